Source: an optimization exercise on an open RTL-to-GDS flow (aim: small area and a short achievable clock period). Production flows keep margins and buffers that such runs may drop.
At most, simulation tests tie the RTL to the original design; equivalence was not proved.
Runs are listed by start time; runs that overlapped did not see each other's results, and the first one shown may already differ from the original design.
Some runs may be left out. An edit can pass the tests and still lose a function that they never use.
No functional check of the RTL was part of runs 3 to 6, 11, 12, 17 to 19, 23 to 26 and 36.
Power and IR drop assume default switching activity.

==> flow/design.v <==
`timescale 1ns / 1ps
module wallace_tree #(
    parameter W  = 32,
    parameter g = 4
)(
    input  wire [(8*W)-1:0] pp_flat,
    input  wire signed [W-1:0] acc_in,
    output wire [(W)+g-1:0] row0,
    output wire [(W)+g-1:0] row1
);
    localparam WT = (W) + g;   
    wire [WT-1:0] pp [0:7];
    genvar j;
    generate
        for (j = 0; j < 8; j = j + 1) begin
            wire [W-1:0] pp_w;
            assign pp_w = pp_flat[(j+1)*W-1 -: W];
            assign pp[j] = {{(WT-W){pp_w[W-1]}}, pp_w};
        end
    endgenerate
    wire [WT-1:0] product_ext;
    assign product_ext = {{(WT-W){acc_in[W-1]}}, acc_in};
    wire [WT-1:0] s1_0, c1_0;
    wire [WT-1:0] s1_1, c1_1;
    wire [WT-1:0] s1_2, c1_2;
    genvar i;
    generate
        for (i = 0; i < WT; i = i + 1) begin
            fa fa1 (pp[0][i], pp[1][i], pp[2][i], s1_0[i], c1_0[i]);
            fa fa2 (pp[3][i], pp[4][i], pp[5][i], s1_1[i], c1_1[i]);
            fa fa3 (pp[6][i], pp[7][i], product_ext[i], s1_2[i], c1_2[i]);
        end
    endgenerate
    wire [WT-1:0] c1_0s = {c1_0[WT-2:0], 1'b0};
    wire [WT-1:0] c1_1s = {c1_1[WT-2:0], 1'b0};
    wire [WT-1:0] c1_2s = {c1_2[WT-2:0], 1'b0};
    wire [WT-1:0] c2_0, c2_1,s2_0,s2_1;
    wire [WT-1:0] c2_0s, c2_1s;
    generate
        for (i = 0; i < WT; i = i + 1) begin
            fa fa4 (s1_0[i], c1_0s[i], s1_2[i], s2_0[i], c2_0[i]);
            fa fa5 (s1_1[i], c1_1s[i], c1_2s[i], s2_1[i], c2_1[i]);
        end
    endgenerate
    assign c2_0s = {c2_0[WT-2:0], 1'b0};
    assign c2_1s = {c2_1[WT-2:0], 1'b0};
    wire [WT-1:0] c3_0,s3_0;
    wire [WT-1:0] c3_0s;
    generate
        for (i = 0; i < WT; i = i + 1) begin
            fa fa6 (s2_0[i], c2_0s[i], s2_1[i], s3_0[i], c3_0[i]);
        end
    endgenerate
    assign c3_0s = {c3_0[WT-2:0], 1'b0};
    wire [WT-1:0] c4_0;
    generate
        for (i = 0; i < WT; i = i + 1) begin
            fa fa7 (s3_0[i], c3_0s[i], c2_1s[i], row0[i], c4_0[i]);
        end
    endgenerate
    assign row1 = {c4_0[WT-2:0], 1'b0};
endmodule
module multiplier_16bit #(
parameter W=16,
parameter g=4
) (
    input  wire clk,
    input  wire rst,
    input  wire signed [W-1:0] a,
    input  wire signed [W-1:0] b,
    output reg  signed [2*W-1:0] product,
    output reg  signed [W-1:0]   a_out,
    output reg  signed [W-1:0]   b_out
);
    localparam WT = (2*W)+g;
    reg signed [2*W-1:0] acc_reg;
    wire signed [(8*2*W)-1:0] pp_flat;
    booth_radix4 booth (
        .a(a),
        .b(b),
        .pp_flat(pp_flat)
    );
    wire signed [WT-1:0] row0, row1;
    wallace_tree wt (
        .pp_flat(pp_flat),
        .acc_in (acc_reg),
        .row0   (row0),
        .row1   (row1)
    );
    wire signed [WT-1:0] final_sum_wide;
    carry_skip_adder cpa (
        .a   (row0),
        .b   (row1),
        .cin (1'b0),
        .sum (final_sum_wide),
        .cout()
    );
    always @(posedge clk) begin
        if (rst) begin
            product <= 0;
            acc_reg <= 0;
            a_out   <= 0;
            b_out   <= 0;
        end else begin
            product <= final_sum_wide[2*W-1:0];
            acc_reg <= final_sum_wide[2*W-1:0];
            a_out <= a;
            b_out <= b;
        end
    end
endmodule
module cla_4bit (
    input  wire [3:0] a, b,
    input  wire       cin,
    output wire [3:0] sum,
    output wire       cout,
    output wire       prop
);
    wire [3:0] g, p;
    wire [4:0] c;
    assign p = a ^ b;
    assign g = a & b;
    assign c[0] = cin;
    assign c[1] = g[0] | (p[0] & c[0]);
    assign c[2] = g[1] | (p[1] & c[1]);
    assign c[3] = g[2] | (p[2] & c[2]);
    assign c[4] = g[3] | (p[3] & c[3]);
    assign sum  = p ^ c[3:0];
    assign cout = c[4];
    assign prop = &p;
endmodule
module carry_skip_adder #(
    parameter W = 16,
    parameter g = 4
)(
    input  wire [(W*2)+g-1:0] a, b,
    input  wire         cin,
    output wire [(W*2)+g-1:0] sum,
    output wire         cout
);
    localparam WT = (2*W)+g;
    localparam BLOCKS = WT / 4;
    wire [BLOCKS:0] c;
    wire [BLOCKS-1:0] block_prop;
    assign c[0] = cin;
    genvar i;
    generate
        for (i = 0; i < BLOCKS; i = i + 1) begin : CSA
            wire cout_i;
            cla_4bit cla (
                .a   (a[i*4 +: 4]),
                .b   (b[i*4 +: 4]),
                .cin (c[i]),
                .sum (sum[i*4 +: 4]),
                .cout(cout_i),
                .prop(block_prop[i])
            );
            assign c[i+1] = block_prop[i] ? c[i] : cout_i;
        end
    endgenerate
    assign cout = c[BLOCKS];
endmodule
module booth_radix4 #(
    parameter W = 16
)(
    input  wire signed [W-1:0] a,
    input  wire signed [W-1:0] b,
    output wire signed [(8*2*W)-1:0] pp_flat
);
    wire signed [W:0]   a_ext = {a[W-1], a};
    wire        [W+1:0] b_ext = {b[W-1], b, 1'b0};
    genvar i;
    generate
        for (i = 0; i < 8; i = i + 1) begin : BOOTH
            wire [2:0] booth_bits = b_ext[2*i +: 3];
            reg  signed [W+1:0] mult;
            wire signed [2*W-1:0] pp_i;
            always @(*) begin
                case (booth_bits)
                    3'b000,
                    3'b111: mult = 0;
                    3'b001,
                    3'b010: mult = {{a_ext[W]}, a_ext};
                    3'b011: mult = {a_ext, 1'b0};
                    3'b100: mult = -{a_ext, 1'b0};
                    3'b101,
                    3'b110: mult = -{{a_ext[W]}, a_ext};
                    default: mult = 0;
                endcase
            end
            assign pp_i = $signed(mult) <<< (2*i);
            assign pp_flat[(i+1)*2*W-1 -: 2*W] = pp_i;
        end
    endgenerate
endmodule
module fa (
    input  wire a,
    input  wire b,
    input  wire c,
    output wire sum,
    output wire carry
);
    assign sum   = a ^ b ^ c;
    assign carry = (a & b) | (b & c) | (a & c);
endmodule
==> flow/run.sh <==
#!/bin/bash
# synth_recipe.tcl (not shown) runs the flow's synth.tcl, then flattens the netlist and writes it again
# the make line also repeats each setting of config.mk as NAME=value (left out here)
make -C /OpenROAD-flow-scripts/flow DESIGN_CONFIG=/design/flow/config.mk WORK_HOME=/design/flow/orfs CLKGATE_MAP_FILE= SYNTH_SCRIPT=/design/flow/synth_recipe.tcl finish
==> flow/config.mk <==
export PLATFORM = sky130hd
export DESIGN_NAME = multiplier_16bit
export DESIGN_NICKNAME = multiplier_16bit
export VERILOG_FILES = /design/flow/design.v
export SDC_FILE = /design/flow/constraint.sdc
export NUM_CORES = 4
export LEC_CHECK = 0
export CAP_MARGIN = 20
export CORE_MARGIN = 2
export CORE_UTILIZATION = 40
export SLEW_MARGIN = 20
==> flow/constraint.sdc <==
create_clock -name core_clock -period 20.0 [get_ports {clk}]
set_input_delay 4.0000 -clock core_clock [delete_from_list [all_inputs] [get_ports {clk}]]
set_output_delay 4.0000 -clock core_clock [all_outputs]
set_load 0.01 [all_outputs]
==> out/results.ini, run 1 <==
[cells_and_area]
fillers=3048
largest_register_ffs=32
area_delta_synth_final_pct=13.0
multi_input_area_sq_um=9800
seqCellArea_sq_um=1280
drive_above_1_share=0.0976
fin_nets=1823
final-instance-count-excl-fill=1970

[sta]
fin_hold_ws_ns=0.627
grt_setup_unrepaired=false
finalSetupTns_ns=0
setup_viol=0
min_period_ns=19.22
skew_ns=0.0134
tightest_slew_ns=1.11
drv_slew=0
slew_headroom=0.250
max_freq_mhz=52.0
hold_violations=0
finalCritPeriodShare=0.961

[power_and_ir_drop]
power_leakage_nw=6.25
pwr-share-clk=0.070
p_sw_frac=0.494
p_int_mw=1.33
powerDensity_nw_per_um2=184
share_comb_of_total_power=0.852
p_sw_mw=1.30
sequentialPowerShare=0.078
peakVddDrop_uv=241

[setup_path]
rr_worst_depth=51
crit_type=primary input to flip-flop
end_kind=flip-flop
rr_endpoint=acc_reg[31]$_SDFF_PP0_
cp_common_cell=fa_1
cpMaxStageDelayCell=clkdlybuf4s50_1
path_max_fanout=13
critical-path-max-stage-delay_ns=0.58
startpoint_type=primary input
r2r_setup_slack_ns=5.92
crit_family=adder cells
timing.rr.start=acc_reg[3]$_SDFF_PP0_
cp_data_arrival_time_ns=19.53
cp_num_buf_inv=7
required_ns=20.31

[cts]
cts_made_buffers=9
clk_latency_ns=0.37
cts_sinks=64
clockBufferDepth=2
ctsResizeCount=0
cts_max_level=3
postCtsHoldBufs=0
cts_root_buf=clkbuf_16
clkTransAtPathRegs_ns=0.06
post_cts_buffers=0
cts_tree=yes

[floorplan]
die_h_microns=182
io-pin-count=98
start_util=0.403
dieArea_sq_um=33000
rows=65
die_w_microns=182
core_area_sq_um=31300

[logic_synthesis]
yosys_warnings=3
synth_area_per_cell_sq_um=8.18
synthArstFlopShare=0
synth_top_area_share=0.273
ys_top_cells_by_area=fa_1 27%, dfxtp_1 10%, inv_1 5.9%, ha_1 5.4%, a221oi_1 4.6%
yosysTopAreaCell=fa_1
ys.flop_type=dfxtp_1
syn_area_sq_um=12600
synth-edff-count=0
seq_area_frac_synth=0.101
syn-instance-count=1543
ys_ff_latch=64
synth.distinct_cells=76

[global_route]
grt_overflow_total=0
grt_pass1_vias=11900
grt_pass1_wl_microns=72500
grt_antenna_before_repair=2
globalRouteTotalUtil=0.293
grt_max_degree=66

[detailed_routing]
wl_microns=47100
drtIter0Drc=1463
vias_per_cell=6.05
ant_nets=0
wire_per_inst_microns=23.9
vias=11900
firstDrtPassIters=6
drc=0

[placed_design]
portBuffers=97
numPlacedInstances=1954
finalWeightedCongestion=1.01
dpl.hpwl_microns=35700

[run_status]
status=finished clean

[min_path]
hold_depth=2
hold_end=acc_reg[0]$_SDFF_PP0_
hold_class=flip-flop to flip-flop
worstHoldStart=acc_reg[0]$_SDFF_PP0_

[flow_run]
drv_cap=0

-- final cells by class --
cell class / count / share of cell area
Multi-Input combinational cell: 1103 / 0.687
Timing Repair Buffer: 180 / 0.110
Sequential cell: 64 / 0.0898
Inverter: 205 / 0.0539
Tap cell: 402 / 0.0353
Clock buffer: 13 / 0.0196
Clock inverter: 2 / 0.00421
Antenna cell: 1 / 0.000175
-- metrics by stage --
step / total power [mW] / util / worst slack (ns) / instance area (sq um)
CTS: 2.69 / 0.455 / 0.602 / 14200
finish: 2.63 / 0.456 / 0.781 / 14300
global route: 3.04 / 0.456 / 0.0477 / 14300
detailed placement: 2.45 / 0.444 / 0.206 / 13900
floorplan: 1.81 / - / 1.26 / 12600
global placement: 2.43 / 0.444 / 0.444 / 13900
-- metal layers --
layer  share of wire  global-route usage  vias to the layer above
met4           0.087               0.219                        0
met5               0                   0                        -
met1            0.38               0.370                     5751
li1                -                   -                     5211
met3           0.092              0.0568                      196
met2            0.44               0.448                      769
-- synthesized netlist by cell type (all sizes together) (4+ instances only) --
master   instances
a2111oi          4
a211o            4
a211oi           6
a21o            10
a21oi           74
a221o           10
a221oi          72
a22o             8
a22oi           21
a2bb2oi          5
a31o             7
a31oi           16
a32oi            4
and2            13
buf             73
clkbuf          98
dfxtp           64
fa             172
ha              54
inv            202
mux2             4
mux2i           41
nand2          119
nand2b           7
nand3            6
nand4            9
nor2           105
nor2b           49
nor3            35
nor4             4
o211ai          14
o21a             4
o21ai           87
o22a             6
o22ai           18
o31ai            5
or2              5
xnor2           52
xor2            23
-- tightest hold or removal path, stage by stage, from the launching register on --
cell and delay [ns]:
dfxtp_1 0.33, ha_1 0.14, nor2b_1 0.12
-- power groups by stage --
stage	clock [mW]	sequential [mW]	combinational, mW
6_report	0.184	0.204	2.24
5_1_grt	0.195	0.208	2.63
4_1_cts	0.191	0.206	2.29
3_5_place_dp	0	0.208	2.24
3_3_place_gp	0	0.209	2.22
2_1_floorplan	0	0.199	1.62
-- logic make-up (layout without fill, tap and decap cells) --
logic type,Yosys count,count (layout),synth area share
other cells,0,1,0
compound gates,395,395,0.220
simple gates,362,362,0.138
xor+xnor,75,75,0.0550
mux,45,45,0.0361
buf+inv,376,400,0.124
flops,64,64,0.101
fa+ha+maj,226,226,0.326
-- worst max-delay path by stage --
| stage | from | end | slack, ns | cells after the start |
|---|---|---|---|---|
| after global placement | a[1] | acc_reg[31]$_SDFF_PP0_ | 0.44 | 59 |
| after CTS | a[0] | acc_reg[31]$_SDFF_PP0_ | 0.60 | 59 |
| after floorplan | a[0] | acc_reg[31]$_SDFF_PP0_ | 1.26 | 59 |
| after detailed placement | a[0] | acc_reg[31]$_SDFF_PP0_ | 0.21 | 59 |
| final | a[2] | acc_reg[31]$_SDFF_PP0_ | 0.78 | 57 |
| after global routing | a[0] | acc_reg[31]$_SDFF_PP0_ | 0.05 | 59 |
-- cells in the final DEF (no fill, tap or decap), drive strengths merged, types with 5 or more instances in the layout --
master	n
nor3	35
and2	13
o21ai	87
ha	54
clkbuf	13
buf	87
a221oi	72
o31ai	5
a31o	7
o211ai	14
dfxtp	64
a221o	10
nand4	9
o22ai	18
a211oi	6
o22a	6
xnor2	52
nor2b	49
nor2	105
or2	5
inv	202
mux2i	41
a2bb2oi	5
fa	172
nand2b	7
nand2	119
a31oi	16
xor2	23
a21oi	74
nand3	6
clkdlybuf4s50	93
a21o	10
a22o	8
a22oi	21
==> run 2, diff against run 1 <==
==> flow/design.v (replaced) <==
`timescale 1ns / 1ps
module multiplier_16bit (
    input  wire clk,
    input  wire rst,
    input  wire signed [15:0] a,
    input  wire signed [15:0] b,
    output reg  signed [31:0] product,
    output reg  signed [15:0] a_out,
    output reg  signed [15:0] b_out
);
    wire [15:0] ag = a & {16{~rst}};
    wire [31:0] accg = product & {32{~rst}};
    wire one0 = b[0] ^ 1'b0;
    wire two0 = (b[1] & ~b[0] & ~1'b0) | (~b[1] & b[0] & 1'b0);
    wire neg0 = b[1];
    wire [16:0] x0;
    assign x0[0] = ((one0 & ag[0]) | (two0 & 1'b0)) ^ neg0;
    assign x0[1] = ((one0 & ag[1]) | (two0 & ag[0])) ^ neg0;
    assign x0[2] = ((one0 & ag[2]) | (two0 & ag[1])) ^ neg0;
    assign x0[3] = ((one0 & ag[3]) | (two0 & ag[2])) ^ neg0;
    assign x0[4] = ((one0 & ag[4]) | (two0 & ag[3])) ^ neg0;
    assign x0[5] = ((one0 & ag[5]) | (two0 & ag[4])) ^ neg0;
    assign x0[6] = ((one0 & ag[6]) | (two0 & ag[5])) ^ neg0;
    assign x0[7] = ((one0 & ag[7]) | (two0 & ag[6])) ^ neg0;
    assign x0[8] = ((one0 & ag[8]) | (two0 & ag[7])) ^ neg0;
    assign x0[9] = ((one0 & ag[9]) | (two0 & ag[8])) ^ neg0;
    assign x0[10] = ((one0 & ag[10]) | (two0 & ag[9])) ^ neg0;
    assign x0[11] = ((one0 & ag[11]) | (two0 & ag[10])) ^ neg0;
    assign x0[12] = ((one0 & ag[12]) | (two0 & ag[11])) ^ neg0;
    assign x0[13] = ((one0 & ag[13]) | (two0 & ag[12])) ^ neg0;
    assign x0[14] = ((one0 & ag[14]) | (two0 & ag[13])) ^ neg0;
    assign x0[15] = ((one0 & ag[15]) | (two0 & ag[14])) ^ neg0;
    assign x0[16] = ((one0 & ag[15]) | (two0 & ag[15])) ^ neg0;
    wire one1 = b[2] ^ b[1];
    wire two1 = (b[3] & ~b[2] & ~b[1]) | (~b[3] & b[2] & b[1]);
    wire neg1 = b[3];
    wire [16:0] x1;
    assign x1[0] = ((one1 & ag[0]) | (two1 & 1'b0)) ^ neg1;
    assign x1[1] = ((one1 & ag[1]) | (two1 & ag[0])) ^ neg1;
    assign x1[2] = ((one1 & ag[2]) | (two1 & ag[1])) ^ neg1;
    assign x1[3] = ((one1 & ag[3]) | (two1 & ag[2])) ^ neg1;
    assign x1[4] = ((one1 & ag[4]) | (two1 & ag[3])) ^ neg1;
    assign x1[5] = ((one1 & ag[5]) | (two1 & ag[4])) ^ neg1;
    assign x1[6] = ((one1 & ag[6]) | (two1 & ag[5])) ^ neg1;
    assign x1[7] = ((one1 & ag[7]) | (two1 & ag[6])) ^ neg1;
    assign x1[8] = ((one1 & ag[8]) | (two1 & ag[7])) ^ neg1;
    assign x1[9] = ((one1 & ag[9]) | (two1 & ag[8])) ^ neg1;
    assign x1[10] = ((one1 & ag[10]) | (two1 & ag[9])) ^ neg1;
    assign x1[11] = ((one1 & ag[11]) | (two1 & ag[10])) ^ neg1;
    assign x1[12] = ((one1 & ag[12]) | (two1 & ag[11])) ^ neg1;
    assign x1[13] = ((one1 & ag[13]) | (two1 & ag[12])) ^ neg1;
    assign x1[14] = ((one1 & ag[14]) | (two1 & ag[13])) ^ neg1;
    assign x1[15] = ((one1 & ag[15]) | (two1 & ag[14])) ^ neg1;
    assign x1[16] = ((one1 & ag[15]) | (two1 & ag[15])) ^ neg1;
    wire one2 = b[4] ^ b[3];
    wire two2 = (b[5] & ~b[4] & ~b[3]) | (~b[5] & b[4] & b[3]);
    wire neg2 = b[5];
    wire [16:0] x2;
    assign x2[0] = ((one2 & ag[0]) | (two2 & 1'b0)) ^ neg2;
    assign x2[1] = ((one2 & ag[1]) | (two2 & ag[0])) ^ neg2;
    assign x2[2] = ((one2 & ag[2]) | (two2 & ag[1])) ^ neg2;
    assign x2[3] = ((one2 & ag[3]) | (two2 & ag[2])) ^ neg2;
    assign x2[4] = ((one2 & ag[4]) | (two2 & ag[3])) ^ neg2;
    assign x2[5] = ((one2 & ag[5]) | (two2 & ag[4])) ^ neg2;
    assign x2[6] = ((one2 & ag[6]) | (two2 & ag[5])) ^ neg2;
    assign x2[7] = ((one2 & ag[7]) | (two2 & ag[6])) ^ neg2;
    assign x2[8] = ((one2 & ag[8]) | (two2 & ag[7])) ^ neg2;
    assign x2[9] = ((one2 & ag[9]) | (two2 & ag[8])) ^ neg2;
    assign x2[10] = ((one2 & ag[10]) | (two2 & ag[9])) ^ neg2;
    assign x2[11] = ((one2 & ag[11]) | (two2 & ag[10])) ^ neg2;
    assign x2[12] = ((one2 & ag[12]) | (two2 & ag[11])) ^ neg2;
    assign x2[13] = ((one2 & ag[13]) | (two2 & ag[12])) ^ neg2;
    assign x2[14] = ((one2 & ag[14]) | (two2 & ag[13])) ^ neg2;
    assign x2[15] = ((one2 & ag[15]) | (two2 & ag[14])) ^ neg2;
    assign x2[16] = ((one2 & ag[15]) | (two2 & ag[15])) ^ neg2;
    wire one3 = b[6] ^ b[5];
    wire two3 = (b[7] & ~b[6] & ~b[5]) | (~b[7] & b[6] & b[5]);
    wire neg3 = b[7];
    wire [16:0] x3;
    assign x3[0] = ((one3 & ag[0]) | (two3 & 1'b0)) ^ neg3;
    assign x3[1] = ((one3 & ag[1]) | (two3 & ag[0])) ^ neg3;
    assign x3[2] = ((one3 & ag[2]) | (two3 & ag[1])) ^ neg3;
    assign x3[3] = ((one3 & ag[3]) | (two3 & ag[2])) ^ neg3;
    assign x3[4] = ((one3 & ag[4]) | (two3 & ag[3])) ^ neg3;
    assign x3[5] = ((one3 & ag[5]) | (two3 & ag[4])) ^ neg3;
    assign x3[6] = ((one3 & ag[6]) | (two3 & ag[5])) ^ neg3;
    assign x3[7] = ((one3 & ag[7]) | (two3 & ag[6])) ^ neg3;
    assign x3[8] = ((one3 & ag[8]) | (two3 & ag[7])) ^ neg3;
    assign x3[9] = ((one3 & ag[9]) | (two3 & ag[8])) ^ neg3;
    assign x3[10] = ((one3 & ag[10]) | (two3 & ag[9])) ^ neg3;
    assign x3[11] = ((one3 & ag[11]) | (two3 & ag[10])) ^ neg3;
    assign x3[12] = ((one3 & ag[12]) | (two3 & ag[11])) ^ neg3;
    assign x3[13] = ((one3 & ag[13]) | (two3 & ag[12])) ^ neg3;
    assign x3[14] = ((one3 & ag[14]) | (two3 & ag[13])) ^ neg3;
    assign x3[15] = ((one3 & ag[15]) | (two3 & ag[14])) ^ neg3;
    assign x3[16] = ((one3 & ag[15]) | (two3 & ag[15])) ^ neg3;
    wire one4 = b[8] ^ b[7];
    wire two4 = (b[9] & ~b[8] & ~b[7]) | (~b[9] & b[8] & b[7]);
    wire neg4 = b[9];
    wire [16:0] x4;
    assign x4[0] = ((one4 & ag[0]) | (two4 & 1'b0)) ^ neg4;
    assign x4[1] = ((one4 & ag[1]) | (two4 & ag[0])) ^ neg4;
    assign x4[2] = ((one4 & ag[2]) | (two4 & ag[1])) ^ neg4;
    assign x4[3] = ((one4 & ag[3]) | (two4 & ag[2])) ^ neg4;
    assign x4[4] = ((one4 & ag[4]) | (two4 & ag[3])) ^ neg4;
    assign x4[5] = ((one4 & ag[5]) | (two4 & ag[4])) ^ neg4;
    assign x4[6] = ((one4 & ag[6]) | (two4 & ag[5])) ^ neg4;
    assign x4[7] = ((one4 & ag[7]) | (two4 & ag[6])) ^ neg4;
    assign x4[8] = ((one4 & ag[8]) | (two4 & ag[7])) ^ neg4;
    assign x4[9] = ((one4 & ag[9]) | (two4 & ag[8])) ^ neg4;
    assign x4[10] = ((one4 & ag[10]) | (two4 & ag[9])) ^ neg4;
    assign x4[11] = ((one4 & ag[11]) | (two4 & ag[10])) ^ neg4;
    assign x4[12] = ((one4 & ag[12]) | (two4 & ag[11])) ^ neg4;
    assign x4[13] = ((one4 & ag[13]) | (two4 & ag[12])) ^ neg4;
    assign x4[14] = ((one4 & ag[14]) | (two4 & ag[13])) ^ neg4;
    assign x4[15] = ((one4 & ag[15]) | (two4 & ag[14])) ^ neg4;
    assign x4[16] = ((one4 & ag[15]) | (two4 & ag[15])) ^ neg4;
    wire one5 = b[10] ^ b[9];
    wire two5 = (b[11] & ~b[10] & ~b[9]) | (~b[11] & b[10] & b[9]);
    wire neg5 = b[11];
    wire [16:0] x5;
    assign x5[0] = ((one5 & ag[0]) | (two5 & 1'b0)) ^ neg5;
    assign x5[1] = ((one5 & ag[1]) | (two5 & ag[0])) ^ neg5;
    assign x5[2] = ((one5 & ag[2]) | (two5 & ag[1])) ^ neg5;
    assign x5[3] = ((one5 & ag[3]) | (two5 & ag[2])) ^ neg5;
    assign x5[4] = ((one5 & ag[4]) | (two5 & ag[3])) ^ neg5;
    assign x5[5] = ((one5 & ag[5]) | (two5 & ag[4])) ^ neg5;
    assign x5[6] = ((one5 & ag[6]) | (two5 & ag[5])) ^ neg5;
    assign x5[7] = ((one5 & ag[7]) | (two5 & ag[6])) ^ neg5;
    assign x5[8] = ((one5 & ag[8]) | (two5 & ag[7])) ^ neg5;
    assign x5[9] = ((one5 & ag[9]) | (two5 & ag[8])) ^ neg5;
    assign x5[10] = ((one5 & ag[10]) | (two5 & ag[9])) ^ neg5;
    assign x5[11] = ((one5 & ag[11]) | (two5 & ag[10])) ^ neg5;
    assign x5[12] = ((one5 & ag[12]) | (two5 & ag[11])) ^ neg5;
    assign x5[13] = ((one5 & ag[13]) | (two5 & ag[12])) ^ neg5;
    assign x5[14] = ((one5 & ag[14]) | (two5 & ag[13])) ^ neg5;
    assign x5[15] = ((one5 & ag[15]) | (two5 & ag[14])) ^ neg5;
    assign x5[16] = ((one5 & ag[15]) | (two5 & ag[15])) ^ neg5;
    wire one6 = b[12] ^ b[11];
    wire two6 = (b[13] & ~b[12] & ~b[11]) | (~b[13] & b[12] & b[11]);
    wire neg6 = b[13];
    wire [16:0] x6;
    assign x6[0] = ((one6 & ag[0]) | (two6 & 1'b0)) ^ neg6;
    assign x6[1] = ((one6 & ag[1]) | (two6 & ag[0])) ^ neg6;
    assign x6[2] = ((one6 & ag[2]) | (two6 & ag[1])) ^ neg6;
    assign x6[3] = ((one6 & ag[3]) | (two6 & ag[2])) ^ neg6;
    assign x6[4] = ((one6 & ag[4]) | (two6 & ag[3])) ^ neg6;
    assign x6[5] = ((one6 & ag[5]) | (two6 & ag[4])) ^ neg6;
    assign x6[6] = ((one6 & ag[6]) | (two6 & ag[5])) ^ neg6;
    assign x6[7] = ((one6 & ag[7]) | (two6 & ag[6])) ^ neg6;
    assign x6[8] = ((one6 & ag[8]) | (two6 & ag[7])) ^ neg6;
    assign x6[9] = ((one6 & ag[9]) | (two6 & ag[8])) ^ neg6;
    assign x6[10] = ((one6 & ag[10]) | (two6 & ag[9])) ^ neg6;
    assign x6[11] = ((one6 & ag[11]) | (two6 & ag[10])) ^ neg6;
    assign x6[12] = ((one6 & ag[12]) | (two6 & ag[11])) ^ neg6;
    assign x6[13] = ((one6 & ag[13]) | (two6 & ag[12])) ^ neg6;
    assign x6[14] = ((one6 & ag[14]) | (two6 & ag[13])) ^ neg6;
    assign x6[15] = ((one6 & ag[15]) | (two6 & ag[14])) ^ neg6;
    assign x6[16] = ((one6 & ag[15]) | (two6 & ag[15])) ^ neg6;
    wire one7 = b[14] ^ b[13];
    wire two7 = (b[15] & ~b[14] & ~b[13]) | (~b[15] & b[14] & b[13]);
    wire neg7 = b[15];
    wire [16:0] x7;
    assign x7[0] = ((one7 & ag[0]) | (two7 & 1'b0)) ^ neg7;
    assign x7[1] = ((one7 & ag[1]) | (two7 & ag[0])) ^ neg7;
    assign x7[2] = ((one7 & ag[2]) | (two7 & ag[1])) ^ neg7;
    assign x7[3] = ((one7 & ag[3]) | (two7 & ag[2])) ^ neg7;
    assign x7[4] = ((one7 & ag[4]) | (two7 & ag[3])) ^ neg7;
    assign x7[5] = ((one7 & ag[5]) | (two7 & ag[4])) ^ neg7;
    assign x7[6] = ((one7 & ag[6]) | (two7 & ag[5])) ^ neg7;
    assign x7[7] = ((one7 & ag[7]) | (two7 & ag[6])) ^ neg7;
    assign x7[8] = ((one7 & ag[8]) | (two7 & ag[7])) ^ neg7;
    assign x7[9] = ((one7 & ag[9]) | (two7 & ag[8])) ^ neg7;
    assign x7[10] = ((one7 & ag[10]) | (two7 & ag[9])) ^ neg7;
    assign x7[11] = ((one7 & ag[11]) | (two7 & ag[10])) ^ neg7;
    assign x7[12] = ((one7 & ag[12]) | (two7 & ag[11])) ^ neg7;
    assign x7[13] = ((one7 & ag[13]) | (two7 & ag[12])) ^ neg7;
    assign x7[14] = ((one7 & ag[14]) | (two7 & ag[13])) ^ neg7;
    assign x7[15] = ((one7 & ag[15]) | (two7 & ag[14])) ^ neg7;
    assign x7[16] = ((one7 & ag[15]) | (two7 & ag[15])) ^ neg7;
    wire s0 = accg[0] ^ neg0 ^ x0[0];
    wire c1 = (accg[0] & neg0) | (accg[0] & x0[0]) | (neg0 & x0[0]);
    wire s2 = accg[1] ^ x0[1] ^ c1;
    wire c3 = (accg[1] & x0[1]) | (accg[1] & c1) | (x0[1] & c1);
    wire s4 = accg[2] ^ neg1 ^ x0[2];
    wire c5 = (accg[2] & neg1) | (accg[2] & x0[2]) | (neg1 & x0[2]);
    wire s6 = x1[0] ^ s4 ^ c3;
    wire c7 = (x1[0] & s4) | (x1[0] & c3) | (s4 & c3);
    wire s8 = accg[3] ^ x0[3] ^ x1[1];
    wire c9 = (accg[3] & x0[3]) | (accg[3] & x1[1]) | (x0[3] & x1[1]);
    wire s10 = c5 ^ s8 ^ c7;
    wire c11 = (c5 & s8) | (c5 & c7) | (s8 & c7);
    wire s12 = accg[4] ^ neg2 ^ x0[4];
    wire c13 = (accg[4] & neg2) | (accg[4] & x0[4]) | (neg2 & x0[4]);
    wire s14 = x1[2] ^ x2[0] ^ c9;
    wire c15 = (x1[2] & x2[0]) | (x1[2] & c9) | (x2[0] & c9);
    wire s16 = s12 ^ s14 ^ c11;
    wire c17 = (s12 & s14) | (s12 & c11) | (s14 & c11);
    wire s18 = accg[5] ^ x0[5] ^ x1[3];
    wire c19 = (accg[5] & x0[5]) | (accg[5] & x1[3]) | (x0[5] & x1[3]);
    wire s20 = x2[1] ^ c13 ^ s18;
    wire c21 = (x2[1] & c13) | (x2[1] & s18) | (c13 & s18);
    wire s22 = c15 ^ s20;
    wire c23 = c15 & s20;
    wire s24 = accg[6] ^ neg3 ^ x0[6];
    wire c25 = (accg[6] & neg3) | (accg[6] & x0[6]) | (neg3 & x0[6]);
    wire s26 = x1[4] ^ x2[2] ^ x3[0];
    wire c27 = (x1[4] & x2[2]) | (x1[4] & x3[0]) | (x2[2] & x3[0]);
    wire s28 = c19 ^ s24 ^ s26;
    wire c29 = (c19 & s24) | (c19 & s26) | (s24 & s26);
    wire s30 = c21 ^ s28 ^ c23;
    wire c31 = (c21 & s28) | (c21 & c23) | (s28 & c23);
    wire s32 = accg[7] ^ x0[7] ^ x1[5];
    wire c33 = (accg[7] & x0[7]) | (accg[7] & x1[5]) | (x0[7] & x1[5]);
    wire s34 = x2[3] ^ x3[1] ^ c25;
    wire c35 = (x2[3] & x3[1]) | (x2[3] & c25) | (x3[1] & c25);
    wire s36 = c27 ^ s32 ^ s34;
    wire c37 = (c27 & s32) | (c27 & s34) | (s32 & s34);
    wire s38 = c29 ^ s36 ^ c31;
    wire c39 = (c29 & s36) | (c29 & c31) | (s36 & c31);
    wire s40 = accg[8] ^ neg4 ^ x0[8];
    wire c41 = (accg[8] & neg4) | (accg[8] & x0[8]) | (neg4 & x0[8]);
    wire s42 = x1[6] ^ x2[4] ^ x3[2];
    wire c43 = (x1[6] & x2[4]) | (x1[6] & x3[2]) | (x2[4] & x3[2]);
    wire s44 = x4[0] ^ c33 ^ s40;
    wire c45 = (x4[0] & c33) | (x4[0] & s40) | (c33 & s40);
    wire s46 = s42 ^ c35 ^ s44;
    wire c47 = (s42 & c35) | (s42 & s44) | (c35 & s44);
    wire s48 = c37 ^ s46;
    wire c49 = c37 & s46;
    wire s50 = accg[9] ^ x0[9] ^ x1[7];
    wire c51 = (accg[9] & x0[9]) | (accg[9] & x1[7]) | (x0[9] & x1[7]);
    wire s52 = x2[5] ^ x3[3] ^ x4[1];
    wire c53 = (x2[5] & x3[3]) | (x2[5] & x4[1]) | (x3[3] & x4[1]);
    wire s54 = c41 ^ c43 ^ s50;
    wire c55 = (c41 & c43) | (c41 & s50) | (c43 & s50);
    wire s56 = s52 ^ c45 ^ s54;
    wire c57 = (s52 & c45) | (s52 & s54) | (c45 & s54);
    wire s58 = c47 ^ s56;
    wire c59 = c47 & s56;
    wire s60 = accg[10] ^ neg5 ^ x0[10];
    wire c61 = (accg[10] & neg5) | (accg[10] & x0[10]) | (neg5 & x0[10]);
    wire s62 = x1[8] ^ x2[6] ^ x3[4];
    wire c63 = (x1[8] & x2[6]) | (x1[8] & x3[4]) | (x2[6] & x3[4]);
    wire s64 = x4[2] ^ x5[0] ^ c51;
    wire c65 = (x4[2] & x5[0]) | (x4[2] & c51) | (x5[0] & c51);
    wire s66 = c53 ^ s60 ^ s62;
    wire c67 = (c53 & s60) | (c53 & s62) | (s60 & s62);
    wire s68 = s64 ^ c55 ^ s66;
    wire c69 = (s64 & c55) | (s64 & s66) | (c55 & s66);
    wire s70 = c57 ^ s68;
    wire c71 = c57 & s68;
    wire s72 = accg[11] ^ x0[11] ^ x1[9];
    wire c73 = (accg[11] & x0[11]) | (accg[11] & x1[9]) | (x0[11] & x1[9]);
    wire s74 = x2[7] ^ x3[5] ^ x4[3];
    wire c75 = (x2[7] & x3[5]) | (x2[7] & x4[3]) | (x3[5] & x4[3]);
    wire s76 = x5[1] ^ c61 ^ c63;
    wire c77 = (x5[1] & c61) | (x5[1] & c63) | (c61 & c63);
    wire s78 = s72 ^ s74 ^ c65;
    wire c79 = (s72 & s74) | (s72 & c65) | (s74 & c65);
    wire s80 = s76 ^ c67 ^ s78;
    wire c81 = (s76 & c67) | (s76 & s78) | (c67 & s78);
    wire s82 = c69 ^ c71;
    wire c83 = c69 & c71;
    wire s84 = accg[12] ^ neg6 ^ x0[12];
    wire c85 = (accg[12] & neg6) | (accg[12] & x0[12]) | (neg6 & x0[12]);
    wire s86 = x1[10] ^ x2[8] ^ x3[6];
    wire c87 = (x1[10] & x2[8]) | (x1[10] & x3[6]) | (x2[8] & x3[6]);
    wire s88 = x4[4] ^ x5[2] ^ x6[0];
    wire c89 = (x4[4] & x5[2]) | (x4[4] & x6[0]) | (x5[2] & x6[0]);
    wire s90 = c73 ^ c75 ^ s84;
    wire c91 = (c73 & c75) | (c73 & s84) | (c75 & s84);
    wire s92 = s86 ^ s88 ^ c77;
    wire c93 = (s86 & s88) | (s86 & c77) | (s88 & c77);
    wire s94 = s90 ^ c79 ^ s92;
    wire c95 = (s90 & c79) | (s90 & s92) | (c79 & s92);
    wire s96 = c81 ^ s94;
    wire c97 = c81 & s94;
    wire s98 = accg[13] ^ x0[13] ^ x1[11];
    wire c99 = (accg[13] & x0[13]) | (accg[13] & x1[11]) | (x0[13] & x1[11]);
    wire s100 = x2[9] ^ x3[7] ^ x4[5];
    wire c101 = (x2[9] & x3[7]) | (x2[9] & x4[5]) | (x3[7] & x4[5]);
    wire s102 = x5[3] ^ x6[1] ^ c85;
    wire c103 = (x5[3] & x6[1]) | (x5[3] & c85) | (x6[1] & c85);
    wire s104 = c87 ^ c89 ^ s98;
    wire c105 = (c87 & c89) | (c87 & s98) | (c89 & s98);
    wire s106 = s100 ^ s102 ^ c91;
    wire c107 = (s100 & s102) | (s100 & c91) | (s102 & c91);
    wire s108 = s104 ^ c93 ^ s106;
    wire c109 = (s104 & c93) | (s104 & s106) | (c93 & s106);
    wire s110 = c95 ^ s108;
    wire c111 = c95 & s108;
    wire s112 = accg[14] ^ neg7 ^ x0[14];
    wire c113 = (accg[14] & neg7) | (accg[14] & x0[14]) | (neg7 & x0[14]);
    wire s114 = x1[12] ^ x2[10] ^ x3[8];
    wire c115 = (x1[12] & x2[10]) | (x1[12] & x3[8]) | (x2[10] & x3[8]);
    wire s116 = x4[6] ^ x5[4] ^ x6[2];
    wire c117 = (x4[6] & x5[4]) | (x4[6] & x6[2]) | (x5[4] & x6[2]);
    wire s118 = x7[0] ^ c99 ^ c101;
    wire c119 = (x7[0] & c99) | (x7[0] & c101) | (c99 & c101);
    wire s120 = s112 ^ s114 ^ s116;
    wire c121 = (s112 & s114) | (s112 & s116) | (s114 & s116);
    wire s122 = c103 ^ s118 ^ c105;
    wire c123 = (c103 & s118) | (c103 & c105) | (s118 & c105);
    wire s124 = s120 ^ c107 ^ s122;
    wire c125 = (s120 & c107) | (s120 & s122) | (c107 & s122);
    wire s126 = c109 ^ s124;
    wire c127 = c109 & s124;
    wire s128 = accg[15] ^ x0[15] ^ x1[13];
    wire c129 = (accg[15] & x0[15]) | (accg[15] & x1[13]) | (x0[15] & x1[13]);
    wire s130 = x2[11] ^ x3[9] ^ x4[7];
    wire c131 = (x2[11] & x3[9]) | (x2[11] & x4[7]) | (x3[9] & x4[7]);
    wire s132 = x5[5] ^ x6[3] ^ x7[1];
    wire c133 = (x5[5] & x6[3]) | (x5[5] & x7[1]) | (x6[3] & x7[1]);
    wire s134 = c113 ^ c115 ^ c117;
    wire c135 = (c113 & c115) | (c113 & c117) | (c115 & c117);
    wire s136 = s128 ^ s130 ^ s132;
    wire c137 = (s128 & s130) | (s128 & s132) | (s130 & s132);
    wire s138 = c119 ^ s134 ^ c121;
    wire c139 = (c119 & s134) | (c119 & c121) | (s134 & c121);
    wire s140 = s136 ^ c123 ^ s138;
    wire c141 = (s136 & c123) | (s136 & s138) | (c123 & s138);
    wire s142 = c125 ^ s140;
    wire c143 = c125 & s140;
    wire s144 = 1'b1 ^ accg[16] ^ ~x0[16];
    wire c145 = (1'b1 & accg[16]) | (1'b1 & ~x0[16]) | (accg[16] & ~x0[16]);
    wire s146 = x1[14] ^ x2[12] ^ x3[10];
    wire c147 = (x1[14] & x2[12]) | (x1[14] & x3[10]) | (x2[12] & x3[10]);
    wire s148 = x4[8] ^ x5[6] ^ x6[4];
    wire c149 = (x4[8] & x5[6]) | (x4[8] & x6[4]) | (x5[6] & x6[4]);
    wire s150 = x7[2] ^ c129 ^ c131;
    wire c151 = (x7[2] & c129) | (x7[2] & c131) | (c129 & c131);
    wire s152 = c133 ^ s144 ^ s146;
    wire c153 = (c133 & s144) | (c133 & s146) | (s144 & s146);
    wire s154 = s148 ^ c135 ^ s150;
    wire c155 = (s148 & c135) | (s148 & s150) | (c135 & s150);
    wire s156 = c137 ^ s152 ^ c139;
    wire c157 = (c137 & s152) | (c137 & c139) | (s152 & c139);
    wire s158 = s154 ^ c141 ^ s156;
    wire c159 = (s154 & c141) | (s154 & s156) | (c141 & s156);
    wire s160 = 1'b1 ^ accg[17] ^ x1[15];
    wire c161 = (1'b1 & accg[17]) | (1'b1 & x1[15]) | (accg[17] & x1[15]);
    wire s162 = x2[13] ^ x3[11] ^ x4[9];
    wire c163 = (x2[13] & x3[11]) | (x2[13] & x4[9]) | (x3[11] & x4[9]);
    wire s164 = x5[7] ^ x6[5] ^ x7[3];
    wire c165 = (x5[7] & x6[5]) | (x5[7] & x7[3]) | (x6[5] & x7[3]);
    wire s166 = c145 ^ c147 ^ c149;
    wire c167 = (c145 & c147) | (c145 & c149) | (c147 & c149);
    wire s168 = s160 ^ s162 ^ s164;
    wire c169 = (s160 & s162) | (s160 & s164) | (s162 & s164);
    wire s170 = c151 ^ s166 ^ c153;
    wire c171 = (c151 & s166) | (c151 & c153) | (s166 & c153);
    wire s172 = s168 ^ c155 ^ s170;
    wire c173 = (s168 & c155) | (s168 & s170) | (c155 & s170);
    wire s174 = c157 ^ s172;
    wire c175 = c157 & s172;
    wire s176 = accg[18] ^ ~x1[16] ^ x2[14];
    wire c177 = (accg[18] & ~x1[16]) | (accg[18] & x2[14]) | (~x1[16] & x2[14]);
    wire s178 = x3[12] ^ x4[10] ^ x5[8];
    wire c179 = (x3[12] & x4[10]) | (x3[12] & x5[8]) | (x4[10] & x5[8]);
    wire s180 = x6[6] ^ x7[4] ^ c161;
    wire c181 = (x6[6] & x7[4]) | (x6[6] & c161) | (x7[4] & c161);
    wire s182 = c163 ^ c165 ^ s176;
    wire c183 = (c163 & c165) | (c163 & s176) | (c165 & s176);
    wire s184 = s178 ^ c167 ^ s180;
    wire c185 = (s178 & c167) | (s178 & s180) | (c167 & s180);
    wire s186 = c169 ^ s182 ^ c171;
    wire c187 = (c169 & s182) | (c169 & c171) | (s182 & c171);
    wire s188 = s184 ^ c173 ^ s186;
    wire c189 = (s184 & c173) | (s184 & s186) | (c173 & s186);
    wire s190 = 1'b1 ^ accg[19] ^ x2[15];
    wire c191 = (1'b1 & accg[19]) | (1'b1 & x2[15]) | (accg[19] & x2[15]);
    wire s192 = x3[13] ^ x4[11] ^ x5[9];
    wire c193 = (x3[13] & x4[11]) | (x3[13] & x5[9]) | (x4[11] & x5[9]);
    wire s194 = x6[7] ^ x7[5] ^ c177;
    wire c195 = (x6[7] & x7[5]) | (x6[7] & c177) | (x7[5] & c177);
    wire s196 = c179 ^ s190 ^ s192;
    wire c197 = (c179 & s190) | (c179 & s192) | (s190 & s192);
    wire s198 = c181 ^ s194 ^ c183;
    wire c199 = (c181 & s194) | (c181 & c183) | (s194 & c183);
    wire s200 = s196 ^ c185 ^ s198;
    wire c201 = (s196 & c185) | (s196 & s198) | (c185 & s198);
    wire s202 = c187 ^ s200;
    wire c203 = c187 & s200;
    wire s204 = accg[20] ^ ~x2[16] ^ x3[14];
    wire c205 = (accg[20] & ~x2[16]) | (accg[20] & x3[14]) | (~x2[16] & x3[14]);
    wire s206 = x4[12] ^ x5[10] ^ x6[8];
    wire c207 = (x4[12] & x5[10]) | (x4[12] & x6[8]) | (x5[10] & x6[8]);
    wire s208 = x7[6] ^ c191 ^ c193;
    wire c209 = (x7[6] & c191) | (x7[6] & c193) | (c191 & c193);
    wire s210 = s204 ^ s206 ^ c195;
    wire c211 = (s204 & s206) | (s204 & c195) | (s206 & c195);
    wire s212 = s208 ^ c197 ^ c199;
    wire c213 = (s208 & c197) | (s208 & c199) | (c197 & c199);
    wire s214 = s210 ^ c201 ^ s212;
    wire c215 = (s210 & c201) | (s210 & s212) | (c201 & s212);
    wire s216 = 1'b1 ^ accg[21] ^ x3[15];
    wire c217 = (1'b1 & accg[21]) | (1'b1 & x3[15]) | (accg[21] & x3[15]);
    wire s218 = x4[13] ^ x5[11] ^ x6[9];
    wire c219 = (x4[13] & x5[11]) | (x4[13] & x6[9]) | (x5[11] & x6[9]);
    wire s220 = x7[7] ^ c205 ^ c207;
    wire c221 = (x7[7] & c205) | (x7[7] & c207) | (c205 & c207);
    wire s222 = s216 ^ s218 ^ c209;
    wire c223 = (s216 & s218) | (s216 & c209) | (s218 & c209);
    wire s224 = s220 ^ c211 ^ s222;
    wire c225 = (s220 & c211) | (s220 & s222) | (c211 & s222);
    wire s226 = c213 ^ s224;
    wire c227 = c213 & s224;
    wire s228 = accg[22] ^ ~x3[16] ^ x4[14];
    wire c229 = (accg[22] & ~x3[16]) | (accg[22] & x4[14]) | (~x3[16] & x4[14]);
    wire s230 = x5[12] ^ x6[10] ^ x7[8];
    wire c231 = (x5[12] & x6[10]) | (x5[12] & x7[8]) | (x6[10] & x7[8]);
    wire s232 = c217 ^ c219 ^ s228;
    wire c233 = (c217 & c219) | (c217 & s228) | (c219 & s228);
    wire s234 = s230 ^ c221 ^ s232;
    wire c235 = (s230 & c221) | (s230 & s232) | (c221 & s232);
    wire s236 = c223 ^ s234 ^ c225;
    wire c237 = (c223 & s234) | (c223 & c225) | (s234 & c225);
    wire s238 = 1'b1 ^ accg[23] ^ x4[15];
    wire c239 = (1'b1 & accg[23]) | (1'b1 & x4[15]) | (accg[23] & x4[15]);
    wire s240 = x5[13] ^ x6[11] ^ x7[9];
    wire c241 = (x5[13] & x6[11]) | (x5[13] & x7[9]) | (x6[11] & x7[9]);
    wire s242 = c229 ^ c231 ^ s238;
    wire c243 = (c229 & c231) | (c229 & s238) | (c231 & s238);
    wire s244 = s240 ^ c233 ^ s242;
    wire c245 = (s240 & c233) | (s240 & s242) | (c233 & s242);
    wire s246 = c235 ^ s244;
    wire c247 = c235 & s244;
    wire s248 = accg[24] ^ ~x4[16] ^ x5[14];
    wire c249 = (accg[24] & ~x4[16]) | (accg[24] & x5[14]) | (~x4[16] & x5[14]);
    wire s250 = x6[12] ^ x7[10] ^ c239;
    wire c251 = (x6[12] & x7[10]) | (x6[12] & c239) | (x7[10] & c239);
    wire s252 = c241 ^ s248 ^ s250;
    wire c253 = (c241 & s248) | (c241 & s250) | (s248 & s250);
    wire s254 = c243 ^ c245 ^ s252;
    wire c255 = (c243 & c245) | (c243 & s252) | (c245 & s252);
    wire s256 = 1'b1 ^ accg[25] ^ x5[15];
    wire c257 = (1'b1 & accg[25]) | (1'b1 & x5[15]) | (accg[25] & x5[15]);
    wire s258 = x6[13] ^ x7[11] ^ c249;
    wire c259 = (x6[13] & x7[11]) | (x6[13] & c249) | (x7[11] & c249);
    wire s260 = s256 ^ c251 ^ s258;
    wire c261 = (s256 & c251) | (s256 & s258) | (c251 & s258);
    wire s262 = c253 ^ s260;
    wire c263 = c253 & s260;
    wire s264 = accg[26] ^ ~x5[16] ^ x6[14];
    wire c265 = (accg[26] & ~x5[16]) | (accg[26] & x6[14]) | (~x5[16] & x6[14]);
    wire s266 = x7[12] ^ c257 ^ s264;
    wire c267 = (x7[12] & c257) | (x7[12] & s264) | (c257 & s264);
    wire s268 = c259 ^ s266 ^ c261;
    wire c269 = (c259 & s266) | (c259 & c261) | (s266 & c261);
    wire s270 = 1'b1 ^ accg[27] ^ x6[15];
    wire c271 = (1'b1 & accg[27]) | (1'b1 & x6[15]) | (accg[27] & x6[15]);
    wire s272 = x7[13] ^ c265 ^ s270;
    wire c273 = (x7[13] & c265) | (x7[13] & s270) | (c265 & s270);
    wire s274 = c267 ^ s272;
    wire c275 = c267 & s272;
    wire s276 = accg[28] ^ ~x6[16] ^ x7[14];
    wire c277 = (accg[28] & ~x6[16]) | (accg[28] & x7[14]) | (~x6[16] & x7[14]);
    wire s278 = c271 ^ s276 ^ c273;
    wire c279 = (c271 & s276) | (c271 & c273) | (s276 & c273);
    wire s280 = 1'b1 ^ accg[29] ^ x7[15];
    wire c281 = (1'b1 & accg[29]) | (1'b1 & x7[15]) | (accg[29] & x7[15]);
    wire s282 = c277 ^ s280 ^ c279;
    wire c283 = (c277 & s280) | (c277 & c279) | (s280 & c279);
    wire s284 = accg[30] ^ ~x7[16] ^ c281;
    wire c285 = (accg[30] & ~x7[16]) | (accg[30] & c281) | (~x7[16] & c281);
    wire s286 = 1'b1 ^ accg[31] ^ c285;
    wire c287 = (1'b1 & accg[31]) | (1'b1 & c285) | (accg[31] & c285);
    wire [31:0] r0 = {s286, s284, s282, c275, s274, c263, s262, c247, s246, c227, s226, c203, s202, c175, s174, c143, c127, c111, c97, c83, s80, c59, c49, s48, s38, s30, s22, s16, s10, s6, s2, s0};
    wire [31:0] r1 = {1'b0, c283, 1'b0, s278, c269, s268, c255, s254, c237, s236, c215, s214, c189, s188, c159, s158, s142, s126, s110, s96, s82, s70, s58, c39, 1'b0, 1'b0, c17, 1'b0, 1'b0, 1'b0, 1'b0, 1'b0};
    wire [31:0] sum = r0 + r1;
    always @(posedge clk) begin
        product <= sum;
        a_out   <= ag;
        b_out   <= b & {16{~rst}};
    end
endmodule
--- a/flow/config.mk
+++ b/flow/config.mk
@@ -5,6 +5,7 @@
 export SDC_FILE = /design/flow/constraint.sdc
 export NUM_CORES = 4
 export LEC_CHECK = 0
+export ABC_AREA = 1
 export CAP_MARGIN = 20
 export CORE_MARGIN = 2
 export CORE_UTILIZATION = 40
==> run 2 against run 1 <==
  * Synthesized cell count decreased by 23%
  * Final cell count decreased by 20%
  * Area after synthesis decreased by 26%
  * Register-to-register slack improved by 9.5 ns
  * Routed wire length decreased by 42%
  * Die area decreased by 25%
  * Clock-buffer cell count decreased by 4
  * Critical path depth decreased by 35
  * Worst hold slack got worse by 0.11 ns
  * Fmax increased by 83%
==> out/results.ini, run 2 <==
[setup_path]
cp_data_arrival_time_ns=10.80
crit_family=adder cells
timing.rr.start=product[14]$_DFF_P_
cpMaxStageDelayCell=clkdlybuf4s50_1
cp.depth=22
crit_type=primary input to flip-flop
rr_worst_depth=16
startpoint_type=primary input
path_max_fanout=15
critical-path-max-stage-delay_ns=0.99
r2r_setup_slack_ns=15.44
rr_endpoint=product[19]$_DFF_P_
required_ns=20.28
cp_num_buf_inv=5
critPathCapture=product[19]$_DFF_P_
crit_start=b[9]
crit_chain=clkdlybuf4s50_1 > inv_1 > nand2_1 > nand2_1 > nand2_1 > o22ai_1 > xor2_1 > fa_1 > inv_1 > fa_1 > fa_1 > inv_1 > fa_1 > fa_1 > inv_1 > ha_1 > nand2_1 > nor2_1 > nand2_1 > o21bai_1 > nand3_1 > xor2_1
end_kind=flip-flop

[detailed_routing]
wire_per_inst_microns=17.4
firstDrtPassIters=5
drc=0
ant_nets=0
vias_per_cell=5.07
wl_microns=27300
vias=7971
drtIter0Drc=682

[cts]
cts_tree=yes
post_cts_buffers=0
clockBufferDepth=2
postCtsHoldBufs=0
ctsResizeCount=0
cts_max_level=3
clkTransAtPathRegs_ns=0.06
cts_made_buffers=9
cts_sinks=64
cts_root_buf=clkbuf_16
clk_latency_ns=0.36

[logic_synthesis]
synth_area_per_cell_sq_um=7.86
synth-edff-count=0
ys_top_cells_by_area=fa_1 25%, dfxtp_1 14%, xor2_1 13%, inv_1 9.6%, nand2_1 9.2%
ys_ff_latch=64
syn_area_sq_um=9370
synth.cells.most_frequent=240 x inv_1, 230 x nand2_1, 138 x xor2_1, 119 x fa_1, 116 x o22ai_1
ys.flop_type=dfxtp_1
synthArstFlopShare=0
seq_area_frac_synth=0.137
synth_top_area_share=0.254
syn-instance-count=1193
yosys_warnings=1
synth.distinct_cells=35
yosysTopAreaCell=fa_1
synth_most_common_cell=inv_1

[global_route]
grt_overflow_total=0
use_met3=0.0361
grt-busiest-layer=met2
grt_pass1_vias=7868
globalRouteTotalUtil=0.229
globalRouteMet2Util=0.363
grt_max_degree=41
met1_usage=0.328
grt_antenna_before_repair=0
grt_pass1_wl_microns=43500

[sta]
drv_slew=0
skew_ns=0.00856
tightest_slew_ns=0.800
min_period_ns=10.53
setup_viol=0
finalSetupTns_ns=0
max_freq_mhz=95.0
hold_violations=0
slew_headroom=0.465
finalCritPeriodShare=0.526
grt_setup_unrepaired=false

[placed_design]
dpl.hpwl_microns=21200
finalWeightedCongestion=1.00
portBuffers=97

[floorplan]
start_util=0.403
die_w_microns=157
dieArea_sq_um=24700
io-pin-count=98
rows=56
die_h_microns=157
core_area_sq_um=23300

[run_status]
status=finished clean

[min_path]
hold_class=flip-flop to flip-flop
worstHoldStart=product[0]$_DFF_P_

[cells_and_area]
layout_commonest_cell=inv_1
seqCellArea_sq_um=1280
largest_register_ffs=32
diodes=0
layout_common_cells=240 x inv_1, 230 x nand2_1, 138 x xor2_1, 119 x fa_1, 116 x o22ai_1
multi_input_area_sq_um=6720
fillers=2329
area_delta_synth_final_pct=13.7
drive_above_1_share=0.0471
fin_nets=1447

[flow_run]
drv_cap=0

## run 2: stage by stage
stage | instance area, sq um | worst slack (ns) | hold WS (ns) | cells | utilization
finish | 10700 | 9.47 | 0.521 | 1571 | 0.458
global route | 10700 | 9.31 | 0.551 | 1571 | 0.458
CTS | 10700 | 9.65 | 0.526 | 1571 | 0.458
detailed placement | 10300 | 9.31 | 0.516 | 1555 | 0.444
global placement | 10300 | 9.43 | 0.506 | 1555 | 0.444
floorplan | 9370 | 11.52 | 0.532 | 1193 | -
## run 2: routing by layer
layer	vias to the layer above	routed length, microns
met3	38	1790
met2	340	12100
met4	0	512
li1	3788	-
met5	-	0
met1	3805	12800
## run 2: cell families (layout without fill, tap and decap cells)
kind of cell,count (synthesis),after routing,share of synthesized area
AND/OR/NAND/NOR,375,375,0.172
buffers and inverters,304,363,0.147
adder cells (fa/ha/maj),166,166,0.317
flip-flops,64,64,0.137
AO/OA/AOI/OAI,143,143,0.0957
XOR/XNOR,141,141,0.132
## run 2: worst min-delay path by stage
stage / depth (start not counted) / slack [ns] / to
floorplan: 2 / 0.53 / product[0]$_DFF_P_
global placement: 2 / 0.51 / product[0]$_DFF_P_
detailed placement: 2 / 0.52 / product[0]$_DFF_P_
CTS: 2 / 0.53 / product[0]$_DFF_P_
global route: 2 / 0.55 / product[0]$_DFF_P_
finish: 2 / 0.52 / product[0]$_DFF_P_
## run 2: final cells by class
class,instances,area share
multi-input combinational,825,0.631
tap,319,0.0375
inverter,248,0.0890
clock inverter,7,0.00893
sequential,64,0.120
timing repair buffer,99,0.0926
clock buffer,9,0.0211
## run 2: worst register-to-register path, cell delays in order, from the launching register on
cell and delay (ns):
dfxtp_1 0.38, inv_1 0.07, nor2_1 0.12, fa_1 0.44
fa_1 0.41, fa_1 0.42, inv_1 0.09, fa_1 0.43
fa_1 0.56, inv_1 0.05, ha_1 0.36, nand2_1 0.11
nor2_1 0.34, nand2_1 0.23, o21bai_1 0.24, nand3_1 0.10
xor2_1 0.16
Power of run 2 is left out: the tool's default activity adds up to more than one toggle a clock period on the data nets, which glitch-free logic cannot reach.
==> run 3, diff against run 2 <==
--- a/flow/design.v
+++ b/flow/design.v
@@ -468,10 +468,14 @@
     wire c287 = (1'b1 & accg[31]) | (1'b1 & c285) | (accg[31] & c285);
     wire [31:0] r0 = {s286, s284, s282, c275, s274, c263, s262, c247, s246, c227, s226, c203, s202, c175, s174, c143, c127, c111, c97, c83, s80, c59, c49, s48, s38, s30, s22, s16, s10, s6, s2, s0};
     wire [31:0] r1 = {1'b0, c283, 1'b0, s278, c269, s268, c255, s254, c237, s236, c215, s214, c189, s188, c159, s158, s142, s126, s110, s96, s82, s70, s58, c39, 1'b0, 1'b0, c17, 1'b0, 1'b0, 1'b0, 1'b0, 1'b0};
-    wire [31:0] sum = r0 + r1;
+    wire [31:0] sum;
+    cpa ucpa (r0, r1, sum);
     always @(posedge clk) begin
         product <= sum;
         a_out   <= ag;
         b_out   <= b & {16{~rst}};
     end
 endmodule
+module cpa (input wire [31:0] a, input wire [31:0] b, output wire [31:0] s);
+    assign s = a + b;
+endmodule
==> flow/flow/run.sh (new file) <==
#!/bin/bash
# Standard synthesis and layout, but with repair_timing aiming for extra setup slack so the
# resizer speeds up the critical paths (the clock constraint itself is unchanged).
set -euo pipefail
MARGIN=$(cat flow/setup_margin.txt)
bash standard.sh synth > synth.log 2>&1
SETUP_SLACK_MARGIN=$MARGIN bash standard.sh finish > layout.log 2>&1
==> flow/flow/setup_margin.txt (new file) <==
12
==> flow/standard.sh (new file) <==
#!/bin/bash
# synth_recipe.tcl (not shown) runs the flow's synth.tcl, then flattens the netlist and writes it again
# the make line also repeats each setting of config.mk as NAME=value (left out here)
make -C /OpenROAD-flow-scripts/flow DESIGN_CONFIG=/design/flow/config.mk WORK_HOME=/design/flow/orfs CLKGATE_MAP_FILE= SYNTH_SCRIPT=/design/flow/synth_recipe.tcl "${@:-finish}"
removed: flow/run.sh
==> run 3 against run 2 <==
  * Synthesized cell count unchanged
  * Final cell count increased by 8.3%
  * Worst setup slack gained 2.4 ns
  * Still clean on timing, DRC and antenna
  * Global-route usage grew 4.4 points
  * Fmax rose by 29%
  * Worst hold slack better by 0.0011 ns
==> out/results.ini, run 3 <==
[run_status]
status=finished clean

[detailed_routing]
drtIter0Drc=912
firstDrtPassIters=5
ant_nets=0
wire_per_inst_microns=20.1
wl_microns=34100
vias_per_cell=5.37
drc=0
vias=9131

[placed_design]
portBuffers=97
finalWeightedCongestion=0.914
dpl.hpwl_microns=21600

[cells_and_area]
fillers=1846
drive_above_1_share=0.326
layout_common_cells=210 x inv_1, 172 x nand2_1, 144 x buf_4, 125 x xor2_1, 92 x fa_1
seqCellArea_sq_um=1280
fin_nets=1611
area_delta_synth_final_pct=46.3
multi_input_area_sq_um=8180
largest_register_ffs=32
diodes=0
layout_commonest_cell=inv_1

[sta]
grt_setup_unrepaired=true
skew_ns=0.0168
min_period_ns=8.14
slew_headroom=0.658
max_freq_mhz=123
drv_slew=0
finalCritPeriodShare=0.407
hold_violations=0
finalSetupTns_ns=0
fin_hold_ws_ns=0.522
tightest_slew_ns=0.507
setup_viol=0

[logic_synthesis]
synth-edff-count=0
yosys_warnings=1
seq_area_frac_synth=0.138
ys_top_cells_by_area=fa_1 26%, dfxtp_1 14%, xor2_1 13%, inv_1 9.7%, nand2_1 9.4%
synth.cells.most_frequent=240 x inv_1, 232 x nand2_1, 139 x xor2_1, 119 x fa_1, 118 x o22ai_1
synthArstFlopShare=0
syn_area_sq_um=9290
synth_area_per_cell_sq_um=7.79
ys.flop_type=dfxtp_1
synth.distinct_cells=32
yosysTopAreaCell=fa_1
ys_ff_latch=64
syn-instance-count=1193
synth_top_area_share=0.256
synth_most_common_cell=inv_1

[setup_path]
startpoint_type=primary input
cp_data_arrival_time_ns=8.40
crit_type=primary input to flip-flop
path_max_fanout=5
crit_family=adder cells
critical-path-max-stage-delay_ns=0.55
cpMaxStageDelayCell=fa_1
rr_worst_depth=18
required_ns=20.26
cp_num_buf_inv=7
cp.depth=26
cp_common_cell=nand2_2
end_kind=flip-flop

[floorplan]
rows=55
start_util=0.409
io-pin-count=98
die_h_microns=156
dieArea_sq_um=24500
die_w_microns=156
core_area_sq_um=22700

[cts]
cts_root_buf=clkbuf_16
cts_tree=yes
clkTransAtPathRegs_ns=0.07
cts_sinks=64
cts_max_level=3
postCtsHoldBufs=0
cts_made_buffers=9
clockBufferDepth=2
clk_latency_ns=0.36

[global_route]
grt_pass1_vias=9132
globalRouteTotalUtil=0.273
grt_max_degree=21
grt_pass1_wl_microns=51200
grt_antenna_before_repair=0
grt_overflow_total=0

[flow_run]
drv_cap=0

[min_path]
hold_class=flip-flop to flip-flop
hold_depth=2

## run 3: cell types whose count changed in the layout (fill, tap and decap cells not counted), sizes merged, moves of 2 or more
| cell | change |
|---|---|
| nand4 | -2 |
| clkinvlp | +4 |
| clkdlybuf4s50 | -32 |
| clkbuf | +2 |
| dlygate4sd2 | +15 |
| inv | -3 |
| buf | +171 |
| dlymetal6s2s | +2 |
## run 3: path summary, 6_finish.rpt
path	start	endpoint	slack (ns)
worst max register to register	product[18]$_DFF_P_	product[25]$_DFF_P_	15.94
worst max-delay path	b[9]	product[25]$_DFF_P_	11.86
worst min-delay path	product[0]$_DFF_P_	product[0]$_DFF_P_	0.52
worst min register to register	product[0]$_DFF_P_	product[0]$_DFF_P_	0.52
## run 3: tightest hold or removal path, delay by kind of cell (launching register included)
kind / cells / cell delay [ns]
flops: 1 / 0.31
xor+xnor: 1 / 0.07
simple gates: 1 / 0.09
## run 3: cells by family (layout without fill, tap and decap cells)
kind of cell	Yosys count	count (layout)	share of synthesized area
buffers and inverters	303	525	0.146
DFF	64	64	0.138
and+or+nand+nor	374	375	0.167
AOI/OAI and AO/OA	144	144	0.0957
adders and majority gates	166	166	0.320
xor gates and xnor gates	142	142	0.134
## run 3: per-stage QoR
| stage | utilization | area (sq um) | setup slack, ns | cells |
|---|---|---|---|---|
| 2_1_floorplan | - | 9880 | 11.92 | 1193 |
| 3_3_place_gp | 0.472 | 10700 | 9.86 | 1521 |
| 3_5_place_dp | 0.472 | 10700 | 9.80 | 1521 |
| 4_1_cts | 0.564 | 12800 | 11.94 | 1678 |
| 5_1_grt | 0.599 | 13600 | 11.73 | 1701 |
| 6_report | 0.599 | 13600 | 11.86 | 1701 |
## run 3: cell type report
class / instances / area share
Sequential cell: 64 / 0.0942
Timing Repair inverter: 3 / 0.00506
Tap cell: 285 / 0.0262
Multi-Input combinational cell: 827 / 0.601
Timing Repair Buffer: 259 / 0.174
Inverter: 247 / 0.0748
Clock buffer: 9 / 0.0166
Clock inverter: 7 / 0.00755
## run 3: metal layers
metal,global-route usage,part of all wire,vias to the layer above
met4,0.114,0.051,0
met2,0.435,0.45,551
li1,-,-,4111
met5,0,0,-
met3,0.0424,0.086,133
met1,0.371,0.41,4336
## run 3: repair_timing
action                     CTS  global route
gates cloned                 5             0
resized for setup          248           129
pin swaps                   85            76
setup endpoints to repair   26            21
buffers inserted           136            23
Power of run 3 is left out for the same reason.
==> run 4: too many edits to list; what changed since run 3 <==
flow/design.v: 481 -> 619 lines; modules unchanged: 0
  multiplier_16bit: edited, 477 -> 610 lines, shown in part
  fa: new, 4 lines
  ha: new, 4 lines
  removed: cpa
==> module multiplier_16bit as of run 4, first 38 of 610 lines <==
module multiplier_16bit (
    input  wire clk,
    input  wire rst,
    input  wire signed [15:0] a,
    input  wire signed [15:0] b,
    output reg  signed [31:0] product,
    output reg  signed [15:0] a_out,
    output reg  signed [15:0] b_out
);
    wire [15:0] ag = a & {16{~rst}};
    wire [31:0] accg = product & {32{~rst}};
    wire one0 = b[0] ^ 1'b0;
    wire two0 = (b[1] & ~b[0] & ~1'b0) | (~b[1] & b[0] & 1'b0);
    wire neg0 = b[1];
    wire [16:0] x0;
    assign x0[0] = ((one0 & ag[0]) | (two0 & 1'b0)) ^ neg0;
    assign x0[1] = ((one0 & ag[1]) | (two0 & ag[0])) ^ neg0;
    assign x0[2] = ((one0 & ag[2]) | (two0 & ag[1])) ^ neg0;
    assign x0[3] = ((one0 & ag[3]) | (two0 & ag[2])) ^ neg0;
    assign x0[4] = ((one0 & ag[4]) | (two0 & ag[3])) ^ neg0;
    assign x0[5] = ((one0 & ag[5]) | (two0 & ag[4])) ^ neg0;
    assign x0[6] = ((one0 & ag[6]) | (two0 & ag[5])) ^ neg0;
    assign x0[7] = ((one0 & ag[7]) | (two0 & ag[6])) ^ neg0;
    assign x0[8] = ((one0 & ag[8]) | (two0 & ag[7])) ^ neg0;
    assign x0[9] = ((one0 & ag[9]) | (two0 & ag[8])) ^ neg0;
    assign x0[10] = ((one0 & ag[10]) | (two0 & ag[9])) ^ neg0;
    assign x0[11] = ((one0 & ag[11]) | (two0 & ag[10])) ^ neg0;
    assign x0[12] = ((one0 & ag[12]) | (two0 & ag[11])) ^ neg0;
    assign x0[13] = ((one0 & ag[13]) | (two0 & ag[12])) ^ neg0;
    assign x0[14] = ((one0 & ag[14]) | (two0 & ag[13])) ^ neg0;
    assign x0[15] = ((one0 & ag[15]) | (two0 & ag[14])) ^ neg0;
    assign x0[16] = ((one0 & ag[15]) | (two0 & ag[15])) ^ neg0;
    wire one1 = b[2] ^ b[1];
    wire two1 = (b[3] & ~b[2] & ~b[1]) | (~b[3] & b[2] & b[1]);
    wire neg1 = b[3];
    wire [16:0] x1;
    assign x1[0] = ((one1 & ag[0]) | (two1 & 1'b0)) ^ neg1;
    assign x1[1] = ((one1 & ag[1]) | (two1 & ag[0])) ^ neg1;
==> module fa as of run 4 <==
module fa (input wire a, input wire b, input wire c, output wire s, output wire co);
    assign s  = a ^ b ^ c;
    assign co = (a & b) | (a & c) | (b & c);
endmodule
==> module ha as of run 4 <==
module ha (input wire a, input wire b, output wire s, output wire co);
    assign s  = a ^ b;
    assign co = a & b;
endmodule
removed: flow/flow/run.sh
removed: flow/flow/setup_margin.txt
removed: flow/standard.sh
==> flow/run.sh (new file) <==
#!/bin/bash
# synth_recipe.tcl (not shown) runs the flow's synth.tcl, then flattens the netlist and writes it again
# the make line also repeats each setting of config.mk as NAME=value (left out here)
make -C /OpenROAD-flow-scripts/flow DESIGN_CONFIG=/design/flow/config.mk WORK_HOME=/design/flow/orfs CLKGATE_MAP_FILE= SYNTH_SCRIPT=/design/flow/synth_recipe.tcl finish
--- a/flow/config.mk
+++ b/flow/config.mk
@@ -10,3 +10,4 @@
 export CORE_MARGIN = 2
 export CORE_UTILIZATION = 40
 export SLEW_MARGIN = 20
+export SYNTH_HIERARCHICAL = 1
==> run 4 against run 3 <==
  * Flip-flop and latch count unchanged
  * Worst setup slack worse by 1.6 ns
  * Clock-buffer cell count unchanged
  * Fmax down 17%
  * Synthesized cell count down 19%
  * Die area down 9.9%
  * Cell area down 28%
  * Register-to-register slack worse by 0.26 ns
  * Via count down 26%
  * Critical path type unchanged
==> out/results.ini, run 4 <==
[run_status]
status=finished clean

[cts]
cts_sinks=64
cts_tree=yes
ctsResizeCount=0
clkTransAtPathRegs_ns=0.07
clockBufferDepth=2
clk_latency_ns=0.36
cts_made_buffers=9
post_cts_buffers=0
postCtsHoldBufs=0
cts_max_level=3
cts_root_buf=clkbuf_16

[setup_path]
path_max_fanout=18
timing.rr.start=product[14]$_DFF_P_
required_ns=20.24
crit_start=b[1]
startpoint_type=primary input
critPathCapture=product[17]$_DFF_P_
cp_data_arrival_time_ns=10.01
rr_worst_depth=15
r2r_setup_slack_ns=15.68
crit_type=primary input to flip-flop
end_kind=flip-flop
rr_endpoint=product[17]$_DFF_P_

[sta]
grt_setup_unrepaired=false
tightest_slew_ns=1.04
min_period_ns=9.76
skew_ns=0.0132
slew_headroom=0.302
setup_viol=0
hold_violations=0
finalCritPeriodShare=0.488
finalSetupTns_ns=0
max_freq_mhz=102
drv_slew=0

[min_path]
hold_class=flip-flop to flip-flop

[global_route]
grt_pass1_wl_microns=36300
grt_pass1_vias=6634
grt_antenna_before_repair=0
globalRouteTotalUtil=0.210
grt_overflow_total=0
grt_max_degree=41

[placed_design]
dpl.hpwl_microns=16400
portBuffers=97
finalWeightedCongestion=0.868

[logic_synthesis]
synth_area_per_cell_sq_um=8.67
synth.distinct_cells=27
synth.cells.most_frequent=135 x nand2_1, 132 x xor2_1, 122 x fa_1, 118 x o22ai_1, 111 x inv_1
syn-instance-count=963
synthArstFlopShare=0
ys_ff_latch=64
yosys_warnings=7
ys_top_cells_by_area=fa_1 29%, dfxtp_1 15%, xor2_1 14%, o22ai_1 8.8%, ha_1 7.0%
synth_most_common_cell=nand2_1
syn_area_sq_um=8350
ys.flop_type=dfxtp_1
synth_top_area_share=0.293
seq_area_frac_synth=0.153
yosysTopAreaCell=fa_1
synth-edff-count=0

[detailed_routing]
drc=0
vias_per_cell=5.21
ant_nets=0
firstDrtPassIters=5
wire_per_inst_microns=16.9
wl_microns=21900
vias=6765
drtIter0Drc=502

[cells_and_area]
layout_commonest_cell=nand2_1
fin_nets=1226
drive_above_1_share=0.0642
area_delta_synth_final_pct=16.6
largest_register_ffs=32
diodes=0
layout_common_cells=135 x nand2_1, 132 x xor2_1, 122 x fa_1, 118 x o22ai_1, 111 x inv_1

[floorplan]
io-pin-count=98
core_area_sq_um=20400
dieArea_sq_um=22000
start_util=0.410
die_h_microns=148
rows=52
die_w_microns=148

[flow_run]
drv_cap=0

-- run 4: how the worst min path moves through the flow --
stage	endpoint	depth (start not counted)	slack (ns)	start
5_1_grt	product[31]$_DFF_P_	4	0.69	product[31]$_DFF_P_
4_1_cts	product[31]$_DFF_P_	4	0.65	product[31]$_DFF_P_
6_report	product[31]$_DFF_P_	4	0.66	product[31]$_DFF_P_
3_5_place_dp	product[31]$_DFF_P_	4	0.64	product[31]$_DFF_P_
2_1_floorplan	product[31]$_DFF_P_	4	0.61	product[31]$_DFF_P_
3_3_place_gp	product[31]$_DFF_P_	4	0.65	product[31]$_DFF_P_
-- run 4: cells by family after synthesis --
kind of cell    Yosys count  synth area share
flops                    64             0.153
xor+xnor                137             0.144
simple gates            270             0.138
buf+inv                 175            0.0929
compound gates          148             0.109
fa+ha+maj               169             0.363
-- run 4: layout make-up --
| class | count | area, sq um |
|---|---|---|
| inverters | 120 | 450 |
| multi-input cells | 724 | 6290 |
| flip-flops and latches | 64 | 1280 |
| well taps | 270 | 338 |
| clock inverters | 7 | 128 |
| clock buffers | 9 | 225 |
| fillers | 1987 | 10600 |
| repair buffers | 104 | 1020 |
-- run 4: layer usage --
layer | track usage | share of wire
met1 | 0.322 | 0.48
met2 | 0.303 | 0.43
met3 | 0.0365 | 0.072
met4 | 0.0624 | 0.014
met5 | 0 | 0
-- run 4: per-stage QoR --
step | util | cells | instance area (sq um) | setup slack (ns) | hold slack, ns
floorplan | - | 963 | 8350 | 11.49 | 0.607
global placement | 0.461 | 1282 | 9390 | 9.88 | 0.654
detailed placement | 0.461 | 1282 | 9390 | 9.80 | 0.638
CTS | 0.478 | 1298 | 9740 | 10.18 | 0.652
global route | 0.478 | 1298 | 9730 | 9.86 | 0.689
finish | 0.478 | 1298 | 9730 | 10.24 | 0.664
-- run 4: per-module statistics from Yosys, one instance, submodules excluded --
module	times used	flops+latches
fa	120	0
multiplier_16bit	1	64
ha	15	0
-- run 4: critical path: stages --
cell,delay (ns)
clkdlybuf4s50_1,1.16
inv_2,0.18
nand2_1,0.18
nand2_1,0.08
nand2_2,0.27
o22ai_1,0.14
xor2_1,0.20
fa_1,0.52
fa_1,0.51
fa_1,0.53
fa_1,0.43
ha_1,0.29
ha_1,0.32
nand2_1,0.08
nor2_1,0.15
nand3_1,0.10
nand3_2,0.25
inv_1,0.09
fa_1,0.38
xnor2_1,0.13
Power of run 4 is left out for the same reason.
==> run 5, diff against run 4 <==
==> flow/flow/run.sh (new file) <==
#!/bin/bash
# The standard synthesis and layout, with two changes to the layout:
#  * the port buffers are the smallest buffer cell (buffer_ports -buffer_cell) instead of
#    the delay-cell buffers buffer_ports picks by itself;
#  * repair_timing aims for extra setup slack (flow/setup_margin.txt, ns) so the resizer
#    speeds up the critical paths. The clock and I/O constraints are unchanged.
set -euo pipefail
export BUFFER_PORTS_ARGS="-buffer_cell sky130_fd_sc_hd__buf_1"
M=$(cat flow/setup_margin.txt)
if [[ "$M" != "0" ]]; then export SETUP_SLACK_MARGIN=$M; fi
S=$(cat flow/move_sequence.txt)
if [[ -n "$S" ]]; then export SETUP_MOVE_SEQUENCE=$S; fi
bash standard.sh synth > synth.log 2>&1
bash standard.sh finish > layout.log 2>&1
==> flow/flow/move_sequence.txt (new file) <==
unbuffer,sizeup,swap
==> flow/flow/setup_margin.txt (new file) <==
11.8
==> flow/standard.sh (new file) <==
#!/bin/bash
# synth_recipe.tcl (not shown) runs the flow's synth.tcl, then flattens the netlist and writes it again
# the make line also repeats each setting of config.mk as NAME=value (left out here)
make -C /OpenROAD-flow-scripts/flow DESIGN_CONFIG=/design/flow/config.mk WORK_HOME=/design/flow/orfs CLKGATE_MAP_FILE= SYNTH_SCRIPT=/design/flow/synth_recipe.tcl "${@:-finish}"
removed: flow/run.sh
==> run 5 against run 4 <==
  * Highest routed layer unchanged
  * Clock-buffer cell count unchanged
  * Flip-flop and latch count unchanged
  * Clock skew down 0.0020 ns
  * Non-clock buffer count up 2
  * Via count up 2.6%
  * Critical path depth up 1
  * Sequential share of layout area down 0.78 points
  * Global-route usage up 0.49 points
  * Final cell count up 0.15%
  * Synthesized cell count unchanged
==> out/results.ini, run 5 <==
[logic_synthesis]
synth.distinct_cells=27
syn_area_sq_um=8350
ys_top_cells_by_area=fa_1 29%, dfxtp_1 15%, xor2_1 14%, o22ai_1 8.8%, ha_1 7.0%
synth_most_common_cell=nand2_1
seq_area_frac_synth=0.153
ys.flop_type=dfxtp_1
synthArstFlopShare=0
yosys_warnings=7
syn-instance-count=963
yosysTopAreaCell=fa_1
synth-edff-count=0
synth_top_area_share=0.293
synth.cells.most_frequent=135 x nand2_1, 132 x xor2_1, 122 x fa_1, 118 x o22ai_1, 111 x inv_1
synth_area_per_cell_sq_um=8.67
ys_ff_latch=64

[cts]
clkTransAtPathRegs_ns=0.07
cts_tree=yes
postCtsHoldBufs=0
cts_root_buf=clkbuf_16
cts_sinks=64
clk_latency_ns=0.35
clockBufferDepth=2
cts_max_level=3
cts_made_buffers=9

[sta]
min_period_ns=8.40
max_freq_mhz=119
setup_viol=0
hold_violations=0
skew_ns=0.0113
finalCritPeriodShare=0.420
tightest_slew_ns=0.437
drv_slew=0
finalSetupTns_ns=0
grt_setup_unrepaired=true
slew_headroom=0.707

[flow_run]
drv_cap=0

[cells_and_area]
layout_commonest_cell=xor2_1
fin_nets=1228
layout_common_cells=122 x xor2_1, 107 x inv_1, 103 x nand2_1, 100 x o22ai_1, 98 x fa_1
multi_input_area_sq_um=7360
fin_util=0.508
area_delta_synth_final_pct=24.0
diodes=0
drive_above_1_share=0.186
largest_register_ffs=32
seqCellArea_sq_um=1280
fillers=1896

[placed_design]
dpl.hpwl_microns=16700
portBuffers=97
finalWeightedCongestion=0.851

[floorplan]
die_h_microns=148
die_w_microns=148
start_util=0.410
io-pin-count=98
dieArea_sq_um=22000
core_area_sq_um=20400
rows=52

[global_route]
grt_antenna_before_repair=0
grt_max_degree=41
globalRouteTotalUtil=0.215
grt_overflow_total=0
grt_pass1_wl_microns=37500
grt_pass1_vias=6976

[setup_path]
required_ns=20.24
startpoint_type=primary input
crit_type=primary input to flip-flop
end_kind=flip-flop
rr_worst_depth=15
cp_data_arrival_time_ns=8.64
path_max_fanout=20

[detailed_routing]
drc=0
vias_per_cell=5.34
wl_microns=22900
drtIter0Drc=387
wire_per_inst_microns=17.6
ant_nets=0
firstDrtPassIters=5
vias=6942

[min_path]
hold_depth=4
hold_class=flip-flop to flip-flop

[run_status]
status=finished clean

-- run 5: cell type report --
type                       count  area share
multi-input combinational    724       0.711
tap                          270      0.0326
timing repair buffer         106      0.0516
sequential                    64       0.124
clock inverter                 7      0.0102
clock buffer                   9      0.0218
inverter                     120      0.0491
-- run 5: through the flow --
stage          hold slack [ns]  instance area, sq um  worst slack [ns]  instances
2_1_floorplan            0.607                  8750             11.76        963
3_3_place_gp             0.640                  9070             10.57       1284
3_5_place_dp             0.649                  9070             10.48       1284
4_1_cts                  0.661                  9890             11.64       1300
5_1_grt                  0.705                 10300             11.41       1300
6_report                 0.659                 10300             11.60       1300
-- run 5: per-layer routing --
layer  wire length [microns]  vias to the layer above  global-route usage
met4                     227                        0              0.0414
met1                   10600                     3436               0.319
met2                   10300                      251               0.324
met5                       0                        -                   0
li1                        -                     3234                   -
met3                    1770                       21              0.0497
-- run 5: worst paths after layout --
kind / slack [ns] / endpoint / from
worst max-delay path: 11.60 / product[17]$_DFF_P_ / b[3]
worst max register to register: 15.90 / product[17]$_DFF_P_ / product[14]$_DFF_P_
worst min-delay path: 0.66 / product[31]$_DFF_P_ / product[31]$_DFF_P_
worst min register to register: 0.66 / product[31]$_DFF_P_ / product[31]$_DFF_P_
-- run 5: critical path, stage by stage --
cell	delay (ns)
buf_1	0.13
buf_12	0.21
inv_2	0.10
nand2_4	0.10
nand2_1	0.08
nand2_4	0.21
o22ai_2	0.10
xor2_1	0.17
fa_2	0.41
fa_1	0.56
fa_2	0.46
fa_2	0.56
ha_4	0.20
ha_4	0.29
nand2_4	0.05
nor2_4	0.09
nand3_2	0.09
nand3_4	0.23
inv_2	0.06
fa_1	0.37
xnor2_1	0.13
-- run 5: per-module statistics from Yosys, one instance, submodules excluded --
| module | flip-flops and latches | cell area, sq um |
|---|---|---|
| multiplier_16bit | 64 | 5760 |
| fa | 0 | 20.0 |
| ha | 0 | 12.5 |
-- run 5: logic make-up after synthesis --
logic type | synth area share
and+or+nand+nor | 0.138
buffers and inverters | 0.0929
adders and majority gates | 0.363
AOI/OAI and AO/OA | 0.109
xor gates and xnor gates | 0.144
DFF | 0.153
-- run 5: what timing repair did --
action                                 in CTS  in global routing
pin swaps                                  29                 50
resized for setup                          93                 95
buffers inserted                            0                  0
endpoints found under the hold margin       0                  0
setup endpoints to repair                  24                 16
Power of run 5 is left out for the same reason.
==> run 6, diff against run 5 <==
==> flow/flow/move_sequence.txt (replaced) <==

==> flow/flow/setup_margin.txt (replaced) <==
0
==> run 6 against run 5 <==
  * Utilization is 6.3 points lower
  * Cell area decreased by 12%
  * Critical path depth decreased by 2
  * Global-route usage down 0.87 points
  * Synthesized cell count unchanged
  * Register-to-register slack lost 0.19 ns
  * Clock skew about the same
  * Sequential share of layout area rose by 1.7 points
  * Critical path type unchanged
  * Largest cell class unchanged
==> out/results.ini, run 6 <==
[run_status]
status=finished clean

[logic_synthesis]
synth.distinct_cells=27
seq_area_frac_synth=0.153
syn-instance-count=963
synth_top_area_share=0.293
ys_ff_latch=64
synth_most_common_cell=nand2_1
yosys_warnings=7
yosysTopAreaCell=fa_1
ys.flop_type=dfxtp_1
synth.cells.most_frequent=135 x nand2_1, 132 x xor2_1, 122 x fa_1, 118 x o22ai_1, 111 x inv_1
synthArstFlopShare=0
ys_top_cells_by_area=fa_1 29%, dfxtp_1 15%, xor2_1 14%, o22ai_1 8.8%, ha_1 7.0%
synth-edff-count=0
synth_area_per_cell_sq_um=8.67
syn_area_sq_um=8350

[cts]
cts_max_level=3
ctsResizeCount=0
post_cts_buffers=0
cts_sinks=64
cts_made_buffers=9
cts_root_buf=clkbuf_16
cts_tree=yes
clockBufferDepth=2
clk_latency_ns=0.35
postCtsHoldBufs=0
clkTransAtPathRegs_ns=0.07

[floorplan]
rows=52
start_util=0.410
core_area_sq_um=20400
dieArea_sq_um=22000
die_h_microns=148
io-pin-count=98
die_w_microns=148

[detailed_routing]
firstDrtPassIters=5
ant_nets=0
wire_per_inst_microns=16.7
drtIter0Drc=555
vias_per_cell=5.20
drc=0
wl_microns=21700
vias=6763

[sta]
finalSetupTns_ns=0
tightest_slew_ns=0.643
grt_setup_unrepaired=false
max_freq_mhz=107
finalCritPeriodShare=0.467
hold_violations=0
drv_slew=0
slew_headroom=0.571
setup_viol=0
fin_hold_ws_ns=0.667
setup_ws_ns=10.66
min_period_ns=9.34
skew_ns=0.0112

[cells_and_area]
area_delta_synth_final_pct=8.71
drive_above_1_share=0.0660
layout_commonest_cell=nand2_1
final-instance-count-excl-fill=1300
layout_common_cells=135 x nand2_1, 132 x xor2_1, 122 x fa_1, 118 x o22ai_1, 111 x inv_1
diodes=0
largest_register_ffs=32
fin_nets=1228

[setup_path]
rr_worst_depth=15
crit_chain=clkbuf_2 > buf_4 > inv_2 > nand2_1 > o22ai_1 > xor2_1 > fa_1 > fa_1 > fa_1 > fa_1 > ha_1 > ha_1 > nand2_1 > nor2_1 > nand3_1 > nand3_2 > inv_1 > fa_1 > inv_1
critPathCapture=product[16]$_DFF_P_
required_ns=20.25
crit_start=rst
rr_endpoint=product[16]$_DFF_P_
cp_data_arrival_time_ns=9.59
crit_type=primary input to flip-flop
path_max_fanout=40
end_kind=flip-flop
cp_common_cell=fa_1
startpoint_type=primary input
timing.rr.start=product[14]$_DFF_P_
critical-path-max-stage-delay_ns=0.54
r2r_setup_slack_ns=15.71
cpMaxStageDelayCell=nand2_1

[placed_design]
dpl.hpwl_microns=16700
portBuffers=97
numPlacedInstances=1284
finalWeightedCongestion=0.877
dpl_worst_slack_ns=10.29

[global_route]
grt_max_degree=41
grt_antenna_before_repair=0
grt_pass1_wl_microns=35900
globalRouteTotalUtil=0.207
grt_pass1_vias=6698
grt_overflow_total=0

[flow_run]
drv_cap=0

[min_path]
hold_class=flip-flop to flip-flop

-- run 6: cell count changes in the layout (fill, tap and decap cells not counted), moves of 12 or more --
cell | before | now
fa_1 | 98 | 122
ha_1 | 33 | 47
fa_2 | 24 | 0
nand2_2 | 17 | 29
nand2_8 | 18 | 0
o22ai_1 | 100 | 118
ha_4 | 14 | 0
nand2_4 | 26 | 0
nand2_1 | 103 | 135
-- run 6: metrics by stage --
step / utilization / cell area, sq um
6_report: 0.446 / 9080
5_1_grt: 0.446 / 9080
4_1_cts: 0.446 / 9080
3_5_place_dp: 0.432 / 8790
3_3_place_gp: 0.432 / 8790
2_1_floorplan: - / 8350
-- run 6: cells by family (layout without fill, tap and decap cells) --
| family | count (synthesis) | count (layout) | share of synthesized area |
|---|---|---|---|
| adder cells (fa/ha/maj) | 169 | 169 | 0.363 |
| AND/OR/NAND/NOR | 270 | 270 | 0.138 |
| XOR/XNOR | 137 | 137 | 0.144 |
| buffers and inverters | 175 | 242 | 0.0929 |
| AO/OA/AOI/OAI | 148 | 148 | 0.109 |
| flip-flops | 64 | 64 | 0.153 |
-- run 6: worst min path at each step --
| stage | from | end | slack, ns | cells past startpoint |
|---|---|---|---|---|
| after floorplan | product[31]$_DFF_P_ | product[31]$_DFF_P_ | 0.61 | 4 |
| after global placement | product[31]$_DFF_P_ | product[31]$_DFF_P_ | 0.65 | 4 |
| after detailed placement | product[31]$_DFF_P_ | product[31]$_DFF_P_ | 0.65 | 4 |
| after CTS | product[31]$_DFF_P_ | product[31]$_DFF_P_ | 0.66 | 4 |
| after global routing | product[31]$_DFF_P_ | product[31]$_DFF_P_ | 0.70 | 4 |
| final | product[31]$_DFF_P_ | product[31]$_DFF_P_ | 0.67 | 4 |
-- run 6: final cells by class --
type                       count  area [sq um]
clock buffer                  10           239
clock inverter                 6          42.5
fill                        2020         11300
inverter                     120           450
multi-input combinational    724          6290
sequential                    64          1280
tap                          270           338
timing repair buffer         106           433
-- run 6: Yosys stat by module (local to each module, per instance) --
module | cells | cell area (sq um)
multiplier_16bit | 828 | 5760
fa | 1 | 20.0
ha | 1 | 12.5
-- run 6: layer usage --
layer  vias to the layer above  wire (microns)  track usage
met2                       267            9430        0.310
met4                         0             306       0.0533
met1                      3232           10300        0.304
met5                         -               0            0
met3                        24            1630       0.0433
li1                       3240               -            -
-- run 6: critical path, delay by kind of cell --
kind / cells / cell delay, ns
fa+ha+maj: 7 / 2.89
simple gates: 5 / 1.11
buf+inv: 5 / 0.98
compound gates: 1 / 0.34
xor+xnor: 1 / 0.23
Power of run 6 is left out for the same reason.
--- run 7: outline of the changes from run 6 ---
flow/design.v: 619 -> 671 lines; modules unchanged: 2
  multiplier_16bit: edited, 610 -> 650 lines, shown in part
  pg: new, 4 lines
  pgi: new, 4 lines
  fa1: new, 4 lines
==> module multiplier_16bit, changes in run 7, first 41 of 635 lines <==
@@ -7,12 +7,12 @@
     output reg  signed [15:0] a_out,
     output reg  signed [15:0] b_out
 );
-    wire [15:0] ag = a & {16{~rst}};
-    wire [31:0] accg = product & {32{~rst}};
+    wire [15:0] ag = a;
+    wire [31:0] accn = product;
     wire one0 = b[0] ^ 1'b0;
     wire two0 = (b[1] & ~b[0] & ~1'b0) | (~b[1] & b[0] & 1'b0);
     wire neg0 = b[1];
-    wire [16:0] x0;
+    wire [16:0] x0;    
     assign x0[0] = ((one0 & ag[0]) | (two0 & 1'b0)) ^ neg0;
     assign x0[1] = ((one0 & ag[1]) | (two0 & ag[0])) ^ neg0;
     assign x0[2] = ((one0 & ag[2]) | (two0 & ag[1])) ^ neg0;
@@ -29,11 +29,11 @@
     assign x0[13] = ((one0 & ag[13]) | (two0 & ag[12])) ^ neg0;
     assign x0[14] = ((one0 & ag[14]) | (two0 & ag[13])) ^ neg0;
     assign x0[15] = ((one0 & ag[15]) | (two0 & ag[14])) ^ neg0;
-    assign x0[16] = ((one0 & ag[15]) | (two0 & ag[15])) ^ neg0;
+    assign x0[16] = ~(((one0 & ag[15]) | (two0 & ag[15])) ^ neg0);
     wire one1 = b[2] ^ b[1];
     wire two1 = (b[3] & ~b[2] & ~b[1]) | (~b[3] & b[2] & b[1]);
     wire neg1 = b[3];
-    wire [16:0] x1;
+    wire [16:0] x1;    
     assign x1[0] = ((one1 & ag[0]) | (two1 & 1'b0)) ^ neg1;
     assign x1[1] = ((one1 & ag[1]) | (two1 & ag[0])) ^ neg1;
     assign x1[2] = ((one1 & ag[2]) | (two1 & ag[1])) ^ neg1;
@@ -50,11 +50,11 @@
     assign x1[13] = ((one1 & ag[13]) | (two1 & ag[12])) ^ neg1;
     assign x1[14] = ((one1 & ag[14]) | (two1 & ag[13])) ^ neg1;
     assign x1[15] = ((one1 & ag[15]) | (two1 & ag[14])) ^ neg1;
-    assign x1[16] = ((one1 & ag[15]) | (two1 & ag[15])) ^ neg1;
+    assign x1[16] = ~(((one1 & ag[15]) | (two1 & ag[15])) ^ neg1);
     wire one2 = b[4] ^ b[3];
     wire two2 = (b[5] & ~b[4] & ~b[3]) | (~b[5] & b[4] & b[3]);
     wire neg2 = b[5];
-    wire [16:0] x2;
+    wire [16:0] x2;    
==> module pg as of run 7 <==
module pg (input wire a, input wire b, output wire p, output wire gn);
    assign p  = a ^ b;
    assign gn = ~(a & b);
endmodule
==> module pgi as of run 7 <==
module pgi (input wire an, input wire bn, output wire p, output wire gn);
    assign p  = an ^ bn;
    assign gn = an | bn;
endmodule
==> module fa1 as of run 7 <==
module fa1 (input wire a, input wire b, output wire s, output wire co);
    assign s  = ~(a ^ b);
    assign co = a | b;
endmodule
==> run 7 against run 6 <==
  * Still clean
  * Clock skew is 0.0063 ns higher
  * Area after synthesis grew 3.6%
  * Worst hold slack improved by 0.011 ns
==> out/results.ini, run 7 <==
[floorplan]
io-pin-count=98
die_h_microns=151
core_area_sq_um=21200
rows=53
die_w_microns=151
dieArea_sq_um=22800
start_util=0.409

[setup_path]
rr_endpoint=product[17]$_DFF_P_
end_kind=flip-flop
path_max_fanout=22
critPathCapture=product[17]$_DFF_P_
startpoint_type=primary input
timing.rr.start=product[13]$_DFF_P_
crit_type=primary input to flip-flop
rr_worst_depth=13
cp_data_arrival_time_ns=9.21
r2r_setup_slack_ns=15.94
crit_start=b[7]
required_ns=20.28

[cts]
cts_made_buffers=9
clk_latency_ns=0.36
post_cts_buffers=0
cts_max_level=3
ctsResizeCount=0
clkTransAtPathRegs_ns=0.06
cts_sinks=64
cts_tree=yes
clockBufferDepth=2
cts_root_buf=clkbuf_16
postCtsHoldBufs=0

[detailed_routing]
drtIter0Drc=527
wire_per_inst_microns=16.8
firstDrtPassIters=5
ant_nets=0
wl_microns=22000
vias_per_cell=5.20
vias=6817
drc=0

[sta]
setup_viol=0
min_period_ns=8.93
finalSetupTns_ns=0
max_freq_mhz=112
hold_violations=0
skew_ns=0.0175
tightest_slew_ns=0.832
finalCritPeriodShare=0.447
slew_headroom=0.445
grt_setup_unrepaired=false
drv_slew=0

[min_path]
hold_depth=3
hold_class=flip-flop to flip-flop

[cells_and_area]
layout_common_cells=127 x xor2_1, 121 x fa_1, 117 x inv_1, 96 x buf_1, 95 x o22ai_1
drive_above_1_share=0.0955
largest_register_ffs=32
area_delta_synth_final_pct=8.84
layout_commonest_cell=xor2_1
fin_nets=1235
diodes=0
fin_util=0.445

[placed_design]
finalWeightedCongestion=0.838
dpl.hpwl_microns=16800
portBuffers=97

[global_route]
grt_pass1_wl_microns=36000
grt_max_degree=48
grt_antenna_before_repair=0
globalRouteTotalUtil=0.204
grt_pass1_vias=6544
grt_overflow_total=0

[logic_synthesis]
synth_area_per_cell_sq_um=8.90
syn-instance-count=972
yosys_warnings=7
syn_area_sq_um=8650

[flow_run]
drv_cap=0

[run_status]
status=finished clean

[run 7: cell type report]
| type | instances | area [sq um] |
|---|---|---|
| fillers | 2137 | 11700 |
| multi-input cells | 707 | 6460 |
| flip-flops and latches | 64 | 1280 |
| inverters | 144 | 541 |
| repair buffers | 106 | 433 |
| well taps | 275 | 344 |
| clock buffers | 9 | 225 |
| clock inverters | 7 | 128 |
[run 7: worst min path at each step]
stage	startpoint	to	slack, ns
3_3_place_gp	product[0]$_DFF_P_	product[0]$_DFF_P_	0.65
4_1_cts	product[0]$_DFF_P_	product[0]$_DFF_P_	0.67
5_1_grt	product[0]$_DFF_P_	product[0]$_DFF_P_	0.73
3_5_place_dp	product[0]$_DFF_P_	product[0]$_DFF_P_	0.66
6_report	product[0]$_DFF_P_	product[0]$_DFF_P_	0.68
2_1_floorplan	product[0]$_DFF_P_	product[0]$_DFF_P_	0.69
[run 7: layer usage]
layer	share of wire	vias to the layer above	track usage
li1	-	3268	-
met1	0.47	3299	0.311
met2	0.44	241	0.294
met3	0.082	9	0.0449
met4	0.0086	0	0.0439
met5	0	-	0
[run 7: per-stage QoR]
step | hold slack, ns | setup slack, ns | area (sq um) | cells
after floorplan | 0.686 | 11.56 | 8650 | 972
after global placement | 0.654 | 10.72 | 9060 | 1296
after detailed placement | 0.661 | 10.72 | 9060 | 1296
after CTS | 0.675 | 11.07 | 9410 | 1312
after global routing | 0.729 | 10.69 | 9410 | 1312
final | 0.678 | 11.07 | 9410 | 1312
[run 7: critical path, stage by stage]
cell,delay [ns]
buf_1,0.08
buf_4,0.34
nor2_1,0.14
o21ai_2,0.63
o22ai_1,0.16
xor2_1,0.22
fa_1,0.47
fa_1,0.47
fa_1,0.53
fa_1,0.41
ha_1,0.29
ha_1,0.33
nand2_2,0.11
inv_1,0.06
a21oi_2,0.17
nand3_4,0.22
ha_1,0.27
o21a_1,0.18
nor3_1,0.11
Power of run 7 is left out for the same reason.
==> run 8, diff against run 7 <==
--- a/flow/config.mk
+++ b/flow/config.mk
@@ -8,6 +8,7 @@
 export ABC_AREA = 1
 export CAP_MARGIN = 20
 export CORE_MARGIN = 2
-export CORE_UTILIZATION = 40
+export CORE_UTILIZATION = 65
+export PLACE_DENSITY = 0.75
 export SLEW_MARGIN = 20
 export SYNTH_HIERARCHICAL = 1
==> run 8 against run 7 <==
  * Still clean on timing, DRC and antenna
  * Clock skew fell by 0.0085 ns
  * Clock-buffer cell count grew 1
  * First-iteration DRC count up 12%
  * Die area decreased by 38%
  * Flip-flop and latch count unchanged
  * Register-to-register slack got worse by 0.07 ns
  * Worst setup slack worse by 0.0060 ns
  * Critical endpoint unchanged
==> out/results.ini, run 8 <==
[placed_design]
numPlacedInstances=1196
finalWeightedCongestion=0.859
dpl_worst_slack_ns=10.73
portBuffers=97
dpl.hpwl_microns=15700

[cells_and_area]
layout_common_cells=127 x xor2_1, 121 x fa_1, 117 x inv_1, 96 x buf_1, 95 x o22ai_1
largest_register_ffs=32
fin_nets=1234
layout_commonest_cell=xor2_1
multi_input_area_sq_um=6460
drive_above_1_share=0.0946
fillers=1088
final-instance-count-excl-fill=1212
diodes=0
area_delta_synth_final_pct=6.78
seqCellArea_sq_um=1280

[cts]
cts_tree=yes
cts_root_buf=clkbuf_16
cts_made_buffers=9
ctsResizeCount=0
clk_latency_ns=0.35
post_cts_buffers=0
postCtsHoldBufs=0
cts_sinks=64
clkTransAtPathRegs_ns=0.06
cts_max_level=3
clockBufferDepth=2

[sta]
drv_slew=0
skew_ns=0.00894
min_period_ns=8.94
slew_headroom=0.329
max_freq_mhz=112
hold_violations=0
grt_setup_unrepaired=false
finalCritPeriodShare=0.447
finalSetupTns_ns=0
setup_viol=0
setup_ws_ns=11.06
tightest_slew_ns=1.01

[floorplan]
core_area_sq_um=13100
die_w_microns=119
start_util=0.658
rows=42
io-pin-count=98
die_h_microns=119
dieArea_sq_um=14200

[global_route]
globalRouteMet2Util=0.490
grt_pass1_vias=6694
grt-busiest-layer=met2
grt_pass1_wl_microns=34100
use_met3=0.0685
globalRouteTotalUtil=0.305
met1_usage=0.418
grt_overflow_total=0
grt_antenna_before_repair=0
grt_max_degree=48

[detailed_routing]
drtIter0Drc=588
ant_nets=0
wl_microns=20400
wire_per_inst_microns=16.9
vias=6889
firstDrtPassIters=5
vias_per_cell=5.68
drc=0

[setup_path]
required_ns=20.19
end_kind=flip-flop
cp_data_arrival_time_ns=9.13
path_max_fanout=22
timing.rr.start=product[14]$_DFF_P_
r2r_setup_slack_ns=15.87
startpoint_type=primary input
rr_endpoint=product[17]$_DFF_P_
rr_worst_depth=13
crit_type=primary input to flip-flop
crit_start=b[5]

[run_status]
status=finished clean

[logic_synthesis]
yosys_warnings=7
syn-instance-count=972
syn_area_sq_um=8650
synth_area_per_cell_sq_um=8.90

[min_path]
hold_depth=3
worstHoldStart=product[0]$_DFF_P_
hold_end=product[0]$_DFF_P_
hold_class=flip-flop to flip-flop

[flow_run]
drv_cap=0

-- run 8: how the worst max path moves through the flow --
stage	cells past startpoint	slack, ns	end
final	19	11.06	product[17]$_DFF_P_
after global routing	21	10.70	product[29]$_DFF_P_
after CTS	19	11.07	product[17]$_DFF_P_
after detailed placement	19	10.73	product[17]$_DFF_P_
after global placement	19	10.80	product[17]$_DFF_P_
after floorplan	20	11.56	product[17]$_DFF_P_
-- run 8: per-layer routing --
layer,routed length (microns),part of all wire
met5,0,0
met4,457,0.022
met3,1370,0.067
met2,9750,0.48
met1,8860,0.43
-- run 8: final cells by class --
cell class / count / share of cell area
inverters: 144 / 0.0585
multi-input cells: 707 / 0.700
well taps: 176 / 0.0238
clock buffers: 10 / 0.0259
flip-flops and latches: 64 / 0.139
clock inverters: 6 / 0.00732
repair buffers: 105 / 0.0461
-- run 8: stage by stage --
stage	area, sq um	utilization	hold WS, ns
detailed placement	8930	0.680	0.670
global placement	8930	0.680	0.645
CTS	9240	0.703	0.683
floorplan	8650	-	0.686
global route	9240	0.703	0.718
finish	9240	0.703	0.666
-- run 8: worst max-delay path, stage by stage --
cell and delay (ns):
buf_1 0.07, buf_4 0.32, nor2_1 0.13, o21ai_2 0.59, o22ai_1 0.17, xor2_1 0.20
fa_1 0.45, fa_1 0.51, fa_1 0.53, fa_1 0.41, ha_1 0.29, ha_1 0.33
nand2_2 0.11, inv_1 0.06, a21oi_2 0.18, nand3_4 0.23, ha_1 0.28, nor3_1 0.16
nor3_1 0.07
Power of run 8 is left out for the same reason.
==> run 9, diff against run 8 <==
==> flow/flow/move_sequence.txt (replaced) <==
unbuffer,sizeup,swap
==> flow/flow/setup_margin.txt (replaced) <==
11.3
--- a/flow/config.mk
+++ b/flow/config.mk
@@ -8,7 +8,6 @@
 export ABC_AREA = 1
 export CAP_MARGIN = 20
 export CORE_MARGIN = 2
-export CORE_UTILIZATION = 65
-export PLACE_DENSITY = 0.75
+export CORE_UTILIZATION = 40
 export SLEW_MARGIN = 20
 export SYNTH_HIERARCHICAL = 1
==> run 9 against run 8 <==
  * Still clean
  * Clock skew up 0.0093 ns
  * Cell area up 7.8%
  * Sequential share of layout area shrank 1.0 points
  * Worst setup slack gained 0.41 ns
  * Non-clock buffer count grew 1
  * Worst hold slack gained 0.0085 ns
  * Largest cell class unchanged
==> out/results.ini, run 9 <==
[placed_design]
placed_area_sq_um=9060
finalWeightedCongestion=0.838
dpl_worst_slack_ns=10.72
portBuffers=97
dpl.hpwl_microns=16800

[setup_path]
required_ns=20.28
crit_type=primary input to flip-flop
end_kind=flip-flop
r2r_setup_slack_ns=16.01
cp_data_arrival_time_ns=8.81
crit_start=b[7]
timing.rr.start=product[14]$_DFF_P_
startpoint_type=primary input
path_max_fanout=22

[cts]
cts_max_level=3
cts_root_buf=clkbuf_16
clkTransAtPathRegs_ns=0.06
cts_tree=yes
cts_made_buffers=9
post_cts_buffers=0
cts_sinks=64
clk_latency_ns=0.36
clockBufferDepth=2

[min_path]
hold_class=flip-flop to flip-flop
worstHoldStart=product[0]$_DFF_P_

[logic_synthesis]
syn-instance-count=972
synth_area_per_cell_sq_um=8.90
syn_area_sq_um=8650
yosys_warnings=7

[cells_and_area]
seqCellArea_sq_um=1280
fin_nets=1235
layout_commonest_cell=xor2_1
diodes=0
largest_register_ffs=32
design_area_sq_um=9960
multi_input_area_sq_um=6890
drive_above_1_share=0.159
fillers=2067
layout_common_cells=124 x xor2_1, 113 x inv_1, 109 x fa_1, 92 x buf_1, 84 x o22ai_1
area_delta_synth_final_pct=15.1

[floorplan]
start_util=0.409
rows=53
die_w_microns=151
dieArea_sq_um=22800
die_h_microns=151
core_area_sq_um=21200
io-pin-count=98

[global_route]
grt_antenna_before_repair=0
grt_overflow_total=0
globalRouteMet2Util=0.295
grt-busiest-layer=met1
use_met3=0.0446
grt_max_degree=48
globalRouteTotalUtil=0.204
grt_pass1_vias=6565
grt_pass1_wl_microns=36000
met1_usage=0.311

[sta]
slew_headroom=0.497
skew_ns=0.0182
setup_ws_ns=11.47
finalCritPeriodShare=0.426
setup_viol=0
max_freq_mhz=117
finalSetupTns_ns=0
drv_slew=0
grt_setup_unrepaired=false
hold_violations=0
min_period_ns=8.53
tightest_slew_ns=0.754

[detailed_routing]
wl_microns=22700
wire_per_inst_microns=17.3
vias_per_cell=5.24
ant_nets=0
firstDrtPassIters=5
drtIter0Drc=557
drc=0
vias=6876

[flow_run]
drv_cap=0

[run_status]
status=finished clean

run 9: timing repair:
action                     in CTS  in global routing
hold buffers                    0                  0
setup endpoints to repair      16                 16
pin swaps                       5                 39
resized for setup              17                 98
run 9: layout make-up:
cell class                 count  share of cell area
clock inverter                 7              0.0128
multi-input combinational    707               0.692
inverter                     144              0.0567
timing repair buffer         106              0.0525
clock buffer                   9              0.0226
sequential                    64               0.129
tap                          275              0.0346
run 9: worst paths after layout:
| kind | end | cells after the start |
|---|---|---|
| worst min register to register | product[0]$_DFF_P_ | 3 |
| worst min-delay path | product[0]$_DFF_P_ | 3 |
| worst max-delay path | product[17]$_DFF_P_ | 19 |
| worst max register to register | product[28]$_DFF_P_ | 15 |
run 9: through the flow:
stage                     instances   util  hold slack [ns]
after floorplan                 972      -            0.686
after global placement         1296  0.428            0.654
after detailed placement       1296  0.428            0.661
after CTS                      1312  0.449            0.675
after global routing           1312  0.471            0.729
final                          1312  0.471            0.675
run 9: worst max-delay path, cell delays in order:
cell and delay, ns:
clkbuf_2 0.11, buf_12 0.19, inv_2 0.08, o21ai_4 0.47, o22ai_2 0.20, xor2_2 0.23
fa_2 0.53, fa_2 0.39, fa_2 0.56, fa_2 0.46, ha_4 0.29, ha_4 0.20
nand2_2 0.09, inv_1 0.05, a21oi_2 0.16, nand3_4 0.24, ha_4 0.25, o21a_1 0.17
nor3_1 0.11
run 9: routing by layer:
layer,wire length (microns),vias up
met1,10700,3370
li1,-,3254
met4,205,0
met2,10200,237
met5,0,-
met3,1590,15
Power of run 9 is left out for the same reason.
==> run 10, diff against run 9 <==
==> flow/flow/setup_margin.txt (replaced) <==
10.8
==> run 10 against run 9 <==
  * Highest routed layer unchanged
  * Die area did not move
  * Clock-buffer cell count is the same
  * Cell area is 5.0% lower
  * Synthesized cell count is the same
  * Flip-flop and latch count unchanged
  * Non-clock buffer count unchanged
  * Clock skew is 0.0020 ns lower
==> out/results.ini, run 10 <==
[cells_and_area]
area_delta_synth_final_pct=9.42
largest_register_ffs=32
fillers=2131
multi_input_area_sq_um=6510
layout_common_cells=127 x xor2_1, 121 x fa_1, 117 x inv_1, 96 x buf_1, 95 x o22ai_1
diodes=0
layout_commonest_cell=xor2_1
drive_above_1_share=0.100
seqCellArea_sq_um=1280
fin_nets=1235

[global_route]
globalRouteMet2Util=0.294
met1_usage=0.311
grt_antenna_before_repair=0
grt_overflow_total=0
grt_pass1_wl_microns=36000
globalRouteTotalUtil=0.204
grt_max_degree=48
grt-busiest-layer=met1
use_met3=0.0449
grt_pass1_vias=6544

[sta]
min_period_ns=8.77
drv_slew=0
tightest_slew_ns=0.757
skew_ns=0.0162
setup_viol=0
finalSetupTns_ns=0
setup_ws_ns=11.23
finalCritPeriodShare=0.438
hold_violations=0
fin_hold_ws_ns=0.675
max_freq_mhz=114
slew_headroom=0.495
grt_setup_unrepaired=false

[detailed_routing]
drc=0
wire_per_inst_microns=16.8
ant_nets=0
wl_microns=22000
vias=6824
vias_per_cell=5.20
firstDrtPassIters=5
drtIter0Drc=576

[cts]
cts_sinks=64
clockBufferDepth=2
clkTransAtPathRegs_ns=0.06
ctsResizeCount=0
cts_tree=yes
cts_root_buf=clkbuf_16
post_cts_buffers=0
cts_max_level=3
clk_latency_ns=0.36
cts_made_buffers=9
postCtsHoldBufs=0

[floorplan]
dieArea_sq_um=22800
io-pin-count=98
rows=53
die_w_microns=151
die_h_microns=151
core_area_sq_um=21200
start_util=0.409

[logic_synthesis]
synth_area_per_cell_sq_um=8.90
syn_area_sq_um=8650
yosys_warnings=7
syn-instance-count=972

[setup_path]
critPathCapture=product[17]$_DFF_P_
rr_worst_depth=13
timing.rr.start=product[13]$_DFF_P_
required_ns=20.28
crit_type=primary input to flip-flop
crit_start=b[3]
end_kind=flip-flop
startpoint_type=primary input
rr_endpoint=product[17]$_DFF_P_
cp_data_arrival_time_ns=9.05
path_max_fanout=22
r2r_setup_slack_ns=15.94

[run_status]
status=finished clean

[placed_design]
dpl.hpwl_microns=16800
finalWeightedCongestion=0.838
dpl_worst_slack_ns=10.72
portBuffers=97

[min_path]
hold_class=flip-flop to flip-flop

[flow_run]
drv_cap=0

## run 10: cell types whose count changed in the layout (fill, tap and decap cells not counted), moves of 5 or more
cell,previous run,this run
fa_1,109,121
fa_2,12,0
nand2_4,13,2
o22ai_1,84,95
o22ai_2,35,24
ha_1,38,48
ha_4,10,0
buf_4,2,9
nand2_2,11,18
buf_12,6,0
clkinvlp_4,5,0
nand2_1,74,79
## run 10: how the worst min path moves through the flow
| stage | from | cells after the start | slack, ns | to |
|---|---|---|---|---|
| 2_1_floorplan | product[0]$_DFF_P_ | 3 | 0.69 | product[0]$_DFF_P_ |
| 3_5_place_dp | product[0]$_DFF_P_ | 3 | 0.66 | product[0]$_DFF_P_ |
| 6_report | product[0]$_DFF_P_ | 3 | 0.68 | product[0]$_DFF_P_ |
| 5_1_grt | product[0]$_DFF_P_ | 3 | 0.73 | product[0]$_DFF_P_ |
| 4_1_cts | product[0]$_DFF_P_ | 3 | 0.67 | product[0]$_DFF_P_ |
| 3_3_place_gp | product[0]$_DFF_P_ | 3 | 0.65 | product[0]$_DFF_P_ |
## run 10: layer usage
metal  part of all wire  routed length (microns)  up-vias
met1               0.48                    10500     3324
met3              0.079                     1730       11
met5                  0                        0        -
met4             0.0079                      174        0
met2               0.44                     9610      227
li1                   -                        -     3262
## run 10: area by class of cell
cell class | count | share of cell area
Clock buffer | 9 | 0.0238
Clock inverter | 7 | 0.0135
Inverter | 144 | 0.0571
Multi-Input combinational cell | 707 | 0.688
Sequential cell | 64 | 0.135
Tap cell | 275 | 0.0364
Timing Repair Buffer | 106 | 0.0457
## run 10: worst max-delay path, cell delays in order
cell and delay [ns]:
buf_1 0.07, buf_4 0.32, inv_2 0.11, o21ai_4 0.49, o22ai_1 0.16, xor2_1 0.19, fa_1 0.51, fa_1 0.51
fa_1 0.53, fa_1 0.41, ha_1 0.29, ha_1 0.33, nand2_2 0.11, inv_1 0.06, a21oi_2 0.17, nand3_4 0.22
ha_1 0.27, o21a_1 0.18, nor3_1 0.11
## run 10: stage by stage
step	instances	utilization	cell area, sq um
after global routing	1312	0.447	9460
after detailed placement	1296	0.428	9060
final	1312	0.447	9460
after floorplan	972	-	8650
after global placement	1296	0.428	9060
after CTS	1312	0.445	9410
Power of run 10 is left out for the same reason.
==> run 11, diff against run 10 <==
--- a/flow/design.v
+++ b/flow/design.v
@@ -10,10 +10,10 @@
 );
     wire [15:0] ag = a;
     wire [31:0] accn = product;
+    wire [16:0] x0;    
     wire one0 = b[0] ^ 1'b0;
     wire two0 = (b[1] & ~b[0] & ~1'b0) | (~b[1] & b[0] & 1'b0);
     wire neg0 = b[1];
-    wire [16:0] x0;    
     assign x0[0] = ((one0 & ag[0]) | (two0 & 1'b0)) ^ neg0;
     assign x0[1] = ((one0 & ag[1]) | (two0 & ag[0])) ^ neg0;
     assign x0[2] = ((one0 & ag[2]) | (two0 & ag[1])) ^ neg0;
@@ -31,10 +31,10 @@
     assign x0[14] = ((one0 & ag[14]) | (two0 & ag[13])) ^ neg0;
     assign x0[15] = ((one0 & ag[15]) | (two0 & ag[14])) ^ neg0;
     assign x0[16] = ~(((one0 & ag[15]) | (two0 & ag[15])) ^ neg0);
+    wire [16:0] x1;    
     wire one1 = b[2] ^ b[1];
     wire two1 = (b[3] & ~b[2] & ~b[1]) | (~b[3] & b[2] & b[1]);
     wire neg1 = b[3];
-    wire [16:0] x1;    
     assign x1[0] = ((one1 & ag[0]) | (two1 & 1'b0)) ^ neg1;
     assign x1[1] = ((one1 & ag[1]) | (two1 & ag[0])) ^ neg1;
     assign x1[2] = ((one1 & ag[2]) | (two1 & ag[1])) ^ neg1;
@@ -52,10 +52,10 @@
     assign x1[14] = ((one1 & ag[14]) | (two1 & ag[13])) ^ neg1;
     assign x1[15] = ((one1 & ag[15]) | (two1 & ag[14])) ^ neg1;
     assign x1[16] = ~(((one1 & ag[15]) | (two1 & ag[15])) ^ neg1);
+    wire [16:0] x2;    
     wire one2 = b[4] ^ b[3];
     wire two2 = (b[5] & ~b[4] & ~b[3]) | (~b[5] & b[4] & b[3]);
     wire neg2 = b[5];
-    wire [16:0] x2;    
     assign x2[0] = ((one2 & ag[0]) | (two2 & 1'b0)) ^ neg2;
     assign x2[1] = ((one2 & ag[1]) | (two2 & ag[0])) ^ neg2;
     assign x2[2] = ((one2 & ag[2]) | (two2 & ag[1])) ^ neg2;
@@ -73,10 +73,10 @@
     assign x2[14] = ((one2 & ag[14]) | (two2 & ag[13])) ^ neg2;
     assign x2[15] = ((one2 & ag[15]) | (two2 & ag[14])) ^ neg2;
     assign x2[16] = ~(((one2 & ag[15]) | (two2 & ag[15])) ^ neg2);
+    wire [16:0] x3;    
     wire one3 = b[6] ^ b[5];
     wire two3 = (b[7] & ~b[6] & ~b[5]) | (~b[7] & b[6] & b[5]);
     wire neg3 = b[7];
-    wire [16:0] x3;    
     assign x3[0] = ((one3 & ag[0]) | (two3 & 1'b0)) ^ neg3;
     assign x3[1] = ((one3 & ag[1]) | (two3 & ag[0])) ^ neg3;
     assign x3[2] = ((one3 & ag[2]) | (two3 & ag[1])) ^ neg3;
@@ -94,10 +94,10 @@
     assign x3[14] = ((one3 & ag[14]) | (two3 & ag[13])) ^ neg3;
     assign x3[15] = ((one3 & ag[15]) | (two3 & ag[14])) ^ neg3;
     assign x3[16] = ~(((one3 & ag[15]) | (two3 & ag[15])) ^ neg3);
+    wire [16:0] x4;    
     wire one4 = b[8] ^ b[7];
     wire two4 = (b[9] & ~b[8] & ~b[7]) | (~b[9] & b[8] & b[7]);
     wire neg4 = b[9];
-    wire [16:0] x4;    
     assign x4[0] = ((one4 & ag[0]) | (two4 & 1'b0)) ^ neg4;
     assign x4[1] = ((one4 & ag[1]) | (two4 & ag[0])) ^ neg4;
     assign x4[2] = ((one4 & ag[2]) | (two4 & ag[1])) ^ neg4;
@@ -115,10 +115,10 @@
     assign x4[14] = ((one4 & ag[14]) | (two4 & ag[13])) ^ neg4;
     assign x4[15] = ((one4 & ag[15]) | (two4 & ag[14])) ^ neg4;
     assign x4[16] = ~(((one4 & ag[15]) | (two4 & ag[15])) ^ neg4);
+    wire [16:0] x5;    
     wire one5 = b[10] ^ b[9];
     wire two5 = (b[11] & ~b[10] & ~b[9]) | (~b[11] & b[10] & b[9]);
     wire neg5 = b[11];
-    wire [16:0] x5;    
     assign x5[0] = ((one5 & ag[0]) | (two5 & 1'b0)) ^ neg5;
     assign x5[1] = ((one5 & ag[1]) | (two5 & ag[0])) ^ neg5;
     assign x5[2] = ((one5 & ag[2]) | (two5 & ag[1])) ^ neg5;
@@ -136,10 +136,10 @@
     assign x5[14] = ((one5 & ag[14]) | (two5 & ag[13])) ^ neg5;
     assign x5[15] = ((one5 & ag[15]) | (two5 & ag[14])) ^ neg5;
     assign x5[16] = ~(((one5 & ag[15]) | (two5 & ag[15])) ^ neg5);
+    wire [16:0] x6;    
     wire one6 = b[12] ^ b[11];
     wire two6 = (b[13] & ~b[12] & ~b[11]) | (~b[13] & b[12] & b[11]);
     wire neg6 = b[13];
-    wire [16:0] x6;    
     assign x6[0] = ((one6 & ag[0]) | (two6 & 1'b0)) ^ neg6;
     assign x6[1] = ((one6 & ag[1]) | (two6 & ag[0])) ^ neg6;
     assign x6[2] = ((one6 & ag[2]) | (two6 & ag[1])) ^ neg6;
@@ -157,10 +157,10 @@
     assign x6[14] = ((one6 & ag[14]) | (two6 & ag[13])) ^ neg6;
     assign x6[15] = ((one6 & ag[15]) | (two6 & ag[14])) ^ neg6;
     assign x6[16] = ~(((one6 & ag[15]) | (two6 & ag[15])) ^ neg6);
+    wire [16:0] x7;    
     wire one7 = b[14] ^ b[13];
     wire two7 = (b[15] & ~b[14] & ~b[13]) | (~b[15] & b[14] & b[13]);
     wire neg7 = b[15];
-    wire [16:0] x7;    
     assign x7[0] = ((one7 & ag[0]) | (two7 & 1'b0)) ^ neg7;
     assign x7[1] = ((one7 & ag[1]) | (two7 & ag[0])) ^ neg7;
     assign x7[2] = ((one7 & ag[2]) | (two7 & ag[1])) ^ neg7;
@@ -179,11 +179,11 @@
     assign x7[15] = ((one7 & ag[15]) | (two7 & ag[14])) ^ neg7;
     assign x7[16] = ~(((one7 & ag[15]) | (two7 & ag[15])) ^ neg7);
     wire s0, c1;
-    fa us0 (accn[0], neg0, x0[0], s0, c1);
+    fa us0 (accn[0], b[1], x0[0], s0, c1);
     wire s2, c3;
     fa us2 (accn[1], x0[1], c1, s2, c3);
     wire s4, c5;
-    fa us4 (accn[2], neg1, x0[2], s4, c5);
+    fa us4 (accn[2], b[3], x0[2], s4, c5);
     wire s6, c7;
     fa us6 (x1[0], s4, c3, s6, c7);
     wire s8, c9;
@@ -191,7 +191,7 @@
     wire s10, c11;
     fa us10 (c5, s8, c7, s10, c11);
     wire s12, c13;
-    fa us12 (accn[4], neg2, x0[4], s12, c13);
+    fa us12 (accn[4], b[5], x0[4], s12, c13);
     wire s14, c15;
     fa us14 (x1[2], x2[0], c9, s14, c15);
     wire s16, c17;
@@ -203,7 +203,7 @@
     wire s22, c23;
     ha us22 (c15, s20, s22, c23);
     wire s24, c25;
-    fa us24 (accn[6], neg3, x0[6], s24, c25);
+    fa us24 (accn[6], b[7], x0[6], s24, c25);
     wire s26, c27;
     fa us26 (x1[4], x2[2], x3[0], s26, c27);
     wire s28, c29;
@@ -219,7 +219,7 @@
     wire s38, c39;
     fa us38 (c29, s36, c31, s38, c39);
     wire s40, c41;
-    fa us40 (accn[8], neg4, x0[8], s40, c41);
+    fa us40 (accn[8], b[9], x0[8], s40, c41);
     wire s42, c43;
     fa us42 (x1[6], x2[4], x3[2], s42, c43);
     wire s44, c45;
@@ -239,7 +239,7 @@
     wire s58, c59;
     ha us58 (c47, s56, s58, c59);
     wire s60, c61;
-    fa us60 (accn[10], neg5, x0[10], s60, c61);
+    fa us60 (accn[10], b[11], x0[10], s60, c61);
     wire s62, c63;
     fa us62 (x1[8], x2[6], x3[4], s62, c63);
     wire s64, c65;
@@ -263,7 +263,7 @@
     wire s82, c83;
     ha us82 (c69, c71, s82, c83);
     wire s84, c85;
-    fa us84 (accn[12], neg6, x0[12], s84, c85);
+    fa us84 (accn[12], b[13], x0[12], s84, c85);
     wire s86, c87;
     fa us86 (x1[10], x2[8], x3[6], s86, c87);
     wire s88, c89;
@@ -291,7 +291,7 @@
     wire s110, c111;
     ha us110 (c95, s108, s110, c111);
     wire s112, c113;
-    fa us112 (accn[14], neg7, x0[14], s112, c113);
+    fa us112 (accn[14], b[15], x0[14], s112, c113);
     wire s114, c115;
     fa us114 (x1[12], x2[10], x3[8], s114, c115);
     wire s116, c117;
@@ -513,135 +513,233 @@
     assign p0[31] = r0[31];
     assign gn[31] = 1'b1;
     wire G288 = ~gn[1] | (p0[1] & ~gn[0]);
-    wire G289 = ~gn[3] | (p0[3] & ~gn[2]);
-    wire P290 = p0[3] & p0[2];
-    wire G291 = ~gn[5] | (p0[5] & ~gn[4]);
-    wire P292 = p0[5] & p0[4];
-    wire G293 = ~gn[7] | (p0[7] & ~gn[6]);
-    wire P294 = p0[7] & p0[6];
-    wire G295 = ~gn[9] | (p0[9] & ~gn[8]);
-    wire P296 = p0[9] & p0[8];
-    wire G297 = ~gn[11] | (p0[11] & ~gn[10]);
-    wire P298 = p0[11] & p0[10];
-    wire G299 = ~gn[13] | (p0[13] & ~gn[12]);
-    wire P300 = p0[13] & p0[12];
-    wire G301 = ~gn[15] | (p0[15] & ~gn[14]);
-    wire P302 = p0[15] & p0[14];
-    wire G303 = ~gn[17] | (p0[17] & ~gn[16]);
-    wire P304 = p0[17] & p0[16];
-    wire G305 = ~gn[19] | (p0[19] & ~gn[18]);
-    wire P306 = p0[19] & p0[18];
-    wire G307 = ~gn[21] | (p0[21] & ~gn[20]);
-    wire P308 = p0[21] & p0[20];
-    wire G309 = ~gn[23] | (p0[23] & ~gn[22]);
-    wire P310 = p0[23] & p0[22];
-    wire G311 = ~gn[25] | (p0[25] & ~gn[24]);
-    wire P312 = p0[25] & p0[24];
-    wire G313 = ~gn[27] | (p0[27] & ~gn[26]);
-    wire P314 = p0[27] & p0[26];
-    wire G315 = ~gn[29] | (p0[29] & ~gn[28]);
-    wire P316 = p0[29] & p0[28];
-    wire G317 = ~gn[31] | (p0[31] & ~gn[30]);
-    wire P318 = p0[31] & p0[30];
-    wire G319 = ~gn[2] | (p0[2] & G288);
-    wire G320 = G289 | (P290 & G288);
-    wire G321 = ~gn[6] | (p0[6] & G291);
-    wire P322 = p0[6] & P292;
-    wire G323 = G293 | (P294 & G291);
-    wire P324 = P294 & P292;
-    wire G325 = ~gn[10] | (p0[10] & G295);
-    wire P326 = p0[10] & P296;
-    wire G327 = G297 | (P298 & G295);
-    wire P328 = P298 & P296;
-    wire G329 = ~gn[14] | (p0[14] & G299);
-    wire P330 = p0[14] & P300;
-    wire G331 = G301 | (P302 & G299);
-    wire P332 = P302 & P300;
-    wire G333 = ~gn[18] | (p0[18] & G303);
-    wire P334 = p0[18] & P304;
-    wire G335 = G305 | (P306 & G303);
-    wire P336 = P306 & P304;
-    wire G337 = ~gn[22] | (p0[22] & G307);
-    wire P338 = p0[22] & P308;
-    wire G339 = G309 | (P310 & G307);
-    wire P340 = P310 & P308;
-    wire G341 = ~gn[26] | (p0[26] & G311);
-    wire P342 = p0[26] & P312;
-    wire G343 = G313 | (P314 & G311);
-    wire P344 = P314 & P312;
-    wire G345 = ~gn[30] | (p0[30] & G315);
-    wire P346 = p0[30] & P316;
-    wire G347 = G317 | (P318 & G315);
-    wire P348 = P318 & P316;
-    wire G349 = ~gn[4] | (p0[4] & G320);
-    wire G350 = G291 | (P292 & G320);
-    wire G351 = G321 | (P322 & G320);
-    wire G352 = G323 | (P324 & G320);
-    wire G353 = ~gn[12] | (p0[12] & G327);
-    wire P354 = p0[12] & P328;
-    wire G355 = G299 | (P300 & G327);
-    wire P356 = P300 & P328;
-    wire G357 = G329 | (P330 & G327);
-    wire P358 = P330 & P328;
-    wire G359 = G331 | (P332 & G327);
-    wire P360 = P332 & P328;
-    wire G361 = ~gn[20] | (p0[20] & G335);
-    wire P362 = p0[20] & P336;
-    wire G363 = G307 | (P308 & G335);
-    wire P364 = P308 & P336;
-    wire G365 = G337 | (P338 & G335);
-    wire P366 = P338 & P336;
-    wire G367 = G339 | (P340 & G335);
-    wire P368 = P340 & P336;
-    wire G369 = ~gn[28] | (p0[28] & G343);
-    wire P370 = p0[28] & P344;
-    wire G371 = G315 | (P316 & G343);
-    wire P372 = P316 & P344;
-    wire G373 = G345 | (P346 & G343);
-    wire P374 = P346 & P344;
-    wire G375 = G347 | (P348 & G343);
-    wire P376 = P348 & P344;
-    wire G377 = ~gn[8] | (p0[8] & G352);
-    wire G378 = G295 | (P296 & G352);
-    wire G379 = G325 | (P326 & G352);
-    wire G380 = G327 | (P328 & G352);
-    wire G381 = G353 | (P354 & G352);
-    wire G382 = G355 | (P356 & G352);
-    wire G383 = G357 | (P358 & G352);
-    wire G384 = G359 | (P360 & G352);
-    wire G385 = ~gn[24] | (p0[24] & G367);
-    wire P386 = p0[24] & P368;
-    wire G387 = G311 | (P312 & G367);
-    wire P388 = P312 & P368;
-    wire G389 = G341 | (P342 & G367);
-    wire P390 = P342 & P368;
-    wire G391 = G343 | (P344 & G367);
-    wire P392 = P344 & P368;
-    wire G393 = G369 | (P370 & G367);
-    wire P394 = P370 & P368;
-    wire G395 = G371 | (P372 & G367);
-    wire P396 = P372 & P368;
-    wire G397 = G373 | (P374 & G367);
-    wire P398 = P374 & P368;
-    wire G399 = G375 | (P376 & G367);
-    wire P400 = P376 & P368;
-    wire G401 = ~gn[16] | (p0[16] & G384);
-    wire G402 = G303 | (P304 & G384);
-    wire G403 = G333 | (P334 & G384);
-    wire G404 = G335 | (P336 & G384);
-    wire G405 = G361 | (P362 & G384);
-    wire G406 = G363 | (P364 & G384);
-    wire G407 = G365 | (P366 & G384);
-    wire G408 = G367 | (P368 & G384);
-    wire G409 = G385 | (P386 & G384);
-    wire G410 = G387 | (P388 & G384);
-    wire G411 = G389 | (P390 & G384);
-    wire G412 = G391 | (P392 & G384);
-    wire G413 = G393 | (P394 & G384);
-    wire G414 = G395 | (P396 & G384);
-    wire G415 = G397 | (P398 & G384);
-    wire G416 = G399 | (P400 & G384);
-    wire [31:0] cy = {G415, G414, G413, G412, G411, G410, G409, G408, G407, G406, G405, G404, G403, G402, G401, G384, G383, G382, G381, G380, G379, G378, G377, G352, G351, G350, G349, G320, G319, G288, ~gn[0], 1'b0};
+    wire G289 = ~gn[2] | (p0[2] & ~gn[1]);
+    wire P290 = p0[2] & p0[1];
+    wire G291 = ~gn[3] | (p0[3] & ~gn[2]);
+    wire P292 = p0[3] & p0[2];
+    wire G293 = ~gn[4] | (p0[4] & ~gn[3]);
+    wire P294 = p0[4] & p0[3];
+    wire G295 = ~gn[5] | (p0[5] & ~gn[4]);
+    wire P296 = p0[5] & p0[4];
+    wire G297 = ~gn[6] | (p0[6] & ~gn[5]);
+    wire P298 = p0[6] & p0[5];
+    wire G299 = ~gn[7] | (p0[7] & ~gn[6]);
+    wire P300 = p0[7] & p0[6];
+    wire G301 = ~gn[8] | (p0[8] & ~gn[7]);
+    wire P302 = p0[8] & p0[7];
+    wire G303 = ~gn[9] | (p0[9] & ~gn[8]);
+    wire P304 = p0[9] & p0[8];
+    wire G305 = ~gn[10] | (p0[10] & ~gn[9]);
+    wire P306 = p0[10] & p0[9];
+    wire G307 = ~gn[11] | (p0[11] & ~gn[10]);
+    wire P308 = p0[11] & p0[10];
+    wire G309 = ~gn[12] | (p0[12] & ~gn[11]);
+    wire P310 = p0[12] & p0[11];
+    wire G311 = ~gn[13] | (p0[13] & ~gn[12]);
+    wire P312 = p0[13] & p0[12];
+    wire G313 = ~gn[14] | (p0[14] & ~gn[13]);
+    wire P314 = p0[14] & p0[13];
+    wire G315 = ~gn[15] | (p0[15] & ~gn[14]);
+    wire P316 = p0[15] & p0[14];
+    wire G317 = ~gn[16] | (p0[16] & ~gn[15]);
+    wire P318 = p0[16] & p0[15];
+    wire G319 = ~gn[17] | (p0[17] & ~gn[16]);
+    wire P320 = p0[17] & p0[16];
+    wire G321 = ~gn[18] | (p0[18] & ~gn[17]);
+    wire P322 = p0[18] & p0[17];
+    wire G323 = ~gn[19] | (p0[19] & ~gn[18]);
+    wire P324 = p0[19] & p0[18];
+    wire G325 = ~gn[20] | (p0[20] & ~gn[19]);
+    wire P326 = p0[20] & p0[19];
+    wire G327 = ~gn[21] | (p0[21] & ~gn[20]);
+    wire P328 = p0[21] & p0[20];
+    wire G329 = ~gn[22] | (p0[22] & ~gn[21]);
+    wire P330 = p0[22] & p0[21];
+    wire G331 = ~gn[23] | (p0[23] & ~gn[22]);
+    wire P332 = p0[23] & p0[22];
+    wire G333 = ~gn[24] | (p0[24] & ~gn[23]);
+    wire P334 = p0[24] & p0[23];
+    wire G335 = ~gn[25] | (p0[25] & ~gn[24]);
+    wire P336 = p0[25] & p0[24];
+    wire G337 = ~gn[26] | (p0[26] & ~gn[25]);
+    wire P338 = p0[26] & p0[25];
+    wire G339 = ~gn[27] | (p0[27] & ~gn[26]);
+    wire P340 = p0[27] & p0[26];
+    wire G341 = ~gn[28] | (p0[28] & ~gn[27]);
+    wire P342 = p0[28] & p0[27];
+    wire G343 = ~gn[29] | (p0[29] & ~gn[28]);
+    wire P344 = p0[29] & p0[28];
+    wire G345 = ~gn[30] | (p0[30] & ~gn[29]);
+    wire P346 = p0[30] & p0[29];
+    wire G347 = ~gn[31] | (p0[31] & ~gn[30]);
+    wire P348 = p0[31] & p0[30];
+    wire G349 = G289 | (P290 & ~gn[0]);
+    wire G350 = G291 | (P292 & G288);
+    wire G351 = G293 | (P294 & G289);
+    wire P352 = P294 & P290;
+    wire G353 = G295 | (P296 & G291);
+    wire P354 = P296 & P292;
+    wire G355 = G297 | (P298 & G293);
+    wire P356 = P298 & P294;
+    wire G357 = G299 | (P300 & G295);
+    wire P358 = P300 & P296;
+    wire G359 = G301 | (P302 & G297);
+    wire P360 = P302 & P298;
+    wire G361 = G303 | (P304 & G299);
+    wire P362 = P304 & P300;
+    wire G363 = G305 | (P306 & G301);
+    wire P364 = P306 & P302;
+    wire G365 = G307 | (P308 & G303);
+    wire P366 = P308 & P304;
+    wire G367 = G309 | (P310 & G305);
+    wire P368 = P310 & P306;
+    wire G369 = G311 | (P312 & G307);
+    wire P370 = P312 & P308;
+    wire G371 = G313 | (P314 & G309);
+    wire P372 = P314 & P310;
+    wire G373 = G315 | (P316 & G311);
+    wire P374 = P316 & P312;
+    wire G375 = G317 | (P318 & G313);
+    wire P376 = P318 & P314;
+    wire G377 = G319 | (P320 & G315);
+    wire P378 = P320 & P316;
+    wire G379 = G321 | (P322 & G317);
+    wire P380 = P322 & P318;
+    wire G381 = G323 | (P324 & G319);
+    wire P382 = P324 & P320;
+    wire G383 = G325 | (P326 & G321);
+    wire P384 = P326 & P322;
+    wire G385 = G327 | (P328 & G323);
+    wire P386 = P328 & P324;
+    wire G387 = G329 | (P330 & G325);
+    wire P388 = P330 & P326;
+    wire G389 = G331 | (P332 & G327);
+    wire P390 = P332 & P328;
+    wire G391 = G333 | (P334 & G329);
+    wire P392 = P334 & P330;
+    wire G393 = G335 | (P336 & G331);
+    wire P394 = P336 & P332;
+    wire G395 = G337 | (P338 & G333);
+    wire P396 = P338 & P334;
+    wire G397 = G339 | (P340 & G335);
+    wire P398 = P340 & P336;
+    wire G399 = G341 | (P342 & G337);
+    wire P400 = P342 & P338;
+    wire G401 = G343 | (P344 & G339);
+    wire P402 = P344 & P340;
+    wire G403 = G345 | (P346 & G341);
+    wire P404 = P346 & P342;
+    wire G405 = G347 | (P348 & G343);
+    wire P406 = P348 & P344;
+    wire G407 = G351 | (P352 & ~gn[0]);
+    wire G408 = G353 | (P354 & G288);
+    wire G409 = G355 | (P356 & G349);
+    wire G410 = G357 | (P358 & G350);
+    wire G411 = G359 | (P360 & G351);
+    wire P412 = P360 & P352;
+    wire G413 = G361 | (P362 & G353);
+    wire P414 = P362 & P354;
+    wire G415 = G363 | (P364 & G355);
+    wire P416 = P364 & P356;
+    wire G417 = G365 | (P366 & G357);
+    wire P418 = P366 & P358;
+    wire G419 = G367 | (P368 & G359);
+    wire P420 = P368 & P360;
+    wire G421 = G369 | (P370 & G361);
+    wire P422 = P370 & P362;
+    wire G423 = G371 | (P372 & G363);
+    wire P424 = P372 & P364;
+    wire G425 = G373 | (P374 & G365);
+    wire P426 = P374 & P366;
+    wire G427 = G375 | (P376 & G367);
+    wire P428 = P376 & P368;
+    wire G429 = G377 | (P378 & G369);
+    wire P430 = P378 & P370;
+    wire G431 = G379 | (P380 & G371);
+    wire P432 = P380 & P372;
+    wire G433 = G381 | (P382 & G373);
+    wire P434 = P382 & P374;
+    wire G435 = G383 | (P384 & G375);
+    wire P436 = P384 & P376;
+    wire G437 = G385 | (P386 & G377);
+    wire P438 = P386 & P378;
+    wire G439 = G387 | (P388 & G379);
+    wire P440 = P388 & P380;
+    wire G441 = G389 | (P390 & G381);
+    wire P442 = P390 & P382;
+    wire G443 = G391 | (P392 & G383);
+    wire P444 = P392 & P384;
+    wire G445 = G393 | (P394 & G385);
+    wire P446 = P394 & P386;
+    wire G447 = G395 | (P396 & G387);
+    wire P448 = P396 & P388;
+    wire G449 = G397 | (P398 & G389);
+    wire P450 = P398 & P390;
+    wire G451 = G399 | (P400 & G391);
+    wire P452 = P400 & P392;
+    wire G453 = G401 | (P402 & G393);
+    wire P454 = P402 & P394;
+    wire G455 = G403 | (P404 & G395);
+    wire P456 = P404 & P396;
+    wire G457 = G405 | (P406 & G397);
+    wire P458 = P406 & P398;
+    wire G459 = G411 | (P412 & ~gn[0]);
+    wire G460 = G413 | (P414 & G288);
+    wire G461 = G415 | (P416 & G349);
+    wire G462 = G417 | (P418 & G350);
+    wire G463 = G419 | (P420 & G407);
+    wire G464 = G421 | (P422 & G408);
+    wire G465 = G423 | (P424 & G409);
+    wire G466 = G425 | (P426 & G410);
+    wire G467 = G427 | (P428 & G411);
+    wire P468 = P428 & P412;
+    wire G469 = G429 | (P430 & G413);
+    wire P470 = P430 & P414;
+    wire G471 = G431 | (P432 & G415);
+    wire P472 = P432 & P416;
+    wire G473 = G433 | (P434 & G417);
+    wire P474 = P434 & P418;
+    wire G475 = G435 | (P436 & G419);
+    wire P476 = P436 & P420;
+    wire G477 = G437 | (P438 & G421);
+    wire P478 = P438 & P422;
+    wire G479 = G439 | (P440 & G423);
+    wire P480 = P440 & P424;
+    wire G481 = G441 | (P442 & G425);
+    wire P482 = P442 & P426;
+    wire G483 = G443 | (P444 & G427);
+    wire P484 = P444 & P428;
+    wire G485 = G445 | (P446 & G429);
+    wire P486 = P446 & P430;
+    wire G487 = G447 | (P448 & G431);
+    wire P488 = P448 & P432;
+    wire G489 = G449 | (P450 & G433);
+    wire P490 = P450 & P434;
+    wire G491 = G451 | (P452 & G435);
+    wire P492 = P452 & P436;
+    wire G493 = G453 | (P454 & G437);
+    wire P494 = P454 & P438;
+    wire G495 = G455 | (P456 & G439);
+    wire P496 = P456 & P440;
+    wire G497 = G457 | (P458 & G441);
+    wire P498 = P458 & P442;
+    wire G499 = G467 | (P468 & ~gn[0]);
+    wire G500 = G469 | (P470 & G288);
+    wire G501 = G471 | (P472 & G349);
+    wire G502 = G473 | (P474 & G350);
+    wire G503 = G475 | (P476 & G407);
+    wire G504 = G477 | (P478 & G408);
+    wire G505 = G479 | (P480 & G409);
+    wire G506 = G481 | (P482 & G410);
+    wire G507 = G483 | (P484 & G459);
+    wire G508 = G485 | (P486 & G460);
+    wire G509 = G487 | (P488 & G461);
+    wire G510 = G489 | (P490 & G462);
+    wire G511 = G491 | (P492 & G463);
+    wire G512 = G493 | (P494 & G464);
+    wire G513 = G495 | (P496 & G465);
+    wire G514 = G497 | (P498 & G466);
+    wire [31:0] cy = {G513, G512, G511, G510, G509, G508, G507, G506, G505, G504, G503, G502, G501, G500, G499, G466, G465, G464, G463, G462, G461, G460, G459, G410, G409, G408, G407, G350, G349, G288, ~gn[0], 1'b0};
     assign sum = p0 ^ cy;
     always @(posedge clk) begin
         product <= sum & {32{~rst}};
@@ -649,6 +747,27 @@
         b_out   <= b & {16{~rst}};
     end
 endmodule
+module booth_enc (input wire b1, input wire b0, input wire bm1, output wire one, output wire two, output wire neg);
+    assign one = b0 ^ bm1;
+    assign two = (b1 & ~b0 & ~bm1) | (~b1 & b0 & bm1);
+    assign neg = b1;
+endmodule
+module booth_row (input wire [15:0] a, input wire [2:0] b, output wire [16:0] x);
+    wire one = b[1] ^ b[0];
+    wire two = (b[2] & ~b[1] & ~b[0]) | (~b[2] & b[1] & b[0]);
+    wire [16:0] a1 = {a[15], a};
+    wire [16:0] a2 = {a, 1'b0};
+    wire [16:0] y = ((a1 & {17{one}}) | (a2 & {17{two}})) ^ {17{b[2]}};
+    assign x = {~y[16], y[15:0]};
+endmodule
+module booth_row_i (input wire [15:0] a, input wire [2:0] b, output wire [16:0] x);
+    wire one = b[1] ^ b[0];
+    wire two = (b[2] & ~b[1] & ~b[0]) | (~b[2] & b[1] & b[0]);
+    wire [16:0] a1 = {a[15], a};
+    wire [16:0] a2 = {a, 1'b0};
+    wire [16:0] y = ((a1 & {17{one}}) | (a2 & {17{two}})) ^ {17{b[2]}};
+    assign x = {y[16], ~y[15:0]};
+endmodule
 module pg (input wire a, input wire b, output wire p, output wire gn);
     assign p  = a ^ b;
     assign gn = ~(a & b);
==> run 11 against run 10 <==
  * Still clean
  * Critical path depth grew 1
  * Die area grew 2.2%
  * Cell area grew 1.8%
  * Non-clock buffer count is the same
  * First-iteration DRC count grew 16%
  * Final cell count grew 8.9%
  * Via count grew 8.7%
  * Clock skew shrank 0.0047 ns
  * Worst setup slack lost 0.068 ns
  * Fmax shrank 0.77%
  * Highest routed layer unchanged
==> out/results.ini, run 11 <==
[floorplan]
core_area_sq_um=21800
die_h_microns=153
die_w_microns=153
start_util=0.407
io-pin-count=98
rows=54
dieArea_sq_um=23300

[logic_synthesis]
yosys_warnings=7
synth_area_per_cell_sq_um=8.17
syn_area_sq_um=8850
syn-instance-count=1083

[detailed_routing]
vias_per_cell=5.19
firstDrtPassIters=5
drtIter0Drc=671
vias=7421
ant_nets=0
drc=0
wl_microns=24400
wire_per_inst_microns=17.1

[global_route]
grt_antenna_before_repair=0
grt_pass1_wl_microns=40000
grt_max_degree=44
globalRouteTotalUtil=0.215
grt_pass1_vias=7253
grt_overflow_total=0

[sta]
slew_headroom=0.475
hold_violations=0
tightest_slew_ns=0.787
setup_ws_ns=11.16
finalCritPeriodShare=0.442
setup_viol=0
min_period_ns=8.84
finalSetupTns_ns=0
drv_slew=0
grt_setup_unrepaired=false
max_freq_mhz=113
skew_ns=0.0114

[setup_path]
cpMaxStageDelayCell=fa_1
critical-path-max-stage-delay_ns=0.52
end_kind=flip-flop
crit_family=adder cells
cp_num_buf_inv=2
cp.depth=20
cp_common_cell=fa_1
crit_type=primary input to flip-flop
required_ns=20.25
startpoint_type=primary input
path_max_fanout=22
cp_data_arrival_time_ns=9.08
rr_worst_depth=14
crit_chain=buf_1 > buf_4 > nor2_1 > o21ai_4 > o22ai_1 > xor2_1 > fa_1 > fa_1 > fa_1 > fa_1 > fa_1 > ha_1 > nand2_2 > nor2_1 > and2_1 > nand2_1 > nand3b_1 > nand2_1 > a21oi_1 > nor2_1

[run_status]
status=finished clean

[cts]
clk_latency_ns=0.35
post_cts_buffers=0
clkTransAtPathRegs_ns=0.06
cts_sinks=64
cts_made_buffers=9
cts_tree=yes
cts_max_level=3
cts_root_buf=clkbuf_16
clockBufferDepth=2

[flow_run]
drv_cap=0

[cells_and_area]
area_delta_synth_final_pct=8.94
fin_nets=1345
drive_above_1_share=0.0540
diodes=0
layout_commonest_cell=inv_1
largest_register_ffs=32
layout_common_cells=159 x inv_1, 157 x nand2_1, 127 x xor2_1, 121 x fa_1, 108 x o22ai_1
design_area_sq_um=9640

[placed_design]
placed_area_sq_um=9270
dpl_worst_slack_ns=10.66
dpl.hpwl_microns=18700
portBuffers=97
finalWeightedCongestion=0.880

[min_path]
hold_class=flip-flop to flip-flop
hold_depth=3

-- run 11: stage by stage --
stage | util | hold WS (ns) | instances
finish | 0.443 | 0.656 | 1429
global route | 0.443 | 0.713 | 1429
CTS | 0.440 | 0.663 | 1429
detailed placement | 0.426 | 0.651 | 1413
global placement | 0.426 | 0.637 | 1413
floorplan | - | 0.686 | 1083
-- run 11: final timing paths --
| kind | slack [ns] | startpoint | end |
|---|---|---|---|
| setup / recovery | 11.16 | b[7] | product[26]$_DFF_P_ |
| hold / removal | 0.66 | product[1]$_DFF_P_ | product[1]$_DFF_P_ |
| setup reg to reg | 15.77 | product[14]$_DFF_P_ | product[26]$_DFF_P_ |
| hold reg to reg | 0.66 | product[1]$_DFF_P_ | product[1]$_DFF_P_ |
-- run 11: timing repair --
| action | CTS | global route |
|---|---|---|
| resized for setup | 0 | 13 |
| setup endpoints to repair | 0 | 15 |
| endpoints found under the hold margin | 0 | 0 |
| hold buffers | 0 | 0 |
-- run 11: per-layer routing --
layer / global-route usage / part of all wire / vias up / wire length (microns)
met4: 0.0485 / 0.011 / 0 / 263
met3: 0.0410 / 0.075 / 18 / 1820
met5: 0 / 0 / - / 0
met1: 0.316 / 0.47 / 3567 / 11400
li1: - / - / 3547 / -
met2: 0.331 / 0.45 / 289 / 10900
-- run 11: cell type report --
cell class	instances	area (sq um)
sequential	64	1280
inverter	179	672
tap	280	350
clock inverter	6	70.1
clock buffer	10	229
multi-input combinational	784	6600
timing repair buffer	106	437
fill	2215	12100
-- run 11: worst min-delay path, cell delays in order, from the launching register on --
cell and delay, ns:
dfxtp_1 0.35, fa_1 0.17, inv_1 0.03, nor2_1 0.06
Power of run 11 is left out for the same reason.
==> run 12: too many edits to list; what changed since run 11 <==
flow/design.v: 790 -> 700 lines; modules unchanged: 8
  multiplier_16bit: edited, 748 -> 658 lines, shown in part
==> module multiplier_16bit, changes in run 12, first 32 of 705 lines <==
@@ -10,173 +10,181 @@
     wire [15:0] ag = a;
     wire [31:0] accn = product;
     wire [16:0] x0;    
-    wire one0 = b[0] ^ 1'b0;
-    wire two0 = (b[1] & ~b[0] & ~1'b0) | (~b[1] & b[0] & 1'b0);
-    wire neg0 = b[1];
-    assign x0[0] = ((one0 & ag[0]) | (two0 & 1'b0)) ^ neg0;
-    assign x0[1] = ((one0 & ag[1]) | (two0 & ag[0])) ^ neg0;
-    assign x0[2] = ((one0 & ag[2]) | (two0 & ag[1])) ^ neg0;
-    assign x0[3] = ((one0 & ag[3]) | (two0 & ag[2])) ^ neg0;
-    assign x0[4] = ((one0 & ag[4]) | (two0 & ag[3])) ^ neg0;
-    assign x0[5] = ((one0 & ag[5]) | (two0 & ag[4])) ^ neg0;
-    assign x0[6] = ((one0 & ag[6]) | (two0 & ag[5])) ^ neg0;
-    assign x0[7] = ((one0 & ag[7]) | (two0 & ag[6])) ^ neg0;
-    assign x0[8] = ((one0 & ag[8]) | (two0 & ag[7])) ^ neg0;
-    assign x0[9] = ((one0 & ag[9]) | (two0 & ag[8])) ^ neg0;
-    assign x0[10] = ((one0 & ag[10]) | (two0 & ag[9])) ^ neg0;
-    assign x0[11] = ((one0 & ag[11]) | (two0 & ag[10])) ^ neg0;
-    assign x0[12] = ((one0 & ag[12]) | (two0 & ag[11])) ^ neg0;
-    assign x0[13] = ((one0 & ag[13]) | (two0 & ag[12])) ^ neg0;
-    assign x0[14] = ((one0 & ag[14]) | (two0 & ag[13])) ^ neg0;
-    assign x0[15] = ((one0 & ag[15]) | (two0 & ag[14])) ^ neg0;
-    assign x0[16] = ~(((one0 & ag[15]) | (two0 & ag[15])) ^ neg0);
+    wire one0_0, two0_0, neg0_0;
+    booth_enc ue0_0 (b[1], b[0], 1'b0, one0_0, two0_0, neg0_0);
+    wire one0_1, two0_1, neg0_1;
+    booth_enc ue0_1 (b[1], b[0], 1'b0, one0_1, two0_1, neg0_1);
+    assign x0[0] = ((one0_0 & ag[0]) | (two0_0 & 1'b0)) ^ neg0_0;
+    assign x0[1] = ((one0_0 & ag[1]) | (two0_0 & ag[0])) ^ neg0_0;
+    assign x0[2] = ((one0_0 & ag[2]) | (two0_0 & ag[1])) ^ neg0_0;
+    assign x0[3] = ((one0_0 & ag[3]) | (two0_0 & ag[2])) ^ neg0_0;
==> run 12 against run 11 <==
  * Still clean on timing, DRC and antenna
  * Critical path depth did not move
  * Fmax down 1.2%
  * Utilization down 0.085 points
==> out/results.ini, run 12 <==
[run_status]
status=finished clean

[detailed_routing]
ant_nets=0
wl_microns=22800
drtIter0Drc=472
wire_per_inst_microns=16.1
vias=7116
vias_per_cell=5.02
drc=0
firstDrtPassIters=7

[sta]
hold_violations=0
skew_ns=0.00974
finalSetupTns_ns=0
finalCritPeriodShare=0.447
max_freq_mhz=112
tightest_slew_ns=0.796
slew_headroom=0.469
grt_setup_unrepaired=true
min_period_ns=8.94
drv_slew=0
setup_viol=0

[global_route]
grt_pass1_vias=7108
grt_pass1_wl_microns=37800
globalRouteTotalUtil=0.203
grt_antenna_before_repair=0
grt_max_degree=48
grt_overflow_total=0

[setup_path]
critical-path-max-stage-delay_ns=0.55
rr_endpoint=product[17]$_DFF_P_
critPathCapture=product[17]$_DFF_P_
cp_common_cell=fa_1
required_ns=20.28
cp_data_arrival_time_ns=9.22
timing.rr.start=product[13]$_DFF_P_
path_max_fanout=29
r2r_setup_slack_ns=15.65
cpMaxStageDelayCell=buf_2
crit_start=b[5]
rr_worst_depth=13
crit_type=primary input to flip-flop
startpoint_type=primary input
end_kind=flip-flop
crit_chain=buf_2 > inv_1 > nand3_1 > nand2_1 > inv_1 > o22ai_1 > xor2_1 > fa_1 > fa_1 > fa_1 > fa_1 > ha_1 > ha_1 > nand2_2 > inv_1 > a21oi_1 > nand3_2 > ha_1 > o21a_1 > nor3_1

[floorplan]
die_w_microns=153
rows=54
start_util=0.407
dieArea_sq_um=23400
io-pin-count=98
core_area_sq_um=21800
die_h_microns=153

[cts]
cts_tree=yes
cts_root_buf=clkbuf_16
ctsResizeCount=0
cts_sinks=64
clockBufferDepth=2
clkTransAtPathRegs_ns=0.06
postCtsHoldBufs=0
cts_max_level=3
clk_latency_ns=0.35
post_cts_buffers=0
cts_made_buffers=9

[cells_and_area]
largest_register_ffs=32
drive_above_1_share=0.0580
area_delta_synth_final_pct=8.50
fin_nets=1335
diodes=0
layout_common_cells=194 x inv_1, 144 x xor2_1, 121 x fa_1, 120 x o22ai_1, 88 x buf_1
layout_commonest_cell=inv_1

[placed_design]
finalWeightedCongestion=0.913
dpl.hpwl_microns=17800
portBuffers=97

[logic_synthesis]
synth_area_per_cell_sq_um=8.30
syn-instance-count=1071
syn_area_sq_um=8890
yosys_warnings=7

[flow_run]
drv_cap=0

[min_path]
hold_class=flip-flop to flip-flop

==> run 12: cell type report <==
class | instances | area, sq um
clock inverter | 7 | 47.5
multi-input combinational | 740 | 6520
timing repair buffer | 100 | 408
fill | 2196 | 12200
inverter | 217 | 818
tap | 280 | 350
clock buffer | 9 | 225
sequential | 64 | 1280
==> run 12: worst min path at each step <==
stage,start,end,slack [ns],depth (start not counted)
finish,product[1]$_DFF_P_,product[1]$_DFF_P_,0.66,3
global route,product[0]$_DFF_P_,product[0]$_DFF_P_,0.74,3
CTS,product[1]$_DFF_P_,product[1]$_DFF_P_,0.67,3
detailed placement,product[1]$_DFF_P_,product[1]$_DFF_P_,0.65,3
global placement,product[1]$_DFF_P_,product[1]$_DFF_P_,0.64,3
floorplan,product[0]$_DFF_P_,product[0]$_DFF_P_,0.69,3
==> run 12: metal layers <==
metal / routed length [microns] / vias to the layer above / global-route usage
met5: 0 / - / 0
met4: 684 / 0 / 0.0705
met3: 1270 / 38 / 0.0425
met2: 10600 / 201 / 0.318
met1: 10300 / 3389 / 0.279
li1: - / 3488 / -
==> run 12: worst max-delay path, delay by kind of cell <==
family	cells	cell delay, ns
xor gates and xnor gates	1	0.20
buffers and inverters	4	0.85
AOI/OAI and AO/OA	3	0.47
adders and majority gates	7	2.92
and+or+nand+nor	5	0.76
==> run 12: through the flow <==
step,setup slack [ns],hold WS (ns),cell area (sq um),std cells,utilization
floorplan,11.73,0.686,8910,1076,-
global placement,10.67,0.640,9360,1401,0.429
detailed placement,10.58,0.653,9360,1401,0.429
CTS,10.95,0.666,9630,1417,0.441
global route,10.78,0.737,9650,1417,0.442
finish,11.06,0.657,9650,1417,0.442
Power of run 12 is left out for the same reason.
==> run 13, diff against run 12 <==
==> flow/design.v: back to that of run 7 <==
--- a/flow/flow/run.sh
+++ b/flow/flow/run.sh
@@ -2,9 +2,12 @@
 # The standard synthesis and layout, with two changes to the layout:
 #  * the port buffers are the smallest buffer cell (buffer_ports -buffer_cell) instead of
 #    the delay-cell buffers buffer_ports picks by itself;
+#  * the clock tree uses the buffers in flow/cts_bufs.txt and no dummy loads;
 #  * repair_timing aims for extra setup slack (flow/setup_margin.txt, ns) so the resizer
 #    speeds up the critical paths. The clock and I/O constraints are unchanged.
 set -euo pipefail
+# clock tree: small clock buffers and no dummy loads (64 flip-flops need little drive)
+export CTS_ARGS="-sink_clustering_enable -repair_clock_nets -buf_list {$(cat flow/cts_bufs.txt)} -dont_use_dummy_load"
 export BUFFER_PORTS_ARGS="-buffer_cell sky130_fd_sc_hd__buf_1"
 M=$(cat flow/setup_margin.txt)
 if [[ "$M" != "0" ]]; then export SETUP_SLACK_MARGIN=$M; fi
==> flow/flow/cts_bufs.txt (new file) <==
sky130_fd_sc_hd__clkbuf_4 sky130_fd_sc_hd__clkbuf_8
--- a/flow/config.mk
+++ b/flow/config.mk
@@ -8,6 +8,7 @@
 export ABC_AREA = 1
 export CAP_MARGIN = 20
 export CORE_MARGIN = 2
-export CORE_UTILIZATION = 40
+export CORE_UTILIZATION = 65
+export PLACE_DENSITY = 0.75
 export SLEW_MARGIN = 20
 export SYNTH_HIERARCHICAL = 1
==> run 13 against run 12 <==
  * Die area fell by 39%
  * Clock skew rose by 0.0099 ns
  * Critical path depth fell by 1
  * Still clean
  * Final cell count fell by 15%
  * Register-to-register slack improved by 0.21 ns
  * Critical path type unchanged
  * Synthesized cell count fell by 9.2%
  * Routed wire length fell by 11%
  * Non-clock buffer count rose by 5
  * Worst setup slack improved by 0.0034 ns
  * Sequential share of layout area rose by 0.84 points
  * Fmax barely moved
==> out/results.ini, run 13 <==
[global_route]
grt_max_degree=48
grt_overflow_total=0
globalRouteTotalUtil=0.301
grt_pass1_wl_microns=33800
grt_antenna_before_repair=0
grt_pass1_vias=6698

[sta]
finalCritPeriodShare=0.447
finalSetupTns_ns=0
drv_slew=0
hold_violations=0
setup_ws_ns=11.06
skew_ns=0.0196
tightest_slew_ns=1.01
max_freq_mhz=112
min_period_ns=8.94
grt_setup_unrepaired=false
setup_viol=0
slew_headroom=0.329

[cells_and_area]
layout_common_cells=127 x xor2_1, 121 x fa_1, 117 x inv_1, 96 x buf_1, 95 x o22ai_1
area_delta_synth_final_pct=4.90
drive_above_1_share=0.0904
layout_commonest_cell=xor2_1
diodes=0
largest_register_ffs=32
fin_nets=1234
design_area_sq_um=9070
final-instance-count-excl-fill=1205

[min_path]
worstHoldStart=product[0]$_DFF_P_
hold_class=flip-flop to flip-flop
hold_depth=3
hold_end=product[0]$_DFF_P_

[setup_path]
rr_endpoint=product[17]$_DFF_P_
end_kind=flip-flop
timing.rr.start=product[13]$_DFF_P_
cp_num_buf_inv=3
cp_common_cell=fa_1
cpMaxStageDelayCell=o21ai_2
cp_data_arrival_time_ns=9.14
rr_worst_depth=13
crit_family=adder cells
path_max_fanout=22
startpoint_type=primary input
critical-path-max-stage-delay_ns=0.60
crit_chain=buf_1 > buf_4 > nor2_1 > o21ai_2 > o22ai_1 > xor2_1 > fa_1 > fa_1 > fa_1 > fa_1 > ha_1 > ha_1 > nand2_2 > inv_1 > a21oi_2 > nand3_4 > ha_1 > nor3_1 > nor3_1
r2r_setup_slack_ns=15.86
crit_type=primary input to flip-flop
required_ns=20.20

[placed_design]
placed_area_sq_um=8930
dpl_worst_slack_ns=10.73
dpl.hpwl_microns=15700
numPlacedInstances=1196
portBuffers=97
finalWeightedCongestion=0.859

[floorplan]
rows=42
core_area_sq_um=13100
die_w_microns=119
start_util=0.658
io-pin-count=98
dieArea_sq_um=14200
die_h_microns=119

[cts]
clk_latency_ns=0.37
post_cts_buffers=0
cts_max_level=3
cts_made_buffers=9
postCtsHoldBufs=0
clockBufferDepth=2
clkTransAtPathRegs_ns=0.07
ctsResizeCount=0
cts_root_buf=clkbuf_8
cts_sinks=64
cts_tree=yes

[detailed_routing]
ant_nets=0
firstDrtPassIters=5
wl_microns=20300
drtIter0Drc=496
wire_per_inst_microns=16.8
vias=6887
vias_per_cell=5.72
drc=0

[flow_run]
drv_cap=0

[logic_synthesis]
yosys_warnings=7
syn-instance-count=972
syn_area_sq_um=8650
synth_area_per_cell_sq_um=8.90

[run_status]
status=finished clean

-- run 13: worst max path at each step --
stage	slack, ns	to	depth (start not counted)	start
6_report	11.06	product[17]$_DFF_P_	19	b[3]
5_1_grt	10.81	product[29]$_DFF_P_	21	b[7]
4_1_cts	11.09	product[17]$_DFF_P_	19	b[3]
3_5_place_dp	10.73	product[17]$_DFF_P_	19	b[3]
3_3_place_gp	10.80	product[17]$_DFF_P_	19	b[3]
2_1_floorplan	11.56	product[17]$_DFF_P_	20	b[4]
-- run 13: layer usage --
| layer | share of wire | global-route usage |
|---|---|---|
| met3 | 0.068 | 0.0656 |
| met2 | 0.47 | 0.484 |
| met5 | 0 | 0 |
| met1 | 0.44 | 0.412 |
| met4 | 0.023 | 0.0868 |
-- run 13: through the flow --
stage                util  hold slack [ns]
finish              0.691            0.678
floorplan               -            0.686
CTS                 0.689            0.692
detailed placement  0.680            0.670
global route        0.691            0.724
global placement    0.680            0.645
-- run 13: area by class of cell --
cell class / count / area, sq um
fill: 1122 / 4060
tap: 176 / 220
sequential: 64 / 1280
clock buffer: 9 / 124
timing repair buffer: 105 / 425
inverter: 144 / 541
multi-input combinational: 707 / 6480
-- run 13: tightest hold or removal path: cells and delay by family, from the launching register on --
family / cells / cell delay, ns
adders and majority gates: 1 / 0.17
DFF: 1 / 0.37
and+or+nand+nor: 1 / 0.07
buffers and inverters: 1 / 0.03
Power of run 13 is left out for the same reason.
==> run 14, diff against run 13 <==
==> flow/flow/cts_bufs.txt (replaced) <==
sky130_fd_sc_hd__clkbuf_8
--- a/flow/config.mk
+++ b/flow/config.mk
@@ -8,7 +8,6 @@
 export ABC_AREA = 1
 export CAP_MARGIN = 20
 export CORE_MARGIN = 2
-export CORE_UTILIZATION = 65
-export PLACE_DENSITY = 0.75
+export CORE_UTILIZATION = 40
 export SLEW_MARGIN = 20
 export SYNTH_HIERARCHICAL = 1
==> run 14 against run 13 <==
  * Register-to-register slack improved by 0.06 ns
  * Flip-flop and latch count did not move
  * Area after synthesis did not move
  * Synthesized cell count did not move
==> out/results.ini, run 14 <==
[run_status]
status=finished clean

[floorplan]
rows=53
io-pin-count=98
start_util=0.409
die_h_microns=151
dieArea_sq_um=22800
core_area_sq_um=21200
die_w_microns=151

[detailed_routing]
wl_microns=21900
vias=6761
vias_per_cell=5.18
ant_nets=0
wire_per_inst_microns=16.8
drc=0
drtIter0Drc=581
firstDrtPassIters=5

[cts]
clk_latency_ns=0.39
clockBufferDepth=2
ctsResizeCount=0
cts_tree=yes
cts_root_buf=clkbuf_8
postCtsHoldBufs=0
cts_max_level=3
clkTransAtPathRegs_ns=0.07
post_cts_buffers=0
cts_made_buffers=9
cts_sinks=64

[global_route]
grt_antenna_before_repair=0
grt-busiest-layer=met1
globalRouteTotalUtil=0.203
globalRouteMet2Util=0.293
grt_max_degree=48
grt_pass1_vias=6519
grt_pass1_wl_microns=35800
met1_usage=0.308
grt_overflow_total=0
use_met3=0.0479

[logic_synthesis]
syn-instance-count=972
yosys_warnings=7
syn_area_sq_um=8650
synth_area_per_cell_sq_um=8.90

[setup_path]
timing.rr.start=product[14]$_DFF_P_
cp_common_cell=fa_1
path_max_fanout=22
critical-path-max-stage-delay_ns=0.67
end_kind=flip-flop
cp_data_arrival_time_ns=9.10
cp_num_buf_inv=3
cpMaxStageDelayCell=o21ai_2
rr_worst_depth=13
rr_endpoint=product[17]$_DFF_P_
crit_type=primary input to flip-flop
crit_family=adder cells
startpoint_type=primary input
r2r_setup_slack_ns=15.92
crit_chain=buf_1 > buf_4 > nor2_1 > o21ai_2 > o22ai_2 > xor2_1 > fa_1 > fa_1 > fa_1 > fa_1 > ha_1 > ha_1 > nand2_2 > inv_1 > a21oi_2 > nand3_4 > ha_1 > o21a_1 > nor3_1
required_ns=20.29

[sta]
grt_setup_unrepaired=false
tightest_slew_ns=0.829
min_period_ns=8.81
max_freq_mhz=113
setup_ws_ns=11.19
skew_ns=0.0281
finalSetupTns_ns=0
hold_violations=0
drv_slew=0
slew_headroom=0.447
finalCritPeriodShare=0.441
setup_viol=0

[cells_and_area]
diodes=0
layout_commonest_cell=xor2_1
drive_above_1_share=0.0932
layout_common_cells=127 x xor2_1, 121 x fa_1, 117 x inv_1, 96 x buf_1, 95 x o22ai_1
largest_register_ffs=32
area_delta_synth_final_pct=6.65
fillers=2158
fin_nets=1235

[flow_run]
drv_cap=0

[min_path]
hold_depth=3
hold_class=flip-flop to flip-flop
worstHoldStart=product[0]$_DFF_P_
hold_end=product[0]$_DFF_P_

[placed_design]
dpl.hpwl_microns=16800
portBuffers=97
dpl_worst_slack_ns=10.72
finalWeightedCongestion=0.838

==> run 14: worst max path at each step <==
stage | startpoint | end | cells past startpoint
floorplan | b[4] | product[17]$_DFF_P_ | 20
global route | b[11] | product[29]$_DFF_P_ | 23
finish | b[11] | product[17]$_DFF_P_ | 19
detailed placement | b[3] | product[17]$_DFF_P_ | 19
CTS | b[3] | product[17]$_DFF_P_ | 19
global placement | b[3] | product[17]$_DFF_P_ | 19
==> run 14: cell type report <==
cell class | instances | area [sq um] | share of cell area
tap | 275 | 344 | 0.0373
clock buffer | 9 | 124 | 0.0134
inverter | 144 | 541 | 0.0586
sequential | 64 | 1280 | 0.139
timing repair buffer | 106 | 433 | 0.0469
multi-input combinational | 707 | 6500 | 0.705
==> run 14: worst reg2reg max path: stages (launching register included) <==
cell	delay, ns
dfxtp_1	0.35
fa_1	0.45
fa_1	0.51
fa_1	0.53
fa_1	0.42
ha_1	0.29
ha_1	0.33
nand2_2	0.11
inv_1	0.06
a21oi_2	0.17
nand3_4	0.22
ha_1	0.27
o21a_1	0.18
nor3_1	0.11
==> run 14: metrics by stage <==
step	hold WS (ns)	area (sq um)	utilization	std cells
finish	0.676	9230	0.436	1305
global route	0.732	9230	0.436	1305
CTS	0.677	9190	0.434	1305
detailed placement	0.661	9060	0.428	1296
global placement	0.654	9060	0.428	1296
floorplan	0.686	8650	-	972
==> run 14: metal layers <==
| metal | routed length (microns) | vias to the layer above |
|---|---|---|
| met4 | 224 | 0 |
| met3 | 1440 | 17 |
| li1 | - | 3251 |
| met1 | 10600 | 3293 |
| met5 | 0 | - |
| met2 | 9600 | 200 |
Power of run 14 is left out for the same reason.
==> run 15, diff against run 14 <==
--- a/flow/flow/run.sh
+++ b/flow/flow/run.sh
@@ -1,5 +1,5 @@
 #!/bin/bash
-# The standard synthesis and layout, with two changes to the layout:
+# The standard synthesis and layout, with these changes to the layout:
 #  * the port buffers are the smallest buffer cell (buffer_ports -buffer_cell) instead of
 #    the delay-cell buffers buffer_ports picks by itself;
 #  * the clock tree uses the buffers in flow/cts_bufs.txt and no dummy loads;
==> run 15 against run 14 <==
  * Still clean on timing, DRC and antenna
  * Register-to-register slack hardly changed
  * Final cell count stayed put
  * Critical path depth stayed put
  * Clock-buffer cell count stayed put
  * Clock skew stayed put
  * Cell area stayed put
  * Routed wire length stayed put
  * Non-clock buffer count stayed put
  * Synthesized cell count stayed put
  * First-iteration DRC count stayed put
==> out/results.ini, run 15 <==
[floorplan]
io-pin-count=98
die_h_microns=151
start_util=0.409
core_area_sq_um=21200
dieArea_sq_um=22800
rows=53
die_w_microns=151

[detailed_routing]
wl_met2_microns=9600
drtIter0Drc=581
m1WireLength_microns=10600
dr.max_layer_used=met4
firstDrtPassIters=5
vias_per_cell=5.18
wl_microns=21900
route.met3.wl_microns=1440
wire_per_inst_microns=16.8
ant_nets=0
drc=0
vias=6761

[sta]
tightest_slew_ns=0.829
setup_ws_ns=11.19
max_freq_mhz=113
drv_slew=0
grt_setup_unrepaired=false
hold_violations=0
slew_headroom=0.447
setup_viol=0
min_period_ns=8.81
finalCritPeriodShare=0.441
skew_ns=0.0281
finalSetupTns_ns=0

[cts]
clockBufferDepth=2
postCtsHoldBufs=0
post_cts_buffers=0
cts_sinks=64
cts_tree=yes
ctsResizeCount=0
cts_made_buffers=9
cts_max_level=3
cts_root_buf=clkbuf_8
clk_latency_ns=0.39
clkTransAtPathRegs_ns=0.07

[setup_path]
crit_type=primary input to flip-flop
required_ns=20.29
rr_worst_depth=13
startpoint_type=primary input
rr_endpoint=product[17]$_DFF_P_
r2r_setup_slack_ns=15.92
path_max_fanout=22
end_kind=flip-flop
timing.rr.start=product[14]$_DFF_P_
cp_data_arrival_time_ns=9.10

[cells_and_area]
fillers=2158
layout_common_cells=127 x xor2_1, 121 x fa_1, 117 x inv_1, 96 x buf_1, 95 x o22ai_1
layout_commonest_cell=xor2_1
diodes=0
final-instance-count-excl-fill=1305
seqCellArea_sq_um=1280
drive_above_1_share=0.0932
multi_input_area_sq_um=6500
area_delta_synth_final_pct=6.65
fin_nets=1235
largest_register_ffs=32

[run_status]
status=finished clean

[min_path]
worstHoldStart=product[0]$_DFF_P_
hold_depth=3
hold_end=product[0]$_DFF_P_
hold_class=flip-flop to flip-flop

[global_route]
grt_max_degree=48
grt_pass1_vias=6519
globalRouteTotalUtil=0.203
grt_pass1_wl_microns=35800
grt_antenna_before_repair=0
grt_overflow_total=0

[logic_synthesis]
yosys_warnings=7
synth_area_per_cell_sq_um=8.90
syn-instance-count=972
syn_area_sq_um=8650

[placed_design]
dpl.hpwl_microns=16800
finalWeightedCongestion=0.838
portBuffers=97
dpl_worst_slack_ns=10.72
numPlacedInstances=1296

[flow_run]
drv_cap=0

-- run 15: area by class of cell --
class / instances / area share
inverters: 144 / 0.0586
repair buffers: 106 / 0.0469
well taps: 275 / 0.0373
multi-input cells: 707 / 0.705
flip-flops and latches: 64 / 0.139
clock buffers: 9 / 0.0134
-- run 15: worst max-delay path: stages --
cell,delay [ns]
buf_1,0.07
buf_4,0.34
nor2_1,0.14
o21ai_2,0.67
o22ai_2,0.13
xor2_1,0.19
fa_1,0.41
fa_1,0.47
fa_1,0.53
fa_1,0.42
ha_1,0.29
ha_1,0.33
nand2_2,0.11
inv_1,0.06
a21oi_2,0.17
nand3_4,0.22
ha_1,0.27
o21a_1,0.18
nor3_1,0.11
-- run 15: stage by stage --
step	hold slack, ns	util	area, sq um
after floorplan	0.686	-	8650
after global placement	0.654	0.428	9060
after detailed placement	0.661	0.428	9060
after CTS	0.677	0.434	9190
after global routing	0.732	0.436	9230
final	0.676	0.436	9230
-- run 15: worst max-delay path by stage --
stage	startpoint	end	slack, ns	cells past startpoint
CTS	b[3]	product[17]$_DFF_P_	11.08	19
global placement	b[3]	product[17]$_DFF_P_	10.72	19
detailed placement	b[3]	product[17]$_DFF_P_	10.72	19
finish	b[11]	product[17]$_DFF_P_	11.19	19
floorplan	b[4]	product[17]$_DFF_P_	11.56	20
global route	b[11]	product[29]$_DFF_P_	10.82	23
-- run 15: metal layers --
| layer | GRT usage | up-vias |
|---|---|---|
| met4 | 0.0416 | 0 |
| met1 | 0.308 | 3293 |
| met3 | 0.0479 | 17 |
| met2 | 0.293 | 200 |
| li1 | - | 3251 |
| met5 | 0 | - |
Power of run 15 is left out for the same reason.
==> run 16, diff against run 15 <==
--- a/flow/config.mk
+++ b/flow/config.mk
@@ -6,8 +6,8 @@
 export NUM_CORES = 4
 export LEC_CHECK = 0
 export ABC_AREA = 1
-export CAP_MARGIN = 20
+export CAP_MARGIN = 5
 export CORE_MARGIN = 2
 export CORE_UTILIZATION = 40
-export SLEW_MARGIN = 20
+export SLEW_MARGIN = 5
 export SYNTH_HIERARCHICAL = 1
==> run 16 against run 15 <==
  * Critical path type unchanged
  * Global-route usage did not move
  * Die area is the same
  * Utilization unchanged
  * Area after synthesis unchanged
  * Clock-buffer cell count stayed put
  * First-iteration DRC count stayed put
  * Synthesized cell count stayed put
  * Fmax unchanged
  * Flip-flop and latch count is the same
  * Final cell count stayed put
==> out/results.ini, run 16 <==
[run_status]
status=finished clean

[cells_and_area]
final-instance-count-excl-fill=1305
diodes=0
largest_register_ffs=32
fin_nets=1235
fin_util=0.436
layout_commonest_cell=xor2_1
layout_common_cells=127 x xor2_1, 121 x fa_1, 117 x inv_1, 96 x buf_1, 95 x o22ai_1
area_delta_synth_final_pct=6.65
drive_above_1_share=0.0932
fillers=2158

[global_route]
grt_pass1_vias=6519
grt_max_degree=48
globalRouteTotalUtil=0.203
grt_overflow_total=0
grt_antenna_before_repair=0
grt_pass1_wl_microns=35800

[min_path]
hold_depth=3
hold_class=flip-flop to flip-flop

[detailed_routing]
wl_microns=21900
drtIter0Drc=581
drc=0
wire_per_inst_microns=16.8
ant_nets=0
firstDrtPassIters=5
vias=6761
vias_per_cell=5.18

[sta]
tightest_slew_ns=0.829
grt_setup_unrepaired=false
finalCritPeriodShare=0.441
skew_ns=0.0281
max_freq_mhz=113
min_period_ns=8.81
hold_violations=0
finalSetupTns_ns=0
slew_headroom=0.447
drv_slew=0
setup_viol=0

[floorplan]
core_area_sq_um=21200
dieArea_sq_um=22800
rows=53
start_util=0.409
die_h_microns=151
io-pin-count=98
die_w_microns=151

[cts]
cts_max_level=3
post_cts_buffers=0
cts_made_buffers=9
clkTransAtPathRegs_ns=0.07
cts_root_buf=clkbuf_8
clk_latency_ns=0.39
clockBufferDepth=2
postCtsHoldBufs=0
cts_tree=yes
cts_sinks=64
ctsResizeCount=0

[setup_path]
r2r_setup_slack_ns=15.92
cp_data_arrival_time_ns=9.10
rr_worst_depth=13
required_ns=20.29
end_kind=flip-flop
startpoint_type=primary input
crit_type=primary input to flip-flop
path_max_fanout=22

[placed_design]
portBuffers=97
dpl.hpwl_microns=16800
numPlacedInstances=1296
finalWeightedCongestion=0.838

[logic_synthesis]
yosys_warnings=7
syn-instance-count=972
synth_area_per_cell_sq_um=8.90
syn_area_sq_um=8650

[flow_run]
drv_cap=0

[run 16: area by class of cell]
cell class / instances / area [sq um] / share of cell area
Multi-Input combinational cell: 707 / 6500 / 0.705
Sequential cell: 64 / 1280 / 0.139
Clock buffer: 9 / 124 / 0.0134
Tap cell: 275 / 344 / 0.0373
Timing Repair Buffer: 106 / 433 / 0.0469
Inverter: 144 / 541 / 0.0586
[run 16: critical path, cell delays in order]
cell and delay, ns:
buf_1 0.07, buf_4 0.34, nor2_1 0.14, o21ai_2 0.67, o22ai_2 0.13, xor2_1 0.19, fa_1 0.41, fa_1 0.47
fa_1 0.53, fa_1 0.42, ha_1 0.29, ha_1 0.33, nand2_2 0.11, inv_1 0.06, a21oi_2 0.17, nand3_4 0.22
ha_1 0.27, o21a_1 0.18, nor3_1 0.11
[run 16: worst paths after layout]
kind / startpoint / to
worst max-delay path: b[11] / product[17]$_DFF_P_
worst min-delay path: product[0]$_DFF_P_ / product[0]$_DFF_P_
worst max register to register: product[14]$_DFF_P_ / product[17]$_DFF_P_
worst min register to register: product[0]$_DFF_P_ / product[0]$_DFF_P_
[run 16: per-layer routing]
metal / up-vias / GRT usage / part of all wire
li1: 3251 / - / -
met4: 0 / 0.0416 / 0.010
met5: - / 0 / 0
met1: 3293 / 0.308 / 0.49
met2: 200 / 0.293 / 0.44
met3: 17 / 0.0479 / 0.066
[run 16: per-stage QoR]
step,worst slack (ns),instance area (sq um),hold WS [ns]
6_report,11.19,9230,0.676
5_1_grt,10.82,9230,0.732
3_5_place_dp,10.72,9060,0.661
3_3_place_gp,10.72,9060,0.654
4_1_cts,11.08,9190,0.677
2_1_floorplan,11.56,8650,0.686
Power of run 16 is left out for the same reason.
==> run 17, diff against run 16 <==
--- a/flow/design.v
+++ b/flow/design.v
@@ -10,10 +10,10 @@
 );
     wire [15:0] ag = a;
     wire [31:0] accn = product;
+    wire [16:0] x0;    
     wire one0 = b[0] ^ 1'b0;
     wire two0 = (b[1] & ~b[0] & ~1'b0) | (~b[1] & b[0] & 1'b0);
     wire neg0 = b[1];
-    wire [16:0] x0;    
     assign x0[0] = ((one0 & ag[0]) | (two0 & 1'b0)) ^ neg0;
     assign x0[1] = ((one0 & ag[1]) | (two0 & ag[0])) ^ neg0;
     assign x0[2] = ((one0 & ag[2]) | (two0 & ag[1])) ^ neg0;
@@ -31,10 +31,10 @@
     assign x0[14] = ((one0 & ag[14]) | (two0 & ag[13])) ^ neg0;
     assign x0[15] = ((one0 & ag[15]) | (two0 & ag[14])) ^ neg0;
     assign x0[16] = ~(((one0 & ag[15]) | (two0 & ag[15])) ^ neg0);
+    wire [16:0] x1;    
     wire one1 = b[2] ^ b[1];
     wire two1 = (b[3] & ~b[2] & ~b[1]) | (~b[3] & b[2] & b[1]);
     wire neg1 = b[3];
-    wire [16:0] x1;    
     assign x1[0] = ((one1 & ag[0]) | (two1 & 1'b0)) ^ neg1;
     assign x1[1] = ((one1 & ag[1]) | (two1 & ag[0])) ^ neg1;
     assign x1[2] = ((one1 & ag[2]) | (two1 & ag[1])) ^ neg1;
@@ -52,10 +52,10 @@
     assign x1[14] = ((one1 & ag[14]) | (two1 & ag[13])) ^ neg1;
     assign x1[15] = ((one1 & ag[15]) | (two1 & ag[14])) ^ neg1;
     assign x1[16] = ~(((one1 & ag[15]) | (two1 & ag[15])) ^ neg1);
+    wire [16:0] x2;    
     wire one2 = b[4] ^ b[3];
     wire two2 = (b[5] & ~b[4] & ~b[3]) | (~b[5] & b[4] & b[3]);
     wire neg2 = b[5];
-    wire [16:0] x2;    
     assign x2[0] = ((one2 & ag[0]) | (two2 & 1'b0)) ^ neg2;
     assign x2[1] = ((one2 & ag[1]) | (two2 & ag[0])) ^ neg2;
     assign x2[2] = ((one2 & ag[2]) | (two2 & ag[1])) ^ neg2;
@@ -73,10 +73,10 @@
     assign x2[14] = ((one2 & ag[14]) | (two2 & ag[13])) ^ neg2;
     assign x2[15] = ((one2 & ag[15]) | (two2 & ag[14])) ^ neg2;
     assign x2[16] = ~(((one2 & ag[15]) | (two2 & ag[15])) ^ neg2);
+    wire [16:0] x3;    
     wire one3 = b[6] ^ b[5];
     wire two3 = (b[7] & ~b[6] & ~b[5]) | (~b[7] & b[6] & b[5]);
     wire neg3 = b[7];
-    wire [16:0] x3;    
     assign x3[0] = ((one3 & ag[0]) | (two3 & 1'b0)) ^ neg3;
     assign x3[1] = ((one3 & ag[1]) | (two3 & ag[0])) ^ neg3;
     assign x3[2] = ((one3 & ag[2]) | (two3 & ag[1])) ^ neg3;
@@ -94,10 +94,10 @@
     assign x3[14] = ((one3 & ag[14]) | (two3 & ag[13])) ^ neg3;
     assign x3[15] = ((one3 & ag[15]) | (two3 & ag[14])) ^ neg3;
     assign x3[16] = ~(((one3 & ag[15]) | (two3 & ag[15])) ^ neg3);
+    wire [16:0] x4;    
     wire one4 = b[8] ^ b[7];
     wire two4 = (b[9] & ~b[8] & ~b[7]) | (~b[9] & b[8] & b[7]);
     wire neg4 = b[9];
-    wire [16:0] x4;    
     assign x4[0] = ((one4 & ag[0]) | (two4 & 1'b0)) ^ neg4;
     assign x4[1] = ((one4 & ag[1]) | (two4 & ag[0])) ^ neg4;
     assign x4[2] = ((one4 & ag[2]) | (two4 & ag[1])) ^ neg4;
@@ -115,10 +115,10 @@
     assign x4[14] = ((one4 & ag[14]) | (two4 & ag[13])) ^ neg4;
     assign x4[15] = ((one4 & ag[15]) | (two4 & ag[14])) ^ neg4;
     assign x4[16] = ~(((one4 & ag[15]) | (two4 & ag[15])) ^ neg4);
+    wire [16:0] x5;    
     wire one5 = b[10] ^ b[9];
     wire two5 = (b[11] & ~b[10] & ~b[9]) | (~b[11] & b[10] & b[9]);
     wire neg5 = b[11];
-    wire [16:0] x5;    
     assign x5[0] = ((one5 & ag[0]) | (two5 & 1'b0)) ^ neg5;
     assign x5[1] = ((one5 & ag[1]) | (two5 & ag[0])) ^ neg5;
     assign x5[2] = ((one5 & ag[2]) | (two5 & ag[1])) ^ neg5;
@@ -136,10 +136,10 @@
     assign x5[14] = ((one5 & ag[14]) | (two5 & ag[13])) ^ neg5;
     assign x5[15] = ((one5 & ag[15]) | (two5 & ag[14])) ^ neg5;
     assign x5[16] = ~(((one5 & ag[15]) | (two5 & ag[15])) ^ neg5);
+    wire [16:0] x6;    
     wire one6 = b[12] ^ b[11];
     wire two6 = (b[13] & ~b[12] & ~b[11]) | (~b[13] & b[12] & b[11]);
     wire neg6 = b[13];
-    wire [16:0] x6;    
     assign x6[0] = ((one6 & ag[0]) | (two6 & 1'b0)) ^ neg6;
     assign x6[1] = ((one6 & ag[1]) | (two6 & ag[0])) ^ neg6;
     assign x6[2] = ((one6 & ag[2]) | (two6 & ag[1])) ^ neg6;
@@ -157,10 +157,10 @@
     assign x6[14] = ((one6 & ag[14]) | (two6 & ag[13])) ^ neg6;
     assign x6[15] = ((one6 & ag[15]) | (two6 & ag[14])) ^ neg6;
     assign x6[16] = ~(((one6 & ag[15]) | (two6 & ag[15])) ^ neg6);
+    wire [16:0] x7;    
     wire one7 = b[14] ^ b[13];
     wire two7 = (b[15] & ~b[14] & ~b[13]) | (~b[15] & b[14] & b[13]);
     wire neg7 = b[15];
-    wire [16:0] x7;    
     assign x7[0] = ((one7 & ag[0]) | (two7 & 1'b0)) ^ neg7;
     assign x7[1] = ((one7 & ag[1]) | (two7 & ag[0])) ^ neg7;
     assign x7[2] = ((one7 & ag[2]) | (two7 & ag[1])) ^ neg7;
@@ -179,11 +179,11 @@
     assign x7[15] = ((one7 & ag[15]) | (two7 & ag[14])) ^ neg7;
     assign x7[16] = ~(((one7 & ag[15]) | (two7 & ag[15])) ^ neg7);
     wire s0, c1;
-    fa us0 (accn[0], neg0, x0[0], s0, c1);
+    fa us0 (accn[0], b[1], x0[0], s0, c1);
     wire s2, c3;
     fa us2 (accn[1], x0[1], c1, s2, c3);
     wire s4, c5;
-    fa us4 (accn[2], neg1, x0[2], s4, c5);
+    fa us4 (accn[2], b[3], x0[2], s4, c5);
     wire s6, c7;
     fa us6 (x1[0], s4, c3, s6, c7);
     wire s8, c9;
@@ -191,7 +191,7 @@
     wire s10, c11;
     fa us10 (c5, s8, c7, s10, c11);
     wire s12, c13;
-    fa us12 (accn[4], neg2, x0[4], s12, c13);
+    fa us12 (accn[4], b[5], x0[4], s12, c13);
     wire s14, c15;
     fa us14 (x1[2], x2[0], c9, s14, c15);
     wire s16, c17;
@@ -203,7 +203,7 @@
     wire s22, c23;
     ha us22 (c15, s20, s22, c23);
     wire s24, c25;
-    fa us24 (accn[6], neg3, x0[6], s24, c25);
+    fa us24 (accn[6], b[7], x0[6], s24, c25);
     wire s26, c27;
     fa us26 (x1[4], x2[2], x3[0], s26, c27);
     wire s28, c29;
@@ -219,7 +219,7 @@
     wire s38, c39;
     fa us38 (c29, s36, c31, s38, c39);
     wire s40, c41;
-    fa us40 (accn[8], neg4, x0[8], s40, c41);
+    fa us40 (accn[8], b[9], x0[8], s40, c41);
     wire s42, c43;
     fa us42 (x1[6], x2[4], x3[2], s42, c43);
     wire s44, c45;
@@ -239,7 +239,7 @@
     wire s58, c59;
     ha us58 (c47, s56, s58, c59);
     wire s60, c61;
-    fa us60 (accn[10], neg5, x0[10], s60, c61);
+    fa us60 (accn[10], b[11], x0[10], s60, c61);
     wire s62, c63;
     fa us62 (x1[8], x2[6], x3[4], s62, c63);
     wire s64, c65;
@@ -263,7 +263,7 @@
     wire s82, c83;
     ha us82 (c69, c71, s82, c83);
     wire s84, c85;
-    fa us84 (accn[12], neg6, x0[12], s84, c85);
+    fa us84 (accn[12], b[13], x0[12], s84, c85);
     wire s86, c87;
     fa us86 (x1[10], x2[8], x3[6], s86, c87);
     wire s88, c89;
@@ -291,7 +291,7 @@
     wire s110, c111;
     ha us110 (c95, s108, s110, c111);
     wire s112, c113;
-    fa us112 (accn[14], neg7, x0[14], s112, c113);
+    fa us112 (accn[14], b[15], x0[14], s112, c113);
     wire s114, c115;
     fa us114 (x1[12], x2[10], x3[8], s114, c115);
     wire s116, c117;
@@ -323,7 +323,7 @@
     wire s142, c143;
     ha us142 (c125, s140, s142, c143);
     wire s144, c145;
-    fa1 us144 (accn[16], x0[16], s144, c145);
+    fa us144 (accn[16], x0[16], 1'b1, s144, c145);
     wire s146, c147;
     fa us146 (x1[14], x2[12], x3[10], s146, c147);
     wire s148, c149;
@@ -339,7 +339,7 @@
     wire s158, c159;
     fa us158 (s154, c141, s156, s158, c159);
     wire s160, c161;
-    fa1 us160 (accn[17], x1[15], s160, c161);
+    fa us160 (accn[17], x1[15], 1'b1, s160, c161);
     wire s162, c163;
     fa us162 (x2[13], x3[11], x4[9], s162, c163);
     wire s164, c165;
@@ -369,7 +369,7 @@
     wire s188, c189;
     fa us188 (s184, c173, s186, s188, c189);
     wire s190, c191;
-    fa1 us190 (accn[19], x2[15], s190, c191);
+    fa us190 (accn[19], x2[15], 1'b1, s190, c191);
     wire s192, c193;
     fa us192 (x3[13], x4[11], x5[9], s192, c193);
     wire s194, c195;
@@ -395,7 +395,7 @@
     wire s214, c215;
     fa us214 (c199, s212, c201, s214, c215);
     wire s216, c217;
-    fa1 us216 (accn[21], x3[15], s216, c217);
+    fa us216 (accn[21], x3[15], 1'b1, s216, c217);
     wire s218, c219;
     fa us218 (x4[13], x5[11], x6[9], s218, c219);
     wire s220, c221;
@@ -417,7 +417,7 @@
     wire s236, c237;
     fa us236 (c223, s234, c225, s236, c237);
     wire s238, c239;
-    fa1 us238 (accn[23], x4[15], s238, c239);
+    fa us238 (accn[23], x4[15], 1'b1, s238, c239);
     wire s240, c241;
     fa us240 (x5[13], x6[11], x7[9], s240, c241);
     wire s242, c243;
@@ -435,7 +435,7 @@
     wire s254, c255;
     fa us254 (c243, s252, c245, s254, c255);
     wire s256, c257;
-    fa1 us256 (accn[25], x5[15], s256, c257);
+    fa us256 (accn[25], x5[15], 1'b1, s256, c257);
     wire s258, c259;
     fa us258 (x6[13], x7[11], s256, s258, c259);
     wire s260, c261;
@@ -449,7 +449,7 @@
     wire s268, c269;
     fa us268 (c259, s266, c261, s268, c269);
     wire s270, c271;
-    fa1 us270 (accn[27], x6[15], s270, c271);
+    fa us270 (accn[27], x6[15], 1'b1, s270, c271);
     wire s272, c273;
     fa us272 (x7[13], s270, c265, s272, c273);
     wire s274, c275;
@@ -459,13 +459,13 @@
     wire s278, c279;
     fa us278 (c271, s276, c273, s278, c279);
     wire s280, c281;
-    fa1 us280 (accn[29], x7[15], s280, c281);
+    fa us280 (accn[29], x7[15], 1'b1, s280, c281);
     wire s282, c283;
     fa us282 (s280, c277, c279, s282, c283);
     wire s284, c285;
     fa us284 (accn[30], x7[16], c281, s284, c285);
     wire s286, c287;
-    fa1 us286 (accn[31], c285, s286, c287);
+    fa us286 (accn[31], c285, 1'b1, s286, c287);
     wire [31:0] r0 = {s286, s284, s282, s278, s274, c263, s262, c247, s246, c227, s226, c203, s202, c175, s174, c143, c127, c111, c97, c83, s80, c59, c49, s48, s38, s30, s22, s16, s10, s6, s2, s0};
     wire [31:0] r1 = {1'b0, c283, 1'b0, c275, 1'b0, s268, c255, s254, c237, s236, c215, s214, c189, s188, c159, s158, s142, s126, s110, s96, s82, s70, s58, c39, 1'b0, 1'b0, c17, 1'b0, 1'b0, 1'b0, 1'b0, 1'b0};
     wire [31:0] sum;
@@ -480,36 +480,80 @@
     assign gn[3] = 1'b1;
     assign p0[4] = r0[4];
     assign gn[4] = 1'b1;
-    pg upg5 (r0[5], r1[5], p0[5], gn[5]);
+    wire g5;
+    ha upg5 (r0[5], r1[5], p0[5], g5);
+    assign gn[5] = ~g5;
     assign p0[6] = r0[6];
     assign gn[6] = 1'b1;
     assign p0[7] = r0[7];
     assign gn[7] = 1'b1;
-    pg upg8 (r0[8], r1[8], p0[8], gn[8]);
-    pg upg9 (r0[9], r1[9], p0[9], gn[9]);
-    pg upg10 (r0[10], r1[10], p0[10], gn[10]);
-    pg upg11 (r0[11], r1[11], p0[11], gn[11]);
-    pg upg12 (r0[12], r1[12], p0[12], gn[12]);
-    pg upg13 (r0[13], r1[13], p0[13], gn[13]);
-    pg upg14 (r0[14], r1[14], p0[14], gn[14]);
-    pg upg15 (r0[15], r1[15], p0[15], gn[15]);
-    pg upg16 (r0[16], r1[16], p0[16], gn[16]);
-    pg upg17 (r0[17], r1[17], p0[17], gn[17]);
-    pg upg18 (r0[18], r1[18], p0[18], gn[18]);
-    pg upg19 (r0[19], r1[19], p0[19], gn[19]);
-    pg upg20 (r0[20], r1[20], p0[20], gn[20]);
-    pg upg21 (r0[21], r1[21], p0[21], gn[21]);
-    pg upg22 (r0[22], r1[22], p0[22], gn[22]);
-    pg upg23 (r0[23], r1[23], p0[23], gn[23]);
-    pg upg24 (r0[24], r1[24], p0[24], gn[24]);
-    pg upg25 (r0[25], r1[25], p0[25], gn[25]);
-    pg upg26 (r0[26], r1[26], p0[26], gn[26]);
+    wire g8;
+    ha upg8 (r0[8], r1[8], p0[8], g8);
+    assign gn[8] = ~g8;
+    wire g9;
+    ha upg9 (r0[9], r1[9], p0[9], g9);
+    assign gn[9] = ~g9;
+    wire g10;
+    ha upg10 (r0[10], r1[10], p0[10], g10);
+    assign gn[10] = ~g10;
+    wire g11;
+    ha upg11 (r0[11], r1[11], p0[11], g11);
+    assign gn[11] = ~g11;
+    wire g12;
+    ha upg12 (r0[12], r1[12], p0[12], g12);
+    assign gn[12] = ~g12;
+    wire g13;
+    ha upg13 (r0[13], r1[13], p0[13], g13);
+    assign gn[13] = ~g13;
+    wire g14;
+    ha upg14 (r0[14], r1[14], p0[14], g14);
+    assign gn[14] = ~g14;
+    wire g15;
+    ha upg15 (r0[15], r1[15], p0[15], g15);
+    assign gn[15] = ~g15;
+    wire g16;
+    ha upg16 (r0[16], r1[16], p0[16], g16);
+    assign gn[16] = ~g16;
+    wire g17;
+    ha upg17 (r0[17], r1[17], p0[17], g17);
+    assign gn[17] = ~g17;
+    wire g18;
+    ha upg18 (r0[18], r1[18], p0[18], g18);
+    assign gn[18] = ~g18;
+    wire g19;
+    ha upg19 (r0[19], r1[19], p0[19], g19);
+    assign gn[19] = ~g19;
+    wire g20;
+    ha upg20 (r0[20], r1[20], p0[20], g20);
+    assign gn[20] = ~g20;
+    wire g21;
+    ha upg21 (r0[21], r1[21], p0[21], g21);
+    assign gn[21] = ~g21;
+    wire g22;
+    ha upg22 (r0[22], r1[22], p0[22], g22);
+    assign gn[22] = ~g22;
+    wire g23;
+    ha upg23 (r0[23], r1[23], p0[23], g23);
+    assign gn[23] = ~g23;
+    wire g24;
+    ha upg24 (r0[24], r1[24], p0[24], g24);
+    assign gn[24] = ~g24;
+    wire g25;
+    ha upg25 (r0[25], r1[25], p0[25], g25);
+    assign gn[25] = ~g25;
+    wire g26;
+    ha upg26 (r0[26], r1[26], p0[26], g26);
+    assign gn[26] = ~g26;
     assign p0[27] = r0[27];
     assign gn[27] = 1'b1;
-    pg upg28 (r0[28], r1[28], p0[28], gn[28]);
+    wire g28;
+    ha upg28 (r0[28], r1[28], p0[28], g28);
+    assign gn[28] = ~g28;
     assign p0[29] = r0[29];
     assign gn[29] = 1'b1;
-    pg upg30 (r0[30], r1[30], p0[30], gn[30]);
+    wire g30;
+    ha upg30 (r0[30], r1[30], p0[30], g30);
+    assign gn[30] = ~g30;
     assign p0[31] = r0[31];
     assign gn[31] = 1'b1;
     wire G288 = ~gn[1] | (p0[1] & ~gn[0]);
@@ -649,6 +693,27 @@
         b_out   <= b & {16{~rst}};
     end
 endmodule
+module booth_enc (input wire b1, input wire b0, input wire bm1, output wire one, output wire two, output wire neg);
+    assign one = b0 ^ bm1;
+    assign two = (b1 & ~b0 & ~bm1) | (~b1 & b0 & bm1);
+    assign neg = b1;
+endmodule
+module booth_row (input wire [15:0] a, input wire [2:0] b, output wire [16:0] x);
+    wire one = b[1] ^ b[0];
+    wire two = (b[2] & ~b[1] & ~b[0]) | (~b[2] & b[1] & b[0]);
+    wire [16:0] a1 = {a[15], a};
+    wire [16:0] a2 = {a, 1'b0};
+    wire [16:0] y = ((a1 & {17{one}}) | (a2 & {17{two}})) ^ {17{b[2]}};
+    assign x = {~y[16], y[15:0]};
+endmodule
+module booth_row_i (input wire [15:0] a, input wire [2:0] b, output wire [16:0] x);
+    wire one = b[1] ^ b[0];
+    wire two = (b[2] & ~b[1] & ~b[0]) | (~b[2] & b[1] & b[0]);
+    wire [16:0] a1 = {a[15], a};
+    wire [16:0] a2 = {a, 1'b0};
+    wire [16:0] y = ((a1 & {17{one}}) | (a2 & {17{two}})) ^ {17{b[2]}};
+    assign x = {y[16], ~y[15:0]};
+endmodule
 module pg (input wire a, input wire b, output wire p, output wire gn);
     assign p  = a ^ b;
     assign gn = ~(a & b);
--- a/flow/config.mk
+++ b/flow/config.mk
@@ -6,8 +6,8 @@
 export NUM_CORES = 4
 export LEC_CHECK = 0
 export ABC_AREA = 1
-export CAP_MARGIN = 5
+export CAP_MARGIN = 20
 export CORE_MARGIN = 2
 export CORE_UTILIZATION = 40
-export SLEW_MARGIN = 5
+export SLEW_MARGIN = 20
 export SYNTH_HIERARCHICAL = 1
==> run 17 against run 16 <==
  * Critical path type unchanged
  * Via count decreased by 1.2%
  * Highest routed layer unchanged
  * Area after synthesis decreased by 2.7%
  * Critical endpoint unchanged
  * Die area decreased by 2.7%
  * Non-clock buffer count unchanged
==> out/results.ini, run 17 <==
[logic_synthesis]
synth_xor_area_frac=0.133
synthArstFlopShare=0
synth_area_per_cell_sq_um=9.16
synth-compound-area-share=0.142
synth.distinct_cells=40
synth_simple_gate_area_frac=0.124
ys_ff_latch=64
synth_top_family_by_area=adder cells
yosys_warnings=7
yosysTopAreaCell=fa_1
ys_top_cells_by_area=fa_1 31%, dfxtp_1 15%, xor2_1 13%, o22ai_1 8.4%, ha_1 5.8%
yosys.area_share.adder=0.367
ys.flop_type=dfxtp_1
synth_most_common_cell=fa_1
synth.mux.area_fraction=0
synth_top_area_share=0.309
seq_area_frac_synth=0.152
synth-edff-count=0
synth.cells.most_frequent=130 x fa_1, 127 x xor2_1, 113 x o22ai_1, 85 x nand2_1, 85 x nor2_1
syn-instance-count=918
syn_area_sq_um=8410

[min_path]
hold_class=flip-flop to flip-flop

[cells_and_area]
drive_above_1_share=0.0813
design_area_sq_um=9030
fin_nets=1189
area_delta_synth_final_pct=7.39
diodes=0
fin_util=0.434
layout_commonest_cell=fa_1
layout_common_cells=130 x fa_1, 126 x xor2_1, 113 x o22ai_1, 96 x buf_1, 85 x nor2_1
largest_register_ffs=32

[sta]
tightest_slew_ns=0.777
finalSetupTns_ns=0
skew_ns=0.0238
max_freq_mhz=112
min_period_ns=8.91
hold_violations=0
finalCritPeriodShare=0.445
slew_headroom=0.482
fin_hold_ws_ns=0.672
drv_slew=0
setup_viol=0
grt_setup_unrepaired=false

[placed_design]
dpl.hpwl_microns=16600
portBuffers=97
placed_area_sq_um=8860
finalWeightedCongestion=0.848

[setup_path]
cp_data_arrival_time_ns=9.18
path_max_fanout=22
startpoint_type=primary input
crit_type=primary input to flip-flop
required_ns=20.27
end_kind=flip-flop

[detailed_routing]
drc=0
drtIter0Drc=548
wl_microns=21800
firstDrtPassIters=5
wire_per_inst_microns=17.3
vias=6680
vias_per_cell=5.31
ant_nets=0

[global_route]
grt_pass1_wl_microns=35800
globalRouteTotalUtil=0.207
grt_max_degree=50
grt_antenna_before_repair=0
grt_pass1_vias=6419
grt_overflow_total=0

[cts]
cts_made_buffers=9
post_cts_buffers=0
clkTransAtPathRegs_ns=0.08
cts_tree=yes
clockBufferDepth=2
cts_sinks=64
clk_latency_ns=0.37
cts_max_level=3
cts_root_buf=clkbuf_8

[floorplan]
die_w_microns=149
start_util=0.404
die_h_microns=149
dieArea_sq_um=22200
io-pin-count=98
rows=53
core_area_sq_um=20800

[flow_run]
drv_cap=0

[run_status]
status=finished clean

run 17: cell count changes in the layout (fill, tap and decap cells not counted), moves of 5 or more:
cell and delta:
conb_1 +9, nand3_1 -7, o22ai_1 +18, ha_1 -9, o21ai_0 -5, nor2_1 +6, o22ai_2 -18, inv_2 -5
fa_1 +9, inv_1 -51
run 17: repair_timing:
| item | 4_1_cts | 5_1_grt |
|---|---|---|
| hold endpoints to repair | 0 | 0 |
| hold buffers | 0 | 0 |
| setup endpoints to repair | 0 | 7 |
| gates resized for setup | 0 | 9 |
run 17: critical path: stages:
cell     delay (ns)
buf_1          0.08
buf_4          0.34
nor2_1         0.14
o21ai_2        0.63
o22ai_1        0.17
xor2_1         0.20
fa_1           0.41
fa_1           0.48
fa_1           0.54
fa_1           0.43
ha_1           0.29
ha_1           0.33
nand2_2        0.11
inv_1          0.06
a21oi_2        0.17
nand3_4        0.24
ha_1           0.28
o21a_1         0.17
nor3_1         0.11
run 17: metrics by stage:
stage	worst slack (ns)	std cells
finish	11.09	1259
global route	10.81	1259
CTS	11.05	1259
detailed placement	10.70	1250
global placement	10.75	1250
floorplan	11.57	926
run 17: cell type report:
| class | count | area [sq um] |
|---|---|---|
| repair buffers | 106 | 433 |
| inverters | 87 | 327 |
| well taps | 275 | 344 |
| flip-flops and latches | 64 | 1280 |
| clock buffers | 9 | 124 |
| fillers | 2063 | 11800 |
| multi-input cells | 718 | 6530 |
run 17: cells by family after synthesis:
group | after synthesis
compound gates | 183
flops | 64
xor+xnor | 128
buf+inv | 144
simple gates | 229
other cells | 1
fa+ha+maj | 169
run 17: worst paths after layout:
check,start,endpoint,slack [ns],depth (start not counted)
min reg2reg,product[0]$_DFF_P_,product[0]$_DFF_P_,0.67,3
max reg2reg,product[14]$_DFF_P_,product[17]$_DFF_P_,15.88,13
max,b[11],product[17]$_DFF_P_,11.09,19
min,product[0]$_DFF_P_,product[0]$_DFF_P_,0.67,3
run 17: Yosys stat by module (local to each module, per instance):
| module | cells inside | flip-flops and latches |
|---|---|---|
| multiplier_16bit | 752 | 64 |
| fa | 1 | 0 |
| ha | 1 | 0 |
run 17: metal layers:
layer / track usage / part of all wire / up-vias
met2: 0.310 / 0.45 / 255
met3: 0.0443 / 0.069 / 33
met1: 0.304 / 0.46 / 3248
li1: - / - / 3144
met5: 0 / 0 / -
met4: 0.0543 / 0.016 / 0
Power of run 17 is left out for the same reason.
==> run 18, diff against run 17 <==
==> flow/flow/setup_margin.txt (replaced) <==
11.3
==> run 18 against run 17 <==
  * Clock-buffer cell count did not move
  * First-iteration DRC count fell by 11%
  * Non-clock buffer count is the same
  * Critical path type unchanged
  * Still clean
  * Global-route usage increased by 0.072 points
==> out/results.ini, run 18 <==
[detailed_routing]
ant_nets=0
drtIter0Drc=487
drc=0
wl_microns=22100
wire_per_inst_microns=17.5
vias=6663
firstDrtPassIters=6
vias_per_cell=5.29

[sta]
hold_violations=0
max_freq_mhz=117
slew_headroom=0.554
drv_slew=0
finalCritPeriodShare=0.426
tightest_slew_ns=0.665
skew_ns=0.0261
finalSetupTns_ns=0
min_period_ns=8.52
setup_viol=0
grt_setup_unrepaired=true

[logic_synthesis]
synth.distinct_cells=40
syn-instance-count=918
yosys_warnings=7
synth_most_common_cell=fa_1
ys.flop_type=dfxtp_1
synth_top_area_share=0.309
synth-edff-count=0
ys_ff_latch=64
synthArstFlopShare=0
synth_area_per_cell_sq_um=9.16
syn_area_sq_um=8410
synth.cells.most_frequent=130 x fa_1, 127 x xor2_1, 113 x o22ai_1, 85 x nand2_1, 85 x nor2_1
seq_area_frac_synth=0.152
yosysTopAreaCell=fa_1
ys_top_cells_by_area=fa_1 31%, dfxtp_1 15%, xor2_1 13%, o22ai_1 8.4%, ha_1 5.8%

[global_route]
grt_max_degree=50
globalRouteTotalUtil=0.208
grt_pass1_vias=6458
grt_pass1_wl_microns=36000
grt_antenna_before_repair=0
grt_overflow_total=0

[placed_design]
dpl.hpwl_microns=16600
portBuffers=97
finalWeightedCongestion=0.848

[cts]
cts_made_buffers=9
cts_sinks=64
cts_max_level=3
clockBufferDepth=2
post_cts_buffers=0
cts_tree=yes
clkTransAtPathRegs_ns=0.09
clk_latency_ns=0.37
cts_root_buf=clkbuf_8

[floorplan]
start_util=0.404
dieArea_sq_um=22200
die_h_microns=149
rows=53
io-pin-count=98
core_area_sq_um=20800
die_w_microns=149

[min_path]
worstHoldStart=product[0]$_DFF_P_
hold_class=flip-flop to flip-flop
hold_depth=3
hold_end=product[0]$_DFF_P_

[setup_path]
crit_type=primary input to flip-flop
required_ns=20.27
rr_endpoint=product[17]$_DFF_P_
timing.rr.start=product[11]$_DFF_P_
cp_data_arrival_time_ns=8.79
startpoint_type=primary input
rr_worst_depth=13
end_kind=flip-flop
path_max_fanout=22
r2r_setup_slack_ns=15.95

[cells_and_area]
drive_above_1_share=0.132
multi_input_area_sq_um=6820
area_delta_synth_final_pct=12.3
layout_commonest_cell=xor2_1
fin_nets=1189
largest_register_ffs=32
layout_common_cells=125 x xor2_1, 124 x fa_1, 102 x o22ai_1, 92 x buf_1, 80 x nor2_1
fillers=2030
diodes=0
seqCellArea_sq_um=1280

[flow_run]
drv_cap=0

[run_status]
status=finished clean

-- run 18: cell counts after synthesis --
Identical to the previous run, type by type.
-- run 18: kinds of logic after synthesis --
kind of cell | synth area share
buf+inv | 0.0812
compound gates | 0.142
fa+ha+maj | 0.367
simple gates | 0.124
other cells | 0.000446
xor+xnor | 0.133
flops | 0.152
-- run 18: per-layer routing --
metal | global-route usage | part of all wire | vias to the layer above
met5 | 0 | 0 | -
met4 | 0.0552 | 0.021 | 0
met3 | 0.0422 | 0.066 | 37
met2 | 0.313 | 0.46 | 241
met1 | 0.305 | 0.45 | 3246
li1 | - | - | 3139
-- run 18: what timing repair did --
action | 4_1_cts | 5_1_grt
gates resized for setup | 18 | 80
pin swaps | 3 | 33
setup endpoints to repair | 16 | 16
hold buffers | 0 | 0
endpoints found under the hold margin | 0 | 0
-- run 18: stage by stage --
stage               hold WS [ns]  cell area, sq um  utilization  instances  setup WS [ns]
floorplan                  0.686              8440            -        926          11.57
detailed placement         0.663              8860        0.426       1250          10.70
global placement           0.652              8860        0.426       1250          10.75
global route               0.760              9440        0.454       1259          11.27
CTS                        0.684              9070        0.435       1259          11.29
finish                     0.672              9440        0.454       1259          11.48
-- run 18: worst max-delay path by stage --
stage               start             endpoint  slack (ns)  depth (start not counted)
finish               b[7]  product[17]$_DFF_P_       11.48                         19
floorplan            b[4]  product[17]$_DFF_P_       11.57                         20
global route         b[3]  product[28]$_DFF_P_       11.27                         23
detailed placement   b[7]  product[17]$_DFF_P_       10.70                         19
global placement     b[3]  product[30]$_DFF_P_       10.75                         22
CTS                  b[7]  product[17]$_DFF_P_       11.29                         19
-- run 18: modules after synthesis (local to each module, per instance) --
module / flops+latches / copies in the design
fa: 0 / 130
multiplier_16bit: 64 / 1
ha: 0 / 36
-- run 18: area by class of cell --
class	count	area share
sequential	64	0.136
inverter	87	0.0380
clock buffer	9	0.0131
tap	275	0.0364
multi-input combinational	718	0.722
timing repair buffer	106	0.0551
-- run 18: critical path: stages --
cell     delay [ns]
buf_1          0.14
buf_12         0.21
inv_2          0.08
o21ai_4        0.47
o22ai_1        0.16
xor2_1         0.18
fa_1           0.41
fa_1           0.45
fa_1           0.51
fa_1           0.43
ha_1           0.29
ha_2           0.31
nand2_2        0.11
inv_1          0.05
a21oi_2        0.16
nand3_4        0.25
ha_4           0.26
o21a_1         0.16
nor3_1         0.12
Power of run 18 is left out for the same reason.
==> run 19, diff against run 18 <==
==> flow/flow/setup_margin.txt (replaced) <==
0
==> run 19 against run 18 <==
  * Largest cell class unchanged
  * Final cell count stayed put
  * Via count is 1.1% lower
  * Critical path depth unchanged
  * Die area unchanged
  * Cell area fell by 4.8%
  * Still clean on timing, DRC and antenna
==> out/results.ini, run 19 <==
[min_path]
hold_end=product[0]$_DFF_P_
hold_class=flip-flop to flip-flop
worstHoldStart=product[0]$_DFF_P_
hold_depth=3

[setup_path]
timing.rr.start=product[14]$_DFF_P_
required_ns=20.27
r2r_setup_slack_ns=15.87
cp_data_arrival_time_ns=9.27
cp_num_buf_inv=3
path_max_fanout=22
crit_family=adder cells
critical-path-max-stage-delay_ns=0.66
end_kind=flip-flop
crit_chain=buf_1 > buf_4 > nor2_1 > o21ai_2 > o22ai_1 > xor2_1 > fa_1 > fa_1 > fa_1 > fa_1 > ha_1 > ha_1 > nand2_2 > inv_1 > a21oi_2 > nand3_4 > ha_1 > o21a_1 > nor3_1
cpMaxStageDelayCell=o21ai_2
rr_worst_depth=13
rr_endpoint=product[17]$_DFF_P_
cp_common_cell=fa_1
startpoint_type=primary input
crit_type=primary input to flip-flop

[logic_synthesis]
ys_ff_latch=64
yosysTopAreaCell=fa_1
syn_area_sq_um=8410
synth.distinct_cells=40
seq_area_frac_synth=0.152
synth_top_area_share=0.309
synthArstFlopShare=0
synth.cells.most_frequent=130 x fa_1, 127 x xor2_1, 113 x o22ai_1, 85 x nand2_1, 85 x nor2_1
yosys_warnings=7
ys_top_cells_by_area=fa_1 31%, dfxtp_1 15%, xor2_1 13%, o22ai_1 8.4%, ha_1 5.8%
synth_most_common_cell=fa_1
syn-instance-count=918
synth_area_per_cell_sq_um=9.16
ys.flop_type=dfxtp_1
synth-edff-count=0

[floorplan]
io-pin-count=98
die_h_microns=149
dieArea_sq_um=22200
die_w_microns=149
core_area_sq_um=20800
rows=53
start_util=0.404

[cells_and_area]
area_delta_synth_final_pct=6.83
multi_input_area_sq_um=6480
fin_nets=1189
layout_common_cells=130 x fa_1, 127 x xor2_1, 113 x o22ai_1, 96 x buf_1
drive_above_1_share=0.0762
largest_register_ffs=32
seqCellArea_sq_um=1280
layout_commonest_cell=fa_1
fillers=2060
diodes=0

[sta]
drv_slew=0
hold_violations=0
grt_setup_unrepaired=false
skew_ns=0.0249
tightest_slew_ns=0.829
slew_headroom=0.448
finalSetupTns_ns=0
max_freq_mhz=111
setup_viol=0
min_period_ns=9.00
finalCritPeriodShare=0.450

[cts]
postCtsHoldBufs=0
cts_root_buf=clkbuf_8
cts_made_buffers=9
cts_max_level=3
clockBufferDepth=2
post_cts_buffers=0
cts_tree=yes
ctsResizeCount=0
clkTransAtPathRegs_ns=0.08
clk_latency_ns=0.37
cts_sinks=64

[placed_design]
finalWeightedCongestion=0.848
dpl.hpwl_microns=16600
portBuffers=97

[detailed_routing]
wire_per_inst_microns=17.3
ant_nets=0
drc=0
wl_microns=21800
firstDrtPassIters=6
drtIter0Drc=516
vias=6592
vias_per_cell=5.24

[global_route]
grt_overflow_total=0
grt_pass1_wl_microns=35800
grt_antenna_before_repair=0
grt_max_degree=50
globalRouteTotalUtil=0.207
grt_pass1_vias=6419

[flow_run]
drv_cap=0

[run_status]
status=finished clean

run 19: cell counts after synthesis:
Identical to the previous run, type by type.
run 19: stage by stage:
step                setup WS [ns]  hold WS [ns]  cell area, sq um  utilization  instances
floorplan                   11.57         0.686              8440            -        926
global placement            10.75         0.652              8860        0.426       1250
detailed placement          10.70         0.663              8860        0.426       1250
CTS                         11.05         0.684              8990        0.432       1259
global route                10.73         0.760              8990        0.432       1259
finish                      11.00         0.671              8990        0.432       1259
run 19: final cells by class:
type	instances	share of cell area
clock buffer	9	0.0138
inverter	87	0.0363
multi-input combinational	718	0.721
tap	275	0.0383
sequential	64	0.143
timing repair buffer	106	0.0482
run 19: tightest hold or removal path, cell delays in order (launching register included):
cell and delay [ns]:
dfxtp_1 0.37, fa_1 0.17, inv_1 0.03, nor2_1 0.06
run 19: modules after synthesis (local to each module, per instance):
module	times used	cell area [sq um]	flops+latches
ha	36	12.5	0
fa	130	20.0	0
multiplier_16bit	1	5360	64
run 19: how the worst max path moves through the flow:
stage / endpoint / cells past startpoint / from
floorplan: product[17]$_DFF_P_ / 20 / b[4]
global placement: product[30]$_DFF_P_ / 22 / b[3]
detailed placement: product[17]$_DFF_P_ / 19 / b[7]
CTS: product[17]$_DFF_P_ / 19 / b[7]
global route: product[17]$_DFF_P_ / 19 / b[7]
finish: product[17]$_DFF_P_ / 19 / b[7]
run 19: cell families (layout without fill, tap and decap cells):
logic type | Yosys count | in the layout | share of synthesized area
simple gates | 229 | 229 | 0.124
compound gates | 183 | 183 | 0.142
fa+ha+maj | 169 | 169 | 0.367
buf+inv | 144 | 202 | 0.0812
xor+xnor | 128 | 128 | 0.133
flops | 64 | 64 | 0.152
other cells | 1 | 9 | 0.000446
run 19: layer usage:
layer	part of all wire	track usage	vias up	wire [microns]
met2	0.45	0.310	251	9890
met3	0.073	0.0443	30	1600
li1	-	-	3141	-
met5	0	0	-	0
met1	0.46	0.304	3170	9930
met4	0.016	0.0543	0	353
Power of run 19 is left out for the same reason.
==> run 20, diff against run 19 <==
--- a/flow/design.v
+++ b/flow/design.v
@@ -237,7 +237,7 @@
     wire s56, c57;
     fa us56 (s52, c45, s54, s56, c57);
     wire s58, c59;
-    ha us58 (c47, s56, s58, c59);
+    fa us58 (c47, s56, c49, s58, c59);
     wire s60, c61;
     fa us60 (accn[10], b[11], x0[10], s60, c61);
     wire s62, c63;
@@ -261,7 +261,7 @@
     wire s80, c81;
     fa us80 (s76, c67, s78, s80, c81);
     wire s82, c83;
-    ha us82 (c69, c71, s82, c83);
+    fa us82 (c69, c71, s80, s82, c83);
     wire s84, c85;
     fa us84 (accn[12], b[13], x0[12], s84, c85);
     wire s86, c87;
@@ -441,7 +441,7 @@
     wire s260, c261;
     fa us260 (c249, c251, s258, s260, c261);
     wire s262, c263;
-    ha us262 (c253, s260, s262, c263);
+    fa us262 (c253, s260, c255, s262, c263);
     wire s264, c265;
     fa us264 (accn[26], x5[16], x6[14], s264, c265);
     wire s266, c267;
@@ -466,8 +466,8 @@
     fa us284 (accn[30], x7[16], c281, s284, c285);
     wire s286, c287;
     fa us286 (accn[31], c285, 1'b1, s286, c287);
-    wire [31:0] r0 = {s286, s284, s282, s278, s274, c263, s262, c247, s246, c227, s226, c203, s202, c175, s174, c143, c127, c111, c97, c83, s80, c59, c49, s48, s38, s30, s22, s16, s10, s6, s2, s0};
-    wire [31:0] r1 = {1'b0, c283, 1'b0, c275, 1'b0, s268, c255, s254, c237, s236, c215, s214, c189, s188, c159, s158, s142, s126, s110, s96, s82, s70, s58, c39, 1'b0, 1'b0, c17, 1'b0, 1'b0, 1'b0, 1'b0, 1'b0};
+    wire [31:0] r0 = {s286, s284, s282, s278, s274, s268, s262, c247, s246, c227, s226, c203, s202, c175, s174, c143, c127, c111, c97, s96, s82, s70, s58, s48, s38, s30, s22, s16, s10, s6, s2, s0};
+    wire [31:0] r1 = {1'b0, c283, 1'b0, c275, 1'b0, c263, 1'b0, s254, c237, s236, c215, s214, c189, s188, c159, s158, s142, s126, s110, c83, 1'b0, c59, 1'b0, c39, 1'b0, 1'b0, c17, 1'b0, 1'b0, 1'b0, 1'b0, 1'b0};
     wire [31:0] sum;
     wire [31:0] p0, gn;
     assign p0[0] = r0[0];
@@ -490,15 +490,13 @@
     wire g8;
     ha upg8 (r0[8], r1[8], p0[8], g8);
     assign gn[8] = ~g8;
-    wire g9;
-    ha upg9 (r0[9], r1[9], p0[9], g9);
-    assign gn[9] = ~g9;
+    assign p0[9] = r0[9];
+    assign gn[9] = 1'b1;
     wire g10;
     ha upg10 (r0[10], r1[10], p0[10], g10);
     assign gn[10] = ~g10;
-    wire g11;
-    ha upg11 (r0[11], r1[11], p0[11], g11);
-    assign gn[11] = ~g11;
+    assign p0[11] = r0[11];
+    assign gn[11] = 1'b1;
     wire g12;
     ha upg12 (r0[12], r1[12], p0[12], g12);
     assign gn[12] = ~g12;
@@ -538,9 +536,8 @@
     wire g24;
     ha upg24 (r0[24], r1[24], p0[24], g24);
     assign gn[24] = ~g24;
-    wire g25;
-    ha upg25 (r0[25], r1[25], p0[25], g25);
-    assign gn[25] = ~g25;
+    assign p0[25] = r0[25];
+    assign gn[25] = 1'b1;
     wire g26;
     ha upg26 (r0[26], r1[26], p0[26], g26);
     assign gn[26] = ~g26;
==> flow/flow/setup_margin.txt (replaced) <==
10.8
==> run 20 against run 19 <==
  * Still clean on timing, DRC and antenna
  * Area after synthesis is 1.1% lower
  * Sequential share of layout area about the same
  * Critical path depth grew 1
  * Die area shrank 1.1%
  * Clock skew grew 0.0061 ns
==> out/results.ini, run 20 <==
[min_path]
hold_class=flip-flop to flip-flop
hold_end=product[0]$_DFF_P_
hold_depth=3
worstHoldStart=product[0]$_DFF_P_

[cts]
clkTransAtPathRegs_ns=0.07
clockBufferDepth=2
cts_max_level=3
postCtsHoldBufs=0
clk_latency_ns=0.37
cts_tree=yes
post_cts_buffers=0
cts_sinks=64
cts_made_buffers=9
cts_root_buf=clkbuf_8

[global_route]
globalRouteMet2Util=0.303
grt-busiest-layer=met2
grt_pass1_wl_microns=35300
grt_antenna_before_repair=0
use_met3=0.0583
globalRouteTotalUtil=0.205
grt_max_degree=51
met1_usage=0.295
grt_overflow_total=0
grt_pass1_vias=6531

[sta]
min_period_ns=8.84
skew_ns=0.0310
max_freq_mhz=113
tightest_slew_ns=0.804
drv_slew=0
fin_hold_ws_ns=0.694
finalCritPeriodShare=0.442
setup_viol=0
grt_setup_unrepaired=false
finalSetupTns_ns=0
slew_headroom=0.463
hold_violations=0

[logic_synthesis]
synth.distinct_cells=39
yosysTopAreaCell=fa_1
syn-instance-count=907
synthArstFlopShare=0
synth_most_common_cell=fa_1
ys_ff_latch=64
syn_area_sq_um=8320
ys.flop_type=dfxtp_1
synth_area_per_cell_sq_um=9.17
ys_top_cells_by_area=fa_1 32%, dfxtp_1 15%, xor2_1 13%, o22ai_1 8.0%, ha_1 5.0%
synth_top_area_share=0.320
yosys_warnings=7
seq_area_frac_synth=0.154
synth-edff-count=0
synth.cells.most_frequent=133 x fa_1, 127 x xor2_1, 106 x o22ai_1, 86 x nand2_1, 86 x nor2_1

[setup_path]
cp_data_arrival_time_ns=9.11
crit_type=primary input to flip-flop
required_ns=20.27
path_max_fanout=22
rr_endpoint=product[17]$_DFF_P_
startpoint_type=primary input
end_kind=flip-flop
rr_worst_depth=13
r2r_setup_slack_ns=15.89
timing.rr.start=product[13]$_DFF_P_

[placed_design]
placed_area_sq_um=8830
finalWeightedCongestion=0.862
dpl.hpwl_microns=16600
portBuffers=97
numPlacedInstances=1236

[detailed_routing]
wire_per_inst_microns=17.3
ant_nets=0
drc=0
vias_per_cell=5.32
wl_microns=21500
vias=6628
firstDrtPassIters=4
drtIter0Drc=484

[cells_and_area]
drive_above_1_share=0.0821
layout_common_cells=133 x fa_1, 127 x xor2_1, 106 x o22ai_1, 96 x buf_1, 86 x nor2_1
layout_commonest_cell=fa_1
fin_nets=1177
largest_register_ffs=32
multi_input_area_sq_um=6470
fillers=1975
design_area_sq_um=8990
area_delta_synth_final_pct=8.09
seqCellArea_sq_um=1280
final-instance-count-excl-fill=1245
diodes=0

[floorplan]
dieArea_sq_um=22000
die_w_microns=148
io-pin-count=98
rows=52
die_h_microns=148
start_util=0.410
core_area_sq_um=20300

[run_status]
status=finished clean

[flow_run]
drv_cap=0

## run 20: layer usage
layer  vias up  routed length, microns
li1       3117                       -
met1      3216                    9810
met2       261                    9560
met3        34                    1730
met4         0                     377
met5         -                       0
## run 20: per-stage QoR
stage / setup WS [ns] / utilization
floorplan: 11.58 / -
global placement: 10.65 / 0.435
detailed placement: 10.55 / 0.435
CTS: 10.91 / 0.441
global route: 10.83 / 0.443
finish: 11.16 / 0.443
## run 20: cell type report
cell class,instances,area share
tap,270,0.0376
multi-input combinational,707,0.720
sequential,64,0.143
timing repair buffer,108,0.0498
clock buffer,9,0.0138
inverter,87,0.0363
## run 20: worst max path at each step
stage / startpoint / end
global placement: b[3] / product[17]$_DFF_P_
detailed placement: b[3] / product[17]$_DFF_P_
CTS: b[3] / product[17]$_DFF_P_
floorplan: b[1] / product[17]$_DFF_P_
finish: b[11] / product[17]$_DFF_P_
global route: b[3] / product[26]$_DFF_P_
## run 20: cell families (layout without fill, tap and decap cells)
group                    count (synthesis)  in the layout  synth area share
adder cells (fa/ha/maj)                166            166             0.370
AND/OR/NAND/NOR                        229            229             0.123
flip-flops                              64             64             0.154
other                                    1              9          0.000451
buffers and inverters                  144            204            0.0761
XOR/XNOR                               128            128             0.135
AO/OA/AOI/OAI                          175            175             0.142
## run 20: timing repair
item | CTS | global route
setup endpoints to repair | 0 | 15
hold endpoints to repair | 0 | 0
resized for setup | 0 | 8
## run 20: critical path: stages
cell and delay (ns):
buf_1 0.07, buf_4 0.34, nor2_1 0.14, inv_1 0.07, nand2_1 0.39, o22ai_1 0.38, xor2_1 0.21, fa_1 0.45
fa_1 0.39, fa_1 0.51, fa_1 0.42, ha_1 0.29, ha_1 0.32, nand2_1 0.11, inv_1 0.06, a21oi_2 0.17
nand3_4 0.23, ha_1 0.27, o21a_1 0.16, nor3_1 0.11
## run 20: modules after synthesis (local to each module, per instance)
module / flops+latches / cells inside
multiplier_16bit: 64 / 744
fa: 0 / 1
ha: 0 / 1
Power of run 20 is left out for the same reason.
==> run 21, diff against run 20 <==
--- a/flow/flow/run.sh
+++ b/flow/flow/run.sh
@@ -7,7 +7,7 @@
 #    speeds up the critical paths. The clock and I/O constraints are unchanged.
 set -euo pipefail
 # clock tree: small clock buffers and no dummy loads (64 flip-flops need little drive)
-export CTS_ARGS="-sink_clustering_enable -repair_clock_nets -buf_list {$(cat flow/cts_bufs.txt)} -dont_use_dummy_load"
+export CTS_ARGS="-sink_clustering_enable -repair_clock_nets -buf_list {$(cat flow/cts_bufs.txt)} -dont_use_dummy_load -sink_clustering_size 24 -sink_clustering_max_diameter 120"
 export BUFFER_PORTS_ARGS="-buffer_cell sky130_fd_sc_hd__buf_1"
 M=$(cat flow/setup_margin.txt)
 if [[ "$M" != "0" ]]; then export SETUP_SLACK_MARGIN=$M; fi
==> run 21 against run 20 <==
  * Via count is the same
  * Critical endpoint unchanged
  * Worst setup slack unchanged
  * Area after synthesis unchanged
  * Register-to-register slack barely moved
  * Still clean
  * Utilization did not move
  * Clock-buffer cell count unchanged
  * Critical path type unchanged
  * Die area did not move
  * Clock skew did not move
  * Fmax is the same
  * Non-clock buffer count stayed put
==> out/results.ini, run 21 <==
[sta]
max_freq_mhz=113
finalCritPeriodShare=0.442
skew_ns=0.0310
drv_slew=0
slew_headroom=0.463
fin_hold_ws_ns=0.694
hold_violations=0
min_period_ns=8.84
tightest_slew_ns=0.804
setup_viol=0
grt_setup_unrepaired=false
finalSetupTns_ns=0

[logic_synthesis]
synthArstFlopShare=0
ys_top_cells_by_area=fa_1 32%, dfxtp_1 15%, xor2_1 13%, o22ai_1 8.0%, ha_1 5.0%
synth_xor_area_frac=0.135
yosys_warnings=7
synth_most_common_cell=fa_1
synth.mux.area_fraction=0
ys.flop_type=dfxtp_1
synth-edff-count=0
ys_ff_latch=64
synth_area_per_cell_sq_um=9.17
seq_area_frac_synth=0.154
yosysTopAreaCell=fa_1
synth.cells.most_frequent=133 x fa_1, 127 x xor2_1, 106 x o22ai_1, 86 x nand2_1, 86 x nor2_1
synth-compound-area-share=0.142
synth_simple_gate_area_frac=0.123
yosys.area_share.adder=0.370
synth_top_area_share=0.320
synth_top_family_by_area=adder cells
syn_area_sq_um=8320
synth.distinct_cells=39
syn-instance-count=907

[placed_design]
numPlacedInstances=1236
dpl.hpwl_microns=16600
finalWeightedCongestion=0.862
portBuffers=97

[floorplan]
io-pin-count=98
die_w_microns=148
rows=52
dieArea_sq_um=22000
die_h_microns=148
start_util=0.410
core_area_sq_um=20300

[global_route]
grt_max_degree=51
grt_pass1_wl_microns=35300
grt_overflow_total=0
globalRouteTotalUtil=0.205
grt_antenna_before_repair=0
grt_pass1_vias=6531

[run_status]
status=finished clean

[cells_and_area]
drive_above_1_share=0.0821
fillers=1975
largest_register_ffs=32
layout_common_cells=133 x fa_1, 127 x xor2_1, 106 x o22ai_1, 96 x buf_1, 86 x nor2_1
diodes=0
fin_util=0.443
fin_nets=1177
layout_commonest_cell=fa_1
area_delta_synth_final_pct=8.09
final-instance-count-excl-fill=1245

[setup_path]
rr_endpoint=product[17]$_DFF_P_
timing.rr.start=product[13]$_DFF_P_
r2r_setup_slack_ns=15.89
crit_type=primary input to flip-flop
cpMaxStageDelayCell=fa_1
end_kind=flip-flop
required_ns=20.27
cp_data_arrival_time_ns=9.11
crit_chain=buf_1 > buf_4 > nor2_1 > inv_1 > nand2_1 > o22ai_1 > xor2_1 > fa_1 > fa_1 > fa_1 > fa_1 > ha_1 > ha_1 > nand2_1 > inv_1 > a21oi_2 > nand3_4 > ha_1 > o21a_1 > nor3_1
critical-path-max-stage-delay_ns=0.51
cp_common_cell=fa_1
path_max_fanout=22
startpoint_type=primary input
rr_worst_depth=13

[detailed_routing]
vias=6628
ant_nets=0
vias_per_cell=5.32
drtIter0Drc=484
firstDrtPassIters=4
wl_microns=21500
wire_per_inst_microns=17.3
drc=0

[cts]
postCtsHoldBufs=0
cts_root_buf=clkbuf_8
cts_made_buffers=9
post_cts_buffers=0
clk_latency_ns=0.37
clkTransAtPathRegs_ns=0.07
cts_tree=yes
clockBufferDepth=2
ctsResizeCount=0
cts_sinks=64
cts_max_level=3

[min_path]
hold_end=product[0]$_DFF_P_
hold_class=flip-flop to flip-flop
worstHoldStart=product[0]$_DFF_P_
hold_depth=3

[flow_run]
drv_cap=0

[run 21: stage by stage]
step	cell area (sq um)	setup WS (ns)
floorplan	8350	11.58
global placement	8830	10.65
detailed placement	8830	10.55
CTS	8950	10.91
global route	8990	10.83
finish	8990	11.16
[run 21: cell type report]
class                   instances  area (sq um)  share of cell area
clock buffers                   9           124              0.0138
multi-input cells             707          6470               0.720
inverters                      87           327              0.0363
flip-flops and latches         64          1280               0.143
well taps                     270           338              0.0376
repair buffers                108           448              0.0498
[run 21: logic make-up (layout without fill, tap and decap cells)]
group	Yosys count	in the layout
flip-flops	64	64
buffers and inverters	144	204
adder cells (fa/ha/maj)	166	166
other	1	9
AND/OR/NAND/NOR	229	229
XOR/XNOR	128	128
AO/OA/AOI/OAI	175	175
[run 21: per-module statistics from Yosys (local to each module, per instance)]
module | flops+latches | area [sq um] | cells | times used
multiplier_16bit | 64 | 5280 | 744 | 1
ha | 0 | 12.5 | 1 | 30
fa | 0 | 20.0 | 1 | 133
[run 21: worst max-delay path: cells and delay by family]
family                   cells  cell delay, ns
AO/OA/AOI/OAI                3            0.71
AND/OR/NAND/NOR              5            0.98
adder cells (fa/ha/maj)      7            2.65
XOR/XNOR                     1            0.21
buffers and inverters        4            0.54
[run 21: how the worst max path moves through the flow]
stage / start / endpoint
floorplan: b[1] / product[17]$_DFF_P_
global placement: b[3] / product[17]$_DFF_P_
detailed placement: b[3] / product[17]$_DFF_P_
CTS: b[3] / product[17]$_DFF_P_
global route: b[3] / product[26]$_DFF_P_
finish: b[11] / product[17]$_DFF_P_
[run 21: layer usage]
layer / share of wire / track usage / wire length [microns]
met2: 0.45 / 0.303 / 9560
met5: 0 / 0 / 0
met4: 0.018 / 0.0519 / 377
met3: 0.081 / 0.0583 / 1730
met1: 0.46 / 0.295 / 9810
Power of run 21 is left out for the same reason.
==> run 22, diff against run 21 <==
--- a/flow/flow/run.sh
+++ b/flow/flow/run.sh
@@ -7,7 +7,7 @@
 #    speeds up the critical paths. The clock and I/O constraints are unchanged.
 set -euo pipefail
 # clock tree: small clock buffers and no dummy loads (64 flip-flops need little drive)
-export CTS_ARGS="-sink_clustering_enable -repair_clock_nets -buf_list {$(cat flow/cts_bufs.txt)} -dont_use_dummy_load -sink_clustering_size 24 -sink_clustering_max_diameter 120"
+export CTS_ARGS="-sink_clustering_enable -repair_clock_nets -buf_list {$(cat flow/cts_bufs.txt)} -dont_use_dummy_load"
 export BUFFER_PORTS_ARGS="-buffer_cell sky130_fd_sc_hd__buf_1"
 M=$(cat flow/setup_margin.txt)
 if [[ "$M" != "0" ]]; then export SETUP_SLACK_MARGIN=$M; fi
--- a/flow/config.mk
+++ b/flow/config.mk
@@ -8,6 +8,7 @@
 export ABC_AREA = 1
 export CAP_MARGIN = 20
 export CORE_MARGIN = 2
-export CORE_UTILIZATION = 40
+export CORE_UTILIZATION = 55
+export PLACE_DENSITY = 0.65
 export SLEW_MARGIN = 20
 export SYNTH_HIERARCHICAL = 1
==> run 22 against run 21 <==
  * Still clean
  * Worst hold slack lost 0.027 ns
  * Global-route usage grew 6.8 points
  * Final cell count shrank 7.0%
  * Via count grew 0.69%
  * Flip-flop and latch count is the same
  * Die area shrank 27%
  * Utilization grew 16 points
  * First-iteration DRC count grew 14%
  * Cell area shrank 1.1%
  * Routed wire length shrank 3.8%
  * Area after synthesis is the same
  * Critical path type unchanged
  * Critical endpoint unchanged
==> out/results.ini, run 22 <==
[global_route]
grt_max_degree=51
grt_antenna_before_repair=0
grt_overflow_total=0
grt_pass1_wl_microns=34400
globalRouteTotalUtil=0.273
grt_pass1_vias=6463

[floorplan]
die_w_microns=127
start_util=0.568
dieArea_sq_um=16100
core_area_sq_um=14600
io-pin-count=98
rows=44
die_h_microns=127

[run_status]
status=finished clean

[cts]
cts_max_level=3
cts_root_buf=clkbuf_8
postCtsHoldBufs=0
clkTransAtPathRegs_ns=0.08
post_cts_buffers=0
ctsResizeCount=0
clk_latency_ns=0.38
cts_tree=yes
cts_made_buffers=9
cts_sinks=64
clockBufferDepth=2

[logic_synthesis]
ys_top_cells_by_area=fa_1 32%, dfxtp_1 15%, xor2_1 13%, o22ai_1 8.0%, ha_1 5.0%
syn-instance-count=907
synth_most_common_cell=fa_1
synth-compound-area-share=0.142
synth_simple_gate_area_frac=0.123
ys.flop_type=dfxtp_1
synthArstFlopShare=0
yosys.area_share.adder=0.370
synth_top_family_by_area=adder cells
yosysTopAreaCell=fa_1
ys_ff_latch=64
yosys_warnings=7
synth.cells.most_frequent=133 x fa_1, 127 x xor2_1, 106 x o22ai_1, 86 x nand2_1, 86 x nor2_1
syn_area_sq_um=8320
synth.mux.area_fraction=0
synth_area_per_cell_sq_um=9.17
seq_area_frac_synth=0.154
synth_top_area_share=0.320
synth_xor_area_frac=0.135
synth-edff-count=0
synth.distinct_cells=39

[sta]
max_freq_mhz=113
setup_viol=0
drv_slew=0
tightest_slew_ns=0.824
skew_ns=0.0268
grt_setup_unrepaired=false
hold_violations=0
finalCritPeriodShare=0.444
finalSetupTns_ns=0
slew_headroom=0.450
min_period_ns=8.88

[setup_path]
path_max_fanout=22
startpoint_type=primary input
required_ns=20.27
crit_type=primary input to flip-flop
rr_worst_depth=13
cp_data_arrival_time_ns=9.16
end_kind=flip-flop

[placed_design]
dpl.hpwl_microns=15800
portBuffers=97
finalWeightedCongestion=0.888

[cells_and_area]
seqCellArea_sq_um=1280
layout_commonest_cell=fa_1
fillers=1349
drive_above_1_share=0.0832
fin_nets=1176
layout_common_cells=133 x fa_1, 127 x xor2_1, 106 x o22ai_1, 96 x buf_1, 86 x nor2_1
area_delta_synth_final_pct=6.86
fin_util=0.607
multi_input_area_sq_um=6480
largest_register_ffs=32
diodes=0

[detailed_routing]
wire_per_inst_microns=17.9
firstDrtPassIters=5
drc=0
ant_nets=0
wl_microns=20700
vias=6674
vias_per_cell=5.76
drtIter0Drc=552

[min_path]
hold_class=flip-flop to flip-flop
hold_depth=3

[flow_run]
drv_cap=0

==> run 22: worst max-delay path: stages <==
cell and delay (ns):
buf_1 0.07, buf_4 0.32, inv_2 0.11, o21ai_4 0.49
o22ai_1 0.15, xor2_1 0.19, fa_1 0.48, fa_1 0.50
fa_1 0.54, fa_1 0.42, ha_1 0.29, ha_1 0.32
nand2_1 0.10, inv_1 0.06, a21oi_2 0.13, nand3_2 0.34
ha_1 0.34, o21a_1 0.17, nor3_1 0.11
==> run 22: area by class of cell <==
class                           count  share of cell area
Clock buffer                        9              0.0139
Inverter                           87              0.0367
Multi-Input combinational cell    707               0.730
Sequential cell                    64               0.144
Tap cell                          184              0.0259
Timing Repair Buffer              107              0.0496
==> run 22: kinds of logic (layout without fill, tap and decap cells) <==
family,count (synthesis),in the layout
other,1,9
xor gates and xnor gates,128,128
and+or+nand+nor,229,229
DFF,64,64
AOI/OAI and AO/OA,175,175
adders and majority gates,166,166
buffers and inverters,144,203
==> run 22: path summary, 6_finish.rpt <==
check	start	endpoint	slack [ns]
worst min register to register	product[0]$_DFF_P_	product[0]$_DFF_P_	0.67
worst max register to register	product[12]$_DFF_P_	product[17]$_DFF_P_	15.77
worst max-delay path	b[3]	product[17]$_DFF_P_	11.12
worst min-delay path	product[0]$_DFF_P_	product[0]$_DFF_P_	0.67
==> run 22: routing by layer <==
metal  vias to the layer above  GRT usage  part of all wire
met4                         0     0.0646             0.015
met2                       255      0.407              0.45
met3                        29     0.0607             0.072
li1                       3129          -                 -
met5                         -          0                 0
met1                      3261      0.407              0.46
==> run 22: Yosys stat by module (local to each module, per instance) <==
| module | cells | flops+latches |
|---|---|---|
| fa | 1 | 0 |
| multiplier_16bit | 744 | 64 |
| ha | 1 | 0 |
==> run 22: stage by stage <==
step                hold slack, ns  cell area, sq um  worst slack (ns)  instances
global placement             0.640              8710             10.65       1149
floorplan                    0.686              8350             11.58        915
CTS                          0.678              8830             10.93       1158
detailed placement           0.658              8710             10.57       1149
global route                 0.724              8890             10.82       1158
finish                       0.668              8890             11.12       1158
Power of run 22 is left out for the same reason.
==> run 23, diff against run 22 <==
--- a/flow/design.v
+++ b/flow/design.v
@@ -215,9 +215,9 @@
     wire s34, c35;
     fa us34 (x2[3], x3[1], c25, s34, c35);
     wire s36, c37;
-    fa us36 (c27, s32, s34, s36, c37);
+    fa us36 (c27, s32, c29, s36, c37);
     wire s38, c39;
-    fa us38 (c29, s36, c31, s38, c39);
+    fa us38 (s34, s36, c31, s38, c39);
     wire s40, c41;
     fa us40 (accn[8], b[9], x0[8], s40, c41);
     wire s42, c43;
@@ -247,7 +247,7 @@
     wire s66, c67;
     fa us66 (c53, s60, s62, s66, c67);
     wire s68, c69;
-    fa us68 (s64, c55, s66, s68, c69);
+    fa us68 (c55, s64, s66, s68, c69);
     wire s70, c71;
     ha us70 (c57, s68, s70, c71);
     wire s72, c73;
@@ -259,9 +259,9 @@
     wire s78, c79;
     fa us78 (s72, s74, c65, s78, c79);
     wire s80, c81;
-    fa us80 (s76, c67, s78, s80, c81);
+    fa us80 (c67, s76, s78, s80, c81);
     wire s82, c83;
-    fa us82 (c69, c71, s80, s82, c83);
+    ha us82 (c69, c71, s82, c83);
     wire s84, c85;
     fa us84 (accn[12], b[13], x0[12], s84, c85);
     wire s86, c87;
@@ -285,7 +285,7 @@
     wire s104, c105;
     fa us104 (c87, c89, s98, s104, c105);
     wire s106, c107;
-    fa us106 (s100, s102, c91, s106, c107);
+    fa us106 (s100, c91, s102, s106, c107);
     wire s108, c109;
     fa us108 (s104, c93, s106, s108, c109);
     wire s110, c111;
@@ -301,7 +301,7 @@
     wire s120, c121;
     fa us120 (s112, s114, s116, s120, c121);
     wire s122, c123;
-    fa us122 (c103, s118, c105, s122, c123);
+    fa us122 (c103, c105, s118, s122, c123);
     wire s124, c125;
     fa us124 (s120, c107, s122, s124, c125);
     wire s126, c127;
@@ -317,7 +317,7 @@
     wire s136, c137;
     fa us136 (s128, s130, s132, s136, c137);
     wire s138, c139;
-    fa us138 (c119, s134, c121, s138, c139);
+    fa us138 (c119, c121, s134, s138, c139);
     wire s140, c141;
     fa us140 (s136, c123, s138, s140, c141);
     wire s142, c143;
@@ -333,9 +333,9 @@
     wire s152, c153;
     fa us152 (c131, c133, s146, s152, c153);
     wire s154, c155;
-    fa us154 (s148, c135, s150, s154, c155);
+    fa us154 (s148, c135, c137, s154, c155);
     wire s156, c157;
-    fa us156 (c137, s152, c139, s156, c157);
+    fa us156 (s150, s152, c139, s156, c157);
     wire s158, c159;
     fa us158 (s154, c141, s156, s158, c159);
     wire s160, c161;
@@ -349,7 +349,7 @@
     wire s168, c169;
     fa us168 (c149, s162, s164, s168, c169);
     wire s170, c171;
-    fa us170 (c151, s166, c153, s170, c171);
+    fa us170 (c151, c153, s166, s170, c171);
     wire s172, c173;
     fa us172 (s168, c155, s170, s172, c173);
     wire s174, c175;
@@ -391,7 +391,7 @@
     wire s210, c211;
     fa us210 (s204, s206, c195, s210, c211);
     wire s212, c213;
-    fa us212 (s208, c197, s210, s212, c213);
+    fa us212 (c197, s208, s210, s212, c213);
     wire s214, c215;
     fa us214 (c199, s212, c201, s214, c215);
     wire s216, c217;
@@ -423,7 +423,7 @@
     wire s242, c243;
     fa us242 (s238, c229, c231, s242, c243);
     wire s244, c245;
-    fa us244 (s240, s242, c233, s244, c245);
+    fa us244 (s240, c233, s242, s244, c245);
     wire s246, c247;
     ha us246 (c235, s244, s246, c247);
     wire s248, c249;
@@ -441,7 +441,7 @@
     wire s260, c261;
     fa us260 (c249, c251, s258, s260, c261);
     wire s262, c263;
-    fa us262 (c253, s260, c255, s262, c263);
+    ha us262 (c253, s260, s262, c263);
     wire s264, c265;
     fa us264 (accn[26], x5[16], x6[14], s264, c265);
     wire s266, c267;
@@ -453,7 +453,7 @@
     wire s272, c273;
     fa us272 (x7[13], s270, c265, s272, c273);
     wire s274, c275;
-    fa us274 (s272, c267, c269, s274, c275);
+    fa us274 (c267, s272, c269, s274, c275);
     wire s276, c277;
     fa us276 (accn[28], x6[16], x7[14], s276, c277);
     wire s278, c279;
@@ -466,8 +466,8 @@
     fa us284 (accn[30], x7[16], c281, s284, c285);
     wire s286, c287;
     fa us286 (accn[31], c285, 1'b1, s286, c287);
-    wire [31:0] r0 = {s286, s284, s282, s278, s274, s268, s262, c247, s246, c227, s226, c203, s202, c175, s174, c143, c127, c111, c97, s96, s82, s70, s58, s48, s38, s30, s22, s16, s10, s6, s2, s0};
-    wire [31:0] r1 = {1'b0, c283, 1'b0, c275, 1'b0, c263, 1'b0, s254, c237, s236, c215, s214, c189, s188, c159, s158, s142, s126, s110, c83, 1'b0, c59, 1'b0, c39, 1'b0, 1'b0, c17, 1'b0, 1'b0, 1'b0, 1'b0, 1'b0};
+    wire [31:0] r0 = {s286, s284, s282, s278, s274, c263, s262, c247, s246, c227, s226, c203, s202, c175, s174, c143, c127, c111, c97, c83, s80, s70, s58, s48, s38, s30, s22, s16, s10, s6, s2, s0};
+    wire [31:0] r1 = {1'b0, c283, 1'b0, c275, 1'b0, s268, c255, s254, c237, s236, c215, s214, c189, s188, c159, s158, s142, s126, s110, s96, s82, c59, 1'b0, c39, 1'b0, 1'b0, c17, 1'b0, 1'b0, 1'b0, 1'b0, 1'b0};
     wire [31:0] sum;
     wire [31:0] p0, gn;
     assign p0[0] = r0[0];
@@ -495,8 +495,9 @@
     wire g10;
     ha upg10 (r0[10], r1[10], p0[10], g10);
     assign gn[10] = ~g10;
-    assign p0[11] = r0[11];
-    assign gn[11] = 1'b1;
+    wire g11;
+    ha upg11 (r0[11], r1[11], p0[11], g11);
+    assign gn[11] = ~g11;
     wire g12;
     ha upg12 (r0[12], r1[12], p0[12], g12);
     assign gn[12] = ~g12;
@@ -536,8 +537,9 @@
     wire g24;
     ha upg24 (r0[24], r1[24], p0[24], g24);
     assign gn[24] = ~g24;
-    assign p0[25] = r0[25];
-    assign gn[25] = 1'b1;
+    wire g25;
+    ha upg25 (r0[25], r1[25], p0[25], g25);
+    assign gn[25] = ~g25;
     wire g26;
     ha upg26 (r0[26], r1[26], p0[26], g26);
     assign gn[26] = ~g26;
--- a/flow/config.mk
+++ b/flow/config.mk
@@ -8,7 +8,6 @@
 export ABC_AREA = 1
 export CAP_MARGIN = 20
 export CORE_MARGIN = 2
-export CORE_UTILIZATION = 55
-export PLACE_DENSITY = 0.65
+export CORE_UTILIZATION = 40
 export SLEW_MARGIN = 20
 export SYNTH_HIERARCHICAL = 1
==> run 23 against run 22 <==
  * Still clean
  * Flip-flop and latch count unchanged
  * Register-to-register slack better by 0.13 ns
  * Die area is 36% higher
  * Via count about the same
  * Routed wire length is 2.9% higher
  * Global-route usage fell by 6.9 points
  * Cell area is 1.2% higher
  * Clock skew fell by 0.0034 ns
  * First-iteration DRC count fell by 2.7%
  * Worst hold slack better by 0.022 ns
  * Non-clock buffer count shrank 1
  * Critical path type unchanged
  * Critical endpoint unchanged
  * Highest routed layer unchanged
==> out/results.ini, run 23 <==
[run_status]
status=finished clean

[detailed_routing]
drtIter0Drc=537
wl_microns=21300
vias_per_cell=5.27
ant_nets=0
vias=6671
wire_per_inst_microns=16.8
firstDrtPassIters=5
drc=0

[floorplan]
io-pin-count=98
dieArea_sq_um=22000
die_h_microns=148
start_util=0.409
core_area_sq_um=20400
die_w_microns=148
rows=52

[setup_path]
startpoint_type=primary input
crit_type=primary input to flip-flop
path_max_fanout=22
cp_data_arrival_time_ns=9.05
required_ns=20.27
end_kind=flip-flop

[cells_and_area]
largest_register_ffs=32
layout_commonest_cell=fa_1
area_delta_synth_final_pct=7.94
drive_above_1_share=0.0633
layout_common_cells=131 x fa_1, 127 x xor2_1, 115 x o22ai_1, 96 x buf_1, 92 x nor2_1
fin_nets=1199
fillers=2046
diodes=0

[sta]
setup_viol=0
finalCritPeriodShare=0.439
slew_headroom=0.462
hold_violations=0
skew_ns=0.0234
fin_hold_ws_ns=0.689
tightest_slew_ns=0.806
min_period_ns=8.77
max_freq_mhz=114
grt_setup_unrepaired=false
finalSetupTns_ns=0
drv_slew=0

[logic_synthesis]
synth_top_family_by_area=adder cells
synthArstFlopShare=0
synth_xor_area_frac=0.135
syn-instance-count=929
ys_ff_latch=64
yosys_warnings=7
synth.distinct_cells=35
syn_area_sq_um=8330
synth-edff-count=0
yosys.area_share.adder=0.370
synth_simple_gate_area_frac=0.124
yosysTopAreaCell=fa_1
synth_most_common_cell=fa_1
ys_top_cells_by_area=fa_1 31%, dfxtp_1 15%, xor2_1 13%, o22ai_1 8.6%, ha_1 5.6%
ys.flop_type=dfxtp_1
synth.cells.most_frequent=131 x fa_1, 127 x xor2_1, 115 x o22ai_1, 98 x nand2_1, 92 x nor2_1
seq_area_frac_synth=0.154
synth-compound-area-share=0.135
synth.mux.area_fraction=0
synth_top_area_share=0.315
synth_area_per_cell_sq_um=8.97

[min_path]
hold_class=flip-flop to flip-flop

[cts]
clkTransAtPathRegs_ns=0.06
post_cts_buffers=0
cts_max_level=3
clk_latency_ns=0.37
postCtsHoldBufs=0
cts_made_buffers=9
clockBufferDepth=2
cts_tree=yes
cts_sinks=64
ctsResizeCount=0
cts_root_buf=clkbuf_8

[placed_design]
dpl.hpwl_microns=16400
finalWeightedCongestion=0.859
portBuffers=97

[flow_run]
drv_cap=0

[global_route]
grt_pass1_wl_microns=35100
grt_overflow_total=0
grt_antenna_before_repair=0
globalRouteTotalUtil=0.204
grt_max_degree=47
grt_pass1_vias=6495

==> run 23: changes by cell type after synthesis, moves of 4 or more <==
cell / previous run / this run
clkbuf_1: 21 / 9
inv_1: 61 / 73
nand2_1: 86 / 98
buf_2: 17 / 26
o22ai_1: 106 / 115
o22ai_2: 13 / 4
inv_2: 12 / 6
nor2_1: 86 / 92
ha_1: 33 / 37
==> run 23: cells by family after synthesis <==
kind of cell | after synthesis
AOI/OAI and AO/OA | 177
xor gates and xnor gates | 128
adders and majority gates | 168
buffers and inverters | 151
DFF | 64
other | 1
and+or+nand+nor | 240
==> run 23: Yosys stat by module (local to each module, per instance) <==
module	times used	flip-flops and latches	cell area, sq um
ha	34	0	12.5
fa	131	0	20.0
multiplier_16bit	1	64	5290
==> run 23: metrics by stage <==
step	utilization	area [sq um]	instances	worst slack, ns
after floorplan	-	8360	937	11.57
after global placement	0.432	8800	1256	10.66
after detailed placement	0.432	8800	1256	10.59
after CTS	0.438	8920	1265	10.96
after global routing	0.442	8990	1265	10.85
final	0.442	8990	1265	11.23
==> run 23: worst max-delay path, cell delays in order <==
cell and delay (ns):
buf_1 0.08, buf_4 0.34, nor2_1 0.16, o21ai_4 0.44, o22ai_1 0.15, xor2_1 0.19
fa_1 0.47, fa_1 0.43, fa_1 0.53, fa_1 0.41, ha_1 0.28, ha_1 0.36
nand2_2 0.14, inv_1 0.04, a21oi_1 0.22, nand3_4 0.23, ha_1 0.26, o21a_1 0.17
nor3_1 0.11
==> run 23: path summary, 6_finish.rpt <==
kind	depth (start not counted)	startpoint	slack (ns)	to
hold reg to reg	3	product[0]$_DFF_P_	0.69	product[0]$_DFF_P_
setup reg to reg	13	product[13]$_DFF_P_	15.90	product[17]$_DFF_P_
hold / removal	3	product[0]$_DFF_P_	0.69	product[0]$_DFF_P_
setup / recovery	19	b[7]	11.23	product[17]$_DFF_P_
==> run 23: cell type report <==
class / instances / area (sq um) / share of cell area
clock buffers: 9 / 124 / 0.0138
inverters: 94 / 353 / 0.0392
multi-input cells: 722 / 6470 / 0.719
flip-flops and latches: 64 / 1280 / 0.142
well taps: 270 / 338 / 0.0376
repair buffers: 106 / 433 / 0.0481
==> run 23: layer usage <==
layer / global-route usage / up-vias / wire (microns)
met5: 0 / - / 0
met4: 0.0510 / 0 / 262
met3: 0.0402 / 23 / 1440
met2: 0.303 / 240 / 9500
met1: 0.305 / 3237 / 10100
li1: - / 3171 / -
Power of run 23 is left out for the same reason.
==> run 24, diff against run 23 <==
==> flow/flow/setup_margin.txt (replaced) <==
0
==> run 24 against run 23 <==
  * Still clean on timing, DRC and antenna
  * Routed wire length shrank 0.25%
  * Flip-flop and latch count unchanged
  * Die area unchanged
  * Utilization shrank 0.34 points
  * Worst hold slack gained 0.0028 ns
  * Synthesized cell count unchanged
  * Global-route usage is the same
  * Via count decreased by 0.73%
  * Critical path depth unchanged
==> out/results.ini, run 24 <==
[global_route]
grt_pass1_wl_microns=35100
grt_pass1_vias=6495
grt_overflow_total=0
grt_antenna_before_repair=0
grt_max_degree=47
globalRouteTotalUtil=0.204

[cts]
cts_made_buffers=9
cts_max_level=3
cts_tree=yes
clkTransAtPathRegs_ns=0.06
clk_latency_ns=0.37
cts_sinks=64
clockBufferDepth=2
postCtsHoldBufs=0
post_cts_buffers=0
cts_root_buf=clkbuf_8
ctsResizeCount=0

[sta]
skew_ns=0.0233
setup_viol=0
tightest_slew_ns=0.838
hold_violations=0
max_freq_mhz=110
min_period_ns=9.06
finalSetupTns_ns=0
finalCritPeriodShare=0.453
grt_setup_unrepaired=false
slew_headroom=0.440
drv_slew=0

[cells_and_area]
fin_nets=1199
diodes=0
layout_common_cells=131 x fa_1, 127 x xor2_1, 115 x o22ai_1, 98 x nand2_1, 96 x buf_1
layout_commonest_cell=fa_1
largest_register_ffs=32
seqCellArea_sq_um=1280
fin_util=0.438
fillers=2046
multi_input_area_sq_um=6400
drive_above_1_share=0.0563
area_delta_synth_final_pct=7.10

[detailed_routing]
vias_per_cell=5.23
wl_microns=21200
wire_per_inst_microns=16.8
firstDrtPassIters=5
wl_met2_microns=9430
drtIter0Drc=444
m1WireLength_microns=10200
drc=0
dr.max_layer_used=met4
ant_nets=0
route.met3.wl_microns=1350
vias=6622

[setup_path]
crit_type=primary input to flip-flop
cpMaxStageDelayCell=o21ai_2
cp_data_arrival_time_ns=9.33
path_max_fanout=22
cp_common_cell=fa_1
crit_chain=buf_1 > buf_4 > nor2_1 > o21ai_2 > o22ai_1 > xor2_1 > fa_1 > fa_1 > fa_1 > fa_1 > ha_1 > ha_1 > nand2_2 > inv_1 > a21oi_1 > nand3_2 > ha_1 > o21a_1 > nor3_1
crit_family=adder cells
cp_num_buf_inv=3
startpoint_type=primary input
critical-path-max-stage-delay_ns=0.62
end_kind=flip-flop
required_ns=20.27

[logic_synthesis]
yosysTopAreaCell=fa_1
ys_top_cells_by_area=fa_1 31%, dfxtp_1 15%, xor2_1 13%, o22ai_1 8.6%, ha_1 5.6%
synth_area_per_cell_sq_um=8.97
synthArstFlopShare=0
ys_ff_latch=64
synth-edff-count=0
syn_area_sq_um=8330
synth_top_area_share=0.315
synth_most_common_cell=fa_1
synth.distinct_cells=35
synth.cells.most_frequent=131 x fa_1, 127 x xor2_1, 115 x o22ai_1, 98 x nand2_1, 92 x nor2_1
seq_area_frac_synth=0.154
ys.flop_type=dfxtp_1
yosys_warnings=7
syn-instance-count=929

[floorplan]
die_h_microns=148
start_util=0.409
die_w_microns=148
core_area_sq_um=20400
dieArea_sq_um=22000
rows=52
io-pin-count=98

[min_path]
hold_class=flip-flop to flip-flop

[run_status]
status=finished clean

[placed_design]
portBuffers=97
dpl.hpwl_microns=16400
finalWeightedCongestion=0.859

[flow_run]
drv_cap=0

## run 24: cell types whose count changed in the layout (fill, tap and decap cells not counted)
cell,previous run,this run
nand2_1,91,98
nand2_2,14,7
nand3_2,4,5
nand3_4,1,0
o21ai_2,1,7
o21ai_4,6,0
## run 24: tightest hold or removal path: stages, from the launching register on
cell	delay, ns
dfxtp_1	0.36
fa_1	0.18
inv_1	0.04
nor2_1	0.08
## run 24: modules after synthesis, one instance, submodules excluded
module / flops+latches / cells / area [sq um]
multiplier_16bit: 64 / 764 / 5290
fa: 0 / 1 / 20.0
ha: 0 / 1 / 12.5
## run 24: cell families after synthesis
family	synth area share
XOR/XNOR	0.135
flip-flops	0.154
buffers and inverters	0.0823
AND/OR/NAND/NOR	0.124
AO/OA/AOI/OAI	0.135
adder cells (fa/ha/maj)	0.370
other	0.000450
## run 24: through the flow
| step | worst slack (ns) | cell area [sq um] | hold WS (ns) | std cells |
|---|---|---|---|---|
| floorplan | 11.57 | 8360 | 0.686 | 937 |
| global placement | 10.66 | 8800 | 0.674 | 1256 |
| detailed placement | 10.59 | 8800 | 0.677 | 1256 |
| CTS | 10.96 | 8920 | 0.701 | 1265 |
| global route | 10.53 | 8920 | 0.738 | 1265 |
| finish | 10.94 | 8920 | 0.692 | 1265 |
## run 24: final timing paths
check,from,to,slack [ns],depth (start not counted)
setup / recovery,b[7],product[17]$_DFF_P_,10.94,19
hold / removal,product[0]$_DFF_P_,product[0]$_DFF_P_,0.69,3
setup reg to reg,product[13]$_DFF_P_,product[17]$_DFF_P_,15.81,13
hold reg to reg,product[0]$_DFF_P_,product[0]$_DFF_P_,0.69,3
## run 24: cell type report
| type | count | share of cell area |
|---|---|---|
| timing repair buffer | 106 | 0.0485 |
| clock buffer | 9 | 0.0139 |
| tap | 270 | 0.0379 |
| multi-input combinational | 722 | 0.717 |
| sequential | 64 | 0.144 |
| inverter | 94 | 0.0395 |
## run 24: routing by layer
layer	up-vias	GRT usage
li1	3172	-
met1	3232	0.305
met2	199	0.303
met3	19	0.0402
met4	0	0.0510
met5	-	0
Power of run 24 is left out for the same reason.
==> run 25, diff against run 24 <==
--- a/flow/design.v
+++ b/flow/design.v
@@ -201,7 +201,7 @@
     wire s20, c21;
     fa us20 (x2[1], c13, s18, s20, c21);
     wire s22, c23;
-    ha us22 (c15, s20, s22, c23);
+    fa us22 (c15, s20, c17, s22, c23);
     wire s24, c25;
     fa us24 (accn[6], b[7], x0[6], s24, c25);
     wire s26, c27;
@@ -215,9 +215,9 @@
     wire s34, c35;
     fa us34 (x2[3], x3[1], c25, s34, c35);
     wire s36, c37;
-    fa us36 (c27, s32, c29, s36, c37);
+    fa us36 (c27, s32, s34, s36, c37);
     wire s38, c39;
-    fa us38 (s34, s36, c31, s38, c39);
+    ha us38 (c29, s36, s38, c39);
     wire s40, c41;
     fa us40 (accn[8], b[9], x0[8], s40, c41);
     wire s42, c43;
@@ -227,7 +227,7 @@
     wire s46, c47;
     fa us46 (s42, c35, s44, s46, c47);
     wire s48, c49;
-    ha us48 (c37, s46, s48, c49);
+    fa us48 (c37, s46, c39, s48, c49);
     wire s50, c51;
     fa us50 (accn[9], x0[9], x1[7], s50, c51);
     wire s52, c53;
@@ -247,9 +247,9 @@
     wire s66, c67;
     fa us66 (c53, s60, s62, s66, c67);
     wire s68, c69;
-    fa us68 (c55, s64, s66, s68, c69);
+    fa us68 (s64, c55, s66, s68, c69);
     wire s70, c71;
-    ha us70 (c57, s68, s70, c71);
+    fa us70 (c57, s68, c59, s70, c71);
     wire s72, c73;
     fa us72 (accn[11], x0[11], x1[9], s72, c73);
     wire s74, c75;
@@ -259,9 +259,9 @@
     wire s78, c79;
     fa us78 (s72, s74, c65, s78, c79);
     wire s80, c81;
-    fa us80 (c67, s76, s78, s80, c81);
+    fa us80 (s76, c67, s78, s80, c81);
     wire s82, c83;
-    ha us82 (c69, c71, s82, c83);
+    ha us82 (c69, s80, s82, c83);
     wire s84, c85;
     fa us84 (accn[12], b[13], x0[12], s84, c85);
     wire s86, c87;
@@ -275,7 +275,7 @@
     wire s94, c95;
     fa us94 (s90, c79, s92, s94, c95);
     wire s96, c97;
-    ha us96 (c81, s94, s96, c97);
+    fa us96 (c81, s94, c83, s96, c97);
     wire s98, c99;
     fa us98 (accn[13], x0[13], x1[11], s98, c99);
     wire s100, c101;
@@ -285,11 +285,11 @@
     wire s104, c105;
     fa us104 (c87, c89, s98, s104, c105);
     wire s106, c107;
-    fa us106 (s100, c91, s102, s106, c107);
+    fa us106 (s100, s102, c91, s106, c107);
     wire s108, c109;
     fa us108 (s104, c93, s106, s108, c109);
     wire s110, c111;
-    ha us110 (c95, s108, s110, c111);
+    fa us110 (c95, s108, c97, s110, c111);
     wire s112, c113;
     fa us112 (accn[14], b[15], x0[14], s112, c113);
     wire s114, c115;
@@ -301,7 +301,7 @@
     wire s120, c121;
     fa us120 (s112, s114, s116, s120, c121);
     wire s122, c123;
-    fa us122 (c103, c105, s118, s122, c123);
+    fa us122 (c103, s118, c105, s122, c123);
     wire s124, c125;
     fa us124 (s120, c107, s122, s124, c125);
     wire s126, c127;
@@ -317,11 +317,11 @@
     wire s136, c137;
     fa us136 (s128, s130, s132, s136, c137);
     wire s138, c139;
-    fa us138 (c119, c121, s134, s138, c139);
+    fa us138 (c119, s134, c121, s138, c139);
     wire s140, c141;
     fa us140 (s136, c123, s138, s140, c141);
     wire s142, c143;
-    ha us142 (c125, s140, s142, c143);
+    fa us142 (c125, s140, c127, s142, c143);
     wire s144, c145;
     fa us144 (accn[16], x0[16], 1'b1, s144, c145);
     wire s146, c147;
@@ -333,9 +333,9 @@
     wire s152, c153;
     fa us152 (c131, c133, s146, s152, c153);
     wire s154, c155;
-    fa us154 (s148, c135, c137, s154, c155);
+    fa us154 (s148, c135, s150, s154, c155);
     wire s156, c157;
-    fa us156 (s150, s152, c139, s156, c157);
+    fa us156 (c137, s152, c139, s156, c157);
     wire s158, c159;
     fa us158 (s154, c141, s156, s158, c159);
     wire s160, c161;
@@ -349,11 +349,11 @@
     wire s168, c169;
     fa us168 (c149, s162, s164, s168, c169);
     wire s170, c171;
-    fa us170 (c151, c153, s166, s170, c171);
+    fa us170 (c151, s166, c153, s170, c171);
     wire s172, c173;
     fa us172 (s168, c155, s170, s172, c173);
     wire s174, c175;
-    ha us174 (c157, s172, s174, c175);
+    fa us174 (c157, s172, c159, s174, c175);
     wire s176, c177;
     fa us176 (accn[18], x1[16], x2[14], s176, c177);
     wire s178, c179;
@@ -381,7 +381,7 @@
     wire s200, c201;
     fa us200 (s196, c185, s198, s200, c201);
     wire s202, c203;
-    ha us202 (c187, s200, s202, c203);
+    fa us202 (c187, s200, c189, s202, c203);
     wire s204, c205;
     fa us204 (accn[20], x2[16], x3[14], s204, c205);
     wire s206, c207;
@@ -391,7 +391,7 @@
     wire s210, c211;
     fa us210 (s204, s206, c195, s210, c211);
     wire s212, c213;
-    fa us212 (c197, s208, s210, s212, c213);
+    fa us212 (s208, c197, s210, s212, c213);
     wire s214, c215;
     fa us214 (c199, s212, c201, s214, c215);
     wire s216, c217;
@@ -405,7 +405,7 @@
     wire s224, c225;
     fa us224 (s220, c211, s222, s224, c225);
     wire s226, c227;
-    ha us226 (c213, s224, s226, c227);
+    fa us226 (c213, s224, c215, s226, c227);
     wire s228, c229;
     fa us228 (accn[22], x3[16], x4[14], s228, c229);
     wire s230, c231;
@@ -423,9 +423,9 @@
     wire s242, c243;
     fa us242 (s238, c229, c231, s242, c243);
     wire s244, c245;
-    fa us244 (s240, c233, s242, s244, c245);
+    fa us244 (s240, s242, c233, s244, c245);
     wire s246, c247;
-    ha us246 (c235, s244, s246, c247);
+    fa us246 (c235, s244, c237, s246, c247);
     wire s248, c249;
     fa us248 (accn[24], x4[16], x5[14], s248, c249);
     wire s250, c251;
@@ -441,7 +441,7 @@
     wire s260, c261;
     fa us260 (c249, c251, s258, s260, c261);
     wire s262, c263;
-    ha us262 (c253, s260, s262, c263);
+    fa us262 (c253, s260, c255, s262, c263);
     wire s264, c265;
     fa us264 (accn[26], x5[16], x6[14], s264, c265);
     wire s266, c267;
@@ -453,7 +453,7 @@
     wire s272, c273;
     fa us272 (x7[13], s270, c265, s272, c273);
     wire s274, c275;
-    fa us274 (c267, s272, c269, s274, c275);
+    fa us274 (s272, c267, c269, s274, c275);
     wire s276, c277;
     fa us276 (accn[28], x6[16], x7[14], s276, c277);
     wire s278, c279;
@@ -466,8 +466,8 @@
     fa us284 (accn[30], x7[16], c281, s284, c285);
     wire s286, c287;
     fa us286 (accn[31], c285, 1'b1, s286, c287);
-    wire [31:0] r0 = {s286, s284, s282, s278, s274, c263, s262, c247, s246, c227, s226, c203, s202, c175, s174, c143, c127, c111, c97, c83, s80, s70, s58, s48, s38, s30, s22, s16, s10, s6, s2, s0};
-    wire [31:0] r1 = {1'b0, c283, 1'b0, c275, 1'b0, s268, c255, s254, c237, s236, c215, s214, c189, s188, c159, s158, s142, s126, s110, s96, s82, c59, 1'b0, c39, 1'b0, 1'b0, c17, 1'b0, 1'b0, 1'b0, 1'b0, 1'b0};
+    wire [31:0] r0 = {s286, s284, s282, s278, s274, s268, s262, s254, s246, s236, s226, s214, s202, s188, s174, s158, s142, s126, s110, s96, s82, s70, s58, s48, s38, s30, s22, s16, s10, s6, s2, s0};
+    wire [31:0] r1 = {1'b0, c283, 1'b0, c275, 1'b0, c263, 1'b0, c247, 1'b0, c227, 1'b0, c203, 1'b0, c175, 1'b0, c143, 1'b0, c111, 1'b0, 1'b0, c71, 1'b0, 1'b0, 1'b0, c31, 1'b0, 1'b0, 1'b0, 1'b0, 1'b0, 1'b0, 1'b0};
     wire [31:0] sum;
     wire [31:0] p0, gn;
     assign p0[0] = r0[0];
@@ -480,66 +480,56 @@
     assign gn[3] = 1'b1;
     assign p0[4] = r0[4];
     assign gn[4] = 1'b1;
-    wire g5;
-    ha upg5 (r0[5], r1[5], p0[5], g5);
-    assign gn[5] = ~g5;
+    assign p0[5] = r0[5];
+    assign gn[5] = 1'b1;
     assign p0[6] = r0[6];
     assign gn[6] = 1'b1;
-    assign p0[7] = r0[7];
-    assign gn[7] = 1'b1;
-    wire g8;
-    ha upg8 (r0[8], r1[8], p0[8], g8);
-    assign gn[8] = ~g8;
+    wire g7;
+    ha upg7 (r0[7], r1[7], p0[7], g7);
+    assign gn[7] = ~g7;
+    assign p0[8] = r0[8];
+    assign gn[8] = 1'b1;
     assign p0[9] = r0[9];
     assign gn[9] = 1'b1;
-    wire g10;
-    ha upg10 (r0[10], r1[10], p0[10], g10);
-    assign gn[10] = ~g10;
+    assign p0[10] = r0[10];
+    assign gn[10] = 1'b1;
     wire g11;
     ha upg11 (r0[11], r1[11], p0[11], g11);
     assign gn[11] = ~g11;
-    wire g12;
-    ha upg12 (r0[12], r1[12], p0[12], g12);
-    assign gn[12] = ~g12;
-    wire g13;
-    ha upg13 (r0[13], r1[13], p0[13], g13);
-    assign gn[13] = ~g13;
+    assign p0[12] = r0[12];
+    assign gn[12] = 1'b1;
+    assign p0[13] = r0[13];
+    assign gn[13] = 1'b1;
     wire g14;
     ha upg14 (r0[14], r1[14], p0[14], g14);
     assign gn[14] = ~g14;
-    wire g15;
-    ha upg15 (r0[15], r1[15], p0[15], g15);
-    assign gn[15] = ~g15;
+    assign p0[15] = r0[15];
+    assign gn[15] = 1'b1;
     wire g16;
     ha upg16 (r0[16], r1[16], p0[16], g16);
     assign gn[16] = ~g16;
-    wire g17;
-    ha upg17 (r0[17], r1[17], p0[17], g17);
-    assign gn[17] = ~g17;
+    assign p0[17] = r0[17];
+    assign gn[17] = 1'b1;
     wire g18;
     ha upg18 (r0[18], r1[18], p0[18], g18);
     assign gn[18] = ~g18;
-    wire g19;
-    ha upg19 (r0[19], r1[19], p0[19], g19);
-    assign gn[19] = ~g19;
+    assign p0[19] = r0[19];
+    assign gn[19] = 1'b1;
     wire g20;
     ha upg20 (r0[20], r1[20], p0[20], g20);
     assign gn[20] = ~g20;
-    wire g21;
-    ha upg21 (r0[21], r1[21], p0[21], g21);
-    assign gn[21] = ~g21;
+    assign p0[21] = r0[21];
+    assign gn[21] = 1'b1;
     wire g22;
     ha upg22 (r0[22], r1[22], p0[22], g22);
     assign gn[22] = ~g22;
-    wire g23;
-    ha upg23 (r0[23], r1[23], p0[23], g23);
-    assign gn[23] = ~g23;
+    assign p0[23] = r0[23];
+    assign gn[23] = 1'b1;
     wire g24;
     ha upg24 (r0[24], r1[24], p0[24], g24);
     assign gn[24] = ~g24;
-    wire g25;
-    ha upg25 (r0[25], r1[25], p0[25], g25);
-    assign gn[25] = ~g25;
+    assign p0[25] = r0[25];
+    assign gn[25] = 1'b1;
     wire g26;
     ha upg26 (r0[26], r1[26], p0[26], g26);
     assign gn[26] = ~g26;
==> flow/flow/setup_margin.txt (replaced) <==
10.8
==> run 25 against run 24 <==
  * Still clean
  * Clock-buffer cell count unchanged
  * Worst hold slack got worse by 0.025 ns
  * Non-clock buffer count increased by 2
  * Die area decreased by 3.1%
  * Via count decreased by 3.6%
  * Critical path type unchanged
  * Largest cell class unchanged
==> out/results.ini, run 25 <==
[global_route]
grt_max_degree=49
globalRouteTotalUtil=0.211
grt_antenna_before_repair=0
grt_pass1_wl_microns=35300
grt_pass1_vias=6291
grt_overflow_total=0

[logic_synthesis]
synth_top_family_by_area=adder cells
yosys_warnings=7
synth.cells.most_frequent=141 x fa_1, 127 x xor2_1, 115 x o22ai_1, 91 x nor2_1, 76 x nand2_1
ys_top_cells_by_area=fa_1 35%, dfxtp_1 16%, xor2_1 14%, o22ai_1 8.9%, nor2_1 4.2%
syn-instance-count=866
yosys.area_share.adder=0.375
synth_top_area_share=0.350
synth-compound-area-share=0.135
yosysTopAreaCell=fa_1
ys_ff_latch=64
synth-edff-count=0
synth_area_per_cell_sq_um=9.32
synth.mux.area_fraction=0
synth_most_common_cell=fa_1
synth_xor_area_frac=0.139
synthArstFlopShare=0
seq_area_frac_synth=0.159
synth_simple_gate_area_frac=0.112
syn_area_sq_um=8070
synth.distinct_cells=36
ys.flop_type=dfxtp_1

[sta]
skew_ns=0.0281
finalSetupTns_ns=0
hold_violations=0
max_freq_mhz=111
tightest_slew_ns=0.740
grt_setup_unrepaired=true
min_period_ns=9.02
drv_slew=0
slew_headroom=0.506
finalCritPeriodShare=0.451
setup_viol=0

[placed_design]
dpl.hpwl_microns=16500
portBuffers=97
finalWeightedCongestion=0.842

[cells_and_area]
area_delta_synth_final_pct=9.60
drive_above_1_share=0.0759
largest_register_ffs=32
layout_common_cells=141 x fa_1, 125 x xor2_1, 113 x o22ai_1, 95 x buf_1, 91 x nor2_1
layout_commonest_cell=fa_1
fin_nets=1129
diodes=0

[min_path]
hold_class=flip-flop to flip-flop

[cts]
cts_made_buffers=9
cts_tree=yes
clk_latency_ns=0.37
cts_sinks=64
postCtsHoldBufs=0
clockBufferDepth=2
clkTransAtPathRegs_ns=0.07
cts_max_level=3
cts_root_buf=clkbuf_8

[run_status]
status=finished clean

[floorplan]
core_area_sq_um=19700
rows=51
die_w_microns=146
die_h_microns=146
start_util=0.410
io-pin-count=98
dieArea_sq_um=21300

[detailed_routing]
wire_per_inst_microns=17.9
drtIter0Drc=382
firstDrtPassIters=5
vias=6382
ant_nets=0
wl_microns=21500
drc=0
vias_per_cell=5.31

[setup_path]
end_kind=flip-flop
path_max_fanout=22
crit_type=primary input to flip-flop
cp_data_arrival_time_ns=9.29
required_ns=20.28
startpoint_type=primary input

[flow_run]
drv_cap=0

run 25: cell types whose count changed in the layout (fill, tap and decap cells not counted), moves of 5 or more:
cell / previous run / this run
nand2_1: 98 / 69
o21ai_4: 0 / 5
ha_1: 37 / 15
fa_1: 131 / 141
inv_1: 73 / 59
a21oi_1: 30 / 16
run 25: Yosys stat by module, one instance, submodules excluded:
module	times used	cells inside	cell area, sq um	flip-flops and latches
ha	14	1	12.5	0
multiplier_16bit	1	711	5070	64
fa	141	1	20.0	0
run 25: worst paths after layout:
check | cells past startpoint | from | end | slack (ns)
max | 21 | b[3] | product[17]$_DFF_P_ | 10.98
min | 3 | product[0]$_DFF_P_ | product[0]$_DFF_P_ | 0.67
max reg2reg | 15 | product[9]$_DFF_P_ | product[17]$_DFF_P_ | 15.42
min reg2reg | 3 | product[0]$_DFF_P_ | product[0]$_DFF_P_ | 0.67
run 25: repair_timing:
action                                  CTS  global route
pin swaps                                 0             9
setup buffers                             0             0
endpoints found under the setup margin   10            17
resized for setup                         5            30
run 25: layout make-up:
| cell class | count | area [sq um] |
|---|---|---|
| clock buffer | 9 | 124 |
| sequential | 64 | 1280 |
| tap | 265 | 332 |
| inverter | 82 | 318 |
| fill | 1977 | 10800 |
| multi-input combinational | 673 | 6290 |
| timing repair buffer | 108 | 494 |
run 25: logic make-up after synthesis:
family	Yosys count
simple gates	212
compound gates	167
fa+ha+maj	157
buf+inv	137
xor+xnor	128
flops	64
other cells	1
run 25: per-layer routing:
layer	up-vias	global-route usage	wire length, microns
met5	-	0	0
met4	0	0.0563	401
met3	26	0.0341	1300
met2	221	0.339	10500
met1	3172	0.297	9320
li1	2963	-	-
run 25: stage by stage:
step / hold WS (ns) / std cells / worst slack, ns / util / instance area, sq um
CTS: 0.681 / 1201 / 10.82 / 0.442 / 8690
global route: 0.722 / 1201 / 10.80 / 0.450 / 8840
floorplan: 0.686 / 874 / 11.27 / - / 8100
global placement: 0.648 / 1192 / 10.37 / 0.435 / 8540
finish: 0.667 / 1201 / 10.98 / 0.450 / 8840
detailed placement: 0.664 / 1192 / 10.27 / 0.435 / 8540
run 25: critical path, cell delays in order:
cell and delay, ns:
buf_1 0.10, buf_12 0.17, nor2_1 0.26, inv_1 0.09, nand2_2 0.29, o22ai_1 0.14
xor2_1 0.19, fa_1 0.42, fa_1 0.41, fa_1 0.52, fa_1 0.44, fa_1 0.42
fa_1 0.37, ha_1 0.30, nand3_1 0.15, a21boi_4 0.36, nand2_4 0.12, inv_4 0.12
ha_1 0.17, nor3_1 0.05, nor3_1 0.18
Power of run 25 is left out for the same reason.
==> run 26, diff against run 25 <==
--- a/flow/design.v
+++ b/flow/design.v
@@ -217,7 +217,7 @@
     wire s36, c37;
     fa us36 (c27, s32, s34, s36, c37);
     wire s38, c39;
-    ha us38 (c29, s36, s38, c39);
+    fa us38 (c29, s36, c31, s38, c39);
     wire s40, c41;
     fa us40 (accn[8], b[9], x0[8], s40, c41);
     wire s42, c43;
@@ -249,7 +249,7 @@
     wire s68, c69;
     fa us68 (s64, c55, s66, s68, c69);
     wire s70, c71;
-    fa us70 (c57, s68, c59, s70, c71);
+    ha us70 (c57, s68, s70, c71);
     wire s72, c73;
     fa us72 (accn[11], x0[11], x1[9], s72, c73);
     wire s74, c75;
@@ -261,7 +261,7 @@
     wire s80, c81;
     fa us80 (s76, c67, s78, s80, c81);
     wire s82, c83;
-    ha us82 (c69, s80, s82, c83);
+    fa us82 (c69, c71, s80, s82, c83);
     wire s84, c85;
     fa us84 (accn[12], b[13], x0[12], s84, c85);
     wire s86, c87;
@@ -305,7 +305,7 @@
     wire s124, c125;
     fa us124 (s120, c107, s122, s124, c125);
     wire s126, c127;
-    ha us126 (c109, s124, s126, c127);
+    fa us126 (c109, s124, c111, s126, c127);
     wire s128, c129;
     fa us128 (accn[15], x0[15], x1[13], s128, c129);
     wire s130, c131;
@@ -467,7 +467,7 @@
     wire s286, c287;
     fa us286 (accn[31], c285, 1'b1, s286, c287);
     wire [31:0] r0 = {s286, s284, s282, s278, s274, s268, s262, s254, s246, s236, s226, s214, s202, s188, s174, s158, s142, s126, s110, s96, s82, s70, s58, s48, s38, s30, s22, s16, s10, s6, s2, s0};
-    wire [31:0] r1 = {1'b0, c283, 1'b0, c275, 1'b0, c263, 1'b0, c247, 1'b0, c227, 1'b0, c203, 1'b0, c175, 1'b0, c143, 1'b0, c111, 1'b0, 1'b0, c71, 1'b0, 1'b0, 1'b0, c31, 1'b0, 1'b0, 1'b0, 1'b0, 1'b0, 1'b0, 1'b0};
+    wire [31:0] r1 = {1'b0, c283, 1'b0, c275, 1'b0, c263, 1'b0, c247, 1'b0, c227, 1'b0, c203, 1'b0, c175, 1'b0, c143, 1'b0, 1'b0, 1'b0, 1'b0, 1'b0, c59, 1'b0, 1'b0, 1'b0, 1'b0, 1'b0, 1'b0, 1'b0, 1'b0, 1'b0, 1'b0};
     wire [31:0] sum;
     wire [31:0] p0, gn;
     assign p0[0] = r0[0];
@@ -484,25 +484,23 @@
     assign gn[5] = 1'b1;
     assign p0[6] = r0[6];
     assign gn[6] = 1'b1;
-    wire g7;
-    ha upg7 (r0[7], r1[7], p0[7], g7);
-    assign gn[7] = ~g7;
+    assign p0[7] = r0[7];
+    assign gn[7] = 1'b1;
     assign p0[8] = r0[8];
     assign gn[8] = 1'b1;
     assign p0[9] = r0[9];
     assign gn[9] = 1'b1;
-    assign p0[10] = r0[10];
-    assign gn[10] = 1'b1;
-    wire g11;
-    ha upg11 (r0[11], r1[11], p0[11], g11);
-    assign gn[11] = ~g11;
+    wire g10;
+    ha upg10 (r0[10], r1[10], p0[10], g10);
+    assign gn[10] = ~g10;
+    assign p0[11] = r0[11];
+    assign gn[11] = 1'b1;
     assign p0[12] = r0[12];
     assign gn[12] = 1'b1;
     assign p0[13] = r0[13];
     assign gn[13] = 1'b1;
-    wire g14;
-    ha upg14 (r0[14], r1[14], p0[14], g14);
-    assign gn[14] = ~g14;
+    assign p0[14] = r0[14];
+    assign gn[14] = 1'b1;
     assign p0[15] = r0[15];
     assign gn[15] = 1'b1;
     wire g16;
==> run 26 against run 25 <==
  * Still clean on timing, DRC and antenna
  * Cell area is 5.2% higher
  * Via count is 3.4% lower
  * Routed wire length is 0.91% higher
  * Utilization is 0.69 points higher
  * Critical path depth is 3 higher
  * Synthesized cell count is 3.2% lower
  * Final cell count is 2.2% lower
  * First-iteration DRC count is 16% higher
  * Worst hold slack better by 0.014 ns
  * Register-to-register slack worse by 0.55 ns
  * Clock skew is 0.014 ns lower
  * Critical path type unchanged
  * Critical endpoint is now product[24]$_DFF_P_
  * Highest routed layer unchanged
==> out/results.ini, run 26 <==
[run_status]
status=finished clean

[logic_synthesis]
syn-instance-count=838
seq_area_frac_synth=0.153
yosysTopAreaCell=fa_1
ys_top_cells_by_area=fa_1 34%, dfxtp_1 15%, xor2_1 13%, o22ai_2 9.3%, o22ai_1 4.3%
ys.flop_type=dfxtp_1
synth.distinct_cells=38
synth-edff-count=0
ys_ff_latch=64
yosys_warnings=7
syn_area_sq_um=8380
synth.cells.most_frequent=143 x fa_1, 127 x xor2_1, 80 x nor2_1, 69 x nand2_1, 64 x dfxtp_1
synth_top_area_share=0.342
synth_most_common_cell=fa_1
synth_area_per_cell_sq_um=10.0
synthArstFlopShare=0

[setup_path]
cp_data_arrival_time_ns=9.61
cpMaxStageDelayCell=fa_1
critical-path-max-stage-delay_ns=0.53
cp_common_cell=fa_2
crit_family=adder cells
crit_chain=buf_2 > buf_12 > inv_4 > nand2_4 > nand2_1 > nand2_4 > o22ai_2 > xor2_1 > fa_1 > fa_1 > fa_1 > ha_2 > fa_2 > fa_2 > fa_2 > fa_2 > fa_2 > ha_4 > nand4_4 > nor2_4 > nand2_2 > nand3_4 > o21ai_1 > a21oi_1
end_kind=flip-flop
cp_num_buf_inv=3
startpoint_type=primary input
crit_type=primary input to flip-flop
required_ns=20.28
path_max_fanout=21

[detailed_routing]
wl_microns=21700
wire_per_inst_microns=18.5
vias=6162
drtIter0Drc=443
firstDrtPassIters=5
ant_nets=0
drc=0
vias_per_cell=5.24

[global_route]
globalRouteTotalUtil=0.207
grt_max_degree=52
grt_pass1_wl_microns=35000
grt_pass1_vias=6372
grt_antenna_before_repair=0
grt_overflow_total=0

[sta]
min_period_ns=9.33
max_freq_mhz=107
finalSetupTns_ns=0
hold_violations=0
finalCritPeriodShare=0.466
grt_setup_unrepaired=true
slew_headroom=0.470
skew_ns=0.0145
setup_viol=0
fin_hold_ws_ns=0.681
drv_slew=0
tightest_slew_ns=0.787

[cts]
clk_latency_ns=0.36
cts_max_level=3
clkTransAtPathRegs_ns=0.07
cts_root_buf=clkbuf_8
cts_tree=yes
clockBufferDepth=2
postCtsHoldBufs=0
cts_made_buffers=9
cts_sinks=64

[flow_run]
drv_cap=0

[floorplan]
start_util=0.411
core_area_sq_um=20400
die_h_microns=149
io-pin-count=98
die_w_microns=149
dieArea_sq_um=22100
rows=52

[placed_design]
finalWeightedCongestion=0.824
portBuffers=97
numPlacedInstances=1166
dpl.hpwl_microns=16500

[cells_and_area]
diodes=0
area_delta_synth_final_pct=11.0
final-instance-count-excl-fill=1175
drive_above_1_share=0.207
fillers=1985
layout_common_cells=126 x xor2_1, 126 x fa_1, 90 x buf_1, 79 x nor2_1, 65 x o22ai_2
fin_nets=1097
largest_register_ffs=32

[min_path]
hold_class=flip-flop to flip-flop

run 26: cell count changes after synthesis, moves of 8 or more:
cell	delta
o22ai_1	-58
nand2_2	+19
nor2_1	-11
inv_1	-10
o21ai_2	-9
clkbuf_1	-11
o22ai_2	+58
a211oi_1	-8
run 26: kinds of logic after synthesis:
family          Yosys count  share of synthesized area
fa+ha+maj               156                      0.361
simple gates            210                      0.116
flops                    64                      0.153
buf+inv                 129                     0.0777
compound gates          150                      0.158
other cells               1                   0.000448
xor+xnor                128                      0.134
run 26: worst paths after layout:
| kind | slack, ns | to | startpoint | cells after the start |
|---|---|---|---|---|
| max | 10.67 | product[24]$_DFF_P_ | b[5] | 24 |
| min | 0.68 | product[0]$_DFF_P_ | product[0]$_DFF_P_ | 3 |
| max reg2reg | 14.87 | product[19]$_DFF_P_ | product[0]$_DFF_P_ | 18 |
| min reg2reg | 0.68 | product[0]$_DFF_P_ | product[0]$_DFF_P_ | 3 |
run 26: repair_timing:
item	4_1_cts	5_1_grt
pin swaps	23	8
resized for setup	72	11
setup endpoints to repair	20	16
setup buffers	0	0
run 26: metal layers:
metal	part of all wire	wire length, microns	vias to the layer above	GRT usage
met5	0	0	-	0
met1	0.42	9130	3061	0.274
li1	-	-	2852	-
met4	0.036	792	0	0.0829
met2	0.48	10500	208	0.330
met3	0.059	1280	41	0.0469
run 26: worst register-to-register path, cell delays in order, from the launching register on:
cell and delay [ns]:
dfxtp_1 0.33, fa_1 0.43, fa_2 0.36, fa_2 0.37
fa_2 0.35, fa_2 0.34, fa_2 0.38, fa_2 0.38
fa_2 0.35, fa_2 0.35, fa_2 0.36, ha_4 0.17
ha_4 0.17, nand3_4 0.09, nor2_2 0.05, nand2_2 0.11
o21bai_4 0.11, or2_2 0.28, nor2_1 0.09
run 26: metrics by stage:
step,utilization,area (sq um),setup slack (ns)
after detailed placement,0.436,8870,9.75
final,0.457,9300,10.67
after floorplan,-,8490,10.79
after CTS,0.454,9260,10.62
after global routing,0.457,9300,10.48
after global placement,0.436,8870,9.75
run 26: modules after synthesis, one instance, submodules excluded:
module            cell area, sq um  cells inside
ha                            12.5             1
fa                            20.0             1
multiplier_16bit              5390           685
run 26: cell type report:
class	count	area, sq um	share of cell area
clock buffers	9	124	0.0133
inverters	73	300	0.0323
multi-input cells	653	6760	0.726
flip-flops and latches	64	1280	0.138
well taps	270	338	0.0363
repair buffers	106	504	0.0542
Power of run 26 is left out for the same reason.
==> run 27, diff against run 26 <==
--- a/flow/design.v
+++ b/flow/design.v
@@ -209,7 +209,7 @@
     wire s28, c29;
     fa us28 (c19, s24, s26, s28, c29);
     wire s30, c31;
-    fa us30 (c21, s28, c23, s30, c31);
+    ha us30 (c21, s28, s30, c31);
     wire s32, c33;
     fa us32 (accn[7], x0[7], x1[5], s32, c33);
     wire s34, c35;
@@ -217,7 +217,7 @@
     wire s36, c37;
     fa us36 (c27, s32, s34, s36, c37);
     wire s38, c39;
-    fa us38 (c29, s36, c31, s38, c39);
+    fa us38 (c29, c31, s36, s38, c39);
     wire s40, c41;
     fa us40 (accn[8], b[9], x0[8], s40, c41);
     wire s42, c43;
@@ -289,7 +289,7 @@
     wire s108, c109;
     fa us108 (s104, c93, s106, s108, c109);
     wire s110, c111;
-    fa us110 (c95, s108, c97, s110, c111);
+    ha us110 (c95, s108, s110, c111);
     wire s112, c113;
     fa us112 (accn[14], b[15], x0[14], s112, c113);
     wire s114, c115;
@@ -321,7 +321,7 @@
     wire s140, c141;
     fa us140 (s136, c123, s138, s140, c141);
     wire s142, c143;
-    fa us142 (c125, s140, c127, s142, c143);
+    ha us142 (c125, s140, s142, c143);
     wire s144, c145;
     fa us144 (accn[16], x0[16], 1'b1, s144, c145);
     wire s146, c147;
@@ -466,8 +466,8 @@
     fa us284 (accn[30], x7[16], c281, s284, c285);
     wire s286, c287;
     fa us286 (accn[31], c285, 1'b1, s286, c287);
-    wire [31:0] r0 = {s286, s284, s282, s278, s274, s268, s262, s254, s246, s236, s226, s214, s202, s188, s174, s158, s142, s126, s110, s96, s82, s70, s58, s48, s38, s30, s22, s16, s10, s6, s2, s0};
-    wire [31:0] r1 = {1'b0, c283, 1'b0, c275, 1'b0, c263, 1'b0, c247, 1'b0, c227, 1'b0, c203, 1'b0, c175, 1'b0, c143, 1'b0, 1'b0, 1'b0, 1'b0, 1'b0, c59, 1'b0, 1'b0, 1'b0, 1'b0, 1'b0, 1'b0, 1'b0, 1'b0, 1'b0, 1'b0};
+    wire [31:0] r0 = {s286, s284, s282, s278, s274, s268, s262, s254, s246, s236, s226, s214, s202, s188, s174, c143, s142, s126, s110, s96, s82, s70, s58, s48, s38, s30, s22, s16, s10, s6, s2, s0};
+    wire [31:0] r1 = {1'b0, c283, 1'b0, c275, 1'b0, c263, 1'b0, c247, 1'b0, c227, 1'b0, c203, 1'b0, c175, 1'b0, s158, c127, 1'b0, c97, 1'b0, 1'b0, c59, 1'b0, 1'b0, 1'b0, c23, 1'b0, 1'b0, 1'b0, 1'b0, 1'b0, 1'b0};
     wire [31:0] sum;
     wire [31:0] p0, gn;
     assign p0[0] = r0[0];
@@ -482,8 +482,9 @@
     assign gn[4] = 1'b1;
     assign p0[5] = r0[5];
     assign gn[5] = 1'b1;
-    assign p0[6] = r0[6];
-    assign gn[6] = 1'b1;
+    wire g6;
+    ha upg6 (r0[6], r1[6], p0[6], g6);
+    assign gn[6] = ~g6;
     assign p0[7] = r0[7];
     assign gn[7] = 1'b1;
     assign p0[8] = r0[8];
@@ -497,12 +498,14 @@
     assign gn[11] = 1'b1;
     assign p0[12] = r0[12];
     assign gn[12] = 1'b1;
-    assign p0[13] = r0[13];
-    assign gn[13] = 1'b1;
+    wire g13;
+    ha upg13 (r0[13], r1[13], p0[13], g13);
+    assign gn[13] = ~g13;
     assign p0[14] = r0[14];
     assign gn[14] = 1'b1;
-    assign p0[15] = r0[15];
-    assign gn[15] = 1'b1;
+    wire g15;
+    ha upg15 (r0[15], r1[15], p0[15], g15);
+    assign gn[15] = ~g15;
     wire g16;
     ha upg16 (r0[16], r1[16], p0[16], g16);
     assign gn[16] = ~g16;
==> run 27 against run 26 <==
  * Synthesized cell count is 3.7% higher
  * Utilization is 0.84 points lower
  * Worst setup slack better by 0.39 ns
  * Worst hold slack worse by 0.0084 ns
  * Routed wire length down 4.4%
  * Non-clock buffer count increased by 2
  * Critical path type unchanged
  * Sequential share of layout area grew 0.81 points
  * Area after synthesis shrank 3.8%
==> out/results.ini, run 27 <==
[logic_synthesis]
seq_area_frac_synth=0.159
synthArstFlopShare=0
ys.flop_type=dfxtp_1
synth.distinct_cells=36
ys_ff_latch=64
synth_most_common_cell=fa_1
synth_top_area_share=0.348
synth.cells.most_frequent=140 x fa_1, 127 x xor2_1, 115 x o22ai_1, 91 x nor2_1, 77 x nand2_1
ys_top_cells_by_area=fa_1 35%, dfxtp_1 16%, xor2_1 14%, o22ai_1 8.9%, nor2_1 4.2%
syn-instance-count=869
synth-edff-count=0
syn_area_sq_um=8060
synth_area_per_cell_sq_um=9.28
yosysTopAreaCell=fa_1
yosys_warnings=7

[detailed_routing]
firstDrtPassIters=5
drc=0
vias=6402
wl_microns=20800
wire_per_inst_microns=17.3
ant_nets=0
drtIter0Drc=449
vias_per_cell=5.32

[global_route]
globalRouteMet2Util=0.346
met1_usage=0.259
grt_pass1_wl_microns=34200
grt_max_degree=47
grt_overflow_total=0
globalRouteTotalUtil=0.202
grt-busiest-layer=met2
grt_pass1_vias=6480
grt_antenna_before_repair=0
use_met3=0.0382

[min_path]
hold_class=flip-flop to flip-flop

[cts]
cts_sinks=64
ctsResizeCount=0
clk_latency_ns=0.36
postCtsHoldBufs=0
cts_root_buf=clkbuf_8
cts_tree=yes
clockBufferDepth=2
post_cts_buffers=0
cts_made_buffers=9
clkTransAtPathRegs_ns=0.07
cts_max_level=3

[sta]
max_freq_mhz=112
finalCritPeriodShare=0.447
setup_ws_ns=11.07
finalSetupTns_ns=0
min_period_ns=8.93
slew_headroom=0.481
setup_viol=0
grt_setup_unrepaired=false
skew_ns=0.0178
tightest_slew_ns=0.778
hold_violations=0
drv_slew=0

[placed_design]
portBuffers=97
dpl.hpwl_microns=15700
dpl_worst_slack_ns=10.47
finalWeightedCongestion=0.819

[setup_path]
crit_type=primary input to flip-flop
startpoint_type=primary input
end_kind=flip-flop
cp_common_cell=fa_1
required_ns=20.28
cp_data_arrival_time_ns=9.22
cpMaxStageDelayCell=clkinv_1
path_max_fanout=17
crit_chain=buf_1 > clkinv_1 > o22ai_1 > xor2_1 > fa_1 > fa_1 > fa_1 > ha_1 > fa_1 > fa_1 > ha_1 > nand2_1 > nor2_1 > a21oi_1 > nand2_2 > ha_1 > o21a_1 > nor3_1
critical-path-max-stage-delay_ns=0.54

[floorplan]
core_area_sq_um=19600
die_w_microns=146
io-pin-count=98
dieArea_sq_um=21300
die_h_microns=146
start_util=0.411
rows=51

[cells_and_area]
fin_util=0.448
diodes=0
layout_common_cells=140 x fa_1, 127 x xor2_1, 115 x o22ai_1, 96 x buf_1, 91 x nor2_1
drive_above_1_share=0.0650
area_delta_synth_final_pct=8.99
largest_register_ffs=32
layout_commonest_cell=fa_1
fin_nets=1133

[run_status]
status=finished clean

[flow_run]
drv_cap=0

-- run 27: path summary, 6_finish.rpt --
check,startpoint,end,slack (ns),cells after the start
hold reg to reg,product[1]$_DFF_P_,product[1]$_DFF_P_,0.67,3
setup / recovery,a[10],product[17]$_DFF_P_,11.07,18
setup reg to reg,product[14]$_DFF_P_,product[24]$_DFF_P_,15.61,16
hold / removal,product[1]$_DFF_P_,product[1]$_DFF_P_,0.67,3
-- run 27: layer usage --
layer | routed length [microns] | up-vias
met5 | 0 | -
met4 | 532 | 0
met3 | 1030 | 45
met2 | 10700 | 212
met1 | 8500 | 3174
li1 | - | 2971
-- run 27: modules after synthesis (local to each module, per instance) --
module            cells inside  copies in the design  area, sq um
multiplier_16bit           713                     1         5060
fa                           1                   140         20.0
ha                           1                    16         12.5
-- run 27: area by class of cell --
| cell class | instances | area (sq um) |
|---|---|---|
| Tap cell | 265 | 332 |
| Multi-Input combinational cell | 676 | 6260 |
| Clock buffer | 9 | 124 |
| Sequential cell | 64 | 1280 |
| Fill cell | 1992 | 10800 |
| Inverter | 81 | 308 |
| Timing Repair Buffer | 108 | 482 |
-- run 27: cells by family (layout without fill, tap and decap cells) --
| group | Yosys count | after routing | synth area share |
|---|---|---|---|
| AOI/OAI and AO/OA | 168 | 168 | 0.136 |
| xor gates and xnor gates | 128 | 128 | 0.139 |
| adders and majority gates | 159 | 159 | 0.377 |
| buffers and inverters | 137 | 198 | 0.0773 |
| DFF | 64 | 64 | 0.159 |
| other | 1 | 9 | 0.000465 |
| and+or+nand+nor | 212 | 212 | 0.111 |
-- run 27: metrics by stage --
stage,instances,hold slack [ns],area (sq um)
after floorplan,877,0.686,8090
after global placement,1194,0.647,8550
after detailed placement,1194,0.673,8550
after CTS,1203,0.680,8670
after global routing,1203,0.720,8780
final,1203,0.673,8780
-- run 27: worst max-delay path: cells and delay by family --
| family | cells | cell delay (ns) |
|---|---|---|
| and+or+nand+nor | 4 | 0.51 |
| buffers and inverters | 2 | 0.62 |
| adders and majority gates | 8 | 3.05 |
| xor gates and xnor gates | 1 | 0.29 |
| AOI/OAI and AO/OA | 3 | 0.75 |
Power of run 27 is left out for the same reason.
==> run 28, diff against run 27 <==
==> flow/flow/setup_margin.txt (replaced) <==
11.3
--- a/flow/config.mk
+++ b/flow/config.mk
@@ -11,3 +11,4 @@
 export CORE_UTILIZATION = 40
 export SLEW_MARGIN = 20
 export SYNTH_HIERARCHICAL = 1
+export TNS_END_PERCENT = 0
==> run 28 against run 27 <==
  * Via count grew 0.44%
  * Fmax increased by 3.7%
  * Global-route usage increased by 0.22 points
  * Area after synthesis unchanged
  * Critical path depth up 1
==> out/results.ini, run 28 <==
[run_status]
status=finished clean

[logic_synthesis]
synth-edff-count=0
synth.cells.most_frequent=140 x fa_1, 127 x xor2_1, 115 x o22ai_1, 91 x nor2_1, 77 x nand2_1
ys_top_cells_by_area=fa_1 35%, dfxtp_1 16%, xor2_1 14%, o22ai_1 8.9%, nor2_1 4.2%
synth_top_area_share=0.348
synth_most_common_cell=fa_1
seq_area_frac_synth=0.159
synthArstFlopShare=0
ys.flop_type=dfxtp_1
syn_area_sq_um=8060
yosysTopAreaCell=fa_1
ys_ff_latch=64
synth_area_per_cell_sq_um=9.28
synth.distinct_cells=36
yosys_warnings=7
syn-instance-count=869

[sta]
finalSetupTns_ns=0
drv_slew=0
grt_setup_unrepaired=true
tightest_slew_ns=0.671
finalCritPeriodShare=0.431
setup_viol=0
skew_ns=0.0161
slew_headroom=0.550
setup_ws_ns=11.39
fin_hold_ws_ns=0.672
min_period_ns=8.61
max_freq_mhz=116
hold_violations=0

[placed_design]
dpl_worst_slack_ns=10.47
numPlacedInstances=1194
portBuffers=97
dpl.hpwl_microns=15700
finalWeightedCongestion=0.819

[global_route]
grt_overflow_total=0
globalRouteTotalUtil=0.204
grt_pass1_wl_microns=34600
grt_pass1_vias=6587
grt_antenna_before_repair=0
grt_max_degree=47

[floorplan]
die_h_microns=146
core_area_sq_um=19600
io-pin-count=98
die_w_microns=146
start_util=0.411
rows=51
dieArea_sq_um=21300

[cts]
cts_tree=yes
cts_max_level=3
postCtsHoldBufs=0
cts_sinks=64
cts_root_buf=clkbuf_8
clkTransAtPathRegs_ns=0.06
post_cts_buffers=0
clk_latency_ns=0.36
clockBufferDepth=2
cts_made_buffers=9

[cells_and_area]
fin_nets=1133
layout_common_cells=123 x xor2_1, 117 x fa_1, 93 x o22ai_1, 90 x buf_1, 84 x nor2_1
largest_register_ffs=32
fillers=1936
drive_above_1_share=0.164
layout_commonest_cell=xor2_1
final-instance-count-excl-fill=1203
diodes=0
area_delta_synth_final_pct=16.1

[setup_path]
required_ns=20.23
rr_worst_depth=14
cp_data_arrival_time_ns=8.84
path_max_fanout=22
startpoint_type=primary input
end_kind=flip-flop
crit_type=primary input to flip-flop

[detailed_routing]
firstDrtPassIters=5
vias=6430
wl_microns=21300
vias_per_cell=5.34
wire_per_inst_microns=17.7
ant_nets=0
drtIter0Drc=434
drc=0

[min_path]
hold_depth=3
hold_class=flip-flop to flip-flop

[flow_run]
drv_cap=0

## run 28: timing repair
item,CTS,global route
endpoints found under the setup margin,16,19
resized for setup,55,98
pin swaps,17,46
## run 28: stage by stage
stage,instance area [sq um],util
floorplan,8090,-
detailed placement,8550,0.436
finish,9360,0.478
global route,9360,0.478
CTS,8940,0.456
global placement,8550,0.436
## run 28: per-layer routing
| metal | GRT usage | up-vias | part of all wire |
|---|---|---|---|
| met5 | 0 | - | 0 |
| met1 | 0.261 | 3243 | 0.40 |
| li1 | - | 2964 | - |
| met4 | 0.0554 | 0 | 0.021 |
| met3 | 0.0392 | 26 | 0.050 |
| met2 | 0.353 | 197 | 0.53 |
## run 28: cells by family (layout without fill, tap and decap cells)
kind of cell / count (synthesis) / in the layout / share of synthesized area
adders and majority gates: 159 / 159 / 0.377
other: 1 / 9 / 0.000465
and+or+nand+nor: 212 / 212 / 0.111
AOI/OAI and AO/OA: 168 / 168 / 0.136
DFF: 64 / 64 / 0.159
xor gates and xnor gates: 128 / 128 / 0.139
buffers and inverters: 137 / 198 / 0.0773
## run 28: final cells by class
type | instances | area (sq um) | area share
timing repair buffer | 108 | 547 | 0.0584
inverter | 81 | 339 | 0.0362
sequential | 64 | 1280 | 0.137
clock buffer | 9 | 124 | 0.0132
tap | 265 | 332 | 0.0354
multi-input combinational | 676 | 6730 | 0.720
## run 28: final timing paths
path                                    startpoint                   to  slack, ns
worst max-delay path                          b[3]  product[16]$_DFF_P_      11.39
worst min-delay path            product[1]$_DFF_P_   product[1]$_DFF_P_       0.67
worst max register to register  product[6]$_DFF_P_  product[16]$_DFF_P_      15.77
worst min register to register  product[1]$_DFF_P_   product[1]$_DFF_P_       0.67
## run 28: Yosys stat by module (local to each module, per instance)
module	flip-flops and latches	cells	area (sq um)
multiplier_16bit	64	713	5060
fa	0	1	20.0
ha	0	1	12.5
## run 28: worst max-delay path, stage by stage
cell	delay (ns)
clkbuf_2	0.10
buf_12	0.19
inv_2	0.08
o21ai_4	0.47
o22ai_2	0.19
xor2_2	0.30
fa_2	0.48
fa_1	0.40
fa_2	0.54
fa_1	0.43
fa_2	0.40
ha_4	0.29
nand2_1	0.09
nor2_4	0.16
nand3_2	0.14
nand2_8	0.17
ha_2	0.29
inv_1	0.05
nor2_1	0.03
Power of run 28 is left out for the same reason.
==> run 29, diff against run 28 <==
--- a/flow/config.mk
+++ b/flow/config.mk
@@ -11,4 +11,3 @@
 export CORE_UTILIZATION = 40
 export SLEW_MARGIN = 20
 export SYNTH_HIERARCHICAL = 1
-export TNS_END_PERCENT = 0
==> run 29 against run 28 <==
  * Still clean
  * Cell area increased by 0.80%
  * Flip-flop and latch count is the same
  * Sequential share of layout area is 0.11 points lower
  * Utilization up 0.38 points
  * Routed wire length rose by 0.94%
  * Via count up 1.4%
  * Critical path depth unchanged
  * Critical endpoint unchanged
  * Highest routed layer unchanged
==> out/results.ini, run 29 <==
[setup_path]
end_kind=flip-flop
r2r_setup_slack_ns=15.79
crit_start=b[3]
cp_data_arrival_time_ns=8.81
startpoint_type=primary input
rr_endpoint=product[16]$_DFF_P_
required_ns=20.23
crit_type=primary input to flip-flop
timing.rr.start=product[6]$_DFF_P_
path_max_fanout=22
critPathCapture=product[16]$_DFF_P_
rr_worst_depth=14

[floorplan]
dieArea_sq_um=21300
io-pin-count=98
rows=51
core_area_sq_um=19600
die_w_microns=146
die_h_microns=146
start_util=0.411

[detailed_routing]
wire_per_inst_microns=17.9
drc=0
wl_microns=21500
vias_per_cell=5.42
ant_nets=0
firstDrtPassIters=5
vias=6522
drtIter0Drc=444

[sta]
tightest_slew_ns=0.663
finalSetupTns_ns=0
skew_ns=0.0156
hold_violations=0
min_period_ns=8.58
setup_viol=0
grt_setup_unrepaired=true
finalCritPeriodShare=0.429
max_freq_mhz=117
fin_hold_ws_ns=0.675
drv_slew=0
slew_headroom=0.556
setup_ws_ns=11.42

[cts]
clockBufferDepth=2
post_cts_buffers=0
cts_max_level=3
clkTransAtPathRegs_ns=0.06
cts_tree=yes
cts_sinks=64
cts_made_buffers=9
cts_root_buf=clkbuf_8
postCtsHoldBufs=0
clk_latency_ns=0.36

[logic_synthesis]
ys_ff_latch=64
synth-edff-count=0
yosys_warnings=7
ys_top_cells_by_area=fa_1 35%, dfxtp_1 16%, xor2_1 14%, o22ai_1 8.9%, nor2_1 4.2%
synth_top_area_share=0.348
synth.cells.most_frequent=140 x fa_1, 127 x xor2_1, 115 x o22ai_1, 91 x nor2_1, 77 x nand2_1
seq_area_frac_synth=0.159
synth.distinct_cells=36
synth_most_common_cell=fa_1
syn_area_sq_um=8060
synthArstFlopShare=0
ys.flop_type=dfxtp_1
yosysTopAreaCell=fa_1
synth_area_per_cell_sq_um=9.28
syn-instance-count=869

[cells_and_area]
drive_above_1_share=0.176
largest_register_ffs=32
layout_commonest_cell=xor2_1
diodes=0
seqCellArea_sq_um=1280
fillers=1927
fin_nets=1133
area_delta_synth_final_pct=17.0
layout_common_cells=122 x xor2_1, 117 x fa_1, 89 x o22ai_1, 88 x buf_1, 83 x nor2_1
design_area_sq_um=9430
multi_input_area_sq_um=6790

[global_route]
grt_pass1_vias=6587
grt_antenna_before_repair=0
grt_overflow_total=0
grt_max_degree=47
globalRouteTotalUtil=0.204
grt_pass1_wl_microns=34600

[min_path]
hold_class=flip-flop to flip-flop
worstHoldStart=product[1]$_DFF_P_

[placed_design]
placed_area_sq_um=8550
dpl.hpwl_microns=15700
portBuffers=97
dpl_worst_slack_ns=10.47
finalWeightedCongestion=0.819

[flow_run]
drv_cap=0

[run_status]
status=finished clean

-- run 29: modules after synthesis (local to each module, per instance) --
module / cell area (sq um) / copies in the design
multiplier_16bit: 5060 / 1
fa: 20.0 / 140
ha: 12.5 / 16
-- run 29: final cells by class --
cell class                 count  area share
clock buffer                   9      0.0131
sequential                    64       0.136
tap                          265      0.0352
multi-input combinational    676       0.720
inverter                      81      0.0377
timing repair buffer         108      0.0586
-- run 29: worst min path at each step --
stage                               to  slack (ns)  cells past startpoint
detailed placement  product[1]$_DFF_P_        0.67                      3
finish              product[1]$_DFF_P_        0.68                      3
global route        product[1]$_DFF_P_        0.72                      3
floorplan           product[0]$_DFF_P_        0.69                      3
global placement    product[1]$_DFF_P_        0.65                      3
CTS                 product[1]$_DFF_P_        0.68                      3
-- run 29: kinds of logic after synthesis --
logic type               Yosys count  share of synthesized area
AND/OR/NAND/NOR                  212                      0.111
buffers and inverters            137                     0.0773
other                              1                   0.000465
adder cells (fa/ha/maj)          159                      0.377
flip-flops                        64                      0.159
XOR/XNOR                         128                      0.139
AO/OA/AOI/OAI                    168                      0.136
-- run 29: timing repair --
action / CTS / global route
pin swaps: 17 / 47
gates resized for setup: 55 / 118
endpoints found under the setup margin: 16 / 19
gates cloned: 0 / 0
-- run 29: through the flow --
step / cells / util
detailed placement: 1194 / 0.436
global route: 1203 / 0.481
CTS: 1203 / 0.456
floorplan: 877 / -
global placement: 1194 / 0.436
finish: 1203 / 0.481
-- run 29: layer usage --
metal	GRT usage	vias to the layer above	wire, microns
met5	0	-	0
met4	0.0554	0	421
met3	0.0392	30	967
met2	0.353	205	11400
met1	0.261	3325	8720
li1	-	2962	-
-- run 29: worst max-delay path: stages --
cell and delay [ns]:
clkbuf_2 0.10, buf_12 0.19, inv_4 0.06, o21ai_4 0.48, o22ai_2 0.20, xor2_2 0.30
fa_2 0.48, fa_1 0.40, fa_2 0.54, fa_1 0.43, fa_2 0.40, ha_4 0.29
nand2_1 0.09, nor2_4 0.18, nand3_4 0.11, nand2_8 0.15, ha_2 0.29, inv_1 0.05
nor2_1 0.03
Power of run 29 is left out for the same reason.
==> run 30, diff against run 29 <==
==> flow/flow/setup_margin.txt (replaced) <==
11.05
==> run 30 against run 29 <==
  * Still clean on timing, DRC and antenna
  * Die area unchanged
  * Clock-buffer cell count unchanged
  * Global-route usage down 0.18 points
  * Routed wire length down 3.2%
  * Flip-flop and latch count unchanged
  * Critical path type unchanged
==> out/results.ini, run 30 <==
[run_status]
status=finished clean

[min_path]
hold_end=product[1]$_DFF_P_
worstHoldStart=product[1]$_DFF_P_
hold_class=flip-flop to flip-flop
hold_depth=3

[logic_synthesis]
synth-edff-count=0
syn_area_sq_um=8060
ys.flop_type=dfxtp_1
synth_area_per_cell_sq_um=9.28
seq_area_frac_synth=0.159
synth_top_area_share=0.348
synth.cells.most_frequent=140 x fa_1, 127 x xor2_1, 115 x o22ai_1, 91 x nor2_1, 77 x nand2_1
yosysTopAreaCell=fa_1
synthArstFlopShare=0
ys_ff_latch=64
synth.distinct_cells=36
synth_most_common_cell=fa_1
syn-instance-count=869
yosys_warnings=7
ys_top_cells_by_area=fa_1 35%, dfxtp_1 16%, xor2_1 14%, o22ai_1 8.9%, nor2_1 4.2%

[detailed_routing]
vias_per_cell=5.30
wire_per_inst_microns=17.3
drtIter0Drc=404
ant_nets=0
drc=0
firstDrtPassIters=5
vias=6380
wl_microns=20800

[cts]
cts_root_buf=clkbuf_8
cts_made_buffers=9
clk_latency_ns=0.36
cts_sinks=64
clkTransAtPathRegs_ns=0.06
clockBufferDepth=2
cts_max_level=3
postCtsHoldBufs=0
post_cts_buffers=0
cts_tree=yes

[sta]
min_period_ns=8.77
drv_slew=0
max_freq_mhz=114
skew_ns=0.0167
grt_setup_unrepaired=true
slew_headroom=0.472
fin_hold_ws_ns=0.673
setup_viol=0
finalSetupTns_ns=0
tightest_slew_ns=0.791
finalCritPeriodShare=0.439
hold_violations=0

[placed_design]
portBuffers=97
numPlacedInstances=1194
finalWeightedCongestion=0.819
dpl.hpwl_microns=15700

[floorplan]
die_h_microns=146
start_util=0.411
io-pin-count=98
core_area_sq_um=19600
dieArea_sq_um=21300
rows=51
die_w_microns=146

[cells_and_area]
seqCellArea_sq_um=1280
fin_nets=1133
drive_above_1_share=0.0896
layout_commonest_cell=fa_1
largest_register_ffs=32
final-instance-count-excl-fill=1203
multi_input_area_sq_um=6420
layout_common_cells=137 x fa_1, 125 x xor2_1, 107 x o22ai_1, 96 x buf_1, 88 x nor2_1
fillers=1975
diodes=0
area_delta_synth_final_pct=11.8

[setup_path]
crit_chain=buf_1 > buf_12 > nor2_1 > o21ai_4 > o22ai_1 > xor2_1 > fa_1 > fa_1 > fa_1 > ha_1 > fa_1 > fa_1 > ha_1 > nand2_1 > nor2_1 > a21oi_1 > nand2_4 > ha_1 > o21a_1 > nor3_1
crit_type=primary input to flip-flop
cp_data_arrival_time_ns=9.06
critical-path-max-stage-delay_ns=0.52
required_ns=20.28
startpoint_type=primary input
rr_endpoint=product[24]$_DFF_P_
cp_common_cell=fa_1
rr_worst_depth=16
end_kind=flip-flop
timing.rr.start=product[14]$_DFF_P_
cpMaxStageDelayCell=fa_1
path_max_fanout=22
r2r_setup_slack_ns=15.70

[flow_run]
drv_cap=0

[global_route]
grt_antenna_before_repair=0
grt_max_degree=47
grt_pass1_wl_microns=34300
grt_overflow_total=0
globalRouteTotalUtil=0.202
grt_pass1_vias=6514

[run 30: cell counts after synthesis]
No cell type changed its count.
[run 30: layout make-up]
cell class              instances  area share
inverters                      81      0.0358
repair buffers                108      0.0588
well taps                     265      0.0368
multi-input cells             676       0.713
clock buffers                   9      0.0137
flip-flops and latches         64       0.142
[run 30: stage by stage]
stage	setup slack [ns]	utilization	cell area (sq um)
after floorplan	11.36	-	8090
after global placement	10.54	0.436	8550
after detailed placement	10.47	0.436	8550
after CTS	11.03	0.446	8730
after global routing	11.00	0.460	9010
final	11.23	0.460	9010
[run 30: routing by layer]
| metal | wire, microns | track usage |
|---|---|---|
| met2 | 10800 | 0.347 |
| met5 | 0 | 0 |
| met4 | 469 | 0.0583 |
| met3 | 1000 | 0.0386 |
| met1 | 8530 | 0.259 |
[run 30: worst max path at each step]
stage	startpoint	end	slack, ns	depth (start not counted)
6_report	b[5]	product[17]$_DFF_P_	11.23	20
3_3_place_gp	b[9]	product[24]$_DFF_P_	10.54	22
2_1_floorplan	b[1]	product[17]$_DFF_P_	11.36	22
3_5_place_dp	b[7]	product[24]$_DFF_P_	10.47	22
4_1_cts	b[7]	product[24]$_DFF_P_	11.03	22
5_1_grt	b[0]	product[17]$_DFF_P_	11.00	19
[run 30: logic make-up after synthesis]
group,after synthesis,synth area share
and+or+nand+nor,212,0.111
adders and majority gates,159,0.377
other,1,0.000465
DFF,64,0.159
xor gates and xnor gates,128,0.139
AOI/OAI and AO/OA,168,0.136
buffers and inverters,137,0.0773
[run 30: worst max-delay path, delay by kind of cell]
family / cells / cell delay (ns)
AO/OA/AOI/OAI: 4 / 0.95
buffers and inverters: 2 / 0.32
adder cells (fa/ha/maj): 8 / 2.97
AND/OR/NAND/NOR: 5 / 0.56
XOR/XNOR: 1 / 0.21
[run 30: what timing repair did]
action | CTS | global route
resized for setup | 12 | 56
endpoints found under the setup margin | 11 | 16
pin swaps | 0 | 15
[run 30: Yosys stat by module (local to each module, per instance)]
| module | area [sq um] | cells inside | flops+latches |
|---|---|---|---|
| fa | 20.0 | 1 | 0 |
| multiplier_16bit | 5060 | 713 | 64 |
| ha | 12.5 | 1 | 0 |
Power of run 30 is left out for the same reason.
==> run 31, diff against run 30 <==
==> flow/flow/cts_bufs.txt (replaced) <==
sky130_fd_sc_hd__clkbuf_4 sky130_fd_sc_hd__clkbuf_8
==> flow/flow/setup_margin.txt (replaced) <==
10.8
==> run 31 against run 30 <==
  * Still clean
  * Area after synthesis did not move
  * Worst setup slack got worse by 0.16 ns
  * Global-route usage barely moved
  * Worst hold slack barely moved
  * Clock-buffer cell count did not move
  * Flip-flop and latch count did not move
  * Via count rose by 0.34%
  * Largest cell class unchanged
==> out/results.ini, run 31 <==
[run_status]
status=finished clean

[cts]
postCtsHoldBufs=0
clockBufferDepth=2
cts_root_buf=clkbuf_8
clkTransAtPathRegs_ns=0.07
cts_sinks=64
clk_latency_ns=0.36
cts_max_level=3
cts_tree=yes
cts_made_buffers=9

[sta]
drv_slew=0
skew_ns=0.0178
grt_setup_unrepaired=false
finalCritPeriodShare=0.447
hold_violations=0
slew_headroom=0.481
finalSetupTns_ns=0
fin_hold_ws_ns=0.673
tightest_slew_ns=0.778
min_period_ns=8.93
max_freq_mhz=112
setup_viol=0

[setup_path]
crit_chain=buf_1 > clkinv_1 > o22ai_1 > xor2_1 > fa_1 > fa_1 > fa_1 > ha_1 > fa_1 > fa_1 > ha_1 > nand2_1 > nor2_1 > a21oi_1 > nand2_2 > ha_1 > o21a_1 > nor3_1
cpMaxStageDelayCell=clkinv_1
path_max_fanout=17
rr_worst_depth=16
cp_common_cell=fa_1
r2r_setup_slack_ns=15.61
crit_family=adder cells
startpoint_type=primary input
required_ns=20.28
cp.depth=18
cp_num_buf_inv=2
cp_data_arrival_time_ns=9.22
critical-path-max-stage-delay_ns=0.54
end_kind=flip-flop
crit_type=primary input to flip-flop

[cells_and_area]
final-instance-count-excl-fill=1203
fin_nets=1133
largest_register_ffs=32
drive_above_1_share=0.0650
area_delta_synth_final_pct=8.99
diodes=0
layout_common_cells=140 x fa_1, 127 x xor2_1, 115 x o22ai_1, 96 x buf_1, 91 x nor2_1
fillers=1992
layout_commonest_cell=fa_1
design_area_sq_um=8780

[detailed_routing]
vias=6402
wire_per_inst_microns=17.3
vias_per_cell=5.32
firstDrtPassIters=5
drtIter0Drc=449
ant_nets=0
wl_microns=20800
drc=0

[global_route]
grt_pass1_wl_microns=34200
grt_antenna_before_repair=0
grt_pass1_vias=6480
grt_overflow_total=0
globalRouteTotalUtil=0.202
grt_max_degree=47

[logic_synthesis]
yosys_warnings=7
synth_most_common_cell=fa_1
synth.cells.most_frequent=140 x fa_1, 127 x xor2_1, 115 x o22ai_1, 91 x nor2_1, 77 x nand2_1
ys.flop_type=dfxtp_1
synthArstFlopShare=0
ys_ff_latch=64
synth_top_area_share=0.348
synth_area_per_cell_sq_um=9.28
syn-instance-count=869
syn_area_sq_um=8060
ys_top_cells_by_area=fa_1 35%, dfxtp_1 16%, xor2_1 14%, o22ai_1 8.9%, nor2_1 4.2%
synth-edff-count=0
synth.distinct_cells=36
yosysTopAreaCell=fa_1
seq_area_frac_synth=0.159

[placed_design]
placed_area_sq_um=8550
portBuffers=97
finalWeightedCongestion=0.819
dpl.hpwl_microns=15700
numPlacedInstances=1194

[floorplan]
die_w_microns=146
rows=51
io-pin-count=98
dieArea_sq_um=21300
die_h_microns=146
core_area_sq_um=19600
start_util=0.411

[flow_run]
drv_cap=0

[min_path]
hold_depth=3
hold_class=flip-flop to flip-flop

## run 31: worst min-delay path, delay by kind of cell (launching register included)
family | cells | cell delay (ns)
fa+ha+maj | 1 | 0.17
buf+inv | 1 | 0.04
flops | 1 | 0.37
simple gates | 1 | 0.06
## run 31: Yosys stat by module (local to each module, per instance)
module,cells inside,flip-flops and latches,cell area [sq um],copies in the design
fa,1,0,20.0,140
ha,1,0,12.5,16
multiplier_16bit,713,64,5060,1
## run 31: layout make-up
type                       count  area (sq um)  share of cell area
sequential                    64          1280               0.146
timing repair buffer         108           482              0.0548
clock buffer                   9           124              0.0141
inverter                      81           308              0.0350
multi-input combinational    676          6260               0.712
tap                          265           332              0.0377
## run 31: worst paths after layout
path	endpoint	startpoint
worst max register to register	product[24]$_DFF_P_	product[14]$_DFF_P_
worst min register to register	product[1]$_DFF_P_	product[1]$_DFF_P_
worst max-delay path	product[17]$_DFF_P_	a[10]
worst min-delay path	product[1]$_DFF_P_	product[1]$_DFF_P_
## run 31: cell families after synthesis
family / share of synthesized area
simple gates: 0.111
other cells: 0.000465
buf+inv: 0.0773
fa+ha+maj: 0.377
compound gates: 0.136
flops: 0.159
xor+xnor: 0.139
## run 31: what timing repair did
| action | in CTS | in global routing |
|---|---|---|
| gates resized for setup | 0 | 25 |
| setup buffers | 0 | 0 |
| endpoints found under the setup margin | 0 | 13 |
## run 31: per-stage QoR
stage,utilization,setup WS (ns)
final,0.448,11.07
after detailed placement,0.436,10.47
after CTS,0.443,10.85
after global routing,0.448,10.80
after global placement,0.436,10.54
after floorplan,-,11.36
## run 31: per-layer routing
layer | GRT usage | routed length, microns | vias to the layer above
li1 | - | - | 2971
met4 | 0.0588 | 532 | 0
met2 | 0.346 | 10700 | 212
met5 | 0 | 0 | -
met1 | 0.259 | 8500 | 3174
met3 | 0.0382 | 1030 | 45
Power of run 31 is left out for the same reason.
==> run 32, diff against run 31 <==
--- a/flow/flow/run.sh
+++ b/flow/flow/run.sh
@@ -8,6 +8,8 @@
 set -euo pipefail
 # clock tree: small clock buffers and no dummy loads (64 flip-flops need little drive)
 export CTS_ARGS="-sink_clustering_enable -repair_clock_nets -buf_list {$(cat flow/cts_bufs.txt)} -dont_use_dummy_load"
+# repair timing once, after global routing, on its parasitics
+export SKIP_CTS_REPAIR_TIMING=1
 export BUFFER_PORTS_ARGS="-buffer_cell sky130_fd_sc_hd__buf_1"
 M=$(cat flow/setup_margin.txt)
 if [[ "$M" != "0" ]]; then export SETUP_SLACK_MARGIN=$M; fi
==> flow/flow/cts_bufs.txt (replaced) <==
sky130_fd_sc_hd__clkbuf_8
==> flow/flow/setup_margin.txt (replaced) <==
11.0
==> run 32 against run 31 <==
  * Still clean
  * Global-route usage is the same
  * Fmax up 1.5%
  * Critical path depth is 2 higher
  * Sequential share of layout area down 0.36 points
  * Non-clock buffer count stayed put
  * Clock-buffer cell count unchanged
  * Worst hold slack about the same
  * First-iteration DRC count decreased by 7.1%
  * Critical endpoint unchanged
==> out/results.ini, run 32 <==
[detailed_routing]
drtIter0Drc=417
wl_microns=20900
route.met3.wl_microns=937
drc=0
dr.max_layer_used=met4
ant_nets=0
wire_per_inst_microns=17.4
wl_met2_microns=10800
vias_per_cell=5.29
m1WireLength_microns=8700
firstDrtPassIters=5
vias=6369

[placed_design]
dpl.hpwl_microns=15700
portBuffers=97
placed_area_sq_um=8550
finalWeightedCongestion=0.819

[setup_path]
cpMaxStageDelayCell=fa_1
crit_chain=buf_1 > buf_12 > nor2_1 > o21ai_4 > o22ai_1 > xor2_1 > fa_1 > fa_1 > fa_1 > ha_1 > fa_1 > fa_1 > ha_1 > nand2_1 > nor2_1 > a21oi_1 > nand2_4 > ha_1 > o21a_1 > nor3_1
crit_type=primary input to flip-flop
end_kind=flip-flop
rr_endpoint=product[24]$_DFF_P_
critical-path-max-stage-delay_ns=0.52
cp_data_arrival_time_ns=9.09
startpoint_type=primary input
crit_family=adder cells
r2r_setup_slack_ns=15.70
cp_common_cell=fa_1
timing.rr.start=product[14]$_DFF_P_
cp_num_buf_inv=2
rr_worst_depth=16
required_ns=20.29
path_max_fanout=22

[cts]
cts_tree=yes
cts_sinks=64
clkTransAtPathRegs_ns=0.07
clk_latency_ns=0.37
clockBufferDepth=2
cts_root_buf=clkbuf_8
cts_made_buffers=9
cts_max_level=3

[cells_and_area]
fin_nets=1133
layout_common_cells=137 x fa_1, 125 x xor2_1, 106 x o22ai_1, 96 x buf_1, 89 x nor2_1
fillers=1971
drive_above_1_share=0.0896
design_area_sq_um=9010
layout_commonest_cell=fa_1
diodes=0
area_delta_synth_final_pct=11.8
largest_register_ffs=32

[floorplan]
start_util=0.411
dieArea_sq_um=21300
die_w_microns=146
core_area_sq_um=19600
die_h_microns=146
io-pin-count=98
rows=51

[min_path]
hold_depth=3
worstHoldStart=product[1]$_DFF_P_
hold_end=product[1]$_DFF_P_
hold_class=flip-flop to flip-flop

[logic_synthesis]
ys_top_cells_by_area=fa_1 35%, dfxtp_1 16%, xor2_1 14%, o22ai_1 8.9%, nor2_1 4.2%
synth_top_area_share=0.348
ys_ff_latch=64
synth.cells.most_frequent=140 x fa_1, 127 x xor2_1, 115 x o22ai_1, 91 x nor2_1, 77 x nand2_1
synth_area_per_cell_sq_um=9.28
syn-instance-count=869
seq_area_frac_synth=0.159
yosysTopAreaCell=fa_1
synth-edff-count=0
synthArstFlopShare=0
yosys_warnings=7
synth.distinct_cells=36
synth_most_common_cell=fa_1
ys.flop_type=dfxtp_1
syn_area_sq_um=8060

[global_route]
grt_pass1_wl_microns=34200
grt_antenna_before_repair=0
globalRouteTotalUtil=0.202
grt_max_degree=47
grt_overflow_total=0
grt_pass1_vias=6480

[run_status]
status=finished clean

[sta]
min_period_ns=8.80
tightest_slew_ns=0.823
finalSetupTns_ns=0
setup_viol=0
drv_slew=0
hold_violations=0
finalCritPeriodShare=0.440
grt_setup_unrepaired=false
max_freq_mhz=114
skew_ns=0.0174
slew_headroom=0.451

[flow_run]
drv_cap=0

==> run 32: modules after synthesis, one instance, submodules excluded <==
module / cells / area [sq um] / flops+latches / times used
multiplier_16bit: 713 / 5060 / 64 / 1
fa: 1 / 20.0 / 0 / 140
ha: 1 / 12.5 / 0 / 16
==> run 32: worst max-delay path by stage <==
| stage | start | end | slack (ns) | cells past startpoint |
|---|---|---|---|---|
| after floorplan | b[1] | product[17]$_DFF_P_ | 11.36 | 22 |
| after global placement | b[9] | product[24]$_DFF_P_ | 10.54 | 22 |
| after detailed placement | b[7] | product[24]$_DFF_P_ | 10.47 | 22 |
| after CTS | b[7] | product[24]$_DFF_P_ | 10.85 | 22 |
| after global routing | b[3] | product[17]$_DFF_P_ | 10.97 | 20 |
| final | b[3] | product[17]$_DFF_P_ | 11.20 | 20 |
==> run 32: area by class of cell <==
cell class	instances	area [sq um]	area share
clock buffers	9	124	0.0137
well taps	265	332	0.0368
flip-flops and latches	64	1280	0.142
multi-input cells	676	6420	0.713
repair buffers	108	531	0.0589
inverters	81	323	0.0358
==> run 32: worst min-delay path: stages (launching register included) <==
cell	delay, ns
dfxtp_1	0.37
fa_1	0.17
inv_1	0.04
nor2_1	0.06
==> run 32: metal layers <==
metal	GRT usage	vias up
met4	0.0588	0
met2	0.346	191
li1	-	2972
met3	0.0382	30
met1	0.259	3176
met5	0	-
==> run 32: through the flow <==
stage | instances | setup WS [ns] | util | hold slack, ns
5_1_grt | 1203 | 10.97 | 0.460 | 0.720
4_1_cts | 1203 | 10.85 | 0.443 | 0.680
2_1_floorplan | 877 | 11.36 | - | 0.686
3_5_place_dp | 1194 | 10.47 | 0.436 | 0.673
6_report | 1203 | 11.20 | 0.460 | 0.672
3_3_place_gp | 1194 | 10.54 | 0.436 | 0.647
==> run 32: logic make-up (layout without fill, tap and decap cells) <==
logic type | count (synthesis) | in the layout | share of synthesized area
AOI/OAI and AO/OA | 168 | 168 | 0.136
xor gates and xnor gates | 128 | 128 | 0.139
adders and majority gates | 159 | 159 | 0.377
buffers and inverters | 137 | 198 | 0.0773
DFF | 64 | 64 | 0.159
other | 1 | 9 | 0.000465
and+or+nand+nor | 212 | 212 | 0.111
Power of run 32 is left out for the same reason.
==> run 33, diff against run 32 <==
==> flow/flow/setup_margin.txt (replaced) <==
11.3
==> run 33 against run 32 <==
  * Final cell count is the same
  * Via count rose by 1.2%
  * Cell area grew 3.5%
  * Highest routed layer unchanged
  * Still clean on timing, DRC and antenna
  * Critical path type unchanged
  * First-iteration DRC count grew 0.96%
==> out/results.ini, run 33 <==
[run_status]
status=finished clean

[sta]
skew_ns=0.0173
slew_headroom=0.442
setup_viol=0
drv_slew=0
finalSetupTns_ns=0
hold_violations=0
finalCritPeriodShare=0.434
grt_setup_unrepaired=true
max_freq_mhz=115
min_period_ns=8.67
tightest_slew_ns=0.836

[cts]
cts_root_buf=clkbuf_8
cts_max_level=3
clk_latency_ns=0.36
cts_made_buffers=9
clockBufferDepth=2
cts_tree=yes
cts_sinks=64
clkTransAtPathRegs_ns=0.07

[setup_path]
cpMaxStageDelayCell=fa_2
r2r_setup_slack_ns=15.79
cp_data_arrival_time_ns=8.91
rr_endpoint=product[24]$_DFF_P_
end_kind=flip-flop
required_ns=20.24
cp_common_cell=fa_2
critical-path-max-stage-delay_ns=0.59
crit_chain=clkbuf_2 > buf_12 > inv_6 > o21ai_4 > o22ai_2 > xor2_1 > fa_1 > fa_2 > fa_1 > fa_2 > fa_2 > fa_2 > ha_4 > nand2_4 > o21bai_4 > nand2_2 > nand2_4 > inv_2 > nand2_2 > nand2_2 > nand2_1 > nor2_1
path_max_fanout=22
crit_type=primary input to flip-flop
rr_worst_depth=16
timing.rr.start=product[6]$_DFF_P_
startpoint_type=primary input

[logic_synthesis]
synth.cells.most_frequent=140 x fa_1, 127 x xor2_1, 115 x o22ai_1, 91 x nor2_1, 77 x nand2_1
synth-edff-count=0
ys_top_cells_by_area=fa_1 35%, dfxtp_1 16%, xor2_1 14%, o22ai_1 8.9%, nor2_1 4.2%
synthArstFlopShare=0
yosys_warnings=7
syn-instance-count=869
ys_ff_latch=64
seq_area_frac_synth=0.159
ys.flop_type=dfxtp_1
synth_most_common_cell=fa_1
syn_area_sq_um=8060
synth.distinct_cells=36
yosysTopAreaCell=fa_1
synth_top_area_share=0.348
synth_area_per_cell_sq_um=9.28

[detailed_routing]
vias_per_cell=5.36
wl_microns=21300
firstDrtPassIters=5
vias=6443
ant_nets=0
drc=0
drtIter0Drc=421
wire_per_inst_microns=17.7

[global_route]
grt_overflow_total=0
grt_max_degree=47
grt_pass1_wl_microns=34200
globalRouteTotalUtil=0.202
grt_antenna_before_repair=0
grt_pass1_vias=6480

[placed_design]
portBuffers=97
dpl.hpwl_microns=15700
finalWeightedCongestion=0.819
placed_area_sq_um=8550

[floorplan]
die_h_microns=146
start_util=0.411
die_w_microns=146
rows=51
core_area_sq_um=19600
dieArea_sq_um=21300
io-pin-count=98

[cells_and_area]
layout_commonest_cell=xor2_1
drive_above_1_share=0.157
fin_util=0.476
area_delta_synth_final_pct=15.7
design_area_sq_um=9330
fin_nets=1133
largest_register_ffs=32
layout_common_cells=125 x xor2_1, 123 x fa_1, 96 x o22ai_1, 92 x buf_1, 83 x nor2_1
diodes=0

[min_path]
worstHoldStart=product[1]$_DFF_P_
hold_end=product[1]$_DFF_P_
hold_class=flip-flop to flip-flop
hold_depth=3

[flow_run]
drv_cap=0

## run 33: cell counts after synthesis
Identical to the previous run, type by type.
## run 33: cells by family (layout without fill, tap and decap cells)
group	count (synthesis)	in the layout	share of synthesized area
simple gates	212	212	0.111
compound gates	168	168	0.136
fa+ha+maj	159	159	0.377
buf+inv	137	198	0.0773
xor+xnor	128	128	0.139
flops	64	64	0.159
other cells	1	9	0.000465
## run 33: critical path, delay by kind of cell
| kind | cells | cell delay [ns] |
|---|---|---|
| adders and majority gates | 7 | 2.97 |
| buffers and inverters | 4 | 0.38 |
| xor gates and xnor gates | 1 | 0.29 |
| and+or+nand+nor | 7 | 0.50 |
| AOI/OAI and AO/OA | 3 | 0.74 |
## run 33: modules after synthesis (local to each module, per instance)
module	area (sq um)	flip-flops and latches	copies in the design	cells inside
fa	20.0	0	140	1
multiplier_16bit	5060	64	1	713
ha	12.5	0	16	1
## run 33: area by class of cell
| cell class | count | area (sq um) |
|---|---|---|
| Fill cell | 1948 | 10300 |
| Sequential cell | 64 | 1280 |
| Tap cell | 265 | 332 |
| Inverter | 81 | 347 |
| Timing Repair Buffer | 108 | 542 |
| Clock buffer | 9 | 124 |
| Multi-Input combinational cell | 676 | 6700 |
## run 33: worst max-delay path by stage
stage          start                  end  depth (start not counted)
2_1_floorplan   b[1]  product[17]$_DFF_P_                         22
3_3_place_gp    b[9]  product[24]$_DFF_P_                         22
3_5_place_dp    b[7]  product[24]$_DFF_P_                         22
4_1_cts         b[7]  product[24]$_DFF_P_                         22
5_1_grt         b[9]  product[24]$_DFF_P_                         22
6_report        b[5]  product[24]$_DFF_P_                         22
## run 33: metrics by stage
| step | setup slack, ns | hold WS (ns) | instances |
|---|---|---|---|
| 6_report | 11.33 | 0.672 | 1203 |
| 5_1_grt | 11.16 | 0.719 | 1203 |
| 4_1_cts | 10.85 | 0.680 | 1203 |
| 3_5_place_dp | 10.47 | 0.673 | 1194 |
| 3_3_place_gp | 10.54 | 0.647 | 1194 |
| 2_1_floorplan | 11.36 | 0.686 | 877 |
## run 33: per-layer routing
metal	GRT usage	up-vias	wire (microns)
met5	0	-	0
met4	0.0588	0	382
met3	0.0382	22	1020
met2	0.346	201	11300
met1	0.259	3249	8580
li1	-	2971	-
Power of run 33 is left out for the same reason.
==> run 34, diff against run 33 <==
--- a/flow/flow/run.sh
+++ b/flow/flow/run.sh
@@ -2,14 +2,15 @@
 # The standard synthesis and layout, with these changes to the layout:
 #  * the port buffers are the smallest buffer cell (buffer_ports -buffer_cell) instead of
 #    the delay-cell buffers buffer_ports picks by itself;
+#  * one tie cell drives all constant inputs;
 #  * the clock tree uses the buffers in flow/cts_bufs.txt and no dummy loads;
 #  * repair_timing aims for extra setup slack (flow/setup_margin.txt, ns) so the resizer
 #    speeds up the critical paths. The clock and I/O constraints are unchanged.
 set -euo pipefail
 # clock tree: small clock buffers and no dummy loads (64 flip-flops need little drive)
 export CTS_ARGS="-sink_clustering_enable -repair_clock_nets -buf_list {$(cat flow/cts_bufs.txt)} -dont_use_dummy_load"
-# repair timing once, after global routing, on its parasitics
-export SKIP_CTS_REPAIR_TIMING=1
+# one tie cell for all constant inputs instead of one per input
+export SKIP_REPAIR_TIE_FANOUT=1
 export BUFFER_PORTS_ARGS="-buffer_cell sky130_fd_sc_hd__buf_1"
 M=$(cat flow/setup_margin.txt)
 if [[ "$M" != "0" ]]; then export SETUP_SLACK_MARGIN=$M; fi
==> flow/flow/setup_margin.txt (replaced) <==
10.8
--- a/flow/config.mk
+++ b/flow/config.mk
@@ -9,5 +9,6 @@
 export CAP_MARGIN = 20
 export CORE_MARGIN = 2
 export CORE_UTILIZATION = 40
+export PLACE_DENSITY = 0.7
 export SLEW_MARGIN = 20
 export SYNTH_HIERARCHICAL = 1
==> run 34 against run 33 <==
  * Register-to-register slack lost 0.21 ns
  * Critical path depth stayed put
  * Clock skew decreased by 0.0085 ns
  * Area after synthesis unchanged
  * Cell area is 6.5% lower
  * Synthesized cell count unchanged
  * Critical endpoint is now product[28]$_DFF_P_
  * Highest routed layer unchanged
==> out/results.ini, run 34 <==
[min_path]
hold_end=product[1]$_DFF_P_
hold_class=flip-flop to flip-flop
hold_depth=3
worstHoldStart=product[1]$_DFF_P_

[global_route]
grt_max_degree=47
grt_pass1_wl_microns=33900
grt_overflow_total=0
grt_pass1_vias=6590
grt_antenna_before_repair=0
globalRouteTotalUtil=0.198

[cells_and_area]
area_delta_synth_final_pct=8.18
fin_nets=1123
fillers=1959
drive_above_1_share=0.0614
diodes=0
layout_commonest_cell=fa_1
multi_input_area_sq_um=6220
design_area_sq_um=8720
largest_register_ffs=32
seqCellArea_sq_um=1280
layout_common_cells=140 x fa_1, 127 x xor2_1, 115 x o22ai_1, 96 x buf_1, 91 x nor2_1

[cts]
clk_latency_ns=0.37
clockBufferDepth=2
cts_tree=yes
cts_sinks=64
cts_made_buffers=9
cts_root_buf=clkbuf_8
cts_max_level=3
clkTransAtPathRegs_ns=0.07
post_cts_buffers=0

[placed_design]
portBuffers=97
placed_area_sq_um=8510
finalWeightedCongestion=0.868
dpl.hpwl_microns=15400

[setup_path]
crit_chain=buf_1 > buf_6 > nor2_1 > o21ai_4 > o22ai_1 > xor2_1 > fa_1 > fa_1 > fa_1 > fa_1 > fa_1 > fa_1 > ha_1 > nand2_2 > nor2_4 > nand2_2 > nor2_1 > nand2_1 > nand3_1 > nand2_1 > inv_1 > nor2_1
timing.rr.start=product[14]$_DFF_P_
cp_num_buf_inv=3
startpoint_type=primary input
path_max_fanout=22
critical-path-max-stage-delay_ns=0.56
crit_type=primary input to flip-flop
rr_worst_depth=16
end_kind=flip-flop
cpMaxStageDelayCell=fa_1
r2r_setup_slack_ns=15.58
required_ns=20.26
cp_data_arrival_time_ns=9.28
rr_endpoint=product[28]$_DFF_P_
cp_common_cell=fa_1
crit_family=adder cells

[floorplan]
io-pin-count=98
die_w_microns=146
start_util=0.411
rows=51
die_h_microns=146
dieArea_sq_um=21300
core_area_sq_um=19600

[detailed_routing]
firstDrtPassIters=5
drc=0
dr.max_layer_used=met4
m1WireLength_microns=8030
route.met3.wl_microns=1350
drtIter0Drc=577
vias_per_cell=5.46
vias=6519
wl_met2_microns=10200
wl_microns=20200
ant_nets=0
wire_per_inst_microns=17.0

[logic_synthesis]
yosysTopAreaCell=fa_1
syn-instance-count=869
ys.flop_type=dfxtp_1
synth_most_common_cell=fa_1
synth.distinct_cells=36
ys_ff_latch=64
synthArstFlopShare=0
yosys_warnings=7
synth_area_per_cell_sq_um=9.28
synth.cells.most_frequent=140 x fa_1, 127 x xor2_1, 115 x o22ai_1, 91 x nor2_1, 77 x nand2_1
seq_area_frac_synth=0.159
synth_top_area_share=0.348
syn_area_sq_um=8060
ys_top_cells_by_area=fa_1 35%, dfxtp_1 16%, xor2_1 14%, o22ai_1 8.9%, nor2_1 4.2%
synth-edff-count=0

[sta]
finalCritPeriodShare=0.451
fin_hold_ws_ns=0.670
finalSetupTns_ns=0
drv_slew=0
hold_violations=0
grt_setup_unrepaired=true
tightest_slew_ns=0.790
skew_ns=0.00882
slew_headroom=0.472
max_freq_mhz=111
setup_viol=0
min_period_ns=9.02

[flow_run]
drv_cap=0

[run_status]
status=finished clean

run 34: cell counts after synthesis:
Identical to the previous run, type by type.
run 34: cell families (layout without fill, tap and decap cells):
family / count (synthesis) / after routing / share of synthesized area
flops: 64 / 64 / 0.159
xor+xnor: 128 / 128 / 0.139
simple gates: 212 / 212 / 0.111
other cells: 1 / 1 / 0.000465
compound gates: 168 / 168 / 0.136
fa+ha+maj: 159 / 159 / 0.377
buf+inv: 137 / 196 / 0.0773
run 34: per-layer routing:
metal,up-vias,track usage
met1,3223,0.251
met3,49,0.0433
met5,-,0
met2,286,0.332
met4,0,0.0716
li1,2961,-
run 34: metrics by stage:
stage / std cells / utilization / setup WS, ns
global placement: 1184 / 0.434 / 10.54
finish: 1193 / 0.445 / 10.98
CTS: 1193 / 0.441 / 10.83
global route: 1193 / 0.445 / 10.79
floorplan: 869 / - / 11.36
detailed placement: 1184 / 0.434 / 10.44
run 34: final cells by class:
type | count | share of cell area
Multi-Input combinational cell | 668 | 0.714
Sequential cell | 64 | 0.147
Timing Repair Buffer | 106 | 0.0522
Tap cell | 265 | 0.0380
Inverter | 81 | 0.0349
Clock buffer | 9 | 0.0142
run 34: worst max-delay path by stage:
| stage | from | endpoint | depth (start not counted) |
|---|---|---|---|
| floorplan | b[1] | product[17]$_DFF_P_ | 22 |
| global placement | b[3] | product[24]$_DFF_P_ | 22 |
| detailed placement | b[3] | product[28]$_DFF_P_ | 22 |
| CTS | b[3] | product[24]$_DFF_P_ | 22 |
| global route | b[11] | product[24]$_DFF_P_ | 22 |
| finish | b[3] | product[28]$_DFF_P_ | 22 |
run 34: worst reg2reg max path, stage by stage, from the launching register on:
cell     delay, ns
dfxtp_1       0.35
fa_1          0.47
fa_1          0.57
fa_1          0.44
fa_1          0.42
fa_1          0.43
fa_1          0.38
ha_1          0.36
nand2_2       0.12
nor2_4        0.21
nand2_2       0.11
nor2_1        0.11
nand2_1       0.10
nand3_1       0.10
nand2_1       0.06
inv_1         0.05
nor2_1        0.03
run 34: per-module statistics from Yosys, one instance, submodules excluded:
| module | cells | flops+latches |
|---|---|---|
| fa | 1 | 0 |
| ha | 1 | 0 |
| multiplier_16bit | 713 | 64 |
run 34: timing repair:
action / CTS / global route
gates resized for setup: 0 / 19
hold buffers: 0 / 0
endpoints found under the setup margin: 0 / 16
Power of run 34 is left out for the same reason.
==> run 35, diff against run 34 <==
--- a/flow/config.mk
+++ b/flow/config.mk
@@ -9,6 +9,6 @@
 export CAP_MARGIN = 20
 export CORE_MARGIN = 2
 export CORE_UTILIZATION = 40
-export PLACE_DENSITY = 0.7
+export GPL_ROUTABILITY_DRIVEN = 0
 export SLEW_MARGIN = 20
 export SYNTH_HIERARCHICAL = 1
==> run 35 against run 34 <==
  * Still clean on timing, DRC and antenna
  * Utilization is 0.19 points higher
  * Register-to-register slack better by 0.03 ns
  * Largest cell class unchanged
  * Final cell count stayed put
==> out/results.ini, run 35 <==
[floorplan]
rows=51
die_h_microns=146
start_util=0.411
die_w_microns=146
dieArea_sq_um=21300
io-pin-count=98
core_area_sq_um=19600

[detailed_routing]
wl_microns=21200
ant_nets=0
wire_per_inst_microns=17.8
vias_per_cell=5.36
firstDrtPassIters=5
drtIter0Drc=540
vias=6397
drc=0

[flow_run]
drv_cap=0

[global_route]
grt-busiest-layer=met2
grt_overflow_total=0
met1_usage=0.254
grt_antenna_before_repair=0
grt_max_degree=47
globalRouteTotalUtil=0.200
use_met3=0.0376
globalRouteMet2Util=0.348
grt_pass1_wl_microns=33800
grt_pass1_vias=6351

[run_status]
status=finished clean

[cts]
postCtsHoldBufs=0
cts_made_buffers=9
post_cts_buffers=0
cts_max_level=3
clk_latency_ns=0.37
clkTransAtPathRegs_ns=0.06
ctsResizeCount=0
cts_sinks=64
cts_root_buf=clkbuf_8
clockBufferDepth=2
cts_tree=yes

[cells_and_area]
layout_commonest_cell=fa_1
diodes=0
final-instance-count-excl-fill=1193
drive_above_1_share=0.0647
area_delta_synth_final_pct=8.63
layout_common_cells=140 x fa_1, 127 x xor2_1, 115 x o22ai_1, 96 x buf_1, 90 x nor2_1
design_area_sq_um=8760
fin_nets=1123
largest_register_ffs=32
fillers=1957

[logic_synthesis]
synth-edff-count=0
synth_most_common_cell=fa_1
ys.flop_type=dfxtp_1
syn-instance-count=869
synth_area_per_cell_sq_um=9.28
ys_ff_latch=64
synth.distinct_cells=36
synth.cells.most_frequent=140 x fa_1, 127 x xor2_1, 115 x o22ai_1, 91 x nor2_1, 77 x nand2_1
ys_top_cells_by_area=fa_1 35%, dfxtp_1 16%, xor2_1 14%, o22ai_1 8.9%, nor2_1 4.2%
syn_area_sq_um=8060
synth_top_area_share=0.348
yosysTopAreaCell=fa_1
synthArstFlopShare=0
yosys_warnings=7
seq_area_frac_synth=0.159

[sta]
finalSetupTns_ns=0
min_period_ns=8.93
max_freq_mhz=112
drv_slew=0
hold_violations=0
setup_viol=0
skew_ns=0.0166
tightest_slew_ns=0.799
finalCritPeriodShare=0.446
slew_headroom=0.467
grt_setup_unrepaired=false

[placed_design]
portBuffers=97
numPlacedInstances=1184
dpl.hpwl_microns=15800
placed_area_sq_um=8510

[setup_path]
timing.rr.start=product[0]$_DFF_P_
rr_worst_depth=15
cp_data_arrival_time_ns=9.18
cp_common_cell=fa_1
critical-path-max-stage-delay_ns=0.56
path_max_fanout=22
crit_chain=buf_1 > buf_12 > nor2_1 > o21ai_4 > o22ai_1 > xor2_1 > fa_1 > fa_1 > fa_1 > fa_1 > fa_1 > fa_1 > ha_1 > nand2_2 > nor2_4 > nand2_2 > inv_1 > nand2_1 > nand2_2 > nand2_1 > nand2_1 > nor2_1
r2r_setup_slack_ns=15.61
end_kind=flip-flop
startpoint_type=primary input
cpMaxStageDelayCell=fa_1
required_ns=20.25
crit_type=primary input to flip-flop
crit_start=b[3]

[min_path]
hold_class=flip-flop to flip-flop
hold_depth=3
worstHoldStart=product[0]$_DFF_P_

==> run 35: cell counts after synthesis <==
Identical to the previous run, type by type.
==> run 35: worst max-delay path: cells and delay by family <==
family	cells	cell delay (ns)
AOI/OAI and AO/OA	2	0.60
xor gates and xnor gates	1	0.19
adders and majority gates	7	3.03
buffers and inverters	3	0.42
and+or+nand+nor	9	0.92
==> run 35: kinds of logic after synthesis <==
family,count (synthesis),share of synthesized area
AO/OA/AOI/OAI,168,0.136
XOR/XNOR,128,0.139
adder cells (fa/ha/maj),159,0.377
buffers and inverters,137,0.0773
flip-flops,64,0.159
other,1,0.000465
AND/OR/NAND/NOR,212,0.111
==> run 35: final timing paths <==
path | endpoint
min reg2reg | product[0]$_DFF_P_
min | product[0]$_DFF_P_
max | product[24]$_DFF_P_
max reg2reg | product[17]$_DFF_P_
==> run 35: routing by layer <==
layer | up-vias | routed length, microns
met4 | 0 | 451
met2 | 231 | 11000
met5 | - | 0
met3 | 33 | 1160
li1 | 2969 | -
met1 | 3164 | 8600
==> run 35: layout make-up <==
cell class / instances / area [sq um] / share of cell area
multi-input cells: 668 / 6240 / 0.712
inverters: 81 / 308 / 0.0352
repair buffers: 106 / 473 / 0.0540
flip-flops and latches: 64 / 1280 / 0.146
well taps: 265 / 332 / 0.0379
clock buffers: 9 / 124 / 0.0141
==> run 35: stage by stage <==
stage	utilization	hold slack, ns	worst slack, ns
2_1_floorplan	-	0.686	11.36
3_3_place_gp	0.434	0.648	10.49
3_5_place_dp	0.434	0.644	10.42
4_1_cts	0.441	0.673	10.81
5_1_grt	0.447	0.728	10.80
6_report	0.447	0.666	11.07
==> run 35: Yosys stat by module (local to each module, per instance) <==
module            cells  flops+latches
ha                    1              0
multiplier_16bit    713             64
fa                    1              0
Power of run 35 is left out for the same reason.
==> run 36, diff against run 35 <==
--- a/flow/design.v
+++ b/flow/design.v
@@ -237,7 +237,7 @@
     wire s56, c57;
     fa us56 (s52, c45, s54, s56, c57);
     wire s58, c59;
-    fa us58 (c47, s56, c49, s58, c59);
+    ha us58 (c47, s56, s58, c59);
     wire s60, c61;
     fa us60 (accn[10], b[11], x0[10], s60, c61);
     wire s62, c63;
@@ -249,7 +249,7 @@
     wire s68, c69;
     fa us68 (s64, c55, s66, s68, c69);
     wire s70, c71;
-    ha us70 (c57, s68, s70, c71);
+    fa us70 (c57, s68, c59, s70, c71);
     wire s72, c73;
     fa us72 (accn[11], x0[11], x1[9], s72, c73);
     wire s74, c75;
@@ -261,7 +261,7 @@
     wire s80, c81;
     fa us80 (s76, c67, s78, s80, c81);
     wire s82, c83;
-    fa us82 (c69, c71, s80, s82, c83);
+    ha us82 (c69, s80, s82, c83);
     wire s84, c85;
     fa us84 (accn[12], b[13], x0[12], s84, c85);
     wire s86, c87;
@@ -305,7 +305,7 @@
     wire s124, c125;
     fa us124 (s120, c107, s122, s124, c125);
     wire s126, c127;
-    fa us126 (c109, s124, c111, s126, c127);
+    ha us126 (c109, s124, s126, c127);
     wire s128, c129;
     fa us128 (accn[15], x0[15], x1[13], s128, c129);
     wire s130, c131;
@@ -353,7 +353,7 @@
     wire s172, c173;
     fa us172 (s168, c155, s170, s172, c173);
     wire s174, c175;
-    fa us174 (c157, s172, c159, s174, c175);
+    ha us174 (c157, s172, s174, c175);
     wire s176, c177;
     fa us176 (accn[18], x1[16], x2[14], s176, c177);
     wire s178, c179;
@@ -381,7 +381,7 @@
     wire s200, c201;
     fa us200 (s196, c185, s198, s200, c201);
     wire s202, c203;
-    fa us202 (c187, s200, c189, s202, c203);
+    ha us202 (c187, s200, s202, c203);
     wire s204, c205;
     fa us204 (accn[20], x2[16], x3[14], s204, c205);
     wire s206, c207;
@@ -405,7 +405,7 @@
     wire s224, c225;
     fa us224 (s220, c211, s222, s224, c225);
     wire s226, c227;
-    fa us226 (c213, s224, c215, s226, c227);
+    ha us226 (c213, s224, s226, c227);
     wire s228, c229;
     fa us228 (accn[22], x3[16], x4[14], s228, c229);
     wire s230, c231;
@@ -425,7 +425,7 @@
     wire s244, c245;
     fa us244 (s240, s242, c233, s244, c245);
     wire s246, c247;
-    fa us246 (c235, s244, c237, s246, c247);
+    ha us246 (c235, s244, s246, c247);
     wire s248, c249;
     fa us248 (accn[24], x4[16], x5[14], s248, c249);
     wire s250, c251;
@@ -466,8 +466,8 @@
     fa us284 (accn[30], x7[16], c281, s284, c285);
     wire s286, c287;
     fa us286 (accn[31], c285, 1'b1, s286, c287);
-    wire [31:0] r0 = {s286, s284, s282, s278, s274, s268, s262, s254, s246, s236, s226, s214, s202, s188, s174, c143, s142, s126, s110, s96, s82, s70, s58, s48, s38, s30, s22, s16, s10, s6, s2, s0};
-    wire [31:0] r1 = {1'b0, c283, 1'b0, c275, 1'b0, c263, 1'b0, c247, 1'b0, c227, 1'b0, c203, 1'b0, c175, 1'b0, s158, c127, 1'b0, c97, 1'b0, 1'b0, c59, 1'b0, 1'b0, 1'b0, c23, 1'b0, 1'b0, 1'b0, 1'b0, 1'b0, 1'b0};
+    wire [31:0] r0 = {s286, s284, s282, s278, s274, s268, s262, c247, s246, c227, s226, c203, s202, c175, s174, c143, c127, c111, s110, s96, s82, s70, s58, s48, s38, s30, s22, s16, s10, s6, s2, s0};
+    wire [31:0] r1 = {1'b0, c283, 1'b0, c275, 1'b0, c263, 1'b0, s254, c237, s236, c215, s214, c189, s188, c159, s158, s142, s126, c97, 1'b0, c71, 1'b0, c49, 1'b0, 1'b0, c23, 1'b0, 1'b0, 1'b0, 1'b0, 1'b0, 1'b0};
     wire [31:0] sum;
     wire [31:0] p0, gn;
     assign p0[0] = r0[0];
@@ -489,43 +489,49 @@
     assign gn[7] = 1'b1;
     assign p0[8] = r0[8];
     assign gn[8] = 1'b1;
-    assign p0[9] = r0[9];
-    assign gn[9] = 1'b1;
-    wire g10;
-    ha upg10 (r0[10], r1[10], p0[10], g10);
-    assign gn[10] = ~g10;
-    assign p0[11] = r0[11];
-    assign gn[11] = 1'b1;
+    wire g9;
+    ha upg9 (r0[9], r1[9], p0[9], g9);
+    assign gn[9] = ~g9;
+    assign p0[10] = r0[10];
+    assign gn[10] = 1'b1;
+    wire g11;
+    ha upg11 (r0[11], r1[11], p0[11], g11);
+    assign gn[11] = ~g11;
     assign p0[12] = r0[12];
     assign gn[12] = 1'b1;
     wire g13;
     ha upg13 (r0[13], r1[13], p0[13], g13);
     assign gn[13] = ~g13;
-    assign p0[14] = r0[14];
-    assign gn[14] = 1'b1;
+    wire g14;
+    ha upg14 (r0[14], r1[14], p0[14], g14);
+    assign gn[14] = ~g14;
     wire g15;
     ha upg15 (r0[15], r1[15], p0[15], g15);
     assign gn[15] = ~g15;
     wire g16;
     ha upg16 (r0[16], r1[16], p0[16], g16);
     assign gn[16] = ~g16;
-    assign p0[17] = r0[17];
-    assign gn[17] = 1'b1;
+    wire g17;
+    ha upg17 (r0[17], r1[17], p0[17], g17);
+    assign gn[17] = ~g17;
     wire g18;
     ha upg18 (r0[18], r1[18], p0[18], g18);
     assign gn[18] = ~g18;
-    assign p0[19] = r0[19];
-    assign gn[19] = 1'b1;
+    wire g19;
+    ha upg19 (r0[19], r1[19], p0[19], g19);
+    assign gn[19] = ~g19;
     wire g20;
     ha upg20 (r0[20], r1[20], p0[20], g20);
     assign gn[20] = ~g20;
-    assign p0[21] = r0[21];
-    assign gn[21] = 1'b1;
+    wire g21;
+    ha upg21 (r0[21], r1[21], p0[21], g21);
+    assign gn[21] = ~g21;
     wire g22;
     ha upg22 (r0[22], r1[22], p0[22], g22);
     assign gn[22] = ~g22;
-    assign p0[23] = r0[23];
-    assign gn[23] = 1'b1;
+    wire g23;
+    ha upg23 (r0[23], r1[23], p0[23], g23);
+    assign gn[23] = ~g23;
     wire g24;
     ha upg24 (r0[24], r1[24], p0[24], g24);
     assign gn[24] = ~g24;
--- a/flow/config.mk
+++ b/flow/config.mk
@@ -9,6 +9,5 @@
 export CAP_MARGIN = 20
 export CORE_MARGIN = 2
 export CORE_UTILIZATION = 40
-export GPL_ROUTABILITY_DRIVEN = 0
 export SLEW_MARGIN = 20
 export SYNTH_HIERARCHICAL = 1
==> run 36 against run 35 <==
  * Via count rose by 3.6%
  * Register-to-register slack barely moved
  * Highest routed layer unchanged
  * Critical endpoint is now product[28]$_DFF_P_
  * Non-clock buffer count did not move
  * Sequential share of layout area fell by 0.24 points
  * Worst hold slack improved by 0.011 ns
  * Clock skew rose by 0.0058 ns
  * Fmax rose by 1.5%
  * Final cell count rose by 3.8%
  * Worst setup slack improved by 0.13 ns
  * Die area rose by 3.7%
  * Synthesized cell count rose by 4.6%
  * Area after synthesis rose by 3.8%
==> out/results.ini, run 36 <==
[run_status]
status=finished clean

[cts]
clockBufferDepth=2
cts_max_level=3
cts_sinks=64
clk_latency_ns=0.37
postCtsHoldBufs=0
cts_root_buf=clkbuf_8
clkTransAtPathRegs_ns=0.07
cts_tree=yes
cts_made_buffers=9
post_cts_buffers=0

[cells_and_area]
design_area_sq_um=8900
final-instance-count-excl-fill=1238
diodes=0
multi_input_area_sq_um=6420
fillers=2020
largest_register_ffs=32
area_delta_synth_final_pct=6.43
fin_nets=1169
fin_util=0.437
seqCellArea_sq_um=1280
layout_common_cells=134 x fa_1, 126 x xor2_1, 104 x o22ai_1, 95 x buf_1, 93 x nor2_1
layout_commonest_cell=fa_1
drive_above_1_share=0.0857

[logic_synthesis]
synth_top_area_share=0.321
syn_area_sq_um=8370
synth.cells.most_frequent=134 x fa_1, 127 x xor2_1, 104 x o22ai_1, 93 x nor2_1, 92 x nand2_1
ys_ff_latch=64
synth.distinct_cells=36
ys.flop_type=dfxtp_1
syn-instance-count=909
yosysTopAreaCell=fa_1
synth-edff-count=0
synth_area_per_cell_sq_um=9.20
synth_most_common_cell=fa_1
synthArstFlopShare=0
yosys_warnings=7
ys_top_cells_by_area=fa_1 32%, dfxtp_1 15%, xor2_1 13%, o22ai_1 7.8%, ha_1 4.6%
seq_area_frac_synth=0.153

[sta]
grt_setup_unrepaired=false
skew_ns=0.0224
drv_slew=0
min_period_ns=8.80
max_freq_mhz=114
hold_violations=0
finalCritPeriodShare=0.440
slew_headroom=0.518
setup_viol=0
tightest_slew_ns=0.719
finalSetupTns_ns=0

[floorplan]
core_area_sq_um=20400
die_w_microns=149
io-pin-count=98
die_h_microns=149
start_util=0.411
dieArea_sq_um=22100
rows=52

[global_route]
grt_overflow_total=0
grt_antenna_before_repair=0
globalRouteTotalUtil=0.209
grt_pass1_wl_microns=35900
grt_pass1_vias=6479
grt_max_degree=48

[placed_design]
finalWeightedCongestion=0.863
numPlacedInstances=1229
dpl.hpwl_microns=16900
placed_area_sq_um=8770
portBuffers=97

[detailed_routing]
drc=0
firstDrtPassIters=5
wl_microns=22000
wire_per_inst_microns=17.8
drtIter0Drc=408
vias=6626
vias_per_cell=5.35
ant_nets=0

[setup_path]
startpoint_type=primary input
crit_type=primary input to flip-flop
path_max_fanout=19
end_kind=flip-flop
cp_data_arrival_time_ns=9.07
required_ns=20.27

[min_path]
hold_class=flip-flop to flip-flop

[flow_run]
drv_cap=0

run 36: cell count changes after synthesis, sizes merged, moves of 2 or more:
cell    previous run  this run
clkbuf            17        13
o21bai             4         2
nand2             86       124
nor2              93        96
a31oi              0         7
a211oi             7         0
fa               140       134
ha                19        31
buf               39        43
o21ai             14         7
a21oi             20        17
nor3               2         6
nand3b             0         2
run 36: cell type report:
class                      count  share of cell area
clock buffer                   9              0.0139
inverter                      81              0.0346
multi-input combinational    708               0.721
sequential                    64               0.144
tap                          270              0.0379
timing repair buffer         106              0.0488
run 36: final timing paths:
check / from / end / slack (ns) / depth (start not counted)
worst min-delay path: product[0]$_DFF_P_ / product[0]$_DFF_P_ / 0.68 / 3
worst max register to register: product[0]$_DFF_P_ / product[17]$_DFF_P_ / 15.61 / 15
worst min register to register: product[0]$_DFF_P_ / product[0]$_DFF_P_ / 0.68 / 3
worst max-delay path: b[1] / product[28]$_DFF_P_ / 11.20 / 24
run 36: stage by stage:
step                hold WS [ns]  setup slack (ns)
global placement           0.641             10.45
global route               0.750             10.84
CTS                        0.693             11.00
floorplan                  0.686             11.76
finish                     0.677             11.20
detailed placement         0.675             10.41
run 36: routing by layer:
metal  track usage  vias up  part of all wire
met4        0.0514        0             0.018
met5             0        -                 0
li1              -     3088                 -
met3        0.0537       25             0.076
met1         0.302     3265              0.45
met2         0.315      248              0.46
run 36: logic make-up (layout without fill, tap and decap cells):
kind of cell | Yosys count | in the layout | share of synthesized area
flip-flops | 64 | 64 | 0.153
other | 1 | 1 | 0.000448
XOR/XNOR | 128 | 128 | 0.134
adder cells (fa/ha/maj) | 165 | 165 | 0.367
buffers and inverters | 137 | 196 | 0.0808
AO/OA/AOI/OAI | 156 | 156 | 0.126
AND/OR/NAND/NOR | 258 | 258 | 0.139
run 36: Yosys stat by module (local to each module, per instance):
module            area [sq um]  copies in the design  flip-flops and latches  cells inside
ha                        12.5                    28                       0             1
multiplier_16bit          5330                     1                      64           747
fa                        20.0                   134                       0             1
run 36: critical path: stages:
cell     delay, ns
buf_1         0.07
buf_4         0.32
inv_4         0.10
nand2_2       0.11
nand2_2       0.23
o22ai_1       0.33
xor2_2        0.28
fa_1          0.49
fa_1          0.55
fa_1          0.45
fa_1          0.42
fa_1          0.48
ha_1          0.36
nand2_2       0.10
inv_1         0.05
nand2_1       0.04
nand2_1       0.15
nand2_1       0.09
nand2_2       0.14
nand2_1       0.11
nand3_1       0.08
nand2_1       0.05
inv_1         0.05
nor2_1        0.03
run 36: repair_timing:
item,in CTS,in global routing
endpoints found under the hold margin,0,0
setup endpoints to repair,1,11
resized for setup,1,5
Power of run 36 is left out for the same reason.
==> run 37, diff against run 36 <==
==> flow/design.v: back to that of run 27 <==
==> run 37 against run 36 <==
  * Die area decreased by 3.6%
  * Fmax decreased by 1.4%
  * Routed wire length down 3.7%
  * Clock skew fell by 0.0058 ns
  * Still clean on timing, DRC and antenna
  * Via count fell by 3.5%
  * Synthesized cell count fell by 4.4%
  * Critical path depth decreased by 2
==> out/results.ini, run 37 <==
[placed_design]
dpl_worst_slack_ns=10.42
dpl.hpwl_microns=15800
portBuffers=97
finalWeightedCongestion=0.829

[sta]
setup_ws_ns=11.07
fin_hold_ws_ns=0.666
grt_setup_unrepaired=false
slew_headroom=0.467
drv_slew=0
setup_viol=0
max_freq_mhz=112
min_period_ns=8.93
skew_ns=0.0166
tightest_slew_ns=0.799
finalCritPeriodShare=0.446
finalSetupTns_ns=0
hold_violations=0

[cells_and_area]
area_delta_synth_final_pct=8.63
layout_common_cells=140 x fa_1, 127 x xor2_1, 115 x o22ai_1, 96 x buf_1, 90 x nor2_1
layout_commonest_cell=fa_1
fin_nets=1123
diodes=0
drive_above_1_share=0.0647
fillers=1957
largest_register_ffs=32

[floorplan]
io-pin-count=98
core_area_sq_um=19600
dieArea_sq_um=21300
start_util=0.411
rows=51
die_w_microns=146
die_h_microns=146

[setup_path]
rr_worst_depth=15
timing.rr.start=product[0]$_DFF_P_
end_kind=flip-flop
cp_common_cell=fa_1
r2r_setup_slack_ns=15.61
crit_chain=buf_1 > buf_12 > nor2_1 > o21ai_4 > o22ai_1 > xor2_1 > fa_1 > fa_1 > fa_1 > fa_1 > fa_1 > fa_1 > ha_1 > nand2_2 > nor2_4 > nand2_2 > inv_1 > nand2_1 > nand2_2 > nand2_1 > nand2_1 > nor2_1
required_ns=20.25
cpMaxStageDelayCell=fa_1
path_max_fanout=22
rr_endpoint=product[17]$_DFF_P_
startpoint_type=primary input
crit_type=primary input to flip-flop
critical-path-max-stage-delay_ns=0.56
cp_data_arrival_time_ns=9.18

[logic_synthesis]
seq_area_frac_synth=0.159
syn_area_sq_um=8060
synth_area_per_cell_sq_um=9.28
yosys_warnings=7
yosysTopAreaCell=fa_1
syn-instance-count=869
synth_xor_area_frac=0.139
synth_top_family_by_area=adder cells
ys_top_cells_by_area=fa_1 35%, dfxtp_1 16%, xor2_1 14%, o22ai_1 8.9%, nor2_1 4.2%
synth_simple_gate_area_frac=0.111
yosys.area_share.adder=0.377
synthArstFlopShare=0
synth_top_area_share=0.348
synth-compound-area-share=0.136
ys.flop_type=dfxtp_1
synth.distinct_cells=36
synth-edff-count=0
synth.cells.most_frequent=140 x fa_1, 127 x xor2_1, 115 x o22ai_1, 91 x nor2_1, 77 x nand2_1
synth_most_common_cell=fa_1
synth.mux.area_fraction=0
ys_ff_latch=64

[min_path]
hold_depth=3
hold_end=product[0]$_DFF_P_
worstHoldStart=product[0]$_DFF_P_
hold_class=flip-flop to flip-flop

[cts]
clk_latency_ns=0.37
cts_sinks=64
clkTransAtPathRegs_ns=0.06
cts_made_buffers=9
cts_max_level=3
clockBufferDepth=2
cts_tree=yes
cts_root_buf=clkbuf_8

[detailed_routing]
route.met3.wl_microns=1160
ant_nets=0
m1WireLength_microns=8600
vias_per_cell=5.36
wl_microns=21200
firstDrtPassIters=5
drtIter0Drc=540
vias=6397
drc=0
wire_per_inst_microns=17.8
dr.max_layer_used=met4
wl_met2_microns=11000

[global_route]
grt_pass1_wl_microns=33800
grt_overflow_total=0
grt_pass1_vias=6351
globalRouteTotalUtil=0.200
grt_max_degree=47
grt_antenna_before_repair=0

[run_status]
status=finished clean

[flow_run]
drv_cap=0

## run 37: cell types whose count changed after synthesis, moves of 5 or more
cell      previous run  this run
nand2_2             27         9
a211oi_1             0         7
nand2_1             92        77
o21ai_2              0         7
o22ai_2             15         4
a31oi_1              7         0
ha_1                31        19
nand2_4              5         0
o22ai_1            104       115
fa_1               134       140
buf_4                3         9
buf_6               17         7
## run 37: worst max-delay path: cells and delay by family
kind | cells | cell delay [ns]
buffers and inverters | 3 | 0.42
AOI/OAI and AO/OA | 2 | 0.60
xor gates and xnor gates | 1 | 0.19
adders and majority gates | 7 | 3.03
and+or+nand+nor | 9 | 0.92
## run 37: repair_timing
item | in CTS | in global routing
resized for setup | 0 | 28
buffers inserted | 0 | 0
hold buffers | 0 | 0
setup endpoints to repair | 0 | 16
## run 37: stage by stage
step	area (sq um)	cells	utilization
detailed placement	8510	1184	0.434
global placement	8510	1184	0.434
floorplan	8060	869	-
finish	8760	1193	0.447
CTS	8630	1193	0.441
global route	8760	1193	0.447
## run 37: cell type report
class,instances,area (sq um),share of cell area
Clock buffer,9,124,0.0141
Inverter,81,308,0.0352
Multi-Input combinational cell,668,6240,0.712
Sequential cell,64,1280,0.146
Tap cell,265,332,0.0379
Timing Repair Buffer,106,473,0.0540
## run 37: Yosys stat by module, one instance, submodules excluded
module / copies in the design / flip-flops and latches / cell area (sq um)
multiplier_16bit: 1 / 64 / 5060
ha: 16 / 0 / 12.5
fa: 140 / 0 / 20.0
## run 37: cell families (layout without fill, tap and decap cells)
logic type / after synthesis / after routing
other: 1 / 1
xor gates and xnor gates: 128 / 128
buffers and inverters: 137 / 196
and+or+nand+nor: 212 / 212
AOI/OAI and AO/OA: 168 / 168
DFF: 64 / 64
adders and majority gates: 159 / 159
## run 37: how the worst max path moves through the flow
| stage | start | end | slack, ns |
|---|---|---|---|
| 6_report | b[3] | product[24]$_DFF_P_ | 11.07 |
| 3_3_place_gp | b[9] | product[24]$_DFF_P_ | 10.49 |
| 4_1_cts | b[3] | product[24]$_DFF_P_ | 10.81 |
| 5_1_grt | b[3] | product[24]$_DFF_P_ | 10.80 |
| 3_5_place_dp | b[3] | product[24]$_DFF_P_ | 10.42 |
| 2_1_floorplan | b[1] | product[17]$_DFF_P_ | 11.36 |
## run 37: layer usage
layer  global-route usage  up-vias
met4               0.0588        0
li1                     -     2969
met5                    0        -
met3               0.0376       33
met1                0.254     3164
met2                0.348      231
Power of run 37 is left out for the same reason.
==> run 38, diff against run 37 <==
--- a/flow/config.mk
+++ b/flow/config.mk
@@ -9,5 +9,5 @@
 export CAP_MARGIN = 20
 export CORE_MARGIN = 2
 export CORE_UTILIZATION = 40
-export SLEW_MARGIN = 20
+export SLEW_MARGIN = 85
 export SYNTH_HIERARCHICAL = 1
==> run 38 against run 37 <==
  * Utilization rose by 13 points
  * Still clean
  * Cell area increased by 29%
  * Routed wire length rose by 14%
  * Critical path depth is 2 higher
  * Worst hold slack about the same
  * Sequential share of layout area is 3.2 points lower
  * Critical endpoint is now product[17]$_DFF_P_
==> out/results.ini, run 38 <==
[run_status]
status=finished clean

[detailed_routing]
wire_per_inst_microns=19.3
drtIter0Drc=425
vias_per_cell=5.50
ant_nets=0
drc=0
wl_microns=24200
firstDrtPassIters=5
vias=6897

[cts]
cts_made_buffers=9
clk_latency_ns=0.39
clockBufferDepth=2
clkTransAtPathRegs_ns=0.07
cts_tree=yes
postCtsHoldBufs=0
cts_sinks=64
cts_root_buf=clkbuf_8
cts_max_level=3

[logic_synthesis]
syn_area_sq_um=8060
synth.distinct_cells=36
syn-instance-count=869
synth_most_common_cell=fa_1
ys.flop_type=dfxtp_1
yosysTopAreaCell=fa_1
seq_area_frac_synth=0.159
ys_ff_latch=64
synthArstFlopShare=0
synth-edff-count=0
synth_top_area_share=0.348
synth_area_per_cell_sq_um=9.28
yosys_warnings=7
synth.cells.most_frequent=140 x fa_1, 127 x xor2_1, 115 x o22ai_1, 91 x nor2_1, 77 x nand2_1
ys_top_cells_by_area=fa_1 35%, dfxtp_1 16%, xor2_1 14%, o22ai_1 8.9%, nor2_1 4.2%

[cells_and_area]
drive_above_1_share=0.368
layout_common_cells=127 x fa_1, 83 x buf_1, 78 x nor2_1, 64 x xor2_2, 63 x xor2_1
area_delta_synth_final_pct=40.2
fin_nets=1184
final-instance-count-excl-fill=1254
fin_util=0.577
layout_commonest_cell=fa_1
largest_register_ffs=32
diodes=0

[setup_path]
cp_data_arrival_time_ns=9.33
cp_common_cell=fa_1
critical-path-max-stage-delay_ns=0.56
crit_type=primary input to flip-flop
startpoint_type=primary input
path_max_fanout=14
end_kind=flip-flop
required_ns=20.30
rr_worst_depth=16
cpMaxStageDelayCell=fa_1
crit_chain=buf_1 > buf_8 > buf_12 > inv_2 > o21ai_4 > clkbuf_4 > buf_2 > buf_2 > o22ai_2 > xor2_2 > fa_1 > fa_1 > fa_1 > ha_1 > fa_1 > fa_2 > ha_4 > nand2_2 > nor2_4 > a21oi_4 > nand2_8 > ha_4 > o21a_1 > nor3_2

[global_route]
grt_overflow_total=0
grt_pass1_vias=7069
grt_max_degree=24
grt_pass1_wl_microns=37100
globalRouteTotalUtil=0.220
grt_antenna_before_repair=0

[placed_design]
dpl.hpwl_microns=18100
portBuffers=97
numPlacedInstances=1242
finalWeightedCongestion=0.829

[sta]
min_period_ns=9.03
drv_slew=0
skew_ns=0.0272
setup_viol=0
grt_setup_unrepaired=false
fin_hold_ws_ns=0.667
max_freq_mhz=111
hold_violations=0
finalSetupTns_ns=0
finalCritPeriodShare=0.452

[min_path]
hold_depth=3
hold_class=flip-flop to flip-flop

[floorplan]
core_area_sq_um=19600
die_h_microns=146
io-pin-count=98
start_util=0.411
rows=51
die_w_microns=146
dieArea_sq_um=21300

[flow_run]
drv_cap=0

run 38: path summary, 6_finish.rpt:
kind	startpoint	end	slack, ns
setup / recovery	b[5]	product[17]$_DFF_P_	10.97
hold / removal	product[1]$_DFF_P_	product[1]$_DFF_P_	0.67
setup reg to reg	product[19]$_DFF_P_	product[24]$_DFF_P_	15.71
hold reg to reg	product[1]$_DFF_P_	product[1]$_DFF_P_	0.67
run 38: critical path: cells and delay by family:
family	cells	cell delay, ns
AO/OA/AOI/OAI	4	0.68
buffers and inverters	7	1.18
XOR/XNOR	1	0.17
adder cells (fa/ha/maj)	8	2.83
AND/OR/NAND/NOR	4	0.42
run 38: per-module statistics from Yosys, one instance, submodules excluded:
module,flip-flops and latches,cells inside
multiplier_16bit,64,713
fa,0,1
ha,0,1
run 38: area by class of cell:
| class | count | area [sq um] |
|---|---|---|
| clock buffer | 9 | 124 |
| fill | 1621 | 8290 |
| inverter | 81 | 412 |
| multi-input combinational | 668 | 7920 |
| sequential | 64 | 1290 |
| tap | 265 | 332 |
| timing repair buffer | 167 | 1220 |
run 38: cells by family (layout without fill, tap and decap cells):
kind of cell / after synthesis / in the layout / share of synthesized area
AO/OA/AOI/OAI: 168 / 168 / 0.136
XOR/XNOR: 128 / 128 / 0.139
adder cells (fa/ha/maj): 159 / 159 / 0.377
buffers and inverters: 137 / 257 / 0.0773
flip-flops: 64 / 64 / 0.159
other: 1 / 1 / 0.000465
AND/OR/NAND/NOR: 212 / 212 / 0.111
run 38: timing repair:
item,4_1_cts,5_1_grt
endpoints found under the setup margin,16,19
pin swaps,10,14
setup buffers,0,0
resized for setup,44,49
run 38: layer usage:
metal  global-route usage  vias to the layer above  wire length (microns)
met5                    0                        -                      0
met2                0.375                      284                  12600
li1                     -                     3038                      -
met1                0.275                     3503                   9290
met3               0.0348                       72                   1190
met4                0.103                        0                   1060
run 38: through the flow:
stage / setup WS, ns / instance area (sq um)
floorplan: 11.36 / 8060
global placement: 10.49 / 8510
detailed placement: 9.75 / 10300
CTS: 10.80 / 10600
global route: 10.78 / 11300
finish: 10.97 / 11300
Power of run 38 is left out for the same reason.
==> run 39, diff against run 38 <==
--- a/flow/config.mk
+++ b/flow/config.mk
@@ -9,5 +9,5 @@
 export CAP_MARGIN = 20
 export CORE_MARGIN = 2
 export CORE_UTILIZATION = 40
-export SLEW_MARGIN = 85
+export SLEW_MARGIN = 70
 export SYNTH_HIERARCHICAL = 1
==> run 39 against run 38 <==
  * Utilization shrank 13 points
  * Largest cell class unchanged
  * Worst hold slack gained 0.0061 ns
  * Synthesized cell count is the same
  * Critical path type unchanged
  * Die area is the same
  * Register-to-register slack lost 0.11 ns
  * Critical endpoint is now product[24]$_DFF_P_
  * Flip-flop and latch count is the same
  * Via count shrank 7.0%
  * Fmax grew 1.4%
  * Global-route usage shrank 1.8 points
  * Highest routed layer unchanged
  * Routed wire length shrank 13%
  * First-iteration DRC count grew 15%
==> out/results.ini, run 39 <==
[detailed_routing]
wire_per_inst_microns=17.6
drc=0
vias=6413
wl_microns=21100
drtIter0Drc=490
vias_per_cell=5.34
firstDrtPassIters=5
ant_nets=0

[sta]
setup_viol=0
hold_violations=0
max_freq_mhz=112
grt_setup_unrepaired=false
min_period_ns=8.91
finalSetupTns_ns=0
finalCritPeriodShare=0.446
skew_ns=0.0141
drv_slew=0

[logic_synthesis]
ys_top_cells_by_area=fa_1 35%, dfxtp_1 16%, xor2_1 14%, o22ai_1 8.9%, nor2_1 4.2%
ys.flop_type=dfxtp_1
synth.distinct_cells=36
syn-instance-count=869
synth_area_per_cell_sq_um=9.28
yosys_warnings=7
synthArstFlopShare=0
synth_most_common_cell=fa_1
seq_area_frac_synth=0.159
ys_ff_latch=64
syn_area_sq_um=8060
synth_top_area_share=0.348
synth-edff-count=0
yosysTopAreaCell=fa_1
synth.cells.most_frequent=140 x fa_1, 127 x xor2_1, 115 x o22ai_1, 91 x nor2_1, 77 x nand2_1

[global_route]
grt_max_degree=47
grt_overflow_total=0
grt_antenna_before_repair=0
grt_pass1_vias=6448
globalRouteTotalUtil=0.203
grt_pass1_wl_microns=34200

[floorplan]
die_h_microns=146
rows=51
start_util=0.411
dieArea_sq_um=21300
io-pin-count=98
core_area_sq_um=19600
die_w_microns=146

[setup_path]
path_max_fanout=22
end_kind=flip-flop
required_ns=20.26
crit_type=primary input to flip-flop
cp_data_arrival_time_ns=9.17
startpoint_type=primary input

[placed_design]
dpl.hpwl_microns=16000
finalWeightedCongestion=0.829
portBuffers=97
placed_area_sq_um=8640

[cells_and_area]
area_delta_synth_final_pct=9.36
drive_above_1_share=0.0898
layout_commonest_cell=fa_1
fin_nets=1130
diodes=0
layout_common_cells=140 x fa_1, 127 x xor2_1, 115 x o22ai_1, 96 x buf_1, 90 x nor2_1
fillers=1933
design_area_sq_um=8810
largest_register_ffs=32

[cts]
post_cts_buffers=0
clkTransAtPathRegs_ns=0.06
clockBufferDepth=2
cts_root_buf=clkbuf_8
cts_made_buffers=9
clk_latency_ns=0.37
cts_sinks=64
cts_max_level=3
cts_tree=yes

[run_status]
status=finished clean

[flow_run]
drv_cap=0

[min_path]
hold_class=flip-flop to flip-flop

[run 39: cell types whose count changed in the layout (fill, tap and decap cells not counted), sizes merged]
cell / delta
dlymetal6s2s: -1
clkdlybuf4s15: -2
clkbuf: -20
clkdlybuf4s18: -1
clkinv: +5
buf: -30
inv: -5
[run 39: what timing repair did]
| action | in CTS | in global routing |
|---|---|---|
| endpoints found under the setup margin | 0 | 10 |
| hold buffers | 0 | 0 |
| resized for setup | 0 | 9 |
[run 39: critical path, stage by stage]
cell     delay (ns)
buf_1          0.09
buf_6          0.26
inv_2          0.10
o21ai_4        0.27
buf_6          0.19
o22ai_1        0.08
xor2_1         0.18
fa_1           0.50
fa_1           0.56
fa_1           0.44
fa_1           0.40
fa_1           0.42
fa_1           0.37
ha_1           0.36
nand2_2        0.12
nor2_4         0.21
nand2_2        0.12
inv_1          0.11
nand2_1        0.07
nand2_2        0.09
nand2_1        0.08
nand2_1        0.06
nor2_1         0.04
[run 39: final cells by class]
class,instances,area (sq um),share of cell area
Multi-Input combinational cell,668,6230,0.707
Sequential cell,64,1280,0.145
Timing Repair Buffer,113,519,0.0589
Tap cell,265,332,0.0376
Inverter,81,325,0.0369
Clock buffer,9,124,0.0141
[run 39: worst paths after layout]
check	slack (ns)	end	depth (start not counted)	startpoint
hold / removal	0.67	product[1]$_DFF_P_	3	product[1]$_DFF_P_
hold reg to reg	0.67	product[1]$_DFF_P_	3	product[1]$_DFF_P_
setup / recovery	11.09	product[24]$_DFF_P_	23	b[3]
setup reg to reg	15.60	product[17]$_DFF_P_	15	product[0]$_DFF_P_
[run 39: per-module statistics from Yosys (local to each module, per instance)]
module / flip-flops and latches / area, sq um
fa: 0 / 20.0
multiplier_16bit: 64 / 5060
ha: 0 / 12.5
[run 39: metrics by stage]
stage	setup slack, ns	hold WS (ns)	utilization	cells
floorplan	11.36	0.686	-	869
global placement	10.49	0.648	0.434	1184
detailed placement	10.59	0.646	0.441	1189
CTS	10.97	0.675	0.447	1198
global route	10.81	0.737	0.450	1200
finish	11.09	0.673	0.450	1200
[run 39: cell families (layout without fill, tap and decap cells)]
logic type	count (synthesis)	count (layout)	synth area share
fa+ha+maj	159	159	0.377
xor+xnor	128	128	0.139
compound gates	168	168	0.136
buf+inv	137	203	0.0773
simple gates	212	212	0.111
other cells	1	1	0.000465
flops	64	64	0.159
[run 39: layer usage]
metal / up-vias / wire length [microns] / global-route usage
met4: 0 / 564 / 0.0662
met5: - / 0 / 0
met3: 29 / 1200 / 0.0392
li1: 2981 / - / -
met1: 3165 / 8500 / 0.254
met2: 238 / 10800 / 0.351
Power of run 39 is left out for the same reason.
==> run 40, diff against run 39 <==
--- a/flow/flow/run.sh
+++ b/flow/flow/run.sh
@@ -2,6 +2,7 @@
 # The standard synthesis and layout, with these changes to the layout:
 #  * the port buffers are the smallest buffer cell (buffer_ports -buffer_cell) instead of
 #    the delay-cell buffers buffer_ports picks by itself;
+#  * input-port buffers with many loads are sized up after global placement;
 #  * one tie cell drives all constant inputs;
 #  * the clock tree uses the buffers in flow/cts_bufs.txt and no dummy loads;
 #  * repair_timing aims for extra setup slack (flow/setup_margin.txt, ns) so the resizer
@@ -11,6 +12,8 @@
 export CTS_ARGS="-sink_clustering_enable -repair_clock_nets -buf_list {$(cat flow/cts_bufs.txt)} -dont_use_dummy_load"
 # one tie cell for all constant inputs instead of one per input
 export SKIP_REPAIR_TIE_FANOUT=1
+# size up the input-port buffers that drive many loads (flow/size_inputs.tcl)
+export POST_GLOBAL_PLACE_TCL=$(pwd)/flow/size_inputs.tcl
 export BUFFER_PORTS_ARGS="-buffer_cell sky130_fd_sc_hd__buf_1"
 M=$(cat flow/setup_margin.txt)
 if [[ "$M" != "0" ]]; then export SETUP_SLACK_MARGIN=$M; fi
==> flow/flow/size_inputs.tcl (new file) <==
# Run after global placement (POST_GLOBAL_PLACE_TCL): every input-port buffer that drives
# many loads is sized up from buf_1, so the resizer need not add a second buffer behind it.
set block [ord::get_db_block]
foreach inst [$block getInsts] {
  set name [$inst getName]
  if { ![string match "input*" $name] } { continue }
  if { [[$inst getMaster] getName] ne "sky130_fd_sc_hd__buf_1" } { continue }
  foreach iterm [$inst getITerms] {
    if { [$iterm isOutputSignal] } {
      set net [$iterm getNet]
      if { $net eq "NULL" } { continue }
      set fanout [expr { [llength [$net getITerms]] - 1 }]
      if { $fanout >= 12 } {
        puts "size_inputs: $name fanout $fanout -> buf_8"
        replace_cell $name sky130_fd_sc_hd__buf_8
      } elseif { $fanout >= 6 } {
        puts "size_inputs: $name fanout $fanout -> buf_4"
        replace_cell $name sky130_fd_sc_hd__buf_4
      }
    }
  }
}
--- a/flow/config.mk
+++ b/flow/config.mk
@@ -9,5 +9,5 @@
 export CAP_MARGIN = 20
 export CORE_MARGIN = 2
 export CORE_UTILIZATION = 40
-export SLEW_MARGIN = 70
+export SLEW_MARGIN = 20
 export SYNTH_HIERARCHICAL = 1
==> run 40 against run 39 <==
  * Still clean
  * Clock skew increased by 0.0024 ns
  * Fmax shrank 0.22%
  * Clock-buffer cell count unchanged
  * Non-clock buffer count decreased by 7
  * Register-to-register slack barely moved
  * Synthesized cell count did not move
  * Critical endpoint unchanged
==> out/results.ini, run 40 <==
[run_status]
status=finished clean

[setup_path]
timing.rr.start=product[0]$_DFF_P_
r2r_setup_slack_ns=15.61
rr_worst_depth=15
path_max_fanout=22
startpoint_type=primary input
cp_common_cell=fa_1
cp_num_buf_inv=3
critical-path-max-stage-delay_ns=0.56
cpMaxStageDelayCell=fa_1
crit_chain=buf_1 > buf_12 > nor2_1 > o21ai_4 > o22ai_1 > xor2_1 > fa_1 > fa_1 > fa_1 > fa_1 > fa_1 > fa_1 > ha_1 > nand2_2 > nor2_4 > nand2_2 > inv_1 > nand2_1 > nand2_2 > nand2_1 > nand2_1 > nor2_1
cp_data_arrival_time_ns=9.18
required_ns=20.25
crit_type=primary input to flip-flop
crit_family=adder cells
end_kind=flip-flop
rr_endpoint=product[17]$_DFF_P_

[global_route]
globalRouteTotalUtil=0.200
grt_max_degree=47
grt_pass1_vias=6351
grt_overflow_total=0
grt_pass1_wl_microns=33800
grt_antenna_before_repair=0

[sta]
finalSetupTns_ns=0
max_freq_mhz=112
hold_violations=0
skew_ns=0.0166
grt_setup_unrepaired=false
drv_slew=0
setup_viol=0
finalCritPeriodShare=0.446
tightest_slew_ns=0.799
min_period_ns=8.93
slew_headroom=0.467

[cells_and_area]
diodes=0
layout_common_cells=140 x fa_1, 127 x xor2_1, 115 x o22ai_1, 96 x buf_1, 90 x nor2_1
largest_register_ffs=32
multi_input_area_sq_um=6240
area_delta_synth_final_pct=8.63
drive_above_1_share=0.0647
fillers=1957
layout_commonest_cell=fa_1
seqCellArea_sq_um=1280
fin_nets=1123

[detailed_routing]
wire_per_inst_microns=17.8
drc=0
firstDrtPassIters=5
vias_per_cell=5.36
vias=6397
ant_nets=0
wl_microns=21200
drtIter0Drc=540

[floorplan]
die_h_microns=146
io-pin-count=98
core_area_sq_um=19600
rows=51
start_util=0.411
dieArea_sq_um=21300
die_w_microns=146

[logic_synthesis]
synth-compound-area-share=0.136
yosys_warnings=7
synth_top_family_by_area=adder cells
synth-edff-count=0
synth.cells.most_frequent=140 x fa_1, 127 x xor2_1, 115 x o22ai_1, 91 x nor2_1, 77 x nand2_1
synth_top_area_share=0.348
ys_ff_latch=64
yosys.area_share.adder=0.377
syn_area_sq_um=8060
synth.distinct_cells=36
syn-instance-count=869
synth_xor_area_frac=0.139
synth_most_common_cell=fa_1
ys_top_cells_by_area=fa_1 35%, dfxtp_1 16%, xor2_1 14%, o22ai_1 8.9%, nor2_1 4.2%
synthArstFlopShare=0
synth_area_per_cell_sq_um=9.28
synth.mux.area_fraction=0
ys.flop_type=dfxtp_1
seq_area_frac_synth=0.159
synth_simple_gate_area_frac=0.111
yosysTopAreaCell=fa_1

[cts]
cts_made_buffers=9
postCtsHoldBufs=0
cts_sinks=64
post_cts_buffers=0
clkTransAtPathRegs_ns=0.06
clockBufferDepth=2
cts_max_level=3
cts_root_buf=clkbuf_8
clk_latency_ns=0.37
ctsResizeCount=0
cts_tree=yes

[placed_design]
dpl.hpwl_microns=15800
portBuffers=97

[flow_run]
drv_cap=0

[min_path]
hold_depth=3
hold_class=flip-flop to flip-flop
worstHoldStart=product[0]$_DFF_P_
hold_end=product[0]$_DFF_P_

-- run 40: kinds of logic (layout without fill, tap and decap cells) --
group           count (synthesis)  count (layout)
simple gates                  212             212
compound gates                168             168
fa+ha+maj                     159             159
buf+inv                       137             196
xor+xnor                      128             128
flops                          64              64
other cells                     1               1
-- run 40: worst reg2reg max path, stage by stage (launching register included) --
cell     delay, ns
dfxtp_1       0.32
fa_1          0.45
fa_1          0.41
fa_1          0.42
fa_1          0.41
fa_1          0.41
fa_1          0.39
ha_1          0.20
ha_1          0.23
nand3_1       0.12
nor2_1        0.06
nand3_1       0.08
nand2_2       0.23
ha_1          0.30
o21a_1        0.16
nor3_1        0.12
-- run 40: area by class of cell --
class                           instances  share of cell area
Clock buffer                            9              0.0141
Multi-Input combinational cell        668               0.712
Timing Repair Buffer                  106              0.0540
Tap cell                              265              0.0379
Sequential cell                        64               0.146
Inverter                               81              0.0352
-- run 40: worst max path at each step --
| stage | from | depth (start not counted) | end | slack (ns) |
|---|---|---|---|---|
| 6_report | b[3] | 22 | product[24]$_DFF_P_ | 11.07 |
| 3_3_place_gp | b[9] | 22 | product[24]$_DFF_P_ | 10.49 |
| 2_1_floorplan | b[1] | 22 | product[17]$_DFF_P_ | 11.36 |
| 3_5_place_dp | b[3] | 22 | product[24]$_DFF_P_ | 10.42 |
| 5_1_grt | b[3] | 22 | product[24]$_DFF_P_ | 10.80 |
| 4_1_cts | b[3] | 22 | product[24]$_DFF_P_ | 10.81 |
-- run 40: layer usage --
metal,track usage,up-vias,routed length [microns]
li1,-,2969,-
met1,0.254,3164,8600
met2,0.348,231,11000
met3,0.0376,33,1160
met4,0.0588,0,451
met5,0,-,0
-- run 40: stage by stage --
step                cells  hold slack [ns]  area, sq um  utilization  setup WS, ns
finish               1193            0.666         8760        0.447         11.07
global route         1193            0.728         8760        0.447         10.80
CTS                  1193            0.673         8630        0.441         10.81
detailed placement   1184            0.644         8510        0.434         10.42
global placement     1184            0.648         8510        0.434         10.49
floorplan             869            0.686         8060            -         11.36
-- run 40: modules after synthesis, one instance, submodules excluded --
module,flops+latches,cells inside,copies in the design,area [sq um]
fa,0,1,140,20.0
ha,0,1,16,12.5
multiplier_16bit,64,713,1,5060
Power of run 40 is left out for the same reason.

==> afterwards: timing with drivers on the ports <==
No port has a modelled driver above. Below, the same layouts with a new extraction and two added sets of constraints. Step 1 (the two cells are an assumption about what drives the block):
set clk [get_ports {clk}]
set_driving_cell -lib_cell sky130_fd_sc_hd__clkbuf_16 $clk
set_driving_cell -lib_cell sky130_fd_sc_hd__buf_2 [delete_from_list [all_inputs] $clk]
Step 2, shift: input delay + t, output delay - t, t = (earliest + latest rising clock arrival at the registers) / 2. This alone moves slack from input paths to output paths. Slacks: ideal ports / drivers / drivers and shift; pairs: ideal ports / drivers.
run	shift t [ns]	slack for setup (ns)	hold slack, ns	worst setup path at the end
run 1	0.418	0.781 / 0.811 / 0.392	0.627 / 0.627 / 0.627	input to register
run 2	0.397	9.474 / 9.496 / 9.100	0.521 / 0.521 / 0.521	input to register
run 3	0.397	11.860 / 11.822 / 11.425	0.522 / 0.522 / 0.522	input to register
run 4	0.392	10.237 / 10.242 / 9.850	0.664 / 0.664 / 0.664	input to register
run 5	0.393	11.597 / 11.592 / 11.200	0.659 / 0.659 / 0.659	input to register
run 6	0.388	10.662 / 10.685 / 10.297	0.667 / 0.667 / 0.667	input to register
run 7	0.402	11.066 / 11.092 / 10.689	0.678 / 0.678 / 0.678	input to register
run 8	0.388	11.060 / 11.081 / 10.693	0.666 / 0.666 / 0.666	input to register
run 9	0.402	11.471 / 11.496 / 11.094	0.675 / 0.675 / 0.675	input to register
run 10	0.402	11.231 / 11.251 / 10.849	0.675 / 0.675 / 0.675	input to register
run 11	0.390	11.162 / 11.179 / 10.790	0.656 / 0.656 / 0.656	input to register
run 12	0.395	11.057 / 11.078 / 10.683	0.657 / 0.657 / 0.657	input to register
run 13	0.395	11.060 / 11.073 / 10.678	0.678 / 0.678 / 0.678	input to register
run 14	0.416	11.189 / 11.199 / 10.783	0.676 / 0.676 / 0.676	input to register
run 15	0.416	11.189 / 11.199 / 10.783	0.676 / 0.676 / 0.676	input to register
run 16	0.416	11.189 / 11.199 / 10.783	0.676 / 0.676 / 0.676	input to register
run 17	0.402	11.091 / 11.109 / 10.707	0.672 / 0.672 / 0.672	input to register
run 18	0.401	11.481 / 11.495 / 11.094	0.672 / 0.672 / 0.672	input to register
run 19	0.401	11.000 / 11.015 / 10.614	0.671 / 0.671 / 0.671	input to register
run 20	0.401	11.157 / 11.175 / 10.773	0.694 / 0.694 / 0.694	input to register
run 21	0.401	11.157 / 11.175 / 10.773	0.694 / 0.694 / 0.694	input to register
run 22	0.401	11.118 / 11.131 / 10.730	0.668 / 0.668 / 0.668	input to register
run 23	0.401	11.226 / 11.248 / 10.847	0.689 / 0.689 / 0.689	input to register
run 24	0.400	10.944 / 10.967 / 10.567	0.692 / 0.692 / 0.692	input to register
run 25	0.397	10.984 / 10.999 / 10.602	0.667 / 0.667 / 0.667	input to register
run 26	0.405	10.675 / 10.670 / 10.265	0.681 / 0.681 / 0.681	input to register
run 27	0.396	11.069 / 11.079 / 10.683	0.673 / 0.673 / 0.673	input to register
run 28	0.396	11.388 / 11.394 / 10.998	0.672 / 0.672 / 0.672	input to register
run 29	0.394	11.420 / 11.425 / 11.031	0.675 / 0.675 / 0.675	input to register
run 30	0.397	11.226 / 11.242 / 10.845	0.673 / 0.673 / 0.673	input to register
run 31	0.396	11.069 / 11.079 / 10.683	0.673 / 0.673 / 0.673	input to register
run 32	0.398	11.198 / 11.205 / 10.807	0.672 / 0.672 / 0.672	input to register
run 33	0.396	11.328 / 11.324 / 10.928	0.672 / 0.672 / 0.672	input to register
run 34	0.400	10.985 / 10.998 / 10.598	0.670 / 0.670 / 0.670	input to register
run 35	0.405	11.071 / 11.082 / 10.677	0.666 / 0.666 / 0.666	input to register
run 36	0.406	11.199 / 11.220 / 10.814	0.677 / 0.677 / 0.677	input to register
run 37	0.405	11.071 / 11.082 / 10.677	0.666 / 0.666 / 0.666	input to register
run 38	0.422	10.969 / 10.989 / 10.567	0.667 / 0.667 / 0.667	input to register
run 39	0.403	11.090 / 11.099 / 10.696	0.673 / 0.673 / 0.673	input to register
run 40	0.405	11.071 / 11.082 / 10.677	0.666 / 0.666 / 0.666	input to register
After both steps setup and hold are still met in every run listed. For run 3, which loses most, drivers alone change the setup slack by -0.038 ns; drivers and shift together by -0.435 ns.
